From an optimization exercise on the open Yosys and OpenROAD flow, aimed at small area; shortcuts taken in it are not production practice. Function was checked by simulation only, so behaviour that the tests miss may differ from the original. Runs are listed by start time; runs that overlapped did not see each other's results, and the first one shown may already differ from the original design. Some runs may be left out. An edit can pass the tests and still lose a function that they never use.

<file path="config.mk">
export PLATFORM = sky130hd
export DESIGN_NAME = goStickMan
export DESIGN_NICKNAME = goStickMan
export VERILOG_FILES = /design/flow/design.v
export SDC_FILE = /design/flow/constraint.sdc
export NUM_CORES = 8
export LEC_CHECK = 0
export CAP_MARGIN = 20
export CORE_MARGIN = 2
export CORE_UTILIZATION = 30
export SLEW_MARGIN = 20
</file>
<file path="design.v">
module goStickMan(clk, resetn, go, up, down, plot, x, y, colour, HEX2, HEX1, HEX0);
  input clk;
  input resetn;
  input go, up, down;
  output reg plot;
  output reg [7:0] x;
  output reg [6:0] y;
  output [2:0] colour;
  output [6:0] HEX2, HEX1, HEX0;
  function [7:0] rom_sc;
    input [5:0] i;
    case (i)
      6'd0: rom_sc = {5'd18, 3'd4};
      6'd1: rom_sc = {5'd18, 3'd2};
      6'd2: rom_sc = {5'd18, 3'd0};
      6'd3: rom_sc = {5'd17, 3'd4};
      6'd4: rom_sc = {5'd17, 3'd2};
      6'd5: rom_sc = {5'd17, 3'd0};
      6'd6: rom_sc = {5'd16, 3'd4};
      6'd7: rom_sc = {5'd16, 3'd3};
      6'd8: rom_sc = {5'd16, 3'd2};
      6'd9: rom_sc = {5'd16, 3'd1};
      6'd10: rom_sc = {5'd16, 3'd0};
      6'd11: rom_sc = {5'd14, 3'd4};
      6'd12: rom_sc = {5'd14, 3'd2};
      6'd13: rom_sc = {5'd14, 3'd1};
      6'd14: rom_sc = {5'd14, 3'd0};
      6'd15: rom_sc = {5'd13, 3'd3};
      6'd16: rom_sc = {5'd13, 3'd2};
      6'd17: rom_sc = {5'd13, 3'd0};
      6'd18: rom_sc = {5'd12, 3'd4};
      6'd19: rom_sc = {5'd12, 3'd3};
      6'd20: rom_sc = {5'd12, 3'd2};
      6'd21: rom_sc = {5'd12, 3'd1};
      6'd22: rom_sc = {5'd12, 3'd0};
      6'd23: rom_sc = {5'd10, 3'd4};
      6'd24: rom_sc = {5'd10, 3'd3};
      6'd25: rom_sc = {5'd10, 3'd2};
      6'd26: rom_sc = {5'd10, 3'd1};
      6'd27: rom_sc = {5'd10, 3'd0};
      6'd28: rom_sc = {5'd9, 3'd4};
      6'd29: rom_sc = {5'd9, 3'd0};
      6'd30: rom_sc = {5'd8, 3'd4};
      6'd31: rom_sc = {5'd8, 3'd3};
      6'd32: rom_sc = {5'd8, 3'd2};
      6'd33: rom_sc = {5'd8, 3'd1};
      6'd34: rom_sc = {5'd8, 3'd0};
      6'd35: rom_sc = {5'd6, 3'd4};
      6'd36: rom_sc = {5'd6, 3'd0};
      6'd37: rom_sc = {5'd5, 3'd4};
      6'd38: rom_sc = {5'd5, 3'd0};
      6'd39: rom_sc = {5'd4, 3'd4};
      6'd40: rom_sc = {5'd4, 3'd3};
      6'd41: rom_sc = {5'd4, 3'd2};
      6'd42: rom_sc = {5'd4, 3'd1};
      6'd43: rom_sc = {5'd4, 3'd0};
      6'd44: rom_sc = {5'd2, 3'd4};
      6'd45: rom_sc = {5'd2, 3'd3};
      6'd46: rom_sc = {5'd2, 3'd2};
      6'd47: rom_sc = {5'd2, 3'd0};
      6'd48: rom_sc = {5'd1, 3'd4};
      6'd49: rom_sc = {5'd1, 3'd2};
      6'd50: rom_sc = {5'd1, 3'd0};
      6'd51: rom_sc = {5'd0, 3'd4};
      6'd52: rom_sc = {5'd0, 3'd2};
      6'd53: rom_sc = {5'd0, 3'd1};
      6'd54: rom_sc = {5'd0, 3'd0};
      default: rom_sc = 8'd0;
    endcase
  endfunction
  function [6:0] rom_dig;
    input [8:0] i;
    case (i)
      9'd0: rom_dig = {3'd0, 4'd1};
      9'd1: rom_dig = {3'd4, 4'd8};
      9'd2: rom_dig = {3'd4, 4'd7};
      9'd3: rom_dig = {3'd4, 4'd6};
      9'd4: rom_dig = {3'd4, 4'd5};
      9'd5: rom_dig = {3'd4, 4'd4};
      9'd6: rom_dig = {3'd4, 4'd3};
      9'd7: rom_dig = {3'd4, 4'd2};
      9'd8: rom_dig = {3'd4, 4'd1};
      9'd9: rom_dig = {3'd3, 4'd9};
      9'd10: rom_dig = {3'd3, 4'd0};
      9'd11: rom_dig = {3'd2, 4'd9};
      9'd12: rom_dig = {3'd2, 4'd0};
      9'd13: rom_dig = {3'd1, 4'd9};
      9'd14: rom_dig = {3'd1, 4'd0};
      9'd15: rom_dig = {3'd0, 4'd8};
      9'd16: rom_dig = {3'd0, 4'd7};
      9'd17: rom_dig = {3'd0, 4'd6};
      9'd18: rom_dig = {3'd0, 4'd5};
      9'd19: rom_dig = {3'd0, 4'd4};
      9'd20: rom_dig = {3'd0, 4'd3};
      9'd21: rom_dig = {3'd0, 4'd2};
      9'd22: rom_dig = {3'd0, 4'd1};
      9'd32: rom_dig = {3'd2, 4'd9};
      9'd33: rom_dig = {3'd2, 4'd8};
      9'd34: rom_dig = {3'd2, 4'd7};
      9'd35: rom_dig = {3'd2, 4'd6};
      9'd36: rom_dig = {3'd2, 4'd5};
      9'd37: rom_dig = {3'd2, 4'd4};
      9'd38: rom_dig = {3'd2, 4'd3};
      9'd39: rom_dig = {3'd2, 4'd2};
      9'd40: rom_dig = {3'd2, 4'd1};
      9'd41: rom_dig = {3'd2, 4'd0};
      9'd42: rom_dig = {3'd3, 4'd9};
      9'd43: rom_dig = {3'd2, 4'd9};
      9'd44: rom_dig = {3'd2, 4'd8};
      9'd45: rom_dig = {3'd2, 4'd7};
      9'd46: rom_dig = {3'd2, 4'd6};
      9'd47: rom_dig = {3'd2, 4'd5};
      9'd48: rom_dig = {3'd2, 4'd4};
      9'd49: rom_dig = {3'd2, 4'd3};
      9'd50: rom_dig = {3'd2, 4'd2};
      9'd51: rom_dig = {3'd2, 4'd1};
      9'd52: rom_dig = {3'd2, 4'd0};
      9'd53: rom_dig = {3'd1, 4'd9};
      9'd54: rom_dig = {3'd1, 4'd1};
      9'd64: rom_dig = {3'd1, 4'd7};
      9'd65: rom_dig = {3'd1, 4'd0};
      9'd66: rom_dig = {3'd0, 4'd9};
      9'd67: rom_dig = {3'd0, 4'd8};
      9'd68: rom_dig = {3'd0, 4'd1};
      9'd69: rom_dig = {3'd4, 4'd9};
      9'd70: rom_dig = {3'd4, 4'd8};
      9'd71: rom_dig = {3'd4, 4'd4};
      9'd72: rom_dig = {3'd4, 4'd3};
      9'd73: rom_dig = {3'd4, 4'd2};
      9'd74: rom_dig = {3'd4, 4'd1};
      9'd75: rom_dig = {3'd3, 4'd9};
      9'd76: rom_dig = {3'd3, 4'd5};
      9'd77: rom_dig = {3'd3, 4'd0};
      9'd78: rom_dig = {3'd2, 4'd9};
      9'd79: rom_dig = {3'd2, 4'd6};
      9'd80: rom_dig = {3'd2, 4'd0};
      9'd81: rom_dig = {3'd1, 4'd9};
      9'd82: rom_dig = {3'd1, 4'd7};
      9'd83: rom_dig = {3'd1, 4'd0};
      9'd84: rom_dig = {3'd0, 4'd9};
      9'd85: rom_dig = {3'd0, 4'd8};
      9'd86: rom_dig = {3'd0, 4'd1};
      9'd96: rom_dig = {3'd2, 4'd4};
      9'd97: rom_dig = {3'd1, 4'd0};
      9'd98: rom_dig = {3'd1, 4'd9};
      9'd99: rom_dig = {3'd1, 4'd0};
      9'd100: rom_dig = {3'd0, 4'd8};
      9'd101: rom_dig = {3'd0, 4'd1};
      9'd102: rom_dig = {3'd4, 4'd8};
      9'd103: rom_dig = {3'd4, 4'd7};
      9'd104: rom_dig = {3'd4, 4'd6};
      9'd105: rom_dig = {3'd4, 4'd5};
      9'd106: rom_dig = {3'd4, 4'd3};
      9'd107: rom_dig = {3'd4, 4'd2};
      9'd108: rom_dig = {3'd4, 4'd1};
      9'd109: rom_dig = {3'd3, 4'd9};
      9'd110: rom_dig = {3'd3, 4'd4};
      9'd111: rom_dig = {3'd3, 4'd0};
      9'd112: rom_dig = {3'd2, 4'd9};
      9'd113: rom_dig = {3'd2, 4'd4};
      9'd114: rom_dig = {3'd2, 4'd0};
      9'd115: rom_dig = {3'd1, 4'd9};
      9'd116: rom_dig = {3'd1, 4'd0};
      9'd117: rom_dig = {3'd0, 4'd8};
      9'd118: rom_dig = {3'd0, 4'd1};
      9'd128: rom_dig = {3'd0, 4'd3};
      9'd129: rom_dig = {3'd0, 4'd2};
      9'd130: rom_dig = {3'd0, 4'd1};
      9'd131: rom_dig = {3'd0, 4'd0};
      9'd132: rom_dig = {3'd4, 4'd5};
      9'd133: rom_dig = {3'd3, 4'd9};
      9'd134: rom_dig = {3'd3, 4'd8};
      9'd135: rom_dig = {3'd3, 4'd7};
      9'd136: rom_dig = {3'd3, 4'd6};
      9'd137: rom_dig = {3'd3, 4'd5};
      9'd138: rom_dig = {3'd3, 4'd4};
      9'd139: rom_dig = {3'd3, 4'd3};
      9'd140: rom_dig = {3'd3, 4'd2};
      9'd141: rom_dig = {3'd3, 4'd1};
      9'd142: rom_dig = {3'd3, 4'd0};
      9'd143: rom_dig = {3'd2, 4'd5};
      9'd144: rom_dig = {3'd1, 4'd5};
      9'd145: rom_dig = {3'd0, 4'd5};
      9'd146: rom_dig = {3'd0, 4'd4};
      9'd147: rom_dig = {3'd0, 4'd3};
      9'd148: rom_dig = {3'd0, 4'd2};
      9'd149: rom_dig = {3'd0, 4'd1};
      9'd150: rom_dig = {3'd0, 4'd0};
      9'd160: rom_dig = {3'd0, 4'd2};
      9'd161: rom_dig = {3'd0, 4'd1};
      9'd162: rom_dig = {3'd0, 4'd0};
      9'd163: rom_dig = {3'd4, 4'd8};
      9'd164: rom_dig = {3'd4, 4'd7};
      9'd165: rom_dig = {3'd4, 4'd6};
      9'd166: rom_dig = {3'd4, 4'd5};
      9'd167: rom_dig = {3'd4, 4'd0};
      9'd168: rom_dig = {3'd3, 4'd9};
      9'd169: rom_dig = {3'd3, 4'd4};
      9'd170: rom_dig = {3'd3, 4'd0};
      9'd171: rom_dig = {3'd2, 4'd9};
      9'd172: rom_dig = {3'd2, 4'd4};
      9'd173: rom_dig = {3'd2, 4'd0};
      9'd174: rom_dig = {3'd1, 4'd9};
      9'd175: rom_dig = {3'd1, 4'd4};
      9'd176: rom_dig = {3'd1, 4'd0};
      9'd177: rom_dig = {3'd0, 4'd9};
      9'd178: rom_dig = {3'd0, 4'd4};
      9'd179: rom_dig = {3'd0, 4'd3};
      9'd180: rom_dig = {3'd0, 4'd2};
      9'd181: rom_dig = {3'd0, 4'd1};
      9'd182: rom_dig = {3'd0, 4'd0};
      9'd192: rom_dig = {3'd0, 4'd1};
      9'd193: rom_dig = {3'd4, 4'd8};
      9'd194: rom_dig = {3'd4, 4'd7};
      9'd195: rom_dig = {3'd4, 4'd6};
      9'd196: rom_dig = {3'd4, 4'd5};
      9'd197: rom_dig = {3'd4, 4'd1};
      9'd198: rom_dig = {3'd3, 4'd9};
      9'd199: rom_dig = {3'd3, 4'd4};
      9'd200: rom_dig = {3'd3, 4'd0};
      9'd201: rom_dig = {3'd2, 4'd9};
      9'd202: rom_dig = {3'd2, 4'd4};
      9'd203: rom_dig = {3'd2, 4'd0};
      9'd204: rom_dig = {3'd1, 4'd9};
      9'd205: rom_dig = {3'd1, 4'd4};
      9'd206: rom_dig = {3'd1, 4'd0};
      9'd207: rom_dig = {3'd0, 4'd8};
      9'd208: rom_dig = {3'd0, 4'd7};
      9'd209: rom_dig = {3'd0, 4'd6};
      9'd210: rom_dig = {3'd0, 4'd5};
      9'd211: rom_dig = {3'd0, 4'd4};
      9'd212: rom_dig = {3'd0, 4'd3};
      9'd213: rom_dig = {3'd0, 4'd2};
      9'd214: rom_dig = {3'd0, 4'd1};
      9'd224: rom_dig = {3'd2, 4'd8};
      9'd225: rom_dig = {3'd2, 4'd7};
      9'd226: rom_dig = {3'd2, 4'd6};
      9'd227: rom_dig = {3'd2, 4'd5};
      9'd228: rom_dig = {3'd2, 4'd0};
      9'd229: rom_dig = {3'd1, 4'd0};
      9'd230: rom_dig = {3'd0, 4'd1};
      9'd231: rom_dig = {3'd0, 4'd0};
      9'd232: rom_dig = {3'd4, 4'd3};
      9'd233: rom_dig = {3'd4, 4'd2};
      9'd234: rom_dig = {3'd4, 4'd1};
      9'd235: rom_dig = {3'd4, 4'd0};
      9'd236: rom_dig = {3'd3, 4'd4};
      9'd237: rom_dig = {3'd3, 4'd0};
      9'd238: rom_dig = {3'd2, 4'd9};
      9'd239: rom_dig = {3'd2, 4'd8};
      9'd240: rom_dig = {3'd2, 4'd7};
      9'd241: rom_dig = {3'd2, 4'd6};
      9'd242: rom_dig = {3'd2, 4'd5};
      9'd243: rom_dig = {3'd2, 4'd0};
      9'd244: rom_dig = {3'd1, 4'd0};
      9'd245: rom_dig = {3'd0, 4'd1};
      9'd246: rom_dig = {3'd0, 4'd0};
      9'd256: rom_dig = {3'd4, 4'd8};
      9'd257: rom_dig = {3'd4, 4'd7};
      9'd258: rom_dig = {3'd4, 4'd6};
      9'd259: rom_dig = {3'd4, 4'd5};
      9'd260: rom_dig = {3'd4, 4'd3};
      9'd261: rom_dig = {3'd4, 4'd2};
      9'd262: rom_dig = {3'd4, 4'd1};
      9'd263: rom_dig = {3'd3, 4'd9};
      9'd264: rom_dig = {3'd3, 4'd4};
      9'd265: rom_dig = {3'd3, 4'd0};
      9'd266: rom_dig = {3'd2, 4'd9};
      9'd267: rom_dig = {3'd2, 4'd4};
      9'd268: rom_dig = {3'd2, 4'd0};
      9'd269: rom_dig = {3'd1, 4'd9};
      9'd270: rom_dig = {3'd1, 4'd4};
      9'd271: rom_dig = {3'd1, 4'd0};
      9'd272: rom_dig = {3'd0, 4'd8};
      9'd273: rom_dig = {3'd0, 4'd7};
      9'd274: rom_dig = {3'd0, 4'd6};
      9'd275: rom_dig = {3'd0, 4'd5};
      9'd276: rom_dig = {3'd0, 4'd3};
      9'd277: rom_dig = {3'd0, 4'd2};
      9'd278: rom_dig = {3'd0, 4'd1};
      9'd288: rom_dig = {3'd0, 4'd1};
      9'd289: rom_dig = {3'd4, 4'd8};
      9'd290: rom_dig = {3'd4, 4'd7};
      9'd291: rom_dig = {3'd4, 4'd6};
      9'd292: rom_dig = {3'd4, 4'd5};
      9'd293: rom_dig = {3'd4, 4'd4};
      9'd294: rom_dig = {3'd4, 4'd3};
      9'd295: rom_dig = {3'd4, 4'd2};
      9'd296: rom_dig = {3'd4, 4'd1};
      9'd297: rom_dig = {3'd3, 4'd9};
      9'd298: rom_dig = {3'd3, 4'd5};
      9'd299: rom_dig = {3'd3, 4'd0};
      9'd300: rom_dig = {3'd2, 4'd9};
      9'd301: rom_dig = {3'd2, 4'd5};
      9'd302: rom_dig = {3'd2, 4'd0};
      9'd303: rom_dig = {3'd1, 4'd9};
      9'd304: rom_dig = {3'd1, 4'd5};
      9'd305: rom_dig = {3'd1, 4'd0};
      9'd306: rom_dig = {3'd0, 4'd8};
      9'd307: rom_dig = {3'd0, 4'd4};
      9'd308: rom_dig = {3'd0, 4'd3};
      9'd309: rom_dig = {3'd0, 4'd2};
      9'd310: rom_dig = {3'd0, 4'd1};
      default: rom_dig = 7'd0;
    endcase
  endfunction
  function [11:0] rom_fig;
    input [8:0] i;
    case (i)
      9'd0: rom_fig = {5'd19, 7'd75};
      9'd1: rom_fig = {5'd19, 7'd74};
      9'd2: rom_fig = {5'd19, 7'd63};
      9'd3: rom_fig = {5'd18, 7'd77};
      9'd4: rom_fig = {5'd18, 7'd76};
      9'd5: rom_fig = {5'd18, 7'd73};
      9'd6: rom_fig = {5'd18, 7'd62};
      9'd7: rom_fig = {5'd18, 7'd55};
      9'd8: rom_fig = {5'd18, 7'd54};
      9'd9: rom_fig = {5'd18, 7'd53};
      9'd10: rom_fig = {5'd18, 7'd52};
      9'd11: rom_fig = {5'd18, 7'd51};
      9'd12: rom_fig = {5'd17, 7'd79};
      9'd13: rom_fig = {5'd17, 7'd78};
      9'd14: rom_fig = {5'd17, 7'd72};
      9'd15: rom_fig = {5'd17, 7'd61};
      9'd16: rom_fig = {5'd17, 7'd60};
      9'd17: rom_fig = {5'd17, 7'd56};
      9'd18: rom_fig = {5'd17, 7'd50};
      9'd19: rom_fig = {5'd16, 7'd71};
      9'd20: rom_fig = {5'd16, 7'd70};
      9'd21: rom_fig = {5'd16, 7'd67};
      9'd22: rom_fig = {5'd16, 7'd60};
      9'd23: rom_fig = {5'd16, 7'd56};
      9'd24: rom_fig = {5'd16, 7'd50};
      9'd25: rom_fig = {5'd15, 7'd69};
      9'd26: rom_fig = {5'd15, 7'd68};
      9'd27: rom_fig = {5'd15, 7'd67};
      9'd28: rom_fig = {5'd15, 7'd66};
      9'd29: rom_fig = {5'd15, 7'd65};
      9'd30: rom_fig = {5'd15, 7'd64};
      9'd31: rom_fig = {5'd15, 7'd63};
      9'd32: rom_fig = {5'd15, 7'd62};
      9'd33: rom_fig = {5'd15, 7'd61};
      9'd34: rom_fig = {5'd15, 7'd60};
      9'd35: rom_fig = {5'd15, 7'd59};
      9'd36: rom_fig = {5'd15, 7'd58};
      9'd37: rom_fig = {5'd15, 7'd57};
      9'd38: rom_fig = {5'd15, 7'd56};
      9'd39: rom_fig = {5'd15, 7'd50};
      9'd40: rom_fig = {5'd14, 7'd71};
      9'd41: rom_fig = {5'd14, 7'd70};
      9'd42: rom_fig = {5'd14, 7'd66};
      9'd43: rom_fig = {5'd14, 7'd60};
      9'd44: rom_fig = {5'd14, 7'd56};
      9'd45: rom_fig = {5'd14, 7'd50};
      9'd46: rom_fig = {5'd13, 7'd73};
      9'd47: rom_fig = {5'd13, 7'd72};
      9'd48: rom_fig = {5'd13, 7'd65};
      9'd49: rom_fig = {5'd13, 7'd61};
      9'd50: rom_fig = {5'd13, 7'd56};
      9'd51: rom_fig = {5'd13, 7'd50};
      9'd52: rom_fig = {5'd12, 7'd75};
      9'd53: rom_fig = {5'd12, 7'd74};
      9'd54: rom_fig = {5'd12, 7'd65};
      9'd55: rom_fig = {5'd12, 7'd62};
      9'd56: rom_fig = {5'd12, 7'd55};
      9'd57: rom_fig = {5'd12, 7'd54};
      9'd58: rom_fig = {5'd12, 7'd53};
      9'd59: rom_fig = {5'd12, 7'd52};
      9'd60: rom_fig = {5'd12, 7'd51};
      9'd61: rom_fig = {5'd11, 7'd77};
      9'd62: rom_fig = {5'd11, 7'd76};
      9'd63: rom_fig = {5'd11, 7'd64};
      9'd64: rom_fig = {5'd11, 7'd63};
      9'd65: rom_fig = {5'd10, 7'd79};
      9'd66: rom_fig = {5'd10, 7'd78};
      9'd128: rom_fig = {5'd18, 7'd66};
      9'd129: rom_fig = {5'd18, 7'd55};
      9'd130: rom_fig = {5'd18, 7'd54};
      9'd131: rom_fig = {5'd18, 7'd53};
      9'd132: rom_fig = {5'd18, 7'd52};
      9'd133: rom_fig = {5'd18, 7'd51};
      9'd134: rom_fig = {5'd17, 7'd77};
      9'd135: rom_fig = {5'd17, 7'd76};
      9'd136: rom_fig = {5'd17, 7'd75};
      9'd137: rom_fig = {5'd17, 7'd74};
      9'd138: rom_fig = {5'd17, 7'd73};
      9'd139: rom_fig = {5'd17, 7'd72};
      9'd140: rom_fig = {5'd17, 7'd65};
      9'd141: rom_fig = {5'd17, 7'd64};
      9'd142: rom_fig = {5'd17, 7'd63};
      9'd143: rom_fig = {5'd17, 7'd62};
      9'd144: rom_fig = {5'd17, 7'd61};
      9'd145: rom_fig = {5'd17, 7'd56};
      9'd146: rom_fig = {5'd17, 7'd50};
      9'd147: rom_fig = {5'd16, 7'd79};
      9'd148: rom_fig = {5'd16, 7'd78};
      9'd149: rom_fig = {5'd16, 7'd71};
      9'd150: rom_fig = {5'd16, 7'd70};
      9'd151: rom_fig = {5'd16, 7'd60};
      9'd152: rom_fig = {5'd16, 7'd56};
      9'd153: rom_fig = {5'd16, 7'd50};
      9'd154: rom_fig = {5'd15, 7'd69};
      9'd155: rom_fig = {5'd15, 7'd68};
      9'd156: rom_fig = {5'd15, 7'd67};
      9'd157: rom_fig = {5'd15, 7'd66};
      9'd158: rom_fig = {5'd15, 7'd65};
      9'd159: rom_fig = {5'd15, 7'd64};
      9'd160: rom_fig = {5'd15, 7'd63};
      9'd161: rom_fig = {5'd15, 7'd62};
      9'd162: rom_fig = {5'd15, 7'd61};
      9'd163: rom_fig = {5'd15, 7'd60};
      9'd164: rom_fig = {5'd15, 7'd59};
      9'd165: rom_fig = {5'd15, 7'd58};
      9'd166: rom_fig = {5'd15, 7'd57};
      9'd167: rom_fig = {5'd15, 7'd56};
      9'd168: rom_fig = {5'd15, 7'd50};
      9'd169: rom_fig = {5'd14, 7'd75};
      9'd170: rom_fig = {5'd14, 7'd74};
      9'd171: rom_fig = {5'd14, 7'd73};
      9'd172: rom_fig = {5'd14, 7'd72};
      9'd173: rom_fig = {5'd14, 7'd71};
      9'd174: rom_fig = {5'd14, 7'd70};
      9'd175: rom_fig = {5'd14, 7'd66};
      9'd176: rom_fig = {5'd14, 7'd60};
      9'd177: rom_fig = {5'd14, 7'd56};
      9'd178: rom_fig = {5'd14, 7'd50};
      9'd179: rom_fig = {5'd13, 7'd79};
      9'd180: rom_fig = {5'd13, 7'd78};
      9'd181: rom_fig = {5'd13, 7'd77};
      9'd182: rom_fig = {5'd13, 7'd76};
      9'd183: rom_fig = {5'd13, 7'd65};
      9'd184: rom_fig = {5'd13, 7'd64};
      9'd185: rom_fig = {5'd13, 7'd63};
      9'd186: rom_fig = {5'd13, 7'd62};
      9'd187: rom_fig = {5'd13, 7'd61};
      9'd188: rom_fig = {5'd13, 7'd56};
      9'd189: rom_fig = {5'd13, 7'd50};
      9'd190: rom_fig = {5'd12, 7'd55};
      9'd191: rom_fig = {5'd12, 7'd54};
      9'd192: rom_fig = {5'd12, 7'd53};
      9'd193: rom_fig = {5'd12, 7'd52};
      9'd194: rom_fig = {5'd12, 7'd51};
      9'd256: rom_fig = {5'd19, 7'd57};
      9'd257: rom_fig = {5'd18, 7'd61};
      9'd258: rom_fig = {5'd18, 7'd58};
      9'd259: rom_fig = {5'd18, 7'd54};
      9'd260: rom_fig = {5'd18, 7'd53};
      9'd261: rom_fig = {5'd18, 7'd52};
      9'd262: rom_fig = {5'd18, 7'd51};
      9'd263: rom_fig = {5'd17, 7'd62};
      9'd264: rom_fig = {5'd17, 7'd60};
      9'd265: rom_fig = {5'd17, 7'd58};
      9'd266: rom_fig = {5'd17, 7'd55};
      9'd267: rom_fig = {5'd17, 7'd50};
      9'd268: rom_fig = {5'd16, 7'd63};
      9'd269: rom_fig = {5'd16, 7'd60};
      9'd270: rom_fig = {5'd16, 7'd58};
      9'd271: rom_fig = {5'd16, 7'd55};
      9'd272: rom_fig = {5'd16, 7'd50};
      9'd273: rom_fig = {5'd15, 7'd59};
      9'd274: rom_fig = {5'd15, 7'd58};
      9'd275: rom_fig = {5'd15, 7'd57};
      9'd276: rom_fig = {5'd15, 7'd56};
      9'd277: rom_fig = {5'd15, 7'd55};
      9'd278: rom_fig = {5'd15, 7'd50};
      9'd279: rom_fig = {5'd14, 7'd63};
      9'd280: rom_fig = {5'd14, 7'd60};
      9'd281: rom_fig = {5'd14, 7'd58};
      9'd282: rom_fig = {5'd14, 7'd55};
      9'd283: rom_fig = {5'd14, 7'd50};
      9'd284: rom_fig = {5'd13, 7'd62};
      9'd285: rom_fig = {5'd13, 7'd60};
      9'd286: rom_fig = {5'd13, 7'd58};
      9'd287: rom_fig = {5'd13, 7'd55};
      9'd288: rom_fig = {5'd13, 7'd50};
      9'd289: rom_fig = {5'd12, 7'd61};
      9'd290: rom_fig = {5'd12, 7'd58};
      9'd291: rom_fig = {5'd12, 7'd54};
      9'd292: rom_fig = {5'd12, 7'd53};
      9'd293: rom_fig = {5'd12, 7'd52};
      9'd294: rom_fig = {5'd12, 7'd51};
      9'd295: rom_fig = {5'd11, 7'd57};
      9'd384: rom_fig = {5'd19, 7'd79};
      9'd385: rom_fig = {5'd19, 7'd73};
      9'd386: rom_fig = {5'd18, 7'd78};
      9'd387: rom_fig = {5'd18, 7'd73};
      9'd388: rom_fig = {5'd18, 7'd70};
      9'd389: rom_fig = {5'd18, 7'd69};
      9'd390: rom_fig = {5'd18, 7'd68};
      9'd391: rom_fig = {5'd18, 7'd67};
      9'd392: rom_fig = {5'd17, 7'd77};
      9'd393: rom_fig = {5'd17, 7'd73};
      9'd394: rom_fig = {5'd17, 7'd71};
      9'd395: rom_fig = {5'd17, 7'd66};
      9'd396: rom_fig = {5'd16, 7'd76};
      9'd397: rom_fig = {5'd16, 7'd73};
      9'd398: rom_fig = {5'd16, 7'd71};
      9'd399: rom_fig = {5'd16, 7'd66};
      9'd400: rom_fig = {5'd15, 7'd79};
      9'd401: rom_fig = {5'd15, 7'd75};
      9'd402: rom_fig = {5'd15, 7'd74};
      9'd403: rom_fig = {5'd15, 7'd73};
      9'd404: rom_fig = {5'd15, 7'd72};
      9'd405: rom_fig = {5'd15, 7'd71};
      9'd406: rom_fig = {5'd15, 7'd66};
      9'd407: rom_fig = {5'd14, 7'd78};
      9'd408: rom_fig = {5'd14, 7'd76};
      9'd409: rom_fig = {5'd14, 7'd73};
      9'd410: rom_fig = {5'd14, 7'd71};
      9'd411: rom_fig = {5'd14, 7'd66};
      9'd412: rom_fig = {5'd13, 7'd77};
      9'd413: rom_fig = {5'd13, 7'd74};
      9'd414: rom_fig = {5'd13, 7'd71};
      9'd415: rom_fig = {5'd13, 7'd66};
      9'd416: rom_fig = {5'd12, 7'd75};
      9'd417: rom_fig = {5'd12, 7'd70};
      9'd418: rom_fig = {5'd12, 7'd69};
      9'd419: rom_fig = {5'd12, 7'd68};
      9'd420: rom_fig = {5'd12, 7'd67};
      9'd421: rom_fig = {5'd11, 7'd76};
      default: rom_fig = 12'd0;
    endcase
  endfunction
  function [14:0] rom_wel;
    input [7:0] i;
    case (i)
      8'd0: rom_wel = {8'd112, 7'd64};
      8'd1: rom_wel = {8'd112, 7'd63};
      8'd2: rom_wel = {8'd112, 7'd62};
      8'd3: rom_wel = {8'd112, 7'd61};
      8'd4: rom_wel = {8'd112, 7'd60};
      8'd5: rom_wel = {8'd112, 7'd59};
      8'd6: rom_wel = {8'd112, 7'd58};
      8'd7: rom_wel = {8'd112, 7'd57};
      8'd8: rom_wel = {8'd112, 7'd56};
      8'd9: rom_wel = {8'd111, 7'd63};
      8'd10: rom_wel = {8'd110, 7'd62};
      8'd11: rom_wel = {8'd110, 7'd61};
      8'd12: rom_wel = {8'd110, 7'd60};
      8'd13: rom_wel = {8'd110, 7'd59};
      8'd14: rom_wel = {8'd110, 7'd58};
      8'd15: rom_wel = {8'd110, 7'd57};
      8'd16: rom_wel = {8'd109, 7'd56};
      8'd17: rom_wel = {8'd108, 7'd64};
      8'd18: rom_wel = {8'd108, 7'd63};
      8'd19: rom_wel = {8'd108, 7'd62};
      8'd20: rom_wel = {8'd108, 7'd61};
      8'd21: rom_wel = {8'd108, 7'd60};
      8'd22: rom_wel = {8'd108, 7'd59};
      8'd23: rom_wel = {8'd108, 7'd58};
      8'd24: rom_wel = {8'd108, 7'd57};
      8'd25: rom_wel = {8'd108, 7'd56};
      8'd26: rom_wel = {8'd106, 7'd64};
      8'd27: rom_wel = {8'd106, 7'd63};
      8'd28: rom_wel = {8'd106, 7'd62};
      8'd29: rom_wel = {8'd106, 7'd61};
      8'd30: rom_wel = {8'd106, 7'd60};
      8'd31: rom_wel = {8'd106, 7'd59};
      8'd32: rom_wel = {8'd106, 7'd58};
      8'd33: rom_wel = {8'd105, 7'd61};
      8'd34: rom_wel = {8'd105, 7'd57};
      8'd35: rom_wel = {8'd104, 7'd61};
      8'd36: rom_wel = {8'd104, 7'd56};
      8'd37: rom_wel = {8'd103, 7'd61};
      8'd38: rom_wel = {8'd103, 7'd57};
      8'd39: rom_wel = {8'd102, 7'd64};
      8'd40: rom_wel = {8'd102, 7'd63};
      8'd41: rom_wel = {8'd102, 7'd62};
      8'd42: rom_wel = {8'd102, 7'd61};
      8'd43: rom_wel = {8'd102, 7'd60};
      8'd44: rom_wel = {8'd102, 7'd59};
      8'd45: rom_wel = {8'd102, 7'd58};
      8'd46: rom_wel = {8'd100, 7'd64};
      8'd47: rom_wel = {8'd100, 7'd63};
      8'd48: rom_wel = {8'd100, 7'd62};
      8'd49: rom_wel = {8'd100, 7'd61};
      8'd50: rom_wel = {8'd100, 7'd60};
      8'd51: rom_wel = {8'd100, 7'd59};
      8'd52: rom_wel = {8'd100, 7'd58};
      8'd53: rom_wel = {8'd100, 7'd57};
      8'd54: rom_wel = {8'd99, 7'd56};
      8'd55: rom_wel = {8'd98, 7'd63};
      8'd56: rom_wel = {8'd98, 7'd62};
      8'd57: rom_wel = {8'd98, 7'd61};
      8'd58: rom_wel = {8'd98, 7'd60};
      8'd59: rom_wel = {8'd98, 7'd59};
      8'd60: rom_wel = {8'd98, 7'd58};
      8'd61: rom_wel = {8'd98, 7'd57};
      8'd62: rom_wel = {8'd97, 7'd64};
      8'd63: rom_wel = {8'd96, 7'd63};
      8'd64: rom_wel = {8'd96, 7'd62};
      8'd65: rom_wel = {8'd96, 7'd61};
      8'd66: rom_wel = {8'd96, 7'd60};
      8'd67: rom_wel = {8'd96, 7'd59};
      8'd68: rom_wel = {8'd96, 7'd58};
      8'd69: rom_wel = {8'd96, 7'd57};
      8'd70: rom_wel = {8'd95, 7'd56};
      8'd71: rom_wel = {8'd94, 7'd64};
      8'd72: rom_wel = {8'd94, 7'd63};
      8'd73: rom_wel = {8'd94, 7'd62};
      8'd74: rom_wel = {8'd94, 7'd61};
      8'd75: rom_wel = {8'd94, 7'd60};
      8'd76: rom_wel = {8'd94, 7'd59};
      8'd77: rom_wel = {8'd94, 7'd58};
      8'd78: rom_wel = {8'd94, 7'd57};
      8'd79: rom_wel = {8'd91, 7'd60};
      8'd80: rom_wel = {8'd90, 7'd60};
      8'd81: rom_wel = {8'd89, 7'd60};
      8'd82: rom_wel = {8'd88, 7'd64};
      8'd83: rom_wel = {8'd88, 7'd56};
      8'd84: rom_wel = {8'd87, 7'd63};
      8'd85: rom_wel = {8'd87, 7'd57};
      8'd86: rom_wel = {8'd86, 7'd62};
      8'd87: rom_wel = {8'd86, 7'd58};
      8'd88: rom_wel = {8'd85, 7'd61};
      8'd89: rom_wel = {8'd85, 7'd59};
      8'd90: rom_wel = {8'd84, 7'd64};
      8'd91: rom_wel = {8'd84, 7'd63};
      8'd92: rom_wel = {8'd84, 7'd62};
      8'd93: rom_wel = {8'd84, 7'd61};
      8'd94: rom_wel = {8'd84, 7'd60};
      8'd95: rom_wel = {8'd84, 7'd59};
      8'd96: rom_wel = {8'd84, 7'd58};
      8'd97: rom_wel = {8'd84, 7'd57};
      8'd98: rom_wel = {8'd84, 7'd56};
      8'd99: rom_wel = {8'd82, 7'd64};
      8'd100: rom_wel = {8'd82, 7'd56};
      8'd101: rom_wel = {8'd81, 7'd64};
      8'd102: rom_wel = {8'd81, 7'd56};
      8'd103: rom_wel = {8'd80, 7'd64};
      8'd104: rom_wel = {8'd80, 7'd56};
      8'd105: rom_wel = {8'd79, 7'd64};
      8'd106: rom_wel = {8'd79, 7'd56};
      8'd107: rom_wel = {8'd78, 7'd64};
      8'd108: rom_wel = {8'd78, 7'd63};
      8'd109: rom_wel = {8'd78, 7'd62};
      8'd110: rom_wel = {8'd78, 7'd61};
      8'd111: rom_wel = {8'd78, 7'd60};
      8'd112: rom_wel = {8'd78, 7'd59};
      8'd113: rom_wel = {8'd78, 7'd58};
      8'd114: rom_wel = {8'd78, 7'd57};
      8'd115: rom_wel = {8'd78, 7'd56};
      8'd116: rom_wel = {8'd76, 7'd64};
      8'd117: rom_wel = {8'd76, 7'd63};
      8'd118: rom_wel = {8'd76, 7'd62};
      8'd119: rom_wel = {8'd76, 7'd61};
      8'd120: rom_wel = {8'd76, 7'd60};
      8'd121: rom_wel = {8'd76, 7'd59};
      8'd122: rom_wel = {8'd76, 7'd58};
      8'd123: rom_wel = {8'd76, 7'd57};
      8'd124: rom_wel = {8'd76, 7'd56};
      8'd125: rom_wel = {8'd74, 7'd56};
      8'd126: rom_wel = {8'd73, 7'd56};
      8'd127: rom_wel = {8'd72, 7'd64};
      8'd128: rom_wel = {8'd72, 7'd63};
      8'd129: rom_wel = {8'd72, 7'd62};
      8'd130: rom_wel = {8'd72, 7'd61};
      8'd131: rom_wel = {8'd72, 7'd60};
      8'd132: rom_wel = {8'd72, 7'd59};
      8'd133: rom_wel = {8'd72, 7'd58};
      8'd134: rom_wel = {8'd72, 7'd57};
      8'd135: rom_wel = {8'd72, 7'd56};
      8'd136: rom_wel = {8'd71, 7'd56};
      8'd137: rom_wel = {8'd70, 7'd56};
      8'd138: rom_wel = {8'd68, 7'd64};
      8'd139: rom_wel = {8'd68, 7'd63};
      8'd140: rom_wel = {8'd68, 7'd62};
      8'd141: rom_wel = {8'd68, 7'd61};
      8'd142: rom_wel = {8'd68, 7'd60};
      8'd143: rom_wel = {8'd68, 7'd56};
      8'd144: rom_wel = {8'd67, 7'd64};
      8'd145: rom_wel = {8'd67, 7'd60};
      8'd146: rom_wel = {8'd67, 7'd56};
      8'd147: rom_wel = {8'd66, 7'd64};
      8'd148: rom_wel = {8'd66, 7'd60};
      8'd149: rom_wel = {8'd66, 7'd56};
      8'd150: rom_wel = {8'd65, 7'd64};
      8'd151: rom_wel = {8'd65, 7'd60};
      8'd152: rom_wel = {8'd65, 7'd56};
      8'd153: rom_wel = {8'd64, 7'd64};
      8'd154: rom_wel = {8'd64, 7'd60};
      8'd155: rom_wel = {8'd64, 7'd59};
      8'd156: rom_wel = {8'd64, 7'd58};
      8'd157: rom_wel = {8'd64, 7'd57};
      8'd158: rom_wel = {8'd64, 7'd56};
      8'd159: rom_wel = {8'd61, 7'd64};
      8'd160: rom_wel = {8'd61, 7'd63};
      8'd161: rom_wel = {8'd61, 7'd61};
      8'd162: rom_wel = {8'd61, 7'd60};
      8'd163: rom_wel = {8'd61, 7'd59};
      8'd164: rom_wel = {8'd61, 7'd58};
      8'd165: rom_wel = {8'd61, 7'd57};
      8'd166: rom_wel = {8'd61, 7'd56};
      8'd167: rom_wel = {8'd58, 7'd64};
      8'd168: rom_wel = {8'd58, 7'd63};
      8'd169: rom_wel = {8'd58, 7'd62};
      8'd170: rom_wel = {8'd58, 7'd61};
      8'd171: rom_wel = {8'd58, 7'd60};
      8'd172: rom_wel = {8'd58, 7'd59};
      8'd173: rom_wel = {8'd58, 7'd58};
      8'd174: rom_wel = {8'd58, 7'd57};
      8'd175: rom_wel = {8'd58, 7'd56};
      8'd176: rom_wel = {8'd57, 7'd64};
      8'd177: rom_wel = {8'd57, 7'd56};
      8'd178: rom_wel = {8'd56, 7'd64};
      8'd179: rom_wel = {8'd56, 7'd56};
      8'd180: rom_wel = {8'd55, 7'd64};
      8'd181: rom_wel = {8'd55, 7'd56};
      8'd182: rom_wel = {8'd54, 7'd64};
      8'd183: rom_wel = {8'd54, 7'd63};
      8'd184: rom_wel = {8'd54, 7'd62};
      8'd185: rom_wel = {8'd54, 7'd61};
      8'd186: rom_wel = {8'd54, 7'd60};
      8'd187: rom_wel = {8'd54, 7'd59};
      8'd188: rom_wel = {8'd54, 7'd58};
      8'd189: rom_wel = {8'd54, 7'd57};
      8'd190: rom_wel = {8'd54, 7'd56};
      8'd191: rom_wel = {8'd52, 7'd64};
      8'd192: rom_wel = {8'd52, 7'd63};
      8'd193: rom_wel = {8'd52, 7'd62};
      8'd194: rom_wel = {8'd52, 7'd61};
      8'd195: rom_wel = {8'd52, 7'd60};
      8'd196: rom_wel = {8'd52, 7'd56};
      8'd197: rom_wel = {8'd51, 7'd64};
      8'd198: rom_wel = {8'd51, 7'd60};
      8'd199: rom_wel = {8'd51, 7'd56};
      8'd200: rom_wel = {8'd50, 7'd64};
      8'd201: rom_wel = {8'd50, 7'd60};
      8'd202: rom_wel = {8'd50, 7'd56};
      8'd203: rom_wel = {8'd49, 7'd64};
      8'd204: rom_wel = {8'd49, 7'd56};
      8'd205: rom_wel = {8'd48, 7'd64};
      8'd206: rom_wel = {8'd48, 7'd63};
      8'd207: rom_wel = {8'd48, 7'd62};
      8'd208: rom_wel = {8'd48, 7'd61};
      8'd209: rom_wel = {8'd48, 7'd60};
      8'd210: rom_wel = {8'd48, 7'd59};
      8'd211: rom_wel = {8'd48, 7'd58};
      8'd212: rom_wel = {8'd48, 7'd57};
      8'd213: rom_wel = {8'd48, 7'd56};
      default: rom_wel = 15'd0;
    endcase
  endfunction
  function [14:0] rom_end;
    input [7:0] i;
    case (i)
      8'd0: rom_end = {8'd100, 7'd73};
      8'd1: rom_end = {8'd100, 7'd66};
      8'd2: rom_end = {8'd100, 7'd65};
      8'd3: rom_end = {8'd100, 7'd58};
      8'd4: rom_end = {8'd100, 7'd53};
      8'd5: rom_end = {8'd100, 7'd48};
      8'd6: rom_end = {8'd99, 7'd73};
      8'd7: rom_end = {8'd99, 7'd67};
      8'd8: rom_end = {8'd99, 7'd64};
      8'd9: rom_end = {8'd99, 7'd58};
      8'd10: rom_end = {8'd99, 7'd53};
      8'd11: rom_end = {8'd99, 7'd48};
      8'd12: rom_end = {8'd98, 7'd72};
      8'd13: rom_end = {8'd98, 7'd68};
      8'd14: rom_end = {8'd98, 7'd63};
      8'd15: rom_end = {8'd98, 7'd58};
      8'd16: rom_end = {8'd98, 7'd53};
      8'd17: rom_end = {8'd98, 7'd48};
      8'd18: rom_end = {8'd97, 7'd71};
      8'd19: rom_end = {8'd97, 7'd68};
      8'd20: rom_end = {8'd97, 7'd63};
      8'd21: rom_end = {8'd97, 7'd58};
      8'd22: rom_end = {8'd97, 7'd53};
      8'd23: rom_end = {8'd97, 7'd48};
      8'd24: rom_end = {8'd96, 7'd70};
      8'd25: rom_end = {8'd96, 7'd68};
      8'd26: rom_end = {8'd96, 7'd63};
      8'd27: rom_end = {8'd96, 7'd58};
      8'd28: rom_end = {8'd96, 7'd53};
      8'd29: rom_end = {8'd96, 7'd48};
      8'd30: rom_end = {8'd95, 7'd69};
      8'd31: rom_end = {8'd95, 7'd68};
      8'd32: rom_end = {8'd95, 7'd63};
      8'd33: rom_end = {8'd95, 7'd58};
      8'd34: rom_end = {8'd95, 7'd53};
      8'd35: rom_end = {8'd95, 7'd48};
      8'd36: rom_end = {8'd94, 7'd73};
      8'd37: rom_end = {8'd94, 7'd72};
      8'd38: rom_end = {8'd94, 7'd71};
      8'd39: rom_end = {8'd94, 7'd70};
      8'd40: rom_end = {8'd94, 7'd69};
      8'd41: rom_end = {8'd94, 7'd68};
      8'd42: rom_end = {8'd94, 7'd67};
      8'd43: rom_end = {8'd94, 7'd66};
      8'd44: rom_end = {8'd94, 7'd65};
      8'd45: rom_end = {8'd94, 7'd64};
      8'd46: rom_end = {8'd94, 7'd63};
      8'd47: rom_end = {8'd94, 7'd58};
      8'd48: rom_end = {8'd94, 7'd57};
      8'd49: rom_end = {8'd94, 7'd56};
      8'd50: rom_end = {8'd94, 7'd55};
      8'd51: rom_end = {8'd94, 7'd54};
      8'd52: rom_end = {8'd94, 7'd53};
      8'd53: rom_end = {8'd94, 7'd52};
      8'd54: rom_end = {8'd94, 7'd51};
      8'd55: rom_end = {8'd94, 7'd50};
      8'd56: rom_end = {8'd94, 7'd49};
      8'd57: rom_end = {8'd94, 7'd48};
      8'd58: rom_end = {8'd90, 7'd58};
      8'd59: rom_end = {8'd90, 7'd57};
      8'd60: rom_end = {8'd90, 7'd56};
      8'd61: rom_end = {8'd90, 7'd55};
      8'd62: rom_end = {8'd90, 7'd54};
      8'd63: rom_end = {8'd90, 7'd53};
      8'd64: rom_end = {8'd90, 7'd52};
      8'd65: rom_end = {8'd90, 7'd51};
      8'd66: rom_end = {8'd90, 7'd50};
      8'd67: rom_end = {8'd90, 7'd49};
      8'd68: rom_end = {8'd89, 7'd73};
      8'd69: rom_end = {8'd89, 7'd68};
      8'd70: rom_end = {8'd89, 7'd63};
      8'd71: rom_end = {8'd89, 7'd48};
      8'd72: rom_end = {8'd88, 7'd73};
      8'd73: rom_end = {8'd88, 7'd68};
      8'd74: rom_end = {8'd88, 7'd63};
      8'd75: rom_end = {8'd88, 7'd48};
      8'd76: rom_end = {8'd87, 7'd73};
      8'd77: rom_end = {8'd87, 7'd68};
      8'd78: rom_end = {8'd87, 7'd63};
      8'd79: rom_end = {8'd87, 7'd57};
      8'd80: rom_end = {8'd87, 7'd56};
      8'd81: rom_end = {8'd87, 7'd55};
      8'd82: rom_end = {8'd87, 7'd54};
      8'd83: rom_end = {8'd87, 7'd53};
      8'd84: rom_end = {8'd87, 7'd52};
      8'd85: rom_end = {8'd87, 7'd51};
      8'd86: rom_end = {8'd87, 7'd50};
      8'd87: rom_end = {8'd87, 7'd49};
      8'd88: rom_end = {8'd86, 7'd73};
      8'd89: rom_end = {8'd86, 7'd68};
      8'd90: rom_end = {8'd86, 7'd63};
      8'd91: rom_end = {8'd86, 7'd58};
      8'd92: rom_end = {8'd85, 7'd73};
      8'd93: rom_end = {8'd85, 7'd68};
      8'd94: rom_end = {8'd85, 7'd63};
      8'd95: rom_end = {8'd85, 7'd57};
      8'd96: rom_end = {8'd85, 7'd56};
      8'd97: rom_end = {8'd85, 7'd55};
      8'd98: rom_end = {8'd85, 7'd54};
      8'd99: rom_end = {8'd85, 7'd53};
      8'd100: rom_end = {8'd85, 7'd52};
      8'd101: rom_end = {8'd85, 7'd51};
      8'd102: rom_end = {8'd85, 7'd50};
      8'd103: rom_end = {8'd85, 7'd49};
      8'd104: rom_end = {8'd84, 7'd73};
      8'd105: rom_end = {8'd84, 7'd68};
      8'd106: rom_end = {8'd84, 7'd63};
      8'd107: rom_end = {8'd84, 7'd48};
      8'd108: rom_end = {8'd83, 7'd73};
      8'd109: rom_end = {8'd83, 7'd72};
      8'd110: rom_end = {8'd83, 7'd71};
      8'd111: rom_end = {8'd83, 7'd70};
      8'd112: rom_end = {8'd83, 7'd69};
      8'd113: rom_end = {8'd83, 7'd68};
      8'd114: rom_end = {8'd83, 7'd67};
      8'd115: rom_end = {8'd83, 7'd66};
      8'd116: rom_end = {8'd83, 7'd65};
      8'd117: rom_end = {8'd83, 7'd64};
      8'd118: rom_end = {8'd83, 7'd63};
      8'd119: rom_end = {8'd83, 7'd48};
      8'd120: rom_end = {8'd82, 7'd58};
      8'd121: rom_end = {8'd82, 7'd57};
      8'd122: rom_end = {8'd82, 7'd56};
      8'd123: rom_end = {8'd82, 7'd55};
      8'd124: rom_end = {8'd82, 7'd54};
      8'd125: rom_end = {8'd82, 7'd53};
      8'd126: rom_end = {8'd82, 7'd52};
      8'd127: rom_end = {8'd82, 7'd51};
      8'd128: rom_end = {8'd82, 7'd50};
      8'd129: rom_end = {8'd82, 7'd49};
      8'd130: rom_end = {8'd78, 7'd70};
      8'd131: rom_end = {8'd78, 7'd69};
      8'd132: rom_end = {8'd78, 7'd68};
      8'd133: rom_end = {8'd78, 7'd67};
      8'd134: rom_end = {8'd78, 7'd66};
      8'd135: rom_end = {8'd78, 7'd65};
      8'd136: rom_end = {8'd78, 7'd64};
      8'd137: rom_end = {8'd78, 7'd63};
      8'd138: rom_end = {8'd78, 7'd58};
      8'd139: rom_end = {8'd78, 7'd57};
      8'd140: rom_end = {8'd78, 7'd56};
      8'd141: rom_end = {8'd78, 7'd55};
      8'd142: rom_end = {8'd78, 7'd54};
      8'd143: rom_end = {8'd78, 7'd53};
      8'd144: rom_end = {8'd78, 7'd52};
      8'd145: rom_end = {8'd78, 7'd51};
      8'd146: rom_end = {8'd78, 7'd50};
      8'd147: rom_end = {8'd77, 7'd71};
      8'd148: rom_end = {8'd77, 7'd53};
      8'd149: rom_end = {8'd77, 7'd49};
      8'd150: rom_end = {8'd76, 7'd72};
      8'd151: rom_end = {8'd76, 7'd53};
      8'd152: rom_end = {8'd76, 7'd48};
      8'd153: rom_end = {8'd75, 7'd73};
      8'd154: rom_end = {8'd75, 7'd53};
      8'd155: rom_end = {8'd75, 7'd47};
      8'd156: rom_end = {8'd74, 7'd72};
      8'd157: rom_end = {8'd74, 7'd53};
      8'd158: rom_end = {8'd74, 7'd48};
      8'd159: rom_end = {8'd73, 7'd71};
      8'd160: rom_end = {8'd73, 7'd53};
      8'd161: rom_end = {8'd73, 7'd49};
      8'd162: rom_end = {8'd72, 7'd70};
      8'd163: rom_end = {8'd72, 7'd69};
      8'd164: rom_end = {8'd72, 7'd68};
      8'd165: rom_end = {8'd72, 7'd67};
      8'd166: rom_end = {8'd72, 7'd66};
      8'd167: rom_end = {8'd72, 7'd65};
      8'd168: rom_end = {8'd72, 7'd64};
      8'd169: rom_end = {8'd72, 7'd63};
      8'd170: rom_end = {8'd72, 7'd58};
      8'd171: rom_end = {8'd72, 7'd57};
      8'd172: rom_end = {8'd72, 7'd56};
      8'd173: rom_end = {8'd72, 7'd55};
      8'd174: rom_end = {8'd72, 7'd54};
      8'd175: rom_end = {8'd72, 7'd53};
      8'd176: rom_end = {8'd72, 7'd52};
      8'd177: rom_end = {8'd72, 7'd51};
      8'd178: rom_end = {8'd72, 7'd50};
      8'd179: rom_end = {8'd68, 7'd73};
      8'd180: rom_end = {8'd68, 7'd72};
      8'd181: rom_end = {8'd68, 7'd71};
      8'd182: rom_end = {8'd68, 7'd70};
      8'd183: rom_end = {8'd68, 7'd69};
      8'd184: rom_end = {8'd68, 7'd68};
      8'd185: rom_end = {8'd68, 7'd67};
      8'd186: rom_end = {8'd68, 7'd66};
      8'd187: rom_end = {8'd68, 7'd65};
      8'd188: rom_end = {8'd68, 7'd64};
      8'd189: rom_end = {8'd68, 7'd63};
      8'd190: rom_end = {8'd68, 7'd58};
      8'd191: rom_end = {8'd68, 7'd57};
      8'd192: rom_end = {8'd68, 7'd56};
      8'd193: rom_end = {8'd68, 7'd55};
      8'd194: rom_end = {8'd68, 7'd54};
      8'd195: rom_end = {8'd68, 7'd53};
      8'd196: rom_end = {8'd68, 7'd48};
      8'd197: rom_end = {8'd67, 7'd73};
      8'd198: rom_end = {8'd67, 7'd63};
      8'd199: rom_end = {8'd67, 7'd58};
      8'd200: rom_end = {8'd67, 7'd53};
      8'd201: rom_end = {8'd67, 7'd48};
      8'd202: rom_end = {8'd66, 7'd73};
      8'd203: rom_end = {8'd66, 7'd63};
      8'd204: rom_end = {8'd66, 7'd58};
      8'd205: rom_end = {8'd66, 7'd53};
      8'd206: rom_end = {8'd66, 7'd48};
      8'd207: rom_end = {8'd65, 7'd73};
      8'd208: rom_end = {8'd65, 7'd63};
      8'd209: rom_end = {8'd65, 7'd58};
      8'd210: rom_end = {8'd65, 7'd53};
      8'd211: rom_end = {8'd65, 7'd48};
      8'd212: rom_end = {8'd64, 7'd73};
      8'd213: rom_end = {8'd64, 7'd63};
      8'd214: rom_end = {8'd64, 7'd58};
      8'd215: rom_end = {8'd64, 7'd48};
      8'd216: rom_end = {8'd63, 7'd73};
      8'd217: rom_end = {8'd63, 7'd63};
      8'd218: rom_end = {8'd63, 7'd58};
      8'd219: rom_end = {8'd63, 7'd48};
      8'd220: rom_end = {8'd62, 7'd73};
      8'd221: rom_end = {8'd62, 7'd72};
      8'd222: rom_end = {8'd62, 7'd71};
      8'd223: rom_end = {8'd62, 7'd70};
      8'd224: rom_end = {8'd62, 7'd69};
      8'd225: rom_end = {8'd62, 7'd68};
      8'd226: rom_end = {8'd62, 7'd67};
      8'd227: rom_end = {8'd62, 7'd66};
      8'd228: rom_end = {8'd62, 7'd65};
      8'd229: rom_end = {8'd62, 7'd64};
      8'd230: rom_end = {8'd62, 7'd63};
      8'd231: rom_end = {8'd62, 7'd58};
      8'd232: rom_end = {8'd62, 7'd57};
      8'd233: rom_end = {8'd62, 7'd56};
      8'd234: rom_end = {8'd62, 7'd55};
      8'd235: rom_end = {8'd62, 7'd54};
      8'd236: rom_end = {8'd62, 7'd53};
      8'd237: rom_end = {8'd62, 7'd52};
      8'd238: rom_end = {8'd62, 7'd51};
      8'd239: rom_end = {8'd62, 7'd50};
      8'd240: rom_end = {8'd62, 7'd49};
      8'd241: rom_end = {8'd62, 7'd48};
      default: rom_end = 15'd0;
    endcase
  endfunction
  localparam P_W = 3'd0, P_R1 = 3'd1, P_R2 = 3'd2, P_J = 3'd3, P_S = 3'd4, P_E = 3'd5;
  localparam PH_PRE = 2'd0, PH_DRAW = 2'd1, PH_PCLR = 2'd3, PH_CLR = 2'd2;
  reg [2:0] pose;
  reg [1:0] ph;
  reg hold;
  reg [3:0] seg;
  reg [9:0] j;
  reg [11:0] score;
  reg [4:0] b;
  reg [3:0] fl;
  reg [3:0] lfsr;
  assign colour = {3{ph[0]}};
  wire game = (pose == P_R1) | (pose == P_R2) | (pose == P_J) | (pose == P_S);
  wire blkseg = seg[3] | (seg[2] & seg[0]) | (seg[2] & seg[1]);    
  wire [1:0] blk = 2'd3 - (seg[1:0] - 2'd1);                      
  reg [9:0] seglast;
  always @(*) begin
    if (seg == 4'd0) seglast = 10'd54;
    else if (seg == 4'd4)
      case (pose)
        P_W: seglast = 10'd213;
        P_R1, P_R2: seglast = 10'd66;
        P_J: seglast = 10'd39;
        P_S: seglast = 10'd37;
        default: seglast = 10'd241;
      endcase
    else if (blkseg) seglast = 10'd116;
    else seglast = 10'd22;
  end
  wire seg_end = (j == seglast);
  wire frame_end = seg_end & ((seg == 4'd8) | (seg == 4'd4 & (pose == P_W | pose == P_E)));
  wire [4:0] bx = b;
  wire collide = game & (ph == PH_CLR) & (b >= 5'd4) & (b <= 5'd9) & (fl[0] ? (pose != P_S) : (pose != P_J));
  reg [2:0] npose; reg [1:0] nph; reg nhold; reg [3:0] nseg; reg [9:0] nj;
  always @(*) begin
    npose = pose; nph = ph; nhold = hold; nseg = seg;
    if (blkseg) nj = (j[2:0] == 3'd4) ? {j[9:3] + 7'd1, 3'd0} : j + 10'd1;
    else nj = j + 10'd1;
    if ((ph == PH_DRAW || ph == PH_CLR) && seg_end && !frame_end && !hold) begin
      nseg = seg + 4'd1; nj = 10'd0;
    end
    case (ph)
      PH_PRE: begin nph = PH_DRAW; nj = 10'd0; nseg = (pose == P_W) ? 4'd4 : 4'd0; nhold = 1'b0; end
      PH_DRAW: begin
        if (pose == P_W) begin
          if (j == 10'd213) begin
            nj = 10'd0;
            if (go) begin nph = PH_PCLR; nhold = 1'b0; end
            else nhold = 1'b1;
          end
        end else if (frame_end) begin nph = PH_PCLR; nj = 10'd0; end
      end
      PH_PCLR: begin
        nj = j + 10'd1;
        if (pose == P_W) begin if (!go) begin nph = PH_CLR; nj = 10'd0; nseg = 4'd4; end end
        else if (pose == P_E) begin if (go) begin nph = PH_CLR; nj = 10'd0; nseg = 4'd0; end end
        else if (j == 10'd600) begin nph = PH_CLR; nj = 10'd0; nseg = 4'd0; end
      end
      default: begin  
        if (pose == P_E) begin
          if ((hold && j == 10'd365) || (!hold && frame_end)) begin
            nj = 10'd0;
            if (!go) begin npose = P_W; nph = PH_PRE; nhold = 1'b0; end
            else nhold = 1'b1;
          end
        end else if (frame_end) begin
          nph = PH_PRE;
          if (pose == P_W) npose = P_R1;
          else if (collide) npose = P_E;
          else if (up) npose = P_J;
          else if (down) npose = P_S;
          else if (pose == P_R1) npose = P_R2;
          else npose = P_R1;
        end
      end
    endcase
  end
  always @(posedge clk) begin
    if (!resetn) begin
      pose <= P_W; ph <= PH_PRE;
    end else begin
      pose <= npose; ph <= nph;
    end
    hold <= nhold; seg <= nseg; j <= nj;
  end
  wire [3:0] dsel = (seg == 4'd1) ? score[3:0] : (seg == 4'd2) ? score[7:4] : score[11:8];
  wire [6:0] dg = rom_dig({dsel, j[4:0]});
  wire [7:0] dxbase = (seg == 4'd1) ? 8'd152 : (seg == 4'd2) ? 8'd146 : 8'd140;
  wire [7:0] sc = rom_sc(j[5:0]);
  wire [11:0] fg = rom_fig({pose[2] ? 2'd3 : (pose[1:0] - 2'd1), j[6:0]});
  wire [14:0] wl = rom_wel(j[7:0]);
  wire [14:0] en = rom_end(j[7:0]);
  wire [7:0] bxj = {b, 1'b0} + {blk, 3'd0} * 5 + 8'd4 - {5'd0, j[2:0]};
  wire [6:0] byj = (fl[blk] ? 7'd54 : 7'd79) - {3'd0, j[6:3]};
  reg [7:0] px; reg [6:0] py;
  always @(*) begin
    if (seg == 4'd0) begin px = 8'd139 + sc[7:3]; py = 7'd7 + sc[2:0]; end
    else if (seg == 4'd4) begin
      if (pose == P_W) begin px = wl[14:7]; py = wl[6:0]; end
      else if (pose == P_E) begin px = en[14:7]; py = en[6:0]; end
      else begin px = {3'd0, fg[11:7]}; py = fg[6:0]; end
    end
    else if (blkseg) begin px = bxj; py = byj; end
    else begin px = dxbase + dg[6:4]; py = 7'd15 + dg[3:0]; end
  end
  always @(posedge clk) begin
    if (!resetn) plot <= 1'b0;
    else plot <= (ph == PH_DRAW) | (ph == PH_CLR) | (ph == PH_PCLR && pose == P_W);
    if ((ph == PH_DRAW || ph == PH_CLR) && !hold) begin x <= px; y <= py; end
  end
  wire score_inc = game & (ph == PH_CLR) & frame_end & !collide & (b < 5'd3);
  always @(posedge clk) begin
    if (!resetn || (pose == P_W && ph == PH_DRAW)) score <= 12'd0;
    else if (score_inc) begin
      score[3:0] <= score[3:0] + 4'd1;
      if (score[3:0] == 4'd9) begin score[7:4] <= score[7:4] + 4'd1; score[3:0] <= 4'd0; end
      if (score[7:4] == 4'd9) begin score[7:4] <= 4'd0; score[11:8] <= score[11:8] + 4'd1; end
      if (score[11:8] == 4'd9) score[11:8] <= 4'd0;
    end
  end
  wire brst = !resetn || (pose == P_W && (ph == PH_PRE || ph == PH_DRAW));
  always @(posedge clk) begin
    if (brst) begin
      b <= 5'd25; fl <= 4'b1010; lfsr <= 4'd0;
    end else begin
      lfsr <= {lfsr[2:0], ~(lfsr[3] ^ lfsr[2])};
      if (game && ph == PH_PRE) begin
        if (b < 5'd3) begin b <= b + 5'd17; fl <= {lfsr[0], fl[3:1]}; end
        else b <= b - 5'd3;
      end
    end
  end
  hexd H2(score[11:8], HEX2);
  hexd H1(score[7:4], HEX1);
  hexd H0(score[3:0], HEX0);
endmodule
module hexd(input [3:0] in, output [6:0] out);
    assign out[0] = (~in[3] & ~in[2] & ~in[1] & in[0]) | (~in[3] & in[2] & ~in[1] & ~in[0]) | (in[3] & ~in[2] & in[1] & in[0]) | (in[3] & in[2] & ~in[1] & in[0]);
    assign out[1] = (~in[3] & in[2] & (in[1] ^ in[0]) ) | (in[3] & in[2] & (in[1] | ~in[0])) | (in[3] & in[1] & in[0]);
    assign out[2] = (in[3] & in[2] & (in[1] | ~in[0]))  |   (~(in[3] ^ in[2]) & in[1] & ~in[0]);
    assign out[3] =  (~in[2] & ~in[1] & in[0]) | (~in[3] & in[2] & ~(in[1] ^ in[0])) |(in[2] & in[1] & in[0]) | (in[3] & ~in[2] & (in[1] ^ in[0]));
    assign out[4] =  (~in[3] & in[0]) | (~in[3] & in[2] & ~in[1] & ~in[0]) | (in[3] & ~in[2] & ~in[1] & in[0]);
    assign out[5] =  (~in[3] & ~in[2] & (in[1] | in[0])) |  (~ in[3] & in[1] & in[0]) | (~(in[3] ^ in[2] ) & ~in[1] & in[0]);
    assign out[6] = (~in[3] & ~in[2] & ~in[1]) | (~in[3] & in[2] & in[1] & in[0]) | (in[3] & in[2] & ~in[1] & ~in[0]);
endmodule
</file>
<file path="constraint.sdc">
create_clock -name core_clock -period 20.0 [get_ports {clk}]
set_input_delay 4.0000 -clock core_clock [delete_from_list [all_inputs] [get_ports {clk}]]
set_output_delay 4.0000 -clock core_clock [all_outputs]
set_load 0.01 [all_outputs]
</file>
<file path="run.sh">
#!/bin/bash
# synth_recipe.tcl (not shown) runs the flow's synth.tcl, then flattens the netlist and writes it again
# the make line also repeats each setting of config.mk as NAME=value (left out here)
make -C /OpenROAD-flow-scripts/flow DESIGN_CONFIG=/design/flow/config.mk WORK_HOME=/design/flow/orfs CLKGATE_MAP_FILE= SYNTH_SCRIPT=/design/flow/synth_recipe.tcl finish
</file>
==> results of run 1 <==
==> results.cfg, run 1 <==
[run_status]
outcome = stopped before the end
haltStage = synthesis
stop_error = ERROR: TCL interpreter returned an error: Source files actually used in the design:

[yosys]
yosysWarnings = 1
==> run 2, diff against run 1 <==
==> design.v (replaced) <==
module goStickMan(clk, resetn, go, up, down, plot, x, y, colour, HEX2, HEX1, HEX0);
  input clk;
  input resetn;
  input go, up, down;
  output reg plot;
  output reg [7:0] x;
  output reg [6:0] y;
  output [2:0] colour;
  output [6:0] HEX2, HEX1, HEX0;
  function [42:0] romH;
    input [9:0] i;
    case (i)
      10'd48: romH = 43'd267911169;
      10'd49: romH = 43'd134742178;
      10'd50: romH = 43'd143130786;
      10'd51: romH = 43'd143130786;
      10'd52: romH = 43'd260571298;
      10'd54: romH = 43'd267911458;
      10'd55: romH = 43'd134742178;
      10'd56: romH = 43'd134742178;
      10'd57: romH = 43'd134742178;
      10'd58: romH = 43'd267911330;
      10'd61: romH = 43'd234357154;
      10'd64: romH = 43'd150471074;
      10'd65: romH = 43'd143130786;
      10'd66: romH = 43'd143130786;
      10'd67: romH = 43'd143130786;
      10'd68: romH = 43'd260571298;
      10'd70: romH = 43'd524578;
      10'd71: romH = 43'd524434;
      10'd72: romH = 43'd267911314;
      10'd73: romH = 43'd524450;
      10'd74: romH = 43'd524434;
      10'd76: romH = 43'd267911442;
      10'd78: romH = 43'd267911458;
      10'd79: romH = 43'd134742178;
      10'd80: romH = 43'd134742178;
      10'd81: romH = 43'd134742178;
      10'd82: romH = 43'd134742178;
      10'd84: romH = 43'd267911458;
      10'd85: romH = 43'd20971682;
      10'd86: romH = 43'd35651740;
      10'd87: romH = 43'd68157598;
      10'd88: romH = 43'd134742176;
      10'd89: romH = 43'd8388770;
      10'd90: romH = 43'd8388762;
      10'd91: romH = 43'd8388762;
      10'd94: romH = 43'd267387290;
      10'd95: romH = 43'd524450;
      10'd96: romH = 43'd133169298;
      10'd97: romH = 43'd134217888;
      10'd98: romH = 43'd133169314;
      10'd99: romH = 43'd524448;
      10'd100: romH = 43'd267387026;
      10'd102: romH = 43'd266338594;
      10'd103: romH = 43'd17825954;
      10'd104: romH = 43'd17301660;
      10'd105: romH = 43'd17825948;
      10'd106: romH = 43'd266338460;
      10'd108: romH = 43'd267911458;
      10'd109: romH = 43'd524450;
      10'd110: romH = 43'd66060434;
      10'd111: romH = 43'd67109022;
      10'd112: romH = 43'd267911328;
      10'd138: romH = 43'd6597069766657;
      10'd139: romH = 43'd1649468768448;
      10'd140: romH = 43'd412619358396;
      10'd141: romH = 43'd103364960440;
      10'd142: romH = 43'd26315595956;
      10'd143: romH = 43'd8589418672;
      10'd144: romH = 43'd26852466860;
      10'd145: romH = 43'd6631455203504;
      10'd146: romH = 43'd1718020980928;
      10'd147: romH = 43'd412383969468;
      10'd268: romH = 43'd507905;
      10'd269: romH = 43'd8246857834640;
      10'd270: romH = 43'd541711671488;
      10'd271: romH = 43'd8589418680;
      10'd272: romH = 43'd6622848491692;
      10'd273: romH = 43'd2165184143552;
      10'd274: romH = 43'd537379004;
      10'd395: romH = 43'd1048577;
      10'd396: romH = 43'd19120276;
      10'd397: romH = 43'd44310684;
      10'd398: romH = 43'd77865118;
      10'd399: romH = 43'd8134816;
      10'd400: romH = 43'd77865112;
      10'd401: romH = 43'd44310688;
      10'd402: romH = 43'd19120286;
      10'd403: romH = 43'd1048732;
      10'd523: romH = 43'd549755813889;
      10'd524: romH = 43'd290984034490;
      10'd525: romH = 43'd1254667321528;
      10'd526: romH = 43'd2835215286460;
      10'd527: romH = 43'd4931159326910;
      10'd528: romH = 43'd636192030912;
      10'd529: romH = 43'd1185947844794;
      10'd530: romH = 43'd2283848859836;
      10'd531: romH = 43'd4466765988030;
      10'd702: romH = 43'd137376036865;
      10'd703: romH = 43'd68788684980;
      10'd704: romH = 43'd68788684980;
      10'd705: romH = 43'd68788750516;
      10'd706: romH = 43'd68788750516;
      10'd707: romH = 43'd68788750516;
      10'd708: romH = 43'd137375975604;
      10'd712: romH = 43'd17116946996;
      10'd713: romH = 43'd17179938990;
      10'd714: romH = 43'd34359806128;
      10'd715: romH = 43'd68719543474;
      10'd716: romH = 43'd34359806132;
      10'd717: romH = 43'd17179938994;
      10'd718: romH = 43'd17116946608;
      10'd722: romH = 43'd4190766;
      10'd723: romH = 43'd137371846806;
      10'd724: romH = 43'd70934071476;
      10'd725: romH = 43'd70936162484;
      10'd726: romH = 43'd70936166580;
      10'd727: romH = 43'd70936162484;
      10'd728: romH = 43'd70934071476;
      10'd729: romH = 43'd70934071476;
      10'd730: romH = 43'd4190388;
      10'd734: romH = 43'd137376037398;
      10'd735: romH = 43'd6511724724;
      10'd736: romH = 43'd10806692012;
      10'd737: romH = 43'd19396626606;
      10'd738: romH = 43'd36576495792;
      10'd739: romH = 43'd69929601202;
      10'd740: romH = 43'd69526948020;
      default: romH = 43'd0;
    endcase
  endfunction
  function [27:0] romS;
    input [4:0] i;
    case (i)
      5'd11: romS = 28'd23553;
      5'd12: romS = 28'd21640;
      5'd13: romS = 28'd29832;
      5'd15: romS = 28'd32008;
      5'd16: romS = 28'd17544;
      5'd17: romS = 28'd17544;
      5'd19: romS = 28'd32008;
      5'd20: romS = 28'd17544;
      5'd21: romS = 28'd31880;
      5'd23: romS = 28'd32008;
      5'd24: romS = 28'd13448;
      5'd25: romS = 28'd23686;
      5'd27: romS = 28'd32008;
      5'd28: romS = 28'd21640;
      5'd29: romS = 28'd21640;
      default: romS = 28'd0;
    endcase
  endfunction
  function [27:0] romD;
    input [8:0] i;
    case (i)
      9'd0: romD = 28'd133693441;
      9'd1: romD = 28'd134480032;
      9'd2: romD = 28'd134480034;
      9'd3: romD = 28'd134480034;
      9'd4: romD = 28'd133693602;
      9'd8: romD = 28'd133693441;
      9'd9: romD = 28'd134480032;
      9'd10: romD = 28'd134480034;
      9'd11: romD = 28'd134480034;
      9'd12: romD = 28'd133693602;
      9'd16: romD = 28'd133693441;
      9'd17: romD = 28'd134480032;
      9'd18: romD = 28'd134480034;
      9'd19: romD = 28'd134480034;
      9'd20: romD = 28'd133693602;
      9'd33: romD = 28'd134742017;
      9'd34: romD = 28'd268173474;
      9'd35: romD = 28'd134217890;
      9'd42: romD = 28'd268173313;
      9'd49: romD = 28'd134742017;
      9'd50: romD = 28'd268173474;
      9'd51: romD = 28'd134217890;
      9'd64: romD = 28'd201850881;
      9'd65: romD = 28'd168034466;
      9'd66: romD = 28'd151257250;
      9'd67: romD = 28'd142868642;
      9'd68: romD = 28'd209191074;
      9'd72: romD = 28'd201850881;
      9'd73: romD = 28'd168034466;
      9'd74: romD = 28'd151257250;
      9'd75: romD = 28'd142868642;
      9'd76: romD = 28'd209191074;
      9'd80: romD = 28'd201850881;
      9'd81: romD = 28'd168034466;
      9'd82: romD = 28'd151257250;
      9'd83: romD = 28'd142868642;
      9'd84: romD = 28'd209191074;
      9'd97: romD = 28'd262145;
      9'd98: romD = 28'd4194448;
      9'd104: romD = 28'd67633153;
      9'd105: romD = 28'd134480032;
      9'd106: romD = 28'd138674338;
      9'd107: romD = 28'd138674338;
      9'd108: romD = 28'd129499298;
      9'd112: romD = 28'd67633153;
      9'd113: romD = 28'd134480032;
      9'd114: romD = 28'd138674338;
      9'd115: romD = 28'd138674338;
      9'd116: romD = 28'd129499298;
      9'd128: romD = 28'd16515073;
      9'd129: romD = 28'd8388762;
      9'd130: romD = 28'd8388762;
      9'd131: romD = 28'd268173466;
      9'd132: romD = 28'd8388770;
      9'd136: romD = 28'd16515073;
      9'd137: romD = 28'd8388762;
      9'd138: romD = 28'd8388762;
      9'd139: romD = 28'd268173466;
      9'd140: romD = 28'd8388770;
      9'd144: romD = 28'd16515073;
      9'd145: romD = 28'd8388762;
      9'd146: romD = 28'd8388762;
      9'd147: romD = 28'd268173466;
      9'd148: romD = 28'd8388770;
      9'd160: romD = 28'd142344193;
      9'd161: romD = 28'd138674338;
      9'd162: romD = 28'd138674338;
      9'd163: romD = 28'd138674338;
      9'd164: romD = 28'd126091426;
      9'd168: romD = 28'd142344193;
      9'd169: romD = 28'd138674338;
      9'd170: romD = 28'd138674338;
      9'd171: romD = 28'd138674338;
      9'd172: romD = 28'd126091426;
      9'd176: romD = 28'd142344193;
      9'd177: romD = 28'd138674338;
      9'd178: romD = 28'd138674338;
      9'd179: romD = 28'd138674338;
      9'd180: romD = 28'd126091426;
      9'd192: romD = 28'd133693441;
      9'd193: romD = 28'd138674336;
      9'd194: romD = 28'd138674338;
      9'd195: romD = 28'd138674338;
      9'd196: romD = 28'd126353570;
      9'd200: romD = 28'd133693441;
      9'd201: romD = 28'd138674336;
      9'd202: romD = 28'd138674338;
      9'd203: romD = 28'd138674338;
      9'd204: romD = 28'd126353570;
      9'd208: romD = 28'd133693441;
      9'd209: romD = 28'd138674336;
      9'd210: romD = 28'd138674338;
      9'd211: romD = 28'd138674338;
      9'd212: romD = 28'd126353570;
      9'd224: romD = 28'd786433;
      9'd225: romD = 28'd262290;
      9'd226: romD = 28'd260309136;
      9'd227: romD = 28'd4456610;
      9'd228: romD = 28'd3932312;
      9'd232: romD = 28'd786433;
      9'd233: romD = 28'd262290;
      9'd234: romD = 28'd260309136;
      9'd235: romD = 28'd4456610;
      9'd236: romD = 28'd3932312;
      9'd240: romD = 28'd786433;
      9'd241: romD = 28'd262290;
      9'd242: romD = 28'd260309136;
      9'd243: romD = 28'd4456610;
      9'd244: romD = 28'd3932312;
      9'd256: romD = 28'd129499137;
      9'd257: romD = 28'd138674336;
      9'd258: romD = 28'd138674338;
      9'd259: romD = 28'd138674338;
      9'd260: romD = 28'd129499298;
      9'd264: romD = 28'd129499137;
      9'd265: romD = 28'd138674336;
      9'd266: romD = 28'd138674338;
      9'd267: romD = 28'd138674338;
      9'd268: romD = 28'd129499298;
      9'd272: romD = 28'd129499137;
      9'd273: romD = 28'd138674336;
      9'd274: romD = 28'd138674338;
      9'd275: romD = 28'd138674338;
      9'd276: romD = 28'd129499298;
      9'd288: romD = 28'd74973185;
      9'd289: romD = 28'd142868640;
      9'd290: romD = 28'd142868642;
      9'd291: romD = 28'd142868642;
      9'd292: romD = 28'd133693602;
      9'd296: romD = 28'd74973185;
      9'd297: romD = 28'd142868640;
      9'd298: romD = 28'd142868642;
      9'd299: romD = 28'd142868642;
      9'd300: romD = 28'd133693602;
      9'd304: romD = 28'd74973185;
      9'd305: romD = 28'd142868640;
      9'd306: romD = 28'd142868642;
      9'd307: romD = 28'd142868642;
      9'd308: romD = 28'd133693602;
      default: romD = 28'd0;
    endcase
  endfunction
  function [8:0] digstart;
    input [3:0] i;
    case (i)
      4'd0: digstart = 9'd5;
      4'd1: digstart = 9'd165;
      4'd2: digstart = 9'd93;
      4'd3: digstart = 9'd144;
      4'd4: digstart = 9'd13;
      4'd5: digstart = 9'd9;
      4'd6: digstart = 9'd5;
      4'd7: digstart = 9'd161;
      4'd8: digstart = 9'd290;
      4'd9: digstart = 9'd5;
      default: digstart = 9'd0;
    endcase
  endfunction
  function [6:0] digfirst;
    input [3:0] i;
    case (i)
      4'd0: digfirst = 7'd72;
      4'd1: digfirst = 7'd57;
      4'd2: digfirst = 7'd73;
      4'd3: digfirst = 7'd72;
      4'd4: digfirst = 7'd69;
      4'd5: digfirst = 7'd72;
      4'd6: digfirst = 7'd72;
      4'd7: digfirst = 7'd67;
      4'd8: digfirst = 7'd72;
      4'd9: digfirst = 7'd72;
      default: digfirst = 7'd0;
    endcase
  endfunction
  localparam P_W = 3'd0, P_R1 = 3'd1, P_R2 = 3'd2, P_J = 3'd3, P_S = 3'd4, P_E = 3'd5;
  localparam PH_PRE = 2'd0, PH_DRAW = 2'd1, PH_PCLR = 2'd3, PH_CLR = 2'd2;
  reg [2:0] pose;
  reg [1:0] ph;
  reg hold;
  reg [3:0] seg;      
  reg [1:0] pass;     
  reg [9:0] j;        
  reg [11:0] score;
  reg [4:0] b;        
  reg [3:0] fl;       
  reg [3:0] lfsr;
  assign colour = {3{ph[0]}};
  wire game = (pose == P_R1) | (pose == P_R2) | (pose == P_J) | (pose == P_S);
  wire active = (ph == PH_DRAW || ph == PH_CLR) && !hold;
  wire low = (seg[3:2] == 2'b00);                  
  wire [6:0] base = low ? 7'd7 : 7'd47;
  wire [5:0] yr = y - base;
  function [3:0] nib; input [1:0] s; input [11:0] sc;
    nib = (s == 2'd1) ? sc[3:0] : (s == 2'd2) ? sc[7:4] : sc[11:8];
  endfunction
  function [2:0] dbase; input [1:0] s;   
    dbase = (s == 2'd1) ? 3'd0 : (s == 2'd2) ? 3'd2 : 3'd4;
  endfunction
  function [7:0] dbx; input [1:0] s;
    dbx = (s == 2'd1) ? 8'd152 : (s == 2'd2) ? 8'd146 : 8'd140;
  endfunction
  wire [3:0] dcur = nib(seg[1:0], score);
  wire [2:0] col = x[2:0] - dbase(seg[1:0]);
  reg [42:0] t;
  always @(*) begin
    if (!low) t = romH({pose, x[6:0]});
    else if (seg[1:0] == 2'd0) t = {15'd0, romS(x[4:0])};
    else t = {15'd0, romD({dcur, pass, col})};
  end
  wire [32:0] m = t[42:10];
  wire [2:0] dxn = t[9:7];
  wire [5:0] ytn = t[6:1];
  wire last = t[0];
  reg [32:0] lm;
  integer k;
  always @(*) for (k = 0; k < 33; k = k + 1) lm[k] = (k < yr);
  wire [32:0] below = m & lm;
  wire any = |below;
  reg [5:0] rn;
  always @(*) begin
    rn = 6'd0;
    for (k = 0; k < 33; k = k + 1) if (below[k]) rn = k;
  end
  wire end_scan = !any & last;
  wire [6:0] sy = base + (any ? rn : ytn);
  wire [7:0] sx = any ? x : x - {5'd0, dxn};
  wire [1:0] bj = 2'd0 - seg[1:0];                  
  wire col_end = (x[2:0] == {b[1:0], 1'b0});
  wire row_end = (y[3:0] == (fl[bj] ? 4'd8 : 4'd1));
  wire blkseg = (seg >= 4'd5) && (seg <= 4'd8);
  wire wrap = low && (seg[1:0] != 2'd0) && (pass != 2'd2);
  wire seg_end = (seg >= 4'd9) || (blkseg ? (col_end & row_end) : (end_scan & !wrap));
  wire frame_end = (seg == 4'd4 && pose == P_W && x == 8'd48 && y == 7'd57) ||
                   (seg == 4'd4 && pose == P_E && x == 8'd62 && y == 7'd49) ||
                   (seg == 4'd8 && row_end && x[2:0] == {b[1:0], 1'b1});
  wire [3:0] nseg = (seg == 4'd9) ? 4'd0 : (seg == 4'd10) ? 4'd4 : seg + 4'd1;
  wire [3:0] dnext = nib(nseg[1:0], score);
  wire [8:0] ds = digstart(dnext);
  wire [6:0] df = digfirst(dcur);
  wire [1:0] nbj = 2'd0 - nseg[1:0];
  reg [7:0] nx; reg [6:0] ny; reg [1:0] npass;
  always @(*) begin
    npass = pass;
    if (seg_end) begin
      case (nseg)
        4'd0: begin nx = 8'd157; ny = 7'd11; end
        4'd1, 4'd2, 4'd3: begin nx = dbx(nseg[1:0]) + ds[8:6]; ny = 7'd15 + ds[5:2]; npass = ds[1:0]; end
        4'd4:
          case (pose)
            P_W: begin nx = 8'd112; ny = 7'd64; end
            P_R1: begin nx = 8'd19; ny = 7'd75; end
            P_R2: begin nx = 8'd18; ny = 7'd66; end
            P_J: begin nx = 8'd19; ny = 7'd57; end
            P_S: begin nx = 8'd19; ny = 7'd79; end
            default: begin nx = 8'd100; ny = 7'd73; end
          endcase
        4'd5: begin nx = {b, 1'b0} + 8'd124; ny = fl[3] ? 7'd54 : 7'd79; end
        default: begin nx = x - 8'd36; ny = fl[nbj] ? 7'd54 : 7'd79; end
      endcase
    end else if (blkseg) begin
      if (col_end) begin nx = x + 8'd4; ny = y - 7'd1; end
      else begin nx = x - 8'd1; ny = y; end
    end else if (end_scan) begin  
      npass = pass + 2'd1;
      if (pass == 2'd0) begin nx = dbx(seg[1:0]) + 8'd1; ny = 7'd24; end
      else begin nx = dbx(seg[1:0]) + df[6:4]; ny = 7'd15 + df[3:0]; end
    end else begin nx = sx; ny = sy; end
  end
  wire collide = game & (ph == PH_CLR) & (b >= 5'd4) & (b <= 5'd9) & (fl[0] ? (pose != P_S) : (pose != P_J));
  reg [2:0] npose; reg [1:0] nph; reg nhold; reg [3:0] nsg; reg [9:0] nj;
  always @(*) begin
    npose = pose; nph = ph; nhold = hold; nj = 10'd0;
    nsg = (active && seg_end) ? nseg : seg;
    case (ph)
      PH_PRE: begin nph = PH_DRAW; nsg = (pose == P_W) ? 4'd10 : 4'd9; nhold = 1'b0; end
      PH_DRAW: begin
        if (pose == P_W) begin
          if (hold) begin
            nj = j + 10'd1;
            if (j == 10'd213) begin
              nj = 10'd0;
              if (go) begin nph = PH_PCLR; nhold = 1'b0; end
            end
          end else if (frame_end) begin
            if (go) nph = PH_PCLR;
            else nhold = 1'b1;
          end
        end else if (frame_end) nph = PH_PCLR;
      end
      PH_PCLR: begin
        nsg = (pose == P_W) ? 4'd10 : 4'd9;
        if (pose == P_W) begin if (!go) nph = PH_CLR; end
        else if (pose == P_E) begin if (go) nph = PH_CLR; end
        else begin
          nj = j + 10'd1;
          if (j == 10'd600) nph = PH_CLR;
        end
      end
      default: begin  
        if (pose == P_E) begin
          if (hold) begin
            nj = j + 10'd1;
            if (j == 10'd365) begin
              nj = 10'd0;
              if (!go) begin npose = P_W; nph = PH_PRE; nhold = 1'b0; end
            end
          end else if (frame_end) begin
            if (!go) begin npose = P_W; nph = PH_PRE; end
            else nhold = 1'b1;
          end
        end else if (frame_end) begin
          nph = PH_PRE;
          if (pose == P_W) npose = P_R1;
          else if (collide) npose = P_E;
          else if (up) npose = P_J;
          else if (down) npose = P_S;
          else if (pose == P_R1) npose = P_R2;
          else npose = P_R1;
        end
      end
    endcase
  end
  always @(posedge clk) begin
    if (!resetn) begin
      pose <= P_W; ph <= PH_PRE;
    end else begin
      pose <= npose; ph <= nph;
    end
    hold <= nhold; seg <= nsg; j <= nj;
    if (active) begin x <= nx; y <= ny; pass <= npass; end
  end
  always @(posedge clk) begin
    if (!resetn) plot <= 1'b0;
    else plot <= (ph == PH_DRAW) | (ph == PH_CLR) | (ph == PH_PCLR && pose == P_W);
  end
  wire score_inc = game & (ph == PH_CLR) & frame_end & !collide & (b < 5'd3);
  always @(posedge clk) begin
    if (!resetn || (pose == P_W && ph == PH_DRAW)) score <= 12'd0;
    else if (score_inc) begin
      score[3:0] <= score[3:0] + 4'd1;
      if (score[3:0] == 4'd9) begin score[7:4] <= score[7:4] + 4'd1; score[3:0] <= 4'd0; end
      if (score[7:4] == 4'd9) begin score[7:4] <= 4'd0; score[11:8] <= score[11:8] + 4'd1; end
      if (score[11:8] == 4'd9) score[11:8] <= 4'd0;
    end
  end
  wire brst = !resetn || (pose == P_W && (ph == PH_PRE || ph == PH_DRAW));
  always @(posedge clk) begin
    if (brst) begin
      b <= 5'd25; fl <= 4'b1010; lfsr <= 4'd0;
    end else begin
      lfsr <= {lfsr[2:0], ~(lfsr[3] ^ lfsr[2])};
      if (game && ph == PH_PRE) begin
        if (b < 5'd3) begin b <= b + 5'd17; fl <= {lfsr[0], fl[3:1]}; end
        else b <= b - 5'd3;
      end
    end
  end
  hexd H2(score[11:8], HEX2);
  hexd H1(score[7:4], HEX1);
  hexd H0(score[3:0], HEX0);
endmodule
module hexd(input [3:0] in, output [6:0] out);
    assign out[0] = (~in[3] & ~in[2] & ~in[1] & in[0]) | (~in[3] & in[2] & ~in[1] & ~in[0]) | (in[3] & ~in[2] & in[1] & in[0]) | (in[3] & in[2] & ~in[1] & in[0]);
    assign out[1] = (~in[3] & in[2] & (in[1] ^ in[0]) ) | (in[3] & in[2] & (in[1] | ~in[0])) | (in[3] & in[1] & in[0]);
    assign out[2] = (in[3] & in[2] & (in[1] | ~in[0]))  |   (~(in[3] ^ in[2]) & in[1] & ~in[0]);
    assign out[3] =  (~in[2] & ~in[1] & in[0]) | (~in[3] & in[2] & ~(in[1] ^ in[0])) |(in[2] & in[1] & in[0]) | (in[3] & ~in[2] & (in[1] ^ in[0]));
    assign out[4] =  (~in[3] & in[0]) | (~in[3] & in[2] & ~in[1] & ~in[0]) | (in[3] & ~in[2] & ~in[1] & in[0]);
    assign out[5] =  (~in[3] & ~in[2] & (in[1] | in[0])) |  (~ in[3] & in[1] & in[0]) | (~(in[3] ^ in[2] ) & ~in[1] & in[0]);
    assign out[6] = (~in[3] & ~in[2] & ~in[1]) | (~in[3] & in[2] & in[1] & in[0]) | (in[3] & in[2] & ~in[1] & ~in[0]);
endmodule
--- a/config.mk
+++ b/config.mk
@@ -9,3 +9,4 @@
 export CORE_MARGIN = 2
 export CORE_UTILIZATION = 30
 export SLEW_MARGIN = 20
+export SYNTH_MEMORY_MAX_BITS = 1048576
==> results.cfg, run 2 <==
[yosys]
yosys-top-cells-area = ha_1 (8.4%), dfxtp_1 (8.1%), nor2_1 (5.6%), a21oi_1 (5.3%), edfxtp_1 (5.3%)
yosys_register_bits = 73
synth_cell_type_count = 112
synth_edf_count = 22
syn_area_per_cell_sq_um = 6.84
synthArstFlopShare_pct = 0
syn_area_sq_um = 12600
synth_common_cells = nor2_1 (187), nand2_1 (175), a21oi_1 (134)
yosysWarnings = 1
ys.flop_type = dfxtp_1
synth_top_area_share_pct = 8.36
ys_seq_area_share_pct = 13.4
synth_most_common_cell = nor2_1
syn-num-nets = 1929
synth_cells = 1837
synth_top_cell_by_area = ha_1

[sta]
grt_setup_unrepaired = false
tns_ns = 0
finalCritPeriodShare_pct = 38.6
timing.final.ws_setup_ns = 12.28
hold-worst-slack_ns = 0.438
max_slew.worst_pin.slew_ns = 1.14
skew_ns = 0.0161
slew_viol_final = 0
max_freq_mhz = 130
finalHoldViolCount = 0
finalSetupViolCount = 0
slew_headroom_pct = 21.8
finalCriticalPeriod_ns = 7.72

[die]
dieArea_sq_um = 43500
fp-row-count = 74
io_pins = 45
dieHeight_um = 209
die_w_um = 209
start_util_pct = 30.6
coreArea_sq_um = 41100

[cts]
postCtsSetupBuffers = 0
clock_path_buffers = 2
clk_pin_slew_ns = 0.07
htree_levels = 3
cts_resized = 0
cts_buffers = 9
postCtsHoldBufs = 0
clkLatencyLatePin_ns = 0.35
numClockSinks = 73
tritoncts = yes
clock-root-buffer = clkbuf_16

[routing]
drcViolationCount = 0
drtAntennaViolNets = 0
routed-via-count = 15368
routed_wl_um = 62500
via_per_inst = 6.58
dr.first_iter.drc_count = 2319
avgRoutedWirePerCell_um = 26.8
firstDrtPassIters = 6

[place]
dpl.hpwl_um = 48300
io_buffers = 44
placed_cell_area_sq_um = 13400
dp_slack_ns = 12.53
gp_congestion = 1.04

[critical_path]
crit_type = register to register
crit_path_end_kind = register
arrival_ns = 7.98
cp-start-kind = register
worstPathCellList = or2_2, inv_1, ha_1, and4_1, o22ai_1, nand2_1, nand2_2, a21oi_1, nor3_1, or4_1, nor4bb_1, buf_4, and3_1, nor2_2, nor2_1, o31ai_2, ha_1, inv_1, nor3_1, a21oi_1, o221ai_1
critical_path.max_fanout = 28
critPathMaxStageDelay_ns = 0.80
critPathSlowestCell = nor2_2
critPathRequiredTime_ns = 20.26

[layout]
drive_gt1_share_pct = 5.82
diodes = 0
fin_nets = 1891
final_cell_mix = nor2_1 (186), nand2_1 (175), a21oi_1 (134), o21ai_0 (114), ha_1 (84)
final_area_sq_um = 13700
layout_commonest_cell = nor2_1
area_growth_pct = 8.73

[job]
cap_violations = 0

[global_route]
grt_start_max_net_pins = 42
grt_util_all_layers_pct = 27.6
grt_pass1_vias = 14162
grt_pass1_wl_um = 92200
antenna_found_initial = 0
overflow = 0

[hold_path]
hold_path.class = register to register

[run_status]
outcome = no timing/DRC/antenna violations
==> run 2: metrics by stage <==
stage                     utilization [%]  std cells
after floorplan                         -       1837
after global placement               32.5       2320
after detailed placement             32.5       2320
after CTS                            33.2       2336
after global routing                 33.2       2336
final                                33.2       2336
==> run 2: area by class of cell <==
type                       count  area, sq um
tap                          532          666
sequential                    73         1680
clock buffer                  10          239
timing repair buffer          74          666
clock inverter                 6         56.3
multi-input combinational   1574        10100
fill                        4521        27400
inverter                      67          256
==> run 2: cells by family (layout without fill, tap and decap cells) <==
| kind of cell | after synthesis | after routing | share of synthesized area [%] |
|---|---|---|---|
| XOR/XNOR | 55 | 55 | 3.94 |
| adder cells (fa/ha/maj) | 88 | 88 | 8.92 |
| AO/OA/AOI/OAI | 623 | 623 | 33.4 |
| multiplexers | 29 | 29 | 2.47 |
| flip-flops | 73 | 73 | 13.4 |
| buffers and inverters | 190 | 157 | 6.32 |
| AND/OR/NAND/NOR | 779 | 779 | 31.6 |
==> run 2: path summary, 6_finish.rpt <==
| kind | endpoint | cells past startpoint | startpoint | slack (ns) |
|---|---|---|---|---|
| worst max-delay path | register | 21 | seg[2] | 12.28 |
| worst min-delay path | lfsr[2] | 1 | lfsr[1] | 0.44 |
| worst max register to register | register | 21 | seg[2] | 12.28 |
| worst min register to register | lfsr[2] | 1 | lfsr[1] | 0.44 |
==> run 2: per-layer routing <==
metal | up-vias | global-route usage [%] | share of wire [%] | wire length, um
met2 | 991 | 43.9 | 44 | 27800
li1 | 6856 | - | - | -
met1 | 7331 | 36.8 | 41 | 25600
met4 | 0 | 13.4 | 5.4 | 3350
met5 | - | 0 | 0 | 0
met3 | 190 | 3.59 | 9.3 | 5790
==> run 2: critical path, delay by kind of cell, from the launching register on <==
kind / cells / cell delay (ns)
compound gates: 5 / 1.61
simple gates: 11 / 3.96
buf+inv: 3 / 0.73
flops: 1 / 0.58
fa+ha+maj: 2 / 0.73
Power of run 2 is not shown: the default activity estimate is doubtful for this run.
==> run 3, diff against run 2 <==
==> design.v (replaced) <==
module goStickMan(clk, resetn, go, up, down, plot, x, y, colour, HEX2, HEX1, HEX0);
  input clk;
  input resetn;
  input go, up, down;
  output reg plot;
  output reg [7:0] x;
  output reg [6:0] y;
  output [2:0] colour;
  output [6:0] HEX2, HEX1, HEX0;
  localparam P_W = 3'd0, P_R1 = 3'd1, P_R2 = 3'd2, P_J = 3'd3, P_S = 3'd4, P_E = 3'd5;
  localparam PH_PRE = 2'd0, PH_DRAW = 2'd1, PH_PCLR = 2'd3, PH_CLR = 2'd2;
  reg [2:0] pose;
  reg [1:0] ph;
  reg hold;
  reg [3:0] seg;      
  reg [1:0] pass;     
  reg [9:0] j;        
  reg [11:0] score;
  reg [4:0] b;        
  reg [3:0] fl;       
  reg [3:0] lfsr;
  assign colour = {3{ph[0]}};
  wire game = (pose == P_R1) | (pose == P_R2) | (pose == P_J) | (pose == P_S);
  wire active = (ph == PH_DRAW || ph == PH_CLR) && !hold;
  wire low = (seg[3:2] == 2'b00);                  
  wire [6:0] base = low ? 7'd7 : 7'd47;
  wire [5:0] yr = y - base;
  function [3:0] nib; input [1:0] s; input [11:0] sc;
    nib = (s == 2'd1) ? sc[3:0] : (s == 2'd2) ? sc[7:4] : sc[11:8];
  endfunction
  function [2:0] dbase; input [1:0] s;   
    dbase = (s == 2'd1) ? 3'd0 : (s == 2'd2) ? 3'd2 : 3'd4;
  endfunction
  function [7:0] dbx; input [1:0] s;
    dbx = (s == 2'd1) ? 8'd152 : (s == 2'd2) ? 8'd146 : 8'd140;
  endfunction
  wire [3:0] dcur = nib(seg[1:0], score);
  wire [2:0] col = x[2:0] - dbase(seg[1:0]);
  wire [3:0] nseg = (seg == 4'd9) ? 4'd0 : (seg == 4'd10) ? 4'd4 : seg + 4'd1;
  wire [3:0] dnext = nib(nseg[1:0], score);
  wire rh_n0 = ~x[0];
  wire rh_n1 = ~x[1] & rh_n0;
  wire rh_n2 = ~x[2] & rh_n1;
  wire rh_n3 = ~x[3] & rh_n2;
  wire rh_n4 = ~x[6] & rh_n3;
  wire rh_n5 = ~x[2] & rh_n0;
  wire rh_n6 = ~x[4] & rh_n5;
  wire rh_n7 = pose[0] ? rh_n6 : rh_n4;
  wire rh_n8 = ~x[4] & rh_n1;
  wire rh_n9 = ~x[2];
  wire rh_n10 = ~x[4] & rh_n9;
  wire rh_n11 = pose[0] ? rh_n10 : rh_n8;
  wire rh_n12 = pose[1] ? rh_n11 : rh_n7;
  wire rh_n13 = ~x[6] & rh_n0;
  wire rh_n14 = pose[0] ? rh_n13 : rh_n10;
  wire rh_n15 = pose[2] ? rh_n14 : rh_n12;
  wire rh_n16 = x[0];
  wire rh_n17 = ~x[1] | rh_n16;
  wire rh_n18 = ~x[2] | rh_n17;
  wire rh_n19 = x[1] | rh_n16;
  wire rh_n20 = x[2] | rh_n19;
  wire rh_n21 = x[3] ? rh_n20 : rh_n18;
  wire rh_n22 = ~x[4] | rh_n21;
  wire rh_n23 = x[2] | rh_n0;
  wire rh_n24 = x[2];
  wire rh_n25 = x[3] ? rh_n24 : rh_n23;
  wire rh_n26 = ~x[4] & rh_n25;
  wire rh_n27 = x[5] ? rh_n26 : rh_n22;
  wire rh_n28 = ~x[6] | rh_n27;
  wire rh_n29 = ~pose[0] & rh_n28;
  wire rh_n30 = x[1] & rh_n0;
  wire rh_n31 = pose[0] & rh_n30;
  wire rh_n32 = pose[1] ? rh_n31 : rh_n29;
  wire rh_n33 = x[1] ? rh_n16 : rh_n0;
  wire rh_n34 = x[4] ? rh_n16 : rh_n33;
  wire rh_n35 = ~x[1] & rh_n16;
  wire rh_n36 = x[2] ? rh_n35 : rh_n16;
  wire rh_n37 = x[3] & rh_n36;
  wire rh_n38 = x[2] & rh_n0;
  wire rh_n39 = x[3] ? rh_n38 : rh_n9;
  wire rh_n40 = x[4] ? rh_n39 : rh_n37;
  wire rh_n41 = ~x[2] & rh_n16;
  wire rh_n42 = x[5] ? rh_n41 : rh_n40;
  wire rh_n43 = x[6] & rh_n42;
  wire rh_n44 = pose[0] ? rh_n43 : rh_n34;
  wire rh_n45 = pose[2] ? rh_n44 : rh_n32;
  wire rh_n46 = x[1];
  wire rh_n47 = x[2] & rh_n46;
  wire rh_n48 = ~x[3] & rh_n47;
  wire rh_n49 = x[4] & rh_n48;
  wire rh_n50 = x[1] & rh_n16;
  wire rh_n51 = ~x[2] | rh_n50;
  wire rh_n52 = x[3] & rh_n51;
  wire rh_n53 = ~x[4] & rh_n52;
  wire rh_n54 = x[5] ? rh_n53 : rh_n49;
  wire rh_n55 = x[6] & rh_n54;
  wire rh_n56 = x[4] ? rh_n33 : rh_n38;
  wire rh_n57 = pose[0] ? rh_n56 : rh_n55;
  wire rh_n58 = x[1] | rh_n0;
  wire rh_n59 = x[4] & rh_n58;
  wire rh_n60 = ~x[1] | rh_n0;
  wire rh_n61 = x[4] ? rh_n46 : rh_n60;
  wire rh_n62 = pose[0] ? rh_n61 : rh_n59;
  wire rh_n63 = pose[1] ? rh_n62 : rh_n57;
  wire rh_n64 = ~x[1];
  wire rh_n65 = x[2] ? rh_n1 : rh_n64;
  wire rh_n66 = ~x[3] | rh_n65;
  wire rh_n67 = x[4] | rh_n66;
  wire rh_n68 = x[2] | rh_n64;
  wire rh_n69 = x[5] ? rh_n68 : rh_n67;
  wire rh_n70 = ~x[6] | rh_n69;
  wire rh_n71 = pose[0] ? rh_n70 : rh_n46;
  wire rh_n72 = pose[2] ? rh_n71 : rh_n63;
  wire rh_n73 = x[2] ? rh_n0 : rh_n46;
  wire rh_n74 = x[3] ? rh_n73 : rh_n47;
  wire rh_n75 = x[4] & rh_n74;
  wire rh_n76 = x[5] ? rh_n53 : rh_n75;
  wire rh_n77 = x[6] & rh_n76;
  wire rh_n78 = x[2] & rh_n64;
  wire rh_n79 = x[4] ? rh_n33 : rh_n78;
  wire rh_n80 = pose[0] ? rh_n79 : rh_n77;
  wire rh_n81 = x[4] ? rh_n58 : rh_n50;
  wire rh_n82 = x[1] ? rh_n0 : rh_n16;
  wire rh_n83 = x[4] ? rh_n58 : rh_n82;
  wire rh_n84 = pose[0] ? rh_n83 : rh_n81;
  wire rh_n85 = pose[1] ? rh_n84 : rh_n80;
  wire rh_n86 = ~x[4] | rh_n19;
  wire rh_n87 = ~x[2] & rh_n35;
  wire rh_n88 = x[3] & rh_n87;
  wire rh_n89 = ~x[3] & rh_n5;
  wire rh_n90 = x[4] ? rh_n89 : rh_n88;
  wire rh_n91 = ~x[2] & rh_n64;
  wire rh_n92 = x[5] ? rh_n91 : rh_n90;
  wire rh_n93 = x[6] & rh_n92;
  wire rh_n94 = pose[0] ? rh_n93 : rh_n86;
  wire rh_n95 = pose[2] ? rh_n94 : rh_n85;
  wire rh_n96 = x[2] & rh_n50;
  wire rh_n97 = x[2] ? rh_n64 : rh_n58;
  wire rh_n98 = x[3] ? rh_n97 : rh_n96;
  wire rh_n99 = x[4] ? rh_n74 : rh_n98;
  wire rh_n100 = x[2] ? rh_n64 : rh_n1;
  wire rh_n101 = ~x[2] | rh_n46;
  wire rh_n102 = x[3] ? rh_n101 : rh_n100;
  wire rh_n103 = ~x[4] & rh_n102;
  wire rh_n104 = x[5] ? rh_n103 : rh_n99;
  wire rh_n105 = x[6] & rh_n104;
  wire rh_n106 = x[4] ? rh_n16 : rh_n24;
  wire rh_n107 = pose[0] ? rh_n106 : rh_n105;
  wire rh_n108 = x[4] ? rh_n46 : rh_n17;
  wire rh_n109 = x[4] ? rh_n58 : rh_n60;
  wire rh_n110 = pose[0] ? rh_n109 : rh_n108;
  wire rh_n111 = pose[1] ? rh_n110 : rh_n107;
  wire rh_n112 = x[2] | rh_n58;
  wire rh_n113 = ~x[3] | rh_n112;
  wire rh_n114 = x[2] | rh_n16;
  wire rh_n115 = x[3] | rh_n114;
  wire rh_n116 = x[4] ? rh_n115 : rh_n113;
  wire rh_n117 = x[2] | rh_n46;
  wire rh_n118 = x[5] ? rh_n117 : rh_n116;
  wire rh_n119 = ~x[6] | rh_n118;
  wire rh_n120 = pose[0] ? rh_n119 : rh_n86;
  wire rh_n121 = pose[2] ? rh_n120 : rh_n111;
  wire rh_n122 = ~x[2] | rh_n60;
  wire rh_n123 = x[2] ? rh_n46 : rh_n35;
  wire rh_n124 = x[3] ? rh_n123 : rh_n122;
  wire rh_n125 = ~x[2] | rh_n64;
  wire rh_n126 = x[2] ? rh_n16 : rh_n64;
  wire rh_n127 = x[3] ? rh_n126 : rh_n125;
  wire rh_n128 = x[4] ? rh_n127 : rh_n124;
  wire rh_n129 = x[2] ? rh_n46 : rh_n19;
  wire rh_n130 = x[3] ? rh_n78 : rh_n129;
  wire rh_n131 = x[4] | rh_n130;
  wire rh_n132 = x[5] ? rh_n131 : rh_n128;
  wire rh_n133 = ~x[6] | rh_n132;
  wire rh_n134 = x[4] ? rh_n17 : rh_n24;
  wire rh_n135 = pose[0] ? rh_n134 : rh_n133;
  wire rh_n136 = x[4] ? rh_n35 : rh_n50;
  wire rh_n137 = pose[0] ? rh_n136 : rh_n81;
  wire rh_n138 = pose[1] ? rh_n137 : rh_n135;
  wire rh_n139 = ~x[2] | rh_n16;
  wire rh_n140 = x[3] ? rh_n139 : rh_n23;
  wire rh_n141 = ~x[4] | rh_n140;
  wire rh_n142 = x[5] | rh_n141;
  wire rh_n143 = ~x[6] | rh_n142;
  wire rh_n144 = pose[0] ? rh_n143 : rh_n86;
  wire rh_n145 = pose[2] ? rh_n144 : rh_n138;
  wire rh_n146 = x[4] ? rh_n30 : rh_n9;
  wire rh_n147 = pose[0] & rh_n146;
  wire rh_n148 = x[4] ? rh_n35 : rh_n30;
  wire rh_n149 = ~pose[0] & rh_n148;
  wire rh_n150 = pose[1] ? rh_n149 : rh_n147;
  wire rh_n151 = x[4] & rh_n1;
  wire rh_n152 = ~pose[0] & rh_n151;
  wire rh_n153 = pose[2] ? rh_n152 : rh_n150;
  wire rh_n154 = x[3] | rh_n18;
  wire rh_n155 = x[3] ? rh_n51 : rh_n18;
  wire rh_n156 = ~x[2] | rh_n19;
  wire rh_n157 = x[3] | rh_n156;
  wire rh_n158 = x[4] ? rh_n157 : rh_n155;
  wire rh_n159 = x[3] ? rh_n156 : rh_n18;
  wire rh_n160 = x[4] | rh_n159;
  wire rh_n161 = x[5] ? rh_n160 : rh_n158;
  wire rh_n162 = x[6] ? rh_n161 : rh_n154;
  wire rh_n163 = pose[0] | rh_n162;
  wire rh_n164 = pose[1] | rh_n163;
  wire rh_n165 = ~x[3] | rh_n20;
  wire rh_n166 = x[3] ? rh_n139 : rh_n114;
  wire rh_n167 = x[4] ? rh_n166 : rh_n165;
  wire rh_n168 = x[5] | rh_n167;
  wire rh_n169 = ~x[6] | rh_n168;
  wire rh_n170 = ~pose[0] | rh_n169;
  wire rh_n171 = pose[2] ? rh_n170 : rh_n164;
  wire rh_n172 = x[2] & rh_n30;
  wire rh_n173 = x[3] ? rh_n24 : rh_n172;
  wire rh_n174 = x[2] ? rh_n30 : rh_n1;
  wire rh_n175 = x[2] & rh_n60;
  wire rh_n176 = x[3] ? rh_n175 : rh_n174;
  wire rh_n177 = x[2] & rh_n1;
  wire rh_n178 = x[3] ? rh_n38 : rh_n177;
  wire rh_n179 = x[4] ? rh_n178 : rh_n176;
  wire rh_n180 = x[3] ? rh_n177 : rh_n172;
  wire rh_n181 = ~x[4] & rh_n180;
  wire rh_n182 = x[5] ? rh_n181 : rh_n179;
  wire rh_n183 = x[6] ? rh_n182 : rh_n173;
  wire rh_n184 = ~pose[0] & rh_n183;
  wire rh_n185 = ~pose[1] & rh_n184;
  wire rh_n186 = ~pose[2] & rh_n185;
  wire rh_n187 = x[3] & rh_n2;
  wire rh_n188 = x[3] ? rh_n38 : rh_n5;
  wire rh_n189 = x[4] ? rh_n188 : rh_n187;
  wire rh_n190 = ~x[5] & rh_n189;
  wire rh_n191 = x[6] & rh_n190;
  wire rh_n192 = pose[0] & rh_n191;
  wire rh_n193 = pose[2] & rh_n192;
  wire rh_n194 = ~x[2] & rh_n50;
  wire rh_n195 = x[3] & rh_n194;
  wire rh_n196 = ~x[4] & rh_n195;
  wire rh_n197 = ~x[5] & rh_n196;
  wire rh_n198 = x[6] & rh_n197;
  wire rh_n199 = pose[0] & rh_n198;
  wire rh_n200 = pose[2] & rh_n199;
  wire rh_n201 = x[2] ? rh_n1 : rh_n30;
  wire rh_n202 = ~x[3] | rh_n201;
  wire rh_n203 = x[2] ? rh_n1 : rh_n16;
  wire rh_n204 = x[3] ? rh_n68 : rh_n203;
  wire rh_n205 = x[4] ? rh_n204 : rh_n202;
  wire rh_n206 = x[5] | rh_n205;
  wire rh_n207 = ~x[6] | rh_n206;
  wire rh_n208 = pose[0] & rh_n207;
  wire rh_n209 = pose[2] & rh_n208;
  wire rh_n210 = x[3] & rh_n35;
  wire rh_n211 = x[2] ? rh_n16 : rh_n0;
  wire rh_n212 = x[3] ? rh_n73 : rh_n211;
  wire rh_n213 = x[4] ? rh_n212 : rh_n210;
  wire rh_n214 = ~x[5] & rh_n213;
  wire rh_n215 = x[6] ? rh_n214 : rh_n0;
  wire rh_n216 = pose[0] & rh_n215;
  wire rh_n217 = pose[2] & rh_n216;
  wire rh_n218 = x[2] & rh_n19;
  wire rh_n219 = x[4] ? rh_n64 : rh_n218;
  wire rh_n220 = pose[0] & rh_n219;
  wire rh_n221 = x[4] ? rh_n64 : rh_n19;
  wire rh_n222 = pose[0] ? rh_n219 : rh_n221;
  wire rh_n223 = pose[1] ? rh_n222 : rh_n220;
  wire rh_n224 = x[2] ? rh_n46 : rh_n1;
  wire rh_n225 = x[3] & rh_n224;
  wire rh_n226 = x[4] ? rh_n212 : rh_n225;
  wire rh_n227 = ~x[5] & rh_n226;
  wire rh_n228 = x[6] ? rh_n227 : rh_n0;
  wire rh_n229 = pose[0] & rh_n228;
  wire rh_n230 = pose[2] ? rh_n229 : rh_n223;
  wire rh_n231 = x[4] ? rh_n30 : rh_n177;
  wire rh_n232 = pose[0] & rh_n231;
  wire rh_n233 = x[4] ? rh_n46 : rh_n1;
  wire rh_n234 = pose[0] ? rh_n231 : rh_n233;
  wire rh_n235 = pose[1] ? rh_n234 : rh_n232;
  wire rh_n236 = pose[2] ? rh_n229 : rh_n235;
  wire rh_n237 = x[3] | rh_n20;
  wire rh_n238 = x[3] ? rh_n117 : rh_n211;
  wire rh_n239 = x[4] ? rh_n238 : rh_n237;
  wire rh_n240 = x[5] | rh_n239;
  wire rh_n241 = x[6] ? rh_n240 : rh_n0;
  wire rh_n242 = pose[0] & rh_n241;
  wire rh_n243 = pose[2] ? rh_n242 : rh_n235;
  wire rh_n244 = x[3] ? rh_n224 : rh_n24;
  wire rh_n245 = x[4] ? rh_n212 : rh_n244;
  wire rh_n246 = ~x[5] & rh_n245;
  wire rh_n247 = x[6] ? rh_n246 : rh_n0;
  wire rh_n248 = pose[0] & rh_n247;
  wire rh_n249 = pose[2] ? rh_n248 : rh_n235;
  wire rh_n250 = x[4] & rh_n46;
  wire rh_n251 = pose[0] ? rh_n219 : rh_n250;
  wire rh_n252 = pose[1] ? rh_n251 : rh_n232;
  wire rh_n253 = pose[2] ? rh_n248 : rh_n252;
  wire rh_n254 = ~x[2] | rh_n1;
  wire rh_n255 = x[3] ? rh_n2 : rh_n254;
  wire rh_n256 = ~x[4] | rh_n255;
  wire rh_n257 = x[3] & rh_n100;
  wire rh_n258 = x[4] | rh_n257;
  wire rh_n259 = x[5] ? rh_n258 : rh_n256;
  wire rh_n260 = ~x[6] | rh_n259;
  wire rh_n261 = pose[0] ? rh_n219 : rh_n260;
  wire rh_n262 = ~x[4] | rh_n64;
  wire rh_n263 = ~x[4] & rh_n96;
  wire rh_n264 = pose[0] ? rh_n263 : rh_n262;
  wire rh_n265 = pose[1] ? rh_n264 : rh_n261;
  wire rh_n266 = pose[2] ? rh_n248 : rh_n265;
  wire rh_n267 = x[3] ? rh_n117 : rh_n174;
  wire rh_n268 = x[3] ? rh_n122 : rh_n2;
  wire rh_n269 = x[2] & rh_n33;
  wire rh_n270 = x[3] ? rh_n24 : rh_n269;
  wire rh_n271 = x[4] ? rh_n270 : rh_n268;
  wire rh_n272 = x[2] ? rh_n17 : rh_n58;
  wire rh_n273 = x[2] ? rh_n60 : rh_n35;
  wire rh_n274 = x[3] ? rh_n273 : rh_n272;
  wire rh_n275 = x[4] | rh_n274;
  wire rh_n276 = x[5] ? rh_n275 : rh_n271;
  wire rh_n277 = x[6] ? rh_n276 : rh_n267;
  wire rh_n278 = pose[0] ? rh_n263 : rh_n277;
  wire rh_n279 = ~x[4] & rh_n50;
  wire rh_n280 = pose[1] ? rh_n279 : rh_n278;
  wire rh_n281 = pose[2] ? rh_n248 : rh_n280;
  wire rh_n282 = x[3] ? rh_n24 : rh_n38;
  wire rh_n283 = x[4] ? rh_n282 : rh_n268;
  wire rh_n284 = x[2] ? rh_n60 : rh_n58;
  wire rh_n285 = x[2] ? rh_n60 : rh_n46;
  wire rh_n286 = x[3] ? rh_n285 : rh_n284;
  wire rh_n287 = x[4] | rh_n286;
  wire rh_n288 = x[5] ? rh_n287 : rh_n283;
  wire rh_n289 = x[6] ? rh_n288 : rh_n267;
  wire rh_n290 = pose[0] ? rh_n263 : rh_n289;
  wire rh_n291 = pose[0] | rh_n279;
  wire rh_n292 = pose[1] ? rh_n291 : rh_n290;
  wire rh_n293 = ~x[3] | rh_n224;
  wire rh_n294 = x[4] ? rh_n173 : rh_n293;
  wire rh_n295 = x[5] | rh_n294;
  wire rh_n296 = ~x[6] | rh_n295;
  wire rh_n297 = pose[0] & rh_n296;
  wire rh_n298 = pose[2] ? rh_n297 : rh_n292;
  wire rh_n299 = x[3] ? rh_n24 : rh_n78;
  wire rh_n300 = x[4] ? rh_n299 : rh_n268;
  wire rh_n301 = x[5] ? rh_n287 : rh_n300;
  wire rh_n302 = x[6] ? rh_n301 : rh_n267;
  wire rh_n303 = pose[0] ? rh_n263 : rh_n302;
  wire rh_n304 = ~pose[0] & rh_n279;
  wire rh_n305 = pose[1] ? rh_n304 : rh_n303;
  wire rh_n306 = ~pose[2] & rh_n305;
  wire rh_n307 = x[3] ? rh_n117 : rh_n284;
  wire rh_n308 = ~x[3] | rh_n122;
  wire rh_n309 = x[3] ? rh_n24 : rh_n177;
  wire rh_n310 = x[4] ? rh_n309 : rh_n308;
  wire rh_n311 = x[5] ? rh_n287 : rh_n310;
  wire rh_n312 = x[6] ? rh_n311 : rh_n307;
  wire rh_n313 = x[4] ? rh_n64 : rh_n47;
  wire rh_n314 = pose[0] ? rh_n313 : rh_n312;
  wire rh_n315 = x[4] ? rh_n1 : rh_n46;
  wire rh_n316 = pose[0] ? rh_n221 : rh_n315;
  wire rh_n317 = pose[1] ? rh_n316 : rh_n314;
  wire rh_n318 = ~pose[2] & rh_n317;
  wire rh_n319 = x[2] ? rh_n60 : rh_n1;
  wire rh_n320 = x[3] ? rh_n117 : rh_n319;
  wire rh_n321 = x[3] ? rh_n122 : rh_n24;
  wire rh_n322 = x[4] ? rh_n299 : rh_n321;
  wire rh_n323 = x[3] ? rh_n122 : rh_n112;
  wire rh_n324 = x[4] | rh_n323;
  wire rh_n325 = x[5] ? rh_n324 : rh_n322;
  wire rh_n326 = x[6] ? rh_n325 : rh_n320;
  wire rh_n327 = x[2] & rh_n16;
  wire rh_n328 = x[4] ? rh_n35 : rh_n327;
  wire rh_n329 = pose[0] ? rh_n328 : rh_n326;
  wire rh_n330 = x[4] ? rh_n35 : rh_n17;
  wire rh_n331 = ~pose[0] & rh_n330;
  wire rh_n332 = pose[1] ? rh_n331 : rh_n329;
  wire rh_n333 = ~pose[2] & rh_n332;
  wire rh_n334 = ~x[2] & rh_n46;
  wire rh_n335 = x[3] ? rh_n334 : rh_n319;
  wire rh_n336 = x[3] ? rh_n125 : rh_n112;
  wire rh_n337 = x[4] | rh_n336;
  wire rh_n338 = x[5] ? rh_n337 : rh_n322;
  wire rh_n339 = x[6] ? rh_n338 : rh_n335;
  wire rh_n340 = x[4] ? rh_n30 : rh_n269;
  wire rh_n341 = pose[0] ? rh_n340 : rh_n339;
  wire rh_n342 = pose[1] ? rh_n331 : rh_n341;
  wire rh_n343 = ~pose[2] & rh_n342;
  wire rh_n344 = x[4] ? rh_n24 : rh_n321;
  wire rh_n345 = x[3] | rh_n24;
  wire rh_n346 = x[4] | rh_n345;
  wire rh_n347 = x[5] ? rh_n346 : rh_n344;
  wire rh_n348 = x[6] ? rh_n347 : rh_n320;
  wire rh_n349 = x[2] ? rh_n50 : rh_n16;
  wire rh_n350 = x[4] ? rh_n50 : rh_n349;
  wire rh_n351 = pose[0] ? rh_n350 : rh_n348;
  wire rh_n352 = pose[1] ? rh_n330 : rh_n351;
  wire rh_n353 = x[4] | rh_n293;
  wire rh_n354 = ~x[2] & rh_n60;
  wire rh_n355 = x[5] ? rh_n354 : rh_n353;
  wire rh_n356 = ~x[6] | rh_n355;
  wire rh_n357 = pose[0] & rh_n356;
  wire rh_n358 = pose[2] ? rh_n357 : rh_n352;
  wire rh_n359 = ~x[4] & rh_n349;
  wire rh_n360 = pose[1] ? rh_n330 : rh_n359;
  wire rh_n361 = x[4] ? rh_n39 : rh_n244;
  wire rh_n362 = x[5] ? rh_n194 : rh_n361;
  wire rh_n363 = x[6] ? rh_n362 : rh_n0;
  wire rh_n364 = pose[0] & rh_n363;
  wire rh_n365 = pose[2] ? rh_n364 : rh_n360;
  wire rh_n366 = x[2] & rh_n17;
  wire rh_n367 = ~x[4] & rh_n366;
  wire rh_n368 = pose[1] ? rh_n330 : rh_n367;
  wire rh_n369 = x[5] ? rh_n24 : rh_n361;
  wire rh_n370 = x[6] ? rh_n369 : rh_n0;
  wire rh_n371 = pose[0] & rh_n370;
  wire rh_n372 = pose[2] ? rh_n371 : rh_n368;
  wire rh_n373 = ~x[4] & rh_n47;
  wire rh_n374 = ~x[4] & rh_n46;
  wire rh_n375 = pose[1] ? rh_n374 : rh_n373;
  wire rh_n376 = pose[0] ? rh_n370 : rh_n219;
  wire rh_n377 = pose[2] ? rh_n376 : rh_n375;
  wire rh_n378 = x[4] ? rh_n1 : rh_n96;
  wire rh_n379 = pose[1] ? rh_n279 : rh_n378;
  wire rh_n380 = pose[0] ? rh_n363 : rh_n231;
  wire rh_n381 = pose[2] ? rh_n380 : rh_n379;
  wire rh_n382 = pose[1] ? rh_n279 : rh_n263;
  wire rh_n383 = x[4] | rh_n244;
  wire rh_n384 = x[5] ? rh_n354 : rh_n383;
  wire rh_n385 = x[6] ? rh_n384 : rh_n0;
  wire rh_n386 = pose[0] ? rh_n385 : rh_n231;
  wire rh_n387 = pose[2] ? rh_n386 : rh_n382;
  wire rh_n388 = x[3] ? rh_n24 : rh_n9;
  wire rh_n389 = x[4] ? rh_n388 : rh_n244;
  wire rh_n390 = ~x[5] & rh_n389;
  wire rh_n391 = x[6] ? rh_n390 : rh_n0;
  wire rh_n392 = pose[0] ? rh_n391 : rh_n231;
  wire rh_n393 = pose[2] & rh_n392;
  wire rh_n394 = x[4] ? rh_n1 : rh_n47;
  wire rh_n395 = x[4] ? rh_n0 : rh_n46;
  wire rh_n396 = pose[1] ? rh_n395 : rh_n394;
  wire rh_n397 = ~x[3] & rh_n24;
  wire rh_n398 = x[4] ? rh_n388 : rh_n397;
  wire rh_n399 = ~x[5] & rh_n398;
  wire rh_n400 = x[6] ? rh_n399 : rh_n0;
  wire rh_n401 = pose[0] ? rh_n400 : rh_n231;
  wire rh_n402 = pose[2] ? rh_n401 : rh_n396;
  wire rh_n403 = pose[1] & rh_n395;
  wire rh_n404 = pose[0] ? rh_n400 : rh_n219;
  wire rh_n405 = pose[2] ? rh_n404 : rh_n403;
  wire rh_n406 = x[4] ? rh_n64 : rh_n327;
  wire rh_n407 = x[4] ? rh_n16 : rh_n46;
  wire rh_n408 = pose[1] ? rh_n407 : rh_n406;
  wire rh_n409 = pose[0] ? rh_n400 : rh_n263;
  wire rh_n410 = pose[2] ? rh_n409 : rh_n408;
  wire rh_n411 = x[4] & rh_n30;
  wire rh_n412 = pose[1] ? rh_n407 : rh_n411;
  wire rh_n413 = x[4] | rh_n47;
  wire rh_n414 = pose[2] ? rh_n413 : rh_n412;
  wire rh_n415 = x[4] ? rh_n50 : rh_n24;
  wire rh_n416 = pose[1] ? rh_n407 : rh_n415;
  wire rh_n417 = ~x[4] & rh_n327;
  wire rh_n418 = pose[2] ? rh_n417 : rh_n416;
  wire rh_n419 = x[4] & rh_n16;
  wire rh_n420 = pose[1] & rh_n419;
  wire rh_n421 = pose[2] ? rh_n263 : rh_n420;
  wire rh_n422 = x[4] ? rh_n46 : rh_n16;
  wire rh_n423 = ~x[4] | rh_n16;
  wire rh_n424 = pose[1] ? rh_n423 : rh_n422;
  wire rh_n425 = ~x[4] & rh_n30;
  wire rh_n426 = pose[2] ? rh_n425 : rh_n424;
  wire rh_n427 = ~x[4];
  wire rh_n428 = pose[1] & rh_n427;
  wire rh_n429 = ~pose[2] & rh_n428;
  wire rh_n430 = ~pose[2];
  wire [42:0] rh = {1'b0, rh_n430, rh_n429, rh_n426, rh_n421, rh_n418, rh_n414, rh_n410, rh_n405, rh_n402, rh_n393, rh_n387, rh_n381, rh_n377, rh_n372, rh_n365, rh_n358, rh_n343, rh_n333, rh_n318, rh_n306, rh_n298, rh_n281, rh_n266, rh_n253, rh_n249, rh_n243, rh_n236, rh_n236, rh_n230, rh_n217, rh_n209, rh_n200, rh_n193, rh_n186, rh_n171, rh_n153, rh_n145, rh_n121, rh_n95, rh_n72, rh_n45, rh_n15};
  wire rs_n0 = ~x[4];
  wire rs_n1 = ~x[2] & rs_n0;
  wire rs_n2 = x[1] & rs_n1;
  wire rs_n3 = x[3] & rs_n2;
  wire rs_n4 = x[0];
  wire rs_n5 = ~x[2] & rs_n4;
  wire rs_n6 = ~x[1] & rs_n5;
  wire rs_n7 = x[3] & rs_n6;
  wire rs_n8 = ~x[0];
  wire rs_n9 = x[2] | rs_n8;
  wire rs_n10 = x[1] | rs_n9;
  wire rs_n11 = ~x[3] | rs_n10;
  wire rs_n12 = ~x[1];
  wire rs_n13 = x[1];
  wire rs_n14 = x[2] & rs_n4;
  wire rs_n15 = x[1] | rs_n14;
  wire rs_n16 = x[1] | rs_n5;
  wire rs_n17 = x[3] ? rs_n16 : rs_n15;
  wire rs_n18 = x[3] | rs_n15;
  wire rs_n19 = x[0] & rs_n0;
  wire rs_n20 = x[2] & rs_n19;
  wire rs_n21 = x[4];
  wire rs_n22 = x[2] | rs_n21;
  wire rs_n23 = x[1] ? rs_n22 : rs_n20;
  wire rs_n24 = x[3] ? rs_n23 : rs_n15;
  wire [27:0] rs = {1'b0, 1'b0, 1'b0, 1'b0, 1'b0, 1'b0, 1'b0, 1'b0, 1'b0, 1'b0, 1'b0, 1'b0, 1'b0, 1'b0, rs_n24, rs_n18, rs_n17, 1'b1, 1'b0, rs_n13, rs_n12, 1'b0, 1'b0, 1'b0, rs_n11, rs_n7, rs_n7, rs_n3};
  wire rd_n0 = ~col[2];
  wire rd_n1 = pass[0];
  wire rd_n2 = dcur[0] & rd_n1;
  wire rd_n3 = ~dcur[3] & rd_n2;
  wire rd_n4 = ~dcur[1] & rd_n3;
  wire rd_n5 = ~dcur[2] & rd_n4;
  wire rd_n6 = col[1] ? rd_n5 : rd_n0;
  wire rd_n7 = dcur[0];
  wire rd_n8 = ~dcur[3] & rd_n7;
  wire rd_n9 = ~pass[1];
  wire rd_n10 = ~pass[0] & rd_n9;
  wire rd_n11 = dcur[0] & rd_n10;
  wire rd_n12 = dcur[1] ? rd_n11 : rd_n8;
  wire rd_n13 = ~dcur[2] & rd_n12;
  wire rd_n14 = ~col[1] & rd_n13;
  wire rd_n15 = col[0] ? rd_n14 : rd_n6;
  wire rd_n16 = ~dcur[0];
  wire rd_n17 = ~dcur[1] | rd_n16;
  wire rd_n18 = ~dcur[2] | rd_n17;
  wire rd_n19 = pass[1];
  wire rd_n20 = pass[0] | rd_n19;
  wire rd_n21 = ~dcur[0] | rd_n20;
  wire rd_n22 = ~dcur[1] | rd_n21;
  wire rd_n23 = dcur[2] ? rd_n17 : rd_n22;
  wire rd_n24 = col[1] ? rd_n23 : rd_n18;
  wire rd_n25 = dcur[1] & rd_n16;
  wire rd_n26 = ~dcur[1] | rd_n7;
  wire rd_n27 = dcur[2] ? rd_n26 : rd_n25;
  wire rd_n28 = col[1] | rd_n27;
  wire rd_n29 = col[0] ? rd_n28 : rd_n24;
  wire rd_n30 = dcur[1] & rd_n7;
  wire rd_n31 = dcur[2] & rd_n30;
  wire rd_n32 = ~dcur[1] & rd_n16;
  wire rd_n33 = dcur[2] & rd_n32;
  wire rd_n34 = col[1] ? rd_n33 : rd_n31;
  wire rd_n35 = col[0] ? rd_n33 : rd_n34;
  wire rd_n36 = dcur[1] & rd_n11;
  wire rd_n37 = dcur[1] ? rd_n7 : rd_n16;
  wire rd_n38 = dcur[2] ? rd_n37 : rd_n36;
  wire rd_n39 = col[1] ? rd_n38 : rd_n31;
  wire rd_n40 = dcur[2] & rd_n37;
  wire rd_n41 = col[1] ? rd_n33 : rd_n40;
  wire rd_n42 = col[0] ? rd_n41 : rd_n39;
  wire rd_n43 = dcur[1] ? rd_n16 : rd_n7;
  wire rd_n44 = dcur[2] ? rd_n43 : rd_n22;
  wire rd_n45 = col[1] ? rd_n44 : rd_n18;
  wire rd_n46 = ~dcur[2] | rd_n43;
  wire rd_n47 = dcur[1] | rd_n7;
  wire rd_n48 = ~dcur[2] | rd_n47;
  wire rd_n49 = col[1] ? rd_n48 : rd_n46;
  wire rd_n50 = col[0] ? rd_n49 : rd_n45;
  wire rd_n51 = ~col[2] | rd_n7;
  wire rd_n52 = dcur[1] ? rd_n7 : rd_n51;
  wire rd_n53 = dcur[2] & rd_n52;
  wire rd_n54 = dcur[2] ? rd_n47 : rd_n22;
  wire rd_n55 = col[1] ? rd_n54 : rd_n53;
  wire rd_n56 = dcur[3] | rd_n16;
  wire rd_n57 = dcur[1] | rd_n56;
  wire rd_n58 = dcur[2] ? rd_n47 : rd_n57;
  wire rd_n59 = dcur[2] | rd_n57;
  wire rd_n60 = col[1] ? rd_n59 : rd_n58;
  wire rd_n61 = col[0] ? rd_n60 : rd_n55;
  wire rd_n62 = dcur[1] | rd_n0;
  wire rd_n63 = ~dcur[2] | rd_n62;
  wire rd_n64 = ~dcur[1] & rd_n8;
  wire rd_n65 = ~dcur[2] & rd_n64;
  wire rd_n66 = col[1] ? rd_n65 : rd_n63;
  wire rd_n67 = col[1] ? rd_n33 : rd_n65;
  wire rd_n68 = col[0] ? rd_n67 : rd_n66;
  wire rd_n69 = col[2];
  wire rd_n70 = ~dcur[1] | rd_n69;
  wire rd_n71 = dcur[1] ? rd_n51 : rd_n0;
  wire rd_n72 = dcur[2] ? rd_n71 : rd_n70;
  wire rd_n73 = col[1] ? rd_n65 : rd_n72;
  wire rd_n74 = col[1] & rd_n33;
  wire rd_n75 = col[0] ? rd_n74 : rd_n73;
  wire rd_n76 = dcur[2] ? rd_n0 : rd_n70;
  wire rd_n77 = col[1] ? rd_n65 : rd_n76;
  wire rd_n78 = col[0] ? rd_n74 : rd_n77;
  wire rd_n79 = ~dcur[3] | rd_n7;
  wire rd_n80 = col[2] & rd_n16;
  wire rd_n81 = dcur[1] ? rd_n80 : rd_n79;
  wire rd_n82 = dcur[2] ? rd_n0 : rd_n81;
  wire rd_n83 = dcur[3] ? rd_n16 : rd_n7;
  wire rd_n84 = dcur[1] ? rd_n7 : rd_n83;
  wire rd_n85 = dcur[2] ? rd_n43 : rd_n84;
  wire rd_n86 = col[1] ? rd_n85 : rd_n82;
  wire rd_n87 = dcur[3] & rd_n16;
  wire rd_n88 = ~dcur[1] & rd_n87;
  wire rd_n89 = dcur[2] ? rd_n47 : rd_n88;
  wire rd_n90 = dcur[1] ? rd_n7 : rd_n87;
  wire rd_n91 = dcur[2] | rd_n90;
  wire rd_n92 = col[1] ? rd_n91 : rd_n89;
  wire rd_n93 = col[0] ? rd_n92 : rd_n86;
  wire rd_n94 = ~dcur[3] | rd_n16;
  wire rd_n95 = col[2] | rd_n94;
  wire rd_n96 = col[2] & rd_n7;
  wire rd_n97 = dcur[1] ? rd_n96 : rd_n95;
  wire rd_n98 = dcur[1] | rd_n69;
  wire rd_n99 = dcur[2] ? rd_n98 : rd_n97;
  wire rd_n100 = ~dcur[1] & rd_n7;
  wire rd_n101 = dcur[2] ? rd_n30 : rd_n100;
  wire rd_n102 = col[1] ? rd_n101 : rd_n99;
  wire rd_n103 = dcur[3] & rd_n7;
  wire rd_n104 = ~dcur[1] & rd_n103;
  wire rd_n105 = ~dcur[2] & rd_n104;
  wire rd_n106 = dcur[1] ? rd_n16 : rd_n103;
  wire rd_n107 = dcur[2] ? rd_n32 : rd_n106;
  wire rd_n108 = col[1] ? rd_n107 : rd_n105;
  wire rd_n109 = col[0] ? rd_n108 : rd_n102;
  wire rd_n110 = dcur[1] ? rd_n16 : rd_n8;
  wire rd_n111 = dcur[2] ? rd_n30 : rd_n110;
  wire rd_n112 = col[1] ? rd_n111 : rd_n99;
  wire rd_n113 = col[0] ? rd_n74 : rd_n112;
  wire rd_n114 = dcur[2] ? rd_n30 : rd_n64;
  wire rd_n115 = col[1] ? rd_n114 : rd_n99;
  wire rd_n116 = ~dcur[2] & rd_n25;
  wire rd_n117 = col[1] ? rd_n33 : rd_n116;
  wire rd_n118 = col[0] ? rd_n117 : rd_n115;
  wire rd_n119 = ~dcur[2];
  wire rd_n120 = col[1] ? rd_n114 : rd_n119;
  wire rd_n121 = col[0] ? rd_n74 : rd_n120;
  wire [27:0] rd = {1'b0, rd_n121, rd_n118, rd_n113, rd_n109, rd_n93, rd_n78, rd_n75, rd_n68, rd_n61, 1'b0, 1'b0, 1'b0, 1'b0, 1'b0, 1'b0, 1'b0, 1'b0, 1'b0, 1'b0, 1'b1, 1'b0, rd_n50, rd_n42, rd_n35, 1'b0, rd_n29, rd_n15};
  wire ds_n0 = ~dnext[3];
  wire ds_n1 = dnext[1] | ds_n0;
  wire ds_n2 = ~dnext[1];
  wire ds_n3 = dnext[0] ? ds_n2 : ds_n1;
  wire ds_n4 = dnext[2] | ds_n3;
  wire ds_n5 = dnext[3];
  wire ds_n6 = ~dnext[1] & ds_n5;
  wire ds_n7 = ~dnext[0] & ds_n6;
  wire ds_n8 = ~dnext[2] & ds_n7;
  wire ds_n9 = ~dnext[0];
  wire ds_n10 = dnext[2] ? ds_n9 : ds_n3;
  wire ds_n11 = dnext[1];
  wire ds_n12 = ~dnext[0] & ds_n11;
  wire ds_n13 = dnext[2] ? ds_n2 : ds_n12;
  wire ds_n14 = ~dnext[2] & ds_n11;
  wire ds_n15 = ~dnext[1] & ds_n0;
  wire ds_n16 = dnext[0] ? ds_n15 : ds_n6;
  wire ds_n17 = dnext[0] & ds_n11;
  wire ds_n18 = dnext[2] ? ds_n17 : ds_n16;
  wire ds_n19 = ~dnext[2] & ds_n12;
  wire ds_n20 = dnext[0] & ds_n1;
  wire ds_n21 = dnext[2] ? ds_n17 : ds_n20;
  wire [8:0] ds = {ds_n8, ds_n21, ds_n19, ds_n18, ds_n14, ds_n13, ds_n10, ds_n8, ds_n4};
  wire df_n0 = dcur[0];
  wire df_n1 = ~dcur[0];
  wire df_n2 = dcur[1] ? df_n1 : df_n0;
  wire df_n3 = ~dcur[3] & df_n2;
  wire df_n4 = dcur[1] ? df_n0 : df_n1;
  wire df_n5 = dcur[2] ? df_n4 : df_n3;
  wire df_n6 = dcur[1] & df_n0;
  wire df_n7 = dcur[2] & df_n6;
  wire df_n8 = ~dcur[1] & df_n1;
  wire df_n9 = dcur[2] & df_n8;
  wire df_n10 = ~dcur[2] | df_n2;
  wire df_n11 = ~dcur[1] & df_n0;
  wire df_n12 = ~dcur[3] & df_n11;
  wire df_n13 = ~dcur[2] & df_n12;
  wire df_n14 = dcur[1] | df_n1;
  wire df_n15 = dcur[3] | df_n14;
  wire df_n16 = dcur[2] | df_n15;
  wire [6:0] df = {df_n16, df_n13, df_n13, df_n10, df_n9, df_n7, df_n5};
  wire h0_n0 = score[2];
  wire h0_n1 = ~score[1] & h0_n0;
  wire h0_n2 = ~score[3];
  wire h0_n3 = ~score[2] & h0_n2;
  wire h0_n4 = ~score[1] & h0_n3;
  wire h0_n5 = score[0] ? h0_n4 : h0_n1;
  wire h0_n6 = score[1] & h0_n0;
  wire h0_n7 = score[0] ? h0_n1 : h0_n6;
  wire h0_n8 = ~score[2];
  wire h0_n9 = score[1] & h0_n8;
  wire h0_n10 = ~score[0] & h0_n9;
  wire h0_n11 = score[1] ? h0_n0 : h0_n8;
  wire h0_n12 = score[0] ? h0_n11 : h0_n1;
  wire h0_n13 = score[0] | h0_n1;
  wire h0_n14 = score[1] | h0_n3;
  wire h0_n15 = score[0] ? h0_n14 : h0_n9;
  wire h0_n16 = score[1] ? h0_n0 : h0_n3;
  wire h0_n17 = score[0] ? h0_n16 : h0_n4;
  wire [6:0] h0 = {h0_n17, h0_n15, h0_n13, h0_n12, h0_n10, h0_n7, h0_n5};
  wire h1_n0 = score[6];
  wire h1_n1 = ~score[5] & h1_n0;
  wire h1_n2 = ~score[7];
  wire h1_n3 = ~score[6] & h1_n2;
  wire h1_n4 = ~score[5] & h1_n3;
  wire h1_n5 = score[4] ? h1_n4 : h1_n1;
  wire h1_n6 = score[5] & h1_n0;
  wire h1_n7 = score[4] ? h1_n1 : h1_n6;
  wire h1_n8 = ~score[6];
  wire h1_n9 = score[5] & h1_n8;
  wire h1_n10 = ~score[4] & h1_n9;
  wire h1_n11 = score[5] ? h1_n0 : h1_n8;
  wire h1_n12 = score[4] ? h1_n11 : h1_n1;
  wire h1_n13 = score[4] | h1_n1;
  wire h1_n14 = score[5] | h1_n3;
  wire h1_n15 = score[4] ? h1_n14 : h1_n9;
  wire h1_n16 = score[5] ? h1_n0 : h1_n3;
  wire h1_n17 = score[4] ? h1_n16 : h1_n4;
  wire [6:0] h1 = {h1_n17, h1_n15, h1_n13, h1_n12, h1_n10, h1_n7, h1_n5};
  wire h2_n0 = score[10];
  wire h2_n1 = ~score[9] & h2_n0;
  wire h2_n2 = ~score[11];
  wire h2_n3 = ~score[10] & h2_n2;
  wire h2_n4 = ~score[9] & h2_n3;
  wire h2_n5 = score[8] ? h2_n4 : h2_n1;
  wire h2_n6 = score[9] & h2_n0;
  wire h2_n7 = score[8] ? h2_n1 : h2_n6;
  wire h2_n8 = ~score[10];
  wire h2_n9 = score[9] & h2_n8;
  wire h2_n10 = ~score[8] & h2_n9;
  wire h2_n11 = score[9] ? h2_n0 : h2_n8;
  wire h2_n12 = score[8] ? h2_n11 : h2_n1;
  wire h2_n13 = score[8] | h2_n1;
  wire h2_n14 = score[9] | h2_n3;
  wire h2_n15 = score[8] ? h2_n14 : h2_n9;
  wire h2_n16 = score[9] ? h2_n0 : h2_n3;
  wire h2_n17 = score[8] ? h2_n16 : h2_n4;
  wire [6:0] h2 = {h2_n17, h2_n15, h2_n13, h2_n12, h2_n10, h2_n7, h2_n5};
  reg [42:0] t;
  always @(*) begin
    if (!low) t = rh;
    else if (seg[1:0] == 2'd0) t = {15'd0, rs};
    else t = {15'd0, rd};
  end
  wire [32:0] m = t[42:10];
  wire [2:0] dxn = t[9:7];
  wire [5:0] ytn = t[6:1];
  wire last = t[0];
  reg [32:0] lm;
  integer k;
  always @(*) for (k = 0; k < 33; k = k + 1) lm[k] = (k < yr);
  wire [32:0] below = m & lm;
  wire any = |below;
  reg [5:0] rn;
  always @(*) begin
    rn = 6'd0;
    for (k = 0; k < 33; k = k + 1) if (below[k]) rn = k;
  end
  wire end_scan = !any & last;
  wire [6:0] sy = base + (any ? rn : ytn);
  wire [7:0] sx = any ? x : x - {5'd0, dxn};
  wire [1:0] bj = 2'd0 - seg[1:0];                  
  wire col_end = (x[2:0] == {b[1:0], 1'b0});
  wire row_end = (y[3:0] == (fl[bj] ? 4'd8 : 4'd1));
  wire blkseg = (seg >= 4'd5) && (seg <= 4'd8);
  wire wrap = low && (seg[1:0] != 2'd0) && (pass != 2'd2);
  wire seg_end = (seg >= 4'd9) || (blkseg ? (col_end & row_end) : (end_scan & !wrap));
  wire frame_end = (seg == 4'd4 && pose == P_W && x == 8'd48 && y == 7'd57) ||
                   (seg == 4'd4 && pose == P_E && x == 8'd62 && y == 7'd49) ||
                   (seg == 4'd8 && row_end && x[2:0] == {b[1:0], 1'b1});
  wire [1:0] nbj = 2'd0 - nseg[1:0];
  reg [7:0] nx; reg [6:0] ny; reg [1:0] npass;
  always @(*) begin
    npass = pass;
    if (seg_end) begin
      case (nseg)
        4'd0: begin nx = 8'd157; ny = 7'd11; end
        4'd1, 4'd2, 4'd3: begin nx = dbx(nseg[1:0]) + ds[8:6]; ny = 7'd15 + ds[5:2]; npass = ds[1:0]; end
        4'd4:
          case (pose)
            P_W: begin nx = 8'd112; ny = 7'd64; end
            P_R1: begin nx = 8'd19; ny = 7'd75; end
            P_R2: begin nx = 8'd18; ny = 7'd66; end
            P_J: begin nx = 8'd19; ny = 7'd57; end
            P_S: begin nx = 8'd19; ny = 7'd79; end
            default: begin nx = 8'd100; ny = 7'd73; end
          endcase
        4'd5: begin nx = {b, 1'b0} + 8'd124; ny = fl[3] ? 7'd54 : 7'd79; end
        default: begin nx = x - 8'd36; ny = fl[nbj] ? 7'd54 : 7'd79; end
      endcase
    end else if (blkseg) begin
      if (col_end) begin nx = x + 8'd4; ny = y - 7'd1; end
      else begin nx = x - 8'd1; ny = y; end
    end else if (end_scan) begin  
      npass = pass + 2'd1;
      if (pass == 2'd0) begin nx = dbx(seg[1:0]) + 8'd1; ny = 7'd24; end
      else begin nx = dbx(seg[1:0]) + df[6:4]; ny = 7'd15 + df[3:0]; end
    end else begin nx = sx; ny = sy; end
  end
  wire collide = game & (ph == PH_CLR) & (b >= 5'd4) & (b <= 5'd9) & (fl[0] ? (pose != P_S) : (pose != P_J));
  reg [2:0] npose; reg [1:0] nph; reg nhold; reg [3:0] nsg; reg [9:0] nj;
  always @(*) begin
    npose = pose; nph = ph; nhold = hold; nj = 10'd0;
    nsg = (active && seg_end) ? nseg : seg;
    case (ph)
      PH_PRE: begin nph = PH_DRAW; nsg = (pose == P_W) ? 4'd10 : 4'd9; nhold = 1'b0; end
      PH_DRAW: begin
        if (pose == P_W) begin
          if (hold) begin
            nj = j + 10'd1;
            if (j == 10'd213) begin
              nj = 10'd0;
              if (go) begin nph = PH_PCLR; nhold = 1'b0; end
            end
          end else if (frame_end) begin
            if (go) nph = PH_PCLR;
            else nhold = 1'b1;
          end
        end else if (frame_end) nph = PH_PCLR;
      end
      PH_PCLR: begin
        nsg = (pose == P_W) ? 4'd10 : 4'd9;
        if (pose == P_W) begin if (!go) nph = PH_CLR; end
        else if (pose == P_E) begin if (go) nph = PH_CLR; end
        else begin
          nj = j + 10'd1;
          if (j == 10'd600) nph = PH_CLR;
        end
      end
      default: begin  
        if (pose == P_E) begin
          if (hold) begin
            nj = j + 10'd1;
            if (j == 10'd365) begin
              nj = 10'd0;
              if (!go) begin npose = P_W; nph = PH_PRE; nhold = 1'b0; end
            end
          end else if (frame_end) begin
            if (!go) begin npose = P_W; nph = PH_PRE; end
            else nhold = 1'b1;
          end
        end else if (frame_end) begin
          nph = PH_PRE;
          if (pose == P_W) npose = P_R1;
          else if (collide) npose = P_E;
          else if (up) npose = P_J;
          else if (down) npose = P_S;
          else if (pose == P_R1) npose = P_R2;
          else npose = P_R1;
        end
      end
    endcase
  end
  always @(posedge clk) begin
    if (!resetn) begin
      pose <= P_W; ph <= PH_PRE;
    end else begin
      pose <= npose; ph <= nph;
    end
    hold <= nhold; seg <= nsg; j <= nj;
    if (active) begin x <= nx; y <= ny; pass <= npass; end
  end
  always @(posedge clk) begin
    if (!resetn) plot <= 1'b0;
    else plot <= (ph == PH_DRAW) | (ph == PH_CLR) | (ph == PH_PCLR && pose == P_W);
  end
  wire score_inc = game & (ph == PH_CLR) & frame_end & !collide & (b < 5'd3);
  always @(posedge clk) begin
    if (!resetn || (pose == P_W && ph == PH_DRAW)) score <= 12'd0;
    else if (score_inc) begin
      score[3:0] <= score[3:0] + 4'd1;
      if (score[3:0] == 4'd9) begin score[7:4] <= score[7:4] + 4'd1; score[3:0] <= 4'd0; end
      if (score[7:4] == 4'd9) begin score[7:4] <= 4'd0; score[11:8] <= score[11:8] + 4'd1; end
      if (score[11:8] == 4'd9) score[11:8] <= 4'd0;
    end
  end
  wire brst = !resetn || (pose == P_W && (ph == PH_PRE || ph == PH_DRAW));
  always @(posedge clk) begin
    if (brst) begin
      b <= 5'd25; fl <= 4'b1010; lfsr <= 4'd0;
    end else begin
      lfsr <= {lfsr[2:0], ~(lfsr[3] ^ lfsr[2])};
      if (game && ph == PH_PRE) begin
        if (b < 5'd3) begin b <= b + 5'd17; fl <= {lfsr[0], fl[3:1]}; end
        else b <= b - 5'd3;
      end
    end
  end
  assign HEX0 = h0;
  assign HEX1 = h1;
  assign HEX2 = h2;
endmodule
--- a/config.mk
+++ b/config.mk
@@ -5,8 +5,8 @@
 export SDC_FILE = /design/flow/constraint.sdc
 export NUM_CORES = 8
 export LEC_CHECK = 0
+export ABC_AREA = 1
 export CAP_MARGIN = 20
 export CORE_MARGIN = 2
 export CORE_UTILIZATION = 30
 export SLEW_MARGIN = 20
-export SYNTH_MEMORY_MAX_BITS = 1048576
==> results.cfg, run 3 <==
[sta]
finalSetupViolCount = 0
slew_headroom_pct = 19.3
finalCritPeriodShare_pct = 30.0
max_freq_mhz = 167
finalHoldViolCount = 0
max_slew.worst_pin.slew_ns = 1.20
finalCriticalPeriod_ns = 6.00
grt_setup_unrepaired = false
skew_ns = 0.00601
tns_ns = 0
slew_viol_final = 0

[yosys]
synth_cell_type_count = 66
synth_common_cells = nand2_1 (373), inv_1 (212), nor2_1 (192)
syn-num-nets = 1706
yosys-top-cells-area = nand2_1 (14%), ha_1 (9.2%), dfxtp_1 (8.5%), inv_1 (8.2%), nor2_1 (7.5%)
synth_top_area_share_pct = 14.5
yosys_register_bits = 63
ys_seq_area_share_pct = 15.3
synth_top_cell_by_area = nand2_1
synth_edf_count = 22
synth_most_common_cell = nand2_1
synth_cells = 1627
syn_area_sq_um = 9670
yosysWarnings = 1
syn_area_per_cell_sq_um = 5.94
synthArstFlopShare_pct = 0
ys.flop_type = dfxtp_1

[critical_path]
critPathMaxStageDelay_ns = 0.61
critical_path.max_fanout = 9
crit_path_end_kind = primary output
cp_num_buf_inv = 2
crit_type = register to primary output
path_depth = 3
critPathRequiredTime_ns = 16.00
arrival_ns = 2.00
critPathTopFamily = buffers and inverters
critPathSlowestCell = clkdlybuf4s50_1
reg2reg_to = y[0]
startpoint = score[4]
cp-start-kind = register
worstPathCellList = inv_1, o311ai_0, clkdlybuf4s50_1
rr_worst_depth = 24
rr_startpoint = x[0]
r2r_setup_slack_ns = 14.25
worstSetupEndpoint = HEX1[5]

[cts]
htree_levels = 3
cts_buffers = 9
clk_pin_slew_ns = 0.05
postCtsHoldBufs = 0
cts_resized = 0
tritoncts = yes
clock_path_buffers = 2
clkLatencyLatePin_ns = 0.34
postCtsSetupBuffers = 0
numClockSinks = 63
clock-root-buffer = clkbuf_16

[layout]
fin_nets = 1695
top_regs = score (12), j (10), x (8)
seqCellArea_sq_um = 1480
largest_reg_flops = 12
multiInputGateArea_sq_um = 6860
layout_commonest_cell = nand2_1
area_growth_pct = 8.64
drive_gt1_share_pct = 5.61
top_register = score
fillers = 3493
final_cell_mix = nand2_1 (373), inv_1 (212), nor2_1 (192), o21ai_0 (114), a21oi_1 (108)

[global_route]
grt_util_all_layers_pct = 23.3
grt_pass1_vias = 10669
overflow = 0
grt_start_max_net_pins = 48
antenna_found_initial = 0
grt_pass1_wl_um = 61000

[routing]
drtAntennaViolNets = 0
routed_wl_um = 40100
avgRoutedWirePerCell_um = 19.8
dr.first_iter.drc_count = 1438
drcViolationCount = 0
routed-via-count = 11627
firstDrtPassIters = 6
via_per_inst = 5.74

[place]
dpl.hpwl_um = 31500
io_buffers = 44
gp_congestion = 1.08

[job]
cap_violations = 0

[die]
die_w_um = 184
start_util_pct = 30.6
dieHeight_um = 184
io_pins = 45
coreArea_sq_um = 31600
dieArea_sq_um = 33700
fp-row-count = 65

[hold_path]
hold_path.class = register to register

[run_status]
outcome = no timing/DRC/antenna violations
run 3: cell count changes after synthesis, moves of 24 or more:
cell	delta
a211oi_1	-28
buf_4	+33
xnor2_1	-32
nand2b_1	-24
inv_1	+151
clkbuf_1	-62
nor3_1	-42
a21oi_1	-26
nand2_1	+198
run 3: logic make-up (layout without fill, tap and decap cells):
group	Yosys count	after routing	share of synthesized area, %
AND/OR/NAND/NOR	747	747	32.8
AO/OA/AOI/OAI	397	397	25.0
buffers and inverters	313	307	13.8
adder cells (fa/ha/maj)	74	74	9.81
flip-flops	63	63	15.3
XOR/XNOR	33	33	3.18
other	0	1	0
run 3: worst register-to-register path, cell delays in order, from the launching register on:
cell       delay, ns
edfxtp_1        0.81
inv_2           0.39
ha_1            0.41
nand2_1         0.17
inv_1           0.11
a21oi_1         0.39
o21ai_1         0.15
nand2_1         0.13
a21oi_2         0.07
o211ai_2        0.11
and2_1          0.16
nand2_1         0.09
a2111oi_0       0.55
nand3_1         0.21
inv_2           0.13
nand2_4         0.08
inv_4           0.09
nand2_4         0.09
inv_2           0.22
o211ai_2        0.14
nand2_4         0.25
inv_2           0.20
nand2_1         0.15
nand2_1         0.07
inv_1           0.24
run 3: worst min path at each step:
stage                     slack, ns  depth (start not counted)     from  endpoint
after floorplan                0.39                          2  lfsr[1]   lfsr[2]
after global placement         0.40                          2  lfsr[1]   lfsr[2]
after detailed placement       0.41                          2  lfsr[1]   lfsr[2]
after CTS                      0.42                          2  lfsr[1]   lfsr[2]
after global routing           0.46                          2  lfsr[1]   lfsr[2]
final                          0.41                          2  lfsr[1]   lfsr[2]
run 3: layout make-up:
class                      instances  share of cell area (%)
clock inverter                     5                   0.238
antenna                            1                  0.0238
inverter                         238                    8.53
timing repair buffer              53                    4.83
multi-input combinational       1251                    65.3
sequential                        63                    14.1
tap                              402                    4.79
clock buffer                      11                    2.21
run 3: layer usage:
| metal | vias to the layer above | share of wire (%) | track usage [%] |
|---|---|---|---|
| li1 | 5420 | - | - |
| met1 | 5422 | 42 | 30.5 |
| met2 | 668 | 44 | 36.8 |
| met3 | 117 | 9.5 | 4.30 |
| met4 | 0 | 4.9 | 11.0 |
| met5 | - | 0 | 0 |
run 3: metrics by stage:
stage	setup slack, ns	util [%]	std cells	hold WS [ns]	cell area (sq um)
floorplan	14.86	-	1627	0.394	9670
global placement	14.27	32.4	2007	0.404	10200
detailed placement	14.33	32.4	2007	0.407	10200
CTS	13.94	33.2	2023	0.416	10500
global route	13.74	33.2	2023	0.459	10500
finish	14.00	33.2	2024	0.411	10500
Power of run 3 is not shown: the default activity estimate is doubtful for this run.
--- run 4: outline of the changes from run 3 ---
design.v: 873 -> 910 lines; modules unchanged: 0
  goStickMan: edited, 873 -> 910 lines, shown in part
==> module goStickMan, changes in run 4, first 49 of 1101 lines <==
@@ -3,498 +3,505 @@
   input resetn;
   input go, up, down;
   output reg plot;
-  output reg [7:0] x;
-  output reg [6:0] y;
+  output [7:0] x;
+  output [6:0] y;
   output [2:0] colour;
   output [6:0] HEX2, HEX1, HEX0;
   localparam P_W = 3'd0, P_R1 = 3'd1, P_R2 = 3'd2, P_J = 3'd3, P_S = 3'd4, P_E = 3'd5;
   localparam PH_PRE = 2'd0, PH_DRAW = 2'd1, PH_PCLR = 2'd3, PH_CLR = 2'd2;
+  localparam S_SC = 4'd0, S_SPR = 4'd4, S_B3 = 4'd11, S_B0 = 4'd8,
+             S_PREF = 4'd7, S_PREW = 4'd6;
   reg [2:0] pose;
   reg [1:0] ph;
-  reg hold;
   reg [3:0] seg;      
   reg [1:0] pass;     
-  reg [9:0] j;        
+  reg hold;           
   reg [11:0] score;
   reg [4:0] b;        
   reg [3:0] fl;       
   reg [3:0] lfsr;
+  reg [7:0] xr;
+  reg [6:0] yr;       
   assign colour = {3{ph[0]}};
+  wire low = (seg[3:2] == 2'b00);           
+  assign x = hold ? ((pose == P_W) ? 8'd48 : 8'd62) : xr;
+  assign y = hold ? ((pose == P_W) ? 7'd56 : 7'd48) : yr - (low ? 7'd57 : 7'd17);
   wire game = (pose == P_R1) | (pose == P_R2) | (pose == P_J) | (pose == P_S);
-  wire active = (ph == PH_DRAW || ph == PH_CLR) && !hold;
-  wire low = (seg[3:2] == 2'b00);                  
-  wire [6:0] base = low ? 7'd7 : 7'd47;
-  wire [5:0] yr = y - base;
+  wire pclr = (ph == PH_PCLR);
+  wire active = !pclr || game;
+  wire blkseg = seg[3];
+  wire [1:0] bj = seg[1:0];                 
   function [3:0] nib; input [1:0] s; input [11:0] sc;
     nib = (s == 2'd1) ? sc[3:0] : (s == 2'd2) ? sc[7:4] : sc[11:8];
   endfunction
-  function [2:0] dbase; input [1:0] s;   
-    dbase = (s == 2'd1) ? 3'd0 : (s == 2'd2) ? 3'd2 : 3'd4;
-  endfunction
-  function [7:0] dbx; input [1:0] s;
+  function [7:0] dbx; input [1:0] s;        
     dbx = (s == 2'd1) ? 8'd152 : (s == 2'd2) ? 8'd146 : 8'd140;
removed: run.sh
==> flow/run.sh (new file) <==
#!/bin/bash
# Own layout flow: the standard ORFS flow (standard.sh), with two synthesis changes:
#  - the half/full adder cells are kept out (DONT_USE_CELLS), so Yosys's adder extraction
#    leaves that logic to ABC instead of fixing it into adder cells;
#  - ABC maps with flow/abc_area.script (several choice-based area mapping rounds).
# Everything else (registers, floorplan, power grid, placement, CTS, routing) is the standard flow.
set -euo pipefail
here=$(pwd)
cp config.mk own_config.mk
echo 'export DONT_USE_CELLS += sky130_fd_sc_hd__ha_1 sky130_fd_sc_hd__fa_1' >> own_config.mk
# synthesis script: synth_recipe.tcl with ABC's script swapped
sed "s#source \$::env(SCRIPTS_DIR)/synth.tcl#source $here/flow/own_synth.tcl#" synth_recipe.tcl > own_synth_top.tcl
sed -e "s#DESIGN_CONFIG=[^ ]*#DESIGN_CONFIG=$here/own_config.mk#" \
    -e "s#SYNTH_SCRIPT=[^ ]*#SYNTH_SCRIPT=$here/own_synth_top.tcl#" standard.sh > own_standard.sh
export OWN_ABC_SCRIPT=$here/flow/abc_area.script
bash own_standard.sh > flow_make.log 2>&1
==> flow/abc_area.script (new file) <==
strash
&get -n
&fraig -x
&put
scorr
dc2
strash
&get -n
&dch -f
&nf -a 
&put
strash
&get -n
&dch -f
&nf -a 
&put
strash
&get -n
&dch -f
&nf -a 
&put
strash
&get -n
&dch -f
&nf -a 
&put
strash
&get -n
&dch -f
&nf -a 
&put
strash
&get -n
&dch -f
&nf -a 
&put
strash
&get -n
&dch -f
&nf -a 
&put
strash
&get -n
&dch -f
&nf -a 
&put
strash
&get -n
&dch -f
&nf -a 
&put
strash
&get -n
&dch -f
&nf -a 
&put
topo
stime -c
upsize -c
dnsize -c
==> flow/own_synth.tcl (new file) <==
# ORFS's synth.tcl, read and run unchanged except that its ABC call uses $OWN_ABC_SCRIPT.
set own_f [open $::env(SCRIPTS_DIR)/synth.tcl]
set own_txt [read $own_f]
close $own_f
set own_old {log_cmd abc {*}$abc_args}
if { [string first $own_old $own_txt] < 0 } { error "own_synth.tcl: ABC call not found in synth.tcl" }
set own_txt [string map [list $own_old {log_cmd abc -script $::env(OWN_ABC_SCRIPT) {*}[lrange $abc_args 2 end]}] $own_txt]
eval $own_txt
==> standard.sh (new file) <==
#!/bin/bash
# synth_recipe.tcl (not shown) runs the flow's synth.tcl, then flattens the netlist and writes it again
# the make line also repeats each setting of config.mk as NAME=value (left out here)
make -C /OpenROAD-flow-scripts/flow DESIGN_CONFIG=/design/flow/config.mk WORK_HOME=/design/flow/orfs CLKGATE_MAP_FILE= SYNTH_SCRIPT=/design/flow/synth_recipe.tcl "${@:-finish}"
==> results.cfg, run 4 <==
[hold_path]
hold_path_depth = 2
hold_path.class = register to register

[layout]
area_growth_pct = 12.9
drive_gt1_share_pct = 3.24
layout_commonest_cell = nor2_1
top_register = score
fillers = 2781
final_cell_mix = nor2_1 (176), nand2_1 (169), a21oi_1 (147), o21ai_0 (133), clkdlybuf4s50_1 (44)
largest_reg_flops = 12
diodes = 0
top_regs = score (12), xr (8), yr (7)
fin_nets = 1209
final_util_pct = 34.2

[routing]
routed-via-count = 9744
firstDrtPassIters = 6
avgRoutedWirePerCell_um = 22.4
drtAntennaViolNets = 0
via_per_inst = 6.37
routed_wl_um = 34200
dr.first_iter.drc_count = 1503
drcViolationCount = 0

[sta]
finalSetupViolCount = 0
slew_headroom_pct = 28.6
max_freq_mhz = 135
tns_ns = 0
max_slew.worst_pin.slew_ns = 1.06
finalCriticalPeriod_ns = 7.38
slew_viol_final = 0
skew_ns = 0.00957
grt_setup_unrepaired = false
finalCritPeriodShare_pct = 36.9
finalHoldViolCount = 0

[die]
start_util_pct = 30.3
io_pins = 45
die_w_um = 160
dieArea_sq_um = 25600
fp-row-count = 57
dieHeight_um = 160
coreArea_sq_um = 24100

[cts]
clock-root-buffer = clkbuf_16
postCtsHoldBufs = 0
htree_levels = 2
numClockSinks = 53
clock_path_buffers = 2
tritoncts = yes
clkLatencyLatePin_ns = 0.30
clk_pin_slew_ns = 0.07
cts_buffers = 5
cts_resized = 0
postCtsSetupBuffers = 0

[run_status]
outcome = no timing/DRC/antenna violations

[global_route]
overflow = 0
antenna_found_initial = 0
grt_pass1_vias = 9111
grt_util_all_layers_pct = 25.8
grt_start_max_net_pins = 46
grt_pass1_wl_um = 52600

[critical_path]
critPathSlowestCell = dfxtp_1
critPathMaxStageDelay_ns = 0.85
arrival_ns = 3.38
critPathRequiredTime_ns = 16.00
path_depth = 8
cp-start-kind = register
crit_path_end_kind = primary output
rr_worst_depth = 17
worstPathCellList = or2_0, nand2_1, nand2_1, and3_1, o21ai_0, and3_1, nor3_1, clkdlybuf4s50_1
critPathTopFamily = simple AND/OR/NAND/NOR gates
crit_type = register to primary output
critical_path.max_fanout = 23
cp_num_buf_inv = 1

[yosys]
synthArstFlopShare_pct = 0
yosysWarnings = 1
syn_area_per_cell_sq_um = 6.30
ys_seq_area_share_pct = 17.0
ys.flop_type = dfxtp_1
synth_edf_count = 18
synth_common_cells = nor2_1 (176), nand2_1 (169), a21oi_1 (147)
yosys-top-cells-area = a21oi_1 (10%), dfxtp_1 (9.6%), o21ai_0 (9.1%), nor2_1 (9.0%), nand2_1 (8.7%)
synth_most_common_cell = nor2_1
synth_cells = 1159
synth_top_area_share_pct = 10.1
syn_area_sq_um = 7310
yosys_register_bits = 53
synth_top_cell_by_area = a21oi_1
synth_cell_type_count = 78
syn-num-nets = 1164

[place]
io_buffers = 44
gp_congestion = 1.05
dpl.hpwl_um = 25800

[job]
cap_violations = 0
run 4: worst register-to-register path, delay by kind of cell (launching register included):
kind             cells  cell delay (ns)
AND/OR/NAND/NOR     11             2.92
AO/OA/AOI/OAI        6             2.82
flip-flops           1             0.76
run 4: cell type report:
cell class                      instances  area (sq um)  share of cell area (%)
Multi-Input combinational cell       1056          5790                    70.2
Sequential cell                        53          1240                    15.0
Timing Repair Buffer                   62           576                    6.98
Tap cell                              324           405                    4.92
Clock buffer                            8           140                    1.70
Inverter                               26          97.6                    1.18
run 4: per-stage QoR:
stage / instances / hold slack [ns] / cell area, sq um / setup slack, ns
2_1_floorplan: 1159 / 0.400 / 7310 / 13.92
3_3_place_gp: 1521 / 0.434 / 8110 / 13.11
3_5_place_dp: 1521 / 0.430 / 8110 / 13.00
4_1_cts: 1529 / 0.443 / 8250 / 12.67
5_1_grt: 1529 / 0.467 / 8250 / 12.32
6_report: 1529 / 0.436 / 8250 / 12.62
run 4: worst paths after layout:
path | start | to | slack [ns]
hold reg to reg | lfsr[0] | lfsr[1] | 0.44
setup / recovery | seg[3] | y[6] | 12.62
hold / removal | lfsr[0] | lfsr[1] | 0.44
setup reg to reg | seg[1] | xr[1] | 13.21
run 4: cell families (layout without fill, tap and decap cells):
kind of cell              after synthesis  count (layout)  synth area share (%)
DFF                                    53              53                  17.0
buffers and inverters                  50              96                  3.80
muxes                                   4               4                 0.719
and+or+nand+nor                       545             545                  34.2
AOI/OAI and AO/OA                     473             473                  39.9
xor gates and xnor gates               34              34                  4.38
run 4: per-layer routing:
| layer | global-route usage (%) | part of all wire (%) |
|---|---|---|
| met5 | 0 | 0 |
| met2 | 41.5 | 44 |
| met4 | 12.7 | 5.6 |
| met3 | 3.77 | 9.6 |
| met1 | 34.0 | 40 |
Power of run 4 is not shown: the default activity estimate is doubtful for this run.
==> run 5, diff against run 4 <==
==> flow/run.sh (replaced) <==
#!/bin/bash
# Own layout flow: the standard ORFS flow (standard.sh) with synthesis and buffering choices:
#  - flow/own.mk is added to the ORFS config: it keeps the half/full adder cells out
#    (DONT_USE_CELLS), so Yosys's adder extraction leaves that logic to ABC, and buffers the
#    ports with the smallest buffer cell;
#  - ABC maps with flow/abc_area.script (several choice-based area mapping rounds).
# Registers, floorplan, power grid, placement, CTS and routing are the standard flow's.
set -euo pipefail
here=$(pwd)
cat config.mk flow/own.mk > own_config.mk
sed "s#source \$::env(SCRIPTS_DIR)/synth.tcl#source $here/flow/own_synth.tcl#" synth_recipe.tcl > own_synth_top.tcl
sed -e "s#DESIGN_CONFIG=[^ ]*#DESIGN_CONFIG=$here/own_config.mk#" \
    -e "s#SYNTH_SCRIPT=[^ ]*#SYNTH_SCRIPT=$here/own_synth_top.tcl#" standard.sh > own_standard.sh
export OWN_ABC_SCRIPT=$here/flow/abc_area.script
bash own_standard.sh > flow_make.log 2>&1
==> flow/abc_area.script (replaced) <==
strash
&get -n
&fraig -x
&put
scorr
dc2
strash
&get -n
&deepsyn -T 300
&put
strash
&get -n
&dch -f
&nf -a
&put
strash
&get -n
&dch -f
&nf -a
&put
strash
&get -n
&dch -f
&nf -a
&put
strash
&get -n
&dch -f
&nf -a
&put
strash
&get -n
&dch -f
&nf -a
&put
strash
&get -n
&dch -f
&nf -a
&put
topo
stime -c
upsize -c
dnsize -c
==> flow/own.mk (new file) <==
export DONT_USE_CELLS += sky130_fd_sc_hd__ha_1 sky130_fd_sc_hd__fa_1
export BUFFER_PORTS_ARGS = -buffer_cell sky130_fd_sc_hd__buf_1
--- a/config.mk
+++ b/config.mk
@@ -9,4 +9,5 @@
 export CAP_MARGIN = 20
 export CORE_MARGIN = 2
 export CORE_UTILIZATION = 30
+export CTS_BUF_LIST = sky130_fd_sc_hd__clkbuf_8
 export SLEW_MARGIN = 20
==> results.cfg, run 5 <==
[die]
fp-row-count = 55
dieHeight_um = 156
io_pins = 45
dieArea_sq_um = 24300
coreArea_sq_um = 22600
die_w_um = 156
start_util_pct = 30.6

[critical_path]
worstPathCellList = nor2_1, nand2_1, nand2_1, o21a_1, buf_1
cp-start-kind = register
critPathTopFamily = simple AND/OR/NAND/NOR gates
critPathRequiredTime_ns = 16.00
r2r_setup_slack_ns = 14.28
critical_path.max_fanout = 18
cp_common_cell = nand2_1
rr_startpoint = seg[1]
rr_worst_depth = 16
arrival_ns = 2.43
crit_type = register to primary output
reg2reg_to = xr[0]
critPathSlowestCell = nor2_1
crit_path_end_kind = primary output
critPathMaxStageDelay_ns = 0.59
cp_num_buf_inv = 1

[hold_path]
min_to = lfsr[2]
hold_path.class = register to register
hp-start = lfsr[1]
hold_path_depth = 1

[sta]
slew_viol_final = 0
finalHoldViolCount = 0
max_slew.worst_pin.slew_ns = 1.10
skew_ns = 0.0189
slew_headroom_pct = 25.6
finalSetupViolCount = 0
tns_ns = 0
max_freq_mhz = 156
finalCritPeriodShare_pct = 32.1
finalCriticalPeriod_ns = 6.43
grt_setup_unrepaired = false

[cts]
clkLatencyLatePin_ns = 0.33
postCtsHoldBufs = 0
numClockSinks = 53
clock_path_buffers = 2
tritoncts = yes
htree_levels = 2
cts_buffers = 5
clock-root-buffer = clkbuf_8
cts_resized = 0
postCtsSetupBuffers = 0
clk_pin_slew_ns = 0.10

[yosys]
syn_area_per_cell_sq_um = 6.68
synth_cells = 1037
synth_top_cell_by_area = dfxtp_1
syn_area_sq_um = 6920
synthArstFlopShare_pct = 0
synth_most_common_cell = nor2_1
synth_cell_type_count = 88
yosys-top-cells-area = dfxtp_1 (10%), nor2_1 (8.3%), edfxtp_1 (7.8%), nand2_1 (7.5%), a21oi_1 (6.6%)
yosys_register_bits = 53
ys_seq_area_share_pct = 17.9
synth_common_cells = nor2_1 (153), nand2_1 (138), a21oi_1 (92)
synth_top_area_share_pct = 10.1
ys.flop_type = dfxtp_1
syn-num-nets = 1042
synth_edf_count = 18
yosysWarnings = 1

[routing]
avgRoutedWirePerCell_um = 24.1
drcViolationCount = 0
drtAntennaViolNets = 0
routed-via-count = 8909
dr.first_iter.drc_count = 1186
routed_wl_um = 33100
firstDrtPassIters = 6
via_per_inst = 6.50

[place]
gp_congestion = 1.06
dp.cells = 1362
dpl.hpwl_um = 25600
io_buffers = 44

[layout]
final_util_pct = 33.1
area_growth_pct = 8.31
top_regs = score (12), xr (8), yr (7)
fin_nets = 1089
layout.cells.non_filler = 1370
diodes = 0
top_register = score
layout_commonest_cell = nor2_1
final_cell_mix = nor2_1 (153), nand2_1 (138), a21oi_1 (92), o21ai_0 (81), nor3_1 (52)
largest_reg_flops = 12
drive_gt1_share_pct = 4.70

[global_route]
grt_start_max_net_pins = 51
antenna_found_initial = 0
grt_util_all_layers_pct = 26.9
grt_pass1_wl_um = 50400
overflow = 0
grt_pass1_vias = 8230

[run_status]
outcome = no timing/DRC/antenna violations

[job]
cap_violations = 0
==> run 5: cell types whose count changed in the layout (fill, tap and decap cells not counted), sizes merged, moves of 10 or more <==
cell           previous run  this run
nand2                   170       139
buf                      18        64
nor3                     39        53
o21ai                   139        86
nor2                    177       156
clkdlybuf4s50            44         0
a21oi                   147        92
o22ai                    25        15
==> run 5: cell type report <==
type | instances | area, sq um
Fill cell | 2495 | 15100
Inverter | 23 | 86.3
Tap cell | 285 | 357
Clock buffer | 5 | 68.8
Clock inverter | 3 | 15.0
Multi-Input combinational cell | 937 | 5420
Timing Repair Buffer | 64 | 315
Sequential cell | 53 | 1240
==> run 5: cells by family after synthesis <==
kind of cell	share of synthesized area [%]
buf+inv	3.85
mux	0.145
compound gates	34.7
xor+xnor	5.82
flops	17.9
simple gates	37.4
fa+ha+maj	0.145
==> run 5: per-stage QoR <==
stage / setup WS (ns) / hold slack [ns] / area, sq um
2_1_floorplan: 14.20 / 0.407 / 6920
3_3_place_gp: 14.02 / 0.425 / 7420
3_5_place_dp: 14.02 / 0.417 / 7420
4_1_cts: 13.65 / 0.456 / 7500
5_1_grt: 13.42 / 0.480 / 7500
6_report: 13.57 / 0.448 / 7500
==> run 5: worst max path at each step <==
stage	start	end	cells past startpoint
4_1_cts	yr[0]	y[6]	9
6_report	pose[1]	y[3]	5
3_3_place_gp	seg[3]	y[6]	9
3_5_place_dp	seg[3]	y[6]	9
5_1_grt	pose[1]	y[3]	5
2_1_floorplan	seg[3]	y[6]	7
==> run 5: worst register-to-register path, delay by kind of cell, from the launching register on <==
kind	cells	cell delay (ns)
flip-flops	1	0.78
AO/OA/AOI/OAI	6	2.09
AND/OR/NAND/NOR	10	2.56
==> run 5: routing by layer <==
layer,share of wire (%),up-vias,track usage [%]
met3,8.9,142,3.33
met5,0,-,0
met2,45,624,43.0
met4,6.5,0,15.7
li1,-,4004,-
met1,39,4139,34.8
Power of run 5 is not shown: the default activity estimate is doubtful for this run.
--- run 6: outline of the changes from run 5 ---
design.v: 910 -> 923 lines; modules unchanged: 0
  goStickMan: edited, 910 -> 923 lines, shown in part
==> module goStickMan, changes in run 6, first 47 of 1140 lines <==
@@ -7,7 +7,7 @@
   output [6:0] y;
   output [2:0] colour;
   output [6:0] HEX2, HEX1, HEX0;
-  localparam P_W = 3'd0, P_R1 = 3'd1, P_R2 = 3'd2, P_J = 3'd3, P_S = 3'd4, P_E = 3'd5;
+  localparam P_W = 3'd0, P_E = 3'd1, P_R1 = 3'd2, P_R2 = 3'd3, P_J = 3'd6, P_S = 3'd7;
   localparam PH_PRE = 2'd0, PH_DRAW = 2'd1, PH_PCLR = 2'd3, PH_CLR = 2'd2;
   localparam S_SC = 4'd0, S_SPR = 4'd4, S_B3 = 4'd11, S_B0 = 4'd8,
              S_PREF = 4'd7, S_PREW = 4'd6;
@@ -15,7 +15,6 @@
   reg [1:0] ph;
   reg [3:0] seg;      
   reg [1:0] pass;     
-  reg hold;           
   reg [11:0] score;
   reg [4:0] b;        
   reg [3:0] fl;       
@@ -23,10 +22,13 @@
   reg [7:0] xr;
   reg [6:0] yr;       
   assign colour = {3{ph[0]}};
+  wire game = pose[1];
+  wire isW = (pose[1:0] == 2'b00);
+  wire isE = (pose[1:0] == 2'b01);
+  wire hold = pose[2] & !pose[1];
   wire low = (seg[3:2] == 2'b00);           
-  assign x = hold ? ((pose == P_W) ? 8'd48 : 8'd62) : xr;
-  assign y = hold ? ((pose == P_W) ? 7'd56 : 7'd48) : yr - (low ? 7'd57 : 7'd17);
-  wire game = (pose == P_R1) | (pose == P_R2) | (pose == P_J) | (pose == P_S);
+  assign x = hold ? (isW ? 8'd48 : 8'd62) : xr;
+  assign y = hold ? (isW ? 7'd56 : 7'd48) : yr - (low ? 7'd57 : 7'd17);
   wire pclr = (ph == PH_PCLR);
   wire active = !pclr || game;
   wire blkseg = seg[3];
@@ -45,438 +47,451 @@
   wire [3:0] sv = nseg[2] ? {1'b0, pose} : dnext;
   wire [7:0] dbase = dbx(seg[1:0]);
   wire [2:0] col = xr[2:0] - dbase[2:0];
-  wire rh_n0 = ~xr[0];
+  wire rh_n0 = ~xr[2];
   wire rh_n1 = ~xr[1] & rh_n0;
-  wire rh_n2 = ~xr[2] & rh_n1;
+  wire rh_n2 = ~xr[0] & rh_n1;
   wire rh_n3 = ~xr[3] & rh_n2;
-  wire rh_n4 = ~xr[6] & rh_n3;
-  wire rh_n5 = ~xr[2] & rh_n0;
-  wire rh_n6 = ~xr[4] & rh_n5;
--- a/flow/abc_area.script
+++ b/flow/abc_area.script
@@ -6,7 +6,7 @@
 dc2
 strash
 &get -n
-&deepsyn -T 300
+&deepsyn -T 900
 &put
 strash
 &get -n
==> results.cfg, run 6 <==
[run_status]
outcome = no timing/DRC/antenna violations

[cts]
cts_buffers = 5
postCtsHoldBufs = 0
clk_pin_slew_ns = 0.12
htree_levels = 2
numClockSinks = 52
clkLatencyLatePin_ns = 0.34
cts_resized = 0
clock-root-buffer = clkbuf_8
clock_path_buffers = 2
postCtsSetupBuffers = 0
tritoncts = yes

[die]
dieHeight_um = 156
die_w_um = 156
dieArea_sq_um = 24200
io_pins = 45
coreArea_sq_um = 22600
fp-row-count = 55
start_util_pct = 30.5

[place]
dp.cells = 1374
dpl.hpwl_um = 24400
io_buffers = 44
placed_cell_area_sq_um = 7340
gp_congestion = 1.10

[yosys]
synth_cells = 1054
syn_area_sq_um = 6890
ys.flop_type = dfxtp_1
syn_area_per_cell_sq_um = 6.53
yosys_register_bits = 52
yosys-top-cells-area = dfxtp_1 (15%), nor2_1 (8.3%), nand2_1 (8.1%), o21ai_0 (7.0%), a21oi_1 (6.3%)
synth_top_area_share_pct = 14.5
synth_common_cells = nor2_1 (153), nand2_1 (149), o21ai_0 (96)
synth_edf_count = 2
synth_cell_type_count = 92
syn-num-nets = 1059
synth_top_cell_by_area = dfxtp_1
synth_most_common_cell = nor2_1
ys_seq_area_share_pct = 15.4
yosysWarnings = 1
synthArstFlopShare_pct = 0

[critical_path]
critPathRequiredTime_ns = 16.00
cp-start-kind = register
critical_path.max_fanout = 17
crit_type = register to primary output
arrival_ns = 2.76
crit_path_end_kind = primary output

[global_route]
use_met1_pct = 34.2
grt_pass1_wl_um = 48300
grt_pass1_vias = 8196
grt_util_all_layers_pct = 25.5
grt-busiest-layer = met2
grt_start_max_net_pins = 62
overflow = 0
antenna_found_initial = 1
gr-usage-met2_pct = 39.0
grt_util_met3_pct = 6.13

[sta]
max_freq_mhz = 148
finalCriticalPeriod_ns = 6.76
grt_setup_unrepaired = false
slew_headroom_pct = 38.2
finalSetupViolCount = 0
finalHoldViolCount = 0
finalCritPeriodShare_pct = 33.8
tns_ns = 0
max_slew.worst_pin.slew_ns = 0.925
skew_ns = 0.0164
slew_viol_final = 0

[routing]
via_per_inst = 6.56
routed-via-count = 9075
avgRoutedWirePerCell_um = 23.0
routed_wl_um = 31800
firstDrtPassIters = 8
drtAntennaViolNets = 0
dr.first_iter.drc_count = 1556
drcViolationCount = 0

[layout]
largest_reg_flops = 12
final_cell_mix = nor2_1 (153), nand2_1 (149), o21ai_0 (96), a21oi_1 (87), dfxtp_1 (49)
top_regs = score (12), xr (8), yr (7)
final_area_sq_um = 7450
fin_nets = 1102
layout_commonest_cell = nor2_1
layout.cells.non_filler = 1384
drive_gt1_share_pct = 5.83
final_util_pct = 33.0
area_growth_pct = 8.21
top_register = score

[hold_path]
hold_path.class = register to register

[job]
cap_violations = 0
==> run 6: worst paths after layout <==
kind,slack [ns],cells past startpoint,from,endpoint
worst min-delay path,0.45,1,lfsr[1],lfsr[2]
worst min register to register,0.45,1,lfsr[1],lfsr[2]
worst max-delay path,13.24,9,yr[2],y[6]
worst max register to register,14.08,18,xr[4],yr[0]
==> run 6: area by class of cell <==
type,count,area (sq um)
Fill cell,2501,15100
Multi-Input combinational cell,954,5550
Sequential cell,52,1060
Tap cell,285,357
Timing Repair Buffer,60,283
Inverter,24,92.6
Clock buffer,5,68.8
Clock inverter,3,33.8
Antenna cell,1,2.50
==> run 6: critical path, stage by stage, from the launching register on <==
cell	delay [ns]
dfxtp_1	0.75
or3_1	0.30
nand2_1	0.15
o21ai_0	0.18
nand2_1	0.13
nor3_1	0.30
a21oi_1	0.15
o21ai_0	0.22
a21oi_1	0.08
buf_1	0.16
==> run 6: per-stage QoR <==
stage	worst slack [ns]	hold slack, ns
5_1_grt	13.03	0.478
3_5_place_dp	13.75	0.427
3_3_place_gp	13.75	0.413
2_1_floorplan	14.08	0.407
6_report	13.24	0.447
4_1_cts	13.36	0.452
==> run 6: cell families after synthesis <==
kind of cell / synth area share (%)
DFF: 15.4
and+or+nand+nor: 38.4
xor gates and xnor gates: 4.94
muxes: 0.363
buffers and inverters: 3.96
AOI/OAI and AO/OA: 36.9
==> run 6: metal layers <==
layer | wire length [um] | part of all wire (%)
met5 | 0 | 0
met4 | 1770 | 5.6
met3 | 3820 | 12
met2 | 13400 | 42
met1 | 12900 | 40
Power of run 6 is not shown: the default activity estimate is doubtful for this run.
==> run 7, diff against run 6 <==
--- a/flow/run.sh
+++ b/flow/run.sh
@@ -3,7 +3,8 @@
 #  - flow/own.mk is added to the ORFS config: it keeps the half/full adder cells out
 #    (DONT_USE_CELLS), so Yosys's adder extraction leaves that logic to ABC, and buffers the
 #    ports with the smallest buffer cell;
-#  - ABC maps with flow/abc_area.script (several choice-based area mapping rounds).
+#  - ABC maps with flow/abc_area.script from several seeds in parallel and the smallest
+#    result is kept (flow/own_synth.tcl).
 # Registers, floorplan, power grid, placement, CTS and routing are the standard flow's.
 set -euo pipefail
 here=$(pwd)
@@ -12,4 +13,6 @@
 sed -e "s#DESIGN_CONFIG=[^ ]*#DESIGN_CONFIG=$here/own_config.mk#" \
     -e "s#SYNTH_SCRIPT=[^ ]*#SYNTH_SCRIPT=$here/own_synth_top.tcl#" standard.sh > own_standard.sh
 export OWN_ABC_SCRIPT=$here/flow/abc_area.script
+export OWN_ABC_DIR=$here/abc_runs
+export OWN_ABC_SEEDS="1 2 3 4 5 6 7 8"
 bash own_standard.sh > flow_make.log 2>&1
--- a/flow/abc_area.script
+++ b/flow/abc_area.script
@@ -6,7 +6,7 @@
 dc2
 strash
 &get -n
-&deepsyn -T 900
+&deepsyn -T 300 -S @SEED@
 &put
 strash
 &get -n
@@ -40,5 +40,3 @@
 &put
 topo
 stime -c
-upsize -c
-dnsize -c
==> flow/own_synth.tcl (replaced) <==
# ORFS's synth.tcl, read and run unchanged except its ABC call: own_abc runs ABC
# on the same input from several random seeds at once (flow/abc_area.script with
# @SEED@ replaced), and keeps the smallest mapped result.
proc own_abc {abc_args} {
  set dir $::env(OWN_ABC_DIR)
  file mkdir $dir
  set rest [lrange $abc_args 2 end]
  # ABC's read_lib / read_constr lines, as Yosys's abc pass writes them
  set readlib "read_lib"
  set lib ""
  set constr ""
  for {set i 0} {$i < [llength $rest]} {incr i} {
    set a [lindex $rest $i]
    if {$a eq "-dont_use"} { incr i; append readlib " -X \"[lindex $rest $i]\"" }
    if {$a eq "-liberty"} { incr i; set lib [lindex $rest $i] }
    if {$a eq "-constr"} { incr i; set constr [lindex $rest $i] }
  }
  append readlib " -w \"$lib\""
  # 1. write ABC's input network
  design -save own_pre
  set f [open $dir/capture.script w]
  puts $f "write_blif $dir/in.blif"
  puts $f "strash"
  puts $f "map"
  close $f
  abc -script $dir/capture.script {*}$rest
  design -load own_pre
  # 2. the seeds, in parallel
  set tf [open $::env(OWN_ABC_SCRIPT)]
  set template [read $tf]
  close $tf
  if {[info exists ::env(YOSYS_EXE)]} {
    set abcbin [file join [file dirname [file normalize $::env(YOSYS_EXE)]] yosys-abc]
  } else {
    set abcbin [auto_execok yosys-abc]
  }
  set sh [open $dir/run_all.sh w]
  foreach s $::env(OWN_ABC_SEEDS) {
    set f [open $dir/seed_$s.script w]
    puts $f [string map [list @SEED@ $s] $template]
    close $f
    set f [open $dir/run_$s.abc w]
    puts $f "read_blif $dir/in.blif"
    puts $f $readlib
    if {$constr ne ""} { puts $f "read_constr -v \"$constr\"" }
    puts $f "source $dir/seed_$s.script"
    puts $f "write_blif $dir/out_$s.blif"
    puts $f "print_stats"
    close $f
    puts $sh "$abcbin -f $dir/run_$s.abc > $dir/log_$s.txt 2>&1 &"
  }
  puts $sh "wait"
  close $sh
  exec bash $dir/run_all.sh
  # 3. the smallest
  set best ""
  set best_area 1e30
  foreach s $::env(OWN_ABC_SEEDS) {
    if {![file exists $dir/out_$s.blif]} continue
    set f [open $dir/log_$s.txt]
    set txt [read $f]
    close $f
    if {[regexp {area =\s*([0-9.]+)} [lindex [regexp -all -inline {area =\s*[0-9.]+} $txt] end] -> area]} {
      puts "own_abc: seed $s area $area"
      if {$area < $best_area} { set best_area $area; set best $s }
    }
  }
  if {$best eq ""} { error "own_abc: no ABC run finished" }
  puts "own_abc: keeping seed $best (area $best_area)"
  # 4. take it in through Yosys's abc pass
  set f [open $dir/take.script w]
  puts $f "read_blif $dir/out_$best.blif"
  close $f
  abc -script $dir/take.script {*}$rest
}
set own_f [open $::env(SCRIPTS_DIR)/synth.tcl]
set own_txt [read $own_f]
close $own_f
set own_old {log_cmd abc {*}$abc_args}
if { [string first $own_old $own_txt] < 0 } { error "own_synth.tcl: ABC call not found in synth.tcl" }
set own_txt [string map [list $own_old {own_abc $abc_args}] $own_txt]
eval $own_txt
==> results.cfg, run 7 <==
[yosys]
syn_area_sq_um = 6680
syn-num-nets = 1077
synth_edf_count = 2
yosys_register_bits = 52
ys_seq_area_share_pct = 15.9
synth_common_cells = nand2_1 (149), nor2_1 (146), a21oi_1 (116)
synth_top_area_share_pct = 15.0
syn_area_per_cell_sq_um = 6.23
synth_cells = 1072
synthArstFlopShare_pct = 0
synth_cell_type_count = 59
synth_top_cell_by_area = dfxtp_1
yosys-top-cells-area = dfxtp_1 (15%), a21oi_1 (8.7%), nand2_1 (8.4%), nor2_1 (8.2%), o21ai_0 (6.7%)
synth_most_common_cell = nand2_1
yosysWarnings = 1
ys.flop_type = dfxtp_1

[critical_path]
critPathMaxStageDelay_ns = 0.74
cp_common_cell = nand2_1
worstPathCellList = or2_0, buf_4, nand2_1, nand2_1, and3_1, a21oi_1, o21ai_0, nand2_1, nor2_1, buf_1
cp_num_buf_inv = 2
crit_path_end_kind = primary output
path_depth = 10
critical_path.max_fanout = 24
arrival_ns = 2.66
crit_type = register to primary output
cp-start-kind = register
critPathRequiredTime_ns = 16.00
rr_worst_depth = 20
critPathSlowestCell = dfxtp_1
critPathTopFamily = simple AND/OR/NAND/NOR gates

[global_route]
grt_util_all_layers_pct = 27.0
grt_util_met3_pct = 4.37
grt_start_max_net_pins = 42
use_met1_pct = 36.1
gr-usage-met2_pct = 41.7
antenna_found_initial = 0
grt-busiest-layer = met2
grt_pass1_wl_um = 50200
grt_pass1_vias = 8319
overflow = 0

[layout]
final_area_sq_um = 7260
top_register = score
layout_commonest_cell = nand2_1
top_regs = score (12), xr (8), yr (7)
diodes = 0
final_cell_mix = nand2_1 (149), nor2_1 (146), a21oi_1 (116), o21ai_0 (90), nor3_1 (57)
drive_gt1_share_pct = 2.50
area_growth_pct = 8.71
fin_nets = 1125
layout.cells.non_filler = 1401
largest_reg_flops = 12
fillers = 2449

[run_status]
outcome = no timing/DRC/antenna violations

[die]
dieHeight_um = 153
dieArea_sq_um = 23500
io_pins = 45
coreArea_sq_um = 21800
start_util_pct = 30.6
fp-row-count = 54
die_w_um = 153

[place]
io_buffers = 44
dp.cells = 1393
placed_cell_area_sq_um = 7170
gp_congestion = 1.04
dpl.hpwl_um = 25000

[routing]
routed-via-count = 9129
avgRoutedWirePerCell_um = 23.4
drcViolationCount = 0
routed_wl_um = 32800
firstDrtPassIters = 7
drtAntennaViolNets = 0
dr.first_iter.drc_count = 1377
via_per_inst = 6.52

[sta]
slew_headroom_pct = 30.9
slew_viol_final = 0
max_slew.worst_pin.slew_ns = 1.03
finalHoldViolCount = 0
grt_setup_unrepaired = false
tns_ns = 0
finalCritPeriodShare_pct = 33.3
skew_ns = 0.0221
finalSetupViolCount = 0
max_freq_mhz = 150
finalCriticalPeriod_ns = 6.66

[hold_path]
hold_path.class = register to register
hold_path_depth = 1

[cts]
postCtsHoldBufs = 0
clkLatencyLatePin_ns = 0.33
clk_pin_slew_ns = 0.12
cts_buffers = 5
tritoncts = yes
htree_levels = 2
numClockSinks = 52
postCtsSetupBuffers = 0
cts_resized = 0
clock-root-buffer = clkbuf_8
clock_path_buffers = 2

[job]
cap_violations = 0
==> run 7: path summary, 6_finish.rpt <==
| check | start | slack (ns) | end |
|---|---|---|---|
| setup / recovery | seg[3] | 13.34 | y[6] |
| hold / removal | lfsr[1] | 0.44 | lfsr[2] |
| setup reg to reg | seg[0] | 13.60 | xr[0] |
| hold reg to reg | lfsr[1] | 0.44 | lfsr[2] |
==> run 7: cells by family after synthesis <==
| kind of cell | Yosys count | synth area share, % |
|---|---|---|
| XOR/XNOR | 37 | 4.85 |
| buffers and inverters | 48 | 4.05 |
| AO/OA/AOI/OAI | 369 | 34.6 |
| multiplexers | 1 | 0.150 |
| AND/OR/NAND/NOR | 565 | 40.4 |
| flip-flops | 52 | 15.9 |
==> run 7: final cells by class <==
class	count	area (sq um)	area share, %
well taps	280	350	4.83
repair buffers	65	323	4.45
flip-flops and latches	52	1060	14.6
inverters	24	90.1	1.24
multi-input cells	972	5350	73.7
clock buffers	5	68.8	0.948
clock inverters	3	20.0	0.276
==> run 7: metrics by stage <==
step / utilization (%) / hold WS [ns] / setup slack, ns
finish: 33.3 / 0.439 / 13.34
global route: 33.3 / 0.460 / 13.07
CTS: 33.3 / 0.445 / 13.43
detailed placement: 32.9 / 0.421 / 13.77
global placement: 32.9 / 0.413 / 13.74
floorplan: - / 0.407 / 13.84
==> run 7: routing by layer <==
metal | vias up | wire [um] | part of all wire [%]
met1 | 4186 | 13100 | 40
met5 | - | 0 | 0
li1 | 4092 | - | -
met4 | 0 | 2060 | 6.3
met2 | 691 | 14200 | 43
met3 | 160 | 3540 | 11
Power of run 7 is not shown: the default activity estimate is doubtful for this run.
==> run 8, diff against run 7 <==
--- a/flow/run.sh
+++ b/flow/run.sh
@@ -3,8 +3,8 @@
 #  - flow/own.mk is added to the ORFS config: it keeps the half/full adder cells out
 #    (DONT_USE_CELLS), so Yosys's adder extraction leaves that logic to ABC, and buffers the
 #    ports with the smallest buffer cell;
-#  - ABC maps with flow/abc_area.script from several seeds in parallel and the smallest
-#    result is kept (flow/own_synth.tcl).
+#  - ABC maps with flow/abc_area.script from several random seeds, run in parallel, and the
+#    smallest result is kept (flow/own_synth.tcl).
 # Registers, floorplan, power grid, placement, CTS and routing are the standard flow's.
 set -euo pipefail
 here=$(pwd)
@@ -14,5 +14,5 @@
     -e "s#SYNTH_SCRIPT=[^ ]*#SYNTH_SCRIPT=$here/own_synth_top.tcl#" standard.sh > own_standard.sh
 export OWN_ABC_SCRIPT=$here/flow/abc_area.script
 export OWN_ABC_DIR=$here/abc_runs
-export OWN_ABC_SEEDS="1 2 3 4 5 6 7 8"
+export OWN_ABC_SEEDS="1 2 3 4 5 6 7 8 9 10 11 12 13 14 15 16"
 bash own_standard.sh > flow_make.log 2>&1
==> flow/abc_area.script (replaced) <==
strash
&get -n
&fraig -x
&put
scorr
dc2
strash
&get -n
&deepsyn -T 60 -S @SEED@
&put
strash
&get -n
&dch -f
&nf -a -R 1000 -C 32 -F 8 -A 8 -p
&put
strash
&get -n
&dch -f
&nf -a -R 1000 -C 32 -F 8 -A 8 -p
&put
topo
stime -c
--- a/flow/own_synth.tcl
+++ b/flow/own_synth.tcl
@@ -47,11 +47,15 @@
     puts $f "write_blif $dir/out_$s.blif"
     puts $f "print_stats"
     close $f
-    puts $sh "$abcbin -f $dir/run_$s.abc > $dir/log_$s.txt 2>&1 &"
+    puts $sh "$abcbin -f $dir/run_$s.abc > $dir/log_$s.txt 2>&1"
   }
-  puts $sh "wait"
   close $sh
-  exec bash $dir/run_all.sh
+  set jobs 8
+  if {[info exists ::env(NUM_CORES)]} { set jobs $::env(NUM_CORES) }
+  set sh [open $dir/run_par.sh w]
+  puts $sh "xargs -P $jobs -I CMD bash -c CMD < $dir/run_all.sh"
+  close $sh
+  exec bash $dir/run_par.sh
   # 3. the smallest
   set best ""
   set best_area 1e30
==> results.cfg, run 8 <==
[routing]
drcViolationCount = 0
routed_wl_um = 30100
routed-via-count = 8872
avgRoutedWirePerCell_um = 21.9
dr.first_iter.drc_count = 1672
firstDrtPassIters = 7
via_per_inst = 6.45
drtAntennaViolNets = 0

[yosys]
ys_seq_area_share_pct = 16.2
yosys_register_bits = 52
syn-num-nets = 1051
synth_edf_count = 2
synthArstFlopShare_pct = 0
syn_area_sq_um = 6540
yosysWarnings = 1
syn_area_per_cell_sq_um = 6.25
synth_cells = 1046
yosys-top-cells-area = dfxtp_1 (15%), nor2_1 (8.3%), nand2_1 (8.0%), a21oi_1 (7.9%), o21ai_0 (7.9%)
synth_cell_type_count = 57
synth_most_common_cell = nor2_1
synth_top_area_share_pct = 15.3
ys.flop_type = dfxtp_1
synth_top_cell_by_area = dfxtp_1
synth_common_cells = nor2_1 (145), nand2_1 (140), a21oi_1 (103), o21ai_0 (103)

[place]
dpl.hpwl_um = 22400
io_buffers = 44
placed_cell_area_sq_um = 7040
gp_congestion = 1.04
dp.cells = 1368

[critical_path]
crit_type = register to register
arrival_ns = 8.17
crit_path_end_kind = register
critPathRequiredTime_ns = 20.24
rr_startpoint = seg[0]
critical_path.max_fanout = 18
startpoint = seg[0]
cp-start-kind = register

[sta]
max_slew.worst_pin.slew_ns = 1.10
finalHoldViolCount = 0
tns_ns = 0
finalCritPeriodShare_pct = 39.6
slew_viol_final = 0
hold-worst-slack_ns = 0.447
skew_ns = 0.00999
finalCriticalPeriod_ns = 7.92
max_freq_mhz = 126
finalSetupViolCount = 0
grt_setup_unrepaired = false
slew_headroom_pct = 26.0

[cts]
clock-root-buffer = clkbuf_8
clk_pin_slew_ns = 0.11
htree_levels = 2
clock_path_buffers = 2
cts_resized = 0
postCtsHoldBufs = 0
tritoncts = yes
cts_buffers = 5
postCtsSetupBuffers = 0
clkLatencyLatePin_ns = 0.32
numClockSinks = 52

[layout]
top_register = score
top_regs = score (12), xr (8), yr (7)
layout.cells.non_filler = 1376
drive_gt1_share_pct = 2.92
final_area_sq_um = 7140
area_growth_pct = 9.24
layout_commonest_cell = nor2_1
diodes = 0
final_cell_mix = nor2_1 (145), nand2_1 (140), a21oi_1 (103), o21ai_0 (103)
fin_nets = 1100
largest_reg_flops = 12

[job]
cap_violations = 0

[die]
start_util_pct = 30.2
dieArea_sq_um = 23000
coreArea_sq_um = 21600
fp-row-count = 54
dieHeight_um = 152
die_w_um = 152
io_pins = 45

[run_status]
outcome = no timing/DRC/antenna violations

[global_route]
antenna_found_initial = 1
grt_start_max_net_pins = 50
grt_pass1_vias = 7818
overflow = 0
grt_util_all_layers_pct = 25.5
grt_pass1_wl_um = 45200

[hold_path]
hp-start = lfsr[1]
hold_path.class = register to register
## run 8: layout make-up
| type | instances | area (sq um) |
|---|---|---|
| clock inverters | 2 | 15.0 |
| multi-input cells | 947 | 5220 |
| fillers | 2410 | 14500 |
| well taps | 280 | 350 |
| flip-flops and latches | 52 | 1060 |
| clock buffers | 6 | 82.6 |
| inverters | 23 | 86.3 |
| repair buffers | 66 | 330 |
## run 8: routing by layer
layer | share of wire [%] | global-route usage [%] | vias to the layer above
li1 | - | - | 4048
met1 | 41 | 34.7 | 4048
met2 | 43 | 39.8 | 665
met3 | 12 | 5.06 | 109
met4 | 4.2 | 9.31 | 2
met5 | 0.043 | 0 | -
## run 8: final timing paths
kind                                 to  slack (ns)  cells after the start
worst max-delay path              xr[0]       12.08                     25
worst max register to register    xr[0]       12.08                     25
worst min register to register  lfsr[2]        0.45                      1
worst min-delay path            lfsr[2]        0.45                      1
## run 8: logic make-up after synthesis
logic type,after synthesis,synth area share (%)
XOR/XNOR,35,4.69
flip-flops,52,16.2
AO/OA/AOI/OAI,387,37.0
AND/OR/NAND/NOR,522,37.4
buffers and inverters,47,4.08
multiplexers,3,0.651
## run 8: per-stage QoR
step	utilization, %	worst slack, ns
global placement	32.6	12.78
detailed placement	32.6	12.37
global route	33.0	11.39
floorplan	-	13.82
CTS	33.0	12.35
finish	33.0	12.08
## run 8: critical path, stage by stage (launching register included)
cell and delay, ns:
dfxtp_1 0.53, or2_0 0.47, and2_0 0.39, o21ai_0 0.83
and2_0 0.30, or3_1 0.17, or2_0 0.27, nand2_1 0.18
o21ai_0 0.44, nor2_1 0.13, a31oi_1 0.17, a21oi_1 0.07
nor2b_1 0.23, nand3_1 0.13, nor4b_1 0.41, nor2b_1 0.23
nor2b_1 0.68, a221oi_1 0.15, a21oi_1 0.24, and2_0 0.78
nand2_1 0.28, clkinv_1 0.16, nand2_1 0.10, o32ai_1 0.31
a21oi_1 0.08, o22ai_1 0.13
Power of run 8 is not shown: the default activity estimate is doubtful for this run.
==> run 9, diff against run 8 <==
--- a/design.v
+++ b/design.v
@@ -806,15 +806,17 @@
   wire [5:0] ytn = t[6:1];
   wire last = t[0];
   wire [32:0] thermo = ~(33'h1ffffffff << yr[5:0]);
-  reg [32:0] below;
+  wire [32:0] below = m & thermo;
+  reg [32:0] above;
   reg [5:0] rn;
   integer k;
   always @(*) begin
-    for (k = 0; k < 33; k = k + 1) below[k] = m[k] & thermo[k];
+    above[32] = 1'b0;
+    for (k = 31; k >= 0; k = k - 1) above[k] = above[k+1] | below[k+1];
     rn = 6'd0;
-    for (k = 0; k < 33; k = k + 1) if (below[k]) rn = k;
+    for (k = 0; k < 33; k = k + 1) if (below[k] & !above[k]) rn = rn | k;
   end
-  wire any = |below;
+  wire any = above[0] | below[0];
   wire end_scan = !any & last;
   wire col_end = (xr[2:0] == {b[1:0], 1'b0});
   wire row_end = (yr[3:0] == (fl[bj] ? 4'd9 : 4'd2));
==> results.cfg, run 9 <==
[run_status]
outcome = no timing/DRC/antenna violations

[place]
dpl.hpwl_um = 23400
io_buffers = 44
gp_congestion = 1.06

[yosys]
yosys_register_bits = 52
synth-xor-area-share_pct = 3.64
synth_top_family_by_area = compound AO/OA/AOI/OAI gates
syn-num-nets = 1055
yosys-top-cells-area = dfxtp_1 (15%), o21ai_0 (9.5%), nand2_1 (8.9%), nor2_1 (8.6%), a21oi_1 (8.2%)
synth_fa_ha_area_share_pct = 0
yosysWarnings = 1
syn_area_sq_um = 6500
synth_common_cells = nand2_1 (155), nor2_1 (149), o21ai_0 (124)
synth_edf_count = 2
synth_top_cell_by_area = dfxtp_1
synth_cell_type_count = 59
synth_simple_gate_area_share_pct = 34.6
synth_compound_area_share_pct = 40.5
ys.flop_type = dfxtp_1
syn_area_per_cell_sq_um = 6.20
synthArstFlopShare_pct = 0
synth_cells = 1050
synthMuxAreaShare_pct = 0.616
synth_top_area_share_pct = 15.4
synth_most_common_cell = nand2_1
ys_seq_area_share_pct = 16.3

[layout]
diodes = 0
area_growth_pct = 9.67
largest_reg_flops = 12
drive_gt1_share_pct = 3.08
final_cell_mix = nand2_1 (155), nor2_1 (149), o21ai_0 (124), a21oi_1 (106)
fin_nets = 1109
top_register = score
final_util_pct = 33.7
top_regs = score (12), xr (8), yr (7)
layout_commonest_cell = nand2_1

[cts]
postCtsHoldBufs = 0
postCtsSetupBuffers = 0
htree_levels = 2
cts_resized = 0
clk_pin_slew_ns = 0.11
clkLatencyLatePin_ns = 0.33
clock_path_buffers = 2
numClockSinks = 52
cts_buffers = 5
tritoncts = yes
clock-root-buffer = clkbuf_8

[routing]
avgRoutedWirePerCell_um = 22.6
drcViolationCount = 0
drtAntennaViolNets = 0
via_per_inst = 6.61
routed_wl_um = 31200
firstDrtPassIters = 6
dr.first_iter.drc_count = 1324
routed-via-count = 9116

[sta]
grt_setup_unrepaired = false
slew_headroom_pct = 37.7
finalSetupViolCount = 0
max_freq_mhz = 132
max_slew.worst_pin.slew_ns = 0.931
slew_viol_final = 0
finalCritPeriodShare_pct = 37.8
finalHoldViolCount = 0
finalCriticalPeriod_ns = 7.56
skew_ns = 0.0145
hold-worst-slack_ns = 0.454
tns_ns = 0

[global_route]
use_met1_pct = 39.0
grt-busiest-layer = met2
grt_util_met3_pct = 4.94
grt_start_max_net_pins = 49
antenna_found_initial = 0
grt_pass1_wl_um = 48500
overflow = 0
grt_util_all_layers_pct = 27.3
grt_pass1_vias = 8199
gr-usage-met2_pct = 40.3

[critical_path]
arrival_ns = 7.78
rr_worst_depth = 21
r2r_setup_slack_ns = 12.44
crit_path_end_kind = register
critical_path.max_fanout = 24
critPathRequiredTime_ns = 20.22
cp_num_buf_inv = 1
critPathMaxStageDelay_ns = 0.85
rr_startpoint = seg[0]
critPathTopFamily = compound AO/OA/AOI/OAI gates
reg2reg_to = xr[6]
crit_type = register to register
worstPathCellList = or2_0, nand2_1, a222oi_1, clkbuf_2, nor2_1, nor2b_1, o221ai_1, a221oi_1, a21oi_1, o211ai_1, a22oi_1, nor3_1, and2_0, nand4b_1, nor2_1, o21ai_0, a21oi_1, nand2_1, o311ai_0, a31oi_1, a2111oi_0
critPathSlowestCell = dfxtp_1
cp-start-kind = register

[die]
die_w_um = 151
dieArea_sq_um = 22900
coreArea_sq_um = 21200
io_pins = 45
fp-row-count = 53
dieHeight_um = 151
start_util_pct = 30.8

[hold_path]
hp-start = lfsr[1]
min_to = lfsr[2]
hold_path_depth = 1
hold_path.class = register to register

[job]
cap_violations = 0
run 9: cell types whose count changed in the layout (fill, tap and decap cells not counted), moves of 7 or more:
cell and delta:
nand2b_1 -13, nand3_1 -11, o21ai_0 +21, nor3b_1 -7, o22ai_1 -8, nand2_1 +15
run 9: worst register-to-register path, delay by kind of cell, from the launching register on:
family	cells	cell delay [ns]
DFF	1	0.85
AOI/OAI and AO/OA	11	3.53
and+or+nand+nor	9	2.82
buffers and inverters	1	0.28
run 9: layout make-up:
cell class | instances | area (sq um)
Fill cell | 2332 | 14000
Multi-Input combinational cell | 947 | 5160
Sequential cell | 52 | 1060
Timing Repair Buffer | 71 | 365
Tap cell | 275 | 344
Inverter | 27 | 101
Clock buffer | 7 | 96.3
Clock inverter | 1 | 3.75
run 9: cell families (layout without fill, tap and decap cells):
family,after synthesis,after routing
compound gates,420,420
flops,52,52
mux,4,4
buf+inv,51,106
simple gates,496,496
xor+xnor,27,27
run 9: worst max path at each step:
stage | start | endpoint | slack, ns | cells past startpoint
2_1_floorplan | seg[0] | xr[6] | 13.43 | 20
3_3_place_gp | seg[0] | xr[6] | 12.88 | 20
3_5_place_dp | seg[0] | xr[6] | 12.57 | 20
4_1_cts | seg[0] | xr[6] | 12.53 | 20
5_1_grt | seg[0] | xr[6] | 11.49 | 21
6_report | seg[0] | xr[6] | 12.44 | 21
run 9: stage by stage:
stage / std cells / instance area, sq um / worst slack (ns)
after floorplan: 1050 / 6500 / 13.43
after global placement: 1371 / 7030 / 12.88
after detailed placement: 1371 / 7030 / 12.57
after CTS: 1379 / 7130 / 12.53
after global routing: 1380 / 7130 / 11.49
final: 1380 / 7130 / 12.44
run 9: metal layers:
metal	routed length (um)	share of wire [%]
met3	3800	12
met4	1390	4.4
met5	0	0
met1	13100	42
met2	12800	41
Power of run 9 is not shown: the default activity estimate is doubtful for this run.
--- run 10: outline of the changes from run 9 ---
design.v: 925 -> 919 lines; modules unchanged: 0
  goStickMan: edited, 925 -> 919 lines, shown in part
==> module goStickMan, changes in run 10, first 41 of 1071 lines <==
@@ -9,7 +9,7 @@
   output [6:0] HEX2, HEX1, HEX0;
   localparam P_W = 3'd0, P_E = 3'd1, P_R1 = 3'd2, P_R2 = 3'd3, P_J = 3'd6, P_S = 3'd7;
   localparam PH_PRE = 2'd0, PH_DRAW = 2'd1, PH_PCLR = 2'd3, PH_CLR = 2'd2;
-  localparam S_SC = 4'd0, S_SPR = 4'd4, S_B3 = 4'd11, S_B0 = 4'd8,
+  localparam S_SC = 4'd0, S_SPR = 4'd4, S_SPRE = 4'd5, S_B3 = 4'd11, S_B0 = 4'd8,
              S_PREF = 4'd7, S_PREW = 4'd6;
   reg [2:0] pose;
   reg [1:0] ph;
@@ -28,7 +28,7 @@
   wire hold = pose[2] & !pose[1];
   wire low = (seg[3:2] == 2'b00);           
   assign x = hold ? (isW ? 8'd48 : 8'd62) : xr;
-  assign y = hold ? (isW ? 7'd56 : 7'd48) : yr - (low ? 7'd57 : 7'd17);
+  assign y = hold ? (isW ? 7'd56 : 7'd48) : yr - (low ? 7'd57 : (seg == S_SPRE) ? 7'd17 : 7'd14);
   wire pclr = (ph == PH_PCLR);
   wire active = !pclr || game;
   wire blkseg = seg[3];
@@ -40,6 +40,7 @@
     dbx = (s == 2'd1) ? 8'd152 : (s == 2'd2) ? 8'd146 : 8'd140;
   endfunction
   wire [3:0] nseg = (seg == S_PREF) ? S_SC : (seg == S_PREW) ? S_SPR :
+                    (seg == 4'd3) ? (isE ? S_SPRE : S_SPR) :
                     (seg == S_SPR) ? S_B3 : seg[3] ? seg - 4'd1 : seg + 4'd1;
   wire [3:0] dcur = nib(seg[1:0], score);
   wire [3:0] dnext = nib(nseg[1:0], score);
@@ -65,433 +66,420 @@
   wire rh_n15 = pose[2] ? rh_n14 : rh_n12;
   wire rh_n16 = pose[1] ? rh_n15 : rh_n5;
   wire rh_n17 = ~xr[6] & rh_n16;
-  wire rh_n18 = ~pose[0];
+  wire rh_n18 = xr[0] | rh_n9;
   wire rh_n19 = xr[1];
-  wire rh_n20 = ~xr[0] & rh_n19;
-  wire rh_n21 = xr[0];
-  wire rh_n22 = xr[0] ? rh_n19 : rh_n9;
-  wire rh_n23 = xr[3] ? rh_n22 : rh_n21;
-  wire rh_n24 = pose[0] ? rh_n23 : rh_n20;
-  wire rh_n25 = pose[2] & rh_n24;
-  wire rh_n26 = pose[1] ? rh_n25 : rh_n18;
-  wire rh_n27 = ~xr[1] | rh_n0;
==> results.cfg, run 10 <==
[place]
gp_congestion = 1.01
io_buffers = 44
dpl.hpwl_um = 23000
dp_slack_ns = 11.29
placed_cell_area_sq_um = 6960

[cts]
numClockSinks = 52
clock_path_buffers = 2
postCtsHoldBufs = 0
htree_levels = 2
cts_resized = 0
clock-root-buffer = clkbuf_8
clkLatencyLatePin_ns = 0.33
tritoncts = yes
cts_buffers = 5
postCtsSetupBuffers = 0
clk_pin_slew_ns = 0.11

[global_route]
grt_pass1_wl_um = 46300
grt_util_all_layers_pct = 26.2
grt_pass1_vias = 7877
overflow = 0
antenna_found_initial = 1
grt_start_max_net_pins = 50

[yosys]
synth_fa_ha_area_share_pct = 0
yosys-top-cells-area = dfxtp_1 (15%), a21oi_1 (8.7%), nand2_1 (8.4%), nor2_1 (7.8%), o21ai_0 (7.7%)
synth_top_family_by_area = compound AO/OA/AOI/OAI gates
synth_common_cells = nand2_1 (145), nor2_1 (135), a21oi_1 (113)
synthArstFlopShare_pct = 0
synthMuxAreaShare_pct = 1.72
synth_edf_count = 2
synth_most_common_cell = nand2_1
synth_top_cell_by_area = dfxtp_1
ys_seq_area_share_pct = 16.4
synth_cell_type_count = 61
yosys_register_bits = 52
yosysWarnings = 1
syn_area_sq_um = 6470
ys.flop_type = dfxtp_1
synth_compound_area_share_pct = 39.4
synth_cells = 1022
synth_simple_gate_area_share_pct = 33.5
syn-num-nets = 1027
synth-xor-area-share_pct = 4.60
syn_area_per_cell_sq_um = 6.33
synth_top_area_share_pct = 15.5

[routing]
firstDrtPassIters = 6
drcViolationCount = 0
routed_wl_um = 30400
dr.first_iter.drc_count = 1278
avgRoutedWirePerCell_um = 22.6
via_per_inst = 6.46
routed-via-count = 8696
drtAntennaViolNets = 0

[sta]
skew_ns = 0.0104
finalCriticalPeriod_ns = 9.14
tns_ns = 0
finalSetupViolCount = 0
grt_setup_unrepaired = false
finalHoldViolCount = 0
max_freq_mhz = 109
slew_headroom_pct = 24.2
slew_viol_final = 0
max_slew.worst_pin.slew_ns = 1.14
timing.final.ws_setup_ns = 10.86
finalCritPeriodShare_pct = 45.7

[layout]
layout_commonest_cell = nand2_1
drive_gt1_share_pct = 2.71
largest_reg_flops = 12
area_growth_pct = 8.97
diodes = 0
top_regs = score (12), xr (8), yr (7)
final_area_sq_um = 7050
fillers = 2367
top_register = score
final_cell_mix = nand2_1 (145), nor2_1 (135), a21oi_1 (113), o21ai_0 (99), dfxtp_1 (50)
fin_nets = 1075

[hold_path]
hold_path.class = register to register
hp-start = lfsr[0]

[die]
start_util_pct = 30.7
fp-row-count = 53
coreArea_sq_um = 21100
io_pins = 45
dieHeight_um = 151
die_w_um = 151
dieArea_sq_um = 22800

[critical_path]
startpoint = xr[0]
rr_startpoint = xr[0]
crit_type = register to register
arrival_ns = 9.36
critical_path.max_fanout = 49
critPathRequiredTime_ns = 20.21
crit_path_end_kind = register
cp-start-kind = register

[run_status]
outcome = no timing/DRC/antenna violations

[job]
cap_violations = 0
run 10: per-stage QoR:
stage               instances  hold slack (ns)  util, %
detailed placement       1338            0.425     33.0
finish                   1346            0.436     33.5
global route             1346            0.472     33.5
CTS                      1346            0.442     33.5
global placement         1338            0.412     33.0
floorplan                1022            0.400        -
run 10: kinds of logic (layout without fill, tap and decap cells):
family	after synthesis	count (layout)
compound gates	406	406
xor+xnor	34	34
buf+inv	51	100
flops	52	52
mux	11	11
simple gates	468	468
run 10: cell type report:
cell class              instances  area (sq um)  share of cell area [%]
flip-flops and latches         52          1060                    15.0
multi-input cells             919          5130                    72.7
repair buffers                 65           323                    4.58
well taps                     275           344                    4.88
clock inverters                 3          25.0                   0.355
clock buffers                   5          68.8                   0.976
inverters                      27           101                    1.44
run 10: critical path, stage by stage, from the launching register on:
cell	delay, ns
dfxtp_1	0.33
buf_4	0.47
clkinv_1	0.58
nor2_1	0.48
or2_0	0.48
a21oi_1	0.18
o21ai_0	0.19
nand2_1	0.09
a311oi_1	0.46
nor2b_1	0.23
nand2_1	0.09
a31o_1	0.24
a211oi_1	0.64
and2_0	0.23
nor3b_1	0.32
nand3_1	0.20
or3_1	0.55
nor2_1	0.75
nor3_1	0.14
a21oi_1	0.29
nand2_1	0.35
a21oi_1	0.98
a21oi_1	0.11
o211ai_1	0.15
a21oi_1	0.09
a2111oi_0	0.42
run 10: metal layers:
metal  GRT usage (%)  vias up  part of all wire [%]
li1                -     3953                     -
met1            35.3     4035                    42
met2            40.7      585                    43
met3            5.63      123                    10
met4            10.1        0                   4.7
met5               0        -                     0
run 10: path summary, 6_finish.rpt:
| check | endpoint | slack [ns] | cells after the start |
|---|---|---|---|
| max | xr[1] | 10.86 | 25 |
| min | lfsr[1] | 0.44 | 2 |
| max reg2reg | xr[1] | 10.86 | 25 |
| min reg2reg | lfsr[1] | 0.44 | 2 |
Power of run 10 is not shown: the default activity estimate is doubtful for this run.
==> run 11, diff against run 10 <==
--- a/design.v
+++ b/design.v
@@ -479,7 +479,7 @@
   wire rh_n428 = pose[0] & rh_n427;
   wire rh_n429 = ~pose[2] & rh_n428;
   wire rh_n430 = ~pose[2];
-  wire [39:0] rh = {1'b0, rh_n430, rh_n429, rh_n426, rh_n421, rh_n414, rh_n408, rh_n399, rh_n393, rh_n386, rh_n381, rh_n378, rh_n374, rh_n365, rh_n354, rh_n348, rh_n344, rh_n336, rh_n327, rh_n310, rh_n294, rh_n286, rh_n276, rh_n252, rh_n231, rh_n226, rh_n226, rh_n220, rh_n209, rh_n195, rh_n180, rh_n174, rh_n155, 1'b0, rh_n136, rh_n126, rh_n99, rh_n71, rh_n45, rh_n17};
+  wire [38:0] rh = {1'b0, rh_n430, rh_n429, rh_n426, rh_n421, rh_n414, rh_n408, rh_n399, rh_n393, rh_n386, rh_n381, rh_n378, rh_n374, rh_n365, rh_n354, rh_n348, rh_n344, rh_n336, rh_n327, rh_n310, rh_n294, rh_n286, rh_n276, rh_n252, rh_n231, rh_n226, rh_n226, rh_n220, rh_n209, rh_n195, rh_n180, rh_n174, rh_n155, rh_n136, rh_n126, rh_n99, rh_n71, rh_n45, rh_n17};
   wire rs_n0 = ~xr[4];
   wire rs_n1 = ~xr[2] & rs_n0;
   wire rs_n2 = xr[1] & rs_n1;
@@ -505,7 +505,7 @@
   wire rs_n22 = xr[2] | rs_n21;
   wire rs_n23 = xr[1] ? rs_n22 : rs_n20;
   wire rs_n24 = xr[3] ? rs_n23 : rs_n15;
-  wire [27:0] rs = {1'b0, 1'b0, 1'b0, 1'b0, 1'b0, 1'b0, 1'b0, 1'b0, 1'b0, 1'b0, 1'b0, 1'b0, 1'b0, 1'b0, rs_n24, rs_n18, rs_n17, 1'b1, 1'b0, rs_n13, rs_n12, 1'b0, 1'b0, 1'b0, rs_n11, rs_n7, rs_n7, rs_n3};
+  wire [26:0] rs = {1'b0, 1'b0, 1'b0, 1'b0, 1'b0, 1'b0, 1'b0, 1'b0, 1'b0, 1'b0, 1'b0, 1'b0, 1'b0, 1'b0, rs_n24, rs_n18, rs_n17, 1'b1, 1'b0, rs_n13, rs_n12, 1'b0, 1'b0, rs_n11, rs_n7, rs_n7, rs_n3};
   wire rd_n0 = ~col[2];
   wire rd_n1 = pass[0];
   wire rd_n2 = dcur[0] & rd_n1;
@@ -628,7 +628,7 @@
   wire rd_n119 = ~dcur[2];
   wire rd_n120 = col[1] ? rd_n114 : rd_n119;
   wire rd_n121 = col[0] ? rd_n74 : rd_n120;
-  wire [27:0] rd = {1'b0, rd_n121, rd_n118, rd_n113, rd_n109, rd_n93, rd_n78, rd_n75, rd_n68, rd_n61, 1'b0, 1'b0, 1'b0, 1'b0, 1'b0, 1'b0, 1'b0, 1'b0, 1'b0, 1'b0, 1'b1, 1'b0, rd_n50, rd_n42, rd_n35, 1'b0, rd_n29, rd_n15};
+  wire [26:0] rd = {1'b0, rd_n121, rd_n118, rd_n113, rd_n109, rd_n93, rd_n78, rd_n75, rd_n68, rd_n61, 1'b0, 1'b0, 1'b0, 1'b0, 1'b0, 1'b0, 1'b0, 1'b0, 1'b0, 1'b0, 1'b1, rd_n50, rd_n42, rd_n35, 1'b0, rd_n29, rd_n15};
   wire st_n0 = ~sv[0];
   wire st_n1 = ~sv[1] | st_n0;
   wire st_n2 = sv[2] | st_n1;
@@ -789,25 +789,27 @@
   wire h2_n16 = score[9] ? h2_n0 : h2_n3;
   wire h2_n17 = score[8] ? h2_n16 : h2_n4;
   wire [6:0] h2 = {h2_n17, h2_n15, h2_n13, h2_n12, h2_n10, h2_n7, h2_n5};
-  reg [39:0] t;
+  wire fe_w = !xr[0] & !xr[1] & !xr[6] & yr[0] & !yr[3];
+  wire fe_e = xr[5] & !yr[0] & !yr[2] & !yr[3] & !yr[4];
+  reg [38:0] t;
   always @(*) begin
     if (!low) t = rh;
-    else if (seg[1:0] == 2'd0) t = {12'd0, rs};
-    else t = {12'd0, rd};
+    else if (seg[1:0] == 2'd0) t = {rh[38:27], rs};
+    else t = {rh[38:27], rd};
   end
-  wire [29:0] m = t[39:10];
-  wire [2:0] dxn = t[9:7];
-  wire [5:0] ytn = t[6:1];
+  wire [29:0] m = t[38:9];
+  wire [2:0] dxn = t[8:6];
+  wire [4:0] ytn = t[5:1];
   wire last = t[0];
-  wire [29:0] thermo = ~(30'h3fffffff << yr[5:0]);
+  wire [29:0] thermo = ~(30'h3fffffff << yr[4:0]);
   wire [29:0] below = m & thermo;
   reg [29:0] above;
-  reg [5:0] rn;
+  reg [4:0] rn;
   integer k;
   always @(*) begin
     above[29] = 1'b0;
     for (k = 28; k >= 0; k = k - 1) above[k] = above[k+1] | below[k+1];
-    rn = 6'd0;
+    rn = 5'd0;
     for (k = 0; k < 30; k = k + 1) if (below[k] & !above[k]) rn = rn | k;
   end
   wire any = above[0] | below[0];
@@ -816,8 +818,8 @@
   wire row_end = (yr[3:0] == (fl[bj] ? 4'd6 : 4'd15));
   wire wrap = low && (seg[1:0] != 2'd0) && (pass != 2'd2);
   wire seg_end = (seg == S_PREF) || (seg == S_PREW) || (blkseg ? (col_end & row_end) : (end_scan & !wrap));
-  wire frame_end = (seg == S_SPR && isW && xr == 8'd48 && yr == 7'd71) ||
-                   (seg == S_SPRE && xr == 8'd62 && yr == 7'd66) ||
+  wire frame_end = (seg == S_SPR && isW && fe_w) ||
+                   (seg == S_SPRE && fe_e) ||
                    (seg == S_B0 && row_end && xr[2:0] == {b[1:0], 1'b1});
   reg [7:0] nx; reg [6:0] ny; reg [1:0] npass;
   always @(*) begin
@@ -838,8 +840,8 @@
       npass = pass + 2'd1;
       if (pass == 2'd0) begin nx = dbase + 8'd1; ny = 7'd81; end
       else begin nx = dbase + df[6:4]; ny = 7'd72 + df[3:0]; end
-    end else if (any) begin nx = xr; ny = {1'b1, rn}; end
-    else begin nx = xr - {5'd0, dxn}; ny = {1'b1, ytn}; end
+    end else if (any) begin nx = xr; ny = {2'b10, rn}; end
+    else begin nx = xr - {5'd0, dxn}; ny = {2'b10, ytn}; end
   end
   wire collide = game & (ph == PH_CLR) & (b >= 5'd4) & (b <= 5'd9) & (fl[0] ? (pose != P_S) : (pose != P_J));
   reg [2:0] npose; reg [1:0] nph; reg [3:0] nsg;
==> results.cfg, run 11 <==
[routing]
routed_wl_um = 32300
firstDrtPassIters = 6
routed-via-count = 8756
drtAntennaViolNets = 0
dr.first_iter.drc_count = 1191
via_per_inst = 6.40
drcViolationCount = 0
avgRoutedWirePerCell_um = 23.6

[yosys]
synth_common_cells = nor2_1 (168), nand2_1 (129), a21oi_1 (115)
ys_seq_area_share_pct = 16.5
synth_most_common_cell = nor2_1
synth_top_area_share_pct = 15.5
syn_area_per_cell_sq_um = 6.20
syn_area_sq_um = 6440
synth_top_cell_by_area = dfxtp_1
yosys_register_bits = 52
yosysWarnings = 1
synth_cell_type_count = 59
ys.flop_type = dfxtp_1
yosys-top-cells-area = dfxtp_1 (16%), nor2_1 (9.8%), a21oi_1 (8.9%), o21ai_0 (8.2%), nand2_1 (7.5%)
syn-num-nets = 1043
synthArstFlopShare_pct = 0
synth_edf_count = 2
synth_cells = 1038

[cts]
cts_resized = 0
clock-root-buffer = clkbuf_8
cts_buffers = 5
htree_levels = 2
postCtsHoldBufs = 0
clkLatencyLatePin_ns = 0.32
clk_pin_slew_ns = 0.11
tritoncts = yes
clock_path_buffers = 2
numClockSinks = 52
postCtsSetupBuffers = 0

[global_route]
overflow = 0
antenna_found_initial = 0
grt_util_all_layers_pct = 28.2
grt_start_max_net_pins = 62
grt_pass1_wl_um = 49000
grt_pass1_vias = 7967

[layout]
largest_reg_flops = 12
layout_commonest_cell = nor2_1
drive_gt1_share_pct = 3.29
final_cell_mix = nor2_1 (168), nand2_1 (129), a21oi_1 (115), o21ai_0 (105), dfxtp_1 (49)
area_growth_pct = 9.77
layout.cells.non_filler = 1368
fin_nets = 1097
diodes = 0
top_register = score
top_regs = score (12), xr (8), yr (7)

[sta]
slew_headroom_pct = 25.4
grt_setup_unrepaired = false
max_freq_mhz = 125
slew_viol_final = 0
finalCriticalPeriod_ns = 7.98
max_slew.worst_pin.slew_ns = 1.11
timing.final.ws_setup_ns = 12.02
hold-worst-slack_ns = 0.454
finalCritPeriodShare_pct = 39.9
skew_ns = 0.00971
tns_ns = 0
finalHoldViolCount = 0
finalSetupViolCount = 0

[critical_path]
critical_path.max_fanout = 16
crit_path_end_kind = register
cp-start-kind = register
arrival_ns = 8.21
crit_type = register to register
critPathRequiredTime_ns = 20.23
critPathMaxStageDelay_ns = 0.71
critPathSlowestCell = dfxtp_1
worstPathCellList = nor2_1, buf_4, nor2_1, nor2_1, nor2_1, nand3b_1, or2_0, nand3_1, nand3_1, a32oi_1, a21o_1, nor4_1, o211ai_1, nor2b_1, nand2_1, or2_0, o21ai_0, o21ai_1, a21oi_1, nor2_1, o21ai_0, buf_4, and3b_1, a311oi_1
cp_common_cell = nor2_1

[place]
io_buffers = 44
dp.cells = 1360
dp_slack_ns = 12.42
gp_congestion = 1.01
dpl.hpwl_um = 24700

[die]
dieArea_sq_um = 22700
io_pins = 45
dieHeight_um = 151
coreArea_sq_um = 21000
start_util_pct = 30.6
fp-row-count = 53
die_w_um = 151

[job]
cap_violations = 0

[hold_path]
hold_path.class = register to register

[run_status]
outcome = no timing/DRC/antenna violations
run 11: changes by cell type in the layout (fill, tap and decap cells not counted), sizes merged, moves of 10 or more:
cell	change
nand2	-16
nand2b	+10
nor2	+33
a32oi	-10
run 11: stage by stage:
stage	area (sq um)	util, %
finish	7070	33.6
global route	7070	33.6
CTS	7070	33.6
detailed placement	6970	33.2
global placement	6970	33.2
floorplan	6440	-
run 11: final timing paths:
path                              start      end  slack, ns  depth (start not counted)
worst max-delay path             seg[1]    yr[1]      12.02                         24
worst min-delay path            lfsr[1]  lfsr[2]       0.45                          1
worst max register to register   seg[1]    yr[1]      12.02                         24
worst min register to register  lfsr[1]  lfsr[2]       0.45                          1
run 11: cells by family after synthesis:
kind of cell    count (synthesis)  synth area share [%]
compound gates                397                  37.9
flops                          52                  16.5
buf+inv                        47                  4.14
mux                             5                 0.797
simple gates                  501                  35.8
xor+xnor                       36                  4.90
run 11: layout make-up:
class                   instances  area, sq um
clock buffers                   6         82.6
clock inverters                 2         13.8
fillers                      2371        14000
inverters                      23         86.3
multi-input cells             939         5110
flip-flops and latches         52         1060
well taps                     275          344
repair buffers                 71          368
run 11: layer usage:
metal,global-route usage (%),vias up,part of all wire [%]
met5,0,-,0
met4,10.5,0,4.6
met3,4.09,110,9.8
met2,42.6,613,42
met1,40.5,4047,44
li1,-,3986,-
run 11: worst max-delay path: cells and delay by family, from the launching register on:
| kind | cells | cell delay, ns |
|---|---|---|
| AO/OA/AOI/OAI | 8 | 2.32 |
| buffers and inverters | 2 | 0.48 |
| flip-flops | 1 | 0.71 |
| AND/OR/NAND/NOR | 14 | 4.37 |
Power of run 11 is not shown: the default activity estimate is doubtful for this run.
## Run 12: large edit since run 11, in outline
design.v: 921 -> 888 lines; modules unchanged: 0
  goStickMan: edited, 921 -> 888 lines, shown in part
==> module goStickMan as of run 12, first 46 of 888 lines <==
module goStickMan(clk, resetn, go, up, down, plot, x, y, colour, HEX2, HEX1, HEX0);
  input clk;
  input resetn;
  input go, up, down;
  output reg plot;
  output [7:0] x;
  output [6:0] y;
  output [2:0] colour;
  output [6:0] HEX2, HEX1, HEX0;
  localparam P_W = 3'd0, P_E = 3'd1, P_R1 = 3'd2, P_R2 = 3'd3, P_J = 3'd6, P_S = 3'd7;
  localparam PH_PRE = 2'd0, PH_DRAW = 2'd1, PH_PCLR = 2'd3, PH_CLR = 2'd2;
  localparam S_SC = 4'd0, S_SPR = 4'd4, S_SPRE = 4'd5, S_B3 = 4'd11, S_B0 = 4'd8,
             S_PREF = 4'd7, S_PREW = 4'd6;
  reg [2:0] pose;
  reg [1:0] ph;
  reg [3:0] seg;      
  reg [1:0] pass;     
  reg [11:0] score;
  reg [4:0] b;        
  reg [3:0] fl;       
  reg [3:0] lfsr;
  reg [7:0] xr;
  reg [6:0] yr;       
  assign colour = {3{ph[0]}};
  wire game = pose[1];
  wire isW = (pose[1:0] == 2'b00);
  wire isE = (pose[1:0] == 2'b01);
  wire hold = pose[2] & !pose[1];
  wire low = (seg[3:2] == 2'b00);           
  assign x = hold ? (isW ? 8'd48 : 8'd62) : xr;
  assign y = hold ? (isW ? 7'd56 : 7'd48) : yr - 7'd14 - (low ? 7'd48 : 7'd0) - ((seg == S_SPRE) ? 7'd4 : 7'd0);
  wire pclr = (ph == PH_PCLR);
  wire active = !pclr || game;
  wire blkseg = seg[3];
  wire [1:0] bj = seg[1:0];                 
  function [3:0] nib; input [1:0] s; input [11:0] sc;
    nib = (s == 2'd1) ? sc[3:0] : (s == 2'd2) ? sc[7:4] : sc[11:8];
  endfunction
  function [7:0] dbx; input [1:0] s;        
    dbx = (s == 2'd1) ? 8'd152 : (s == 2'd2) ? 8'd146 : 8'd140;
  endfunction
  wire [3:0] nseg = (seg == S_PREF) ? S_SC : (seg == S_PREW) ? S_SPR :
                    (seg == 4'd3) ? (isE ? S_SPRE : S_SPR) :
                    (seg == S_SPR) ? S_B3 : seg[3] ? seg - 4'd1 : seg + 4'd1;
  wire [3:0] dcur = nib(seg[1:0], score);
  wire [3:0] dnext = nib(nseg[1:0], score);
==> flow/own.mk (replaced) <==
export DONT_USE_CELLS += sky130_fd_sc_hd__ha_1 sky130_fd_sc_hd__fa_1
export BUFFER_PORTS_ARGS = -buffer_cell sky130_fd_sc_hd__buf_1
override export MIN_BUF_CELL_AND_PORTS = sky130_fd_sc_hd__buf_1 A X
==> results.cfg, run 12 <==
[critical_path]
critPathSlowestCell = a222oi_1
reg2reg_to = xr[0]
crit_path_end_kind = register
rr_startpoint = seg[0]
cp-start-kind = register
startpoint = seg[0]
arrival_ns = 9.38
cp_common_cell = nor2_1
critPathRequiredTime_ns = 20.19
worstSetupEndpoint = xr[0]
critPathMaxStageDelay_ns = 0.96
rr_worst_depth = 25
r2r_setup_slack_ns = 10.81
crit_type = register to register
critical_path.max_fanout = 20

[routing]
drtAntennaViolNets = 0
drcViolationCount = 0
routed-via-count = 8687
firstDrtPassIters = 9
via_per_inst = 6.45
avgRoutedWirePerCell_um = 21.9
dr.first_iter.drc_count = 1322
routed_wl_um = 29400

[hold_path]
hold_path.class = register to register

[layout]
layout.cells.non_filler = 1347
top_register = score
layout_commonest_cell = nand2_1
multiInputGateArea_sq_um = 5120
largest_reg_flops = 12
drive_gt1_share_pct = 2.88
seqCellArea_sq_um = 1060
fin_nets = 1080
final_area_sq_um = 7080
fillers = 2246
final_cell_mix = nand2_1 (152), nor2_1 (140), a21oi_1 (101), o21ai_0 (93), dfxtp_1 (49)
area_growth_pct = 12.6
top_regs = score (12), xr (8), yr (7)

[global_route]
grt_util_all_layers_pct = 25.9
grt_pass1_wl_um = 45100
antenna_found_initial = 1
grt_pass1_vias = 7629
overflow = 0
grt_start_max_net_pins = 60

[yosys]
synth_most_common_cell = nand2_1
synthArstFlopShare_pct = 0
syn-num-nets = 1011
ys_seq_area_share_pct = 16.9
synth_top_cell_by_area = dfxtp_1
synth_top_area_share_pct = 15.9
syn_area_sq_um = 6290
synth_cell_type_count = 60
yosysWarnings = 1
synth_common_cells = nand2_1 (152), nor2_1 (140), a21oi_1 (101)
synth_cells = 1006
ys.flop_type = dfxtp_1
synth_edf_count = 2
syn_area_per_cell_sq_um = 6.25
yosys-top-cells-area = dfxtp_1 (16%), nand2_1 (9.1%), nor2_1 (8.4%), a21oi_1 (8.0%), o21ai_0 (7.4%)
yosys_register_bits = 52

[run_status]
outcome = no timing/DRC/antenna violations

[place]
gp_congestion = 1.06
io_buffers = 44
placed_cell_area_sq_um = 6930
dpl.hpwl_um = 22100
dp.cells = 1336

[cts]
clock_path_buffers = 2
postCtsHoldBufs = 0
cts_resized = 0
clock-root-buffer = clkbuf_8
numClockSinks = 52
clkLatencyLatePin_ns = 0.33
tritoncts = yes
postCtsSetupBuffers = 0
htree_levels = 2
clk_pin_slew_ns = 0.11
cts_buffers = 5

[sta]
finalCritPeriodShare_pct = 46.0
hold-worst-slack_ns = 0.458
grt_setup_unrepaired = false
slew_viol_final = 0
max_freq_mhz = 109
finalHoldViolCount = 0
finalCriticalPeriod_ns = 9.19
slew_headroom_pct = 28.2
max_slew.worst_pin.slew_ns = 1.07
skew_ns = 0.00889
tns_ns = 0
finalSetupViolCount = 0

[die]
coreArea_sq_um = 20400
die_w_um = 149
dieArea_sq_um = 22100
start_util_pct = 30.8
fp-row-count = 52
dieHeight_um = 149
io_pins = 45

[job]
cap_violations = 0
==> run 12: metrics by stage <==
| step | utilization [%] | worst slack [ns] |
|---|---|---|
| after floorplan | - | 12.77 |
| after global placement | 33.9 | 11.08 |
| after detailed placement | 33.9 | 10.75 |
| after CTS | 34.6 | 10.62 |
| after global routing | 34.7 | 10.02 |
| final | 34.7 | 10.81 |
==> run 12: critical path, delay by kind of cell, from the launching register on <==
kind | cells | cell delay (ns)
AOI/OAI and AO/OA | 9 | 2.73
DFF | 1 | 0.79
and+or+nand+nor | 16 | 5.49
==> run 12: worst min-delay path by stage <==
stage | startpoint | depth (start not counted) | end
after global placement | lfsr[1] | 1 | lfsr[2]
final | lfsr[1] | 1 | lfsr[2]
after floorplan | lfsr[1] | 1 | lfsr[2]
after global routing | lfsr[1] | 1 | lfsr[2]
after CTS | lfsr[1] | 1 | lfsr[2]
after detailed placement | lfsr[1] | 1 | lfsr[2]
==> run 12: area by class of cell <==
class / instances / share of cell area [%]
clock inverters: 3 / 0.972
diodes: 1 / 0.0353
well taps: 270 / 4.77
repair buffers: 65 / 4.49
clock buffers: 5 / 0.972
flip-flops and latches: 52 / 15.0
inverters: 29 / 1.54
multi-input cells: 922 / 72.2
==> run 12: cells by family after synthesis <==
logic type / after synthesis / share of synthesized area, %
flip-flops: 52 / 16.9
buffers and inverters: 32 / 1.91
XOR/XNOR: 34 / 4.73
AO/OA/AOI/OAI: 374 / 37.8
multiplexers: 6 / 0.974
AND/OR/NAND/NOR: 508 / 37.7
==> run 12: metal layers <==
metal,wire length (um),up-vias,GRT usage [%]
met5,36,-,0
met4,1210,2,8.24
met3,3460,119,6.06
met2,11900,638,37.6
met1,12900,3972,37.6
li1,-,3956,-
Power of run 12 is not shown: the default activity estimate is doubtful for this run.
==> run 13, diff against run 12 <==
--- a/design.v
+++ b/design.v
@@ -36,6 +36,9 @@
   function [3:0] nib; input [1:0] s; input [11:0] sc;
     nib = (s == 2'd1) ? sc[3:0] : (s == 2'd2) ? sc[7:4] : sc[11:8];
   endfunction
+  function [4:0] dbx5; input [1:0] s;       
+    dbx5 = (s == 2'd1) ? 5'd24 : (s == 2'd2) ? 5'd18 : 5'd12;
+  endfunction
   function [7:0] dbx; input [1:0] s;        
     dbx = (s == 2'd1) ? 8'd152 : (s == 2'd2) ? 8'd146 : 8'd140;
   endfunction
@@ -44,8 +47,7 @@
                     (seg == S_SPR) ? S_B3 : seg[3] ? seg - 4'd1 : seg + 4'd1;
   wire [3:0] dcur = nib(seg[1:0], score);
   wire [3:0] dnext = nib(nseg[1:0], score);
-  wire [2:0] sk = nseg[2:0];
-  wire [3:0] sv = nseg[2] ? {1'b0, pose} : dnext;
+  wire [1:0] sk = {nseg[2], nseg[0]};
   wire [7:0] dbase = dbx(seg[1:0]);
   wire [2:0] col = xr[2:0] - dbase[2:0];
   wire rh_n0 = ~xr[2];
@@ -625,112 +627,71 @@
   wire rd_n120 = col[1] ? rd_n114 : rd_n119;
   wire rd_n121 = col[0] ? rd_n73 : rd_n120;
   wire [31:0] rd = {1'b0, rd_n121, rd_n118, rd_n113, rd_n109, rd_n93, rd_n77, rd_n74, rd_n67, rd_n58, 1'b0, 1'b0, 1'b0, 1'b0, 1'b0, 1'b0, 1'b0, 1'b0, 1'b0, 1'b0, 1'b0, 1'b0, 1'b0, 1'b0, 1'b0, 1'b1, rd_n47, rd_n44, rd_n41, rd_n37, rd_n26, rd_n15};
-  wire st_n0 = ~sv[0];
-  wire st_n1 = ~sv[1] | st_n0;
-  wire st_n2 = sv[2] | st_n1;
-  wire st_n3 = sv[0];
-  wire st_n4 = sv[3] ? st_n3 : st_n2;
-  wire st_n5 = sk[0] & st_n4;
-  wire st_n6 = sk[1] ? st_n4 : st_n5;
-  wire st_n7 = ~sk[2] & st_n6;
-  wire st_n8 = sv[3] & st_n0;
-  wire st_n9 = sk[0] & st_n8;
-  wire st_n10 = sk[1] ? st_n8 : st_n9;
-  wire st_n11 = ~sk[2] & st_n10;
-  wire st_n12 = sv[1] & st_n3;
-  wire st_n13 = sv[2] ? st_n3 : st_n12;
-  wire st_n14 = sv[3] ? st_n0 : st_n13;
-  wire st_n15 = ~sk[0] | st_n14;
-  wire st_n16 = sk[1] ? st_n14 : st_n15;
-  wire st_n17 = sv[1] & st_n0;
-  wire st_n18 = sv[1];
-  wire st_n19 = sv[2] ? st_n18 : st_n17;
-  wire st_n20 = sk[0] | st_n19;
-  wire st_n21 = sk[2] ? st_n20 : st_n16;
-  wire st_n22 = ~sv[1];
-  wire st_n23 = sv[1] ? st_n0 : st_n3;
-  wire st_n24 = sv[2] ? st_n23 : st_n22;
-  wire st_n25 = sv[3] ? st_n3 : st_n24;
-  wire st_n26 = sk[0] & st_n25;
-  wire st_n27 = sk[1] ? st_n25 : st_n26;
-  wire st_n28 = sv[2] ? st_n1 : st_n22;
-  wire st_n29 = sk[0] | st_n28;
-  wire st_n30 = sk[2] ? st_n29 : st_n27;
-  wire st_n31 = sv[1] | st_n3;
-  wire st_n32 = sv[2] ? st_n31 : st_n1;
-  wire st_n33 = sv[3] | st_n32;
-  wire st_n34 = sk[0] & st_n33;
-  wire st_n35 = sk[1] ? st_n33 : st_n34;
-  wire st_n36 = sv[2] | st_n22;
-  wire st_n37 = ~sk[0] & st_n36;
-  wire st_n38 = sk[2] ? st_n37 : st_n35;
-  wire st_n39 = ~sv[1] & st_n0;
-  wire st_n40 = sv[2] ? st_n23 : st_n39;
-  wire st_n41 = sv[3] ? st_n3 : st_n40;
-  wire st_n42 = ~sk[0] | st_n41;
-  wire st_n43 = sk[1] ? st_n41 : st_n42;
-  wire st_n44 = ~sv[1] | st_n3;
-  wire st_n45 = sv[2] ? st_n44 : st_n1;
-  wire st_n46 = sk[0] | st_n45;
-  wire st_n47 = sk[2] ? st_n46 : st_n43;
-  wire st_n48 = sv[1] ? st_n3 : st_n0;
-  wire st_n49 = sv[2] ? st_n48 : st_n31;
-  wire st_n50 = sv[3] ? st_n0 : st_n49;
-  wire st_n51 = sk[0] & st_n50;
-  wire st_n52 = sk[1] ? st_n50 : st_n51;
-  wire st_n53 = sv[2] ? st_n12 : st_n18;
-  wire st_n54 = sk[0] | st_n53;
-  wire st_n55 = sk[2] ? st_n54 : st_n52;
-  wire st_n56 = ~sv[2] & st_n17;
-  wire st_n57 = ~sv[3] & st_n56;
-  wire st_n58 = ~sk[0] | st_n57;
-  wire st_n59 = sk[1] ? st_n57 : st_n58;
-  wire st_n60 = ~sk[0] & st_n19;
-  wire st_n61 = sk[2] ? st_n60 : st_n59;
-  wire st_n62 = sv[2] ? st_n12 : st_n3;
-  wire st_n63 = ~sv[3] & st_n62;
-  wire st_n64 = sk[0] & st_n63;
-  wire st_n65 = sv[2] ? st_n1 : st_n0;
-  wire st_n66 = sv[3] | st_n65;
-  wire st_n67 = sk[0] ? st_n63 : st_n66;
-  wire st_n68 = sk[1] ? st_n67 : st_n64;
-  wire st_n69 = ~sk[0] & st_n18;
-  wire st_n70 = sk[2] ? st_n69 : st_n68;
-  wire st_n71 = ~sk[0] | st_n8;
-  wire st_n72 = sv[3] ? st_n0 : st_n62;
-  wire st_n73 = ~sv[3] | st_n3;
-  wire st_n74 = sk[0] ? st_n73 : st_n72;
-  wire st_n75 = sk[1] ? st_n74 : st_n71;
-  wire st_n76 = sk[0];
-  wire st_n77 = sk[2] ? st_n76 : st_n75;
-  wire st_n78 = sk[0] & st_n73;
-  wire st_n79 = ~sk[1] | st_n78;
-  wire st_n80 = ~sk[2] & st_n79;
-  wire st_n81 = ~sk[1] | st_n71;
-  wire st_n82 = ~sk[0];
-  wire st_n83 = sk[2] ? st_n82 : st_n81;
-  wire st_n84 = sk[0] | st_n22;
-  wire st_n85 = sk[2] & st_n84;
-  wire st_n86 = ~sk[2];
-  wire [16:0] st = {st_n86, st_n85, st_n85, st_n83, st_n80, st_n77, st_n70, st_n61, 1'b1, 1'b0, st_n55, st_n47, st_n38, st_n30, st_n21, st_n11, st_n7};
-  wire df_n0 = dcur[0];
-  wire df_n1 = ~dcur[0];
-  wire df_n2 = dcur[1] ? df_n1 : df_n0;
-  wire df_n3 = ~dcur[3] & df_n2;
-  wire df_n4 = dcur[1] ? df_n0 : df_n1;
+  wire st_n0 = ~sk[1];
+  wire st_n1 = pose[1] | st_n0;
+  wire st_n2 = ~pose[1] | st_n0;
+  wire st_n3 = pose[2] | st_n2;
+  wire st_n4 = pose[0] ? st_n3 : st_n1;
+  wire st_n5 = sk[1];
+  wire st_n6 = ~pose[1] & st_n5;
+  wire st_n7 = pose[2] ? st_n5 : st_n6;
+  wire st_n8 = pose[0] ? st_n6 : st_n7;
+  wire st_n9 = pose[1] & st_n5;
+  wire st_n10 = pose[2] & st_n9;
+  wire st_n11 = pose[0] ? st_n10 : st_n7;
+  wire st_n12 = ~pose[2] | st_n2;
+  wire st_n13 = pose[0] ? st_n3 : st_n12;
+  wire st_n14 = ~pose[2] & st_n9;
+  wire st_n15 = pose[0] ? st_n5 : st_n14;
+  wire st_n16 = pose[2] ? st_n1 : st_n0;
+  wire st_n17 = pose[0] ? st_n16 : st_n1;
+  wire st_n18 = pose[0] ? st_n2 : st_n0;
+  wire st_n19 = ~pose[0] | st_n1;
+  wire [14:0] st = {st_n0, st_n6, st_n6, st_n19, st_n0, st_n18, st_n9, st_n17, 1'b1, 1'b0, st_n15, st_n13, st_n11, st_n8, st_n4};
+  wire ds_n0 = ~dnext[0];
+  wire ds_n1 = ~dnext[1] | ds_n0;
+  wire ds_n2 = dnext[2] | ds_n1;
+  wire ds_n3 = dnext[0];
+  wire ds_n4 = dnext[3] ? ds_n3 : ds_n2;
+  wire ds_n5 = dnext[3] & ds_n0;
+  wire ds_n6 = dnext[1] & ds_n3;
+  wire ds_n7 = dnext[2] ? ds_n3 : ds_n6;
+  wire ds_n8 = dnext[3] ? ds_n0 : ds_n7;
+  wire ds_n9 = ~dnext[1];
+  wire ds_n10 = dnext[1] ? ds_n0 : ds_n3;
+  wire ds_n11 = dnext[2] ? ds_n10 : ds_n9;
+  wire ds_n12 = dnext[3] ? ds_n3 : ds_n11;
+  wire ds_n13 = dnext[1] | ds_n3;
+  wire ds_n14 = dnext[2] ? ds_n13 : ds_n1;
+  wire ds_n15 = dnext[3] | ds_n14;
+  wire ds_n16 = ~dnext[1] & ds_n0;
+  wire ds_n17 = dnext[2] ? ds_n10 : ds_n16;
+  wire ds_n18 = dnext[3] ? ds_n3 : ds_n17;
+  wire ds_n19 = dnext[1] ? ds_n3 : ds_n0;
+  wire ds_n20 = dnext[2] ? ds_n19 : ds_n13;
+  wire ds_n21 = dnext[3] ? ds_n0 : ds_n20;
+  wire ds_n22 = dnext[1] & ds_n0;
+  wire ds_n23 = ~dnext[2] & ds_n22;
+  wire ds_n24 = ~dnext[3] & ds_n23;
+  wire ds_n25 = dnext[2] ? ds_n6 : ds_n3;
+  wire ds_n26 = ~dnext[3] & ds_n25;
+  wire [11:0] ds = {ds_n5, ds_n26, ds_n24, 1'b1, 1'b0, ds_n21, ds_n18, ds_n15, ds_n12, ds_n8, ds_n5, ds_n4};
+  wire df_n0 = ~dcur[0];
+  wire df_n1 = dcur[3] | df_n0;
+  wire df_n2 = dcur[0];
+  wire df_n3 = dcur[1] ? df_n2 : df_n1;
+  wire df_n4 = dcur[1] ? df_n0 : df_n2;
   wire df_n5 = dcur[2] ? df_n4 : df_n3;
-  wire df_n6 = dcur[1] & df_n0;
-  wire df_n7 = dcur[2] & df_n6;
-  wire df_n8 = ~dcur[1] & df_n1;
-  wire df_n9 = dcur[2] & df_n8;
-  wire df_n10 = ~dcur[2] | df_n2;
-  wire df_n11 = ~dcur[1] & df_n0;
-  wire df_n12 = ~dcur[3] & df_n11;
-  wire df_n13 = ~dcur[2] & df_n12;
-  wire df_n14 = dcur[1] | df_n1;
-  wire df_n15 = dcur[3] | df_n14;
-  wire df_n16 = dcur[2] | df_n15;
-  wire [6:0] df = {df_n16, df_n13, df_n13, df_n10, df_n9, df_n7, df_n5};
+  wire df_n6 = ~dcur[3] & df_n2;
+  wire df_n7 = dcur[1] ? df_n0 : df_n6;
+  wire df_n8 = ~dcur[1] & df_n0;
+  wire df_n9 = dcur[2] ? df_n8 : df_n7;
+  wire df_n10 = ~dcur[2] | df_n4;
+  wire df_n11 = ~dcur[1] & df_n6;
+  wire df_n12 = ~dcur[2] & df_n11;
+  wire df_n13 = dcur[1] | df_n1;
+  wire df_n14 = dcur[2] | df_n13;
+  wire [9:0] df = {df_n14, df_n12, df_n12, 1'b1, 1'b0, 1'b1, 1'b0, df_n10, df_n9, df_n5};
   function [6:0] seg7;
     input [3:0] i;
     reg seg7_t_n0, seg7_t_n1, seg7_t_n2, seg7_t_n3, seg7_t_n4, seg7_t_n5, seg7_t_n6, seg7_t_n7, seg7_t_n8, seg7_t_n9, seg7_t_n10, seg7_t_n11, seg7_t_n12, seg7_t_n13, seg7_t_n14, seg7_t_n15, seg7_t_n16, seg7_t_n17;
@@ -788,27 +749,34 @@
   wire frame_end = (seg == S_SPR && isW && fe_w) ||
                    (seg == S_SPRE && fe_e) ||
                    (seg == S_B0 && row_end && xr[2:0] == {b[1:0], 1'b1});
+  wire [2:0] dcol = seg_end ? ds[11:9] : (pass == 2'd0) ? 3'd1 : df[9:7];
+  wire [4:0] dxs = dbx5(seg_end ? nseg[1:0] : seg[1:0]) + {2'b00, dcol};
+  wire bstep = pclr || (blkseg && !seg_end);
+  wire b3 = seg_end && (nseg == S_B3);
+  reg [7:0] kx;
+  always @(*) begin
+    if (bstep) kx = col_end ? 8'd4 : -8'd1;
+    else if (b3) kx = 8'd124;
+    else if (seg_end) kx = -8'd36;
+    else if (any) kx = 8'd0;
+    else kx = -{5'd0, dxn};
+  end
+  wire [7:0] xs = (b3 ? {2'b00, b, 1'b0} : xr) + kx;
   reg [7:0] nx; reg [6:0] ny; reg [1:0] npass;
   always @(*) begin
-    npass = pass;
+    npass = pass; nx = xs;
     if (pclr && !game) begin  
       nx = 8'd48; ny = 7'd70;
-    end else if (pclr) begin  
-      if (col_end) begin nx = xr + 8'd4; ny = yr - 7'd1; end
-      else begin nx = xr - 8'd1; ny = yr; end
-    end else if (seg_end) begin
-      if (!nseg[3]) begin nx = st[16:9]; ny = st[8:2]; npass = st[1:0]; end
-      else if (nseg == S_B3) begin nx = {b, 1'b0} + 8'd124; ny = fl[3] ? 7'd68 : 7'd93; end
-      else begin nx = xr - 8'd36; ny = fl[nseg[1:0]] ? 7'd68 : 7'd93; end
-    end else if (blkseg) begin
-      if (col_end) begin nx = xr + 8'd4; ny = yr - 7'd1; end
-      else begin nx = xr - 8'd1; ny = yr; end
+    end else if (bstep) ny = col_end ? yr - 7'd1 : yr;    
+    else if (seg_end) begin
+      if (!nseg[3] && !nseg[2] && nseg[1:0] != 2'd0) begin  
+        nx = {3'b100, dxs}; ny = ds[8:2]; npass = ds[1:0];
+      end else if (!nseg[3]) begin nx = st[14:7]; ny = st[6:0]; end
+      else ny = fl[nseg[1:0]] ? 7'd68 : 7'd93;
     end else if (end_scan) begin  
       npass = pass + 2'd1;
-      if (pass == 2'd0) begin nx = dbase + 8'd1; ny = 7'd86; end
-      else begin nx = dbase + df[6:4]; ny = 7'd77 + df[3:0]; end
-    end else if (any) begin nx = xr; ny = {2'b10, rn}; end
-    else begin nx = xr - {5'd0, dxn}; ny = {2'b10, ytn}; end
+      nx = {3'b100, dxs}; ny = (pass == 2'd0) ? 7'd86 : df[6:0];
+    end else ny = {2'b10, any ? rn : ytn};
   end
   wire collide = game & (ph == PH_CLR) & (b >= 5'd4) & (b <= 5'd9) & (fl[0] ? (pose != P_S) : (pose != P_J));
   reg [2:0] npose; reg [1:0] nph; reg [3:0] nsg;
--- a/config.mk
+++ b/config.mk
@@ -10,4 +10,5 @@
 export CORE_MARGIN = 2
 export CORE_UTILIZATION = 30
 export CTS_BUF_LIST = sky130_fd_sc_hd__clkbuf_8
+export GPL_TIMING_DRIVEN = 0
 export SLEW_MARGIN = 20
==> results.cfg, run 13 <==
[yosys]
ys.flop_type = dfxtp_1
ys_seq_area_share_pct = 17.9
synth_top_cell_by_area = dfxtp_1
synth_most_common_cell = nand2_1
synthMuxAreaShare_pct = 1.03
yosys-top-cells-area = dfxtp_1 (17%), nand2_1 (8.9%), nor2_1 (8.0%), o21ai_0 (8.0%), a21oi_1 (7.4%)
synth-xor-area-share_pct = 3.98
synth_cells = 939
syn-num-nets = 944
syn_area_sq_um = 5940
synth_simple_gate_area_share_pct = 37.2
synth_common_cells = nand2_1 (140), nor2_1 (127), o21ai_0 (95)
yosysWarnings = 1
synth_cell_type_count = 58
synth_top_family_by_area = compound AO/OA/AOI/OAI gates
synth_edf_count = 2
syn_area_per_cell_sq_um = 6.32
synth_top_area_share_pct = 16.9
synthArstFlopShare_pct = 0
yosys_register_bits = 52
synth_compound_area_share_pct = 37.9
synth_fa_ha_area_share_pct = 0.169

[die]
coreArea_sq_um = 19500
io_pins = 45
fp-row-count = 51
start_util_pct = 30.5
dieHeight_um = 145
die_w_um = 145
dieArea_sq_um = 20900

[routing]
routed-via-count = 7913
avgRoutedWirePerCell_um = 19.7
drcViolationCount = 0
routed_wl_um = 24800
drtAntennaViolNets = 0
firstDrtPassIters = 6
dr.first_iter.drc_count = 1123
via_per_inst = 6.29

[hold_path]
hold_path.class = register to register
hp-start = lfsr[1]

[cts]
tritoncts = yes
postCtsSetupBuffers = 0
clock_path_buffers = 2
postCtsHoldBufs = 0
cts_resized = 0
clkLatencyLatePin_ns = 0.32
htree_levels = 2
numClockSinks = 52
clock-root-buffer = clkbuf_8
cts_buffers = 5
clk_pin_slew_ns = 0.10

[layout]
largest_reg_flops = 12
drive_gt1_share_pct = 1.61
area_growth_pct = 10.9
multiInputGateArea_sq_um = 4770
final_cell_mix = nand2_1 (140), nor2_1 (126), o21ai_0 (95), a21oi_1 (88), buf_1 (47)
diodes = 0
seqCellArea_sq_um = 1070
layout.cells.non_filler = 1259
layout_commonest_cell = nand2_1
fin_nets = 998
fillers = 2178
top_regs = score (12), xr (8), yr (7)
top_register = score

[critical_path]
critPathSlowestCell = a2111oi_1
rr_startpoint = seg[0]
cp_num_buf_inv = 1
critical_path.max_fanout = 13
arrival_ns = 10.73
startpoint = seg[0]
critPathRequiredTime_ns = 20.23
cp-start-kind = register
critPathTopFamily = simple AND/OR/NAND/NOR gates
crit_path_end_kind = register
crit_type = register to register
cp_common_cell = nand3_1
critPathMaxStageDelay_ns = 0.88

[sta]
max_freq_mhz = 95.2
finalCriticalPeriod_ns = 10.51
max_slew.worst_pin.slew_ns = 1.20
slew_headroom_pct = 19.6
finalSetupViolCount = 0
finalHoldViolCount = 0
skew_ns = 0.0143
finalCritPeriodShare_pct = 52.5
tns_ns = 0
slew_viol_final = 0
grt_setup_unrepaired = false

[global_route]
antenna_found_initial = 0
grt_util_all_layers_pct = 23.5
grt_pass1_vias = 6907
grt_pass1_wl_um = 38800
grt_start_max_net_pins = 41
overflow = 0

[job]
cap_violations = 0

[place]
gp_congestion = 1.00
dp.cells = 1251
io_buffers = 44
dpl.hpwl_um = 18500

[run_status]
outcome = no timing/DRC/antenna violations
[run 13: changes by cell type in the layout (fill, tap and decap cells not counted), moves of 7 or more]
| cell | delta |
|---|---|
| or3_1 | -10 |
| a31oi_1 | -7 |
| xnor2_1 | -8 |
| buf_4 | -19 |
| a21oi_1 | -13 |
| nor2_1 | -14 |
| nand2_1 | -12 |
| a21boi_0 | +7 |
[run 13: logic make-up (layout without fill, tap and decap cells)]
group           Yosys count  count (layout)
compound gates          352             352
xor+xnor                 27              27
fa+ha+maj                 1               1
buf+inv                  30              85
flops                    52              52
mux                       6               6
simple gates            471             471
[run 13: stage by stage]
stage	worst slack (ns)	hold slack, ns	util, %	area [sq um]
3_3_place_gp	9.18	0.415	33.1	6430
3_5_place_dp	9.85	0.419	33.4	6500
5_1_grt	8.45	0.482	33.8	6580
2_1_floorplan	11.72	0.407	-	5940
6_report	9.49	0.440	33.8	6580
4_1_cts	9.80	0.450	33.8	6580
[run 13: metal layers]
layer	vias up	GRT usage, %	wire length (um)	part of all wire, %
li1	3665	-	-	-
met1	3610	34.8	10900	44
met2	540	33.5	10000	40
met3	98	3.88	2800	11
met4	0	9.35	1080	4.3
met5	-	0	0	0
[run 13: cell type report]
cell class	count	share of cell area (%)
multi-input combinational	857	72.5
sequential	52	16.2
tap	265	5.04
timing repair buffer	47	3.34
inverter	27	1.54
clock buffer	5	1.05
clock inverter	3	0.190
buffer	3	0.171
[run 13: final timing paths]
path                            depth (start not counted)  endpoint  slack [ns]
worst max register to register                         35     xr[7]        9.49
worst min-delay path                                    1   lfsr[2]        0.44
worst min register to register                          1   lfsr[2]        0.44
worst max-delay path                                   35     xr[7]        9.49
Power of run 13 is not shown: the default activity estimate is doubtful for this run.
==> run 14, diff against run 13 <==
==> flow/run.sh (replaced) <==
#!/bin/bash
# Own layout flow: the standard ORFS flow (standard.sh) with synthesis and buffering choices:
#  - flow/own.mk is added to the ORFS config: it keeps the half/full adder cells out
#    (DONT_USE_CELLS), so Yosys's adder extraction leaves that logic to ABC; it buffers the
#    ports, and the wires Yosys would leave as assignments, with the smallest buffer cell;
#    and it builds the clock tree from clkbuf_8 cells without dummy loads;
#  - ABC maps with flow/abc_area.script from several random seeds, run in parallel, and the
#    smallest result is kept (flow/own_synth.tcl).
# Registers, floorplan, power grid, placement, clock tree and routing come from the standard
# flow's steps.
set -euo pipefail
here=$(pwd)
cat config.mk flow/own.mk > own_config.mk
sed "s#source \$::env(SCRIPTS_DIR)/synth.tcl#source $here/flow/own_synth.tcl#" synth_recipe.tcl > own_synth_top.tcl
sed -e "s#DESIGN_CONFIG=[^ ]*#DESIGN_CONFIG=$here/own_config.mk#" \
    -e "s#SYNTH_SCRIPT=[^ ]*#SYNTH_SCRIPT=$here/own_synth_top.tcl#" standard.sh > own_standard.sh
export OWN_ABC_SCRIPT=$here/flow/abc_area.script
export OWN_ABC_DIR=$here/abc_runs
export OWN_ABC_SEEDS="1 2 3 4 5 6 7 8 9 10 11 12 13 14 15 16 17 18 19 20 21 22 23 24"
bash own_standard.sh > flow_make.log 2>&1
==> flow/own.mk (replaced) <==
export DONT_USE_CELLS += sky130_fd_sc_hd__ha_1 sky130_fd_sc_hd__fa_1
export BUFFER_PORTS_ARGS = -buffer_cell sky130_fd_sc_hd__buf_1
override export MIN_BUF_CELL_AND_PORTS = sky130_fd_sc_hd__buf_1 A X
export CTS_ARGS = -sink_clustering_enable -repair_clock_nets -buf_list sky130_fd_sc_hd__clkbuf_8 -dont_use_dummy_load
==> results.cfg, run 14 <==
[sta]
tns_ns = 0
finalSetupViolCount = 0
finalCriticalPeriod_ns = 9.56
grt_setup_unrepaired = false
max_freq_mhz = 105
finalCritPeriodShare_pct = 47.8
skew_ns = 0.0106
slew_headroom_pct = 22.2
finalHoldViolCount = 0
max_slew.worst_pin.slew_ns = 1.16
slew_viol_final = 0

[layout]
area_growth_pct = 10.1
top_regs = score (12), xr (8), yr (7)
final_area_sq_um = 6600
largest_reg_flops = 12
diodes = 0
final_cell_mix = nor2_1 (154), nand2_1 (152), a21oi_1 (103), o21ai_0 (92), buf_1 (47)
drive_gt1_share_pct = 1.18
top_register = score
fillers = 2241
layout_commonest_cell = nor2_1
fin_nets = 1027

[global_route]
grt_start_max_net_pins = 36
grt_util_all_layers_pct = 24.1
use_met1_pct = 31.0
overflow = 0
grt-busiest-layer = met2
grt_pass1_wl_um = 41500
gr-usage-met2_pct = 39.4
antenna_found_initial = 0
grt_util_met3_pct = 3.13
grt_pass1_vias = 7433

[cts]
clock_path_buffers = 2
postCtsHoldBufs = 0
clk_pin_slew_ns = 0.09
clock-root-buffer = clkbuf_8
numClockSinks = 52
htree_levels = 2
cts_resized = 0
postCtsSetupBuffers = 0
cts_buffers = 5
tritoncts = yes
clkLatencyLatePin_ns = 0.31

[critical_path]
rr_worst_depth = 32
crit_path_end_kind = register
critPathMaxStageDelay_ns = 0.97
crit_type = register to register
r2r_setup_slack_ns = 10.44
cp-start-kind = register
critical_path.max_fanout = 33
arrival_ns = 9.82
critPathRequiredTime_ns = 20.26
critPathSlowestCell = nor2_1

[die]
fp-row-count = 51
dieArea_sq_um = 21100
die_w_um = 145
start_util_pct = 30.7
dieHeight_um = 145
coreArea_sq_um = 19500
io_pins = 45

[routing]
firstDrtPassIters = 5
drtAntennaViolNets = 0
avgRoutedWirePerCell_um = 20.9
routed-via-count = 8155
drcViolationCount = 0
dr.first_iter.drc_count = 993
routed_wl_um = 26900
via_per_inst = 6.35

[yosys]
yosys-top-cells-area = dfxtp_1 (17%), nor2_1 (9.6%), nand2_1 (9.5%), a21oi_1 (8.6%), o21ai_0 (7.8%)
ys.flop_type = dfxtp_1
synth_common_cells = nor2_1 (154), nand2_1 (152), a21oi_1 (103)
ys_seq_area_share_pct = 17.7
synth_top_cell_by_area = dfxtp_1
yosysWarnings = 1
syn_area_sq_um = 6000
syn_area_per_cell_sq_um = 6.18
synth_top_area_share_pct = 16.7
syn-num-nets = 975
synth_edf_count = 2
synthArstFlopShare_pct = 0
synth_most_common_cell = nor2_1
synth_cell_type_count = 59
yosys_register_bits = 52
synth_cells = 970

[hold_path]
hold_path.class = register to register
hold_path_depth = 1

[job]
cap_violations = 0

[place]
placed_cell_area_sq_um = 6530
io_buffers = 44
dpl.hpwl_um = 19900
gp_congestion = 1.01

[run_status]
outcome = no timing/DRC/antenna violations
[run 14: through the flow]
stage          util (%)  worst slack [ns]  std cells  hold WS (ns)
2_1_floorplan         -             12.82        970         0.414
3_3_place_gp       33.3             10.00       1279         0.420
3_5_place_dp       33.4             10.89       1280         0.428
4_1_cts            33.8             10.85       1285         0.451
5_1_grt            33.8              9.86       1285         0.478
6_report           33.8             10.44       1285         0.449
[run 14: cell families after synthesis]
logic type,after synthesis,synth area share [%]
xor+xnor,24,3.51
mux,10,1.69
buf+inv,29,1.82
compound gates,366,38.3
flops,52,17.7
simple gates,489,37.0
[run 14: routing by layer]
| layer | vias up | routed length [um] |
|---|---|---|
| met1 | 3779 | 10900 |
| met3 | 113 | 2320 |
| li1 | 3771 | - |
| met4 | 0 | 1430 |
| met5 | - | 0 |
| met2 | 492 | 12200 |
[run 14: critical path: cells and delay by family (launching register included)]
family / cells / cell delay, ns
flip-flops: 1 / 0.82
buffers and inverters: 1 / 0.65
AND/OR/NAND/NOR: 15 / 4.41
AO/OA/AOI/OAI: 14 / 2.93
multiplexers: 2 / 0.65
[run 14: worst paths after layout]
check            end     from
max            xr[7]    xr[3]
min          lfsr[2]  lfsr[1]
max reg2reg    xr[7]    xr[3]
min reg2reg  lfsr[2]  lfsr[1]
[run 14: cell type report]
type	instances	area (sq um)	share of cell area, %
multi-input cells	889	4830	73.2
clock buffers	5	68.8	1.04
plain buffers	3	11.3	0.171
inverters	26	97.6	1.48
flip-flops and latches	52	1070	16.2
repair buffers	45	193	2.92
well taps	265	332	5.02
Power of run 14 is not shown: the default activity estimate is doubtful for this run.
==> run 15, diff against run 14 <==
--- a/flow/run.sh
+++ b/flow/run.sh
@@ -16,5 +16,5 @@
     -e "s#SYNTH_SCRIPT=[^ ]*#SYNTH_SCRIPT=$here/own_synth_top.tcl#" standard.sh > own_standard.sh
 export OWN_ABC_SCRIPT=$here/flow/abc_area.script
 export OWN_ABC_DIR=$here/abc_runs
-export OWN_ABC_SEEDS="1 2 3 4 5 6 7 8 9 10 11 12 13 14 15 16 17 18 19 20 21 22 23 24"
+export OWN_ABC_SEEDS="1 2 3 4 5 6 7 8 9 10 11 12 13 14 15 16"
 bash own_standard.sh > flow_make.log 2>&1
--- a/flow/abc_area.script
+++ b/flow/abc_area.script
@@ -6,7 +6,7 @@
 dc2
 strash
 &get -n
-&deepsyn -T 60 -S @SEED@
+&deepsyn -J 100 -T 1800 -S @SEED@
 &put
 strash
 &get -n
==> results.cfg, run 15 <==
[run_status]
outcome = no timing/DRC/antenna violations

[yosys]
yosysWarnings = 1
synth_edf_count = 2
syn-num-nets = 938
synth_common_cells = nor2_1 (142), nand2_1 (134), o21ai_0 (105)
yosys_register_bits = 52
syn_area_per_cell_sq_um = 6.27
synth_top_cell_by_area = dfxtp_1
yosys-top-cells-area = dfxtp_1 (17%), nor2_1 (9.1%), o21ai_0 (9.0%), nand2_1 (8.6%), a21oi_1 (6.7%)
synthArstFlopShare_pct = 0
ys.flop_type = dfxtp_1
synth_top_area_share_pct = 17.1
synth_cells = 933
synth_cell_type_count = 55
syn_area_sq_um = 5850
synth_most_common_cell = nor2_1
ys_seq_area_share_pct = 18.2

[critical_path]
critPathSlowestCell = nor2b_1
critical_path.max_fanout = 17
rr_worst_depth = 35
cp-start-kind = register
crit_path_end_kind = register
cp_common_cell = nand2_1
critPathTopFamily = simple AND/OR/NAND/NOR gates
path_depth = 35
crit_type = register to register
reg2reg_to = xr[7]
rr_startpoint = seg[0]
critPathMaxStageDelay_ns = 0.88
r2r_setup_slack_ns = 10.11
arrival_ns = 10.09
cp_num_buf_inv = 1
critPathRequiredTime_ns = 20.20

[layout]
top_regs = score (12), xr (8), yr (7)
final_cell_mix = nor2_1 (141), nand2_1 (134), o21ai_0 (104), a21oi_1 (78), buf_1 (47)
fin_nets = 990
final_area_sq_um = 6430
area_growth_pct = 9.93
layout_commonest_cell = nor2_1
largest_reg_flops = 12
diodes = 0
final_util_pct = 33.3
top_register = score
drive_gt1_share_pct = 1.32

[global_route]
overflow = 0
use_met1_pct = 33.5
antenna_found_initial = 0
grt_util_all_layers_pct = 24.8
grt_start_max_net_pins = 39
grt_pass1_wl_um = 39900
grt_pass1_vias = 7084
gr-usage-met2_pct = 37.3
grt-busiest-layer = met2
grt_util_met3_pct = 4.57

[cts]
postCtsHoldBufs = 0
numClockSinks = 52
postCtsSetupBuffers = 0
cts_buffers = 5
htree_levels = 2
clock_path_buffers = 2
clock-root-buffer = clkbuf_8
clk_pin_slew_ns = 0.10
tritoncts = yes
cts_resized = 0
clkLatencyLatePin_ns = 0.32

[sta]
max_freq_mhz = 101
slew_headroom_pct = 28.6
tns_ns = 0
skew_ns = 0.0166
grt_setup_unrepaired = false
finalHoldViolCount = 0
max_slew.worst_pin.slew_ns = 1.07
finalCritPeriodShare_pct = 49.4
finalCriticalPeriod_ns = 9.89
slew_viol_final = 0
finalSetupViolCount = 0

[routing]
drcViolationCount = 0
routed_wl_um = 25900
drtAntennaViolNets = 0
dr.first_iter.drc_count = 1129
via_per_inst = 6.26
routed-via-count = 7813
avgRoutedWirePerCell_um = 20.8
firstDrtPassIters = 6

[die]
start_util_pct = 30.3
coreArea_sq_um = 19300
io_pins = 45
dieHeight_um = 144
fp-row-count = 51
dieArea_sq_um = 20600
die_w_um = 144

[hold_path]
hp-start = lfsr[1]
hold_path.class = register to register
hold_path_depth = 1
min_to = lfsr[2]

[place]
io_buffers = 44
gp_congestion = 1.06
dpl.hpwl_um = 19300
placed_cell_area_sq_um = 6360

[job]
cap_violations = 0
==> run 15: changes by cell type in the layout (fill, tap and decap cells not counted), moves of 9 or more <==
cell      delta
nand2b_1     +9
a21oi_1     -25
clkinv_1     -9
nor2b_1     +12
nor2_1      -13
o21ai_0     +12
a31oi_1     -10
nand2_1     -18
and3_1       +9
==> run 15: layer usage <==
metal	wire length, um	vias to the layer above
met5	0	-
met4	1490	0
met3	2690	112
met2	11000	523
met1	10700	3583
li1	-	3595
==> run 15: worst max-delay path by stage <==
| stage | from | end | slack, ns |
|---|---|---|---|
| 4_1_cts | seg[0] | xr[7] | 10.41 |
| 3_3_place_gp | seg[0] | xr[7] | 10.23 |
| 2_1_floorplan | seg[0] | xr[7] | 12.99 |
| 6_report | seg[0] | xr[7] | 10.11 |
| 3_5_place_dp | seg[0] | xr[7] | 10.48 |
| 5_1_grt | seg[0] | xr[7] | 9.37 |
==> run 15: worst reg2reg max path, delay by kind of cell, from the launching register on <==
kind                      cells  cell delay (ns)
and+or+nand+nor              18             4.94
AOI/OAI and AO/OA            14             3.54
DFF                           1             0.73
buffers and inverters         1             0.28
xor gates and xnor gates      1             0.17
muxes                         1             0.13
==> run 15: final cells by class <==
| type | count | area, sq um |
|---|---|---|
| sequential | 52 | 1070 |
| fill | 2208 | 12800 |
| multi-input combinational | 861 | 4710 |
| timing repair buffer | 45 | 170 |
| tap | 265 | 332 |
| clock buffer | 5 | 68.8 |
| buffer | 3 | 11.3 |
| inverter | 17 | 63.8 |
==> run 15: per-stage QoR <==
stage / setup WS [ns] / std cells / hold WS [ns]
after CTS: 10.41 / 1248 / 0.442
after detailed placement: 10.48 / 1243 / 0.420
after global placement: 10.23 / 1242 / 0.418
final: 10.11 / 1248 / 0.442
after floorplan: 12.99 / 933 / 0.414
after global routing: 9.37 / 1248 / 0.462
==> run 15: logic make-up after synthesis <==
kind of cell	synth area share [%]
buffers and inverters	1.28
XOR/XNOR	4.79
AND/OR/NAND/NOR	39.5
AO/OA/AOI/OAI	35.0
flip-flops	18.2
adder cells (fa/ha/maj)	0.171
multiplexers	1.05
Power of run 15 is not shown: the default activity estimate is doubtful for this run.
==> run 16, diff against run 15 <==
--- a/flow/run.sh
+++ b/flow/run.sh
@@ -16,5 +16,5 @@
     -e "s#SYNTH_SCRIPT=[^ ]*#SYNTH_SCRIPT=$here/own_synth_top.tcl#" standard.sh > own_standard.sh
 export OWN_ABC_SCRIPT=$here/flow/abc_area.script
 export OWN_ABC_DIR=$here/abc_runs
-export OWN_ABC_SEEDS="1 2 3 4 5 6 7 8 9 10 11 12 13 14 15 16"
+export OWN_ABC_SEEDS="1 2 3 4 5 6 7 8 9 10 11 12 13 14 15 16 17 18 19 20 21 22 23 24"
 bash own_standard.sh > flow_make.log 2>&1
--- a/flow/abc_area.script
+++ b/flow/abc_area.script
@@ -6,7 +6,7 @@
 dc2
 strash
 &get -n
-&deepsyn -J 100 -T 1800 -S @SEED@
+&deepsyn -J 200 -T 3000 -S @SEED@
 &put
 strash
 &get -n
--- a/config.mk
+++ b/config.mk
@@ -8,7 +8,7 @@
 export ABC_AREA = 1
 export CAP_MARGIN = 20
 export CORE_MARGIN = 2
-export CORE_UTILIZATION = 30
+export CORE_UTILIZATION = 50
 export CTS_BUF_LIST = sky130_fd_sc_hd__clkbuf_8
 export GPL_TIMING_DRIVEN = 0
 export SLEW_MARGIN = 20
==> results.cfg, run 16 <==
[sta]
tns_ns = 0
slew_viol_final = 0
max_freq_mhz = 101
finalHoldViolCount = 0
grt_setup_unrepaired = false
skew_ns = 0.0289
max_slew.worst_pin.slew_ns = 1.14
hold-worst-slack_ns = 0.459
finalSetupViolCount = 0
finalCriticalPeriod_ns = 9.89
timing.final.ws_setup_ns = 10.12
slew_headroom_pct = 23.8
finalCritPeriodShare_pct = 49.4

[routing]
drtAntennaViolNets = 0
routed-via-count = 8243
dr.first_iter.drc_count = 1318
drcViolationCount = 0
via_per_inst = 7.26
firstDrtPassIters = 9
avgRoutedWirePerCell_um = 23.1
routed_wl_um = 26200

[critical_path]
critPathRequiredTime_ns = 20.19
critPathMaxStageDelay_ns = 0.89
critPathTopFamily = compound AO/OA/AOI/OAI gates
cp_num_buf_inv = 2
crit_type = register to register
crit_path_end_kind = register
cp-start-kind = register
cp_common_cell = nor2_1
critical_path.max_fanout = 13
arrival_ns = 10.07
critPathSlowestCell = a222oi_1

[die]
io_pins = 45
coreArea_sq_um = 11400
start_util_pct = 51.2
dieArea_sq_um = 12500
die_w_um = 112
fp-row-count = 39
dieHeight_um = 112

[cts]
tritoncts = yes
numClockSinks = 52
clkLatencyLatePin_ns = 0.32
htree_levels = 2
clock-root-buffer = clkbuf_8
clock_path_buffers = 2
cts_resized = 0
clk_pin_slew_ns = 0.10
postCtsSetupBuffers = 0
cts_buffers = 5
postCtsHoldBufs = 0

[yosys]
synthArstFlopShare_pct = 0
syn-num-nets = 945
synth_common_cells = nor2_1 (140), nand2_1 (135), a21oi_1 (108), o21ai_0 (108), dfxtp_1 (50)
syn_area_sq_um = 5820
yosysWarnings = 1
ys_seq_area_share_pct = 18.2
yosys_register_bits = 52
synth_cell_type_count = 58
synth_top_cell_by_area = dfxtp_1
ys.flop_type = dfxtp_1
synth_cells = 940
synth_most_common_cell = nor2_1
synth_top_area_share_pct = 17.2
synth_edf_count = 2
yosys-top-cells-area = dfxtp_1 (17%), a21oi_1 (9.3%), o21ai_0 (9.3%), nor2_1 (9.0%), nand2_1 (8.7%)
syn_area_per_cell_sq_um = 6.19

[global_route]
grt_pass1_vias = 7611
grt_util_all_layers_pct = 39.9
grt-busiest-layer = met2
gr-usage-met2_pct = 65.2
grt_start_max_net_pins = 37
overflow = 0
grt_pass1_wl_um = 40100
grt_util_met3_pct = 8.22
use_met1_pct = 47.1
antenna_found_initial = 0

[place]
dp_slack_ns = 10.59
gp_congestion = 1.01
dpl.hpwl_um = 19500
io_buffers = 44

[layout]
final_cell_mix = nor2_1 (139), nand2_1 (135), o21ai_0 (108), a21oi_1 (108)
fillers = 1145
drive_gt1_share_pct = 1.31
layout_commonest_cell = nor2_1
top_regs = score (12), xr (8), yr (7)
area_growth_pct = 8.04
top_register = score
largest_reg_flops = 12
fin_nets = 999
diodes = 0

[job]
cap_violations = 0

[run_status]
outcome = no timing/DRC/antenna violations

[hold_path]
hold_path.class = register to register
[run 16: through the flow]
step | util (%) | area [sq um] | cells
final | 55.3 | 6290 | 1135
after detailed placement | 54.6 | 6210 | 1129
after floorplan | - | 5820 | 940
after global placement | 54.2 | 6160 | 1127
after CTS | 55.2 | 6280 | 1134
after global routing | 55.3 | 6290 | 1135
[run 16: cell families (layout without fill, tap and decap cells)]
family / Yosys count / count (layout) / synth area share [%]
and+or+nand+nor: 475 / 475 / 38.0
AOI/OAI and AO/OA: 356 / 356 / 37.5
xor gates and xnor gates: 24 / 24 / 3.61
DFF: 52 / 52 / 18.2
buffers and inverters: 28 / 80 / 1.81
muxes: 5 / 5 / 0.860
[run 16: area by class of cell]
| cell class | instances | area [sq um] | share of cell area, % |
|---|---|---|---|
| multi-input cells | 860 | 4660 | 74.2 |
| flip-flops and latches | 52 | 1060 | 16.9 |
| repair buffers | 47 | 208 | 3.30 |
| well taps | 143 | 179 | 2.85 |
| inverters | 25 | 93.8 | 1.49 |
| clock buffers | 5 | 68.8 | 1.09 |
| plain buffers | 3 | 11.3 | 0.179 |
[run 16: path summary, 6_finish.rpt]
| check | end | from | cells after the start | slack, ns |
|---|---|---|---|---|
| hold / removal | lfsr[2] | lfsr[1] | 1 | 0.46 |
| setup / recovery | xr[7] | seg[1] | 31 | 10.12 |
| hold reg to reg | lfsr[2] | lfsr[1] | 1 | 0.46 |
| setup reg to reg | xr[7] | seg[1] | 31 | 10.12 |
[run 16: worst register-to-register path: cells and delay by family (launching register included)]
family,cells,cell delay [ns]
and+or+nand+nor,14,3.99
DFF,1,0.55
AOI/OAI and AO/OA,15,4.87
buffers and inverters,2,0.37
[run 16: routing by layer]
metal / vias up / routed length (um) / share of wire [%]
met4: 0 / 2070 / 7.9
met1: 3726 / 9340 / 36
met3: 197 / 3080 / 12
met5: - / 0 / 0
met2: 682 / 11700 / 45
li1: 3638 / - / -
Power of run 16 is not shown: the default activity estimate is doubtful for this run.
==> run 17, diff against run 16 <==
--- a/flow/run.sh
+++ b/flow/run.sh
@@ -16,5 +16,5 @@
     -e "s#SYNTH_SCRIPT=[^ ]*#SYNTH_SCRIPT=$here/own_synth_top.tcl#" standard.sh > own_standard.sh
 export OWN_ABC_SCRIPT=$here/flow/abc_area.script
 export OWN_ABC_DIR=$here/abc_runs
-export OWN_ABC_SEEDS="1 2 3 4 5 6 7 8 9 10 11 12 13 14 15 16 17 18 19 20 21 22 23 24"
+export OWN_ABC_SEEDS="1 2 3 4 5 6 7 8 9 10 11 12 13 14 15 16 17 18 19 20 21 22 23 24 25 26 27 28 29 30 31 32 33 34 35 36 37 38 39 40 41 42 43 44 45 46 47 48"
 bash own_standard.sh > flow_make.log 2>&1
--- a/flow/abc_area.script
+++ b/flow/abc_area.script
@@ -6,7 +6,7 @@
 dc2
 strash
 &get -n
-&deepsyn -J 200 -T 3000 -S @SEED@
+&deepsyn -J 100 -T 1800 -S @SEED@
 &put
 strash
 &get -n
--- a/config.mk
+++ b/config.mk
@@ -8,7 +8,7 @@
 export ABC_AREA = 1
 export CAP_MARGIN = 20
 export CORE_MARGIN = 2
-export CORE_UTILIZATION = 50
+export CORE_UTILIZATION = 30
 export CTS_BUF_LIST = sky130_fd_sc_hd__clkbuf_8
 export GPL_TIMING_DRIVEN = 0
 export SLEW_MARGIN = 20
==> results.cfg, run 17 <==
[critical_path]
critPathRequiredTime_ns = 20.19
rr_worst_depth = 37
r2r_setup_slack_ns = 9.84
arrival_ns = 10.34
critPathTopFamily = simple AND/OR/NAND/NOR gates
cp-start-kind = register
crit_type = register to register
critPathSlowestCell = dfxtp_1
rr_startpoint = xr[3]
critPathMaxStageDelay_ns = 1.09
critical_path.max_fanout = 25
reg2reg_to = xr[7]
cp_num_buf_inv = 2
crit_path_end_kind = register
cp_common_cell = nor2_1

[global_route]
gr-usage-met2_pct = 35.8
use_met1_pct = 33.5
grt_util_met3_pct = 5.06
grt-busiest-layer = met2
grt_util_all_layers_pct = 24.0
overflow = 0
grt_start_max_net_pins = 38
antenna_found_initial = 0
grt_pass1_wl_um = 38800
grt_pass1_vias = 7002

[routing]
via_per_inst = 6.34
drcViolationCount = 0
avgRoutedWirePerCell_um = 20.3
firstDrtPassIters = 5
routed-via-count = 7884
routed_wl_um = 25300
drtAntennaViolNets = 0
dr.first_iter.drc_count = 1079

[layout]
largest_reg_flops = 12
area_growth_pct = 10.0
top_register = score
fin_nets = 991
diodes = 0
drive_gt1_share_pct = 1.22
top_regs = score (12), xr (8), yr (7)
final_cell_mix = nor2_1 (153), nand2_1 (124), a21oi_1 (93), o21ai_0 (83)
fillers = 2130
layout_commonest_cell = nor2_1

[sta]
tns_ns = 0
skew_ns = 0.0117
grt_setup_unrepaired = false
finalSetupViolCount = 0
max_slew.worst_pin.slew_ns = 1.16
finalCriticalPeriod_ns = 10.16
max_freq_mhz = 98.5
finalHoldViolCount = 0
slew_headroom_pct = 22.8
slew_viol_final = 0
finalCritPeriodShare_pct = 50.8

[cts]
cts_buffers = 5
numClockSinks = 52
cts_resized = 0
clock-root-buffer = clkbuf_8
tritoncts = yes
postCtsHoldBufs = 0
clkLatencyLatePin_ns = 0.34
htree_levels = 2
clk_pin_slew_ns = 0.10
postCtsSetupBuffers = 0
clock_path_buffers = 2

[yosys]
ys_seq_area_share_pct = 18.2
synthArstFlopShare_pct = 0
synth_top_area_share_pct = 17.2
synth_cells = 934
synth_common_cells = nor2_1 (154), nand2_1 (124), a21oi_1 (93)
yosys_register_bits = 52
synth_most_common_cell = nor2_1
synth_cell_type_count = 60
ys.flop_type = dfxtp_1
syn_area_sq_um = 5820
yosys-top-cells-area = dfxtp_1 (17%), nor2_1 (9.9%), a21oi_1 (8.0%), nand2_1 (8.0%), o21ai_0 (7.2%)
yosysWarnings = 1
synth_edf_count = 2
syn_area_per_cell_sq_um = 6.23
syn-num-nets = 939
synth_top_cell_by_area = dfxtp_1

[die]
start_util_pct = 30.8
coreArea_sq_um = 18900
dieArea_sq_um = 20500
dieHeight_um = 143
io_pins = 45
fp-row-count = 50
die_w_um = 143

[hold_path]
hp-start = lfsr[1]
hold_path.class = register to register
hold_path_depth = 1
min_to = lfsr[2]

[job]
cap_violations = 0

[run_status]
outcome = no timing/DRC/antenna violations

[place]
io_buffers = 44
gp_congestion = 1.02
dpl.hpwl_um = 18500
run 17: stage by stage:
| step | instance area, sq um | hold slack, ns | std cells | worst slack (ns) | util (%) |
|---|---|---|---|---|---|
| CTS | 6400 | 0.453 | 1244 | 10.31 | 33.9 |
| global route | 6400 | 0.458 | 1244 | 9.08 | 33.9 |
| detailed placement | 6340 | 0.429 | 1239 | 10.37 | 33.5 |
| global placement | 6310 | 0.420 | 1238 | 9.80 | 33.4 |
| finish | 6400 | 0.455 | 1244 | 9.84 | 33.9 |
| floorplan | 5820 | 0.414 | 934 | 12.73 | - |
run 17: routing by layer:
layer / share of wire [%] / wire [um]
met1: 41 / 10400
met2: 42 / 10500
met3: 12 / 3120
met4: 4.8 / 1210
met5: 0 / 0
run 17: logic make-up after synthesis:
kind of cell    Yosys count  share of synthesized area [%]
compound gates          331                           35.5
simple gates            489                           39.1
buf+inv                  29                           1.87
flops                    52                           18.2
mux                       7                           1.42
xor+xnor                 26                           3.91
run 17: worst max path at each step:
stage | end | from | slack (ns) | depth (start not counted)
after floorplan | xr[7] | xr[0] | 12.73 | 37
after global placement | xr[7] | xr[0] | 9.80 | 37
after detailed placement | xr[7] | xr[3] | 10.37 | 37
after CTS | xr[7] | xr[3] | 10.31 | 37
after global routing | xr[7] | xr[3] | 9.08 | 36
final | xr[7] | xr[3] | 9.84 | 37
run 17: cell type report:
type	instances	area, sq um	share of cell area, %
well taps	260	325	5.08
flip-flops and latches	52	1060	16.6
repair buffers	45	176	2.75
inverters	26	97.6	1.52
clock buffers	5	68.8	1.07
multi-input cells	853	4660	72.8
plain buffers	3	11.3	0.176
Power of run 17 is not shown: the default activity estimate is doubtful for this run.
==> run 18, diff against run 17 <==
==> design.v (replaced) <==
module goStickMan(clk, resetn, go, up, down, plot, x, y, colour, HEX2, HEX1, HEX0);
  input clk;
  input resetn;
  input go, up, down;
  output reg plot;
  output [7:0] x;
  output [6:0] y;
  output [2:0] colour;
  output [6:0] HEX2, HEX1, HEX0;
  localparam P_W = 3'd0, P_E = 3'd1, P_R1 = 3'd2, P_R2 = 3'd3, P_J = 3'd6, P_S = 3'd7;
  localparam PH_PRE = 2'd0, PH_DRAW = 2'd1, PH_PCLR = 2'd3, PH_CLR = 2'd2;
  localparam S_SC = 4'd0, S_SPR = 4'd4, S_SPRE = 4'd5, S_B3 = 4'd11, S_B0 = 4'd8,
             S_PREF = 4'd7, S_PREW = 4'd6;
  reg [2:0] pose;
  reg [1:0] ph;
  reg [3:0] seg;      
  reg [1:0] pass;     
  reg [11:0] score;
  reg [4:0] b;        
  reg [3:0] fl;       
  reg [3:0] lfsr;
  reg [7:0] xr;
  reg [6:0] yr;       
  assign colour = {3{ph[0]}};
  wire game = pose[1];
  wire isW = (pose[1:0] == 2'b00);
  wire isE = (pose[1:0] == 2'b01);
  wire hold = pose[2] & !pose[1];
  wire low = (seg[3:2] == 2'b00);           
  assign x = hold ? (isW ? 8'd48 : 8'd62) : xr;
  assign y = hold ? (isW ? 7'd56 : 7'd48) : yr - 7'd14 - (low ? 7'd48 : 7'd0) - ((seg == S_SPRE) ? 7'd4 : 7'd0);
  wire pclr = (ph == PH_PCLR);
  wire active = !pclr || game;
  wire blkseg = seg[3];
  wire [1:0] bj = seg[1:0];                 
  function [3:0] nib; input [1:0] s; input [11:0] sc;
    nib = (s == 2'd1) ? sc[3:0] : (s == 2'd2) ? sc[7:4] : sc[11:8];
  endfunction
  function [4:0] dbx5; input [1:0] s;       
    dbx5 = (s == 2'd1) ? 5'd24 : (s == 2'd2) ? 5'd18 : 5'd12;
  endfunction
  function [7:0] dbx; input [1:0] s;        
    dbx = (s == 2'd1) ? 8'd152 : (s == 2'd2) ? 8'd146 : 8'd140;
  endfunction
  wire [3:0] nseg = (seg == S_PREF) ? S_SC : (seg == S_PREW) ? S_SPR :
                    (seg == 4'd3) ? (isE ? S_SPRE : S_SPR) :
                    (seg == S_SPR) ? S_B3 : seg[3] ? seg - 4'd1 : seg + 4'd1;
  wire [3:0] dcur = nib(seg[1:0], score);
  wire [3:0] dnext = nib(nseg[1:0], score);
  wire [1:0] sk = {nseg[2], nseg[0]};
  wire [7:0] dbase = dbx(seg[1:0]);
  wire [2:0] col = xr[2:0] - dbase[2:0];
  wire rh_n0 = ~xr[0];
  wire rh_n1 = ~xr[1] & rh_n0;
  wire rh_n2 = ~xr[2] & rh_n1;
  wire rh_n3 = ~xr[3] & rh_n2;
  wire rh_n4 = ~xr[6] & rh_n3;
  wire rh_n5 = ~xr[6] & rh_n0;
  wire rh_n6 = pose[0] ? rh_n5 : rh_n4;
  wire rh_n7 = pose[2];
  wire rh_n8 = ~xr[0] | rh_n7;
  wire rh_n9 = ~xr[2] & rh_n8;
  wire rh_n10 = ~xr[4] & rh_n9;
  wire rh_n11 = ~pose[2];
  wire rh_n12 = ~xr[0] & rh_n11;
  wire rh_n13 = ~xr[1] & rh_n12;
  wire rh_n14 = ~xr[2] | rh_n13;
  wire rh_n15 = ~xr[4] & rh_n14;
  wire rh_n16 = pose[0] ? rh_n15 : rh_n10;
  wire rh_n17 = pose[1] ? rh_n16 : rh_n6;
  wire rh_n18 = xr[1] & rh_n0;
  wire rh_n19 = xr[2] & rh_n18;
  wire rh_n20 = xr[3] ? rh_n2 : rh_n19;
  wire rh_n21 = xr[4] & rh_n20;
  wire rh_n22 = xr[0];
  wire rh_n23 = ~xr[2] & rh_n22;
  wire rh_n24 = ~xr[2];
  wire rh_n25 = xr[3] ? rh_n24 : rh_n23;
  wire rh_n26 = xr[4] | rh_n25;
  wire rh_n27 = xr[5] ? rh_n26 : rh_n21;
  wire rh_n28 = xr[6] & rh_n27;
  wire rh_n29 = xr[1] | rh_n0;
  wire rh_n30 = xr[2] ? rh_n29 : rh_n0;
  wire rh_n31 = ~xr[3] | rh_n30;
  wire rh_n32 = xr[2];
  wire rh_n33 = ~xr[2] | rh_n22;
  wire rh_n34 = xr[3] ? rh_n33 : rh_n32;
  wire rh_n35 = xr[4] ? rh_n34 : rh_n31;
  wire rh_n36 = xr[2] | rh_n0;
  wire rh_n37 = xr[5] ? rh_n36 : rh_n35;
  wire rh_n38 = ~xr[6] | rh_n37;
  wire rh_n39 = pose[0] ? rh_n38 : rh_n28;
  wire rh_n40 = xr[0] | rh_n11;
  wire rh_n41 = ~xr[1] | rh_n40;
  wire rh_n42 = ~xr[2] | rh_n41;
  wire rh_n43 = xr[4] ? rh_n41 : rh_n42;
  wire rh_n44 = ~xr[0] | rh_n11;
  wire rh_n45 = xr[1] ? rh_n44 : rh_n22;
  wire rh_n46 = xr[1] ? rh_n0 : rh_n44;
  wire rh_n47 = xr[4] ? rh_n46 : rh_n45;
  wire rh_n48 = pose[0] ? rh_n47 : rh_n43;
  wire rh_n49 = pose[1] ? rh_n48 : rh_n39;
  wire rh_n50 = ~xr[1] | rh_n0;
  wire rh_n51 = ~xr[2] | rh_n50;
  wire rh_n52 = xr[1] | rh_n22;
  wire rh_n53 = xr[2] | rh_n52;
  wire rh_n54 = xr[3] ? rh_n53 : rh_n51;
  wire rh_n55 = ~xr[4] | rh_n54;
  wire rh_n56 = xr[3] ? rh_n51 : rh_n36;
  wire rh_n57 = ~xr[4] & rh_n56;
  wire rh_n58 = xr[5] ? rh_n57 : rh_n55;
  wire rh_n59 = ~xr[6] | rh_n58;
  wire rh_n60 = xr[1] ? rh_n22 : rh_n0;
  wire rh_n61 = ~xr[1];
  wire rh_n62 = xr[2] ? rh_n61 : rh_n60;
  wire rh_n63 = ~xr[3] | rh_n62;
  wire rh_n64 = xr[4] ? rh_n34 : rh_n63;
  wire rh_n65 = xr[2] | rh_n60;
  wire rh_n66 = xr[5] ? rh_n65 : rh_n64;
  wire rh_n67 = ~xr[6] | rh_n66;
  wire rh_n68 = pose[0] ? rh_n67 : rh_n59;
  wire rh_n69 = xr[1] ? rh_n12 : rh_n8;
  wire rh_n70 = xr[2] & rh_n69;
  wire rh_n71 = xr[1] ? rh_n22 : rh_n12;
  wire rh_n72 = xr[4] ? rh_n71 : rh_n70;
  wire rh_n73 = ~xr[0] & rh_n7;
  wire rh_n74 = xr[1] ? rh_n73 : rh_n0;
  wire rh_n75 = xr[0] ? rh_n7 : rh_n11;
  wire rh_n76 = xr[1] ? rh_n0 : rh_n75;
  wire rh_n77 = xr[4] ? rh_n76 : rh_n74;
  wire rh_n78 = pose[0] ? rh_n77 : rh_n72;
  wire rh_n79 = pose[1] ? rh_n78 : rh_n68;
  wire rh_n80 = ~xr[1] | rh_n22;
  wire rh_n81 = ~xr[2] | rh_n80;
  wire rh_n82 = xr[2] ? rh_n22 : rh_n61;
  wire rh_n83 = xr[3] ? rh_n82 : rh_n81;
  wire rh_n84 = ~xr[4] | rh_n83;
  wire rh_n85 = ~xr[3] | rh_n32;
  wire rh_n86 = xr[4] | rh_n85;
  wire rh_n87 = xr[5] ? rh_n86 : rh_n84;
  wire rh_n88 = ~xr[6] | rh_n87;
  wire rh_n89 = xr[2] & rh_n0;
  wire rh_n90 = xr[3] ? rh_n89 : rh_n23;
  wire rh_n91 = xr[4] & rh_n90;
  wire rh_n92 = xr[5] ? rh_n2 : rh_n91;
  wire rh_n93 = xr[6] & rh_n92;
  wire rh_n94 = pose[0] ? rh_n93 : rh_n88;
  wire rh_n95 = xr[1] | rh_n73;
  wire rh_n96 = ~xr[2] | rh_n95;
  wire rh_n97 = xr[1] ? rh_n0 : rh_n22;
  wire rh_n98 = xr[4] ? rh_n97 : rh_n96;
  wire rh_n99 = xr[0] & rh_n11;
  wire rh_n100 = xr[1] ? rh_n75 : rh_n99;
  wire rh_n101 = xr[0] ? rh_n11 : rh_n7;
  wire rh_n102 = xr[1] ? rh_n22 : rh_n101;
  wire rh_n103 = xr[4] ? rh_n102 : rh_n100;
  wire rh_n104 = pose[0] ? rh_n103 : rh_n98;
  wire rh_n105 = pose[1] ? rh_n104 : rh_n94;
  wire rh_n106 = ~xr[1] & rh_n22;
  wire rh_n107 = xr[1];
  wire rh_n108 = xr[2] ? rh_n107 : rh_n106;
  wire rh_n109 = xr[3] ? rh_n108 : rh_n51;
  wire rh_n110 = xr[4] | rh_n109;
  wire rh_n111 = xr[2] ? rh_n107 : rh_n52;
  wire rh_n112 = xr[3] ? rh_n81 : rh_n111;
  wire rh_n113 = xr[4] | rh_n112;
  wire rh_n114 = xr[5] ? rh_n113 : rh_n110;
  wire rh_n115 = ~xr[6] | rh_n114;
  wire rh_n116 = ~xr[5] | rh_n53;
  wire rh_n117 = ~xr[6] | rh_n116;
  wire rh_n118 = pose[0] ? rh_n117 : rh_n115;
  wire rh_n119 = xr[1] ? rh_n7 : rh_n40;
  wire rh_n120 = ~xr[2] | rh_n119;
  wire rh_n121 = xr[1] | rh_n7;
  wire rh_n122 = xr[4] ? rh_n121 : rh_n120;
  wire rh_n123 = xr[1] | rh_n8;
  wire rh_n124 = xr[0] | rh_n7;
  wire rh_n125 = xr[1] | rh_n124;
  wire rh_n126 = xr[4] ? rh_n125 : rh_n123;
  wire rh_n127 = pose[0] ? rh_n126 : rh_n122;
  wire rh_n128 = pose[1] ? rh_n127 : rh_n118;
  wire rh_n129 = xr[3] ? rh_n33 : rh_n36;
  wire rh_n130 = ~xr[4] | rh_n129;
  wire rh_n131 = xr[5] | rh_n130;
  wire rh_n132 = ~xr[6] | rh_n131;
  wire rh_n133 = pose[0] & rh_n132;
  wire rh_n134 = ~xr[2] | rh_n11;
  wire rh_n135 = xr[4] ? rh_n11 : rh_n134;
  wire rh_n136 = xr[4] | rh_n123;
  wire rh_n137 = pose[0] ? rh_n136 : rh_n135;
  wire rh_n138 = pose[1] ? rh_n137 : rh_n133;
  wire rh_n139 = xr[3] | rh_n81;
  wire rh_n140 = xr[1] & rh_n22;
  wire rh_n141 = ~xr[2] | rh_n140;
  wire rh_n142 = xr[3] ? rh_n141 : rh_n81;
  wire rh_n143 = ~xr[2] | rh_n52;
  wire rh_n144 = xr[3] | rh_n143;
  wire rh_n145 = xr[4] ? rh_n144 : rh_n142;
  wire rh_n146 = xr[3] ? rh_n143 : rh_n81;
  wire rh_n147 = xr[4] | rh_n146;
  wire rh_n148 = xr[5] ? rh_n147 : rh_n145;
  wire rh_n149 = xr[6] ? rh_n148 : rh_n139;
  wire rh_n150 = ~xr[3] | rh_n53;
  wire rh_n151 = xr[2] | rh_n22;
  wire rh_n152 = xr[3] ? rh_n33 : rh_n151;
  wire rh_n153 = xr[4] ? rh_n152 : rh_n150;
  wire rh_n154 = xr[5] | rh_n153;
  wire rh_n155 = ~xr[6] | rh_n154;
  wire rh_n156 = pose[0] ? rh_n155 : rh_n149;
  wire rh_n157 = pose[1] | rh_n156;
  wire rh_n158 = xr[3] ? rh_n32 : rh_n19;
  wire rh_n159 = xr[2] ? rh_n18 : rh_n1;
  wire rh_n160 = xr[2] & rh_n50;
  wire rh_n161 = xr[3] ? rh_n160 : rh_n159;
  wire rh_n162 = xr[2] & rh_n1;
  wire rh_n163 = xr[3] ? rh_n89 : rh_n162;
  wire rh_n164 = xr[4] ? rh_n163 : rh_n161;
  wire rh_n165 = xr[3] ? rh_n162 : rh_n19;
  wire rh_n166 = ~xr[4] & rh_n165;
  wire rh_n167 = xr[5] ? rh_n166 : rh_n164;
  wire rh_n168 = xr[6] ? rh_n167 : rh_n158;
  wire rh_n169 = ~pose[0] & rh_n168;
  wire rh_n170 = ~pose[1] & rh_n169;
  wire rh_n171 = xr[3] & rh_n2;
  wire rh_n172 = ~xr[2] & rh_n0;
  wire rh_n173 = xr[3] ? rh_n89 : rh_n172;
  wire rh_n174 = xr[4] ? rh_n173 : rh_n171;
  wire rh_n175 = ~xr[5] & rh_n174;
  wire rh_n176 = xr[6] & rh_n175;
  wire rh_n177 = pose[0] & rh_n176;
  wire rh_n178 = ~pose[1] & rh_n177;
  wire rh_n179 = xr[2] & rh_n52;
  wire rh_n180 = xr[4] ? rh_n61 : rh_n179;
  wire rh_n181 = xr[1] ? rh_n11 : rh_n99;
  wire rh_n182 = xr[2] & rh_n181;
  wire rh_n183 = ~xr[1] & rh_n11;
  wire rh_n184 = xr[4] ? rh_n183 : rh_n182;
  wire rh_n185 = pose[0] ? rh_n184 : rh_n180;
  wire rh_n186 = pose[1] & rh_n185;
  wire rh_n187 = ~xr[2] & rh_n140;
  wire rh_n188 = xr[3] & rh_n187;
  wire rh_n189 = ~xr[4] & rh_n188;
  wire rh_n190 = ~xr[5] & rh_n189;
  wire rh_n191 = xr[6] & rh_n190;
  wire rh_n192 = pose[0] & rh_n191;
  wire rh_n193 = xr[4] ? rh_n18 : rh_n162;
  wire rh_n194 = xr[2] & rh_n13;
  wire rh_n195 = xr[1] & rh_n12;
  wire rh_n196 = xr[4] ? rh_n195 : rh_n194;
  wire rh_n197 = pose[0] ? rh_n196 : rh_n193;
  wire rh_n198 = pose[1] ? rh_n197 : rh_n192;
  wire rh_n199 = xr[2] ? rh_n1 : rh_n18;
  wire rh_n200 = ~xr[3] | rh_n199;
  wire rh_n201 = xr[2] ? rh_n1 : rh_n22;
  wire rh_n202 = xr[2] | rh_n61;
  wire rh_n203 = xr[3] ? rh_n202 : rh_n201;
  wire rh_n204 = xr[4] ? rh_n203 : rh_n200;
  wire rh_n205 = xr[5] | rh_n204;
  wire rh_n206 = ~xr[6] | rh_n205;
  wire rh_n207 = pose[0] & rh_n206;
  wire rh_n208 = pose[1] ? rh_n197 : rh_n207;
  wire rh_n209 = xr[3] & rh_n106;
  wire rh_n210 = xr[2] ? rh_n22 : rh_n0;
  wire rh_n211 = xr[2] ? rh_n0 : rh_n107;
  wire rh_n212 = xr[3] ? rh_n211 : rh_n210;
  wire rh_n213 = xr[4] ? rh_n212 : rh_n209;
  wire rh_n214 = ~xr[5] & rh_n213;
  wire rh_n215 = xr[6] ? rh_n214 : rh_n0;
  wire rh_n216 = pose[0] & rh_n215;
  wire rh_n217 = pose[1] ? rh_n197 : rh_n216;
  wire rh_n218 = xr[2] ? rh_n107 : rh_n1;
  wire rh_n219 = xr[3] & rh_n218;
  wire rh_n220 = xr[4] ? rh_n212 : rh_n219;
  wire rh_n221 = ~xr[5] & rh_n220;
  wire rh_n222 = xr[6] ? rh_n221 : rh_n0;
  wire rh_n223 = pose[0] & rh_n222;
  wire rh_n224 = pose[1] ? rh_n197 : rh_n223;
  wire rh_n225 = xr[1] ? rh_n7 : rh_n75;
  wire rh_n226 = xr[2] & rh_n225;
  wire rh_n227 = xr[1] ? rh_n12 : rh_n7;
  wire rh_n228 = xr[4] ? rh_n227 : rh_n226;
  wire rh_n229 = xr[4] & rh_n195;
  wire rh_n230 = pose[0] ? rh_n229 : rh_n228;
  wire rh_n231 = pose[1] ? rh_n230 : rh_n223;
  wire rh_n232 = ~xr[2] | rh_n1;
  wire rh_n233 = xr[3] ? rh_n2 : rh_n232;
  wire rh_n234 = ~xr[4] | rh_n233;
  wire rh_n235 = xr[2] ? rh_n61 : rh_n1;
  wire rh_n236 = xr[3] & rh_n235;
  wire rh_n237 = xr[4] | rh_n236;
  wire rh_n238 = xr[5] ? rh_n237 : rh_n234;
  wire rh_n239 = ~xr[6] | rh_n238;
  wire rh_n240 = pose[0] ? rh_n222 : rh_n239;
  wire rh_n241 = xr[1] ? rh_n40 : rh_n99;
  wire rh_n242 = xr[2] & rh_n241;
  wire rh_n243 = xr[4] ? rh_n183 : rh_n242;
  wire rh_n244 = pose[0] ? rh_n184 : rh_n243;
  wire rh_n245 = pose[1] ? rh_n244 : rh_n240;
  wire rh_n246 = xr[2] | rh_n107;
  wire rh_n247 = xr[3] ? rh_n246 : rh_n159;
  wire rh_n248 = xr[3] ? rh_n51 : rh_n2;
  wire rh_n249 = xr[2] & rh_n60;
  wire rh_n250 = xr[3] ? rh_n32 : rh_n249;
  wire rh_n251 = xr[4] ? rh_n250 : rh_n248;
  wire rh_n252 = xr[2] ? rh_n80 : rh_n29;
  wire rh_n253 = xr[2] ? rh_n50 : rh_n106;
  wire rh_n254 = xr[3] ? rh_n253 : rh_n252;
  wire rh_n255 = xr[4] | rh_n254;
  wire rh_n256 = xr[5] ? rh_n255 : rh_n251;
  wire rh_n257 = xr[6] ? rh_n256 : rh_n247;
  wire rh_n258 = xr[3] | rh_n53;
  wire rh_n259 = xr[3] ? rh_n246 : rh_n210;
  wire rh_n260 = xr[4] ? rh_n259 : rh_n258;
  wire rh_n261 = xr[5] | rh_n260;
  wire rh_n262 = xr[6] ? rh_n261 : rh_n0;
  wire rh_n263 = pose[0] ? rh_n262 : rh_n257;
  wire rh_n264 = xr[2] & rh_n140;
  wire rh_n265 = ~xr[4] & rh_n264;
  wire rh_n266 = xr[1] & rh_n99;
  wire rh_n267 = xr[2] & rh_n266;
  wire rh_n268 = ~xr[4] & rh_n267;
  wire rh_n269 = pose[0] ? rh_n268 : rh_n265;
  wire rh_n270 = pose[1] ? rh_n269 : rh_n263;
  wire rh_n271 = xr[3] ? rh_n32 : rh_n89;
  wire rh_n272 = xr[4] ? rh_n271 : rh_n248;
  wire rh_n273 = xr[2] ? rh_n50 : rh_n29;
  wire rh_n274 = xr[2] ? rh_n50 : rh_n107;
  wire rh_n275 = xr[3] ? rh_n274 : rh_n273;
  wire rh_n276 = xr[4] | rh_n275;
  wire rh_n277 = xr[5] ? rh_n276 : rh_n272;
  wire rh_n278 = xr[6] ? rh_n277 : rh_n247;
  wire rh_n279 = xr[3] ? rh_n218 : rh_n32;
  wire rh_n280 = xr[4] ? rh_n212 : rh_n279;
  wire rh_n281 = ~xr[5] & rh_n280;
  wire rh_n282 = xr[6] ? rh_n281 : rh_n0;
  wire rh_n283 = pose[0] ? rh_n282 : rh_n278;
  wire rh_n284 = xr[1] ? rh_n124 : rh_n7;
  wire rh_n285 = xr[2] & rh_n284;
  wire rh_n286 = xr[1] ? rh_n73 : rh_n7;
  wire rh_n287 = xr[4] ? rh_n286 : rh_n285;
  wire rh_n288 = pose[0] ? rh_n268 : rh_n287;
  wire rh_n289 = pose[1] ? rh_n288 : rh_n283;
  wire rh_n290 = xr[2] & rh_n61;
  wire rh_n291 = xr[3] ? rh_n32 : rh_n290;
  wire rh_n292 = xr[4] ? rh_n291 : rh_n248;
  wire rh_n293 = xr[5] ? rh_n276 : rh_n292;
  wire rh_n294 = xr[6] ? rh_n293 : rh_n247;
  wire rh_n295 = pose[0] ? rh_n282 : rh_n294;
  wire rh_n296 = pose[1] ? rh_n269 : rh_n295;
  wire rh_n297 = xr[3] ? rh_n246 : rh_n273;
  wire rh_n298 = ~xr[3] | rh_n51;
  wire rh_n299 = xr[3] ? rh_n32 : rh_n162;
  wire rh_n300 = xr[4] ? rh_n299 : rh_n298;
  wire rh_n301 = xr[5] ? rh_n276 : rh_n300;
  wire rh_n302 = xr[6] ? rh_n301 : rh_n297;
  wire rh_n303 = pose[0] ? rh_n282 : rh_n302;
  wire rh_n304 = xr[0] & rh_n7;
  wire rh_n305 = xr[1] | rh_n304;
  wire rh_n306 = xr[2] & rh_n305;
  wire rh_n307 = xr[4] ? rh_n61 : rh_n306;
  wire rh_n308 = xr[1] & rh_n11;
  wire rh_n309 = xr[2] & rh_n308;
  wire rh_n310 = xr[4] ? rh_n13 : rh_n309;
  wire rh_n311 = pose[0] ? rh_n310 : rh_n307;
  wire rh_n312 = pose[1] ? rh_n311 : rh_n303;
  wire rh_n313 = xr[2] ? rh_n50 : rh_n1;
  wire rh_n314 = xr[3] ? rh_n246 : rh_n313;
  wire rh_n315 = xr[3] ? rh_n51 : rh_n32;
  wire rh_n316 = xr[4] ? rh_n291 : rh_n315;
  wire rh_n317 = xr[2] | rh_n29;
  wire rh_n318 = xr[3] ? rh_n51 : rh_n317;
  wire rh_n319 = xr[4] | rh_n318;
  wire rh_n320 = xr[5] ? rh_n319 : rh_n316;
  wire rh_n321 = xr[6] ? rh_n320 : rh_n314;
  wire rh_n322 = pose[0] ? rh_n282 : rh_n321;
  wire rh_n323 = xr[1] ? rh_n22 : rh_n99;
  wire rh_n324 = xr[2] & rh_n323;
  wire rh_n325 = ~xr[1] & rh_n99;
  wire rh_n326 = xr[4] ? rh_n325 : rh_n324;
  wire rh_n327 = xr[2] & rh_n99;
  wire rh_n328 = xr[4] ? rh_n325 : rh_n327;
  wire rh_n329 = pose[0] ? rh_n328 : rh_n326;
  wire rh_n330 = pose[1] ? rh_n329 : rh_n322;
  wire rh_n331 = ~xr[2] & rh_n107;
  wire rh_n332 = xr[3] ? rh_n331 : rh_n313;
  wire rh_n333 = ~xr[2] | rh_n61;
  wire rh_n334 = xr[3] ? rh_n333 : rh_n317;
  wire rh_n335 = xr[4] | rh_n334;
  wire rh_n336 = xr[5] ? rh_n335 : rh_n316;
  wire rh_n337 = xr[6] ? rh_n336 : rh_n332;
  wire rh_n338 = ~xr[3] | rh_n218;
  wire rh_n339 = xr[4] ? rh_n158 : rh_n338;
  wire rh_n340 = xr[5] | rh_n339;
  wire rh_n341 = ~xr[6] | rh_n340;
  wire rh_n342 = pose[0] ? rh_n341 : rh_n337;
  wire rh_n343 = xr[4] ? rh_n18 : rh_n249;
  wire rh_n344 = pose[0] ? rh_n328 : rh_n343;
  wire rh_n345 = pose[1] ? rh_n344 : rh_n342;
  wire rh_n346 = xr[4] ? rh_n32 : rh_n315;
  wire rh_n347 = xr[3] | rh_n32;
  wire rh_n348 = xr[4] | rh_n347;
  wire rh_n349 = xr[5] ? rh_n348 : rh_n346;
  wire rh_n350 = xr[6] ? rh_n349 : rh_n314;
  wire rh_n351 = ~pose[0] & rh_n350;
  wire rh_n352 = xr[2] ? rh_n140 : rh_n22;
  wire rh_n353 = xr[4] ? rh_n140 : rh_n352;
  wire rh_n354 = pose[0] ? rh_n328 : rh_n353;
  wire rh_n355 = pose[1] ? rh_n354 : rh_n351;
  wire rh_n356 = ~xr[4] & rh_n352;
  wire rh_n357 = pose[0] ? rh_n328 : rh_n356;
  wire rh_n358 = pose[1] & rh_n357;
  wire rh_n359 = xr[2] & rh_n80;
  wire rh_n360 = ~xr[4] & rh_n359;
  wire rh_n361 = pose[0] ? rh_n328 : rh_n360;
  wire rh_n362 = pose[1] & rh_n361;
  wire rh_n363 = xr[2] & rh_n107;
  wire rh_n364 = ~xr[4] & rh_n363;
  wire rh_n365 = ~xr[1] & rh_n7;
  wire rh_n366 = xr[4] ? rh_n365 : rh_n306;
  wire rh_n367 = pose[0] ? rh_n366 : rh_n364;
  wire rh_n368 = pose[1] & rh_n367;
  wire rh_n369 = xr[4] | rh_n338;
  wire rh_n370 = ~xr[2] & rh_n50;
  wire rh_n371 = xr[5] ? rh_n370 : rh_n369;
  wire rh_n372 = ~xr[6] | rh_n371;
  wire rh_n373 = xr[4] ? rh_n1 : rh_n264;
  wire rh_n374 = xr[1] ? rh_n99 : rh_n0;
  wire rh_n375 = xr[2] & rh_n374;
  wire rh_n376 = xr[4] ? rh_n18 : rh_n375;
  wire rh_n377 = pose[0] ? rh_n376 : rh_n373;
  wire rh_n378 = pose[1] ? rh_n377 : rh_n372;
  wire rh_n379 = xr[3] ? rh_n89 : rh_n24;
  wire rh_n380 = xr[4] ? rh_n379 : rh_n279;
  wire rh_n381 = xr[5] ? rh_n187 : rh_n380;
  wire rh_n382 = xr[6] ? rh_n381 : rh_n0;
  wire rh_n383 = pose[0] ? rh_n376 : rh_n265;
  wire rh_n384 = pose[1] ? rh_n383 : rh_n382;
  wire rh_n385 = xr[5] ? rh_n32 : rh_n380;
  wire rh_n386 = xr[6] ? rh_n385 : rh_n0;
  wire rh_n387 = pose[0] & rh_n193;
  wire rh_n388 = pose[1] ? rh_n387 : rh_n386;
  wire rh_n389 = xr[4] ? rh_n1 : rh_n363;
  wire rh_n390 = xr[1] ? rh_n12 : rh_n0;
  wire rh_n391 = xr[2] & rh_n390;
  wire rh_n392 = xr[1] ? rh_n0 : rh_n12;
  wire rh_n393 = xr[4] ? rh_n392 : rh_n391;
  wire rh_n394 = pose[0] ? rh_n393 : rh_n389;
  wire rh_n395 = pose[1] ? rh_n394 : rh_n386;
  wire rh_n396 = ~xr[1] & rh_n8;
  wire rh_n397 = xr[4] ? rh_n396 : rh_n306;
  wire rh_n398 = pose[0] & rh_n397;
  wire rh_n399 = pose[1] ? rh_n398 : rh_n382;
  wire rh_n400 = xr[4] | rh_n279;
  wire rh_n401 = xr[5] ? rh_n370 : rh_n400;
  wire rh_n402 = xr[6] ? rh_n401 : rh_n0;
  wire rh_n403 = xr[2] & rh_n22;
  wire rh_n404 = xr[4] ? rh_n61 : rh_n403;
  wire rh_n405 = xr[1] & rh_n40;
  wire rh_n406 = xr[2] & rh_n405;
  wire rh_n407 = xr[4] ? rh_n325 : rh_n406;
  wire rh_n408 = pose[0] ? rh_n407 : rh_n404;
  wire rh_n409 = pose[1] ? rh_n408 : rh_n402;
  wire rh_n410 = xr[3] ? rh_n32 : rh_n24;
  wire rh_n411 = xr[4] ? rh_n410 : rh_n279;
  wire rh_n412 = ~xr[5] & rh_n411;
  wire rh_n413 = xr[6] ? rh_n412 : rh_n0;
  wire rh_n414 = xr[4] & rh_n18;
  wire rh_n415 = xr[4] ? rh_n125 : rh_n363;
  wire rh_n416 = pose[0] ? rh_n415 : rh_n414;
  wire rh_n417 = pose[1] ? rh_n416 : rh_n413;
  wire rh_n418 = ~xr[3] & rh_n32;
  wire rh_n419 = xr[4] ? rh_n410 : rh_n418;
  wire rh_n420 = ~xr[5] & rh_n419;
  wire rh_n421 = xr[6] ? rh_n420 : rh_n0;
  wire rh_n422 = xr[4] ? rh_n140 : rh_n32;
  wire rh_n423 = xr[1] ? rh_n40 : rh_n304;
  wire rh_n424 = xr[2] & rh_n423;
  wire rh_n425 = xr[4] ? rh_n325 : rh_n424;
  wire rh_n426 = pose[0] ? rh_n425 : rh_n422;
  wire rh_n427 = pose[1] ? rh_n426 : rh_n421;
  wire rh_n428 = xr[4] ? rh_n325 : rh_n264;
  wire rh_n429 = pose[0] & rh_n428;
  wire rh_n430 = pose[1] ? rh_n429 : rh_n421;
  wire rh_n431 = xr[4] ? rh_n107 : rh_n22;
  wire rh_n432 = xr[1] ? rh_n0 : rh_n11;
  wire rh_n433 = xr[4] ? rh_n325 : rh_n432;
  wire rh_n434 = pose[0] ? rh_n433 : rh_n431;
  wire rh_n435 = pose[1] ? rh_n434 : rh_n421;
  wire rh_n436 = ~xr[4] & rh_n61;
  wire rh_n437 = pose[0] & rh_n436;
  wire rh_n438 = ~pose[0] | rh_n61;
  wire [38:0] rh = {1'b0, rh_n438, rh_n437, rh_n435, rh_n430, rh_n427, rh_n417, rh_n409, rh_n399, rh_n395, rh_n388, rh_n384, rh_n378, rh_n368, rh_n362, rh_n358, rh_n355, rh_n345, rh_n330, rh_n312, rh_n296, rh_n289, rh_n270, rh_n245, rh_n231, rh_n224, rh_n217, rh_n208, rh_n198, rh_n186, rh_n178, rh_n170, rh_n157, rh_n138, rh_n128, rh_n105, rh_n79, rh_n49, rh_n17};
  wire rs_n0 = ~xr[2];
  wire rs_n1 = xr[1] & rs_n0;
  wire rs_n2 = ~xr[4] & rs_n1;
  wire rs_n3 = xr[2];
  wire rs_n4 = ~xr[0] | rs_n3;
  wire rs_n5 = xr[1] | rs_n4;
  wire rs_n6 = ~xr[3] | rs_n5;
  wire rs_n7 = ~xr[4] | rs_n6;
  wire rs_n8 = ~xr[1];
  wire rs_n9 = xr[1];
  wire rs_n10 = xr[0] & rs_n3;
  wire rs_n11 = xr[1] | rs_n10;
  wire rs_n12 = xr[0] & rs_n0;
  wire rs_n13 = xr[1] | rs_n12;
  wire rs_n14 = xr[3] ? rs_n13 : rs_n11;
  wire rs_n15 = xr[4] ? rs_n14 : rs_n9;
  wire rs_n16 = xr[3] | rs_n11;
  wire rs_n17 = ~xr[4] | rs_n16;
  wire rs_n18 = xr[0];
  wire rs_n19 = xr[1] ? rs_n3 : rs_n18;
  wire rs_n20 = xr[3] ? rs_n9 : rs_n11;
  wire rs_n21 = xr[4] ? rs_n20 : rs_n19;
  wire [31:0] rs = {1'b0, 1'b0, 1'b0, 1'b0, 1'b0, 1'b0, 1'b0, 1'b0, 1'b0, 1'b0, 1'b0, 1'b0, 1'b0, 1'b0, rs_n21, rs_n17, rs_n15, 1'b1, 1'b0, 1'b0, 1'b0, 1'b0, 1'b0, 1'b0, rs_n9, rs_n8, 1'b0, 1'b1, 1'b0, 1'b0, rs_n7, rs_n2};
  wire rd_n0 = ~col[2];
  wire rd_n1 = pass[0];
  wire rd_n2 = dcur[0] & rd_n1;
  wire rd_n3 = ~dcur[3] & rd_n2;
  wire rd_n4 = ~dcur[1] & rd_n3;
  wire rd_n5 = ~dcur[2] & rd_n4;
  wire rd_n6 = col[1] ? rd_n5 : rd_n0;
  wire rd_n7 = dcur[0];
  wire rd_n8 = ~dcur[3] & rd_n7;
  wire rd_n9 = ~pass[1];
  wire rd_n10 = ~pass[0] & rd_n9;
  wire rd_n11 = dcur[0] & rd_n10;
  wire rd_n12 = dcur[1] ? rd_n11 : rd_n8;
  wire rd_n13 = ~dcur[2] & rd_n12;
  wire rd_n14 = ~col[1] & rd_n13;
  wire rd_n15 = col[0] ? rd_n14 : rd_n6;
  wire rd_n16 = dcur[1] & rd_n7;
  wire rd_n17 = dcur[2] & rd_n16;
  wire rd_n18 = dcur[1] & rd_n11;
  wire rd_n19 = dcur[2] ? rd_n16 : rd_n18;
  wire rd_n20 = col[1] ? rd_n19 : rd_n17;
  wire rd_n21 = ~dcur[1] | rd_n7;
  wire rd_n22 = ~dcur[0];
  wire rd_n23 = dcur[1] & rd_n22;
  wire rd_n24 = dcur[2] ? rd_n23 : rd_n21;
  wire rd_n25 = ~col[1] & rd_n24;
  wire rd_n26 = col[0] ? rd_n25 : rd_n20;
  wire rd_n27 = ~dcur[1] | rd_n22;
  wire rd_n28 = ~dcur[2] | rd_n27;
  wire rd_n29 = pass[1];
  wire rd_n30 = pass[0] | rd_n29;
  wire rd_n31 = ~dcur[0] | rd_n30;
  wire rd_n32 = ~dcur[1] | rd_n31;
  wire rd_n33 = dcur[2] ? rd_n27 : rd_n32;
  wire rd_n34 = col[1] ? rd_n33 : rd_n28;
  wire rd_n35 = dcur[2] ? rd_n21 : rd_n23;
  wire rd_n36 = col[1] | rd_n35;
  wire rd_n37 = col[0] ? rd_n36 : rd_n34;
  wire rd_n38 = dcur[1] | rd_n7;
  wire rd_n39 = ~dcur[2] | rd_n38;
  wire rd_n40 = col[1] ? rd_n39 : rd_n28;
  wire rd_n41 = col[0] ? rd_n39 : rd_n40;
  wire rd_n42 = col[1] & rd_n19;
  wire rd_n43 = ~col[1] & rd_n17;
  wire rd_n44 = col[0] ? rd_n43 : rd_n42;
  wire rd_n45 = ~col[1] | rd_n33;
  wire rd_n46 = col[1] | rd_n28;
  wire rd_n47 = col[0] ? rd_n46 : rd_n45;
  wire rd_n48 = ~col[2] | rd_n7;
  wire rd_n49 = dcur[1] ? rd_n7 : rd_n48;
  wire rd_n50 = dcur[2] & rd_n49;
  wire rd_n51 = dcur[2] ? rd_n38 : rd_n32;
  wire rd_n52 = col[1] ? rd_n51 : rd_n50;
  wire rd_n53 = dcur[3] | rd_n22;
  wire rd_n54 = dcur[1] | rd_n53;
  wire rd_n55 = dcur[2] ? rd_n38 : rd_n54;
  wire rd_n56 = dcur[2] | rd_n54;
  wire rd_n57 = col[1] ? rd_n56 : rd_n55;
  wire rd_n58 = col[0] ? rd_n57 : rd_n52;
  wire rd_n59 = dcur[1] | rd_n0;
  wire rd_n60 = ~dcur[2] | rd_n59;
  wire rd_n61 = ~dcur[1] & rd_n8;
  wire rd_n62 = ~dcur[2] & rd_n61;
  wire rd_n63 = col[1] ? rd_n62 : rd_n60;
  wire rd_n64 = ~dcur[1] & rd_n22;
  wire rd_n65 = dcur[2] & rd_n64;
  wire rd_n66 = col[1] ? rd_n65 : rd_n62;
  wire rd_n67 = col[0] ? rd_n66 : rd_n63;
  wire rd_n68 = col[2];
  wire rd_n69 = ~dcur[1] | rd_n68;
  wire rd_n70 = dcur[1] ? rd_n48 : rd_n0;
  wire rd_n71 = dcur[2] ? rd_n70 : rd_n69;
  wire rd_n72 = col[1] ? rd_n62 : rd_n71;
  wire rd_n73 = col[1] & rd_n65;
  wire rd_n74 = col[0] ? rd_n73 : rd_n72;
  wire rd_n75 = dcur[2] ? rd_n0 : rd_n69;
  wire rd_n76 = col[1] ? rd_n62 : rd_n75;
  wire rd_n77 = col[0] ? rd_n73 : rd_n76;
  wire rd_n78 = ~dcur[3] | rd_n7;
  wire rd_n79 = col[2] & rd_n22;
  wire rd_n80 = dcur[1] ? rd_n79 : rd_n78;
  wire rd_n81 = dcur[2] ? rd_n0 : rd_n80;
  wire rd_n82 = dcur[3] ? rd_n22 : rd_n7;
  wire rd_n83 = dcur[1] ? rd_n7 : rd_n82;
  wire rd_n84 = dcur[1] ? rd_n22 : rd_n7;
  wire rd_n85 = dcur[2] ? rd_n84 : rd_n83;
  wire rd_n86 = col[1] ? rd_n85 : rd_n81;
  wire rd_n87 = dcur[3] & rd_n22;
  wire rd_n88 = ~dcur[1] & rd_n87;
  wire rd_n89 = dcur[2] ? rd_n38 : rd_n88;
  wire rd_n90 = dcur[1] ? rd_n7 : rd_n87;
  wire rd_n91 = dcur[2] | rd_n90;
  wire rd_n92 = col[1] ? rd_n91 : rd_n89;
  wire rd_n93 = col[0] ? rd_n92 : rd_n86;
  wire rd_n94 = ~dcur[3] | rd_n22;
  wire rd_n95 = col[2] | rd_n94;
  wire rd_n96 = col[2] & rd_n7;
  wire rd_n97 = dcur[1] ? rd_n96 : rd_n95;
  wire rd_n98 = dcur[1] | rd_n68;
  wire rd_n99 = dcur[2] ? rd_n98 : rd_n97;
  wire rd_n100 = ~dcur[1] & rd_n7;
  wire rd_n101 = dcur[2] ? rd_n16 : rd_n100;
  wire rd_n102 = col[1] ? rd_n101 : rd_n99;
  wire rd_n103 = dcur[3] & rd_n7;
  wire rd_n104 = ~dcur[1] & rd_n103;
  wire rd_n105 = ~dcur[2] & rd_n104;
  wire rd_n106 = dcur[1] ? rd_n22 : rd_n103;
  wire rd_n107 = dcur[2] ? rd_n64 : rd_n106;
  wire rd_n108 = col[1] ? rd_n107 : rd_n105;
  wire rd_n109 = col[0] ? rd_n108 : rd_n102;
  wire rd_n110 = dcur[1] ? rd_n22 : rd_n8;
  wire rd_n111 = dcur[2] ? rd_n16 : rd_n110;
  wire rd_n112 = col[1] ? rd_n111 : rd_n99;
  wire rd_n113 = col[0] ? rd_n73 : rd_n112;
  wire rd_n114 = dcur[2] ? rd_n16 : rd_n61;
  wire rd_n115 = col[1] ? rd_n114 : rd_n99;
  wire rd_n116 = ~dcur[2] & rd_n23;
  wire rd_n117 = col[1] ? rd_n65 : rd_n116;
  wire rd_n118 = col[0] ? rd_n117 : rd_n115;
  wire rd_n119 = ~dcur[2];
  wire rd_n120 = col[1] ? rd_n114 : rd_n119;
  wire rd_n121 = col[0] ? rd_n73 : rd_n120;
  wire [31:0] rd = {1'b0, rd_n121, rd_n118, rd_n113, rd_n109, rd_n93, rd_n77, rd_n74, rd_n67, rd_n58, 1'b0, 1'b0, 1'b0, 1'b0, 1'b0, 1'b0, 1'b0, 1'b0, 1'b0, 1'b0, 1'b0, 1'b0, 1'b0, 1'b0, 1'b0, 1'b1, rd_n47, rd_n44, rd_n41, rd_n37, rd_n26, rd_n15};
  wire st_n0 = ~sk[1];
  wire st_n1 = pose[1] | st_n0;
  wire st_n2 = ~pose[1] | st_n0;
  wire st_n3 = pose[2] | st_n2;
  wire st_n4 = pose[0] ? st_n3 : st_n1;
  wire st_n5 = sk[1];
  wire st_n6 = ~pose[1] & st_n5;
  wire st_n7 = pose[2] ? st_n5 : st_n6;
  wire st_n8 = pose[0] ? st_n6 : st_n7;
  wire st_n9 = pose[1] & st_n5;
  wire st_n10 = pose[2] & st_n9;
  wire st_n11 = pose[0] ? st_n10 : st_n7;
  wire st_n12 = ~pose[2] | st_n2;
  wire st_n13 = pose[0] ? st_n3 : st_n12;
  wire st_n14 = ~pose[2] & st_n9;
  wire st_n15 = pose[0] ? st_n5 : st_n14;
  wire st_n16 = pose[2] ? st_n1 : st_n0;
  wire st_n17 = pose[0] ? st_n16 : st_n1;
  wire st_n18 = pose[0] ? st_n2 : st_n0;
  wire st_n19 = ~pose[0] | st_n1;
  wire [14:0] st = {st_n0, st_n6, st_n6, st_n19, st_n0, st_n18, st_n9, st_n17, 1'b1, 1'b0, st_n15, st_n13, st_n11, st_n8, st_n4};
  wire ds_n0 = ~dnext[0];
  wire ds_n1 = ~dnext[1] | ds_n0;
  wire ds_n2 = dnext[2] | ds_n1;
  wire ds_n3 = dnext[0];
  wire ds_n4 = dnext[3] ? ds_n3 : ds_n2;
  wire ds_n5 = dnext[3] & ds_n0;
  wire ds_n6 = dnext[1] & ds_n3;
  wire ds_n7 = dnext[2] ? ds_n3 : ds_n6;
  wire ds_n8 = dnext[3] ? ds_n0 : ds_n7;
  wire ds_n9 = ~dnext[1];
  wire ds_n10 = dnext[1] ? ds_n0 : ds_n3;
  wire ds_n11 = dnext[2] ? ds_n10 : ds_n9;
  wire ds_n12 = dnext[3] ? ds_n3 : ds_n11;
  wire ds_n13 = dnext[1] | ds_n3;
  wire ds_n14 = dnext[2] ? ds_n13 : ds_n1;
  wire ds_n15 = dnext[3] | ds_n14;
  wire ds_n16 = ~dnext[1] & ds_n0;
  wire ds_n17 = dnext[2] ? ds_n10 : ds_n16;
  wire ds_n18 = dnext[3] ? ds_n3 : ds_n17;
  wire ds_n19 = dnext[1] ? ds_n3 : ds_n0;
  wire ds_n20 = dnext[2] ? ds_n19 : ds_n13;
  wire ds_n21 = dnext[3] ? ds_n0 : ds_n20;
  wire ds_n22 = dnext[1] & ds_n0;
  wire ds_n23 = ~dnext[2] & ds_n22;
  wire ds_n24 = ~dnext[3] & ds_n23;
  wire ds_n25 = dnext[2] ? ds_n6 : ds_n3;
  wire ds_n26 = ~dnext[3] & ds_n25;
  wire [11:0] ds = {ds_n5, ds_n26, ds_n24, 1'b1, 1'b0, ds_n21, ds_n18, ds_n15, ds_n12, ds_n8, ds_n5, ds_n4};
  wire df_n0 = ~dcur[0];
  wire df_n1 = dcur[3] | df_n0;
  wire df_n2 = dcur[0];
  wire df_n3 = dcur[1] ? df_n2 : df_n1;
  wire df_n4 = dcur[1] ? df_n0 : df_n2;
  wire df_n5 = dcur[2] ? df_n4 : df_n3;
  wire df_n6 = ~dcur[3] & df_n2;
  wire df_n7 = dcur[1] ? df_n0 : df_n6;
  wire df_n8 = ~dcur[1] & df_n0;
  wire df_n9 = dcur[2] ? df_n8 : df_n7;
  wire df_n10 = ~dcur[2] | df_n4;
  wire df_n11 = ~dcur[1] & df_n6;
  wire df_n12 = ~dcur[2] & df_n11;
  wire df_n13 = dcur[1] | df_n1;
  wire df_n14 = dcur[2] | df_n13;
  wire [9:0] df = {df_n14, df_n12, df_n12, 1'b1, 1'b0, 1'b1, 1'b0, df_n10, df_n9, df_n5};
  function [6:0] seg7;
    input [3:0] i;
    reg seg7_t_n0, seg7_t_n1, seg7_t_n2, seg7_t_n3, seg7_t_n4, seg7_t_n5, seg7_t_n6, seg7_t_n7, seg7_t_n8, seg7_t_n9, seg7_t_n10, seg7_t_n11, seg7_t_n12, seg7_t_n13, seg7_t_n14, seg7_t_n15, seg7_t_n16, seg7_t_n17;
    begin
      seg7_t_n0 = i[2];
      seg7_t_n1 = ~i[1] & seg7_t_n0;
      seg7_t_n2 = ~i[3];
      seg7_t_n3 = ~i[2] & seg7_t_n2;
      seg7_t_n4 = ~i[1] & seg7_t_n3;
      seg7_t_n5 = i[0] ? seg7_t_n4 : seg7_t_n1;
      seg7_t_n6 = i[1] & seg7_t_n0;
      seg7_t_n7 = i[0] ? seg7_t_n1 : seg7_t_n6;
      seg7_t_n8 = ~i[2];
      seg7_t_n9 = i[1] & seg7_t_n8;
      seg7_t_n10 = ~i[0] & seg7_t_n9;
      seg7_t_n11 = i[1] ? seg7_t_n0 : seg7_t_n8;
      seg7_t_n12 = i[0] ? seg7_t_n11 : seg7_t_n1;
      seg7_t_n13 = i[0] | seg7_t_n1;
      seg7_t_n14 = i[1] | seg7_t_n3;
      seg7_t_n15 = i[0] ? seg7_t_n14 : seg7_t_n9;
      seg7_t_n16 = i[1] ? seg7_t_n0 : seg7_t_n3;
      seg7_t_n17 = i[0] ? seg7_t_n16 : seg7_t_n4;
      seg7 = {seg7_t_n17, seg7_t_n15, seg7_t_n13, seg7_t_n12, seg7_t_n10, seg7_t_n7, seg7_t_n5};
    end
  endfunction
  wire fe_w = !xr[0] & !xr[1] & !xr[6] & yr[0] & !yr[3];
  wire fe_e = xr[5] & yr[0] & !yr[2] & !yr[3] & !yr[4];
  reg [38:0] t;
  always @(*) begin
    if (!low) t = rh;
    else if (seg[1:0] == 2'd0) t = {rh[38:32], rs};
    else t = {rh[38:32], rd};
  end
  wire [29:0] m = t[38:9];
  wire [2:0] dxn = t[8:6];
  wire [4:0] ytn = t[5:1];
  wire last = t[0];
  wire [29:0] thermo = ~(30'h3fffffff << yr[4:0]);
  wire [29:0] below = m & thermo;
  reg [29:0] above;
  reg [4:0] rn;
  integer k;
  always @(*) begin
    above[29] = 1'b0;
    for (k = 28; k >= 0; k = k - 1) above[k] = above[k+1] | below[k+1];
    rn = 5'd0;
    for (k = 0; k < 30; k = k + 1) if (below[k] & !above[k]) rn = rn | k;
  end
  wire any = above[0] | below[0];
  wire end_scan = !any & last;
  wire col_end = (xr[2:0] == {b[1:0], 1'b0});
  wire row_end = (yr[3:0] == (fl[bj] ? 4'd6 : 4'd15));
  wire wrap = low && (seg[1:0] != 2'd0) && (pass != 2'd2);
  wire seg_end = (seg == S_PREF) || (seg == S_PREW) || (blkseg ? (col_end & row_end) : (end_scan & !wrap));
  wire frame_end = (seg == S_SPR && isW && fe_w) ||
                   (seg == S_SPRE && fe_e) ||
                   (seg == S_B0 && row_end && xr[2:0] == {b[1:0], 1'b1});
  wire [2:0] dcol = seg_end ? ds[11:9] : (pass == 2'd0) ? 3'd1 : df[9:7];
  wire [4:0] dxs = dbx5(seg_end ? nseg[1:0] : seg[1:0]) + {2'b00, dcol};
  wire bstep = pclr || (blkseg && !seg_end);
  wire b3 = seg_end && (nseg == S_B3);
  reg [7:0] kx;
  always @(*) begin
    if (bstep) kx = col_end ? 8'd4 : -8'd1;
    else if (b3) kx = 8'd124;
    else if (seg_end) kx = -8'd36;
    else if (any) kx = 8'd0;
    else kx = -{5'd0, dxn};
  end
  wire [7:0] xs = (b3 ? {2'b00, b, 1'b0} : xr) + kx;
  reg [7:0] nx; reg [6:0] ny; reg [1:0] npass;
  always @(*) begin
    npass = pass; nx = xs;
    if (pclr && !game) begin  
      nx = 8'd48; ny = 7'd70;
    end else if (bstep) ny = col_end ? yr - 7'd1 : yr;    
    else if (seg_end) begin
      if (!nseg[3] && !nseg[2] && nseg[1:0] != 2'd0) begin  
        nx = {3'b100, dxs}; ny = ds[8:2]; npass = ds[1:0];
      end else if (!nseg[3]) begin nx = st[14:7]; ny = st[6:0]; end
      else ny = fl[nseg[1:0]] ? 7'd68 : 7'd93;
    end else if (end_scan) begin  
      npass = pass + 2'd1;
      nx = {3'b100, dxs}; ny = (pass == 2'd0) ? 7'd86 : df[6:0];
    end else ny = {2'b10, any ? rn : ytn};
  end
  wire collide = game & (ph == PH_CLR) & (b >= 5'd4) & (b <= 5'd9) & (fl[0] ? (pose != P_S) : (pose != P_J));
  reg [2:0] npose; reg [1:0] nph; reg [3:0] nsg;
  always @(*) begin
    npose = pose; nph = ph;
    nsg = (active && seg_end) ? nseg : seg;
    case (ph)
      PH_PRE: begin nph = PH_DRAW; nsg = isW ? S_PREW : S_PREF; end
      PH_DRAW: begin
        if (frame_end) begin
          if (!isW || go) begin nph = PH_PCLR; if (isW) npose = P_W; end
          else begin npose = P_W | 3'd4; nsg = S_PREW; end
        end
      end
      PH_PCLR: begin
        nsg = isW ? S_PREW : S_PREF;
        if (isW) begin if (!go) nph = PH_CLR; end
        else if (isE) begin if (go) nph = PH_CLR; end
        else if (col_end && yr == (fl[0] ? 7'd62 : 7'd87)) nph = PH_CLR;
      end
      default: begin  
        if (isE) begin
          if (frame_end) begin
            if (!go) begin npose = P_W; nph = PH_PRE; end
            else begin npose = P_E | 3'd4; nsg = S_PREF; end
          end
        end else if (frame_end) begin
          nph = PH_PRE;
          if (isW) npose = P_R1;
          else if (collide) npose = P_E;
          else if (up) npose = P_J;
          else if (down) npose = P_S;
          else if (pose == P_R1) npose = P_R2;
          else npose = P_R1;
        end
      end
    endcase
  end
  always @(posedge clk) begin
    if (!resetn) begin
      pose <= P_W; ph <= PH_PRE;
    end else begin
      pose <= npose; ph <= nph;
    end
    seg <= nsg;
    xr <= nx; yr <= ny; pass <= npass;
  end
  always @(posedge clk) begin
    if (!resetn) plot <= 1'b0;
    else plot <= (ph == PH_DRAW) | (ph == PH_CLR) | (ph == PH_PCLR && isW);
  end
  wire score_inc = game & (ph == PH_CLR) & frame_end & !collide & (b < 5'd3);
  always @(posedge clk) begin
    if (!resetn || (isW && ph == PH_DRAW)) score <= 12'd0;
    else if (score_inc) begin
      score[3:0] <= score[3:0] + 4'd1;
      if (score[3:0] == 4'd9) begin score[7:4] <= score[7:4] + 4'd1; score[3:0] <= 4'd0; end
      if (score[7:4] == 4'd9) begin score[7:4] <= 4'd0; score[11:8] <= score[11:8] + 4'd1; end
      if (score[11:8] == 4'd9) score[11:8] <= 4'd0;
    end
  end
  wire brst = !resetn || (isW && (ph == PH_PRE || ph == PH_DRAW));
  always @(posedge clk) begin
    if (brst) begin
      b <= 5'd25; fl <= 4'b1010; lfsr <= 4'd0;
    end else begin
      lfsr <= {lfsr[2:0], ~(lfsr[3] ^ lfsr[2])};
      if (game && ph == PH_PRE) begin
        if (b < 5'd3) begin b <= b + 5'd17; fl <= {lfsr[0], fl[3:1]}; end
        else b <= b - 5'd3;
      end
    end
  end
  assign HEX0 = seg7(score[3:0]);
  assign HEX1 = seg7(score[7:4]);
  assign HEX2 = seg7(score[11:8]);
endmodule
==> results.cfg, run 18 <==
[place]
dpl.hpwl_um = 18000
io_buffers = 44
dp.cells = 1213
gp_congestion = 1.03

[yosys]
synth_cell_type_count = 59
yosysWarnings = 1
synthArstFlopShare_pct = 0
ys.flop_type = dfxtp_1
syn_area_sq_um = 5780
synth_edf_count = 2
synth_common_cells = nor2_1 (144), nand2_1 (122), o21ai_0 (86)
yosys-top-cells-area = dfxtp_1 (17%), nor2_1 (9.4%), nand2_1 (7.9%), o21ai_0 (7.4%), a21oi_1 (7.2%)
synth_cells = 905
syn_area_per_cell_sq_um = 6.39
synth_top_cell_by_area = dfxtp_1
synth_top_area_share_pct = 17.3
syn-num-nets = 910
yosys_register_bits = 52
synth_most_common_cell = nor2_1
ys_seq_area_share_pct = 18.4

[sta]
max_freq_mhz = 87.2
hold-worst-slack_ns = 0.462
skew_ns = 0.0203
finalCriticalPeriod_ns = 11.46
finalCritPeriodShare_pct = 57.3
slew_headroom_pct = 29.4
tns_ns = 0
max_slew.worst_pin.slew_ns = 1.03
grt_setup_unrepaired = false
finalSetupViolCount = 0
finalHoldViolCount = 0
slew_viol_final = 0

[cts]
tritoncts = yes
htree_levels = 2
clock_path_buffers = 2
clk_pin_slew_ns = 0.10
cts_buffers = 5
postCtsHoldBufs = 0
numClockSinks = 52
postCtsSetupBuffers = 0
cts_resized = 0
clock-root-buffer = clkbuf_8
clkLatencyLatePin_ns = 0.32

[layout]
top_register = score
top_regs = score (12), xr (8), yr (7)
diodes = 0
layout.cells.non_filler = 1220
final_cell_mix = nor2_1 (143), nand2_1 (122), o21ai_0 (86), a21oi_1 (83), buf_1 (47)
area_growth_pct = 10.8
fin_nets = 967
drive_gt1_share_pct = 1.67
largest_reg_flops = 12
layout_commonest_cell = nor2_1

[critical_path]
critical_path.max_fanout = 17
crit_type = register to register
critPathTopFamily = simple AND/OR/NAND/NOR gates
path_depth = 41
crit_path_end_kind = register
r2r_setup_slack_ns = 8.54
cp_num_buf_inv = 2
critPathSlowestCell = a2111oi_0
critPathMaxStageDelay_ns = 0.92
arrival_ns = 11.69
rr_worst_depth = 41
critPathRequiredTime_ns = 20.22
cp-start-kind = register
cp_common_cell = nor2_1
reg2reg_to = xr[7]
rr_startpoint = seg[0]

[hold_path]
min_to = lfsr[2]
hold_path.class = register to register
hold_path_depth = 1
hp-start = lfsr[1]

[job]
cap_violations = 0

[routing]
via_per_inst = 6.26
dr.first_iter.drc_count = 1370
firstDrtPassIters = 6
avgRoutedWirePerCell_um = 20.0
drtAntennaViolNets = 0
drcViolationCount = 0
routed-via-count = 7632
routed_wl_um = 24400

[global_route]
antenna_found_initial = 0
grt_start_max_net_pins = 41
grt_util_all_layers_pct = 23.5
overflow = 0
grt_pass1_vias = 7032
grt_pass1_wl_um = 38300

[die]
io_pins = 45
dieHeight_um = 143
fp-row-count = 50
coreArea_sq_um = 18800
die_w_um = 143
start_util_pct = 30.7
dieArea_sq_um = 20400

[run_status]
outcome = no timing/DRC/antenna violations
## run 18: area by class of cell
| cell class | instances | area [sq um] |
|---|---|---|
| clock buffers | 5 | 68.8 |
| plain buffers | 3 | 11.3 |
| fillers | 2087 | 12400 |
| inverters | 13 | 48.8 |
| well taps | 260 | 325 |
| repair buffers | 50 | 220 |
| multi-input cells | 837 | 4660 |
| flip-flops and latches | 52 | 1070 |
## run 18: logic make-up after synthesis
kind of cell	after synthesis	synth area share (%)
XOR/XNOR	31	4.70
buffers and inverters	16	1.04
flip-flops	52	18.4
AO/OA/AOI/OAI	316	34.8
multiplexers	9	1.58
AND/OR/NAND/NOR	481	39.5
## run 18: worst max-delay path by stage
stage | start | endpoint | slack [ns]
2_1_floorplan | seg[0] | xr[7] | 10.98
3_3_place_gp | seg[0] | xr[7] | 8.15
3_5_place_dp | seg[0] | xr[7] | 8.21
4_1_cts | seg[0] | xr[7] | 8.15
5_1_grt | seg[0] | xr[7] | 7.79
6_report | seg[0] | xr[7] | 8.54
## run 18: through the flow
stage          worst slack [ns]  area, sq um  util, %
2_1_floorplan             10.98         5780        -
3_5_place_dp               8.21         6320     33.6
5_1_grt                    7.79         6400     34.0
3_3_place_gp               8.15         6270     33.3
4_1_cts                    8.15         6390     33.9
6_report                   8.54         6400     34.0
## run 18: routing by layer
layer	vias up	routed length (um)	GRT usage [%]
li1	3534	-	-
met1	3474	10200	31.4
met2	523	10600	37.3
met3	101	2470	3.22
met4	0	1190	11.2
met5	-	0	0
Power of run 18 is not shown: the default activity estimate is doubtful for this run.
==> run 19, diff against run 18 <==
==> design.v (replaced) <==
module goStickMan(clk, resetn, go, up, down, plot, x, y, colour, HEX2, HEX1, HEX0);
  input clk;
  input resetn;
  input go, up, down;
  output reg plot;
  output [7:0] x;
  output [6:0] y;
  output [2:0] colour;
  output [6:0] HEX2, HEX1, HEX0;
  localparam P_W = 3'd0, P_E = 3'd1, P_R1 = 3'd2, P_R2 = 3'd3, P_J = 3'd6, P_S = 3'd7;
  localparam PH_PRE = 2'd0, PH_DRAW = 2'd1, PH_PCLR = 2'd3, PH_CLR = 2'd2;
  localparam S_SC = 4'd0, S_SPR = 4'd4, S_SPRE = 4'd5, S_B3 = 4'd11, S_B0 = 4'd8,
             S_PREF = 4'd7, S_PREW = 4'd6;
  reg [2:0] pose;
  reg [1:0] ph;
  reg [3:0] seg;      
  reg [1:0] pass;     
  reg [11:0] score;
  reg [4:0] b;        
  reg [3:0] fl;       
  reg [3:0] lfsr;
  reg [7:0] xr;
  reg [6:0] yr;       
  assign colour = {3{ph[0]}};
  wire game = pose[1];
  wire isW = (pose[1:0] == 2'b00);
  wire isE = (pose[1:0] == 2'b01);
  wire hold = pose[2] & !pose[1];
  wire low = (seg[3:2] == 2'b00);           
  assign x = hold ? (isW ? 8'd48 : 8'd62) : xr;
  assign y = hold ? (isW ? 7'd56 : 7'd48) : yr - 7'd14 - (low ? 7'd48 : 7'd0) - ((seg == S_SPRE) ? 7'd4 : 7'd0);
  wire pclr = (ph == PH_PCLR);
  wire active = !pclr || game;
  wire blkseg = seg[3];
  wire [1:0] bj = seg[1:0];                 
  function [3:0] nib; input [1:0] s; input [11:0] sc;
    nib = (s == 2'd1) ? sc[3:0] : (s == 2'd2) ? sc[7:4] : sc[11:8];
  endfunction
  function [4:0] dbx5; input [1:0] s;       
    dbx5 = (s == 2'd1) ? 5'd24 : (s == 2'd2) ? 5'd18 : 5'd12;
  endfunction
  function [7:0] dbx; input [1:0] s;        
    dbx = (s == 2'd1) ? 8'd152 : (s == 2'd2) ? 8'd146 : 8'd140;
  endfunction
  wire [3:0] nseg = (seg == S_PREF) ? S_SC : (seg == S_PREW) ? S_SPR :
                    (seg == 4'd3) ? (isE ? S_SPRE : S_SPR) :
                    (seg == S_SPR) ? S_B3 : seg[3] ? seg - 4'd1 : seg + 4'd1;
  wire [3:0] dcur = nib(seg[1:0], score);
  wire [3:0] dnext = nib(nseg[1:0], score);
  wire [1:0] sk = {nseg[2], nseg[0]};
  wire [7:0] dbase = dbx(seg[1:0]);
  wire [2:0] col = xr[2:0] - dbase[2:0];
  wire rh_n0 = ~xr[1];
  wire rh_n1 = ~xr[0] & rh_n0;
  wire rh_n2 = ~xr[3] & rh_n1;
  wire rh_n3 = ~xr[6] & rh_n2;
  wire rh_n4 = xr[4] & rh_n3;
  wire rh_n5 = ~xr[2] & rh_n4;
  wire rh_n6 = xr[5] & rh_n5;
  wire rh_n7 = ~xr[0];
  wire rh_n8 = ~xr[4] & rh_n7;
  wire rh_n9 = ~xr[2] & rh_n8;
  wire rh_n10 = ~xr[4];
  wire rh_n11 = ~xr[2] & rh_n10;
  wire rh_n12 = pose[2] ? rh_n11 : rh_n9;
  wire rh_n13 = pose[1] ? rh_n12 : rh_n6;
  wire rh_n14 = xr[4] & rh_n7;
  wire rh_n15 = xr[2] & rh_n14;
  wire rh_n16 = xr[5] & rh_n15;
  wire rh_n17 = xr[2] & rh_n1;
  wire rh_n18 = pose[2] ? rh_n11 : rh_n17;
  wire rh_n19 = pose[1] ? rh_n18 : rh_n16;
  wire rh_n20 = pose[0] ? rh_n19 : rh_n13;
  wire rh_n21 = xr[3] & rh_n1;
  wire rh_n22 = xr[4] & rh_n21;
  wire rh_n23 = xr[1];
  wire rh_n24 = ~xr[0] & rh_n23;
  wire rh_n25 = ~xr[3] & rh_n24;
  wire rh_n26 = xr[4] & rh_n25;
  wire rh_n27 = xr[2] ? rh_n26 : rh_n22;
  wire rh_n28 = xr[0];
  wire rh_n29 = xr[3] | rh_n28;
  wire rh_n30 = xr[6];
  wire rh_n31 = xr[4] ? rh_n30 : rh_n29;
  wire rh_n32 = ~xr[2] & rh_n31;
  wire rh_n33 = xr[5] ? rh_n32 : rh_n27;
  wire rh_n34 = xr[0] | rh_n0;
  wire rh_n35 = ~pose[2] | rh_n34;
  wire rh_n36 = pose[1] ? rh_n35 : rh_n33;
  wire rh_n37 = ~xr[3] | rh_n7;
  wire rh_n38 = xr[3];
  wire rh_n39 = xr[4] ? rh_n38 : rh_n37;
  wire rh_n40 = ~xr[3] | rh_n28;
  wire rh_n41 = xr[4] ? rh_n40 : rh_n37;
  wire rh_n42 = xr[2] ? rh_n41 : rh_n39;
  wire rh_n43 = xr[2] | rh_n7;
  wire rh_n44 = xr[5] ? rh_n43 : rh_n42;
  wire rh_n45 = xr[0] ? rh_n0 : rh_n23;
  wire rh_n46 = xr[2] ? rh_n45 : rh_n7;
  wire rh_n47 = ~pose[2] | rh_n46;
  wire rh_n48 = pose[1] ? rh_n47 : rh_n44;
  wire rh_n49 = pose[0] ? rh_n48 : rh_n36;
  wire rh_n50 = xr[0] | rh_n23;
  wire rh_n51 = ~xr[3] | rh_n50;
  wire rh_n52 = ~xr[4] | rh_n51;
  wire rh_n53 = ~xr[0] | rh_n0;
  wire rh_n54 = xr[3] | rh_n53;
  wire rh_n55 = ~xr[4] | rh_n54;
  wire rh_n56 = xr[2] ? rh_n55 : rh_n52;
  wire rh_n57 = xr[3] | rh_n7;
  wire rh_n58 = ~xr[6];
  wire rh_n59 = xr[4] ? rh_n58 : rh_n57;
  wire rh_n60 = ~xr[3] | rh_n53;
  wire rh_n61 = xr[4] | rh_n60;
  wire rh_n62 = xr[2] ? rh_n61 : rh_n59;
  wire rh_n63 = xr[5] ? rh_n62 : rh_n56;
  wire rh_n64 = xr[0] ? rh_n23 : rh_n0;
  wire rh_n65 = xr[4] & rh_n64;
  wire rh_n66 = xr[2] ? rh_n7 : rh_n65;
  wire rh_n67 = xr[0] & rh_n23;
  wire rh_n68 = xr[2] ? rh_n0 : rh_n67;
  wire rh_n69 = pose[2] ? rh_n68 : rh_n66;
  wire rh_n70 = pose[1] ? rh_n69 : rh_n63;
  wire rh_n71 = ~xr[3] | rh_n64;
  wire rh_n72 = xr[4] ? rh_n38 : rh_n71;
  wire rh_n73 = ~xr[3] | rh_n34;
  wire rh_n74 = xr[4] ? rh_n40 : rh_n73;
  wire rh_n75 = xr[2] ? rh_n74 : rh_n72;
  wire rh_n76 = xr[2] | rh_n64;
  wire rh_n77 = xr[5] ? rh_n76 : rh_n75;
  wire rh_n78 = ~xr[2] & rh_n7;
  wire rh_n79 = xr[2] ? rh_n7 : rh_n45;
  wire rh_n80 = pose[2] ? rh_n79 : rh_n78;
  wire rh_n81 = pose[1] ? rh_n80 : rh_n77;
  wire rh_n82 = pose[0] ? rh_n81 : rh_n70;
  wire rh_n83 = ~xr[3] | rh_n0;
  wire rh_n84 = ~xr[4] | rh_n83;
  wire rh_n85 = xr[3] ? rh_n28 : rh_n34;
  wire rh_n86 = ~xr[4] | rh_n85;
  wire rh_n87 = xr[2] ? rh_n86 : rh_n84;
  wire rh_n88 = ~xr[3];
  wire rh_n89 = xr[4] | rh_n88;
  wire rh_n90 = xr[2] | rh_n89;
  wire rh_n91 = xr[5] ? rh_n90 : rh_n87;
  wire rh_n92 = ~xr[4] | rh_n45;
  wire rh_n93 = xr[2] ? rh_n23 : rh_n92;
  wire rh_n94 = ~xr[0] | rh_n23;
  wire rh_n95 = xr[2] ? rh_n94 : rh_n45;
  wire rh_n96 = pose[2] ? rh_n95 : rh_n93;
  wire rh_n97 = pose[1] ? rh_n96 : rh_n91;
  wire rh_n98 = ~xr[3] & rh_n28;
  wire rh_n99 = xr[4] & rh_n98;
  wire rh_n100 = xr[3] & rh_n7;
  wire rh_n101 = xr[4] & rh_n100;
  wire rh_n102 = xr[2] ? rh_n101 : rh_n99;
  wire rh_n103 = ~xr[2] & rh_n1;
  wire rh_n104 = xr[5] ? rh_n103 : rh_n102;
  wire rh_n105 = xr[2] ? rh_n53 : rh_n28;
  wire rh_n106 = xr[2] ? rh_n67 : rh_n64;
  wire rh_n107 = pose[2] ? rh_n106 : rh_n105;
  wire rh_n108 = pose[1] ? rh_n107 : rh_n104;
  wire rh_n109 = pose[0] ? rh_n108 : rh_n97;
  wire rh_n110 = xr[4] | rh_n40;
  wire rh_n111 = xr[3] ? rh_n50 : rh_n7;
  wire rh_n112 = xr[4] | rh_n111;
  wire rh_n113 = xr[2] ? rh_n112 : rh_n110;
  wire rh_n114 = xr[3] | rh_n50;
  wire rh_n115 = xr[4] | rh_n114;
  wire rh_n116 = xr[3] ? rh_n34 : rh_n50;
  wire rh_n117 = xr[4] | rh_n116;
  wire rh_n118 = xr[2] ? rh_n117 : rh_n115;
  wire rh_n119 = xr[5] ? rh_n118 : rh_n113;
  wire rh_n120 = ~xr[4] | rh_n23;
  wire rh_n121 = xr[2] ? rh_n0 : rh_n120;
  wire rh_n122 = ~xr[2] | rh_n50;
  wire rh_n123 = pose[2] ? rh_n122 : rh_n121;
  wire rh_n124 = pose[1] ? rh_n123 : rh_n119;
  wire rh_n125 = xr[2] | rh_n50;
  wire rh_n126 = ~xr[5] | rh_n125;
  wire rh_n127 = xr[2] ? rh_n94 : rh_n50;
  wire rh_n128 = pose[2] | rh_n127;
  wire rh_n129 = pose[1] ? rh_n128 : rh_n126;
  wire rh_n130 = pose[0] ? rh_n129 : rh_n124;
  wire rh_n131 = ~pose[2];
  wire rh_n132 = pose[1] & rh_n131;
  wire rh_n133 = ~xr[4] | rh_n57;
  wire rh_n134 = ~xr[4] | rh_n40;
  wire rh_n135 = xr[2] ? rh_n134 : rh_n133;
  wire rh_n136 = xr[5] | rh_n135;
  wire rh_n137 = ~xr[2] | rh_n94;
  wire rh_n138 = pose[2] | rh_n137;
  wire rh_n139 = pose[1] ? rh_n138 : rh_n136;
  wire rh_n140 = pose[0] ? rh_n139 : rh_n132;
  wire rh_n141 = xr[4] ? rh_n114 : rh_n85;
  wire rh_n142 = ~xr[2] | rh_n141;
  wire rh_n143 = xr[3] ? rh_n50 : rh_n34;
  wire rh_n144 = xr[3] | rh_n34;
  wire rh_n145 = xr[4] ? rh_n144 : rh_n143;
  wire rh_n146 = ~xr[2] | rh_n145;
  wire rh_n147 = xr[5] ? rh_n146 : rh_n142;
  wire rh_n148 = pose[1] | rh_n147;
  wire rh_n149 = xr[4] ? rh_n29 : rh_n51;
  wire rh_n150 = xr[2] ? rh_n134 : rh_n149;
  wire rh_n151 = xr[5] | rh_n150;
  wire rh_n152 = pose[1] | rh_n151;
  wire rh_n153 = pose[0] ? rh_n152 : rh_n148;
  wire rh_n154 = ~xr[4] & rh_n2;
  wire rh_n155 = xr[3] ? rh_n7 : rh_n24;
  wire rh_n156 = xr[3] ? rh_n7 : rh_n1;
  wire rh_n157 = xr[4] ? rh_n156 : rh_n155;
  wire rh_n158 = xr[2] ? rh_n157 : rh_n154;
  wire rh_n159 = xr[3] ? rh_n1 : rh_n24;
  wire rh_n160 = xr[3] | rh_n24;
  wire rh_n161 = xr[4] ? rh_n160 : rh_n159;
  wire rh_n162 = xr[2] & rh_n161;
  wire rh_n163 = xr[5] ? rh_n162 : rh_n158;
  wire rh_n164 = ~pose[1] & rh_n163;
  wire rh_n165 = ~pose[0] & rh_n164;
  wire rh_n166 = ~xr[3] & rh_n7;
  wire rh_n167 = xr[4] ? rh_n166 : rh_n21;
  wire rh_n168 = xr[2] ? rh_n101 : rh_n167;
  wire rh_n169 = ~xr[5] & rh_n168;
  wire rh_n170 = ~pose[1] & rh_n169;
  wire rh_n171 = pose[0] & rh_n170;
  wire rh_n172 = xr[4] & rh_n0;
  wire rh_n173 = xr[2] ? rh_n50 : rh_n172;
  wire rh_n174 = pose[1] & rh_n173;
  wire rh_n175 = xr[2] ? rh_n50 : rh_n34;
  wire rh_n176 = ~pose[2] & rh_n175;
  wire rh_n177 = pose[1] & rh_n176;
  wire rh_n178 = pose[0] ? rh_n177 : rh_n174;
  wire rh_n179 = xr[4] & rh_n24;
  wire rh_n180 = xr[2] ? rh_n1 : rh_n179;
  wire rh_n181 = pose[1] & rh_n180;
  wire rh_n182 = xr[3] & rh_n67;
  wire rh_n183 = ~xr[4] & rh_n182;
  wire rh_n184 = ~xr[2] & rh_n183;
  wire rh_n185 = ~xr[5] & rh_n184;
  wire rh_n186 = xr[2] ? rh_n1 : rh_n24;
  wire rh_n187 = ~pose[2] & rh_n186;
  wire rh_n188 = pose[1] ? rh_n187 : rh_n185;
  wire rh_n189 = pose[0] ? rh_n188 : rh_n181;
  wire rh_n190 = ~xr[3] | rh_n24;
  wire rh_n191 = xr[3] ? rh_n34 : rh_n28;
  wire rh_n192 = xr[4] ? rh_n191 : rh_n190;
  wire rh_n193 = ~xr[3] | rh_n1;
  wire rh_n194 = xr[3] | rh_n1;
  wire rh_n195 = xr[4] ? rh_n194 : rh_n193;
  wire rh_n196 = xr[2] ? rh_n195 : rh_n192;
  wire rh_n197 = xr[5] | rh_n196;
  wire rh_n198 = pose[1] ? rh_n187 : rh_n197;
  wire rh_n199 = pose[0] ? rh_n198 : rh_n181;
  wire rh_n200 = xr[0] & rh_n0;
  wire rh_n201 = xr[3] & rh_n200;
  wire rh_n202 = xr[3] ? rh_n24 : rh_n7;
  wire rh_n203 = xr[4] ? rh_n202 : rh_n201;
  wire rh_n204 = xr[3] & rh_n28;
  wire rh_n205 = xr[3] ? rh_n7 : rh_n28;
  wire rh_n206 = xr[4] ? rh_n205 : rh_n204;
  wire rh_n207 = xr[2] ? rh_n206 : rh_n203;
  wire rh_n208 = xr[5] ? rh_n15 : rh_n207;
  wire rh_n209 = pose[1] ? rh_n187 : rh_n208;
  wire rh_n210 = pose[0] ? rh_n209 : rh_n181;
  wire rh_n211 = xr[4] ? rh_n202 : rh_n21;
  wire rh_n212 = xr[3] & rh_n24;
  wire rh_n213 = xr[4] ? rh_n205 : rh_n212;
  wire rh_n214 = xr[2] ? rh_n213 : rh_n211;
  wire rh_n215 = xr[5] ? rh_n15 : rh_n214;
  wire rh_n216 = pose[1] ? rh_n187 : rh_n215;
  wire rh_n217 = pose[0] ? rh_n216 : rh_n181;
  wire rh_n218 = pose[2] ? rh_n173 : rh_n180;
  wire rh_n219 = pose[1] & rh_n218;
  wire rh_n220 = ~xr[2] & rh_n24;
  wire rh_n221 = ~pose[2] & rh_n220;
  wire rh_n222 = pose[1] ? rh_n221 : rh_n215;
  wire rh_n223 = pose[0] ? rh_n222 : rh_n219;
  wire rh_n224 = ~xr[4] | rh_n193;
  wire rh_n225 = ~xr[4] | rh_n2;
  wire rh_n226 = xr[2] ? rh_n225 : rh_n224;
  wire rh_n227 = xr[4] | rh_n21;
  wire rh_n228 = xr[5] ? rh_n227 : rh_n226;
  wire rh_n229 = xr[2] & rh_n67;
  wire rh_n230 = pose[2] ? rh_n229 : rh_n173;
  wire rh_n231 = pose[1] ? rh_n230 : rh_n228;
  wire rh_n232 = xr[2] | rh_n34;
  wire rh_n233 = ~pose[2] & rh_n232;
  wire rh_n234 = pose[1] ? rh_n233 : rh_n215;
  wire rh_n235 = pose[0] ? rh_n234 : rh_n231;
  wire rh_n236 = ~xr[4] & rh_n194;
  wire rh_n237 = xr[3] | rh_n64;
  wire rh_n238 = xr[4] ? rh_n237 : rh_n100;
  wire rh_n239 = xr[2] ? rh_n238 : rh_n236;
  wire rh_n240 = xr[3] ? rh_n28 : rh_n7;
  wire rh_n241 = xr[3] ? rh_n24 : rh_n1;
  wire rh_n242 = xr[6] | rh_n241;
  wire rh_n243 = xr[4] ? rh_n242 : rh_n240;
  wire rh_n244 = xr[3] ? rh_n7 : rh_n34;
  wire rh_n245 = xr[4] ? rh_n160 : rh_n244;
  wire rh_n246 = xr[2] ? rh_n245 : rh_n243;
  wire rh_n247 = xr[5] ? rh_n246 : rh_n239;
  wire rh_n248 = pose[1] ? rh_n229 : rh_n247;
  wire rh_n249 = xr[4] ? rh_n202 : rh_n114;
  wire rh_n250 = ~xr[4] | rh_n29;
  wire rh_n251 = xr[2] ? rh_n250 : rh_n249;
  wire rh_n252 = ~xr[4] | rh_n7;
  wire rh_n253 = ~xr[2] | rh_n252;
  wire rh_n254 = xr[5] ? rh_n253 : rh_n251;
  wire rh_n255 = ~pose[2] & rh_n229;
  wire rh_n256 = pose[1] ? rh_n255 : rh_n254;
  wire rh_n257 = pose[0] ? rh_n256 : rh_n248;
  wire rh_n258 = xr[4] ? rh_n57 : rh_n100;
  wire rh_n259 = xr[2] ? rh_n258 : rh_n236;
  wire rh_n260 = xr[4] ? rh_n242 : rh_n202;
  wire rh_n261 = xr[4] ? rh_n160 : rh_n7;
  wire rh_n262 = xr[2] ? rh_n261 : rh_n260;
  wire rh_n263 = xr[5] ? rh_n262 : rh_n259;
  wire rh_n264 = pose[2] | rh_n229;
  wire rh_n265 = pose[1] ? rh_n264 : rh_n263;
  wire rh_n266 = xr[4] ? rh_n205 : rh_n190;
  wire rh_n267 = xr[2] ? rh_n266 : rh_n211;
  wire rh_n268 = xr[5] ? rh_n15 : rh_n267;
  wire rh_n269 = pose[1] ? rh_n255 : rh_n268;
  wire rh_n270 = pose[0] ? rh_n269 : rh_n265;
  wire rh_n271 = xr[3] | rh_n0;
  wire rh_n272 = xr[4] ? rh_n271 : rh_n100;
  wire rh_n273 = xr[2] ? rh_n272 : rh_n236;
  wire rh_n274 = xr[5] ? rh_n262 : rh_n273;
  wire rh_n275 = pose[1] ? rh_n255 : rh_n274;
  wire rh_n276 = pose[0] ? rh_n269 : rh_n275;
  wire rh_n277 = xr[4] ? rh_n194 : rh_n37;
  wire rh_n278 = xr[2] ? rh_n277 : rh_n10;
  wire rh_n279 = xr[3] ? rh_n24 : rh_n94;
  wire rh_n280 = xr[6] | rh_n279;
  wire rh_n281 = xr[4] ? rh_n280 : rh_n202;
  wire rh_n282 = xr[4] ? rh_n57 : rh_n7;
  wire rh_n283 = xr[2] ? rh_n282 : rh_n281;
  wire rh_n284 = xr[5] ? rh_n283 : rh_n278;
  wire rh_n285 = xr[2] ? rh_n23 : rh_n172;
  wire rh_n286 = pose[2] ? rh_n175 : rh_n285;
  wire rh_n287 = pose[1] ? rh_n286 : rh_n284;
  wire rh_n288 = xr[2] ? rh_n94 : rh_n1;
  wire rh_n289 = ~pose[2] & rh_n288;
  wire rh_n290 = pose[1] ? rh_n289 : rh_n268;
  wire rh_n291 = pose[0] ? rh_n290 : rh_n287;
  wire rh_n292 = ~xr[4] & rh_n38;
  wire rh_n293 = xr[2] ? rh_n277 : rh_n292;
  wire rh_n294 = xr[4] ? rh_n242 : rh_n57;
  wire rh_n295 = xr[4] ? rh_n57 : rh_n37;
  wire rh_n296 = xr[2] ? rh_n295 : rh_n294;
  wire rh_n297 = xr[5] ? rh_n296 : rh_n293;
  wire rh_n298 = xr[4] & rh_n200;
  wire rh_n299 = xr[2] ? rh_n28 : rh_n298;
  wire rh_n300 = ~pose[2] & rh_n299;
  wire rh_n301 = pose[1] ? rh_n300 : rh_n297;
  wire rh_n302 = ~pose[2] & rh_n28;
  wire rh_n303 = pose[1] ? rh_n302 : rh_n268;
  wire rh_n304 = pose[0] ? rh_n303 : rh_n301;
  wire rh_n305 = xr[2] ? rh_n295 : rh_n292;
  wire rh_n306 = xr[4] ? rh_n166 : rh_n37;
  wire rh_n307 = xr[2] ? rh_n306 : rh_n294;
  wire rh_n308 = xr[5] ? rh_n307 : rh_n305;
  wire rh_n309 = xr[2] ? rh_n64 : rh_n179;
  wire rh_n310 = ~pose[2] & rh_n309;
  wire rh_n311 = pose[1] ? rh_n310 : rh_n308;
  wire rh_n312 = ~xr[4] & rh_n193;
  wire rh_n313 = xr[4] ? rh_n160 : rh_n190;
  wire rh_n314 = xr[2] ? rh_n313 : rh_n312;
  wire rh_n315 = xr[5] | rh_n314;
  wire rh_n316 = pose[1] ? rh_n302 : rh_n315;
  wire rh_n317 = pose[0] ? rh_n316 : rh_n311;
  wire rh_n318 = xr[4] | rh_n37;
  wire rh_n319 = xr[2] ? rh_n318 : rh_n292;
  wire rh_n320 = xr[4] ? rh_n242 : rh_n38;
  wire rh_n321 = xr[2] ? rh_n133 : rh_n320;
  wire rh_n322 = xr[5] ? rh_n321 : rh_n319;
  wire rh_n323 = xr[4] ? rh_n67 : rh_n28;
  wire rh_n324 = xr[2] ? rh_n67 : rh_n323;
  wire rh_n325 = pose[1] ? rh_n324 : rh_n322;
  wire rh_n326 = pose[1] & rh_n302;
  wire rh_n327 = pose[0] ? rh_n326 : rh_n325;
  wire rh_n328 = ~xr[4] & rh_n28;
  wire rh_n329 = xr[2] ? rh_n67 : rh_n328;
  wire rh_n330 = pose[0] ? rh_n326 : rh_n329;
  wire rh_n331 = xr[2] & rh_n34;
  wire rh_n332 = pose[0] ? rh_n326 : rh_n331;
  wire rh_n333 = xr[2] & rh_n23;
  wire rh_n334 = xr[2] & rh_n94;
  wire rh_n335 = pose[2] ? rh_n173 : rh_n334;
  wire rh_n336 = pose[1] & rh_n335;
  wire rh_n337 = pose[0] ? rh_n336 : rh_n333;
  wire rh_n338 = xr[4] & rh_n1;
  wire rh_n339 = xr[2] ? rh_n67 : rh_n338;
  wire rh_n340 = xr[4] | rh_n193;
  wire rh_n341 = xr[4] | rh_n190;
  wire rh_n342 = xr[2] ? rh_n341 : rh_n340;
  wire rh_n343 = xr[4];
  wire rh_n344 = xr[2] ? rh_n343 : rh_n53;
  wire rh_n345 = xr[5] ? rh_n344 : rh_n342;
  wire rh_n346 = pose[2] ? rh_n180 : rh_n229;
  wire rh_n347 = pose[1] ? rh_n346 : rh_n345;
  wire rh_n348 = pose[0] ? rh_n347 : rh_n339;
  wire rh_n349 = xr[4] ? rh_n88 : rh_n21;
  wire rh_n350 = xr[4] ? rh_n100 : rh_n190;
  wire rh_n351 = xr[2] ? rh_n350 : rh_n349;
  wire rh_n352 = xr[2] ? rh_n14 : rh_n67;
  wire rh_n353 = xr[5] ? rh_n352 : rh_n351;
  wire rh_n354 = pose[1] ? rh_n346 : rh_n353;
  wire rh_n355 = pose[0] ? rh_n354 : rh_n229;
  wire rh_n356 = xr[2] & rh_n252;
  wire rh_n357 = xr[5] ? rh_n356 : rh_n351;
  wire rh_n358 = pose[2] & rh_n180;
  wire rh_n359 = pose[1] ? rh_n358 : rh_n357;
  wire rh_n360 = pose[0] & rh_n359;
  wire rh_n361 = xr[2] ? rh_n24 : rh_n338;
  wire rh_n362 = pose[2] ? rh_n180 : rh_n7;
  wire rh_n363 = pose[1] ? rh_n362 : rh_n357;
  wire rh_n364 = pose[0] ? rh_n363 : rh_n361;
  wire rh_n365 = pose[2] ? rh_n173 : rh_n7;
  wire rh_n366 = pose[1] ? rh_n365 : rh_n353;
  wire rh_n367 = pose[0] & rh_n366;
  wire rh_n368 = xr[2] ? rh_n341 : rh_n227;
  wire rh_n369 = xr[2] ? rh_n14 : rh_n53;
  wire rh_n370 = xr[5] ? rh_n369 : rh_n368;
  wire rh_n371 = xr[2] ? rh_n7 : rh_n28;
  wire rh_n372 = pose[2] ? rh_n229 : rh_n371;
  wire rh_n373 = pose[1] ? rh_n372 : rh_n370;
  wire rh_n374 = pose[0] ? rh_n373 : rh_n299;
  wire rh_n375 = ~xr[2] & rh_n14;
  wire rh_n376 = xr[4] ? rh_n38 : rh_n190;
  wire rh_n377 = xr[2] ? rh_n376 : rh_n349;
  wire rh_n378 = xr[5] ? rh_n15 : rh_n377;
  wire rh_n379 = xr[2] ? rh_n23 : rh_n343;
  wire rh_n380 = pose[2] ? rh_n379 : rh_n371;
  wire rh_n381 = pose[1] ? rh_n380 : rh_n378;
  wire rh_n382 = pose[0] ? rh_n381 : rh_n375;
  wire rh_n383 = xr[4] & rh_n67;
  wire rh_n384 = xr[2] | rh_n383;
  wire rh_n385 = xr[4] & rh_n88;
  wire rh_n386 = xr[4] ? rh_n38 : rh_n88;
  wire rh_n387 = xr[2] ? rh_n386 : rh_n385;
  wire rh_n388 = xr[5] ? rh_n15 : rh_n387;
  wire rh_n389 = xr[2] & rh_n28;
  wire rh_n390 = pose[2] ? rh_n389 : rh_n371;
  wire rh_n391 = pose[1] ? rh_n390 : rh_n388;
  wire rh_n392 = pose[0] ? rh_n391 : rh_n384;
  wire rh_n393 = ~xr[2] & rh_n28;
  wire rh_n394 = pose[2] ? rh_n229 : rh_n393;
  wire rh_n395 = pose[1] ? rh_n394 : rh_n388;
  wire rh_n396 = pose[0] & rh_n395;
  wire rh_n397 = xr[4] ? rh_n7 : rh_n28;
  wire rh_n398 = ~xr[4] | rh_n38;
  wire rh_n399 = xr[2] ? rh_n398 : rh_n385;
  wire rh_n400 = xr[5] ? rh_n15 : rh_n399;
  wire rh_n401 = xr[2] | rh_n28;
  wire rh_n402 = xr[2] & rh_n7;
  wire rh_n403 = pose[2] ? rh_n402 : rh_n401;
  wire rh_n404 = pose[1] ? rh_n403 : rh_n400;
  wire rh_n405 = pose[0] ? rh_n404 : rh_n397;
  wire rh_n406 = xr[2];
  wire rh_n407 = ~pose[2] & rh_n406;
  wire rh_n408 = pose[0] & rh_n407;
  wire rh_n409 = ~pose[0] | rh_n131;
  wire [38:0] rh = {1'b0, rh_n409, rh_n408, rh_n405, rh_n396, rh_n392, rh_n382, rh_n374, rh_n367, rh_n364, rh_n360, rh_n355, rh_n348, rh_n337, rh_n332, rh_n330, rh_n327, rh_n317, rh_n304, rh_n291, rh_n276, rh_n270, rh_n257, rh_n235, rh_n223, rh_n217, rh_n210, rh_n199, rh_n189, rh_n178, rh_n171, rh_n165, rh_n153, rh_n140, rh_n130, rh_n109, rh_n82, rh_n49, rh_n20};
  wire rs_n0 = ~xr[2];
  wire rs_n1 = xr[1] & rs_n0;
  wire rs_n2 = ~xr[4] & rs_n1;
  wire rs_n3 = xr[2];
  wire rs_n4 = ~xr[0] | rs_n3;
  wire rs_n5 = xr[1] | rs_n4;
  wire rs_n6 = ~xr[3] | rs_n5;
  wire rs_n7 = ~xr[4] | rs_n6;
  wire rs_n8 = ~xr[1];
  wire rs_n9 = xr[1];
  wire rs_n10 = xr[0] & rs_n3;
  wire rs_n11 = xr[1] | rs_n10;
  wire rs_n12 = xr[0] & rs_n0;
  wire rs_n13 = xr[1] | rs_n12;
  wire rs_n14 = xr[3] ? rs_n13 : rs_n11;
  wire rs_n15 = xr[4] ? rs_n14 : rs_n9;
  wire rs_n16 = xr[3] | rs_n11;
  wire rs_n17 = ~xr[4] | rs_n16;
  wire rs_n18 = xr[0];
  wire rs_n19 = xr[1] ? rs_n3 : rs_n18;
  wire rs_n20 = xr[3] ? rs_n9 : rs_n11;
  wire rs_n21 = xr[4] ? rs_n20 : rs_n19;
  wire [31:0] rs = {1'b0, 1'b0, 1'b0, 1'b0, 1'b0, 1'b0, 1'b0, 1'b0, 1'b0, 1'b0, 1'b0, 1'b0, 1'b0, 1'b0, rs_n21, rs_n17, rs_n15, 1'b1, 1'b0, 1'b0, 1'b0, 1'b0, 1'b0, 1'b0, rs_n9, rs_n8, 1'b0, 1'b1, 1'b0, 1'b0, rs_n7, rs_n2};
  wire rd_n0 = ~col[2];
  wire rd_n1 = pass[0];
  wire rd_n2 = dcur[0] & rd_n1;
  wire rd_n3 = ~dcur[3] & rd_n2;
  wire rd_n4 = ~dcur[1] & rd_n3;
  wire rd_n5 = ~dcur[2] & rd_n4;
  wire rd_n6 = col[1] ? rd_n5 : rd_n0;
  wire rd_n7 = dcur[0];
  wire rd_n8 = ~dcur[3] & rd_n7;
  wire rd_n9 = ~pass[1];
  wire rd_n10 = ~pass[0] & rd_n9;
  wire rd_n11 = dcur[0] & rd_n10;
  wire rd_n12 = dcur[1] ? rd_n11 : rd_n8;
  wire rd_n13 = ~dcur[2] & rd_n12;
  wire rd_n14 = ~col[1] & rd_n13;
  wire rd_n15 = col[0] ? rd_n14 : rd_n6;
  wire rd_n16 = dcur[1] & rd_n7;
  wire rd_n17 = dcur[2] & rd_n16;
  wire rd_n18 = dcur[1] & rd_n11;
  wire rd_n19 = dcur[2] ? rd_n16 : rd_n18;
  wire rd_n20 = col[1] ? rd_n19 : rd_n17;
  wire rd_n21 = ~dcur[1] | rd_n7;
  wire rd_n22 = ~dcur[0];
  wire rd_n23 = dcur[1] & rd_n22;
  wire rd_n24 = dcur[2] ? rd_n23 : rd_n21;
  wire rd_n25 = ~col[1] & rd_n24;
  wire rd_n26 = col[0] ? rd_n25 : rd_n20;
  wire rd_n27 = ~dcur[1] | rd_n22;
  wire rd_n28 = ~dcur[2] | rd_n27;
  wire rd_n29 = pass[1];
  wire rd_n30 = pass[0] | rd_n29;
  wire rd_n31 = ~dcur[0] | rd_n30;
  wire rd_n32 = ~dcur[1] | rd_n31;
  wire rd_n33 = dcur[2] ? rd_n27 : rd_n32;
  wire rd_n34 = col[1] ? rd_n33 : rd_n28;
  wire rd_n35 = dcur[2] ? rd_n21 : rd_n23;
  wire rd_n36 = col[1] | rd_n35;
  wire rd_n37 = col[0] ? rd_n36 : rd_n34;
  wire rd_n38 = dcur[1] | rd_n7;
  wire rd_n39 = ~dcur[2] | rd_n38;
  wire rd_n40 = col[1] ? rd_n39 : rd_n28;
  wire rd_n41 = col[0] ? rd_n39 : rd_n40;
  wire rd_n42 = col[1] & rd_n19;
  wire rd_n43 = ~col[1] & rd_n17;
  wire rd_n44 = col[0] ? rd_n43 : rd_n42;
  wire rd_n45 = ~col[1] | rd_n33;
  wire rd_n46 = col[1] | rd_n28;
  wire rd_n47 = col[0] ? rd_n46 : rd_n45;
  wire rd_n48 = ~col[2] | rd_n7;
  wire rd_n49 = dcur[1] ? rd_n7 : rd_n48;
  wire rd_n50 = dcur[2] & rd_n49;
  wire rd_n51 = dcur[2] ? rd_n38 : rd_n32;
  wire rd_n52 = col[1] ? rd_n51 : rd_n50;
  wire rd_n53 = dcur[3] | rd_n22;
  wire rd_n54 = dcur[1] | rd_n53;
  wire rd_n55 = dcur[2] ? rd_n38 : rd_n54;
  wire rd_n56 = dcur[2] | rd_n54;
  wire rd_n57 = col[1] ? rd_n56 : rd_n55;
  wire rd_n58 = col[0] ? rd_n57 : rd_n52;
  wire rd_n59 = dcur[1] | rd_n0;
  wire rd_n60 = ~dcur[2] | rd_n59;
  wire rd_n61 = ~dcur[1] & rd_n8;
  wire rd_n62 = ~dcur[2] & rd_n61;
  wire rd_n63 = col[1] ? rd_n62 : rd_n60;
  wire rd_n64 = ~dcur[1] & rd_n22;
  wire rd_n65 = dcur[2] & rd_n64;
  wire rd_n66 = col[1] ? rd_n65 : rd_n62;
  wire rd_n67 = col[0] ? rd_n66 : rd_n63;
  wire rd_n68 = col[2];
  wire rd_n69 = ~dcur[1] | rd_n68;
  wire rd_n70 = dcur[1] ? rd_n48 : rd_n0;
  wire rd_n71 = dcur[2] ? rd_n70 : rd_n69;
  wire rd_n72 = col[1] ? rd_n62 : rd_n71;
  wire rd_n73 = col[1] & rd_n65;
  wire rd_n74 = col[0] ? rd_n73 : rd_n72;
  wire rd_n75 = dcur[2] ? rd_n0 : rd_n69;
  wire rd_n76 = col[1] ? rd_n62 : rd_n75;
  wire rd_n77 = col[0] ? rd_n73 : rd_n76;
  wire rd_n78 = ~dcur[3] | rd_n7;
  wire rd_n79 = col[2] & rd_n22;
  wire rd_n80 = dcur[1] ? rd_n79 : rd_n78;
  wire rd_n81 = dcur[2] ? rd_n0 : rd_n80;
  wire rd_n82 = dcur[3] ? rd_n22 : rd_n7;
  wire rd_n83 = dcur[1] ? rd_n7 : rd_n82;
  wire rd_n84 = dcur[1] ? rd_n22 : rd_n7;
  wire rd_n85 = dcur[2] ? rd_n84 : rd_n83;
  wire rd_n86 = col[1] ? rd_n85 : rd_n81;
  wire rd_n87 = dcur[3] & rd_n22;
  wire rd_n88 = ~dcur[1] & rd_n87;
  wire rd_n89 = dcur[2] ? rd_n38 : rd_n88;
  wire rd_n90 = dcur[1] ? rd_n7 : rd_n87;
  wire rd_n91 = dcur[2] | rd_n90;
  wire rd_n92 = col[1] ? rd_n91 : rd_n89;
  wire rd_n93 = col[0] ? rd_n92 : rd_n86;
  wire rd_n94 = ~dcur[3] | rd_n22;
  wire rd_n95 = col[2] | rd_n94;
  wire rd_n96 = col[2] & rd_n7;
  wire rd_n97 = dcur[1] ? rd_n96 : rd_n95;
  wire rd_n98 = dcur[1] | rd_n68;
  wire rd_n99 = dcur[2] ? rd_n98 : rd_n97;
  wire rd_n100 = ~dcur[1] & rd_n7;
  wire rd_n101 = dcur[2] ? rd_n16 : rd_n100;
  wire rd_n102 = col[1] ? rd_n101 : rd_n99;
  wire rd_n103 = dcur[3] & rd_n7;
  wire rd_n104 = ~dcur[1] & rd_n103;
  wire rd_n105 = ~dcur[2] & rd_n104;
  wire rd_n106 = dcur[1] ? rd_n22 : rd_n103;
  wire rd_n107 = dcur[2] ? rd_n64 : rd_n106;
  wire rd_n108 = col[1] ? rd_n107 : rd_n105;
  wire rd_n109 = col[0] ? rd_n108 : rd_n102;
  wire rd_n110 = dcur[1] ? rd_n22 : rd_n8;
  wire rd_n111 = dcur[2] ? rd_n16 : rd_n110;
  wire rd_n112 = col[1] ? rd_n111 : rd_n99;
  wire rd_n113 = col[0] ? rd_n73 : rd_n112;
  wire rd_n114 = dcur[2] ? rd_n16 : rd_n61;
  wire rd_n115 = col[1] ? rd_n114 : rd_n99;
  wire rd_n116 = ~dcur[2] & rd_n23;
  wire rd_n117 = col[1] ? rd_n65 : rd_n116;
  wire rd_n118 = col[0] ? rd_n117 : rd_n115;
  wire rd_n119 = ~dcur[2];
  wire rd_n120 = col[1] ? rd_n114 : rd_n119;
  wire rd_n121 = col[0] ? rd_n73 : rd_n120;
  wire [31:0] rd = {1'b0, rd_n121, rd_n118, rd_n113, rd_n109, rd_n93, rd_n77, rd_n74, rd_n67, rd_n58, 1'b0, 1'b0, 1'b0, 1'b0, 1'b0, 1'b0, 1'b0, 1'b0, 1'b0, 1'b0, 1'b0, 1'b0, 1'b0, 1'b0, 1'b0, 1'b1, rd_n47, rd_n44, rd_n41, rd_n37, rd_n26, rd_n15};
  wire st_n0 = ~sk[1];
  wire st_n1 = pose[1] | st_n0;
  wire st_n2 = ~pose[1] | st_n0;
  wire st_n3 = pose[2] | st_n2;
  wire st_n4 = pose[0] ? st_n3 : st_n1;
  wire st_n5 = sk[1];
  wire st_n6 = ~pose[1] & st_n5;
  wire st_n7 = pose[2] ? st_n5 : st_n6;
  wire st_n8 = pose[0] ? st_n6 : st_n7;
  wire st_n9 = pose[1] & st_n5;
  wire st_n10 = pose[2] & st_n9;
  wire st_n11 = pose[0] ? st_n10 : st_n7;
  wire st_n12 = ~pose[2] | st_n2;
  wire st_n13 = pose[0] ? st_n3 : st_n12;
  wire st_n14 = ~pose[2] & st_n9;
  wire st_n15 = pose[0] ? st_n5 : st_n14;
  wire st_n16 = pose[2] ? st_n1 : st_n0;
  wire st_n17 = pose[0] ? st_n16 : st_n1;
  wire st_n18 = pose[0] ? st_n2 : st_n0;
  wire st_n19 = ~pose[0] | st_n1;
  wire [14:0] st = {st_n0, st_n6, st_n6, st_n19, st_n0, st_n18, st_n9, st_n17, 1'b1, 1'b0, st_n15, st_n13, st_n11, st_n8, st_n4};
  wire ds_n0 = ~dnext[0];
  wire ds_n1 = ~dnext[1] | ds_n0;
  wire ds_n2 = dnext[2] | ds_n1;
  wire ds_n3 = dnext[0];
  wire ds_n4 = dnext[3] ? ds_n3 : ds_n2;
  wire ds_n5 = dnext[3] & ds_n0;
  wire ds_n6 = dnext[1] & ds_n3;
  wire ds_n7 = dnext[2] ? ds_n3 : ds_n6;
  wire ds_n8 = dnext[3] ? ds_n0 : ds_n7;
  wire ds_n9 = ~dnext[1];
  wire ds_n10 = dnext[1] ? ds_n0 : ds_n3;
  wire ds_n11 = dnext[2] ? ds_n10 : ds_n9;
  wire ds_n12 = dnext[3] ? ds_n3 : ds_n11;
  wire ds_n13 = dnext[1] | ds_n3;
  wire ds_n14 = dnext[2] ? ds_n13 : ds_n1;
  wire ds_n15 = dnext[3] | ds_n14;
  wire ds_n16 = ~dnext[1] & ds_n0;
  wire ds_n17 = dnext[2] ? ds_n10 : ds_n16;
  wire ds_n18 = dnext[3] ? ds_n3 : ds_n17;
  wire ds_n19 = dnext[1] ? ds_n3 : ds_n0;
  wire ds_n20 = dnext[2] ? ds_n19 : ds_n13;
  wire ds_n21 = dnext[3] ? ds_n0 : ds_n20;
  wire ds_n22 = dnext[1] & ds_n0;
  wire ds_n23 = ~dnext[2] & ds_n22;
  wire ds_n24 = ~dnext[3] & ds_n23;
  wire ds_n25 = dnext[2] ? ds_n6 : ds_n3;
  wire ds_n26 = ~dnext[3] & ds_n25;
  wire [11:0] ds = {ds_n5, ds_n26, ds_n24, 1'b1, 1'b0, ds_n21, ds_n18, ds_n15, ds_n12, ds_n8, ds_n5, ds_n4};
  wire df_n0 = ~dcur[0];
  wire df_n1 = dcur[3] | df_n0;
  wire df_n2 = dcur[0];
  wire df_n3 = dcur[1] ? df_n2 : df_n1;
  wire df_n4 = dcur[1] ? df_n0 : df_n2;
  wire df_n5 = dcur[2] ? df_n4 : df_n3;
  wire df_n6 = ~dcur[3] & df_n2;
  wire df_n7 = dcur[1] ? df_n0 : df_n6;
  wire df_n8 = ~dcur[1] & df_n0;
  wire df_n9 = dcur[2] ? df_n8 : df_n7;
  wire df_n10 = ~dcur[2] | df_n4;
  wire df_n11 = ~dcur[1] & df_n6;
  wire df_n12 = ~dcur[2] & df_n11;
  wire df_n13 = dcur[1] | df_n1;
  wire df_n14 = dcur[2] | df_n13;
  wire [9:0] df = {df_n14, df_n12, df_n12, 1'b1, 1'b0, 1'b1, 1'b0, df_n10, df_n9, df_n5};
  function [6:0] seg7;
    input [3:0] i;
    reg seg7_t_n0, seg7_t_n1, seg7_t_n2, seg7_t_n3, seg7_t_n4, seg7_t_n5, seg7_t_n6, seg7_t_n7, seg7_t_n8, seg7_t_n9, seg7_t_n10, seg7_t_n11, seg7_t_n12, seg7_t_n13, seg7_t_n14, seg7_t_n15, seg7_t_n16, seg7_t_n17;
    begin
      seg7_t_n0 = i[2];
      seg7_t_n1 = ~i[1] & seg7_t_n0;
      seg7_t_n2 = ~i[3];
      seg7_t_n3 = ~i[2] & seg7_t_n2;
      seg7_t_n4 = ~i[1] & seg7_t_n3;
      seg7_t_n5 = i[0] ? seg7_t_n4 : seg7_t_n1;
      seg7_t_n6 = i[1] & seg7_t_n0;
      seg7_t_n7 = i[0] ? seg7_t_n1 : seg7_t_n6;
      seg7_t_n8 = ~i[2];
      seg7_t_n9 = i[1] & seg7_t_n8;
      seg7_t_n10 = ~i[0] & seg7_t_n9;
      seg7_t_n11 = i[1] ? seg7_t_n0 : seg7_t_n8;
      seg7_t_n12 = i[0] ? seg7_t_n11 : seg7_t_n1;
      seg7_t_n13 = i[0] | seg7_t_n1;
      seg7_t_n14 = i[1] | seg7_t_n3;
      seg7_t_n15 = i[0] ? seg7_t_n14 : seg7_t_n9;
      seg7_t_n16 = i[1] ? seg7_t_n0 : seg7_t_n3;
      seg7_t_n17 = i[0] ? seg7_t_n16 : seg7_t_n4;
      seg7 = {seg7_t_n17, seg7_t_n15, seg7_t_n13, seg7_t_n12, seg7_t_n10, seg7_t_n7, seg7_t_n5};
    end
  endfunction
  wire fe_w = !xr[0] & !xr[1] & !xr[6] & yr[0] & !yr[3];
  wire fe_e = xr[5] & yr[0] & !yr[2] & !yr[3] & !yr[4];
  reg [38:0] t;
  always @(*) begin
    if (!low) t = rh;
    else if (seg[1:0] == 2'd0) t = {rh[38:32], rs};
    else t = {rh[38:32], rd};
  end
  wire [29:0] m = t[38:9];
  wire [2:0] dxn = t[8:6];
  wire [4:0] ytn = t[5:1];
  wire last = t[0];
  wire [29:0] thermo = ~(30'h3fffffff << yr[4:0]);
  wire [29:0] below = m & thermo;
  reg [29:0] above;
  reg [4:0] rn;
  integer k;
  always @(*) begin
    above[29] = 1'b0;
    for (k = 28; k >= 0; k = k - 1) above[k] = above[k+1] | below[k+1];
    rn = 5'd0;
    for (k = 0; k < 30; k = k + 1) if (below[k] & !above[k]) rn = rn | k;
  end
  wire any = above[0] | below[0];
  wire end_scan = !any & last;
  wire col_end = (xr[2:0] == {b[1:0], 1'b0});
  wire row_end = (yr[3:0] == (fl[bj] ? 4'd6 : 4'd15));
  wire wrap = low && (seg[1:0] != 2'd0) && (pass != 2'd2);
  wire seg_end = (seg == S_PREF) || (seg == S_PREW) || (blkseg ? (col_end & row_end) : (end_scan & !wrap));
  wire frame_end = (seg == S_SPR && isW && fe_w) ||
                   (seg == S_SPRE && fe_e) ||
                   (seg == S_B0 && row_end && xr[2:0] == {b[1:0], 1'b1});
  wire [2:0] dcol = seg_end ? ds[11:9] : (pass == 2'd0) ? 3'd1 : df[9:7];
  wire [4:0] dxs = dbx5(seg_end ? nseg[1:0] : seg[1:0]) + {2'b00, dcol};
  wire bstep = pclr || (blkseg && !seg_end);
  wire b3 = seg_end && (nseg == S_B3);
  reg [7:0] kx;
  always @(*) begin
    if (bstep) kx = col_end ? 8'd4 : -8'd1;
    else if (b3) kx = 8'd124;
    else if (seg_end) kx = -8'd36;
    else if (any) kx = 8'd0;
    else kx = -{5'd0, dxn};
  end
  wire [7:0] xs = (b3 ? {2'b00, b, 1'b0} : xr) + kx;
  reg [7:0] nx; reg [6:0] ny; reg [1:0] npass;
  always @(*) begin
    npass = pass; nx = xs;
    if (pclr && !game) begin  
      nx = 8'd48; ny = 7'd70;
    end else if (bstep) ny = col_end ? yr - 7'd1 : yr;    
    else if (seg_end) begin
      if (!nseg[3] && !nseg[2] && nseg[1:0] != 2'd0) begin  
        nx = {3'b100, dxs}; ny = ds[8:2]; npass = ds[1:0];
      end else if (!nseg[3]) begin nx = st[14:7]; ny = st[6:0]; end
      else ny = fl[nseg[1:0]] ? 7'd68 : 7'd93;
    end else if (end_scan) begin  
      npass = pass + 2'd1;
      nx = {3'b100, dxs}; ny = (pass == 2'd0) ? 7'd86 : df[6:0];
    end else ny = {2'b10, any ? rn : ytn};
  end
  wire collide = game & (ph == PH_CLR) & (b >= 5'd4) & (b <= 5'd9) & (fl[0] ? (pose != P_S) : (pose != P_J));
  reg [2:0] npose; reg [1:0] nph; reg [3:0] nsg;
  always @(*) begin
    npose = pose; nph = ph;
    nsg = (active && seg_end) ? nseg : seg;
    case (ph)
      PH_PRE: begin nph = PH_DRAW; nsg = isW ? S_PREW : S_PREF; end
      PH_DRAW: begin
        if (frame_end) begin
          if (!isW || go) begin nph = PH_PCLR; if (isW) npose = P_W; end
          else begin npose = P_W | 3'd4; nsg = S_PREW; end
        end
      end
      PH_PCLR: begin
        nsg = isW ? S_PREW : S_PREF;
        if (isW) begin if (!go) nph = PH_CLR; end
        else if (isE) begin if (go) nph = PH_CLR; end
        else if (col_end && yr == (fl[0] ? 7'd62 : 7'd87)) nph = PH_CLR;
      end
      default: begin  
        if (isE) begin
          if (frame_end) begin
            if (!go) begin npose = P_W; nph = PH_PRE; end
            else begin npose = P_E | 3'd4; nsg = S_PREF; end
          end
        end else if (frame_end) begin
          nph = PH_PRE;
          if (isW) npose = P_R1;
          else if (collide) npose = P_E;
          else if (up) npose = P_J;
          else if (down) npose = P_S;
          else if (pose == P_R1) npose = P_R2;
          else npose = P_R1;
        end
      end
    endcase
  end
  always @(posedge clk) begin
    if (!resetn) begin
      pose <= P_W; ph <= PH_PRE;
    end else begin
      pose <= npose; ph <= nph;
    end
    seg <= nsg;
    xr <= nx; yr <= ny; pass <= npass;
  end
  always @(posedge clk) begin
    if (!resetn) plot <= 1'b0;
    else plot <= (ph == PH_DRAW) | (ph == PH_CLR) | (ph == PH_PCLR && isW);
  end
  wire score_inc = game & (ph == PH_CLR) & frame_end & !collide & (b < 5'd3);
  always @(posedge clk) begin
    if (!resetn || (isW && ph == PH_DRAW)) score <= 12'd0;
    else if (score_inc) begin
      score[3:0] <= score[3:0] + 4'd1;
      if (score[3:0] == 4'd9) begin score[7:4] <= score[7:4] + 4'd1; score[3:0] <= 4'd0; end
      if (score[7:4] == 4'd9) begin score[7:4] <= 4'd0; score[11:8] <= score[11:8] + 4'd1; end
      if (score[11:8] == 4'd9) score[11:8] <= 4'd0;
    end
  end
  wire brst = !resetn || (isW && (ph == PH_PRE || ph == PH_DRAW));
  always @(posedge clk) begin
    if (brst) begin
      b <= 5'd25; fl <= 4'b1010; lfsr <= 4'd0;
    end else begin
      lfsr <= {lfsr[2:0], ~(lfsr[3] ^ lfsr[2])};
      if (game && ph == PH_PRE) begin
        if (b < 5'd3) begin b <= b + 5'd17; fl <= {lfsr[0], fl[3:1]}; end
        else b <= b - 5'd3;
      end
    end
  end
  assign HEX0 = seg7(score[3:0]);
  assign HEX1 = seg7(score[7:4]);
  assign HEX2 = seg7(score[11:8]);
endmodule
==> results.cfg, run 19 <==
[yosys]
synth_fa_ha_area_share_pct = 0
synthArstFlopShare_pct = 0
synth_edf_count = 2
synth_common_cells = nand2_1 (132), nor2_1 (119), o21ai_0 (100)
yosysWarnings = 1
syn_area_sq_um = 5780
synthMuxAreaShare_pct = 0.866
synth-xor-area-share_pct = 5.30
synth_cell_type_count = 57
synth_top_family_by_area = simple AND/OR/NAND/NOR gates
synth_compound_area_share_pct = 35.5
syn_area_per_cell_sq_um = 6.34
synth_most_common_cell = nand2_1
synth_top_area_share_pct = 17.3
synth_top_cell_by_area = dfxtp_1
synth_simple_gate_area_share_pct = 38.3
yosys_register_bits = 52
ys_seq_area_share_pct = 18.4
ys.flop_type = dfxtp_1
syn-num-nets = 917
yosys-top-cells-area = dfxtp_1 (17%), o21ai_0 (8.7%), nand2_1 (8.6%), nor2_1 (7.7%), a21oi_1 (7.5%)
synth_cells = 912

[hold_path]
hold_path_depth = 1
hold_path.class = register to register
min_to = lfsr[2]
hp-start = lfsr[1]

[critical_path]
critical_path.max_fanout = 39
rr_worst_depth = 29
arrival_ns = 9.69
cp-start-kind = register
critPathSlowestCell = dfxtp_2
rr_startpoint = xr[0]
critPathMaxStageDelay_ns = 0.90
crit_path_end_kind = register
critPathRequiredTime_ns = 20.25
crit_type = register to register
r2r_setup_slack_ns = 10.57
reg2reg_to = xr[7]

[layout]
area_growth_pct = 9.93
layout.cells.non_filler = 1222
fin_nets = 969
fillers = 2119
layout_commonest_cell = nand2_1
largest_reg_flops = 12
top_register = score
drive_gt1_share_pct = 1.35
diodes = 0
top_regs = score (12), xr (8), yr (7)
final_cell_mix = nand2_1 (132), nor2_1 (118), o21ai_0 (100), a21oi_1 (87)

[sta]
tns_ns = 0
skew_ns = 0.0309
max_slew.worst_pin.slew_ns = 1.18
finalCritPeriodShare_pct = 47.2
finalSetupViolCount = 0
hold-worst-slack_ns = 0.459
finalCriticalPeriod_ns = 9.43
grt_setup_unrepaired = false
finalHoldViolCount = 0
slew_headroom_pct = 21.4
max_freq_mhz = 106
slew_viol_final = 0

[job]
cap_violations = 0

[place]
dpl.hpwl_um = 17900
io_buffers = 44
gp_congestion = 1.07
dp.cells = 1216

[cts]
postCtsHoldBufs = 0
clkLatencyLatePin_ns = 0.32
cts_buffers = 5
postCtsSetupBuffers = 0
clock_path_buffers = 2
clock-root-buffer = clkbuf_8
clk_pin_slew_ns = 0.10
cts_resized = 0
numClockSinks = 52
htree_levels = 2
tritoncts = yes

[global_route]
overflow = 0
grt_start_max_net_pins = 40
grt_util_all_layers_pct = 23.5
grt_pass1_wl_um = 38100
antenna_found_initial = 0
grt_pass1_vias = 6951

[run_status]
outcome = no timing/DRC/antenna violations

[routing]
avgRoutedWirePerCell_um = 20.1
firstDrtPassIters = 8
dr.first_iter.drc_count = 1124
routed-via-count = 7692
drtAntennaViolNets = 0
routed_wl_um = 24500
drcViolationCount = 0
via_per_inst = 6.29

[die]
die_w_um = 143
dieArea_sq_um = 20400
start_util_pct = 30.7
io_pins = 45
fp-row-count = 50
coreArea_sq_um = 18800
dieHeight_um = 143
run 19: worst max-delay path by stage:
stage          depth (start not counted)   start    end  slack, ns
3_5_place_dp                          29  seg[1]  xr[7]      10.63
5_1_grt                               29   xr[0]  xr[7]       9.92
4_1_cts                               29  seg[1]  xr[7]      10.62
2_1_floorplan                         29  seg[1]  xr[7]      13.11
6_report                              29   xr[0]  xr[7]      10.57
3_3_place_gp                          29   xr[0]  xr[7]      10.26
run 19: logic make-up after synthesis:
group,count (synthesis)
AO/OA/AOI/OAI,328
XOR/XNOR,35
buffers and inverters,26
flip-flops,52
multiplexers,5
AND/OR/NAND/NOR,466
run 19: layout make-up:
type                    count  area [sq um]  area share (%)
plain buffers               3          11.3           0.177
clock buffers               5          68.8            1.08
inverters                  23          86.3            1.36
flip-flops and latches     52          1070            16.8
multi-input cells         834          4630            72.8
well taps                 260           325            5.12
repair buffers             45           170            2.68
run 19: routing by layer:
metal	global-route usage, %	vias to the layer above	part of all wire, %
met3	3.92	102	9.8
met2	36.4	507	44
met5	0	-	0
met4	11.7	0	5.2
li1	-	3550	-
met1	31.6	3533	41
run 19: metrics by stage:
| stage | cell area [sq um] | worst slack, ns | util (%) |
|---|---|---|---|
| after global routing | 6360 | 9.92 | 33.8 |
| after detailed placement | 6280 | 10.63 | 33.3 |
| after CTS | 6350 | 10.62 | 33.7 |
| final | 6360 | 10.57 | 33.8 |
| after global placement | 6270 | 10.26 | 33.3 |
| after floorplan | 5780 | 13.11 | - |
run 19: worst max-delay path, delay by kind of cell, from the launching register on:
family,cells,cell delay [ns]
simple gates,17,5.31
compound gates,8,2.10
flops,1,0.90
buf+inv,2,0.72
mux,1,0.16
xor+xnor,1,0.16
Power of run 19 is not shown: the default activity estimate is doubtful for this run.
==> run 20, diff against run 19 <==
==> design.v (replaced) <==
module goStickMan(clk, resetn, go, up, down, plot, x, y, colour, HEX2, HEX1, HEX0);
  input clk;
  input resetn;
  input go, up, down;
  output reg plot;
  output [7:0] x;
  output [6:0] y;
  output [2:0] colour;
  output [6:0] HEX2, HEX1, HEX0;
  localparam P_W = 3'd0, P_E = 3'd1, P_R1 = 3'd2, P_R2 = 3'd3, P_J = 3'd6, P_S = 3'd7;
  localparam PH_PRE = 2'd0, PH_DRAW = 2'd1, PH_PCLR = 2'd3, PH_CLR = 2'd2;
  localparam S_SC = 4'd0, S_SPR = 4'd4, S_SPRE = 4'd5, S_B3 = 4'd11, S_B0 = 4'd8,
             S_PREF = 4'd7, S_PREW = 4'd6;
  reg [2:0] pose;
  reg [1:0] ph;
  reg [3:0] seg;      
  reg [1:0] pass;     
  reg [11:0] score;
  reg [4:0] b;        
  reg [3:0] fl;       
  reg [3:0] lfsr;
  reg [7:0] xr;
  reg [6:0] yr;       
  assign colour = {3{ph[0]}};
  wire game = pose[1];
  wire isW = (pose[1:0] == 2'b00);
  wire isE = (pose[1:0] == 2'b01);
  wire hold = pose[2] & !pose[1];
  wire low = (seg[3:2] == 2'b00);           
  assign x = hold ? (isW ? 8'd48 : 8'd62) : xr;
  assign y = hold ? (isW ? 7'd56 : 7'd48) : yr - 7'd14 - (low ? 7'd48 : 7'd0) - ((seg == S_SPRE) ? 7'd4 : 7'd0);
  wire pclr = (ph == PH_PCLR);
  wire active = !pclr || game;
  wire blkseg = seg[3];
  wire [1:0] bj = seg[1:0];                 
  function [3:0] nib; input [1:0] s; input [11:0] sc;
    nib = (s == 2'd1) ? sc[3:0] : (s == 2'd2) ? sc[7:4] : sc[11:8];
  endfunction
  function [4:0] dbx5; input [1:0] s;       
    dbx5 = (s == 2'd1) ? 5'd24 : (s == 2'd2) ? 5'd18 : 5'd12;
  endfunction
  function [7:0] dbx; input [1:0] s;        
    dbx = (s == 2'd1) ? 8'd152 : (s == 2'd2) ? 8'd146 : 8'd140;
  endfunction
  wire [3:0] nseg = (seg == S_PREF) ? S_SC : (seg == S_PREW) ? S_SPR :
                    (seg == 4'd3) ? (isE ? S_SPRE : S_SPR) :
                    (seg == S_SPR) ? S_B3 : seg[3] ? seg - 4'd1 : seg + 4'd1;
  wire [3:0] dcur = nib(seg[1:0], score);
  wire [3:0] dnext = nib(nseg[1:0], score);
  wire [1:0] sk = {nseg[2], nseg[0]};
  wire [7:0] dbase = dbx(seg[1:0]);
  wire [2:0] col = xr[2:0] - dbase[2:0];
  wire rh_n0 = ~xr[1];
  wire rh_n1 = ~xr[0] & rh_n0;
  wire rh_n2 = ~xr[2] & rh_n1;
  wire rh_n3 = ~xr[3] & rh_n2;
  wire rh_n4 = ~xr[6] & rh_n3;
  wire rh_n5 = xr[4] & rh_n4;
  wire rh_n6 = ~xr[0];
  wire rh_n7 = ~xr[6] & rh_n6;
  wire rh_n8 = xr[4] & rh_n7;
  wire rh_n9 = pose[0] ? rh_n8 : rh_n5;
  wire rh_n10 = ~xr[2] & rh_n6;
  wire rh_n11 = ~xr[4] & rh_n10;
  wire rh_n12 = ~xr[2];
  wire rh_n13 = ~xr[4] & rh_n12;
  wire rh_n14 = pose[2] ? rh_n13 : rh_n11;
  wire rh_n15 = ~xr[4] & rh_n1;
  wire rh_n16 = pose[2] ? rh_n13 : rh_n15;
  wire rh_n17 = pose[0] ? rh_n16 : rh_n14;
  wire rh_n18 = pose[1] ? rh_n17 : rh_n9;
  wire rh_n19 = xr[5];
  wire rh_n20 = xr[0] & rh_n19;
  wire rh_n21 = ~xr[2] & rh_n20;
  wire rh_n22 = ~xr[2] & rh_n19;
  wire rh_n23 = xr[3] ? rh_n22 : rh_n21;
  wire rh_n24 = ~xr[1] & rh_n19;
  wire rh_n25 = ~xr[0] & rh_n24;
  wire rh_n26 = xr[1];
  wire rh_n27 = ~xr[0] & rh_n26;
  wire rh_n28 = xr[2] ? rh_n27 : rh_n25;
  wire rh_n29 = xr[3] ? rh_n2 : rh_n28;
  wire rh_n30 = xr[6] & rh_n29;
  wire rh_n31 = xr[4] ? rh_n30 : rh_n23;
  wire rh_n32 = ~xr[5];
  wire rh_n33 = ~xr[0] | rh_n32;
  wire rh_n34 = xr[2] | rh_n33;
  wire rh_n35 = xr[3] ? rh_n6 : rh_n34;
  wire rh_n36 = xr[2];
  wire rh_n37 = xr[0];
  wire rh_n38 = ~xr[2] | rh_n37;
  wire rh_n39 = xr[3] ? rh_n38 : rh_n36;
  wire rh_n40 = ~xr[6] | rh_n39;
  wire rh_n41 = xr[4] ? rh_n40 : rh_n35;
  wire rh_n42 = pose[0] ? rh_n41 : rh_n31;
  wire rh_n43 = xr[0] | rh_n0;
  wire rh_n44 = ~pose[2] | rh_n43;
  wire rh_n45 = xr[0] ? rh_n0 : rh_n26;
  wire rh_n46 = xr[4] ? rh_n6 : rh_n45;
  wire rh_n47 = ~pose[2] | rh_n46;
  wire rh_n48 = pose[0] ? rh_n47 : rh_n44;
  wire rh_n49 = pose[1] ? rh_n48 : rh_n42;
  wire rh_n50 = ~xr[1] | rh_n32;
  wire rh_n51 = ~xr[0] | rh_n50;
  wire rh_n52 = ~xr[2] | rh_n51;
  wire rh_n53 = xr[3] ? rh_n52 : rh_n34;
  wire rh_n54 = xr[1] | rh_n32;
  wire rh_n55 = xr[0] | rh_n54;
  wire rh_n56 = ~xr[0] | rh_n0;
  wire rh_n57 = xr[2] ? rh_n56 : rh_n55;
  wire rh_n58 = xr[0] | rh_n26;
  wire rh_n59 = xr[2] | rh_n58;
  wire rh_n60 = xr[3] ? rh_n59 : rh_n57;
  wire rh_n61 = ~xr[6] | rh_n60;
  wire rh_n62 = xr[4] ? rh_n61 : rh_n53;
  wire rh_n63 = xr[0] ? rh_n54 : rh_n50;
  wire rh_n64 = xr[2] | rh_n63;
  wire rh_n65 = xr[0] ? rh_n26 : rh_n0;
  wire rh_n66 = xr[2] ? rh_n43 : rh_n65;
  wire rh_n67 = xr[3] ? rh_n66 : rh_n64;
  wire rh_n68 = xr[4] ? rh_n40 : rh_n67;
  wire rh_n69 = pose[0] ? rh_n68 : rh_n62;
  wire rh_n70 = xr[2] & rh_n6;
  wire rh_n71 = xr[4] ? rh_n65 : rh_n70;
  wire rh_n72 = xr[0] & rh_n26;
  wire rh_n73 = xr[4] ? rh_n72 : rh_n0;
  wire rh_n74 = pose[2] ? rh_n73 : rh_n71;
  wire rh_n75 = xr[4] & rh_n6;
  wire rh_n76 = xr[4] ? rh_n45 : rh_n6;
  wire rh_n77 = pose[2] ? rh_n76 : rh_n75;
  wire rh_n78 = pose[0] ? rh_n77 : rh_n74;
  wire rh_n79 = pose[1] ? rh_n78 : rh_n69;
  wire rh_n80 = xr[2] | rh_n32;
  wire rh_n81 = ~xr[3] | rh_n80;
  wire rh_n82 = ~xr[2] | rh_n43;
  wire rh_n83 = xr[2] ? rh_n37 : rh_n0;
  wire rh_n84 = xr[3] ? rh_n83 : rh_n82;
  wire rh_n85 = ~xr[6] | rh_n84;
  wire rh_n86 = xr[4] ? rh_n85 : rh_n81;
  wire rh_n87 = ~xr[2] & rh_n25;
  wire rh_n88 = ~xr[3] & rh_n87;
  wire rh_n89 = ~xr[2] & rh_n37;
  wire rh_n90 = xr[3] ? rh_n70 : rh_n89;
  wire rh_n91 = xr[6] & rh_n90;
  wire rh_n92 = xr[4] ? rh_n91 : rh_n88;
  wire rh_n93 = pose[0] ? rh_n92 : rh_n86;
  wire rh_n94 = ~xr[2] | rh_n26;
  wire rh_n95 = xr[4] ? rh_n45 : rh_n94;
  wire rh_n96 = ~xr[0] | rh_n26;
  wire rh_n97 = xr[4] ? rh_n45 : rh_n96;
  wire rh_n98 = pose[2] ? rh_n97 : rh_n95;
  wire rh_n99 = xr[4] ? rh_n37 : rh_n56;
  wire rh_n100 = xr[4] ? rh_n65 : rh_n72;
  wire rh_n101 = pose[2] ? rh_n100 : rh_n99;
  wire rh_n102 = pose[0] ? rh_n101 : rh_n98;
  wire rh_n103 = pose[1] ? rh_n102 : rh_n93;
  wire rh_n104 = xr[0] ? rh_n19 : rh_n54;
  wire rh_n105 = xr[2] ? rh_n104 : rh_n55;
  wire rh_n106 = xr[0] | rh_n19;
  wire rh_n107 = xr[1] ? rh_n32 : rh_n19;
  wire rh_n108 = xr[0] | rh_n107;
  wire rh_n109 = xr[2] ? rh_n108 : rh_n106;
  wire rh_n110 = xr[3] ? rh_n109 : rh_n105;
  wire rh_n111 = xr[4] | rh_n110;
  wire rh_n112 = xr[2] | rh_n55;
  wire rh_n113 = xr[3] | rh_n112;
  wire rh_n114 = xr[4] | rh_n113;
  wire rh_n115 = pose[0] ? rh_n114 : rh_n111;
  wire rh_n116 = ~xr[2] | rh_n0;
  wire rh_n117 = xr[4] ? rh_n26 : rh_n116;
  wire rh_n118 = xr[4] | rh_n58;
  wire rh_n119 = pose[2] ? rh_n118 : rh_n117;
  wire rh_n120 = xr[4] ? rh_n58 : rh_n96;
  wire rh_n121 = pose[2] | rh_n120;
  wire rh_n122 = pose[0] ? rh_n121 : rh_n119;
  wire rh_n123 = pose[1] ? rh_n122 : rh_n115;
  wire rh_n124 = xr[2] | rh_n6;
  wire rh_n125 = xr[3] ? rh_n38 : rh_n124;
  wire rh_n126 = ~xr[6] | rh_n125;
  wire rh_n127 = ~xr[4] | rh_n126;
  wire rh_n128 = pose[0] & rh_n127;
  wire rh_n129 = ~pose[2];
  wire rh_n130 = xr[4] | rh_n96;
  wire rh_n131 = pose[2] | rh_n130;
  wire rh_n132 = pose[0] ? rh_n131 : rh_n129;
  wire rh_n133 = pose[1] ? rh_n132 : rh_n128;
  wire rh_n134 = xr[1] & rh_n19;
  wire rh_n135 = xr[0] | rh_n134;
  wire rh_n136 = ~xr[2] | rh_n135;
  wire rh_n137 = xr[3] ? rh_n136 : rh_n82;
  wire rh_n138 = xr[3] | rh_n82;
  wire rh_n139 = ~xr[2] | rh_n58;
  wire rh_n140 = xr[3] | rh_n139;
  wire rh_n141 = xr[6] ? rh_n140 : rh_n138;
  wire rh_n142 = xr[4] ? rh_n141 : rh_n137;
  wire rh_n143 = ~xr[3] | rh_n59;
  wire rh_n144 = xr[2] | rh_n37;
  wire rh_n145 = xr[3] ? rh_n38 : rh_n144;
  wire rh_n146 = ~xr[6] | rh_n145;
  wire rh_n147 = xr[4] ? rh_n146 : rh_n143;
  wire rh_n148 = pose[0] ? rh_n147 : rh_n142;
  wire rh_n149 = pose[1] | rh_n148;
  wire rh_n150 = ~xr[1] & rh_n32;
  wire rh_n151 = ~xr[0] & rh_n150;
  wire rh_n152 = xr[2] ? rh_n27 : rh_n151;
  wire rh_n153 = ~xr[0] & rh_n50;
  wire rh_n154 = xr[2] & rh_n153;
  wire rh_n155 = xr[3] ? rh_n154 : rh_n152;
  wire rh_n156 = xr[2] & rh_n27;
  wire rh_n157 = xr[3] ? rh_n36 : rh_n156;
  wire rh_n158 = xr[2] & rh_n1;
  wire rh_n159 = xr[3] ? rh_n70 : rh_n158;
  wire rh_n160 = xr[6] ? rh_n159 : rh_n157;
  wire rh_n161 = xr[4] ? rh_n160 : rh_n155;
  wire rh_n162 = ~pose[0] & rh_n161;
  wire rh_n163 = ~pose[1] & rh_n162;
  wire rh_n164 = xr[3] & rh_n2;
  wire rh_n165 = xr[3] ? rh_n70 : rh_n10;
  wire rh_n166 = xr[6] & rh_n165;
  wire rh_n167 = xr[4] ? rh_n166 : rh_n164;
  wire rh_n168 = pose[0] & rh_n167;
  wire rh_n169 = ~pose[1] & rh_n168;
  wire rh_n170 = xr[2] & rh_n58;
  wire rh_n171 = xr[4] ? rh_n0 : rh_n170;
  wire rh_n172 = xr[4] ? rh_n43 : rh_n58;
  wire rh_n173 = ~pose[2] & rh_n172;
  wire rh_n174 = pose[0] ? rh_n173 : rh_n171;
  wire rh_n175 = pose[1] & rh_n174;
  wire rh_n176 = ~xr[2] & rh_n72;
  wire rh_n177 = xr[3] & rh_n176;
  wire rh_n178 = ~xr[4] & rh_n177;
  wire rh_n179 = pose[0] & rh_n178;
  wire rh_n180 = xr[4] ? rh_n27 : rh_n158;
  wire rh_n181 = xr[4] ? rh_n27 : rh_n1;
  wire rh_n182 = ~pose[2] & rh_n181;
  wire rh_n183 = pose[0] ? rh_n182 : rh_n180;
  wire rh_n184 = pose[1] ? rh_n183 : rh_n179;
  wire rh_n185 = xr[2] ? rh_n1 : rh_n27;
  wire rh_n186 = ~xr[3] | rh_n185;
  wire rh_n187 = xr[2] ? rh_n1 : rh_n37;
  wire rh_n188 = xr[2] | rh_n43;
  wire rh_n189 = xr[3] ? rh_n188 : rh_n187;
  wire rh_n190 = ~xr[6] | rh_n189;
  wire rh_n191 = xr[4] ? rh_n190 : rh_n186;
  wire rh_n192 = pose[0] & rh_n191;
  wire rh_n193 = pose[1] ? rh_n183 : rh_n192;
  wire rh_n194 = xr[0] & rh_n0;
  wire rh_n195 = xr[2] ? rh_n37 : rh_n194;
  wire rh_n196 = xr[3] & rh_n195;
  wire rh_n197 = xr[2] ? rh_n37 : rh_n6;
  wire rh_n198 = xr[2] ? rh_n6 : rh_n27;
  wire rh_n199 = xr[3] ? rh_n198 : rh_n197;
  wire rh_n200 = xr[6] ? rh_n199 : rh_n6;
  wire rh_n201 = xr[4] ? rh_n200 : rh_n196;
  wire rh_n202 = pose[0] & rh_n201;
  wire rh_n203 = pose[1] ? rh_n183 : rh_n202;
  wire rh_n204 = xr[2] ? rh_n27 : rh_n1;
  wire rh_n205 = xr[3] & rh_n204;
  wire rh_n206 = xr[4] ? rh_n200 : rh_n205;
  wire rh_n207 = pose[0] & rh_n206;
  wire rh_n208 = pose[1] ? rh_n183 : rh_n207;
  wire rh_n209 = pose[2] ? rh_n171 : rh_n180;
  wire rh_n210 = xr[4] & rh_n27;
  wire rh_n211 = ~pose[2] & rh_n210;
  wire rh_n212 = pose[0] ? rh_n211 : rh_n209;
  wire rh_n213 = pose[1] ? rh_n212 : rh_n207;
  wire rh_n214 = xr[0] ? rh_n54 : rh_n32;
  wire rh_n215 = xr[2] ? rh_n151 : rh_n214;
  wire rh_n216 = xr[0] ? rh_n32 : rh_n50;
  wire rh_n217 = xr[2] ? rh_n216 : rh_n1;
  wire rh_n218 = xr[3] ? rh_n217 : rh_n215;
  wire rh_n219 = ~xr[2] | rh_n1;
  wire rh_n220 = xr[3] ? rh_n2 : rh_n219;
  wire rh_n221 = ~xr[6] | rh_n220;
  wire rh_n222 = xr[4] ? rh_n221 : rh_n218;
  wire rh_n223 = pose[0] ? rh_n206 : rh_n222;
  wire rh_n224 = xr[2] & rh_n72;
  wire rh_n225 = ~xr[4] & rh_n224;
  wire rh_n226 = pose[2] ? rh_n225 : rh_n171;
  wire rh_n227 = ~xr[4] | rh_n43;
  wire rh_n228 = ~pose[2] & rh_n227;
  wire rh_n229 = pose[0] ? rh_n228 : rh_n226;
  wire rh_n230 = pose[1] ? rh_n229 : rh_n223;
  wire rh_n231 = ~xr[1] | rh_n19;
  wire rh_n232 = ~xr[0] & rh_n231;
  wire rh_n233 = xr[0] | rh_n24;
  wire rh_n234 = xr[2] ? rh_n233 : rh_n232;
  wire rh_n235 = xr[0] | rh_n150;
  wire rh_n236 = xr[2] ? rh_n6 : rh_n235;
  wire rh_n237 = xr[3] ? rh_n236 : rh_n234;
  wire rh_n238 = xr[2] | rh_n27;
  wire rh_n239 = xr[3] ? rh_n238 : rh_n204;
  wire rh_n240 = xr[2] ? rh_n65 : rh_n25;
  wire rh_n241 = xr[3] ? rh_n36 : rh_n240;
  wire rh_n242 = xr[6] ? rh_n241 : rh_n239;
  wire rh_n243 = xr[4] ? rh_n242 : rh_n237;
  wire rh_n244 = xr[1] | rh_n19;
  wire rh_n245 = xr[0] | rh_n244;
  wire rh_n246 = xr[2] | rh_n245;
  wire rh_n247 = xr[3] | rh_n246;
  wire rh_n248 = xr[3] ? rh_n238 : rh_n197;
  wire rh_n249 = xr[6] ? rh_n248 : rh_n6;
  wire rh_n250 = xr[4] ? rh_n249 : rh_n247;
  wire rh_n251 = pose[0] ? rh_n250 : rh_n243;
  wire rh_n252 = ~xr[4] & rh_n72;
  wire rh_n253 = pose[2] ? rh_n252 : rh_n225;
  wire rh_n254 = ~pose[2] & rh_n252;
  wire rh_n255 = pose[0] ? rh_n254 : rh_n253;
  wire rh_n256 = pose[1] ? rh_n255 : rh_n251;
  wire rh_n257 = ~xr[0] & rh_n244;
  wire rh_n258 = xr[2] ? rh_n257 : rh_n232;
  wire rh_n259 = ~xr[0] & rh_n54;
  wire rh_n260 = xr[2] ? rh_n6 : rh_n259;
  wire rh_n261 = xr[3] ? rh_n260 : rh_n258;
  wire rh_n262 = xr[2] ? rh_n6 : rh_n25;
  wire rh_n263 = xr[3] ? rh_n36 : rh_n262;
  wire rh_n264 = xr[6] ? rh_n263 : rh_n239;
  wire rh_n265 = xr[4] ? rh_n264 : rh_n261;
  wire rh_n266 = xr[2] & rh_n32;
  wire rh_n267 = xr[3] ? rh_n204 : rh_n266;
  wire rh_n268 = xr[4] ? rh_n200 : rh_n267;
  wire rh_n269 = pose[0] ? rh_n268 : rh_n265;
  wire rh_n270 = pose[2] | rh_n225;
  wire rh_n271 = pose[0] ? rh_n254 : rh_n270;
  wire rh_n272 = pose[1] ? rh_n271 : rh_n269;
  wire rh_n273 = xr[2] ? rh_n0 : rh_n25;
  wire rh_n274 = xr[3] ? rh_n36 : rh_n273;
  wire rh_n275 = xr[6] ? rh_n274 : rh_n239;
  wire rh_n276 = xr[4] ? rh_n275 : rh_n261;
  wire rh_n277 = pose[0] ? rh_n268 : rh_n276;
  wire rh_n278 = ~pose[2] & rh_n225;
  wire rh_n279 = pose[0] ? rh_n254 : rh_n278;
  wire rh_n280 = pose[1] ? rh_n279 : rh_n277;
  wire rh_n281 = ~xr[0] | rh_n54;
  wire rh_n282 = xr[2] ? rh_n6 : rh_n281;
  wire rh_n283 = xr[3] ? rh_n260 : rh_n282;
  wire rh_n284 = xr[2] ? rh_n6 : rh_n96;
  wire rh_n285 = xr[3] ? rh_n238 : rh_n284;
  wire rh_n286 = xr[2] ? rh_n1 : rh_n25;
  wire rh_n287 = xr[3] ? rh_n36 : rh_n286;
  wire rh_n288 = xr[6] ? rh_n287 : rh_n285;
  wire rh_n289 = xr[4] ? rh_n288 : rh_n283;
  wire rh_n290 = pose[0] ? rh_n268 : rh_n289;
  wire rh_n291 = xr[2] & rh_n26;
  wire rh_n292 = xr[4] ? rh_n0 : rh_n291;
  wire rh_n293 = pose[2] ? rh_n172 : rh_n292;
  wire rh_n294 = xr[4] ? rh_n1 : rh_n96;
  wire rh_n295 = ~pose[2] & rh_n294;
  wire rh_n296 = pose[0] ? rh_n295 : rh_n293;
  wire rh_n297 = pose[1] ? rh_n296 : rh_n290;
  wire rh_n298 = ~xr[0] & rh_n19;
  wire rh_n299 = xr[2] | rh_n298;
  wire rh_n300 = ~xr[2] | rh_n6;
  wire rh_n301 = xr[3] ? rh_n300 : rh_n299;
  wire rh_n302 = xr[2] ? rh_n6 : rh_n1;
  wire rh_n303 = xr[3] ? rh_n238 : rh_n302;
  wire rh_n304 = xr[6] ? rh_n287 : rh_n303;
  wire rh_n305 = xr[4] ? rh_n304 : rh_n301;
  wire rh_n306 = pose[0] ? rh_n268 : rh_n305;
  wire rh_n307 = xr[2] & rh_n37;
  wire rh_n308 = xr[4] ? rh_n194 : rh_n307;
  wire rh_n309 = ~pose[2] & rh_n308;
  wire rh_n310 = ~pose[2] & rh_n37;
  wire rh_n311 = pose[0] ? rh_n310 : rh_n309;
  wire rh_n312 = pose[1] ? rh_n311 : rh_n306;
  wire rh_n313 = ~xr[2] & rh_n27;
  wire rh_n314 = xr[3] ? rh_n313 : rh_n302;
  wire rh_n315 = xr[6] ? rh_n263 : rh_n314;
  wire rh_n316 = xr[4] ? rh_n315 : rh_n301;
  wire rh_n317 = ~xr[3] | rh_n204;
  wire rh_n318 = ~xr[6] | rh_n157;
  wire rh_n319 = xr[4] ? rh_n318 : rh_n317;
  wire rh_n320 = pose[0] ? rh_n319 : rh_n316;
  wire rh_n321 = xr[2] & rh_n65;
  wire rh_n322 = xr[4] ? rh_n27 : rh_n321;
  wire rh_n323 = ~pose[2] & rh_n322;
  wire rh_n324 = pose[0] ? rh_n310 : rh_n323;
  wire rh_n325 = pose[1] ? rh_n324 : rh_n320;
  wire rh_n326 = xr[3] ? rh_n300 : rh_n36;
  wire rh_n327 = xr[2] | rh_n25;
  wire rh_n328 = xr[3] ? rh_n36 : rh_n327;
  wire rh_n329 = xr[6] ? rh_n328 : rh_n303;
  wire rh_n330 = xr[4] ? rh_n329 : rh_n326;
  wire rh_n331 = ~pose[0] & rh_n330;
  wire rh_n332 = xr[2] ? rh_n72 : rh_n37;
  wire rh_n333 = xr[4] ? rh_n72 : rh_n332;
  wire rh_n334 = pose[0] ? rh_n310 : rh_n333;
  wire rh_n335 = pose[1] ? rh_n334 : rh_n331;
  wire rh_n336 = ~xr[4] & rh_n332;
  wire rh_n337 = pose[0] ? rh_n310 : rh_n336;
  wire rh_n338 = pose[1] & rh_n337;
  wire rh_n339 = xr[2] & rh_n43;
  wire rh_n340 = ~xr[4] & rh_n339;
  wire rh_n341 = pose[0] ? rh_n310 : rh_n340;
  wire rh_n342 = pose[1] & rh_n341;
  wire rh_n343 = ~xr[4] & rh_n291;
  wire rh_n344 = ~xr[4] & rh_n96;
  wire rh_n345 = pose[2] ? rh_n171 : rh_n344;
  wire rh_n346 = pose[0] ? rh_n345 : rh_n343;
  wire rh_n347 = pose[1] & rh_n346;
  wire rh_n348 = xr[2] ? rh_n32 : rh_n51;
  wire rh_n349 = xr[3] ? rh_n204 : rh_n348;
  wire rh_n350 = xr[4] | rh_n349;
  wire rh_n351 = xr[4] ? rh_n1 : rh_n224;
  wire rh_n352 = pose[2] ? rh_n180 : rh_n252;
  wire rh_n353 = pose[0] ? rh_n352 : rh_n351;
  wire rh_n354 = pose[1] ? rh_n353 : rh_n350;
  wire rh_n355 = xr[0] & rh_n134;
  wire rh_n356 = xr[2] ? rh_n32 : rh_n355;
  wire rh_n357 = xr[3] ? rh_n204 : rh_n356;
  wire rh_n358 = xr[3] ? rh_n70 : rh_n12;
  wire rh_n359 = xr[6] ? rh_n358 : rh_n6;
  wire rh_n360 = xr[4] ? rh_n359 : rh_n357;
  wire rh_n361 = pose[0] ? rh_n352 : rh_n225;
  wire rh_n362 = pose[1] ? rh_n361 : rh_n360;
  wire rh_n363 = xr[3] ? rh_n204 : rh_n36;
  wire rh_n364 = xr[4] ? rh_n359 : rh_n363;
  wire rh_n365 = pose[2] & rh_n180;
  wire rh_n366 = pose[0] & rh_n365;
  wire rh_n367 = pose[1] ? rh_n366 : rh_n364;
  wire rh_n368 = xr[4] ? rh_n1 : rh_n156;
  wire rh_n369 = pose[2] ? rh_n180 : rh_n6;
  wire rh_n370 = pose[0] ? rh_n369 : rh_n368;
  wire rh_n371 = pose[1] ? rh_n370 : rh_n364;
  wire rh_n372 = pose[2] ? rh_n171 : rh_n6;
  wire rh_n373 = pose[0] & rh_n372;
  wire rh_n374 = pose[1] ? rh_n373 : rh_n360;
  wire rh_n375 = xr[0] ? rh_n24 : rh_n19;
  wire rh_n376 = xr[2] ? rh_n32 : rh_n375;
  wire rh_n377 = xr[3] ? rh_n204 : rh_n376;
  wire rh_n378 = xr[6] | rh_n6;
  wire rh_n379 = xr[4] ? rh_n378 : rh_n377;
  wire rh_n380 = xr[4] ? rh_n37 : rh_n6;
  wire rh_n381 = pose[2] ? rh_n225 : rh_n380;
  wire rh_n382 = pose[0] ? rh_n381 : rh_n308;
  wire rh_n383 = pose[1] ? rh_n382 : rh_n379;
  wire rh_n384 = xr[3] ? rh_n36 : rh_n12;
  wire rh_n385 = xr[6] ? rh_n384 : rh_n6;
  wire rh_n386 = xr[4] ? rh_n385 : rh_n267;
  wire rh_n387 = xr[4] | rh_n291;
  wire rh_n388 = pose[2] ? rh_n387 : rh_n380;
  wire rh_n389 = pose[0] ? rh_n388 : rh_n75;
  wire rh_n390 = pose[1] ? rh_n389 : rh_n386;
  wire rh_n391 = ~xr[3] & rh_n266;
  wire rh_n392 = xr[4] ? rh_n385 : rh_n391;
  wire rh_n393 = xr[4] ? rh_n72 : rh_n36;
  wire rh_n394 = ~xr[4] & rh_n307;
  wire rh_n395 = pose[2] ? rh_n394 : rh_n380;
  wire rh_n396 = pose[0] ? rh_n395 : rh_n393;
  wire rh_n397 = pose[1] ? rh_n396 : rh_n392;
  wire rh_n398 = xr[4] & rh_n37;
  wire rh_n399 = pose[2] ? rh_n225 : rh_n398;
  wire rh_n400 = pose[0] & rh_n399;
  wire rh_n401 = pose[1] ? rh_n400 : rh_n392;
  wire rh_n402 = xr[4] ? rh_n6 : rh_n37;
  wire rh_n403 = ~xr[4] | rh_n37;
  wire rh_n404 = ~xr[4] & rh_n6;
  wire rh_n405 = pose[2] ? rh_n404 : rh_n403;
  wire rh_n406 = pose[0] ? rh_n405 : rh_n402;
  wire rh_n407 = pose[1] ? rh_n406 : rh_n392;
  wire rh_n408 = ~xr[4];
  wire rh_n409 = ~pose[2] & rh_n408;
  wire rh_n410 = pose[0] & rh_n409;
  wire rh_n411 = ~pose[0] | rh_n129;
  wire [38:0] rh = {1'b0, rh_n411, rh_n410, rh_n407, rh_n401, rh_n397, rh_n390, rh_n383, rh_n374, rh_n371, rh_n367, rh_n362, rh_n354, rh_n347, rh_n342, rh_n338, rh_n335, rh_n325, rh_n312, rh_n297, rh_n280, rh_n272, rh_n256, rh_n230, rh_n213, rh_n208, rh_n203, rh_n193, rh_n184, rh_n175, rh_n169, rh_n163, rh_n149, rh_n133, rh_n123, rh_n103, rh_n79, rh_n49, rh_n18};
  wire rs_n0 = ~xr[2];
  wire rs_n1 = xr[1] & rs_n0;
  wire rs_n2 = ~xr[4] & rs_n1;
  wire rs_n3 = xr[2];
  wire rs_n4 = ~xr[0] | rs_n3;
  wire rs_n5 = xr[1] | rs_n4;
  wire rs_n6 = ~xr[3] | rs_n5;
  wire rs_n7 = ~xr[4] | rs_n6;
  wire rs_n8 = ~xr[1];
  wire rs_n9 = xr[1];
  wire rs_n10 = xr[0] & rs_n3;
  wire rs_n11 = xr[1] | rs_n10;
  wire rs_n12 = xr[0] & rs_n0;
  wire rs_n13 = xr[1] | rs_n12;
  wire rs_n14 = xr[3] ? rs_n13 : rs_n11;
  wire rs_n15 = xr[4] ? rs_n14 : rs_n9;
  wire rs_n16 = xr[3] | rs_n11;
  wire rs_n17 = ~xr[4] | rs_n16;
  wire rs_n18 = xr[0];
  wire rs_n19 = xr[1] ? rs_n3 : rs_n18;
  wire rs_n20 = xr[3] ? rs_n9 : rs_n11;
  wire rs_n21 = xr[4] ? rs_n20 : rs_n19;
  wire [31:0] rs = {1'b0, 1'b0, 1'b0, 1'b0, 1'b0, 1'b0, 1'b0, 1'b0, 1'b0, 1'b0, 1'b0, 1'b0, 1'b0, 1'b0, rs_n21, rs_n17, rs_n15, 1'b1, 1'b0, 1'b0, 1'b0, 1'b0, 1'b0, 1'b0, rs_n9, rs_n8, 1'b0, 1'b1, 1'b0, 1'b0, rs_n7, rs_n2};
  wire rd_n0 = ~col[2];
  wire rd_n1 = pass[0];
  wire rd_n2 = dcur[0] & rd_n1;
  wire rd_n3 = ~dcur[3] & rd_n2;
  wire rd_n4 = ~dcur[1] & rd_n3;
  wire rd_n5 = ~dcur[2] & rd_n4;
  wire rd_n6 = col[1] ? rd_n5 : rd_n0;
  wire rd_n7 = dcur[0];
  wire rd_n8 = ~dcur[3] & rd_n7;
  wire rd_n9 = ~pass[1];
  wire rd_n10 = ~pass[0] & rd_n9;
  wire rd_n11 = dcur[0] & rd_n10;
  wire rd_n12 = dcur[1] ? rd_n11 : rd_n8;
  wire rd_n13 = ~dcur[2] & rd_n12;
  wire rd_n14 = ~col[1] & rd_n13;
  wire rd_n15 = col[0] ? rd_n14 : rd_n6;
  wire rd_n16 = dcur[1] & rd_n7;
  wire rd_n17 = dcur[2] & rd_n16;
  wire rd_n18 = dcur[1] & rd_n11;
  wire rd_n19 = dcur[2] ? rd_n16 : rd_n18;
  wire rd_n20 = col[1] ? rd_n19 : rd_n17;
  wire rd_n21 = ~dcur[1] | rd_n7;
  wire rd_n22 = ~dcur[0];
  wire rd_n23 = dcur[1] & rd_n22;
  wire rd_n24 = dcur[2] ? rd_n23 : rd_n21;
  wire rd_n25 = ~col[1] & rd_n24;
  wire rd_n26 = col[0] ? rd_n25 : rd_n20;
  wire rd_n27 = ~dcur[1] | rd_n22;
  wire rd_n28 = ~dcur[2] | rd_n27;
  wire rd_n29 = pass[1];
  wire rd_n30 = pass[0] | rd_n29;
  wire rd_n31 = ~dcur[0] | rd_n30;
  wire rd_n32 = ~dcur[1] | rd_n31;
  wire rd_n33 = dcur[2] ? rd_n27 : rd_n32;
  wire rd_n34 = col[1] ? rd_n33 : rd_n28;
  wire rd_n35 = dcur[2] ? rd_n21 : rd_n23;
  wire rd_n36 = col[1] | rd_n35;
  wire rd_n37 = col[0] ? rd_n36 : rd_n34;
  wire rd_n38 = dcur[1] | rd_n7;
  wire rd_n39 = ~dcur[2] | rd_n38;
  wire rd_n40 = col[1] ? rd_n39 : rd_n28;
  wire rd_n41 = col[0] ? rd_n39 : rd_n40;
  wire rd_n42 = col[1] & rd_n19;
  wire rd_n43 = ~col[1] & rd_n17;
  wire rd_n44 = col[0] ? rd_n43 : rd_n42;
  wire rd_n45 = ~col[1] | rd_n33;
  wire rd_n46 = col[1] | rd_n28;
  wire rd_n47 = col[0] ? rd_n46 : rd_n45;
  wire rd_n48 = ~col[2] | rd_n7;
  wire rd_n49 = dcur[1] ? rd_n7 : rd_n48;
  wire rd_n50 = dcur[2] & rd_n49;
  wire rd_n51 = dcur[2] ? rd_n38 : rd_n32;
  wire rd_n52 = col[1] ? rd_n51 : rd_n50;
  wire rd_n53 = dcur[3] | rd_n22;
  wire rd_n54 = dcur[1] | rd_n53;
  wire rd_n55 = dcur[2] ? rd_n38 : rd_n54;
  wire rd_n56 = dcur[2] | rd_n54;
  wire rd_n57 = col[1] ? rd_n56 : rd_n55;
  wire rd_n58 = col[0] ? rd_n57 : rd_n52;
  wire rd_n59 = dcur[1] | rd_n0;
  wire rd_n60 = ~dcur[2] | rd_n59;
  wire rd_n61 = ~dcur[1] & rd_n8;
  wire rd_n62 = ~dcur[2] & rd_n61;
  wire rd_n63 = col[1] ? rd_n62 : rd_n60;
  wire rd_n64 = ~dcur[1] & rd_n22;
  wire rd_n65 = dcur[2] & rd_n64;
  wire rd_n66 = col[1] ? rd_n65 : rd_n62;
  wire rd_n67 = col[0] ? rd_n66 : rd_n63;
  wire rd_n68 = col[2];
  wire rd_n69 = ~dcur[1] | rd_n68;
  wire rd_n70 = dcur[1] ? rd_n48 : rd_n0;
  wire rd_n71 = dcur[2] ? rd_n70 : rd_n69;
  wire rd_n72 = col[1] ? rd_n62 : rd_n71;
  wire rd_n73 = col[1] & rd_n65;
  wire rd_n74 = col[0] ? rd_n73 : rd_n72;
  wire rd_n75 = dcur[2] ? rd_n0 : rd_n69;
  wire rd_n76 = col[1] ? rd_n62 : rd_n75;
  wire rd_n77 = col[0] ? rd_n73 : rd_n76;
  wire rd_n78 = ~dcur[3] | rd_n7;
  wire rd_n79 = col[2] & rd_n22;
  wire rd_n80 = dcur[1] ? rd_n79 : rd_n78;
  wire rd_n81 = dcur[2] ? rd_n0 : rd_n80;
  wire rd_n82 = dcur[3] ? rd_n22 : rd_n7;
  wire rd_n83 = dcur[1] ? rd_n7 : rd_n82;
  wire rd_n84 = dcur[1] ? rd_n22 : rd_n7;
  wire rd_n85 = dcur[2] ? rd_n84 : rd_n83;
  wire rd_n86 = col[1] ? rd_n85 : rd_n81;
  wire rd_n87 = dcur[3] & rd_n22;
  wire rd_n88 = ~dcur[1] & rd_n87;
  wire rd_n89 = dcur[2] ? rd_n38 : rd_n88;
  wire rd_n90 = dcur[1] ? rd_n7 : rd_n87;
  wire rd_n91 = dcur[2] | rd_n90;
  wire rd_n92 = col[1] ? rd_n91 : rd_n89;
  wire rd_n93 = col[0] ? rd_n92 : rd_n86;
  wire rd_n94 = ~dcur[3] | rd_n22;
  wire rd_n95 = col[2] | rd_n94;
  wire rd_n96 = col[2] & rd_n7;
  wire rd_n97 = dcur[1] ? rd_n96 : rd_n95;
  wire rd_n98 = dcur[1] | rd_n68;
  wire rd_n99 = dcur[2] ? rd_n98 : rd_n97;
  wire rd_n100 = ~dcur[1] & rd_n7;
  wire rd_n101 = dcur[2] ? rd_n16 : rd_n100;
  wire rd_n102 = col[1] ? rd_n101 : rd_n99;
  wire rd_n103 = dcur[3] & rd_n7;
  wire rd_n104 = ~dcur[1] & rd_n103;
  wire rd_n105 = ~dcur[2] & rd_n104;
  wire rd_n106 = dcur[1] ? rd_n22 : rd_n103;
  wire rd_n107 = dcur[2] ? rd_n64 : rd_n106;
  wire rd_n108 = col[1] ? rd_n107 : rd_n105;
  wire rd_n109 = col[0] ? rd_n108 : rd_n102;
  wire rd_n110 = dcur[1] ? rd_n22 : rd_n8;
  wire rd_n111 = dcur[2] ? rd_n16 : rd_n110;
  wire rd_n112 = col[1] ? rd_n111 : rd_n99;
  wire rd_n113 = col[0] ? rd_n73 : rd_n112;
  wire rd_n114 = dcur[2] ? rd_n16 : rd_n61;
  wire rd_n115 = col[1] ? rd_n114 : rd_n99;
  wire rd_n116 = ~dcur[2] & rd_n23;
  wire rd_n117 = col[1] ? rd_n65 : rd_n116;
  wire rd_n118 = col[0] ? rd_n117 : rd_n115;
  wire rd_n119 = ~dcur[2];
  wire rd_n120 = col[1] ? rd_n114 : rd_n119;
  wire rd_n121 = col[0] ? rd_n73 : rd_n120;
  wire [31:0] rd = {1'b0, rd_n121, rd_n118, rd_n113, rd_n109, rd_n93, rd_n77, rd_n74, rd_n67, rd_n58, 1'b0, 1'b0, 1'b0, 1'b0, 1'b0, 1'b0, 1'b0, 1'b0, 1'b0, 1'b0, 1'b0, 1'b0, 1'b0, 1'b0, 1'b0, 1'b1, rd_n47, rd_n44, rd_n41, rd_n37, rd_n26, rd_n15};
  wire st_n0 = ~sk[1];
  wire st_n1 = pose[1] | st_n0;
  wire st_n2 = ~pose[1] | st_n0;
  wire st_n3 = pose[2] | st_n2;
  wire st_n4 = pose[0] ? st_n3 : st_n1;
  wire st_n5 = sk[1];
  wire st_n6 = ~pose[1] & st_n5;
  wire st_n7 = pose[2] ? st_n5 : st_n6;
  wire st_n8 = pose[0] ? st_n6 : st_n7;
  wire st_n9 = pose[1] & st_n5;
  wire st_n10 = pose[2] & st_n9;
  wire st_n11 = pose[0] ? st_n10 : st_n7;
  wire st_n12 = ~pose[2] | st_n2;
  wire st_n13 = pose[0] ? st_n3 : st_n12;
  wire st_n14 = ~pose[2] & st_n9;
  wire st_n15 = pose[0] ? st_n5 : st_n14;
  wire st_n16 = pose[2] ? st_n1 : st_n0;
  wire st_n17 = pose[0] ? st_n16 : st_n1;
  wire st_n18 = pose[0] ? st_n2 : st_n0;
  wire st_n19 = ~pose[0] | st_n1;
  wire [14:0] st = {st_n0, st_n6, st_n6, st_n19, st_n0, st_n18, st_n9, st_n17, 1'b1, 1'b0, st_n15, st_n13, st_n11, st_n8, st_n4};
  wire ds_n0 = ~dnext[0];
  wire ds_n1 = ~dnext[1] | ds_n0;
  wire ds_n2 = dnext[2] | ds_n1;
  wire ds_n3 = dnext[0];
  wire ds_n4 = dnext[3] ? ds_n3 : ds_n2;
  wire ds_n5 = dnext[3] & ds_n0;
  wire ds_n6 = dnext[1] & ds_n3;
  wire ds_n7 = dnext[2] ? ds_n3 : ds_n6;
  wire ds_n8 = dnext[3] ? ds_n0 : ds_n7;
  wire ds_n9 = ~dnext[1];
  wire ds_n10 = dnext[1] ? ds_n0 : ds_n3;
  wire ds_n11 = dnext[2] ? ds_n10 : ds_n9;
  wire ds_n12 = dnext[3] ? ds_n3 : ds_n11;
  wire ds_n13 = dnext[1] | ds_n3;
  wire ds_n14 = dnext[2] ? ds_n13 : ds_n1;
  wire ds_n15 = dnext[3] | ds_n14;
  wire ds_n16 = ~dnext[1] & ds_n0;
  wire ds_n17 = dnext[2] ? ds_n10 : ds_n16;
  wire ds_n18 = dnext[3] ? ds_n3 : ds_n17;
  wire ds_n19 = dnext[1] ? ds_n3 : ds_n0;
  wire ds_n20 = dnext[2] ? ds_n19 : ds_n13;
  wire ds_n21 = dnext[3] ? ds_n0 : ds_n20;
  wire ds_n22 = dnext[1] & ds_n0;
  wire ds_n23 = ~dnext[2] & ds_n22;
  wire ds_n24 = ~dnext[3] & ds_n23;
  wire ds_n25 = dnext[2] ? ds_n6 : ds_n3;
  wire ds_n26 = ~dnext[3] & ds_n25;
  wire [11:0] ds = {ds_n5, ds_n26, ds_n24, 1'b1, 1'b0, ds_n21, ds_n18, ds_n15, ds_n12, ds_n8, ds_n5, ds_n4};
  wire df_n0 = ~dcur[0];
  wire df_n1 = dcur[3] | df_n0;
  wire df_n2 = dcur[0];
  wire df_n3 = dcur[1] ? df_n2 : df_n1;
  wire df_n4 = dcur[1] ? df_n0 : df_n2;
  wire df_n5 = dcur[2] ? df_n4 : df_n3;
  wire df_n6 = ~dcur[3] & df_n2;
  wire df_n7 = dcur[1] ? df_n0 : df_n6;
  wire df_n8 = ~dcur[1] & df_n0;
  wire df_n9 = dcur[2] ? df_n8 : df_n7;
  wire df_n10 = ~dcur[2] | df_n4;
  wire df_n11 = ~dcur[1] & df_n6;
  wire df_n12 = ~dcur[2] & df_n11;
  wire df_n13 = dcur[1] | df_n1;
  wire df_n14 = dcur[2] | df_n13;
  wire [9:0] df = {df_n14, df_n12, df_n12, 1'b1, 1'b0, 1'b1, 1'b0, df_n10, df_n9, df_n5};
  function [6:0] seg7;
    input [3:0] i;
    reg seg7_t_n0, seg7_t_n1, seg7_t_n2, seg7_t_n3, seg7_t_n4, seg7_t_n5, seg7_t_n6, seg7_t_n7, seg7_t_n8, seg7_t_n9, seg7_t_n10, seg7_t_n11, seg7_t_n12, seg7_t_n13, seg7_t_n14, seg7_t_n15, seg7_t_n16, seg7_t_n17;
    begin
      seg7_t_n0 = i[2];
      seg7_t_n1 = ~i[1] & seg7_t_n0;
      seg7_t_n2 = ~i[3];
      seg7_t_n3 = ~i[2] & seg7_t_n2;
      seg7_t_n4 = ~i[1] & seg7_t_n3;
      seg7_t_n5 = i[0] ? seg7_t_n4 : seg7_t_n1;
      seg7_t_n6 = i[1] & seg7_t_n0;
      seg7_t_n7 = i[0] ? seg7_t_n1 : seg7_t_n6;
      seg7_t_n8 = ~i[2];
      seg7_t_n9 = i[1] & seg7_t_n8;
      seg7_t_n10 = ~i[0] & seg7_t_n9;
      seg7_t_n11 = i[1] ? seg7_t_n0 : seg7_t_n8;
      seg7_t_n12 = i[0] ? seg7_t_n11 : seg7_t_n1;
      seg7_t_n13 = i[0] | seg7_t_n1;
      seg7_t_n14 = i[1] | seg7_t_n3;
      seg7_t_n15 = i[0] ? seg7_t_n14 : seg7_t_n9;
      seg7_t_n16 = i[1] ? seg7_t_n0 : seg7_t_n3;
      seg7_t_n17 = i[0] ? seg7_t_n16 : seg7_t_n4;
      seg7 = {seg7_t_n17, seg7_t_n15, seg7_t_n13, seg7_t_n12, seg7_t_n10, seg7_t_n7, seg7_t_n5};
    end
  endfunction
  wire fe_w = !xr[0] & !xr[1] & !xr[6] & yr[0] & !yr[3];
  wire fe_e = xr[5] & yr[0] & !yr[2] & !yr[3] & !yr[4];
  reg [38:0] t;
  always @(*) begin
    if (!low) t = rh;
    else if (seg[1:0] == 2'd0) t = {rh[38:32], rs};
    else t = {rh[38:32], rd};
  end
  wire [29:0] m = t[38:9];
  wire [2:0] dxn = t[8:6];
  wire [4:0] ytn = t[5:1];
  wire last = t[0];
  wire [29:0] thermo = ~(30'h3fffffff << yr[4:0]);
  wire [29:0] below = m & thermo;
  reg [29:0] above;
  reg [4:0] rn;
  integer k;
  always @(*) begin
    above[29] = 1'b0;
    for (k = 28; k >= 0; k = k - 1) above[k] = above[k+1] | below[k+1];
    rn = 5'd0;
    for (k = 0; k < 30; k = k + 1) if (below[k] & !above[k]) rn = rn | k;
  end
  wire any = above[0] | below[0];
  wire end_scan = !any & last;
  wire col_end = (xr[2:0] == {b[1:0], 1'b0});
  wire row_end = (yr[3:0] == (fl[bj] ? 4'd6 : 4'd15));
  wire wrap = low && (seg[1:0] != 2'd0) && (pass != 2'd2);
  wire seg_end = (seg == S_PREF) || (seg == S_PREW) || (blkseg ? (col_end & row_end) : (end_scan & !wrap));
  wire frame_end = (seg == S_SPR && isW && fe_w) ||
                   (seg == S_SPRE && fe_e) ||
                   (seg == S_B0 && row_end && xr[2:0] == {b[1:0], 1'b1});
  wire [2:0] dcol = seg_end ? ds[11:9] : (pass == 2'd0) ? 3'd1 : df[9:7];
  wire [4:0] dxs = dbx5(seg_end ? nseg[1:0] : seg[1:0]) + {2'b00, dcol};
  wire bstep = pclr || (blkseg && !seg_end);
  wire b3 = seg_end && (nseg == S_B3);
  reg [7:0] kx;
  always @(*) begin
    if (bstep) kx = col_end ? 8'd4 : -8'd1;
    else if (b3) kx = 8'd124;
    else if (seg_end) kx = -8'd36;
    else if (any) kx = 8'd0;
    else kx = -{5'd0, dxn};
  end
  wire [7:0] xs = (b3 ? {2'b00, b, 1'b0} : xr) + kx;
  reg [7:0] nx; reg [6:0] ny; reg [1:0] npass;
  always @(*) begin
    npass = pass; nx = xs;
    if (pclr && !game) begin  
      nx = 8'd48; ny = 7'd70;
    end else if (bstep) ny = col_end ? yr - 7'd1 : yr;    
    else if (seg_end) begin
      if (!nseg[3] && !nseg[2] && nseg[1:0] != 2'd0) begin  
        nx = {3'b100, dxs}; ny = ds[8:2]; npass = ds[1:0];
      end else if (!nseg[3]) begin nx = st[14:7]; ny = st[6:0]; end
      else ny = fl[nseg[1:0]] ? 7'd68 : 7'd93;
    end else if (end_scan) begin  
      npass = pass + 2'd1;
      nx = {3'b100, dxs}; ny = (pass == 2'd0) ? 7'd86 : df[6:0];
    end else ny = {2'b10, any ? rn : ytn};
  end
  wire collide = game & (ph == PH_CLR) & (b >= 5'd4) & (b <= 5'd9) & (fl[0] ? (pose != P_S) : (pose != P_J));
  reg [2:0] npose; reg [1:0] nph; reg [3:0] nsg;
  always @(*) begin
    npose = pose; nph = ph;
    nsg = (active && seg_end) ? nseg : seg;
    case (ph)
      PH_PRE: begin nph = PH_DRAW; nsg = isW ? S_PREW : S_PREF; end
      PH_DRAW: begin
        if (frame_end) begin
          if (!isW || go) begin nph = PH_PCLR; if (isW) npose = P_W; end
          else begin npose = P_W | 3'd4; nsg = S_PREW; end
        end
      end
      PH_PCLR: begin
        nsg = isW ? S_PREW : S_PREF;
        if (isW) begin if (!go) nph = PH_CLR; end
        else if (isE) begin if (go) nph = PH_CLR; end
        else if (col_end && yr == (fl[0] ? 7'd62 : 7'd87)) nph = PH_CLR;
      end
      default: begin  
        if (isE) begin
          if (frame_end) begin
            if (!go) begin npose = P_W; nph = PH_PRE; end
            else begin npose = P_E | 3'd4; nsg = S_PREF; end
          end
        end else if (frame_end) begin
          nph = PH_PRE;
          if (isW) npose = P_R1;
          else if (collide) npose = P_E;
          else if (up) npose = P_J;
          else if (down) npose = P_S;
          else if (pose == P_R1) npose = P_R2;
          else npose = P_R1;
        end
      end
    endcase
  end
  always @(posedge clk) begin
    if (!resetn) begin
      pose <= P_W; ph <= PH_PRE;
    end else begin
      pose <= npose; ph <= nph;
    end
    seg <= nsg;
    xr <= nx; yr <= ny; pass <= npass;
  end
  always @(posedge clk) begin
    if (!resetn) plot <= 1'b0;
    else plot <= (ph == PH_DRAW) | (ph == PH_CLR) | (ph == PH_PCLR && isW);
  end
  wire score_inc = game & (ph == PH_CLR) & frame_end & !collide & (b < 5'd3);
  always @(posedge clk) begin
    if (!resetn || (isW && ph == PH_DRAW)) score <= 12'd0;
    else if (score_inc) begin
      score[3:0] <= score[3:0] + 4'd1;
      if (score[3:0] == 4'd9) begin score[7:4] <= score[7:4] + 4'd1; score[3:0] <= 4'd0; end
      if (score[7:4] == 4'd9) begin score[7:4] <= 4'd0; score[11:8] <= score[11:8] + 4'd1; end
      if (score[11:8] == 4'd9) score[11:8] <= 4'd0;
    end
  end
  wire brst = !resetn || (isW && (ph == PH_PRE || ph == PH_DRAW));
  always @(posedge clk) begin
    if (brst) begin
      b <= 5'd25; fl <= 4'b1010; lfsr <= 4'd0;
    end else begin
      lfsr <= {lfsr[2:0], ~(lfsr[3] ^ lfsr[2])};
      if (game && ph == PH_PRE) begin
        if (b < 5'd3) begin b <= b + 5'd17; fl <= {lfsr[0], fl[3:1]}; end
        else b <= b - 5'd3;
      end
    end
  end
  assign HEX0 = seg7(score[3:0]);
  assign HEX1 = seg7(score[7:4]);
  assign HEX2 = seg7(score[11:8]);
endmodule
==> results.cfg, run 20 <==
[cts]
postCtsHoldBufs = 0
tritoncts = yes
cts_buffers = 5
cts_resized = 0
postCtsSetupBuffers = 0
clock-root-buffer = clkbuf_8
clock_path_buffers = 2
clkLatencyLatePin_ns = 0.32
clk_pin_slew_ns = 0.10
numClockSinks = 52
htree_levels = 2

[yosys]
syn_area_per_cell_sq_um = 6.29
synth_most_common_cell = nor2_1
syn-num-nets = 910
ys_seq_area_share_pct = 18.6
yosys-top-cells-area = dfxtp_1 (18%), o21ai_0 (9.5%), nor2_1 (9.0%), a21oi_1 (7.7%), nand2_1 (7.5%)
ys.flop_type = dfxtp_1
synth_top_area_share_pct = 17.6
yosys_register_bits = 52
synth_cell_type_count = 56
synth_cells = 905
syn_area_sq_um = 5690
synth_edf_count = 2
synthArstFlopShare_pct = 0
synth_top_cell_by_area = dfxtp_1
yosysWarnings = 1
synth_common_cells = nor2_1 (137), nand2_1 (114), o21ai_0 (108)

[hold_path]
hp-start = lfsr[1]
hold_path.class = register to register

[die]
fp-row-count = 50
start_util_pct = 30.5
dieArea_sq_um = 20100
dieHeight_um = 142
die_w_um = 142
io_pins = 45
coreArea_sq_um = 18600

[sta]
max_slew.worst_pin.slew_ns = 1.17
slew_headroom_pct = 22.2
tns_ns = 0
timing.final.ws_setup_ns = 9.51
hold-worst-slack_ns = 0.435
grt_setup_unrepaired = false
max_freq_mhz = 95.3
finalHoldViolCount = 0
finalSetupViolCount = 0
skew_ns = 0.0159
finalCriticalPeriod_ns = 10.49
finalCritPeriodShare_pct = 52.5
slew_viol_final = 0

[layout]
top_regs = score (12), xr (8), yr (7)
seqCellArea_sq_um = 1060
fillers = 2105
diodes = 0
area_growth_pct = 9.98
largest_reg_flops = 12
multiInputGateArea_sq_um = 4540
final_cell_mix = nor2_1 (135), nand2_1 (114), o21ai_0 (108), a21oi_1 (88), nand3_1 (50)
drive_gt1_share_pct = 1.26
layout_commonest_cell = nor2_1
fin_nets = 963
final_area_sq_um = 6260
top_register = score

[critical_path]
critPathRequiredTime_ns = 20.24
crit_type = register to register
arrival_ns = 10.73
rr_worst_depth = 37
startpoint = seg[0]
critPathSlowestCell = a222oi_1
critPathMaxStageDelay_ns = 0.79
critical_path.max_fanout = 19
cp_common_cell = nor2_1
r2r_setup_slack_ns = 9.51
worstSetupEndpoint = xr[7]
crit_path_end_kind = register
rr_startpoint = seg[0]
reg2reg_to = xr[7]
cp-start-kind = register

[routing]
firstDrtPassIters = 6
via_per_inst = 6.45
drcViolationCount = 0
avgRoutedWirePerCell_um = 20.7
routed_wl_um = 24600
dr.first_iter.drc_count = 1242
drtAntennaViolNets = 0
routed-via-count = 7677

[place]
placed_cell_area_sq_um = 6180
gp_congestion = 1.01
io_buffers = 44
dpl.hpwl_um = 18300
dp_slack_ns = 9.58

[global_route]
grt_pass1_wl_um = 37600
overflow = 0
grt_pass1_vias = 6791
antenna_found_initial = 0
grt_util_all_layers_pct = 23.5
grt_start_max_net_pins = 38

[job]
cap_violations = 0

[run_status]
outcome = no timing/DRC/antenna violations
run 20: changes by cell type after synthesis, sizes merged, moves of 7 or more:
cell    delta
a31oi     +10
o21ai      +8
nand2b     -7
nor3       -8
xnor2      -7
nand2     -18
nor2      +18
run 20: stage by stage:
step | utilization [%] | instances
finish | 33.6 | 1190
global route | 33.6 | 1190
CTS | 33.5 | 1189
detailed placement | 33.2 | 1184
global placement | 33.0 | 1183
floorplan | - | 905
run 20: worst min-delay path by stage:
stage | to | slack [ns] | depth (start not counted)
4_1_cts | lfsr[2] | 0.44 | 1
2_1_floorplan | lfsr[2] | 0.41 | 1
3_5_place_dp | lfsr[2] | 0.43 | 1
3_3_place_gp | lfsr[2] | 0.43 | 1
5_1_grt | lfsr[2] | 0.46 | 1
6_report | lfsr[2] | 0.44 | 1
run 20: logic make-up (layout without fill, tap and decap cells):
kind of cell | after synthesis | count (layout) | synth area share [%]
buffers and inverters | 25 | 76 | 1.65
muxes | 5 | 5 | 0.879
DFF | 52 | 52 | 18.6
and+or+nand+nor | 447 | 447 | 36.7
AOI/OAI and AO/OA | 350 | 350 | 38.1
xor gates and xnor gates | 26 | 26 | 4.00
run 20: worst max-delay path, delay by kind of cell (launching register included):
kind | cells | cell delay [ns]
XOR/XNOR | 1 | 0.17
AND/OR/NAND/NOR | 18 | 4.76
multiplexers | 1 | 0.30
flip-flops | 1 | 0.76
AO/OA/AOI/OAI | 17 | 4.39
run 20: area by class of cell:
type	instances	area share (%)
timing repair buffer	46	3.16
buffer	3	0.180
tap	234	4.68
sequential	52	17.0
inverter	22	1.32
multi-input combinational	828	72.6
clock buffer	5	1.10
run 20: per-layer routing:
metal / part of all wire (%) / global-route usage (%) / vias to the layer above
li1: - / - / 3527
met1: 42 / 32.1 / 3531
met2: 43 / 36.5 / 523
met3: 10 / 3.78 / 96
met4: 4.8 / 10.5 / 0
met5: 0 / 0 / -
Power of run 20 is not shown: the default activity estimate is doubtful for this run.

==> port drivers added, routing unchanged <==
The flow's constraints put no driver on any port. The routed layouts listed below were extracted and timed again, unchanged, in two steps. Step 1, drivers: a clkbuf_16 drives clk and a buf_2 each remaining input, both assumed. Step 2 times the ports against the registers' clock, not the clock port: input delays grow and output delays shrink by t, the midpoint of the rising clock arrivals with the driver on. Slacks: ideal ports / drivers / drivers and shift; pairs: ideal ports / drivers.
| run | shift t [ns] | setup slack, ns | worst hold slack (ns) | clock arrival spread, ns | pins driven straight from the clock port |
|---|---|---|---|---|---|
| run 2 | 0.384 | 12.281 / 12.281 / 12.281 | 0.438 / 0.438 / 0.438 | 0.016 / 0.016 | 1 |
| run 3 | 0.377 | 13.999 / 13.956 / 14.250 | 0.411 / 0.411 / 0.411 | 0.006 / 0.006 | 1 |
| run 4 | 0.336 | 12.620 / 12.581 / 12.917 | 0.436 / 0.436 / 0.436 | 0.009 / 0.010 | 1 |
| run 5 | 0.353 | 13.575 / 13.546 / 13.898 | 0.448 / 0.448 / 0.448 | 0.020 / 0.019 | 1 |
| run 6 | 0.365 | 13.236 / 13.200 / 13.565 | 0.447 / 0.447 / 0.447 | 0.016 / 0.016 | 1 |
| run 7 | 0.353 | 13.340 / 13.311 / 13.596 | 0.439 / 0.439 / 0.439 | 0.022 / 0.022 | 1 |
| run 8 | 0.352 | 12.076 / 12.076 / 12.076 | 0.447 / 0.447 / 0.447 | 0.010 / 0.010 | 1 |
| run 9 | 0.350 | 12.436 / 12.436 / 12.436 | 0.454 / 0.454 / 0.454 | 0.015 / 0.014 | 1 |
| run 10 | 0.360 | 10.855 / 10.855 / 10.855 | 0.436 / 0.436 / 0.436 | 0.011 / 0.010 | 1 |
| run 11 | 0.350 | 12.021 / 12.021 / 12.021 | 0.454 / 0.454 / 0.454 | 0.010 / 0.010 | 1 |
| run 12 | 0.357 | 10.809 / 10.809 / 10.809 | 0.458 / 0.458 / 0.458 | 0.009 / 0.009 | 1 |
| run 13 | 0.345 | 9.495 / 9.495 / 9.495 | 0.440 / 0.440 / 0.440 | 0.014 / 0.015 | 1 |
| run 14 | 0.337 | 10.437 / 10.437 / 10.437 | 0.449 / 0.449 / 0.449 | 0.011 / 0.011 | 1 |
| run 15 | 0.337 | 10.112 / 10.112 / 10.112 | 0.442 / 0.442 / 0.442 | 0.016 / 0.017 | 1 |
| run 16 | 0.338 | 10.115 / 10.115 / 10.115 | 0.459 / 0.459 / 0.459 | 0.029 / 0.029 | 1 |
| run 17 | 0.363 | 9.845 / 9.845 / 9.845 | 0.455 / 0.455 / 0.455 | 0.012 / 0.012 | 1 |
| run 18 | 0.342 | 8.535 / 8.535 / 8.535 | 0.462 / 0.462 / 0.462 | 0.020 / 0.020 | 1 |
| run 19 | 0.338 | 10.565 / 10.565 / 10.565 | 0.459 / 0.459 / 0.459 | 0.031 / 0.031 | 1 |
| run 20 | 0.339 | 9.509 / 9.509 / 9.509 | 0.435 / 0.435 / 0.435 | 0.015 / 0.016 | 1 |
After both steps setup and hold are still met in every run listed.
